This is an optimization exercise on Yosys and OpenROAD, whose aim is small area and a short achievable clock period, not a production implementation. Where RTL was checked, it was by simulation tests only, not by an equivalence proof against the original. The runs stand in the order in which they began. Some may have run side by side, so a run need not build on the results above it, and the first need not be the original design. The series may have gaps, and a smaller design here may also do less where the tests do not look. No functional check of the RTL was part of runs 1 to 3, 9, 11 and 12. No activity file was given, so power comes from the tool's default toggle rates.

--- design.v ---
module HA (input logic a, b, output logic s, c );
    assign s = a ^ b;
    assign c = a & b;
endmodule
module mBB (
    input  logic       en,
    input  logic [1:0] a, b, sel,
    output logic [3:0] p
);
    localparam UxU = 2'b00;
    localparam UxS = 2'b01;
    localparam SxU = 2'b10;
    localparam SxS = 2'b11;
    logic [1:0] ai, bi;
    logic [3:0] pi;
    assign ai = (!en)? 0 : (sel==UxS)? b : a;
    assign bi = (!en)? 0 : (sel==UxS)? a : b;
    logic [1:0] pp0, pp1;
    assign pp0 = { (ai[1] & bi[0]), (ai[0] & bi[0]) };
    assign pp1 = { (ai[1] & bi[1]), (ai[0] & bi[1]) };
    assign pi[0] = pp0[0];
    logic HA_p1_co;
    HA HA_p1(
        .a((sel==0)? pp0[1] : ~pp0[1]),
        .b((sel==0)? pp1[0] : ~pp1[0]),
        .c(HA_p1_co),
        .s(pi[1]));
    logic HA_p2_1_co, HA_p2_1_s;
    HA HA_p2_1(
        .a(1'b1),
        .b(pp1[1]),
        .c(HA_p2_1_co),
        .s(HA_p2_1_s));
    logic HA_p2_0_a, p3_0;
    assign HA_p2_0_a = (sel==0)? pp1[1] : HA_p2_1_s;
    HA HA_p2_0(
        .a(HA_p2_0_a),
        .b(HA_p1_co),
        .c(p3_0),
        .s(pi[2]));
    assign pi[3] = (sel==0)? p3_0: ~(HA_p2_1_co | p3_0);
    always @(*) begin
        if (en) begin
            case (sel)
                UxU, SxS: p <= pi;
                UxS, SxU: p <= (~bi[1])? pi : 
                        {(pi[3] ^ ai[1]) ^ (pi[2] & ai[0]),  
                         (pi[2] ^ ai[0]) ,  pi[1:0]};        
            endcase
        end else begin
            p <= 4'b0; 
        end
    end
endmodule
module mFU (
    input  logic        clk, nrst,
    input  logic [ 7:0] a, b,
    input  logic [ 1:0] mode,
    output logic [15:0] p
);
    localparam _8x8 = 2'b00;
    localparam _4x4 = 2'b01;
    localparam _2x2 = 2'b10;
    localparam NOOP = 2'b11;
    logic [15:0] en;
    always @(*) begin
        case (mode)
            _8x8: en = 16'b1111_1111_1111_1111;
            _4x4: en = 16'b1111_0000_0000_1111;
            _2x2: en = 16'b1001_0000_0000_1001; 
            default: en = 16'b0;
        endcase
    end
    logic [31:0] sel;
    always @(*) begin
        case (mode)
            _8x8: sel = 32'b11100100_10100000_01000100_00000000;
            _4x4: sel = 32'b11100100_00000000_00000000_11100100;
            _2x2: sel = 32'b11000011_00000000_00000000_11000011; 
            default: sel = 32'b0;
        endcase
    end
    logic [3:0] p0_ll, p0_hl, p0_lh, p0_hh;
    logic [3:0] p1_ll, p1_hl, p1_lh, p1_hh;
    logic [3:0] p2_ll, p2_hl, p2_lh, p2_hh;
    logic [3:0] p3_ll, p3_hl, p3_lh, p3_hh;
    mBB mbb_0_hh(.en(en[15]), .a(a[7:6]), .b(b[7:6]), .sel(sel[31:30]), .p(p0_hh));
    mBB mbb_0_hl(.en(en[14]), .a(a[7:6]), .b(b[5:4]), .sel(sel[29:28]), .p(p0_hl));
    mBB mbb_0_lh(.en(en[13]), .a(a[5:4]), .b(b[7:6]), .sel(sel[27:26]), .p(p0_lh));
    mBB mbb_0_ll(.en(en[12]), .a(a[5:4]), .b(b[5:4]), .sel(sel[25:24]), .p(p0_ll));
    mBB mbb_1_hh(.en(en[11]), .a(a[7:6]), .b(b[3:2]), .sel(sel[23:22]), .p(p1_hh));
    mBB mbb_1_hl(.en(en[10]), .a(a[7:6]), .b(b[1:0]), .sel(sel[21:20]), .p(p1_hl));
    mBB mbb_1_lh(.en(en[ 9]), .a(a[5:4]), .b(b[3:2]), .sel(sel[19:18]), .p(p1_lh));
    mBB mbb_1_ll(.en(en[ 8]), .a(a[5:4]), .b(b[1:0]), .sel(sel[17:16]), .p(p1_ll));
    mBB mbb_2_hh(.en(en[ 7]), .a(a[3:2]), .b(b[7:6]), .sel(sel[15:14]), .p(p2_hh));
    mBB mbb_2_hl(.en(en[ 6]), .a(a[3:2]), .b(b[5:4]), .sel(sel[13:12]), .p(p2_hl));
    mBB mbb_2_lh(.en(en[ 5]), .a(a[1:0]), .b(b[7:6]), .sel(sel[11:10]), .p(p2_lh));
    mBB mbb_2_ll(.en(en[ 4]), .a(a[1:0]), .b(b[5:4]), .sel(sel[ 9: 8]), .p(p2_ll));
    mBB mbb_3_hh(.en(en[ 3]), .a(a[3:2]), .b(b[3:2]), .sel(sel[ 7: 6]), .p(p3_hh));
    mBB mbb_3_hl(.en(en[ 2]), .a(a[3:2]), .b(b[1:0]), .sel(sel[ 5: 4]), .p(p3_hl));
    mBB mbb_3_lh(.en(en[ 1]), .a(a[1:0]), .b(b[3:2]), .sel(sel[ 3: 2]), .p(p3_lh));
    mBB mbb_3_ll(.en(en[ 0]), .a(a[1:0]), .b(b[1:0]), .sel(sel[ 1: 0]), .p(p3_ll));
    logic [7:0] p0, p1, p2, p3;
    logic p1_lh_ex, p2_hl_ex;
    logic p3_hl_ex, p3_lh_ex;
    assign p1_lh_ex = (mode==_8x8)? 0 : p1_lh[3];
    assign p2_hl_ex = (mode==_8x8)? 0 : p2_hl[3];
    assign p3_hl_ex = (mode==_8x8)? 0 : p3_hl[3];
    assign p3_lh_ex = (mode==_8x8)? 0 : p3_lh[3];
    assign p0 = {p0_hh,p0_ll} + { { {2{p0_hl[3]}} , p0_hl } + { {2{p0_lh[3]}} , p0_lh } , 2'b00};
    assign p1 = {p1_hh,p1_ll} + { { {2{p1_hl[3]}} , p1_hl } + { {2{p1_lh_ex}} , p1_lh } , 2'b00};
    assign p2 = {p2_hh,p2_ll} + { { {2{p2_hl_ex}} , p2_hl } + { {2{p2_lh[3]}} , p2_lh } , 2'b00};
    assign p3 = {p3_hh,p3_ll} + { { {2{p3_hl_ex}} , p3_hl } + { {2{p3_lh_ex}} , p3_lh } , 2'b00};
    always @(*) begin
        if (!nrst) begin
            p = 16'h0;
        end else begin
            case (mode)
                _8x8:    p = { p0, p3 } +  { { {4{p1[7]}} , p1 } + { {4{p2[7]}} , p2 } , 4'b0000 };
                _4x4:    p = {{8{p0[7]}},p0} + {{8{p3[7]}},p3};
                _2x2:    p = {{12{p0_hh[3]}},p0_hh} + {{12{p0_ll[3]}},p0_ll} + {{12{p3_hh[3]}},p3_hh} + {{12{p3_ll[3]}},p3_ll};
                default: p = 16'h0;
            endcase
        end
    end
endmodule
module pe #(
    parameter int DATA_WIDTH = 8
) (
    input logic i_clk, i_nrst, 
    input logic [1:0] i_mode,
    input logic [DATA_WIDTH-1:0] i_ifmap, i_weight,
    input logic [DATA_WIDTH*2-1:0] i_psum,
    input logic i_reg_clear,  
    input logic i_pe_en,   
    input logic i_psum_out_en,
    output logic [DATA_WIDTH-1:0] o_ifmap, o_weight,
    output logic [DATA_WIDTH*2-1:0] o_ofmap
);
    logic [DATA_WIDTH-1:0] reg_ifmap, reg_weight;
    logic [DATA_WIDTH*2-1:0] reg_psum, o_multiplier, reg_psum_out;
    always_ff @(posedge i_clk or negedge i_nrst) begin
        if (~i_nrst) begin
            reg_ifmap <= 0;
            reg_weight <= 0;
        end else begin
            if (i_reg_clear) begin
                reg_ifmap <= 0;
                reg_weight <= 0;
            end else if (i_pe_en) begin
                reg_ifmap <= i_ifmap;
                reg_weight <= i_weight;
            end
        end
    end
    mFU mfu (
        .clk(i_clk),
        .nrst(i_nrst),
        .a(i_ifmap),
        .b(i_weight),
        .mode(i_mode),
        .p(o_multiplier)
    );
    logic write_en;
    assign write_en = i_pe_en & (reg_ifmap != 0 & reg_weight != 0);
    always_ff @(posedge i_clk or negedge i_nrst) begin
        if(~i_nrst) begin
            reg_psum <= 0;
            reg_psum_out <= 0;
        end else begin
            if(i_psum_out_en) begin
                reg_psum_out <= reg_psum;
            end else if (i_reg_clear) begin
                reg_psum <= 0;
                reg_psum_out <= 0;
            end else if(i_pe_en) begin
                reg_psum <= reg_psum + o_multiplier;
            end 
        end
    end
    always_comb begin
        o_ifmap = reg_ifmap;
        o_weight = reg_weight;
        o_ofmap = reg_psum_out;
    end
endmodule
module systolic_array #(
    parameter DATA_WIDTH = 8,
    parameter WIDTH = 2,
    parameter HEIGHT = 2
) (
    input logic i_clk, i_nrst, i_reg_clear, i_pe_en, i_psum_out_en,
    input logic [1:0] i_mode,
    input logic [0:HEIGHT-1][DATA_WIDTH-1:0] i_ifmap, 
    input logic [0:WIDTH-1][DATA_WIDTH-1:0] i_weight,
    output logic [0:HEIGHT-1][DATA_WIDTH*2-1:0] o_ofmap
);
    logic [0:HEIGHT-1][0:WIDTH][DATA_WIDTH-1:0] mat_A;
    logic [0:HEIGHT][0:WIDTH-1][DATA_WIDTH-1:0] mat_B;
    logic [0:HEIGHT-1][0:WIDTH][DATA_WIDTH*2-1:0] mat_C;
    genvar jj;
    generate
        for (jj=0; jj < HEIGHT; jj++) begin : y_ios
            assign mat_A[jj][0] = i_ifmap[jj]; 
            assign o_ofmap[jj] = mat_C[jj][0];
        end
    endgenerate
    genvar ii;
    generate
        for (ii=0; ii < WIDTH; ii++) begin : x_ios
            assign mat_B[0][ii] = i_weight[ii];
        end
    endgenerate
    genvar i, j;
    generate
        for (j=0; j < HEIGHT; j++) begin : y_axis
            for (i=0; i < WIDTH; i++) begin : x_axis
                pe #(
                    .DATA_WIDTH(DATA_WIDTH)
                ) pe_inst (
                    .i_clk(i_clk),
                    .i_nrst(i_nrst),
                    .i_mode(i_mode),
                    .i_ifmap(mat_A[j][i]),
                    .i_weight(mat_B[j][i]),
                    .i_reg_clear(i_reg_clear),
                    .i_pe_en(i_pe_en),
                    .i_psum_out_en(i_psum_out_en),
                    .o_ifmap(mat_A[j][i+1]),
                    .o_weight(mat_B[j+1][i]),
                    .o_ofmap(mat_C[j][i])
                );
            end
        end
    endgenerate
endmodule
module systolic_top (
    input  logic         i_clk,
    input  logic         i_nrst,
    input  logic         i_reg_clear,
    input  logic         i_pe_en,
    input  logic         i_psum_out_en,
    input  logic [1:0]   i_mode,
    input  logic [63:0]  i_ifmap,    
    input  logic [7:0]   i_weight,
    output logic [127:0] o_ofmap     
);
    systolic_array #(
        .DATA_WIDTH(8),
        .WIDTH(1),
        .HEIGHT(8)
    ) systolic_array_inst (
        .i_clk(i_clk),
        .i_nrst(i_nrst),
        .i_mode(i_mode),
        .i_reg_clear(i_reg_clear),
        .i_pe_en(i_pe_en),
        .i_psum_out_en(i_psum_out_en),
        .i_ifmap(i_ifmap),
        .i_weight(i_weight),
        .o_ofmap(o_ofmap)
    );
endmodule
--- run.sh ---
#!/bin/bash
# synth_recipe.tcl (not shown) runs the flow's synth.tcl, then flattens the netlist and writes it again
# the make line also repeats each setting of config.mk as NAME=value (left out here)
make -C /OpenROAD-flow-scripts/flow DESIGN_CONFIG=/design/flow/config.mk WORK_HOME=/design/flow/orfs CLKGATE_MAP_FILE= SYNTH_SCRIPT=/design/flow/synth_recipe.tcl finish
--- config.mk ---
export PLATFORM = sky130hd
export DESIGN_NAME = systolic_top
export DESIGN_NICKNAME = systolic_top
export VERILOG_FILES = /design/flow/design.v
export SDC_FILE = /design/flow/constraint.sdc
export NUM_CORES = 4
export LEC_CHECK = 0
export CAP_MARGIN = 20
export CORE_MARGIN = 2
export CORE_UTILIZATION = 40
export SLEW_MARGIN = 20
--- constraint.sdc ---
create_clock -name core_clock -period 10.0 [get_ports {i_clk}]
set_input_delay 2.0000 -clock core_clock [delete_from_list [all_inputs] [get_ports {i_clk}]]
set_output_delay 2.0000 -clock core_clock [all_outputs]
set_load 0.01 [all_outputs]
==> summary.md, run 1 <==
| Metric | Value |
|---|---|
| Worst-Skew Late Latency | `about 0.60 ns` |
| Area grow syn2layout | `12.11%` |
| Leading cell type by number of instances after synthesis | `ha_1` |
| Synthesized area per cell | `approximately 8 sq um` |
| Gr usage total | `24.38%` |
| Leakage | `0.03363 uW` |
| Number of synthesized flops with an enable pin | `0` |
| TritonRoute pass-1 iters | `8` |
| Top cell by count, worst path | `ha_1` |
| Worst min path class | `flip-flop to flip-flop` |
| Mapped cell area | `between 50000 and 60000 sq um` |
| CTS Root Cell | `clkbuf_16` |
| Top_reg_cell synth | `dfrtp_1` |
| Die height | `about 380 um` |
| Routed WL per cell | `approximately 19 um` |
| Vias in the first global route | `51160` |
| Pin count of the biggest net entering global routing | `approximately 150` |
| Peak Freq | `approximately 0.10 GHz` |
| Total congestion overflow | `0` |
| Clk slew on worst S/H paths | `0.06 ns` |
| Placed inst area | `about 62000 sq um` |
| Post-synth ARST share | `between 90% and 100%` |
| PwrDens | `roughly 120 nW/um^2` |
| Maximum Capacitance Violations | `0` |
| Max FO, Critical Path | `39` |
| Clk buf depth | `3` |
| Routed Antenna Nets | `0` |
| Gpl congestion | `0.9184` |
| Final wirelength | `175500 um` |
| Final HPWL DP | `roughly 140000 um` |
| Worst clock skew | `between 0.02 and 0.03 ns` |
| Drt drc | `0` |
| Postcts setup bufs | `0` |
| Final Setup Violations | `0` |
| Die W | `378.6 um` |
| CTS tree | `done` |
| Post-route cell area | `62920 sq um` |
| Worst Path Arrival | `~10 ns` |
| Synth top area share | `approximately a quarter` |
| Highest-delay cell along the critical path | `or4_1` |
| Max IR drop VDD | `around 0.11 mV` |
| Rows | `between 100 and 150` |
| Initial antenna violation count | `14` |
| Crit-path leading delay family | `adder cells` |
| Fin. max-slew vios | `0` |
| Syn Inst Count | `roughly 7000` |
| Initial Utilization | `about 40%` |
| Slew margin rel. | `20.90%` |
| Crit. Startpoint | `i_mode[0]` |
| Final min period | `9.532 ns` |
| Initial DRC Count | `3109` |
| CP bufs+invs | `7` |
| Register bit total from synthesis | `between 300 and 400` |
| Netlist cell types | `73` |
| Sequential area share after synthesis | `13.91%` |
| CTS Buf Count | `38` |
| Yosys warnings | `3` |
| Crit. End Element | `flip-flop` |
| Worst EP required | `between 10 and 15 ns` |
| First-pass GRT wire length | `between 200000 and 300000 um` |
| Top post-synthesis cells by count | `ha_1, a21oi_1, nand2_1, inv_1, xnor2_1` |
| Status | `no timing/DRC/antenna violations` |
| Measured slew at the worst slew-check pin | `roughly 1.2 ns` |
| Final Hold Violating Endpoints | `0` |
| Vias per std cell | `around 5.6` |
| Total number of vias | `50360` |
| Nets | `~8500` |
| Core ar. | `approximately 140000 sq um` |
| IO Pins | `approximately 210` |
| Delay of the slowest critical-path stage | `0.51 ns` |
| Crit share post-route | `a little over nine tenths` |
| Share of cells above drive strength 1 | `5.536%` |
| CP startpoint kind | `input port` |
| Final TNS setup | `0 ns` |
| Critical setup path kind | `input port to flip-flop` |
| Cell taking the most area after synthesis | `ha_1` |
| Port Buffers | `a little over 200` |
| CTS H-tree depth | `2` |
| Syn Nets | `between 8000 and 9000` |
| Synth top area cells | `ha_1, dfrtp_1, xnor2_1` |
| Sink Count | `around 310` |
| Die area | `~140000 sq um` |
## metal layers
layer	wire length, um	vias to the layer above	GRT usage, %
met5	7	-	0
met4	8389	2	10.56
met3	5683	329	1.772
met2	90650	893	46.30
met1	70720	24300	27.72
li1	-	24840	-
## worst paths after layout
kind	endpoint	slack (ns)	depth (start not counted)
setup / recovery	flip-flop	0.47	37
hold / removal	flip-flop	0.50	1
setup reg to reg	flip-flop	2.52	32
hold reg to reg	flip-flop	0.50	1
max in group asynchronous	asynchronous set/reset pin	6.56	3
min in group asynchronous	asynchronous set/reset pin	1.35	1
## cells by family after synthesis
group,count (synthesis),synth area share [%]
muxes,150,2.675
buffers and inverters,979,6.577
xor gates and xnor gates,651,10.23
adders and majority gates,1222,29.60
AOI/OAI and AO/OA,1828,20.83
and+or+nand+nor,1875,16.18
DFF,312,13.91
## state kept, by name (all words and copies together) (netlist names)
signal	count
systolic_array_inst.y_axis.x_axis.pe_inst.reg_psum_out	128
systolic_array_inst.y_axis.x_axis.pe_inst.reg_weight	56
systolic_array_inst.y_axis.x_axis.pe_inst.reg_psum	128
## power by group
| group | total [uW] | leakage, uW | internal, uW | switching, uW |
|---|---|---|---|---|
| Sequential | 1520 | 0.00431 | 1380 | 141 |
| Combinational | 4770 | 0.0287 | 2120 | 2650 |
| Clock | 1530 | 0.000653 | 895 | 639 |
## through the flow
stage               hold WS [ns]  setup slack (ns)  util (%)  cells  power [uW]
floorplan                 0.4759            0.7167         -   7017        4819
global placement          0.4812          -0.01504     44.17   8999        6219
detailed placement        0.4807           -0.1558     44.17   8999        6292
CTS                       0.4987            0.4343     45.13   9065        7879
global route              0.5056        -0.0006963     45.14   9069        8486
finish                    0.4952            0.4685     45.15   9071        7824
## layout by cell type, fill, tap and decap left out, types with 151 or more instances in the layout
cell type / count
a21o_1: 243
and3_1: 233
dfrtp_1: 312
xnor2_1: 520
nand2_1: 636
buf_4: 261
a21oi_1: 694
ha_1: 1040
clkdlybuf4s50_1: 202
inv_1: 597
a22o_1: 151
fa_1: 176
o21ai_0: 253
nor2_1: 339
and2_1: 177
## what timing repair did
action	in CTS	in global routing
hold buffers	0	0
gates resized for setup	0	4
endpoints found under the setup margin	0	6
## worst reg2reg max path, delay by kind of cell (launching register included)
kind | cells | cell delay (ns)
adder cells (fa/ha/maj) | 8 | 2.21
AO/OA/AOI/OAI | 11 | 2.13
AND/OR/NAND/NOR | 5 | 1.09
flip-flops | 1 | 0.79
XOR/XNOR | 5 | 0.76
buffers and inverters | 3 | 0.37
## final cells by class
class / instances / area, sq um
clock buffers: 45 / 1028
diodes: 6 / 15.01
flip-flops and latches: 312 / 7807
multi-input cells: 5726 / 44760
clock inverters: 21 / 299.0
well taps: 1876 / 2347
repair buffers: 485 / 4402
inverters: 600 / 2256
fillers: 13770 / 76440
==> inputs of run 2 (changes only) <==
==> design.v (replaced) <==
module fa (
    input  logic a, b, c,
    output logic s, co
);
    assign s  = a ^ b ^ c;
    assign co = (a & b) | (a & c) | (b & c);
endmodule
module mFU (
    input  logic [7:0]  a, b,
    input  logic        m8, m4, m2,
    input  logic [15:0] acc,
    output logic [15:0] sum
);
    wire p0_0 = (((m8|m4)&(a[0]&b[0])))|(m2&((~a[1]&a[0]&~b[1]&b[0])|(~a[1]&a[0]&b[1]&b[0])|(a[1]&a[0]&~b[1]&b[0])|(a[1]&a[0]&b[1]&b[0])));
    wire p0_1 = (((m4)&(a[4]&b[4])))|(m2&((~a[3]&a[2]&~b[3]&b[2])|(~a[3]&a[2]&b[3]&b[2])|(a[3]&a[2]&~b[3]&b[2])|(a[3]&a[2]&b[3]&b[2])));
    wire p0_2 = (m2&((~a[5]&a[4]&~b[5]&b[4])|(~a[5]&a[4]&b[5]&b[4])|(a[5]&a[4]&~b[5]&b[4])|(a[5]&a[4]&b[5]&b[4])));
    wire p0_3 = (m2&((~a[7]&a[6]&~b[7]&b[6])|(~a[7]&a[6]&b[7]&b[6])|(a[7]&a[6]&~b[7]&b[6])|(a[7]&a[6]&b[7]&b[6])));
    wire p0_4 = acc[0];
    wire p1_0 = (((m8|m4)&(a[0]&b[1])))|(m2&((~a[1]&~a[0]&~b[1]&~b[0])|(~a[1]&~a[0]&~b[1]&b[0])|(~a[1]&~a[0]&b[1]&~b[0])|(~a[1]&~a[0]&b[1]&b[0])|(~a[1]&a[0]&~b[1]&~b[0])|(~a[1]&a[0]&~b[1]&b[0])|(a[1]&~a[0]&~b[1]&~b[0])|(a[1]&~a[0]&b[1]&~b[0])|(a[1]&a[0]&~b[1]&~b[0])|(a[1]&a[0]&b[1]&b[0])));
    wire p1_1 = (((m8|m4)&(a[1]&b[0])))|(m2&((~a[3]&~a[2]&~b[3]&~b[2])|(~a[3]&~a[2]&~b[3]&b[2])|(~a[3]&~a[2]&b[3]&~b[2])|(~a[3]&~a[2]&b[3]&b[2])|(~a[3]&a[2]&~b[3]&~b[2])|(~a[3]&a[2]&~b[3]&b[2])|(a[3]&~a[2]&~b[3]&~b[2])|(a[3]&~a[2]&b[3]&~b[2])|(a[3]&a[2]&~b[3]&~b[2])|(a[3]&a[2]&b[3]&b[2])));
    wire p1_2 = (((m4)&(a[4]&b[5])))|(m2&((~a[5]&~a[4]&~b[5]&~b[4])|(~a[5]&~a[4]&~b[5]&b[4])|(~a[5]&~a[4]&b[5]&~b[4])|(~a[5]&~a[4]&b[5]&b[4])|(~a[5]&a[4]&~b[5]&~b[4])|(~a[5]&a[4]&~b[5]&b[4])|(a[5]&~a[4]&~b[5]&~b[4])|(a[5]&~a[4]&b[5]&~b[4])|(a[5]&a[4]&~b[5]&~b[4])|(a[5]&a[4]&b[5]&b[4])));
    wire p1_3 = (((m4)&(a[5]&b[4])))|(m2&((~a[7]&~a[6]&~b[7]&~b[6])|(~a[7]&~a[6]&~b[7]&b[6])|(~a[7]&~a[6]&b[7]&~b[6])|(~a[7]&~a[6]&b[7]&b[6])|(~a[7]&a[6]&~b[7]&~b[6])|(~a[7]&a[6]&~b[7]&b[6])|(a[7]&~a[6]&~b[7]&~b[6])|(a[7]&~a[6]&b[7]&~b[6])|(a[7]&a[6]&~b[7]&~b[6])|(a[7]&a[6]&b[7]&b[6])));
    wire p1_4 = acc[1];
    wire p2_0 = (((m8|m4)&(a[0]&b[2])))|(m2&((a[1]&~a[0]&b[1]&~b[0])|(a[1]&~a[0]&b[1]&b[0])|(a[1]&a[0]&b[1]&~b[0])));
    wire p2_1 = (((m8|m4)&(a[1]&b[1])))|(m2&((a[3]&~a[2]&b[3]&~b[2])|(a[3]&~a[2]&b[3]&b[2])|(a[3]&a[2]&b[3]&~b[2])));
    wire p2_2 = (((m8|m4)&(a[2]&b[0])))|(m2&((a[5]&~a[4]&b[5]&~b[4])|(a[5]&~a[4]&b[5]&b[4])|(a[5]&a[4]&b[5]&~b[4])));
    wire p2_3 = (((m4)&(a[4]&b[6])))|(m2&((a[7]&~a[6]&b[7]&~b[6])|(a[7]&~a[6]&b[7]&b[6])|(a[7]&a[6]&b[7]&~b[6])));
    wire p2_4 = (((m4)&(a[5]&b[5])));
    wire p2_5 = (((m4)&(a[6]&b[4])));
    wire p2_6 = acc[2];
    wire p3_0 = (((m8)&(a[0]&b[3]))|((m4)&~(a[0]&b[3])))|(m2);
    wire p3_1 = (((m8|m4)&(a[1]&b[2])));
    wire p3_2 = (((m8|m4)&(a[2]&b[1])));
    wire p3_3 = (((m8)&(a[3]&b[0]))|((m4)&~(a[3]&b[0])));
    wire p3_4 = (((m4)&~(a[4]&b[7])));
    wire p3_5 = (((m4)&(a[5]&b[6])));
    wire p3_6 = (((m4)&(a[6]&b[5])));
    wire p3_7 = (((m4)&~(a[7]&b[4])));
    wire p3_8 = acc[3];
    wire p4_0 = (((m8)&(a[1]&b[3]))|((m4)&~(a[1]&b[3])))|(m2);
    wire p4_1 = (((m8|m4)&(a[2]&b[2])));
    wire p4_2 = (((m8)&(a[3]&b[1]))|((m4)&~(a[3]&b[1])));
    wire p4_3 = (((m8)&(a[0]&b[4])))|(((m4)&~(a[5]&b[7])));
    wire p4_4 = (((m8)&(a[4]&b[0])))|(((m4)&(a[6]&b[6])));
    wire p4_5 = (((m4)&~(a[7]&b[5])));
    wire p4_6 = acc[4];
    wire p5_0 = (((m8)&(a[2]&b[3]))|((m4)&~(a[2]&b[3])));
    wire p5_1 = (((m8)&(a[3]&b[2]))|((m4)&~(a[3]&b[2])));
    wire p5_2 = (m4|m2)|(((m8)&(a[0]&b[5])));
    wire p5_3 = (((m8)&(a[1]&b[4])))|(((m4)&~(a[6]&b[7])));
    wire p5_4 = (((m8)&(a[4]&b[1])))|(((m4)&~(a[7]&b[6])));
    wire p5_5 = (((m8)&(a[5]&b[0])));
    wire p5_6 = acc[5];
    wire p6_0 = (((m8|m4)&(a[3]&b[3])))|(m2);
    wire p6_1 = (((m8)&(a[0]&b[6])))|(((m4)&(a[7]&b[7])));
    wire p6_2 = (((m8)&(a[1]&b[5])));
    wire p6_3 = (((m8)&(a[2]&b[4])));
    wire p6_4 = (((m8)&(a[4]&b[2])));
    wire p6_5 = (((m8)&(a[5]&b[1])));
    wire p6_6 = (((m8)&(a[6]&b[0])));
    wire p6_7 = acc[6];
    wire p7_0 = (((m8)&~(a[0]&b[7])))|(m2);
    wire p7_1 = (((m8)&(a[1]&b[6])));
    wire p7_2 = (((m8)&(a[2]&b[5])));
    wire p7_3 = (((m8)&(a[3]&b[4])));
    wire p7_4 = (((m8)&(a[4]&b[3])));
    wire p7_5 = (((m8)&(a[5]&b[2])));
    wire p7_6 = (((m8)&(a[6]&b[1])));
    wire p7_7 = (((m8)&~(a[7]&b[0])));
    wire p7_8 = acc[7];
    wire p8_0 = (m8|m4|m2);
    wire p8_1 = (((m8)&~(a[1]&b[7])));
    wire p8_2 = (((m8)&(a[2]&b[6])));
    wire p8_3 = (((m8)&(a[3]&b[5])));
    wire p8_4 = (((m8)&(a[4]&b[4])));
    wire p8_5 = (((m8)&(a[5]&b[3])));
    wire p8_6 = (((m8)&(a[6]&b[2])));
    wire p8_7 = (((m8)&~(a[7]&b[1])));
    wire p8_8 = acc[8];
    wire p9_0 = (m4|m2)|(((m8)&~(a[2]&b[7])));
    wire p9_1 = (((m8)&(a[3]&b[6])));
    wire p9_2 = (((m8)&(a[4]&b[5])));
    wire p9_3 = (((m8)&(a[5]&b[4])));
    wire p9_4 = (((m8)&(a[6]&b[3])));
    wire p9_5 = (((m8)&~(a[7]&b[2])));
    wire p9_6 = acc[9];
    wire p10_0 = (m4|m2)|(((m8)&~(a[3]&b[7])));
    wire p10_1 = (((m8)&(a[4]&b[6])));
    wire p10_2 = (((m8)&(a[5]&b[5])));
    wire p10_3 = (((m8)&(a[6]&b[4])));
    wire p10_4 = (((m8)&~(a[7]&b[3])));
    wire p10_5 = acc[10];
    wire p11_0 = (m4|m2)|(((m8)&~(a[4]&b[7])));
    wire p11_1 = (((m8)&(a[5]&b[6])));
    wire p11_2 = (((m8)&(a[6]&b[5])));
    wire p11_3 = (((m8)&~(a[7]&b[4])));
    wire p11_4 = acc[11];
    wire p12_0 = (m4|m2)|(((m8)&~(a[5]&b[7])));
    wire p12_1 = (((m8)&(a[6]&b[6])));
    wire p12_2 = (((m8)&~(a[7]&b[5])));
    wire p12_3 = acc[12];
    wire p13_0 = (m4|m2)|(((m8)&~(a[6]&b[7])));
    wire p13_1 = (((m8)&~(a[7]&b[6])));
    wire p13_2 = acc[13];
    wire p14_0 = (m4|m2)|(((m8)&(a[7]&b[7])));
    wire p14_1 = acc[14];
    wire p15_0 = (m8|m4|m2);
    wire p15_1 = acc[15];
    wire s0, c0;
    fa us0 (.a(p0_4), .b(p0_2), .c(p0_3), .s(s0), .co(c0));
    wire s1, c1;
    fa us1 (.a(p0_0), .b(p0_1), .c(s0), .s(s1), .co(c1));
    wire s2, c2;
    fa us2 (.a(p1_4), .b(p1_0), .c(p1_1), .s(s2), .co(c2));
    wire s3, c3;
    fa us3 (.a(p1_2), .b(p1_3), .c(c0), .s(s3), .co(c3));
    wire s4, c4;
    fa us4 (.a(s2), .b(c1), .c(s3), .s(s4), .co(c4));
    wire s5, c5;
    fa us5 (.a(p2_6), .b(p2_4), .c(p2_5), .s(s5), .co(c5));
    wire s6, c6;
    fa us6 (.a(p2_0), .b(p2_1), .c(p2_2), .s(s6), .co(c6));
    wire s7, c7;
    fa us7 (.a(p2_3), .b(s5), .c(c2), .s(s7), .co(c7));
    wire s8, c8;
    fa us8 (.a(s6), .b(c3), .c(s7), .s(s8), .co(c8));
    wire s9, c9;
    fa us9 (.a(p3_8), .b(p3_1), .c(p3_2), .s(s9), .co(c9));
    wire s10, c10;
    fa us10 (.a(p3_3), .b(p3_4), .c(p3_5), .s(s10), .co(c10));
    wire s11, c11;
    fa us11 (.a(p3_6), .b(p3_7), .c(p3_0), .s(s11), .co(c11));
    wire s12, c12;
    fa us12 (.a(c5), .b(s10), .c(s9), .s(s12), .co(c12));
    wire s13, c13;
    fa us13 (.a(c6), .b(s11), .c(s12), .s(s13), .co(c13));
    wire s14, c14;
    fa us14 (.a(c7), .b(s13), .c(c8), .s(s14), .co(c14));
    wire s15, c15;
    fa us15 (.a(p4_6), .b(p4_1), .c(p4_2), .s(s15), .co(c15));
    wire s16, c16;
    fa us16 (.a(p4_5), .b(p4_0), .c(p4_3), .s(s16), .co(c16));
    wire s17, c17;
    fa us17 (.a(p4_4), .b(c10), .c(c9), .s(s17), .co(c17));
    wire s18, c18;
    fa us18 (.a(s15), .b(c11), .c(s16), .s(s18), .co(c18));
    wire s19, c19;
    fa us19 (.a(c12), .b(s17), .c(s18), .s(s19), .co(c19));
    wire s20, c20;
    fa us20 (.a(c13), .b(s19), .c(c14), .s(s20), .co(c20));
    wire s21, c21;
    fa us21 (.a(p5_6), .b(p5_0), .c(p5_1), .s(s21), .co(c21));
    wire s22, c22;
    fa us22 (.a(p5_5), .b(p5_2), .c(p5_3), .s(s22), .co(c22));
    wire s23, c23;
    fa us23 (.a(p5_4), .b(c15), .c(s21), .s(s23), .co(c23));
    wire s24, c24;
    fa us24 (.a(c16), .b(s22), .c(c17), .s(s24), .co(c24));
    wire s25, c25;
    fa us25 (.a(s23), .b(c18), .c(s24), .s(s25), .co(c25));
    wire s26, c26;
    fa us26 (.a(c19), .b(s25), .c(c20), .s(s26), .co(c26));
    wire s27, c27;
    fa us27 (.a(p6_7), .b(p6_2), .c(p6_3), .s(s27), .co(c27));
    wire s28, c28;
    fa us28 (.a(p6_4), .b(p6_5), .c(p6_6), .s(s28), .co(c28));
    wire s29, c29;
    fa us29 (.a(p6_0), .b(p6_1), .c(c21), .s(s29), .co(c29));
    wire s30, c30;
    fa us30 (.a(s27), .b(s28), .c(c22), .s(s30), .co(c30));
    wire s31, c31;
    fa us31 (.a(c23), .b(s29), .c(s30), .s(s31), .co(c31));
    wire s32, c32;
    fa us32 (.a(c24), .b(s31), .c(c25), .s(s32), .co(c32));
    wire s33, c33;
    fa us33 (.a(p7_8), .b(p7_1), .c(p7_2), .s(s33), .co(c33));
    wire s34, c34;
    fa us34 (.a(p7_3), .b(p7_4), .c(p7_5), .s(s34), .co(c34));
    wire s35, c35;
    fa us35 (.a(p7_6), .b(p7_7), .c(p7_0), .s(s35), .co(c35));
    wire s36, c36;
    fa us36 (.a(c27), .b(c28), .c(s33), .s(s36), .co(c36));
    wire s37, c37;
    fa us37 (.a(s34), .b(s35), .c(c29), .s(s37), .co(c37));
    wire s38, c38;
    fa us38 (.a(s36), .b(c30), .c(s37), .s(s38), .co(c38));
    wire s39, c39;
    fa us39 (.a(c31), .b(s38), .c(c32), .s(s39), .co(c39));
    wire s40, c40;
    fa us40 (.a(p8_8), .b(p8_0), .c(p8_1), .s(s40), .co(c40));
    wire s41, c41;
    fa us41 (.a(p8_2), .b(p8_3), .c(p8_4), .s(s41), .co(c41));
    wire s42, c42;
    fa us42 (.a(p8_5), .b(p8_6), .c(p8_7), .s(s42), .co(c42));
    wire s43, c43;
    fa us43 (.a(c33), .b(c34), .c(s40), .s(s43), .co(c43));
    wire s44, c44;
    fa us44 (.a(s41), .b(s42), .c(c35), .s(s44), .co(c44));
    wire s45, c45;
    fa us45 (.a(c36), .b(s43), .c(s44), .s(s45), .co(c45));
    wire s46, c46;
    fa us46 (.a(c37), .b(s45), .c(c38), .s(s46), .co(c46));
    wire s47, c47;
    fa us47 (.a(p9_6), .b(p9_1), .c(p9_2), .s(s47), .co(c47));
    wire s48, c48;
    fa us48 (.a(p9_3), .b(p9_4), .c(p9_5), .s(s48), .co(c48));
    wire s49, c49;
    fa us49 (.a(p9_0), .b(c40), .c(c41), .s(s49), .co(c49));
    wire s50, c50;
    fa us50 (.a(c42), .b(s47), .c(s48), .s(s50), .co(c50));
    wire s51, c51;
    fa us51 (.a(c43), .b(s49), .c(s50), .s(s51), .co(c51));
    wire s52, c52;
    fa us52 (.a(c44), .b(s51), .c(c45), .s(s52), .co(c52));
    wire s53, c53;
    fa us53 (.a(p10_5), .b(p10_1), .c(p10_2), .s(s53), .co(c53));
    wire s54, c54;
    fa us54 (.a(p10_3), .b(p10_4), .c(p10_0), .s(s54), .co(c54));
    wire s55, c55;
    fa us55 (.a(c47), .b(c48), .c(s53), .s(s55), .co(c55));
    wire s56, c56;
    fa us56 (.a(s54), .b(c49), .c(c50), .s(s56), .co(c56));
    wire s57, c57;
    fa us57 (.a(s55), .b(c51), .c(s56), .s(s57), .co(c57));
    wire s58, c58;
    fa us58 (.a(p11_4), .b(p11_1), .c(p11_2), .s(s58), .co(c58));
    wire s59, c59;
    fa us59 (.a(p11_3), .b(p11_0), .c(c53), .s(s59), .co(c59));
    wire s60, c60;
    fa us60 (.a(s58), .b(c54), .c(c55), .s(s60), .co(c60));
    wire s61, c61;
    fa us61 (.a(s59), .b(c56), .c(s60), .s(s61), .co(c61));
    wire s62, c62;
    fa us62 (.a(p12_3), .b(p12_1), .c(p12_2), .s(s62), .co(c62));
    wire s63, c63;
    fa us63 (.a(p12_0), .b(c58), .c(s62), .s(s63), .co(c63));
    wire s64, c64;
    fa us64 (.a(c59), .b(s63), .c(c60), .s(s64), .co(c64));
    wire s65, c65;
    fa us65 (.a(p13_2), .b(p13_1), .c(p13_0), .s(s65), .co(c65));
    wire s66, c66;
    fa us66 (.a(c62), .b(s65), .c(c63), .s(s66), .co(c66));
    wire s67, c67;
    fa us67 (.a(p14_1), .b(p14_0), .c(c65), .s(s67), .co(c67));
    wire s68, c68;
    fa us68 (.a(p15_1), .b(p15_0), .c(c67), .s(s68), .co(c68));
    wire [15:0] x = {s68, s67, s66, c61, c57, s57, s52, s46, s39, s32, s26, s20, s14, c4, s4, s1};
    wire [15:0] y = {1'b0, c66, c64, s64, s61, c52, c46, c39, 1'b0, c26, 1'b0, 1'b0, 1'b0, s8, 1'b0, 1'b0};
    assign sum = x + y;
endmodule
module pe (
    input  logic        i_clk, i_nrst,
    input  logic        i_reg_clear, i_pe_en, i_psum_out_en,
    input  logic [1:0]  i_mode,
    input  logic [7:0]  i_ifmap, i_weight,
    output logic [7:0]  o_weight,
    output logic [15:0] o_ofmap
);
    logic [7:0]  w_q, a_q;
    logic        m8_q, m4_q, m2_q;
    logic [15:0] acc_q, out_q, sum;
    wire go = i_pe_en & ~i_reg_clear & ~i_psum_out_en;
    always_ff @(posedge i_clk or negedge i_nrst) begin
        if (~i_nrst) begin
            w_q   <= 8'd0;
            m8_q  <= 1'b0;
            m4_q  <= 1'b0;
            m2_q  <= 1'b0;
            acc_q <= 16'd0;
            out_q <= 16'd0;
        end else begin
            if (i_reg_clear)      w_q <= 8'd0;
            else if (i_pe_en)     w_q <= i_weight;
            m8_q <= go & (i_mode == 2'b00);
            m4_q <= go & (i_mode == 2'b01);
            m2_q <= go & (i_mode == 2'b10);
            acc_q <= (i_reg_clear & ~i_psum_out_en) ? 16'd0 : sum;
            if (i_psum_out_en)    out_q <= sum;
            else if (i_reg_clear) out_q <= 16'd0;
        end
    end
    always_ff @(posedge i_clk) a_q <= i_ifmap;
    mFU mfu (.a(a_q), .b(w_q), .m8(m8_q), .m4(m4_q), .m2(m2_q), .acc(acc_q), .sum(sum));
    assign o_weight = w_q;
    assign o_ofmap  = out_q;
endmodule
module systolic_array #(
    parameter int HEIGHT = 8
) (
    input  logic                         i_clk, i_nrst, i_reg_clear, i_pe_en, i_psum_out_en,
    input  logic [1:0]                   i_mode,
    input  logic [0:HEIGHT-1][7:0]       i_ifmap,
    input  logic [7:0]                   i_weight,
    output logic [0:HEIGHT-1][15:0]      o_ofmap
);
    logic [0:HEIGHT][7:0] wchain;
    assign wchain[0] = i_weight;
    genvar r;
    generate
        for (r = 0; r < HEIGHT; r++) begin : y_axis
            pe pe_inst (
                .i_clk(i_clk), .i_nrst(i_nrst),
                .i_reg_clear(i_reg_clear), .i_pe_en(i_pe_en), .i_psum_out_en(i_psum_out_en),
                .i_mode(i_mode),
                .i_ifmap(i_ifmap[r]), .i_weight(wchain[r]),
                .o_weight(wchain[r+1]), .o_ofmap(o_ofmap[r])
            );
        end
    endgenerate
endmodule
module systolic_top (
    input  logic         i_clk,
    input  logic         i_nrst,
    input  logic         i_reg_clear,
    input  logic         i_pe_en,
    input  logic         i_psum_out_en,
    input  logic [1:0]   i_mode,
    input  logic [63:0]  i_ifmap,    
    input  logic [7:0]   i_weight,
    output logic [127:0] o_ofmap     
);
    systolic_array #(.HEIGHT(8)) systolic_array_inst (
        .i_clk(i_clk), .i_nrst(i_nrst), .i_mode(i_mode),
        .i_reg_clear(i_reg_clear), .i_pe_en(i_pe_en), .i_psum_out_en(i_psum_out_en),
        .i_ifmap(i_ifmap), .i_weight(i_weight), .o_ofmap(o_ofmap)
    );
endmodule
==> run 2 against run 1 <==
Still clean. Die area decreased by 37%. Non-clock buffer count decreased by 255. Sequential share of layout area increased by 11 points. Register-to-register slack improved by 0.62 ns. Worst hold slack got worse by 0.019 ns. Synthesized cell count decreased by 48%. Global-route usage decreased by 2.1 points. Sequential cell count increased by 75. Total power decreased by 16%. Cell count decreased by 47%. Synthesized area decreased by 37%. Highest routed layer is now met4.
==> summary.md, run 2 <==
| Metric | Value |
|---|---|
| ANT cells | `0 (was 6)` |
| CP startpoint kind | `flip-flop (was input port)` |
| Critical path depth in cells | `16 (was 37)` |
| Placed Cells | `4758 (was 8999)` |
| PwrDens | `166.5 nW/um^2 (was 124.4 nW/um^2)` |
| Initial antenna violation count | `0 (was 14)` |
| Share of cells above drive strength 1 | `4.415% (was 5.536%)` |
| Measured slew at the worst slew-check pin | `0.9529 ns (was 1.187 ns)` |
| Netlist cell types | `60 (was 73)` |
| Mapped cell area | `35310 sq um (was 56120 sq um)` |
| Non-filler instance count after layout | `4847 (was 9071)` |
| Clk slew on worst S/H paths | `0.06 ns (about the same)` |
| Critical R2R Capture | `systolic_array_inst.y_axis[1].pe_inst.acc_q[15]` |
| Worst min path class | `flip-flop to flip-flop (unchanged)` |
| Crit share post-route | `68.64% (was 95.32%)` |
| Final min period | `6.864 ns (was 9.532 ns)` |
| Drt drc | `0 (unchanged)` |
| Delay of the slowest critical-path stage | `0.99 ns (was 0.51 ns)` |
| Post-synth ARST share | `83.46% (was 100.0%)` |
| Placed inst area | `37980 sq um (was 61560 sq um)` |
| Synthesized area per cell | `9.657 sq um (was 7.998 sq um)` |
| Postcts setup bufs | `0 (unchanged)` |
| Cell taking the most area after synthesis | `fa_1 (was ha_1)` |
| First-pass GRT wire length | `158300 um (was 278600 um)` |
| Number of synthesized flops with an enable pin | `0 (unchanged)` |
| Post-route cell area | `39580 sq um (was 62920 sq um)` |
| Finished Core Util | `45.41% (was 45.15%)` |
| CTS tree | `done (unchanged)` |
| Highest-delay cell along the critical path | `dfrtp_4 (was or4_1)` |
| Gr usage total | `22.27% (was 24.38%)` |
| Max IR drop VDD | `0.1176 mV (was 0.1072 mV)` |
| Vias in the first global route | `27060 (was 51160)` |
| Critical setup path kind | `flip-flop to flip-flop (was input port to flip-flop)` |
| Core ar. | `87160 sq um (was 139400 sq um)` |
| Top post-synthesis cells by count | `fa_1, inv_1, nand2_1, dfrtp_1, clkbuf_1 (was ha_1, a21oi_1, nand2_1, inv_1, xnor2_1)` |
| Gpl congestion | `0.8437 (was 0.9184)` |
| Final Hold Violating Endpoints | `0 (unchanged)` |
| Total number of vias | `26150 (was 50360)` |
| CP endpoint | `systolic_array_inst.y_axis[1].pe_inst.acc_q[15]` |
| Leakage | `0.01927 uW (was 0.03363 uW)` |
| Rows | `108 (was 137)` |
| Worst EP required | `10.51 ns (was 10.46 ns)` |
| Pin count of the biggest net entering global routing | `136 (was 145)` |
| Top cell by count, worst path | `fa_1 (was ha_1)` |
| Unrepaired setup endpoints after global routing | `no` |
| Worst-path cell chain | `or2_2 -> buf_4 -> nand3_1 -> fa_1 -> fa_1 -> fa_1 -> inv_1 -> fa_1 -> fa_1 -> inv_1 -> fa_1 -> nand4b_1 -> o21ai_0 -> nand4_1 -> a31oi_1 -> mux2i_1` |
| Worst Path Arrival | `7.38 ns (was 9.99 ns)` |
| Nets | `4358 (was 8464)` |
| Clk buf depth | `3 (unchanged)` |
| Worst Hold Depth | `2 (was 1)` |
| Crit-path leading delay family | `adder cells (unchanged)` |
| Final Setup Violations | `0 (unchanged)` |
| Initial Utilization | `40.51% (was 40.27%)` |
| Die area | `90660 sq um (was 143300 sq um)` |
| Top_reg_cell synth | `dfrtp_1 (unchanged)` |
| Crit. End Element | `flip-flop (unchanged)` |
| Final HPWL DP | `69890 um (was 139700 um)` |
| Most frequent cells in the layout | `fa_1, inv_1, nand2_1 (was ha_1, a21oi_1, nand2_1)` |
| Maximum Capacitance Violations | `0 (unchanged)` |
| Max FO, Critical Path | `100 (was 39)` |
| Peak Freq | `0.1457 GHz (was 0.1049 GHz)` |
| Reg2reg path depth | `16 (was 32)` |
| Biggest regs | `systolic_array_inst.y_axis.pe_inst.acc_q (128), systolic_array_inst.y_axis.pe_inst.out_q (128) (was systolic_array_inst.y_axis.x_axis.pe_inst.reg_psum (128), systolic_array_inst.y_axis.x_axis.pe_inst.reg_psum_out (128), systolic_array_inst.y_axis.x_axis.pe_inst.reg_weight (56))` |
| Status | `no timing/DRC/antenna violations (unchanged)` |
| IO Pins | `207 (unchanged)` |
| Routed Antenna Nets | `0 (unchanged)` |
| Commonest non-fill, non-tap cell in the layout | `fa_1 (was ha_1)` |
| Die W | `301.1 um (was 378.6 um)` |
| Routed WL per cell | `20.42 um (was 19.34 um)` |
| Fin. max-slew vios | `0 (unchanged)` |
| Area grow syn2layout | `12.12% (was 12.11%)` |
| CTS Root Cell | `clkbuf_16 (unchanged)` |
| Worst clock skew | `0.01361 ns (was 0.02543 ns)` |
| CTS H-tree depth | `2 (unchanged)` |
| Register bit total from synthesis | `387 (was 312)` |
| Sink Count | `387 (was 312)` |
| R2R setup slack | `3.14 ns (was 2.52 ns)` |
| Worst-Skew Late Latency | `0.59 ns (was 0.60 ns)` |
| Initial DRC Count | `1783 (was 3109)` |
| Port Buffers | `206 (unchanged)` |
| Syn Nets | `4360 (was 8318)` |
| Sequential area share after synthesis | `26.52% (was 13.91%)` |
| CP bufs+invs | `3 (was 7)` |
| Leading cell type by number of instances after synthesis | `fa_1 (was ha_1)` |
| Synth top area cells | `fa_1, dfrtp_1, inv_1 (was ha_1, dfrtp_1, xnor2_1)` |
| Syn Inst Count | `3656 (was 7017)` |
| Post-cts sizing count | `0 (unchanged)` |
| Die height | `301.1 um (was 378.6 um)` |
| Total power | `6589 uW (was 7824 uW)` |
| Hold_sp | `systolic_array_inst.y_axis[4].pe_inst.out_q[6]` |
| Vias per std cell | `5.395 (was 5.552)` |
| Yosys warnings | `1 (was 3)` |
| Synth top area share | `30.85% (was 23.32%)` |
| Hold Buf Count CTS | `0 (unchanged)` |
| Final wirelength | `99000 um (was 175500 um)` |
| Total congestion overflow | `0 (unchanged)` |
| Slew margin rel. | `36.48% (was 20.90%)` |
| Crit. Startpoint | `systolic_array_inst.y_axis[1].pe_inst.m8_q (was i_mode[0])` |
| R2R Path Start | `systolic_array_inst.y_axis[1].pe_inst.m8_q` |
| CTS Buf Count | `49 (was 38)` |
| TritonRoute pass-1 iters | `6 (was 8)` |
| Final TNS setup | `0 ns (unchanged)` |
-- run 2: logic make-up after synthesis --
family / share of synthesized area [%]
compound gates: 9.473
xor+xnor: 3.250
fa+ha+maj: 33.72
buf+inv: 8.619
flops: 26.52
mux: 2.949
simple gates: 15.47
-- run 2: worst min path at each step --
stage                                                            endpoint  slack [ns]
after floorplan           systolic_array_inst.y_axis[0].pe_inst.out_q[10]        0.52
after CTS                  systolic_array_inst.y_axis[4].pe_inst.out_q[7]        0.48
final                      systolic_array_inst.y_axis[4].pe_inst.out_q[6]        0.48
after global placement     systolic_array_inst.y_axis[2].pe_inst.out_q[6]        0.46
after global routing       systolic_array_inst.y_axis[3].pe_inst.out_q[7]        0.50
after detailed placement   systolic_array_inst.y_axis[4].pe_inst.out_q[7]        0.47
-- run 2: stage by stage --
stage,setup slack [ns],hold slack [ns]
2_1_floorplan,4.684,0.5162
3_3_place_gp,3.353,0.4638
3_5_place_dp,3.273,0.4711
4_1_cts,3.243,0.4832
5_1_grt,2.788,0.5008
6_report,3.136,0.4764
-- run 2: layer usage --
metal | vias up | wire length, um | track usage, %
li1 | 11830 | - | -
met1 | 13440 | 44520 | 32.11
met2 | 760 | 46490 | 35.36
met3 | 121 | 5904 | 3.307
met4 | 0 | 2079 | 5.449
met5 | - | 0 | 0
-- run 2: tightest hold or removal path: cells and delay by family, from the launching register on --
family,cells,cell delay [ns]
simple gates,1,0.04
flops,1,0.34
compound gates,1,0.06
-- run 2: power breakdown --
group	switching, uW	total (uW)	internal (uW)
clock network	728	1790	1060
registers	322	2270	1950
logic	1370	2530	1150
-- run 2: area by class of cell --
| cell class | instances | area (sq um) |
|---|---|---|
| clock buffer | 72 | 1433 |
| inverter | 525 | 1972 |
| multi-input combinational | 2461 | 22920 |
| sequential | 387 | 9375 |
| clock inverter | 17 | 175.2 |
| tap | 1155 | 1445 |
| fill | 8412 | 47580 |
| timing repair buffer | 230 | 2262 |
==> inputs of run 3 (changes only) <==
==> design.v (replaced) <==
module fa (
    input  logic a, b, c,
    output logic s, co
);
    assign s  = a ^ b ^ c;
    assign co = (a & b) | (a & c) | (b & c);
endmodule
module ha (
    input  logic a, b,
    output logic s, co
);
    assign s  = a ^ b;
    assign co = a & b;
endmodule
module mFU (
    input  logic [7:0]  a, b,
    input  logic        s_2, s_4, s_8, s_24, s_48, s_248,
    input  logic [15:0] acc,
    input  logic [2:0]  accc,
    output logic [2:0]  sumc,
    output logic [15:0] sum
);
    wire p0_0 = ((s_48&(a[0]&b[0])))|(s_2&((~a[1]&a[0]&~b[1]&b[0])|(~a[1]&a[0]&b[1]&b[0])|(a[1]&a[0]&~b[1]&b[0])|(a[1]&a[0]&b[1]&b[0])));
    wire p0_1 = ((s_4&(a[4]&b[4])))|(s_2&((~a[3]&a[2]&~b[3]&b[2])|(~a[3]&a[2]&b[3]&b[2])|(a[3]&a[2]&~b[3]&b[2])|(a[3]&a[2]&b[3]&b[2])));
    wire p0_2 = (s_2&((~a[5]&a[4]&~b[5]&b[4])|(~a[5]&a[4]&b[5]&b[4])|(a[5]&a[4]&~b[5]&b[4])|(a[5]&a[4]&b[5]&b[4])));
    wire p0_3 = (s_2&((~a[7]&a[6]&~b[7]&b[6])|(~a[7]&a[6]&b[7]&b[6])|(a[7]&a[6]&~b[7]&b[6])|(a[7]&a[6]&b[7]&b[6])));
    wire p0_4 = acc[0];
    wire p1_0 = ((s_48&(a[0]&b[1])))|(s_2&((~a[1]&~a[0]&~b[1]&~b[0])|(~a[1]&~a[0]&~b[1]&b[0])|(~a[1]&~a[0]&b[1]&~b[0])|(~a[1]&~a[0]&b[1]&b[0])|(~a[1]&a[0]&~b[1]&~b[0])|(~a[1]&a[0]&~b[1]&b[0])|(a[1]&~a[0]&~b[1]&~b[0])|(a[1]&~a[0]&b[1]&~b[0])|(a[1]&a[0]&~b[1]&~b[0])|(a[1]&a[0]&b[1]&b[0])));
    wire p1_1 = ((s_48&(a[1]&b[0])))|(s_2&((~a[3]&~a[2]&~b[3]&~b[2])|(~a[3]&~a[2]&~b[3]&b[2])|(~a[3]&~a[2]&b[3]&~b[2])|(~a[3]&~a[2]&b[3]&b[2])|(~a[3]&a[2]&~b[3]&~b[2])|(~a[3]&a[2]&~b[3]&b[2])|(a[3]&~a[2]&~b[3]&~b[2])|(a[3]&~a[2]&b[3]&~b[2])|(a[3]&a[2]&~b[3]&~b[2])|(a[3]&a[2]&b[3]&b[2])));
    wire p1_2 = ((s_4&(a[4]&b[5])))|(s_2&((~a[5]&~a[4]&~b[5]&~b[4])|(~a[5]&~a[4]&~b[5]&b[4])|(~a[5]&~a[4]&b[5]&~b[4])|(~a[5]&~a[4]&b[5]&b[4])|(~a[5]&a[4]&~b[5]&~b[4])|(~a[5]&a[4]&~b[5]&b[4])|(a[5]&~a[4]&~b[5]&~b[4])|(a[5]&~a[4]&b[5]&~b[4])|(a[5]&a[4]&~b[5]&~b[4])|(a[5]&a[4]&b[5]&b[4])));
    wire p1_3 = ((s_4&(a[5]&b[4])))|(s_2&((~a[7]&~a[6]&~b[7]&~b[6])|(~a[7]&~a[6]&~b[7]&b[6])|(~a[7]&~a[6]&b[7]&~b[6])|(~a[7]&~a[6]&b[7]&b[6])|(~a[7]&a[6]&~b[7]&~b[6])|(~a[7]&a[6]&~b[7]&b[6])|(a[7]&~a[6]&~b[7]&~b[6])|(a[7]&~a[6]&b[7]&~b[6])|(a[7]&a[6]&~b[7]&~b[6])|(a[7]&a[6]&b[7]&b[6])));
    wire p1_4 = acc[1];
    wire p2_0 = ((s_48&(a[0]&b[2])))|(s_2&((a[1]&~a[0]&b[1]&~b[0])|(a[1]&~a[0]&b[1]&b[0])|(a[1]&a[0]&b[1]&~b[0])));
    wire p2_1 = ((s_48&(a[1]&b[1])))|(s_2&((a[3]&~a[2]&b[3]&~b[2])|(a[3]&~a[2]&b[3]&b[2])|(a[3]&a[2]&b[3]&~b[2])));
    wire p2_2 = ((s_48&(a[2]&b[0])))|(s_2&((a[5]&~a[4]&b[5]&~b[4])|(a[5]&~a[4]&b[5]&b[4])|(a[5]&a[4]&b[5]&~b[4])));
    wire p2_3 = ((s_4&(a[4]&b[6])))|(s_2&((a[7]&~a[6]&b[7]&~b[6])|(a[7]&~a[6]&b[7]&b[6])|(a[7]&a[6]&b[7]&~b[6])));
    wire p2_4 = ((s_4&(a[5]&b[5])));
    wire p2_5 = ((s_4&(a[6]&b[4])));
    wire p2_6 = acc[2];
    wire p3_0 = ((s_8&(a[0]&b[3]))|(s_4&~(a[0]&b[3])))|(s_2);
    wire p3_1 = ((s_48&(a[1]&b[2])));
    wire p3_2 = ((s_48&(a[2]&b[1])));
    wire p3_3 = ((s_8&(a[3]&b[0]))|(s_4&~(a[3]&b[0])));
    wire p3_4 = ((s_4&~(a[4]&b[7])));
    wire p3_5 = ((s_4&(a[5]&b[6])));
    wire p3_6 = ((s_4&(a[6]&b[5])));
    wire p3_7 = ((s_4&~(a[7]&b[4])));
    wire p3_8 = acc[3];
    wire p4_0 = ((s_8&(a[1]&b[3]))|(s_4&~(a[1]&b[3])))|(s_2);
    wire p4_1 = ((s_48&(a[2]&b[2])));
    wire p4_2 = ((s_8&(a[3]&b[1]))|(s_4&~(a[3]&b[1])));
    wire p4_3 = ((s_8&(a[0]&b[4])))|((s_4&~(a[5]&b[7])));
    wire p4_4 = ((s_8&(a[4]&b[0])))|((s_4&(a[6]&b[6])));
    wire p4_5 = ((s_4&~(a[7]&b[5])));
    wire p4_6 = acc[4];
    wire p4_7 = accc[0];
    wire p5_0 = ((s_8&(a[2]&b[3]))|(s_4&~(a[2]&b[3])));
    wire p5_1 = ((s_8&(a[3]&b[2]))|(s_4&~(a[3]&b[2])));
    wire p5_2 = (s_24)|((s_8&(a[0]&b[5])));
    wire p5_3 = ((s_8&(a[1]&b[4])))|((s_4&~(a[6]&b[7])));
    wire p5_4 = ((s_8&(a[4]&b[1])))|((s_4&~(a[7]&b[6])));
    wire p5_5 = ((s_8&(a[5]&b[0])));
    wire p5_6 = acc[5];
    wire p6_0 = ((s_48&(a[3]&b[3])))|(s_2);
    wire p6_1 = ((s_8&(a[0]&b[6])))|((s_4&(a[7]&b[7])));
    wire p6_2 = ((s_8&(a[1]&b[5])));
    wire p6_3 = ((s_8&(a[2]&b[4])));
    wire p6_4 = ((s_8&(a[4]&b[2])));
    wire p6_5 = ((s_8&(a[5]&b[1])));
    wire p6_6 = ((s_8&(a[6]&b[0])));
    wire p6_7 = acc[6];
    wire p7_0 = ((s_8&~(a[0]&b[7])))|(s_2);
    wire p7_1 = ((s_8&(a[1]&b[6])));
    wire p7_2 = ((s_8&(a[2]&b[5])));
    wire p7_3 = ((s_8&(a[3]&b[4])));
    wire p7_4 = ((s_8&(a[4]&b[3])));
    wire p7_5 = ((s_8&(a[5]&b[2])));
    wire p7_6 = ((s_8&(a[6]&b[1])));
    wire p7_7 = ((s_8&~(a[7]&b[0])));
    wire p7_8 = acc[7];
    wire p8_0 = (s_248);
    wire p8_1 = ((s_8&~(a[1]&b[7])));
    wire p8_2 = ((s_8&(a[2]&b[6])));
    wire p8_3 = ((s_8&(a[3]&b[5])));
    wire p8_4 = ((s_8&(a[4]&b[4])));
    wire p8_5 = ((s_8&(a[5]&b[3])));
    wire p8_6 = ((s_8&(a[6]&b[2])));
    wire p8_7 = ((s_8&~(a[7]&b[1])));
    wire p8_8 = acc[8];
    wire p8_9 = accc[1];
    wire p9_0 = (s_24)|((s_8&~(a[2]&b[7])));
    wire p9_1 = ((s_8&(a[3]&b[6])));
    wire p9_2 = ((s_8&(a[4]&b[5])));
    wire p9_3 = ((s_8&(a[5]&b[4])));
    wire p9_4 = ((s_8&(a[6]&b[3])));
    wire p9_5 = ((s_8&~(a[7]&b[2])));
    wire p9_6 = acc[9];
    wire p10_0 = (s_24)|((s_8&~(a[3]&b[7])));
    wire p10_1 = ((s_8&(a[4]&b[6])));
    wire p10_2 = ((s_8&(a[5]&b[5])));
    wire p10_3 = ((s_8&(a[6]&b[4])));
    wire p10_4 = ((s_8&~(a[7]&b[3])));
    wire p10_5 = acc[10];
    wire p11_0 = (s_24)|((s_8&~(a[4]&b[7])));
    wire p11_1 = ((s_8&(a[5]&b[6])));
    wire p11_2 = ((s_8&(a[6]&b[5])));
    wire p11_3 = ((s_8&~(a[7]&b[4])));
    wire p11_4 = acc[11];
    wire p12_0 = (s_24)|((s_8&~(a[5]&b[7])));
    wire p12_1 = ((s_8&(a[6]&b[6])));
    wire p12_2 = ((s_8&~(a[7]&b[5])));
    wire p12_3 = acc[12];
    wire p12_4 = accc[2];
    wire p13_0 = (s_24)|((s_8&~(a[6]&b[7])));
    wire p13_1 = ((s_8&~(a[7]&b[6])));
    wire p13_2 = acc[13];
    wire p14_0 = (s_24)|((s_8&(a[7]&b[7])));
    wire p14_1 = acc[14];
    wire p15_0 = (s_248);
    wire p15_1 = acc[15];
    wire s0, c0;
    ha us0 (.a(p8_8), .b(p8_9), .s(s0), .co(c0));
    wire s1, c1;
    ha us1 (.a(p2_6), .b(p2_4), .s(s1), .co(c1));
    wire s2, c2;
    fa us2 (.a(p3_8), .b(p3_1), .c(p3_2), .s(s2), .co(c2));
    wire s3, c3;
    fa us3 (.a(p3_3), .b(p3_4), .c(p3_5), .s(s3), .co(c3));
    wire s4, c4;
    fa us4 (.a(p4_6), .b(p4_7), .c(p4_1), .s(s4), .co(c4));
    wire s5, c5;
    fa us5 (.a(p4_2), .b(p4_5), .c(p4_0), .s(s5), .co(c5));
    wire s6, c6;
    fa us6 (.a(p5_6), .b(p5_0), .c(p5_1), .s(s6), .co(c6));
    wire s7, c7;
    ha us7 (.a(p5_5), .b(p5_2), .s(s7), .co(c7));
    wire s8, c8;
    fa us8 (.a(p6_7), .b(p6_2), .c(p6_3), .s(s8), .co(c8));
    wire s9, c9;
    fa us9 (.a(p6_4), .b(p6_5), .c(p6_6), .s(s9), .co(c9));
    wire s10, c10;
    fa us10 (.a(p7_8), .b(p7_1), .c(p7_2), .s(s10), .co(c10));
    wire s11, c11;
    fa us11 (.a(p7_3), .b(p7_4), .c(p7_5), .s(s11), .co(c11));
    wire s12, c12;
    ha us12 (.a(p7_6), .b(p7_7), .s(s12), .co(c12));
    wire s13, c13;
    fa us13 (.a(p8_0), .b(s0), .c(p8_1), .s(s13), .co(c13));
    wire s14, c14;
    fa us14 (.a(p8_2), .b(p8_3), .c(p8_4), .s(s14), .co(c14));
    wire s15, c15;
    fa us15 (.a(p8_5), .b(p8_6), .c(p8_7), .s(s15), .co(c15));
    wire s16, c16;
    fa us16 (.a(p9_6), .b(c0), .c(p9_1), .s(s16), .co(c16));
    wire s17, c17;
    fa us17 (.a(p9_2), .b(p9_3), .c(p9_4), .s(s17), .co(c17));
    wire s18, c18;
    ha us18 (.a(p9_5), .b(p9_0), .s(s18), .co(c18));
    wire s19, c19;
    fa us19 (.a(p10_5), .b(p10_1), .c(p10_2), .s(s19), .co(c19));
    wire s20, c20;
    ha us20 (.a(p10_3), .b(p10_4), .s(s20), .co(c20));
    wire s21, c21;
    ha us21 (.a(p11_4), .b(p11_1), .s(s21), .co(c21));
    wire s22, c22;
    ha us22 (.a(p0_4), .b(p0_2), .s(s22), .co(c22));
    wire s23, c23;
    fa us23 (.a(p1_4), .b(p1_0), .c(p1_1), .s(s23), .co(c23));
    wire s24, c24;
    fa us24 (.a(p2_5), .b(p2_0), .c(p2_1), .s(s24), .co(c24));
    wire s25, c25;
    ha us25 (.a(p2_2), .b(p2_3), .s(s25), .co(c25));
    wire s26, c26;
    fa us26 (.a(p3_6), .b(p3_7), .c(p3_0), .s(s26), .co(c26));
    wire s27, c27;
    fa us27 (.a(c1), .b(s2), .c(s3), .s(s27), .co(c27));
    wire s28, c28;
    fa us28 (.a(p4_3), .b(p4_4), .c(c2), .s(s28), .co(c28));
    wire s29, c29;
    fa us29 (.a(c3), .b(s4), .c(s5), .s(s29), .co(c29));
    wire s30, c30;
    fa us30 (.a(p5_3), .b(p5_4), .c(c4), .s(s30), .co(c30));
    wire s31, c31;
    fa us31 (.a(s6), .b(s7), .c(c5), .s(s31), .co(c31));
    wire s32, c32;
    fa us32 (.a(p6_0), .b(p6_1), .c(c6), .s(s32), .co(c32));
    wire s33, c33;
    fa us33 (.a(c7), .b(s8), .c(s9), .s(s33), .co(c33));
    wire s34, c34;
    fa us34 (.a(p7_0), .b(s12), .c(c8), .s(s34), .co(c34));
    wire s35, c35;
    fa us35 (.a(c9), .b(s10), .c(s11), .s(s35), .co(c35));
    wire s36, c36;
    fa us36 (.a(c12), .b(c10), .c(c11), .s(s36), .co(c36));
    wire s37, c37;
    fa us37 (.a(s13), .b(s14), .c(s15), .s(s37), .co(c37));
    wire s38, c38;
    fa us38 (.a(c13), .b(c14), .c(c15), .s(s38), .co(c38));
    wire s39, c39;
    fa us39 (.a(s16), .b(s17), .c(s18), .s(s39), .co(c39));
    wire s40, c40;
    fa us40 (.a(p10_0), .b(s20), .c(c16), .s(s40), .co(c40));
    wire s41, c41;
    fa us41 (.a(c17), .b(c18), .c(s19), .s(s41), .co(c41));
    wire s42, c42;
    fa us42 (.a(p11_2), .b(p11_3), .c(p11_0), .s(s42), .co(c42));
    wire s43, c43;
    fa us43 (.a(c20), .b(s21), .c(c19), .s(s43), .co(c43));
    wire s44, c44;
    fa us44 (.a(p12_3), .b(p12_4), .c(p12_1), .s(s44), .co(c44));
    wire s45, c45;
    fa us45 (.a(p12_2), .b(p12_0), .c(c21), .s(s45), .co(c45));
    wire s46, c46;
    ha us46 (.a(p13_2), .b(p13_1), .s(s46), .co(c46));
    wire s47, c47;
    ha us47 (.a(p0_3), .b(p0_0), .s(s47), .co(c47));
    wire s48, c48;
    fa us48 (.a(p1_2), .b(p1_3), .c(c22), .s(s48), .co(c48));
    wire s49, c49;
    fa us49 (.a(s1), .b(s25), .c(c23), .s(s49), .co(c49));
    wire s50, c50;
    fa us50 (.a(c25), .b(c24), .c(s26), .s(s50), .co(c50));
    wire s51, c51;
    fa us51 (.a(c26), .b(c27), .c(s28), .s(s51), .co(c51));
    wire s52, c52;
    fa us52 (.a(c28), .b(s30), .c(c29), .s(s52), .co(c52));
    wire s53, c53;
    fa us53 (.a(c30), .b(s32), .c(s33), .s(s53), .co(c53));
    wire s54, c54;
    fa us54 (.a(c32), .b(c33), .c(s34), .s(s54), .co(c54));
    wire s55, c55;
    fa us55 (.a(c34), .b(c35), .c(s36), .s(s55), .co(c55));
    wire s56, c56;
    fa us56 (.a(c36), .b(c37), .c(s38), .s(s56), .co(c56));
    wire s57, c57;
    fa us57 (.a(c38), .b(c39), .c(s40), .s(s57), .co(c57));
    wire s58, c58;
    fa us58 (.a(s42), .b(c40), .c(c41), .s(s58), .co(c58));
    wire s59, c59;
    fa us59 (.a(s44), .b(c42), .c(s45), .s(s59), .co(c59));
    wire s60, c60;
    fa us60 (.a(p13_0), .b(s46), .c(c44), .s(s60), .co(c60));
    wire s61, c61;
    ha us61 (.a(p14_1), .b(p14_0), .s(s61), .co(c61));
    wire s62, c62;
    ha us62 (.a(p0_1), .b(s22), .s(s62), .co(c62));
    wire s63, c63;
    fa us63 (.a(c47), .b(s23), .c(s48), .s(s63), .co(c63));
    wire s64, c64;
    fa us64 (.a(s24), .b(c48), .c(s49), .s(s64), .co(c64));
    wire s65, c65;
    fa us65 (.a(s27), .b(c49), .c(s50), .s(s65), .co(c65));
    wire s66, c66;
    fa us66 (.a(c50), .b(s29), .c(s51), .s(s66), .co(c66));
    wire s67, c67;
    fa us67 (.a(s31), .b(c51), .c(s52), .s(s67), .co(c67));
    wire s68, c68;
    fa us68 (.a(c31), .b(s53), .c(c52), .s(s68), .co(c68));
    wire s69, c69;
    fa us69 (.a(s35), .b(c53), .c(s54), .s(s69), .co(c69));
    wire s70, c70;
    fa us70 (.a(s37), .b(c54), .c(s55), .s(s70), .co(c70));
    wire s71, c71;
    fa us71 (.a(s39), .b(c55), .c(s56), .s(s71), .co(c71));
    wire s72, c72;
    fa us72 (.a(s41), .b(c56), .c(s57), .s(s72), .co(c72));
    wire s73, c73;
    fa us73 (.a(s43), .b(c57), .c(s58), .s(s73), .co(c73));
    wire s74, c74;
    fa us74 (.a(c43), .b(s59), .c(c58), .s(s74), .co(c74));
    wire s75, c75;
    fa us75 (.a(c45), .b(s60), .c(c59), .s(s75), .co(c75));
    wire s76, c76;
    fa us76 (.a(c46), .b(s61), .c(c60), .s(s76), .co(c76));
    wire s77, c77;
    fa us77 (.a(p15_1), .b(p15_0), .c(c61), .s(s77), .co(c77));
    wire [15:0] x = {s77, s76, s75, c73, c72, c71, c70, c69, s69, c67, c66, c65, c64, c63, c62, s47};
    wire [15:0] y = {c76, c75, c74, s74, s73, s72, s71, s70, c68, s68, s67, s66, s65, s64, s63, s62};
    assign {sumc[0], sum[3:0]} = {1'b0, x[3:0]} + {1'b0, y[3:0]};
    assign {sumc[1], sum[7:4]} = {1'b0, x[7:4]} + {1'b0, y[7:4]};
    assign {sumc[2], sum[11:8]} = {1'b0, x[11:8]} + {1'b0, y[11:8]};
    assign sum[15:12] = x[15:12] + y[15:12];
endmodule
module pe (
    input  logic        i_clk, i_nrst,
    input  logic        i_reg_clear, i_pe_en, i_psum_out_en,
    input  logic [1:0]  i_mode,
    input  logic [7:0]  i_ifmap, i_weight,
    output logic [7:0]  o_weight,
    output logic [15:0] o_ofmap
);
    logic [7:0]  w_q, a_q;
    logic [15:0] acc_q, out_q, sum;
    logic [2:0]  accc_q, outc_q, sumc;
    logic        s_2, s_4, s_8, s_24, s_48, s_248;
    wire go = i_pe_en & ~i_reg_clear & ~i_psum_out_en & (|i_ifmap);
    wire d8 = go & (i_mode == 2'b00);
    wire d4 = go & (i_mode == 2'b01);
    wire d2 = go & (i_mode == 2'b10);
    wire clr_acc = i_reg_clear & ~i_psum_out_en;
    always_ff @(posedge i_clk or negedge i_nrst) begin
        if (~i_nrst) begin
            w_q   <= 8'd0;
            acc_q <= 16'd0;
            out_q <= 16'd0;
            accc_q <= '0;
            outc_q <= '0;
            s_2 <= 1'b0;
            s_4 <= 1'b0;
            s_8 <= 1'b0;
            s_24 <= 1'b0;
            s_48 <= 1'b0;
            s_248 <= 1'b0;
        end else begin
            if (i_reg_clear)      w_q <= 8'd0;
            else if (i_pe_en)     w_q <= i_weight;
            s_2 <= d2;
            s_4 <= d4;
            s_8 <= d8;
            s_24 <= d2 | d4;
            s_48 <= d4 | d8;
            s_248 <= d2 | d4 | d8;
            acc_q <= clr_acc ? 16'd0 : sum;
            accc_q <= clr_acc ? '0 : sumc;
            if (i_psum_out_en) begin
                out_q <= sum;
                outc_q <= sumc;
            end else if (i_reg_clear) begin
                out_q <= 16'd0;
                outc_q <= '0;
            end
        end
    end
    always_ff @(posedge i_clk) a_q <= i_ifmap;
    mFU mfu (.a(a_q), .b(w_q), .s_2(s_2), .s_4(s_4), .s_8(s_8), .s_24(s_24), .s_48(s_48), .s_248(s_248), .acc(acc_q), .accc(accc_q), .sumc(sumc), .sum(sum));
    assign o_weight = w_q;
    assign o_ofmap  = out_q + {12'd0, outc_q[0], 4'd0} + {8'd0, outc_q[1], 8'd0} + {4'd0, outc_q[2], 12'd0};
endmodule
module systolic_array #(
    parameter int HEIGHT = 8
) (
    input  logic                         i_clk, i_nrst, i_reg_clear, i_pe_en, i_psum_out_en,
    input  logic [1:0]                   i_mode,
    input  logic [0:HEIGHT-1][7:0]       i_ifmap,
    input  logic [7:0]                   i_weight,
    output logic [0:HEIGHT-1][15:0]      o_ofmap
);
    logic [0:HEIGHT][7:0] wchain;
    assign wchain[0] = i_weight;
    genvar r;
    generate
        for (r = 0; r < HEIGHT; r++) begin : y_axis
            pe pe_inst (
                .i_clk(i_clk), .i_nrst(i_nrst),
                .i_reg_clear(i_reg_clear), .i_pe_en(i_pe_en), .i_psum_out_en(i_psum_out_en),
                .i_mode(i_mode),
                .i_ifmap(i_ifmap[r]), .i_weight(wchain[r]),
                .o_weight(wchain[r+1]), .o_ofmap(o_ofmap[r])
            );
        end
    endgenerate
endmodule
module systolic_top (
    input  logic         i_clk,
    input  logic         i_nrst,
    input  logic         i_reg_clear,
    input  logic         i_pe_en,
    input  logic         i_psum_out_en,
    input  logic [1:0]   i_mode,
    input  logic [63:0]  i_ifmap,    
    input  logic [7:0]   i_weight,
    output logic [127:0] o_ofmap     
);
    systolic_array #(.HEIGHT(8)) systolic_array_inst (
        .i_clk(i_clk), .i_nrst(i_nrst), .i_mode(i_mode),
        .i_reg_clear(i_reg_clear), .i_pe_en(i_pe_en), .i_psum_out_en(i_psum_out_en),
        .i_ifmap(i_ifmap), .i_weight(i_weight), .o_ofmap(o_ofmap)
    );
endmodule
==> run 3 against run 2 <==
Synthesized area grew 18%. Clock skew rose by 0.0097 ns. Setup slack improved by 1.6 ns. Sequential power is about 20% higher. Combinational power rose by 9.5%. First-iteration DRC count is 6.4% higher. Utilization is 0.54 points lower. Clock power rose by 27%. Critical path depth decreased by 9. Sequential share of layout area is 1.5 points higher.
==> summary.md, run 3 <==
| Metric | Value |
|---|---|
| Final TNS setup | `0 ns (unchanged)` |
| Adder-Cell Fraction of Synth Area | `33.75% (was 33.72%)` |
| Die height | `327.1 um (was 301.1 um)` |
| Vias per std cell | `5.209 (was 5.395)` |
| CP startpoint kind | `flip-flop (unchanged)` |
| Leakage | `0.02329 uW (was 0.01927 uW)` |
| Worst-Skew Late Latency | `0.67 ns (was 0.59 ns)` |
| Int Pwr | `4989 uW (was 4166 uW)` |
| Clk slew on worst S/H paths | `0.06 ns (about the same)` |
| Maximum Capacitance Violations | `0 (unchanged)` |
| Seq pwr share | `35.0% (was 34.5%)` |
| Fin. max-slew vios | `0 (unchanged)` |
| Clock power frac | `29.4% (was 27.2%)` |
| Synthesized area per cell | `9.720 sq um (was 9.657 sq um)` |
| Post-cts sizing count | `0 (unchanged)` |
| Final Setup Violations | `0 (unchanged)` |
| Clk buf depth | `3 (unchanged)` |
| Yosys warnings | `1 (unchanged)` |
| Worst EP required | `8.00 ns (was 10.51 ns)` |
| First-pass GRT wire length | `178600 um (was 158300 um)` |
| Mux cell area share after synthesis | `2.325% (was 2.949%)` |
| TritonRoute pass-1 iters | `5 (was 6)` |
| CTS Root Cell | `clkbuf_16 (unchanged)` |
| Core ar. | `103500 sq um (was 87160 sq um)` |
| Crit share post-route | `52.25% (was 68.64%)` |
| Initial Utilization | `40.34% (was 40.51%)` |
| Die area | `107000 sq um (was 90660 sq um)` |
| Area grow syn2layout | `11.22% (was 12.12%)` |
| Simple-Gate Fraction of Synth Area | `12.49% (was 15.47%)` |
| Final min period | `5.225 ns (was 6.864 ns)` |
| Worst min path class | `flip-flop to flip-flop (unchanged)` |
| Pin count of the biggest net entering global routing | `164 (was 136)` |
| Synth top area share | `26.08% (was 30.85%)` |
| Final Hold Violating Endpoints | `0 (unchanged)` |
| Gr usage total | `21.17% (was 22.27%)` |
| Post-Synth XOR/XNOR Area | `3.734% (was 3.250%)` |
| Netlist cell types | `46 (was 60)` |
| Postcts setup bufs | `0 (unchanged)` |
| Syn Inst Count | `4296 (was 3656)` |
| Largest family of logic cells by synthesized area | `adder cells (unchanged)` |
| Final HPWL DP | `80140 um (was 69890 um)` |
| Critical setup path kind | `flip-flop to primary output (was flip-flop to flip-flop)` |
| Rows | `118 (was 108)` |
| IO Pins | `207 (unchanged)` |
| Top post-synthesis cells by count | `inv_1, fa_1, dfrtp_1, nand2_1, ha_1 (was fa_1, inv_1, nand2_1, dfrtp_1, clkbuf_1)` |
| Post-synth ARST share | `86.67% (was 83.46%)` |
| Most frequent cells in the layout | `inv_1, fa_1, dfrtp_1 (was fa_1, inv_1, nand2_1)` |
| Commonest non-fill, non-tap cell in the layout | `inv_1 (was fa_1)` |
| Number of synthesized flops with an enable pin | `0 (unchanged)` |
| Final wirelength | `109500 um (was 99000 um)` |
| Sw Share | `35.71% (was 36.78%)` |
| Max IR drop VDD | `0.1390 mV (was 0.1176 mV)` |
| Unrepaired setup endpoints after global routing | `no (unchanged)` |
| Crit. End Element | `primary output (was flip-flop)` |
| CTS H-tree depth | `2 (unchanged)` |
| Mapped cell area | `41760 sq um (was 35310 sq um)` |
| Hold Buf Count CTS | `0 (unchanged)` |
| Routed WL per cell | `19.25 um (was 20.42 um)` |
| Total congestion overflow | `0 (unchanged)` |
| Port Buffers | `206 (unchanged)` |
| Psw | `2772 uW (was 2424 uW)` |
| PwrDens | `167.1 nW/um^2 (was 166.5 nW/um^2)` |
| Measured slew at the worst slew-check pin | `1.179 ns (was 0.9529 ns)` |
| FILL cells | `9901 (was 8412)` |
| Vias in the first global route | `30890 (was 27060)` |
| Drt drc | `0 (unchanged)` |
| Syn Nets | `5175 (was 4360)` |
| Synth top area cells | `fa_1, dfrtp_1, ha_1 (was fa_1, dfrtp_1, inv_1)` |
| Status | `no timing/DRC/antenna violations (unchanged)` |
| Cell taking the most area after synthesis | `fa_1 (unchanged)` |
| Sink Count | `480 (was 387)` |
| Biggest regs | `systolic_array_inst.y_axis.pe_inst.acc_q (128), systolic_array_inst.y_axis.pe_inst.out_q (128) (unchanged)` |
| Nets | `5138 (was 4358)` |
| Finished Core Util | `44.87% (was 45.41%)` |
| Initial antenna violation count | `5 (was 0)` |
| Total power | `7761 uW (was 6589 uW)` |
| Worst clock skew | `0.02333 ns (was 0.01361 ns)` |
| Worst Path Arrival | `3.22 ns (was 7.38 ns)` |
| Sequential area share after synthesis | `28.00% (was 26.52%)` |
| Total number of vias | `29640 (was 26150)` |
| Register bit total from synthesis | `480 (was 387)` |
| Leading cell type by number of instances after synthesis | `inv_1 (was fa_1)` |
| Routed Antenna Nets | `0 (unchanged)` |
| Gpl congestion | `0.8477 (was 0.8437)` |
| Die W | `327.1 um (was 301.1 um)` |
| Initial DRC Count | `1898 (was 1783)` |
| CTS tree | `done (unchanged)` |
| Peak Freq | `0.1914 GHz (was 0.1457 GHz)` |
| Max FO, Critical Path | `3 (was 100)` |
| CTS Buf Count | `58 (was 49)` |
| Share of cells above drive strength 1 | `3.504% (was 4.415%)` |
| Slew margin rel. | `21.38% (was 36.48%)` |
| Compound-Gate Fraction of Synth Area | `10.05% (was 9.473%)` |
| Top_reg_cell synth | `dfrtp_1 (unchanged)` |
| Comb pwr share | `35.6% (was 38.3%)` |
==> run 3: changes by cell type after synthesis, sizes merged, moves of 22 or more <==
cell / delta
inv: +188
dfrtp: +93
ha: +175
a21oi: +56
nor2: +39
and3: -79
xor2: +29
a21boi: +22
nor2b: +37
or4: +23
buf: +45
mux2: -24
a21o: +66
==> run 3: final timing paths <==
path                                                                 from  slack, ns                                               to  cells after the start
hold / removal             systolic_array_inst.y_axis[5].pe_inst.out_q[1]       0.48   systolic_array_inst.y_axis[5].pe_inst.out_q[1]                      2
setup reg to reg                systolic_array_inst.y_axis[0].pe_inst.s_8       5.43  systolic_array_inst.y_axis[0].pe_inst.outc_q[2]                     14
setup / recovery           systolic_array_inst.y_axis[7].pe_inst.out_q[4]       4.78                                      o_ofmap[14]                      7
min in group asynchronous                                          i_nrst       1.38   systolic_array_inst.y_axis[0].pe_inst.out_q[0]                      1
hold reg to reg            systolic_array_inst.y_axis[5].pe_inst.out_q[1]       0.48   systolic_array_inst.y_axis[5].pe_inst.out_q[1]                      2
max in group asynchronous                                          i_nrst       7.07   systolic_array_inst.y_axis[3].pe_inst.acc_q[3]                      2
==> run 3: power groups by stage <==
stage | clock network [uW] | registers [uW] | logic [uW]
2_1_floorplan | 0 | 2580 | 1860
3_3_place_gp | 0 | 2740 | 2780
3_5_place_dp | 0 | 2750 | 2810
4_1_cts | 2340 | 2710 | 2840
5_1_grt | 2420 | 2770 | 3160
6_report | 2280 | 2720 | 2770
==> run 3: critical path, cell delays in order, from the launching register on <==
cell and delay (ns):
dfrtp_1 0.39, ha_1 0.26, ha_1 0.26, a41oi_1 0.47, nor2_1 0.07, o21ai_0 0.22
xnor2_1 0.28, clkdlybuf4s50_1 0.63
==> run 3: logic make-up after synthesis <==
family,count (synthesis)
simple gates,1104
mux,96
buf+inv,1032
xor+xnor,178
compound gates,606
fa+ha+maj,800
flops,480
==> run 3: per-layer routing <==
metal  part of all wire (%)  track usage, %  wire length [um]  up-vias
li1                       -               -                 -    13640
met1                     45           30.13             49340    15110
met2                     48           34.55             52110      757
met3                    5.5           2.943              6005      132
met4                    1.9           4.378              2060        0
met5                      0               0                 0        -
==> run 3: area by class of cell <==
| cell class | count | area [sq um] | share of cell area, % |
|---|---|---|---|
| tap | 1380 | 1727 | 3.718 |
| multi-input combinational | 2784 | 26040 | 56.08 |
| clock buffer | 83 | 1785 | 3.845 |
| timing repair buffer | 222 | 2215 | 4.769 |
| antenna | 1 | 2.502 | 0.005389 |
| inverter | 713 | 2679 | 5.768 |
| clock inverter | 27 | 295.3 | 0.6358 |
| sequential | 480 | 11690 | 25.18 |
==> run 3: through the flow <==
step                hold slack, ns  area [sq um]  instances  worst slack (ns)
detailed placement          0.4695         44360       5579             5.136
global route                0.5003         46440       5690             4.596
finish                      0.4796         46440       5690             4.775
CTS                         0.4835         46440       5689             4.662
floorplan                   0.4510         41760       4296             5.794
global placement            0.4638         44360       5579             5.209
==> inputs of run 4 (changes only) <==
--- a/design.v
+++ b/design.v
@@ -16,8 +16,6 @@
     input  logic [7:0]  a, b,
     input  logic        s_2, s_4, s_8, s_24, s_48, s_248,
     input  logic [15:0] acc,
-    input  logic [2:0]  accc,
-    output logic [2:0]  sumc,
     output logic [15:0] sum
 );
     wire p0_0 = ((s_48&(a[0]&b[0])))|(s_2&((~a[1]&a[0]&~b[1]&b[0])|(~a[1]&a[0]&b[1]&b[0])|(a[1]&a[0]&~b[1]&b[0])|(a[1]&a[0]&b[1]&b[0])));
@@ -53,7 +51,6 @@
     wire p4_4 = ((s_8&(a[4]&b[0])))|((s_4&(a[6]&b[6])));
     wire p4_5 = ((s_4&~(a[7]&b[5])));
     wire p4_6 = acc[4];
-    wire p4_7 = accc[0];
     wire p5_0 = ((s_8&(a[2]&b[3]))|(s_4&~(a[2]&b[3])));
     wire p5_1 = ((s_8&(a[3]&b[2]))|(s_4&~(a[3]&b[2])));
     wire p5_2 = (s_24)|((s_8&(a[0]&b[5])));
@@ -87,7 +84,6 @@
     wire p8_6 = ((s_8&(a[6]&b[2])));
     wire p8_7 = ((s_8&~(a[7]&b[1])));
     wire p8_8 = acc[8];
-    wire p8_9 = accc[1];
     wire p9_0 = (s_24)|((s_8&~(a[2]&b[7])));
     wire p9_1 = ((s_8&(a[3]&b[6])));
     wire p9_2 = ((s_8&(a[4]&b[5])));
@@ -110,7 +106,6 @@
     wire p12_1 = ((s_8&(a[6]&b[6])));
     wire p12_2 = ((s_8&~(a[7]&b[5])));
     wire p12_3 = acc[12];
-    wire p12_4 = accc[2];
     wire p13_0 = (s_24)|((s_8&~(a[6]&b[7])));
     wire p13_1 = ((s_8&~(a[7]&b[6])));
     wire p13_2 = acc[13];
@@ -119,167 +114,150 @@
     wire p15_0 = (s_248);
     wire p15_1 = acc[15];
     wire s0, c0;
-    ha us0 (.a(p8_8), .b(p8_9), .s(s0), .co(c0));
+    ha us0 (.a(p2_6), .b(p2_4), .s(s0), .co(c0));
     wire s1, c1;
-    ha us1 (.a(p2_6), .b(p2_4), .s(s1), .co(c1));
+    fa us1 (.a(p3_8), .b(p3_1), .c(p3_2), .s(s1), .co(c1));
     wire s2, c2;
-    fa us2 (.a(p3_8), .b(p3_1), .c(p3_2), .s(s2), .co(c2));
+    fa us2 (.a(p3_3), .b(p3_4), .c(p3_5), .s(s2), .co(c2));
     wire s3, c3;
-    fa us3 (.a(p3_3), .b(p3_4), .c(p3_5), .s(s3), .co(c3));
+    fa us3 (.a(p4_6), .b(p4_1), .c(p4_2), .s(s3), .co(c3));
     wire s4, c4;
-    fa us4 (.a(p4_6), .b(p4_7), .c(p4_1), .s(s4), .co(c4));
+    ha us4 (.a(p4_5), .b(p4_0), .s(s4), .co(c4));
     wire s5, c5;
-    fa us5 (.a(p4_2), .b(p4_5), .c(p4_0), .s(s5), .co(c5));
+    fa us5 (.a(p5_6), .b(p5_0), .c(p5_1), .s(s5), .co(c5));
     wire s6, c6;
-    fa us6 (.a(p5_6), .b(p5_0), .c(p5_1), .s(s6), .co(c6));
+    ha us6 (.a(p5_5), .b(p5_2), .s(s6), .co(c6));
     wire s7, c7;
-    ha us7 (.a(p5_5), .b(p5_2), .s(s7), .co(c7));
+    fa us7 (.a(p6_7), .b(p6_2), .c(p6_3), .s(s7), .co(c7));
     wire s8, c8;
-    fa us8 (.a(p6_7), .b(p6_2), .c(p6_3), .s(s8), .co(c8));
+    fa us8 (.a(p6_4), .b(p6_5), .c(p6_6), .s(s8), .co(c8));
     wire s9, c9;
-    fa us9 (.a(p6_4), .b(p6_5), .c(p6_6), .s(s9), .co(c9));
+    fa us9 (.a(p7_8), .b(p7_1), .c(p7_2), .s(s9), .co(c9));
     wire s10, c10;
-    fa us10 (.a(p7_8), .b(p7_1), .c(p7_2), .s(s10), .co(c10));
+    fa us10 (.a(p7_3), .b(p7_4), .c(p7_5), .s(s10), .co(c10));
     wire s11, c11;
-    fa us11 (.a(p7_3), .b(p7_4), .c(p7_5), .s(s11), .co(c11));
+    ha us11 (.a(p7_6), .b(p7_7), .s(s11), .co(c11));
     wire s12, c12;
-    ha us12 (.a(p7_6), .b(p7_7), .s(s12), .co(c12));
+    fa us12 (.a(p8_8), .b(p8_0), .c(p8_1), .s(s12), .co(c12));
     wire s13, c13;
-    fa us13 (.a(p8_0), .b(s0), .c(p8_1), .s(s13), .co(c13));
+    fa us13 (.a(p8_2), .b(p8_3), .c(p8_4), .s(s13), .co(c13));
     wire s14, c14;
-    fa us14 (.a(p8_2), .b(p8_3), .c(p8_4), .s(s14), .co(c14));
+    fa us14 (.a(p8_5), .b(p8_6), .c(p8_7), .s(s14), .co(c14));
     wire s15, c15;
-    fa us15 (.a(p8_5), .b(p8_6), .c(p8_7), .s(s15), .co(c15));
+    fa us15 (.a(p9_6), .b(p9_1), .c(p9_2), .s(s15), .co(c15));
     wire s16, c16;
-    fa us16 (.a(p9_6), .b(c0), .c(p9_1), .s(s16), .co(c16));
+    fa us16 (.a(p9_3), .b(p9_4), .c(p9_5), .s(s16), .co(c16));
     wire s17, c17;
-    fa us17 (.a(p9_2), .b(p9_3), .c(p9_4), .s(s17), .co(c17));
+    fa us17 (.a(p10_5), .b(p10_1), .c(p10_2), .s(s17), .co(c17));
     wire s18, c18;
-    ha us18 (.a(p9_5), .b(p9_0), .s(s18), .co(c18));
+    ha us18 (.a(p0_4), .b(p0_2), .s(s18), .co(c18));
     wire s19, c19;
-    fa us19 (.a(p10_5), .b(p10_1), .c(p10_2), .s(s19), .co(c19));
+    fa us19 (.a(p1_4), .b(p1_0), .c(p1_1), .s(s19), .co(c19));
     wire s20, c20;
-    ha us20 (.a(p10_3), .b(p10_4), .s(s20), .co(c20));
+    fa us20 (.a(p2_5), .b(p2_0), .c(p2_1), .s(s20), .co(c20));
     wire s21, c21;
-    ha us21 (.a(p11_4), .b(p11_1), .s(s21), .co(c21));
+    ha us21 (.a(p2_2), .b(p2_3), .s(s21), .co(c21));
     wire s22, c22;
-    ha us22 (.a(p0_4), .b(p0_2), .s(s22), .co(c22));
+    fa us22 (.a(p3_6), .b(p3_7), .c(p3_0), .s(s22), .co(c22));
     wire s23, c23;
-    fa us23 (.a(p1_4), .b(p1_0), .c(p1_1), .s(s23), .co(c23));
+    fa us23 (.a(c0), .b(s1), .c(s2), .s(s23), .co(c23));
     wire s24, c24;
-    fa us24 (.a(p2_5), .b(p2_0), .c(p2_1), .s(s24), .co(c24));
+    fa us24 (.a(p4_3), .b(p4_4), .c(c1), .s(s24), .co(c24));
     wire s25, c25;
-    ha us25 (.a(p2_2), .b(p2_3), .s(s25), .co(c25));
+    fa us25 (.a(c2), .b(s3), .c(s4), .s(s25), .co(c25));
     wire s26, c26;
-    fa us26 (.a(p3_6), .b(p3_7), .c(p3_0), .s(s26), .co(c26));
+    fa us26 (.a(p5_3), .b(p5_4), .c(c3), .s(s26), .co(c26));
     wire s27, c27;
-    fa us27 (.a(c1), .b(s2), .c(s3), .s(s27), .co(c27));
+    fa us27 (.a(c4), .b(s5), .c(s6), .s(s27), .co(c27));
     wire s28, c28;
-    fa us28 (.a(p4_3), .b(p4_4), .c(c2), .s(s28), .co(c28));
+    fa us28 (.a(p6_0), .b(p6_1), .c(c5), .s(s28), .co(c28));
     wire s29, c29;
-    fa us29 (.a(c3), .b(s4), .c(s5), .s(s29), .co(c29));
+    fa us29 (.a(c6), .b(s7), .c(s8), .s(s29), .co(c29));
     wire s30, c30;
-    fa us30 (.a(p5_3), .b(p5_4), .c(c4), .s(s30), .co(c30));
+    fa us30 (.a(p7_0), .b(s11), .c(c7), .s(s30), .co(c30));
     wire s31, c31;
-    fa us31 (.a(s6), .b(s7), .c(c5), .s(s31), .co(c31));
+    fa us31 (.a(c8), .b(s10), .c(s9), .s(s31), .co(c31));
     wire s32, c32;
-    fa us32 (.a(p6_0), .b(p6_1), .c(c6), .s(s32), .co(c32));
+    fa us32 (.a(c11), .b(c10), .c(c9), .s(s32), .co(c32));
     wire s33, c33;
-    fa us33 (.a(c7), .b(s8), .c(s9), .s(s33), .co(c33));
+    fa us33 (.a(s12), .b(s13), .c(s14), .s(s33), .co(c33));
     wire s34, c34;
-    fa us34 (.a(p7_0), .b(s12), .c(c8), .s(s34), .co(c34));
+    fa us34 (.a(p9_0), .b(c12), .c(c13), .s(s34), .co(c34));
     wire s35, c35;
-    fa us35 (.a(c9), .b(s10), .c(s11), .s(s35), .co(c35));
+    fa us35 (.a(c14), .b(s15), .c(s16), .s(s35), .co(c35));
     wire s36, c36;
-    fa us36 (.a(c12), .b(c10), .c(c11), .s(s36), .co(c36));
+    fa us36 (.a(p10_3), .b(p10_4), .c(p10_0), .s(s36), .co(c36));
     wire s37, c37;
-    fa us37 (.a(s13), .b(s14), .c(s15), .s(s37), .co(c37));
+    fa us37 (.a(c15), .b(c16), .c(s17), .s(s37), .co(c37));
     wire s38, c38;
-    fa us38 (.a(c13), .b(c14), .c(c15), .s(s38), .co(c38));
+    fa us38 (.a(p11_4), .b(p11_1), .c(p11_2), .s(s38), .co(c38));
     wire s39, c39;
-    fa us39 (.a(s16), .b(s17), .c(s18), .s(s39), .co(c39));
+    fa us39 (.a(p11_3), .b(p11_0), .c(c17), .s(s39), .co(c39));
     wire s40, c40;
-    fa us40 (.a(p10_0), .b(s20), .c(c16), .s(s40), .co(c40));
+    fa us40 (.a(p12_3), .b(p12_1), .c(p12_2), .s(s40), .co(c40));
     wire s41, c41;
-    fa us41 (.a(c17), .b(c18), .c(s19), .s(s41), .co(c41));
+    ha us41 (.a(p0_3), .b(p0_0), .s(s41), .co(c41));
     wire s42, c42;
-    fa us42 (.a(p11_2), .b(p11_3), .c(p11_0), .s(s42), .co(c42));
+    fa us42 (.a(p1_2), .b(p1_3), .c(c18), .s(s42), .co(c42));
     wire s43, c43;
-    fa us43 (.a(c20), .b(s21), .c(c19), .s(s43), .co(c43));
+    fa us43 (.a(s0), .b(s21), .c(c19), .s(s43), .co(c43));
     wire s44, c44;
-    fa us44 (.a(p12_3), .b(p12_4), .c(p12_1), .s(s44), .co(c44));
+    fa us44 (.a(c21), .b(c20), .c(s22), .s(s44), .co(c44));
     wire s45, c45;
-    fa us45 (.a(p12_2), .b(p12_0), .c(c21), .s(s45), .co(c45));
+    fa us45 (.a(c22), .b(c23), .c(s24), .s(s45), .co(c45));
     wire s46, c46;
-    ha us46 (.a(p13_2), .b(p13_1), .s(s46), .co(c46));
+    fa us46 (.a(c24), .b(c25), .c(s26), .s(s46), .co(c46));
     wire s47, c47;
-    ha us47 (.a(p0_3), .b(p0_0), .s(s47), .co(c47));
+    fa us47 (.a(c26), .b(c27), .c(s28), .s(s47), .co(c47));
     wire s48, c48;
-    fa us48 (.a(p1_2), .b(p1_3), .c(c22), .s(s48), .co(c48));
+    fa us48 (.a(c28), .b(c29), .c(s30), .s(s48), .co(c48));
     wire s49, c49;
-    fa us49 (.a(s1), .b(s25), .c(c23), .s(s49), .co(c49));
+    fa us49 (.a(c30), .b(c31), .c(s32), .s(s49), .co(c49));
     wire s50, c50;
-    fa us50 (.a(c25), .b(c24), .c(s26), .s(s50), .co(c50));
+    fa us50 (.a(c32), .b(c33), .c(s34), .s(s50), .co(c50));
     wire s51, c51;
-    fa us51 (.a(c26), .b(c27), .c(s28), .s(s51), .co(c51));
+    fa us51 (.a(s36), .b(c34), .c(c35), .s(s51), .co(c51));
     wire s52, c52;
-    fa us52 (.a(c28), .b(s30), .c(c29), .s(s52), .co(c52));
+    fa us52 (.a(s38), .b(c36), .c(c37), .s(s52), .co(c52));
     wire s53, c53;
-    fa us53 (.a(c30), .b(s32), .c(s33), .s(s53), .co(c53));
+    fa us53 (.a(p12_0), .b(c38), .c(s40), .s(s53), .co(c53));
     wire s54, c54;
-    fa us54 (.a(c32), .b(c33), .c(s34), .s(s54), .co(c54));
+    fa us54 (.a(p13_2), .b(p13_1), .c(p13_0), .s(s54), .co(c54));
     wire s55, c55;
-    fa us55 (.a(c34), .b(c35), .c(s36), .s(s55), .co(c55));
+    ha us55 (.a(p0_1), .b(s18), .s(s55), .co(c55));
     wire s56, c56;
-    fa us56 (.a(c36), .b(c37), .c(s38), .s(s56), .co(c56));
+    fa us56 (.a(c41), .b(s19), .c(s42), .s(s56), .co(c56));
     wire s57, c57;
-    fa us57 (.a(c38), .b(c39), .c(s40), .s(s57), .co(c57));
+    fa us57 (.a(s20), .b(c42), .c(s43), .s(s57), .co(c57));
     wire s58, c58;
-    fa us58 (.a(s42), .b(c40), .c(c41), .s(s58), .co(c58));
+    fa us58 (.a(s23), .b(c43), .c(s44), .s(s58), .co(c58));
     wire s59, c59;
-    fa us59 (.a(s44), .b(c42), .c(s45), .s(s59), .co(c59));
+    fa us59 (.a(s25), .b(c44), .c(s45), .s(s59), .co(c59));
     wire s60, c60;
-    fa us60 (.a(p13_0), .b(s46), .c(c44), .s(s60), .co(c60));
+    fa us60 (.a(s27), .b(c45), .c(s46), .s(s60), .co(c60));
     wire s61, c61;
-    ha us61 (.a(p14_1), .b(p14_0), .s(s61), .co(c61));
+    fa us61 (.a(s29), .b(c46), .c(s47), .s(s61), .co(c61));
     wire s62, c62;
-    ha us62 (.a(p0_1), .b(s22), .s(s62), .co(c62));
+    fa us62 (.a(s31), .b(c47), .c(s48), .s(s62), .co(c62));
     wire s63, c63;
-    fa us63 (.a(c47), .b(s23), .c(s48), .s(s63), .co(c63));
+    fa us63 (.a(s33), .b(c48), .c(s49), .s(s63), .co(c63));
     wire s64, c64;
-    fa us64 (.a(s24), .b(c48), .c(s49), .s(s64), .co(c64));
+    fa us64 (.a(s35), .b(c49), .c(s50), .s(s64), .co(c64));
     wire s65, c65;
-    fa us65 (.a(s27), .b(c49), .c(s50), .s(s65), .co(c65));
+    fa us65 (.a(s37), .b(c50), .c(s51), .s(s65), .co(c65));
     wire s66, c66;
-    fa us66 (.a(c50), .b(s29), .c(s51), .s(s66), .co(c66));
+    fa us66 (.a(s39), .b(c51), .c(s52), .s(s66), .co(c66));
     wire s67, c67;
-    fa us67 (.a(s31), .b(c51), .c(s52), .s(s67), .co(c67));
+    fa us67 (.a(c39), .b(s53), .c(c52), .s(s67), .co(c67));
     wire s68, c68;
-    fa us68 (.a(c31), .b(s53), .c(c52), .s(s68), .co(c68));
+    fa us68 (.a(c40), .b(s54), .c(c53), .s(s68), .co(c68));
     wire s69, c69;
-    fa us69 (.a(s35), .b(c53), .c(s54), .s(s69), .co(c69));
+    fa us69 (.a(p14_1), .b(p14_0), .c(c54), .s(s69), .co(c69));
     wire s70, c70;
-    fa us70 (.a(s37), .b(c54), .c(s55), .s(s70), .co(c70));
-    wire s71, c71;
-    fa us71 (.a(s39), .b(c55), .c(s56), .s(s71), .co(c71));
-    wire s72, c72;
-    fa us72 (.a(s41), .b(c56), .c(s57), .s(s72), .co(c72));
-    wire s73, c73;
-    fa us73 (.a(s43), .b(c57), .c(s58), .s(s73), .co(c73));
-    wire s74, c74;
-    fa us74 (.a(c43), .b(s59), .c(c58), .s(s74), .co(c74));
-    wire s75, c75;
-    fa us75 (.a(c45), .b(s60), .c(c59), .s(s75), .co(c75));
-    wire s76, c76;
-    fa us76 (.a(c46), .b(s61), .c(c60), .s(s76), .co(c76));
-    wire s77, c77;
-    fa us77 (.a(p15_1), .b(p15_0), .c(c61), .s(s77), .co(c77));
-    wire [15:0] x = {s77, s76, s75, c73, c72, c71, c70, c69, s69, c67, c66, c65, c64, c63, c62, s47};
-    wire [15:0] y = {c76, c75, c74, s74, s73, s72, s71, s70, c68, s68, s67, s66, s65, s64, s63, s62};
-    assign {sumc[0], sum[3:0]} = {1'b0, x[3:0]} + {1'b0, y[3:0]};
-    assign {sumc[1], sum[7:4]} = {1'b0, x[7:4]} + {1'b0, y[7:4]};
-    assign {sumc[2], sum[11:8]} = {1'b0, x[11:8]} + {1'b0, y[11:8]};
-    assign sum[15:12] = x[15:12] + y[15:12];
+    ha us70 (.a(p15_1), .b(p15_0), .s(s70), .co(c70));
+    wire [15:0] x = {s70, s69, s68, c66, c65, c64, c63, c62, c61, c60, c59, c58, c57, c56, c55, s41};
+    wire [15:0] y = {c69, c68, c67, s67, s66, s65, s64, s63, s62, s61, s60, s59, s58, s57, s56, s55};
+    assign sum = x + y;
 endmodule
 module pe (
     input  logic        i_clk, i_nrst,
@@ -291,7 +269,6 @@
 );
     logic [7:0]  w_q, a_q;
     logic [15:0] acc_q, out_q, sum;
-    logic [2:0]  accc_q, outc_q, sumc;
     logic        s_2, s_4, s_8, s_24, s_48, s_248;
     wire go = i_pe_en & ~i_reg_clear & ~i_psum_out_en & (|i_ifmap);
     wire d8 = go & (i_mode == 2'b00);
@@ -303,8 +280,6 @@
             w_q   <= 8'd0;
             acc_q <= 16'd0;
             out_q <= 16'd0;
-            accc_q <= '0;
-            outc_q <= '0;
             s_2 <= 1'b0;
             s_4 <= 1'b0;
             s_8 <= 1'b0;
@@ -321,20 +296,17 @@
             s_48 <= d4 | d8;
             s_248 <= d2 | d4 | d8;
             acc_q <= clr_acc ? 16'd0 : sum;
-            accc_q <= clr_acc ? '0 : sumc;
             if (i_psum_out_en) begin
                 out_q <= sum;
-                outc_q <= sumc;
             end else if (i_reg_clear) begin
                 out_q <= 16'd0;
-                outc_q <= '0;
             end
         end
     end
     always_ff @(posedge i_clk) a_q <= i_ifmap;
-    mFU mfu (.a(a_q), .b(w_q), .s_2(s_2), .s_4(s_4), .s_8(s_8), .s_24(s_24), .s_48(s_48), .s_248(s_248), .acc(acc_q), .accc(accc_q), .sumc(sumc), .sum(sum));
+    mFU mfu (.a(a_q), .b(w_q), .s_2(s_2), .s_4(s_4), .s_8(s_8), .s_24(s_24), .s_48(s_48), .s_248(s_248), .acc(acc_q), .sum(sum));
     assign o_weight = w_q;
-    assign o_ofmap  = out_q + {12'd0, outc_q[0], 4'd0} + {8'd0, outc_q[1], 8'd0} + {4'd0, outc_q[2], 12'd0};
+    assign o_ofmap  = out_q;
 endmodule
 module systolic_array #(
     parameter int HEIGHT = 8
==> run 4 against run 3 <==
Still clean on timing, DRC and antenna. Global-route usage grew 1.3 points. Worst hold slack lost 0.0034 ns. Cell count shrank 3.9%. Die area shrank 7.3%. Wire length shrank 1.3%. Non-clock buffer count grew 6. Synthesized cell count shrank 3.4%. Synthesized area shrank 7.4%. Utilization grew 0.16 points. Clock skew grew 0.0031 ns. First-iteration DRC count grew 12%. Sequential share of layout area shrank 0.98 points.
==> summary.md, run 4 <==
| Metric | Value |
|---|---|
| Synth top area cells | `fa_1, dfrtp_1, inv_1 (was fa_1, dfrtp_1, ha_1)` |
| Final Setup Violations | `0 (unchanged)` |
| Initial Utilization | `40.15% (was 40.34%)` |
| Register bit total from synthesis | `432 (was 480)` |
| Worst hold margin | `0.4762 ns (was 0.4796 ns)` |
| Unrepaired setup endpoints after global routing | `no (unchanged)` |
| Max IR drop VDD | `0.1121 mV (was 0.1390 mV)` |
| Simple-Gate Fraction of Synth Area | `13.99% (was 12.49%)` |
| Leading cell type by number of instances after synthesis | `inv_1 (unchanged)` |
| Biggest regs | `systolic_array_inst.y_axis.pe_inst.acc_q (128), systolic_array_inst.y_axis.pe_inst.out_q (128) (unchanged)` |
| Final Hold Violating Endpoints | `0 (unchanged)` |
| Sequential cell area | `10490 sq um (was 11690 sq um)` |
| Clk slew on worst S/H paths | `0.06 ns (about the same)` |
| Compound-Gate Fraction of Synth Area | `12.06% (was 10.05%)` |
| Total congestion overflow | `0 (unchanged)` |
| Initial DRC Count | `2123 (was 1898)` |
| Multi-input gate area | `24650 sq um (was 26040 sq um)` |
| FILL cells | `9309 (was 9901)` |
| Rows | `114 (was 118)` |
| Commonest non-fill, non-tap cell in the layout | `inv_1 (unchanged)` |
| Crit. End Element | `flip-flop (was primary output)` |
| Worst Path Arrival | `5.59 ns (was 3.22 ns)` |
| Seq pwr share | `33.9% (was 35.0%)` |
| Post-synth ARST share | `85.19% (was 86.67%)` |
| Number of synthesized flops with an enable pin | `0 (unchanged)` |
| Die area | `99140 sq um (was 107000 sq um)` |
| Adder-Cell Fraction of Synth Area | `32.06% (was 33.75%)` |
| Hold Buf Count CTS | `0 (unchanged)` |
| Fin. max-slew vios | `0 (unchanged)` |
| Status | `no timing/DRC/antenna violations (unchanged)` |
| Port Buffers | `206 (unchanged)` |
| Worst-Skew Late Latency | `0.65 ns (was 0.67 ns)` |
| Vias per std cell | `5.326 (was 5.209)` |
| Syn Nets | `4917 (was 5175)` |
| Final TNS setup | `0 ns (unchanged)` |
| Total power | `7181 uW (was 7761 uW)` |
| IO Pins | `207 (unchanged)` |
| Pin count of the biggest net entering global routing | `125 (was 164)` |
| PwrDens | `165.6 nW/um^2 (was 167.1 nW/um^2)` |
| Postcts setup bufs | `0 (unchanged)` |
| Routed WL per cell | `19.77 um (was 19.25 um)` |
| Gr usage total | `22.42% (was 21.17%)` |
| Mux cell area share after synthesis | `2.564% (was 2.325%)` |
| Largest family of logic cells by synthesized area | `adder cells (unchanged)` |
| Initial antenna violation count | `2 (was 5)` |
| Share of cells above drive strength 1 | `4.103% (was 3.504%)` |
| Worst EP required | `10.53 ns (was 8.00 ns)` |
| First-pass GRT wire length | `174800 um (was 178600 um)` |
| Mapped cell area | `38660 sq um (was 41760 sq um)` |
| CTS tree | `done (unchanged)` |
| Critical setup path kind | `flip-flop to flip-flop (was flip-flop to primary output)` |
| Final wirelength | `108100 um (was 109500 um)` |
| Measured slew at the worst slew-check pin | `0.9983 ns (was 1.179 ns)` |
| Routed Antenna Nets | `0 (unchanged)` |
| Leakage | `0.02170 uW (was 0.02329 uW)` |
| Peak Freq | `0.1977 GHz (was 0.1914 GHz)` |
| Worst clock skew | `0.02642 ns (was 0.02333 ns)` |
| TritonRoute pass-1 iters | `6 (was 5)` |
| Vias in the first global route | `30400 (was 30890)` |
| Gpl congestion | `0.8914 (was 0.8477)` |
| Max FO, Critical Path | `50 (was 3)` |
| Comb pwr share | `36.2% (was 35.6%)` |
| Int Pwr | `4573 uW (was 4989 uW)` |
| Crit share post-route | `50.58% (was 52.25%)` |
| Post-Synth XOR/XNOR Area | `3.059% (was 3.734%)` |
| Area grow syn2layout | `12.16% (was 11.22%)` |
| Core ar. | `96280 sq um (was 103500 sq um)` |
| Slew margin rel. | `33.44% (was 21.38%)` |
| Most frequent cells in the layout | `inv_1, fa_1, nand2_1 (was inv_1, fa_1, dfrtp_1)` |
| Sequential area share after synthesis | `27.14% (was 28.00%)` |
| Clk buf depth | `3 (unchanged)` |
| Synthesized area per cell | `9.315 sq um (was 9.720 sq um)` |
| Drt drc | `0 (unchanged)` |
| Final min period | `5.058 ns (was 5.225 ns)` |
| Die W | `314.9 um (was 327.1 um)` |
| Top post-synthesis cells by count | `inv_1, fa_1, nand2_1, dfrtp_1, nor2_1 (was inv_1, fa_1, dfrtp_1, nand2_1, ha_1)` |
| Sink Count | `432 (was 480)` |
| Worst-path cell chain | `buf_4 -> and2_1 -> nand2_1 -> fa_1 -> inv_1 -> fa_1 -> fa_1 -> inv_1 -> fa_1 -> inv_1 -> ha_1 -> a21oi_4 -> a21oi_1 -> o21ai_2 -> nor4b_2 -> a21oi_1 -> or3_1 -> a32o_1 (was ha_1 -> ha_1 -> a41oi_1 -> nor2_1 -> o21ai_0 -> xnor2_1 -> clkdlybuf4s50_1)` |
| Top cell by count, worst path | `fa_1 (was ha_1)` |
| ANT cells | `0 (was 1)` |
| Netlist cell types | `78 (was 46)` |
| Sw Share | `36.31% (was 35.71%)` |
| Psw | `2607 uW (was 2772 uW)` |
| Clock power frac | `29.8% (was 29.4%)` |
| CTS H-tree depth | `2 (unchanged)` |
| Non-filler instance count after layout | `5468 (was 5690)` |
| CTS Buf Count | `53 (was 58)` |
| Nets | `4915 (was 5138)` |
| Top_reg_cell synth | `dfrtp_1 (unchanged)` |
| Final HPWL DP | `78640 um (was 80140 um)` |
| Syn Inst Count | `4150 (was 4296)` |
| Die height | `314.9 um (was 327.1 um)` |
| Placed Cells | `5369 (was 5579)` |
| Cell taking the most area after synthesis | `fa_1 (unchanged)` |
| CP startpoint kind | `flip-flop (unchanged)` |
| Highest-delay cell along the critical path | `fa_1 (was clkdlybuf4s50_1)` |
| Yosys warnings | `1 (unchanged)` |
| Synth top area share | `26.10% (was 26.08%)` |
| Maximum Capacitance Violations | `0 (unchanged)` |
| Total number of vias | `29120 (was 29640)` |
| CTS Root Cell | `clkbuf_16 (unchanged)` |
| Post-cts sizing count | `0 (unchanged)` |
| Delay of the slowest critical-path stage | `0.52 ns (was 0.63 ns)` |
| Worst min path class | `flip-flop to flip-flop (unchanged)` |
[run 4: cell count changes after synthesis, moves of 21 or more]
cell / change
ha_1: -72
o21ai_0: +27
buf_4: -31
and3_1: +44
inv_1: -60
nor2_1: +61
nor2b_1: -47
buf_2: -21
a22o_1: -38
fa_1: -40
xnor2_1: -24
or4_1: -23
dfrtp_1: -48
[run 4: power groups by stage]
| stage | Combinational [uW] | Sequential [uW] | Clock, uW |
|---|---|---|---|
| after detailed placement | 2620 | 2470 | 0 |
| after global routing | 2970 | 2480 | 2260 |
| after global placement | 2600 | 2470 | 0 |
| after floorplan | 1640 | 2400 | 0 |
| final | 2600 | 2440 | 2140 |
| after CTS | 2650 | 2440 | 2200 |
[run 4: layout make-up]
type,instances,area share (%)
multi-input cells,2780,56.85
inverters,653,5.659
clock buffers,75,3.728
clock inverters,24,0.7388
flip-flops and latches,432,24.19
well taps,1276,3.682
repair buffers,228,5.148
[run 4: cells by family after synthesis]
logic type               count (synthesis)
buffers and inverters                  938
multiplexers                            97
XOR/XNOR                               135
flip-flops                             432
adder cells (fa/ha/maj)                688
AND/OR/NAND/NOR                       1178
AO/OA/AOI/OAI                          682
[run 4: through the flow]
| stage | area (sq um) | setup WS (ns) | utilization [%] |
|---|---|---|---|
| 3_3_place_gp | 41420 | 5.070 | 43.02 |
| 3_5_place_dp | 41420 | 4.998 | 43.02 |
| 4_1_cts | 43360 | 4.968 | 45.03 |
| 6_report | 43360 | 4.942 | 45.03 |
| 2_1_floorplan | 38660 | 5.168 | - |
| 5_1_grt | 43360 | 4.562 | 45.03 |
[run 4: layer usage]
metal,share of wire [%],GRT usage [%],vias to the layer above
met3,6.0,3.289,173
met5,0.011,0,-
met2,46,35.72,914
met1,45,31.73,14610
li1,-,-,13420
met4,2.8,6.602,2
[run 4: path summary, 6_finish.rpt]
check                                                                from                                               to  slack, ns  depth (start not counted)
min                        systolic_array_inst.y_axis[1].pe_inst.out_q[7]   systolic_array_inst.y_axis[1].pe_inst.out_q[7]       0.48                          2
max                             systolic_array_inst.y_axis[7].pe_inst.s_8  systolic_array_inst.y_axis[7].pe_inst.out_q[14]       4.94                         18
min reg2reg                systolic_array_inst.y_axis[1].pe_inst.out_q[7]   systolic_array_inst.y_axis[1].pe_inst.out_q[7]       0.48                          2
min in group asynchronous                                          i_nrst  systolic_array_inst.y_axis[1].pe_inst.out_q[10]       1.33                          1
max in group asynchronous                                          i_nrst   systolic_array_inst.y_axis[5].pe_inst.out_q[8]       6.80                          3
max reg2reg                     systolic_array_inst.y_axis[7].pe_inst.s_8  systolic_array_inst.y_axis[7].pe_inst.out_q[14]       4.94                         18
[run 4: critical path, delay by kind of cell, from the launching register on]
family,cells,cell delay [ns]
adder cells (fa/ha/maj),5,2.31
AND/OR/NAND/NOR,4,0.95
AO/OA/AOI/OAI,5,0.85
buffers and inverters,4,0.50
flip-flops,1,0.32
==> inputs of run 5 (changes only) <==
--- a/config.mk
+++ b/config.mk
@@ -5,6 +5,7 @@
 export SDC_FILE = /design/flow/constraint.sdc
 export NUM_CORES = 4
 export LEC_CHECK = 0
+export ABC_CLOCK_PERIOD_IN_PS = 4000
 export CAP_MARGIN = 20
 export CORE_MARGIN = 2
 export CORE_UTILIZATION = 40
==> run 5 against run 4 <==
Worst hold slack unchanged. Fmax unchanged. Total power unchanged. Via count unchanged. Design area unchanged. Count of clock-buffer cells in the layout unchanged. Sequential share of layout area unchanged. Clock power about the same. Synthesized cell count unchanged. Critical endpoint unchanged. Highest routed layer unchanged.
==> summary.md, run 5 <==
| Metric | Value |
|---|---|
| Status | `no timing/DRC/antenna violations (unchanged)` |
| Number of synthesized flops with an enable pin | `0 (unchanged)` |
| Synthesized area per cell | `9.315 sq um (unchanged)` |
| Max IR drop VDD | `0.1121 mV (unchanged)` |
| Die area | `99140 sq um (unchanged)` |
| Initial DRC Count | `2123 (unchanged)` |
| Leakage | `0.02170 uW (unchanged)` |
| Vias per std cell | `5.326 (unchanged)` |
| Met3 Resource Use GR | `3.289% (unchanged)` |
| Fin. max-slew vios | `0 (unchanged)` |
| Core ar. | `96280 sq um (unchanged)` |
| Slew margin rel. | `33.44% (unchanged)` |
| Initial antenna violation count | `2 (unchanged)` |
| CTS Buf Count | `53 (unchanged)` |
| Unrepaired setup endpoints after global routing | `no (unchanged)` |
| Netlist cell types | `78 (unchanged)` |
| Worst hold margin | `0.4762 ns (unchanged)` |
| Share of cells above drive strength 1 | `4.103% (unchanged)` |
| Worst EP required | `10.53 ns (about the same)` |
| Synth top area share | `26.10% (unchanged)` |
| Nets | `4915 (unchanged)` |
| Max FO, Critical Path | `50 (unchanged)` |
| Routed Antenna Nets | `0 (unchanged)` |
| Final min period | `5.058 ns (unchanged)` |
| Syn Nets | `4917 (unchanged)` |
| Final TNS setup | `0 ns (unchanged)` |
| Drt drc | `0 (unchanged)` |
| GR Util met1 | `31.73% (unchanged)` |
| Top_reg_cell synth | `dfrtp_1 (unchanged)` |
| Port Buffers | `206 (unchanged)` |
| Routing usage on met2 | `35.72% (unchanged)` |
| Critical setup path kind | `flip-flop to flip-flop (unchanged)` |
| Postcts setup bufs | `0 (unchanged)` |
| Worst clock skew | `0.02642 ns (unchanged)` |
| Gr usage total | `22.42% (unchanged)` |
| CTS H-tree depth | `2 (unchanged)` |
| Cell taking the most area after synthesis | `fa_1 (unchanged)` |
| Post-synth ARST share | `85.19% (unchanged)` |
| Post-cts sizing count | `0 (unchanged)` |
| Crit share post-route | `50.58% (unchanged)` |
| Peak Freq | `0.1977 GHz (unchanged)` |
| Comb pwr share | `36.2% (about the same)` |
| CP startpoint kind | `flip-flop (unchanged)` |
| Most frequent cells in the layout | `inv_1, fa_1, nand2_1 (unchanged)` |
| Top post-synthesis cells by count | `inv_1, fa_1, nand2_1, dfrtp_1, nor2_1 (unchanged)` |
| Clock power frac | `29.8% (about the same)` |
| Leading cell type by number of instances after synthesis | `inv_1 (unchanged)` |
| Int Pwr | `4573 uW (unchanged)` |
| Final HPWL DP | `78640 um (unchanged)` |
| Total number of vias | `29120 (unchanged)` |
| Crit. End Element | `flip-flop (unchanged)` |
| Sink Count | `432 (unchanged)` |
| Total congestion overflow | `0 (unchanged)` |
| Final Hold Violating Endpoints | `0 (unchanged)` |
| Synth top area cells | `fa_1, dfrtp_1, inv_1 (unchanged)` |
| Commonest non-fill, non-tap cell in the layout | `inv_1 (unchanged)` |
| Sw Share | `36.31% (unchanged)` |
| Mapped cell area | `38660 sq um (unchanged)` |
| Syn Inst Count | `4150 (unchanged)` |
| TritonRoute pass-1 iters | `6 (unchanged)` |
| Worst Path Arrival | `5.59 ns (about the same)` |
| IO Pins | `207 (unchanged)` |
| Final Setup Violations | `0 (unchanged)` |
| Seq pwr share | `33.9% (about the same)` |
| Total power | `7181 uW (unchanged)` |
| Area grow syn2layout | `12.16% (unchanged)` |
| Die W | `314.9 um (unchanged)` |
| First-pass GRT wire length | `174800 um (unchanged)` |
| Die height | `314.9 um (unchanged)` |
| Maximum Capacitance Violations | `0 (unchanged)` |
| Biggest regs | `systolic_array_inst.y_axis.pe_inst.acc_q (128), systolic_array_inst.y_axis.pe_inst.out_q (128) (unchanged)` |
| Hold Buf Count CTS | `0 (unchanged)` |
| Clk slew on worst S/H paths | `0.06 ns (about the same)` |
| Clk buf depth | `3 (unchanged)` |
| Final wirelength | `108100 um (unchanged)` |
| Sequential area share after synthesis | `27.14% (unchanged)` |
| Register bit total from synthesis | `432 (unchanged)` |
| Vias in the first global route | `30400 (unchanged)` |
| Worst min path class | `flip-flop to flip-flop (unchanged)` |
| Yosys warnings | `1 (unchanged)` |
| Pin count of the biggest net entering global routing | `125 (unchanged)` |
| PwrDens | `165.6 nW/um^2 (unchanged)` |
| CTS tree | `done (unchanged)` |
| Measured slew at the worst slew-check pin | `0.9983 ns (unchanged)` |
| CTS Root Cell | `clkbuf_16 (unchanged)` |
| ANT cells | `0 (unchanged)` |
| Most crowded layer after global routing | `met2 (unchanged)` |
| Psw | `2607 uW (unchanged)` |
| Worst-Skew Late Latency | `0.65 ns (about the same)` |
| Initial Utilization | `40.15% (unchanged)` |
| Gpl congestion | `0.8914 (unchanged)` |
| Routed WL per cell | `19.77 um (unchanged)` |
| Rows | `114 (unchanged)` |
run 5: cell counts after synthesis:
No cell type changed its count.
run 5: final timing paths:
check	to	slack (ns)	startpoint	cells after the start
max	systolic_array_inst.y_axis[7].pe_inst.out_q[14]	4.94	systolic_array_inst.y_axis[7].pe_inst.s_8	18
max reg2reg	systolic_array_inst.y_axis[7].pe_inst.out_q[14]	4.94	systolic_array_inst.y_axis[7].pe_inst.s_8	18
max in group asynchronous	systolic_array_inst.y_axis[5].pe_inst.out_q[8]	6.80	i_nrst	3
min	systolic_array_inst.y_axis[1].pe_inst.out_q[7]	0.48	systolic_array_inst.y_axis[1].pe_inst.out_q[7]	2
min reg2reg	systolic_array_inst.y_axis[1].pe_inst.out_q[7]	0.48	systolic_array_inst.y_axis[1].pe_inst.out_q[7]	2
min in group asynchronous	systolic_array_inst.y_axis[1].pe_inst.out_q[10]	1.33	i_nrst	1
run 5: power groups by stage:
| stage | registers (uW) | logic (uW) | clock network, uW |
|---|---|---|---|
| floorplan | 2400 | 1640 | 0 |
| global placement | 2470 | 2600 | 0 |
| detailed placement | 2470 | 2620 | 0 |
| CTS | 2440 | 2650 | 2200 |
| global route | 2480 | 2970 | 2260 |
| finish | 2440 | 2600 | 2140 |
run 5: per-stage QoR:
| step | utilization [%] | cells | worst slack (ns) | area (sq um) |
|---|---|---|---|---|
| after global routing | 45.03 | 5468 | 4.562 | 43360 |
| final | 45.03 | 5468 | 4.942 | 43360 |
| after global placement | 43.02 | 5369 | 5.070 | 41420 |
| after floorplan | - | 4150 | 5.168 | 38660 |
| after CTS | 45.03 | 5468 | 4.968 | 43360 |
| after detailed placement | 43.02 | 5369 | 4.998 | 41420 |
run 5: cells by family (layout without fill, tap and decap cells):
group / after synthesis / after routing / synth area share (%)
flip-flops: 432 / 432 / 27.14
adder cells (fa/ha/maj): 688 / 688 / 32.06
AO/OA/AOI/OAI: 682 / 682 / 12.06
AND/OR/NAND/NOR: 1178 / 1178 / 13.99
multiplexers: 97 / 97 / 2.564
XOR/XNOR: 135 / 135 / 3.059
buffers and inverters: 938 / 980 / 9.137
run 5: final cells by class:
class	count	area, sq um
Fill cell	9309	52920
Multi-Input combinational cell	2780	24650
Sequential cell	432	10490
Inverter	653	2454
Timing Repair Buffer	228	2232
Clock buffer	75	1617
Tap cell	1276	1597
Clock inverter	24	320.3
run 5: critical path, stage by stage (launching register included):
cell and delay [ns]:
dfrtp_1 0.32, buf_4 0.36, and2_1 0.30, nand2_1 0.10, fa_1 0.51, inv_1 0.05, fa_1 0.39, fa_1 0.52
inv_1 0.05, fa_1 0.48, inv_1 0.04, ha_1 0.41, a21oi_4 0.22, a21oi_1 0.12, o21ai_2 0.15, nor4b_2 0.21
a21oi_1 0.10, or3_1 0.34, a32o_1 0.26
run 5: metal layers:
metal	vias up	part of all wire, %
met5	-	0.011
met1	14610	45
li1	13420	-
met2	914	46
met4	2	2.8
met3	173	6.0
==> inputs of run 6 (changes only) <==
--- a/config.mk
+++ b/config.mk
@@ -5,8 +5,8 @@
 export SDC_FILE = /design/flow/constraint.sdc
 export NUM_CORES = 4
 export LEC_CHECK = 0
-export ABC_CLOCK_PERIOD_IN_PS = 4000
 export CAP_MARGIN = 20
 export CORE_MARGIN = 2
 export CORE_UTILIZATION = 40
+export SETUP_SLACK_MARGIN = 5
 export SLEW_MARGIN = 20
==> run 6 against run 5 <==
Largest cell class unchanged. Synthesized cell count is the same. First-iteration DRC count shrank 1.2%. Design area grew 0.81%. Sequential cell count is the same. Count of clock-buffer cells in the layout is the same. Wire length grew 0.42%. Synthesized area is the same. Die area is the same. Total power grew 0.16%. Critical endpoint is now systolic_array_inst.y_axis[3].pe_inst.out_q[13]. Sequential power is essentially flat. Register-to-register slack gained 0.27 ns.
==> summary.md, run 6 <==
| Metric | Value |
|---|---|
| Status | `no timing/DRC/antenna violations (unchanged)` |
| Highest-delay cell along the critical path | `fa_1 (unchanged)` |
| Worst Path Arrival | `5.29 ns (was 5.59 ns)` |
| ANT cells | `0 (unchanged)` |
| CP startpoint kind | `flip-flop (unchanged)` |
| Sequential cell area | `10570 sq um (was 10490 sq um)` |
| CTS Root Cell | `clkbuf_16 (unchanged)` |
| Final min period | `4.789 ns (was 5.058 ns)` |
| Place WS | `4.998 ns (unchanged)` |
| CTS H-tree depth | `2 (unchanged)` |
| Final Setup Violations | `0 (unchanged)` |
| Nets | `4929 (was 4915)` |
| Unrepaired setup endpoints after global routing | `yes (was no)` |
| Gpl congestion | `0.8914 (unchanged)` |
| Max FO, Critical Path | `50 (unchanged)` |
| Number of synthesized flops with an enable pin | `0 (unchanged)` |
| Worst min path class | `flip-flop to flip-flop (unchanged)` |
| Gr usage total | `22.42% (about the same)` |
| Biggest regs | `systolic_array_inst.y_axis.pe_inst.acc_q (128), systolic_array_inst.y_axis.pe_inst.out_q (128) (unchanged)` |
| Commonest non-fill, non-tap cell in the layout | `inv_1 (unchanged)` |
| Total number of vias | `29150 (was 29120)` |
| Netlist cell types | `78 (unchanged)` |
| Met2 WL post-DR | `50200 um (was 49940 um)` |
| Max IR drop VDD | `0.1123 mV (was 0.1121 mV)` |
| Syn Nets | `4917 (unchanged)` |
| Share of cells above drive strength 1 | `6.372% (was 4.103%)` |
| Finished Core Util | `45.40% (was 45.03%)` |
| PwrDens | `164.6 nW/um^2 (was 165.6 nW/um^2)` |
| Synthesized area per cell | `9.315 sq um (unchanged)` |
| Vias per std cell | `5.317 (was 5.326)` |
| CTS Buf Count | `53 (unchanged)` |
| Top sig layer | `met5 (unchanged)` |
| Maximum Capacitance Violations | `0 (unchanged)` |
| Cell taking the most area after synthesis | `fa_1 (unchanged)` |
| Leading cell type by number of instances after synthesis | `inv_1 (unchanged)` |
| Met1 wire length | `49140 um (was 48670 um)` |
| Routed WL per cell | `19.80 um (was 19.77 um)` |
| Worst-path cell chain | `buf_8 -> and2_1 -> nand2_1 -> fa_1 -> inv_1 -> fa_1 -> fa_1 -> inv_1 -> fa_1 -> inv_1 -> ha_1 -> a21oi_1 -> nor2b_1 -> o21ai_0 -> o31ai_2 -> o41ai_2 -> xor2_1 -> o21ai_1 (was buf_4 -> and2_1 -> nand2_1 -> fa_1 -> inv_1 -> fa_1 -> fa_1 -> inv_1 -> fa_1 -> inv_1 -> ha_1 -> a21oi_4 -> a21oi_1 -> o21ai_2 -> nor4b_2 -> a21oi_1 -> or3_1 -> a32o_1)` |
| Area grow syn2layout | `13.07% (was 12.16%)` |
| Clk slew on worst S/H paths | `0.06 ns (about the same)` |
| Fin. max-slew vios | `0 (unchanged)` |
| Crit share post-route | `47.89% (was 50.58%)` |
| FILL cells | `9277 (was 9309)` |
| Slew margin rel. | `34.05% (was 33.44%)` |
| Hold Buf Count CTS | `0 (unchanged)` |
| Final wirelength | `108500 um (was 108100 um)` |
| Final TNS setup | `0 ns (unchanged)` |
| Reg2reg path depth | `18 (unchanged)` |
| Total power | `7192 uW (was 7181 uW)` |
| Initial DRC Count | `2098 (was 2123)` |
| Die area | `99140 sq um (unchanged)` |
| Total congestion overflow | `0 (unchanged)` |
| Sequential area share after synthesis | `27.14% (unchanged)` |
| Measured slew at the worst slew-check pin | `0.9892 ns (was 0.9983 ns)` |
| Initial Utilization | `40.15% (unchanged)` |
| Multi-input gate area | `24710 sq um (was 24650 sq um)` |
| IO Pins | `207 (unchanged)` |
| Top post-synthesis cells by count | `inv_1, fa_1, nand2_1, dfrtp_1, nor2_1 (unchanged)` |
| Worst EP required | `10.50 ns (was 10.53 ns)` |
| Die height | `314.9 um (unchanged)` |
| Most frequent cells in the layout | `inv_1, fa_1, nand2_1 (unchanged)` |
| Final Hold Violating Endpoints | `0 (unchanged)` |
| Sink Count | `432 (unchanged)` |
| CTS tree | `done (unchanged)` |
| Worst-Skew Late Latency | `0.65 ns (about the same)` |
| Pin count of the biggest net entering global routing | `125 (unchanged)` |
| Syn Inst Count | `4150 (unchanged)` |
| Slack of the critical path | `5.211 ns (was 4.942 ns)` |
| Worst Hold Depth | `2 (unchanged)` |
| Mapped cell area | `38660 sq um (unchanged)` |
| Synth top area share | `26.10% (unchanged)` |
| Port Buffers | `206 (unchanged)` |
| Synth top area cells | `fa_1, dfrtp_1, inv_1 (unchanged)` |
| First-pass GRT wire length | `174800 um (about the same)` |
| Leakage | `0.02172 uW (was 0.02170 uW)` |
| Vias in the first global route | `30400 (about the same)` |
| Crit. End Element | `flip-flop (unchanged)` |
| Core ar. | `96280 sq um (unchanged)` |
| DR WL met3 | `6213 um (was 6463 um)` |
| TritonRoute pass-1 iters | `6 (unchanged)` |
| Initial antenna violation count | `2 (unchanged)` |
| Final HPWL DP | `78640 um (unchanged)` |
| Clk buf depth | `3 (unchanged)` |
| Routed Antenna Nets | `0 (unchanged)` |
| Drt drc | `0 (unchanged)` |
| Post-synth ARST share | `85.19% (unchanged)` |
| Worst clock skew | `0.02525 ns (was 0.02642 ns)` |
| Rows | `114 (unchanged)` |
| Register bit total from synthesis | `432 (unchanged)` |
| Delay of the slowest critical-path stage | `0.52 ns (about the same)` |
| Yosys warnings | `1 (unchanged)` |
| Die W | `314.9 um (unchanged)` |
| Top_reg_cell synth | `dfrtp_1 (unchanged)` |
| Peak Freq | `0.2088 GHz (was 0.1977 GHz)` |
| Top cell by count, worst path | `fa_1 (unchanged)` |
| Critical setup path kind | `flip-flop to flip-flop (unchanged)` |
## run 6: where the power goes
part | total, uW | internal [uW] | switching, uW
Combinational | 2610 | 1140 | 1470
Clock | 2140 | 1310 | 833
Sequential | 2440 | 2140 | 305
Total | 7190 | 4580 | 2610
## run 6: metal layers
layer,up-vias,track usage [%]
met4,2,6.602
met1,14650,31.73
met3,173,3.289
li1,13450,-
met5,-,0
met2,870,35.72
## run 6: area by class of cell
class | count | area share, %
multi-input cells | 2780 | 56.53
well taps | 1276 | 3.653
repair buffers | 242 | 5.585
clock inverters | 24 | 0.7328
flip-flops and latches | 432 | 24.19
clock buffers | 75 | 3.699
inverters | 653 | 5.614
## run 6: final timing paths
check	to	slack (ns)	startpoint
worst max-delay path	systolic_array_inst.y_axis[3].pe_inst.out_q[13]	5.21	systolic_array_inst.y_axis[3].pe_inst.s_8
worst min-delay path	systolic_array_inst.y_axis[1].pe_inst.out_q[7]	0.48	systolic_array_inst.y_axis[1].pe_inst.out_q[7]
worst max register to register	systolic_array_inst.y_axis[3].pe_inst.out_q[13]	5.21	systolic_array_inst.y_axis[3].pe_inst.s_8
worst min register to register	systolic_array_inst.y_axis[1].pe_inst.out_q[7]	0.48	systolic_array_inst.y_axis[1].pe_inst.out_q[7]
max in group asynchronous	systolic_array_inst.y_axis[5].pe_inst.s_4	6.76	i_nrst
min in group asynchronous	systolic_array_inst.y_axis[1].pe_inst.out_q[10]	1.34	i_nrst
## run 6: per-stage QoR
stage	cells	hold WS [ns]	area (sq um)
6_report	5482	0.4774	43710
3_5_place_dp	5369	0.4718	41420
3_3_place_gp	5369	0.4607	41420
2_1_floorplan	4150	0.5162	38660
5_1_grt	5482	0.4993	43710
4_1_cts	5468	0.4851	43360
## run 6: kinds of logic after synthesis
group	Yosys count	synth area share [%]
muxes	97	2.564
adders and majority gates	688	32.06
buffers and inverters	938	9.137
AOI/OAI and AO/OA	682	12.06
xor gates and xnor gates	135	3.059
and+or+nand+nor	1178	13.99
DFF	432	27.14
## run 6: what timing repair did
item / in CTS / in global routing
setup endpoints to repair: 1 / 78
cloned: 0 / 1
setup buffers: 0 / 13
resized for setup: 1 / 107
pin swaps: 0 / 6
## run 6: critical path: cells and delay by family, from the launching register on
kind            cells  cell delay, ns
compound gates      5            0.88
xor+xnor            1            0.25
fa+ha+maj           5            2.26
buf+inv             4            0.40
flops               1            0.36
simple gates        3            0.49
==> inputs of run 7 (changes only) <==
--- a/config.mk
+++ b/config.mk
@@ -10,3 +10,5 @@
 export CORE_UTILIZATION = 40
 export SETUP_SLACK_MARGIN = 5
 export SLEW_MARGIN = 20
+export SYNTH_HIERARCHICAL = 1
+export SYNTH_MINIMUM_KEEP_SIZE = 0
==> run 7 against run 6 <==
Still clean. Sequential share of layout area increased by 0.27 points. Setup slack got worse by 0.069 ns. Clock power about the same. Synthesized area decreased by 0.64%. Non-clock buffer count decreased by 10. First-iteration DRC count decreased by 1.9%. Sequential power increased by 2%.
==> summary.md, run 7 <==
| Metric | Value |
|---|---|
| Status | `no timing/DRC/antenna violations (unchanged)` |
| Initial antenna violation count | `1 (was 2)` |
| CP bufs+invs | `0 (was 4)` |
| Gr usage total | `22.52% (was 22.42%)` |
| Most frequent cells in the layout | `fa_1, dfrtp_1, and3_1 (was inv_1, fa_1, nand2_1)` |
| Initial Utilization | `40.42% (was 40.15%)` |
| Pin count of the biggest net entering global routing | `81 (was 125)` |
| Leakage | `0.02143 uW (was 0.02172 uW)` |
| Sink Count | `432 (unchanged)` |
| CTS Buf Count | `53 (unchanged)` |
| Highest-delay cell along the critical path | `dfrtp_1 (was fa_1)` |
| Routed Antenna Nets | `0 (unchanged)` |
| Area grow syn2layout | `12.52% (was 13.07%)` |
| PwrDens | `174.2 nW/um^2 (was 164.6 nW/um^2)` |
| Fin. max-slew vios | `0 (unchanged)` |
| Yosys warnings | `7 (was 1)` |
| FILL cells | `8993 (was 9277)` |
| Netlist cell types | `52 (was 78)` |
| Largest family of logic cells by synthesized area | `adder cells (unchanged)` |
| Post-Synth XOR/XNOR Area | `3.101% (was 3.059%)` |
| Adder-Cell Fraction of Synth Area | `32.53% (was 32.06%)` |
| Sequential area share after synthesis | `27.31% (was 27.14%)` |
| Top_reg_cell synth | `dfrtp_1 (unchanged)` |
| Compound-Gate Fraction of Synth Area | `14.75% (was 12.06%)` |
| Routed WL per cell | `22.18 um (was 19.80 um)` |
| Peak Freq | `0.2059 GHz (was 0.2088 GHz)` |
| Unrepaired setup endpoints after global routing | `yes (unchanged)` |
| Final TNS setup | `0 ns (unchanged)` |
| Syn Inst Count | `3592 (was 4150)` |
| Final min period | `4.857 ns (was 4.789 ns)` |
| Max FO, Critical Path | `12 (was 50)` |
| Slack of the critical path | `5.143 ns (was 5.211 ns)` |
| Final Setup Violations | `0 (unchanged)` |
| Crit. End Element | `flip-flop (unchanged)` |
| Worst EP required | `10.54 ns (was 10.50 ns)` |
| Top cell by count, worst path | `fa_1 (unchanged)` |
| TritonRoute pass-1 iters | `5 (was 6)` |
| Worst-Skew Late Latency | `0.65 ns (about the same)` |
| CTS Root Cell | `clkbuf_16 (unchanged)` |
| Delay of the slowest critical-path stage | `0.64 ns (was 0.52 ns)` |
| Top post-synthesis cells by count | `fa_1, dfrtp_1, and3_1, nand2_1, clkbuf_1 (was inv_1, fa_1, nand2_1, dfrtp_1, nor2_1)` |
| Sequential cell area | `10570 sq um (about the same)` |
| Die area | `98510 sq um (was 99140 sq um)` |
| Total number of vias | `28130 (was 29150)` |
| CTS tree | `done (unchanged)` |
| Die height | `313.9 um (was 314.9 um)` |
| Final wirelength | `109200 um (was 108500 um)` |
| Crit-path leading delay family | `adder cells (unchanged)` |
| Core ar. | `95010 sq um (was 96280 sq um)` |
| Vias in the first global route | `29760 (was 30400)` |
| Measured slew at the worst slew-check pin | `1.159 ns (was 0.9892 ns)` |
| Mux cell area share after synthesis | `2.606% (was 2.564%)` |
| Place WS | `5.054 ns (was 4.998 ns)` |
| Initial DRC Count | `2058 (was 2098)` |
| Total congestion overflow | `0 (unchanged)` |
| Biggest regs | `systolic_array_inst.y_axis.pe_inst.acc_q (128), systolic_array_inst.y_axis.pe_inst.out_q (128) (unchanged)` |
| Vias per std cell | `5.711 (was 5.317)` |
| Share of cells above drive strength 1 | `8.661% (was 6.372%)` |
| Synth top area cells | `fa_1, dfrtp_1, ha_1 (was fa_1, dfrtp_1, inv_1)` |
| Leading cell type by number of instances after synthesis | `fa_1 (was inv_1)` |
| Critical setup path kind | `flip-flop to flip-flop (unchanged)` |
| Syn Nets | `4367 (was 4917)` |
| Final Hold Violating Endpoints | `0 (unchanged)` |
| Worst Path Arrival | `5.40 ns (was 5.29 ns)` |
| Worst-path cell chain | `nand2_1 -> mux2_2 -> fa_1 -> fa_1 -> fa_1 -> fa_1 -> ha_1 -> nor2_1 -> o211ai_2 -> a31o_1 -> o311ai_2 -> or3b_1 -> a22o_1 (was buf_8 -> and2_1 -> nand2_1 -> fa_1 -> inv_1 -> fa_1 -> fa_1 -> inv_1 -> fa_1 -> inv_1 -> ha_1 -> a21oi_1 -> nor2b_1 -> o21ai_0 -> o31ai_2 -> o41ai_2 -> xor2_1 -> o21ai_1)` |
| IO Pins | `207 (unchanged)` |
| Die W | `313.9 um (was 314.9 um)` |
| Nets | `4390 (was 4929)` |
| Synthesized area per cell | `10.69 sq um (was 9.315 sq um)` |
| Synth top area share | `26.27% (was 26.10%)` |
| Slew margin rel. | `22.00% (was 34.05%)` |
| Commonest non-fill, non-tap cell in the layout | `fa_1 (was inv_1)` |
| First-pass GRT wire length | `175500 um (was 174800 um)` |
| Final HPWL DP | `78890 um (was 78640 um)` |
| Drt drc | `0 (unchanged)` |
| Post-synth ARST share | `85.19% (unchanged)` |
| Max IR drop VDD | `0.1340 mV (was 0.1123 mV)` |
| Worst min path class | `flip-flop to flip-flop (unchanged)` |
| Finished Core Util | `45.49% (was 45.40%)` |
| Number of synthesized flops with an enable pin | `0 (unchanged)` |
| CTS H-tree depth | `2 (unchanged)` |
| Clk buf depth | `3 (unchanged)` |
| Rows | `113 (was 114)` |
| Postcts setup bufs | `0 (unchanged)` |
| Gpl congestion | `0.8878 (was 0.8914)` |
| Crit share post-route | `48.57% (was 47.89%)` |
| Port Buffers | `206 (unchanged)` |
| Cell taking the most area after synthesis | `fa_1 (unchanged)` |
| Simple-Gate Fraction of Synth Area | `15.90% (was 13.99%)` |
| Clk slew on worst S/H paths | `0.06 ns (about the same)` |
| CP startpoint kind | `flip-flop (unchanged)` |
| Maximum Capacitance Violations | `0 (unchanged)` |
| Register bit total from synthesis | `432 (unchanged)` |
| Mapped cell area | `38410 sq um (was 38660 sq um)` |
| Multi-input gate area | `26510 sq um (was 24710 sq um)` |
| Worst clock skew | `0.01835 ns (was 0.02525 ns)` |
| ANT cells | `0 (unchanged)` |
==> run 7: layout make-up <==
class / instances / area share, %
well taps: 1265 / 3.662
inverters: 104 / 0.9033
clock buffers: 75 / 3.567
clock inverters: 25 / 0.8078
repair buffers: 232 / 5.255
flip-flops and latches: 432 / 24.46
multi-input cells: 2792 / 61.35
==> run 7: path summary, 6_finish.rpt <==
kind	start	to	slack, ns	cells past startpoint
max	systolic_array_inst.y_axis[1].pe_inst.w_q[2]	systolic_array_inst.y_axis[1].pe_inst.out_q[13]	5.14	13
min	systolic_array_inst.y_axis[1].pe_inst.out_q[4]	systolic_array_inst.y_axis[1].pe_inst.out_q[4]	0.49	1
max reg2reg	systolic_array_inst.y_axis[1].pe_inst.w_q[2]	systolic_array_inst.y_axis[1].pe_inst.out_q[13]	5.14	13
min reg2reg	systolic_array_inst.y_axis[1].pe_inst.out_q[4]	systolic_array_inst.y_axis[1].pe_inst.out_q[4]	0.49	1
max in group asynchronous	i_nrst	systolic_array_inst.y_axis[2].pe_inst.out_q[2]	6.64	3
min in group asynchronous	i_nrst	systolic_array_inst.y_axis[7].pe_inst.acc_q[1]	1.36	1
==> run 7: report_power, final <==
part	switching, uW	leakage, uW	total [uW]	internal, uW
Combinational	1530	0.0152	2900	1370
Clock	844	0.000917	2120	1280
Sequential	359	0.00536	2500	2150
Total	2730	0.0214	7530	4790
==> run 7: worst reg2reg max path, stage by stage (launching register included) <==
cell      delay [ns]
dfrtp_1         0.64
nand2_1         0.17
mux2_2          0.32
fa_1            0.49
fa_1            0.44
fa_1            0.55
fa_1            0.42
ha_1            0.27
nor2_1          0.15
o211ai_2        0.16
a31o_1          0.30
o311ai_2        0.21
or3b_1          0.39
a22o_1          0.24
==> run 7: routing by layer <==
metal	global-route usage [%]	share of wire, %
met1	31.18	44
met2	37.14	49
met3	3.015	4.7
met4	6.133	2.3
met5	0	0.015
==> run 7: logic make-up after synthesis <==
logic type	count (synthesis)
AOI/OAI and AO/OA	728
xor gates and xnor gates	136
adders and majority gates	696
buffers and inverters	368
DFF	432
muxes	96
and+or+nand+nor	1136
==> run 7: Yosys stat by module, one instance, submodules excluded, a selection <==
module,copies in the design,area (sq um)
pe,8,1817
mFU,8,1630
fa,496,20.02
ha,72,12.51
==> run 7: timing repair <==
item | CTS | global route
endpoints found under the setup margin | 0 | 14
hold buffers | 0 | 0
resized for setup | 0 | 75
==> run 7: through the flow <==
stage / hold slack (ns) / area [sq um] / total power, uW / instances
6_report: 0.4933 / 43220 / 7528 / 4925
5_1_grt: 0.5072 / 43220 / 8045 / 4925
4_1_cts: 0.4980 / 43070 / 7627 / 4925
3_5_place_dp: 0.4786 / 41180 / 5432 / 4825
3_3_place_gp: 0.4804 / 41160 / 5436 / 4824
2_1_floorplan: 0.4843 / 38410 / 4314 / 3592
==> inputs of run 8 (changes only) <==
--- a/config.mk
+++ b/config.mk
@@ -8,7 +8,6 @@
 export CAP_MARGIN = 20
 export CORE_MARGIN = 2
 export CORE_UTILIZATION = 40
+export CTS_BUF_LIST = sky130_fd_sc_hd__clkbuf_8
 export SETUP_SLACK_MARGIN = 5
 export SLEW_MARGIN = 20
-export SYNTH_HIERARCHICAL = 1
-export SYNTH_MINIMUM_KEEP_SIZE = 0
==> run 8 against run 7 <==
Still clean. Register-to-register slack better by 0.04 ns. Count of clock-buffer cells in the layout rose by 30. Utilization fell by 0.11 points. Non-clock buffer count rose by 12. Synthesized area rose by 0.65%. Largest cell class unchanged.
==> summary.md, run 8 <==
| Metric | Value |
|---|---|
| Critical setup path kind | `flip-flop to flip-flop (unchanged)` |
| Vias per std cell | `5.314 (was 5.711)` |
| Worst EP required | `10.59 ns (was 10.54 ns)` |
| Status | `no timing/DRC/antenna violations (unchanged)` |
| Share of cells above drive strength 1 | `7.225% (was 8.661%)` |
| Die area | `99140 sq um (was 98510 sq um)` |
| Syn Inst Count | `4150 (was 3592)` |
| Vias in the first global route | `30730 (was 29760)` |
| Netlist cell types | `78 (was 52)` |
| First-pass GRT wire length | `175600 um (was 175500 um)` |
| PwrDens | `161.5 nW/um^2 (was 174.2 nW/um^2)` |
| CTS Buf Count | `83 (was 53)` |
| Nets | `4961 (was 4390)` |
| Worst clock skew | `0.03011 ns (was 0.01835 ns)` |
| Synth top area cells | `fa_1, dfrtp_1, inv_1 (was fa_1, dfrtp_1, ha_1)` |
| Hold_sp | `systolic_array_inst.y_axis[4].pe_inst.out_q[10] (was systolic_array_inst.y_axis[1].pe_inst.out_q[4])` |
| Non-filler instance count after layout | `5540 (was 4925)` |
| Gr usage total | `22.52% (about the same)` |
| Fin. max-slew vios | `0 (unchanged)` |
| Die height | `314.9 um (was 313.9 um)` |
| Crit. Startpoint | `systolic_array_inst.y_axis[5].pe_inst.a_q[5] (was systolic_array_inst.y_axis[1].pe_inst.w_q[2])` |
| Final TNS setup | `0 ns (unchanged)` |
| Clock power frac | `28.4% (was 28.2%)` |
| Hold Buf Count CTS | `0 (unchanged)` |
| Max FO, Critical Path | `14 (was 12)` |
| Seq pwr share | `34.6% (was 33.3%)` |
| Number of synthesized flops with an enable pin | `0 (unchanged)` |
| Final Setup Violations | `0 (unchanged)` |
| Final min period | `4.819 ns (was 4.857 ns)` |
| Int Pwr | `4429 uW (was 4793 uW)` |
| Top post-synthesis cells by count | `inv_1, fa_1, nand2_1, dfrtp_1, nor2_1 (was fa_1, dfrtp_1, and3_1, nand2_1, clkbuf_1)` |
| Register bit total from synthesis | `432 (unchanged)` |
| Routed WL per cell | `19.70 um (was 22.18 um)` |
| Most frequent cells in the layout | `inv_1, fa_1, nand2_1 (was fa_1, dfrtp_1, and3_1)` |
| Final Hold Violating Endpoints | `0 (unchanged)` |
| Yosys warnings | `1 (was 7)` |
| Sequential area share after synthesis | `27.14% (was 27.31%)` |
| Worst min path class | `flip-flop to flip-flop (unchanged)` |
| Leading cell type by number of instances after synthesis | `inv_1 (was fa_1)` |
| Psw | `2627 uW (was 2735 uW)` |
| FILL cells | `9316 (was 8993)` |
| CTS tree | `done (unchanged)` |
| Crit share post-route | `48.19% (was 48.57%)` |
| Total power | `7056 uW (was 7528 uW)` |
| Crit. End Element | `flip-flop (unchanged)` |
| Synthesized area per cell | `9.315 sq um (was 10.69 sq um)` |
| Initial DRC Count | `2096 (was 2058)` |
| Placed Cells | `5369 (was 4825)` |
| TritonRoute pass-1 iters | `5 (unchanged)` |
| Commonest non-fill, non-tap cell in the layout | `inv_1 (was fa_1)` |
| Pin count of the biggest net entering global routing | `125 (was 81)` |
| Worst Path Arrival | `5.41 ns (was 5.40 ns)` |
| Worst-Skew Late Latency | `0.72 ns (was 0.65 ns)` |
| Measured slew at the worst slew-check pin | `0.9841 ns (was 1.159 ns)` |
| Core ar. | `96280 sq um (was 95010 sq um)` |
| Port Buffers | `206 (unchanged)` |
| Initial Utilization | `40.15% (was 40.42%)` |
| Max IR drop VDD | `0.1036 mV (was 0.1340 mV)` |
| Final HPWL DP | `78640 um (was 78890 um)` |
| Post-synth ARST share | `85.19% (unchanged)` |
| Biggest regs | `systolic_array_inst.y_axis.pe_inst.acc_q (128), systolic_array_inst.y_axis.pe_inst.out_q (128) (unchanged)` |
| Total congestion overflow | `0 (unchanged)` |
| Routed Antenna Nets | `0 (unchanged)` |
| Unrepaired setup endpoints after global routing | `yes (unchanged)` |
| R2R Path Start | `systolic_array_inst.y_axis[5].pe_inst.a_q[5] (was systolic_array_inst.y_axis[1].pe_inst.w_q[2])` |
| Initial antenna violation count | `2 (was 1)` |
| Top_reg_cell synth | `dfrtp_1 (unchanged)` |
| Cell taking the most area after synthesis | `fa_1 (unchanged)` |
| Peak Freq | `0.2075 GHz (was 0.2059 GHz)` |
| Maximum Capacitance Violations | `0 (unchanged)` |
| Clk buf depth | `3 (unchanged)` |
| Synth top area share | `26.10% (was 26.27%)` |
| Syn Nets | `4917 (was 4367)` |
| Die W | `314.9 um (was 313.9 um)` |
| Sw Share | `37.23% (was 36.33%)` |
| Gpl congestion | `0.8914 (was 0.8878)` |
| Sink Count | `432 (unchanged)` |
| Comb pwr share | `37.0% (was 38.5%)` |
| Leakage | `0.02184 uW (was 0.02143 uW)` |
| CP startpoint kind | `flip-flop (unchanged)` |
| CTS Root Cell | `clkbuf_8 (was clkbuf_16)` |
| Clk slew on worst S/H paths | `0.06 ns (about the same)` |
| Area grow syn2layout | `13.01% (was 12.52%)` |
| Drt drc | `0 (unchanged)` |
| Slew margin rel. | `34.39% (was 22.00%)` |
| Rows | `114 (was 113)` |
| Mapped cell area | `38660 sq um (was 38410 sq um)` |
| CTS H-tree depth | `3 (was 2)` |
| Final wirelength | `109100 um (was 109200 um)` |
| Total number of vias | `29440 (was 28130)` |
| IO Pins | `207 (unchanged)` |
==> run 8: cell count changes in the layout (fill, tap and decap cells not counted), sizes merged, moves of 36 or more <==
cell,change
nand3,+93
nor2,+149
a31oi,+47
a211oi,-36
and3,-128
o21ai,+127
nand2,+133
inv,+573
a22o,-117
and2,-126
nand4,-47
==> run 8: per-stage QoR <==
step / hold WS [ns] / util [%] / worst slack (ns) / cell area, sq um
after floorplan: 0.5162 / - / 5.168 / 38660
after global placement: 0.4607 / 43.02 / 5.070 / 41420
after detailed placement: 0.4718 / 43.02 / 4.998 / 41420
after CTS: 0.4843 / 44.98 / 5.001 / 43310
after global routing: 0.5009 / 45.37 / 4.990 / 43690
final: 0.4766 / 45.37 / 5.181 / 43690
==> run 8: final cells by class <==
| cell class | count | area, sq um | area share, % |
|---|---|---|---|
| clock inverter | 49 | 436.7 | 0.9996 |
| sequential | 432 | 10570 | 24.20 |
| multi-input combinational | 2780 | 24710 | 56.56 |
| timing repair buffer | 244 | 2474 | 5.662 |
| inverter | 653 | 2454 | 5.616 |
| clock buffer | 105 | 1445 | 3.308 |
| tap | 1276 | 1597 | 3.655 |
| antenna | 1 | 2.502 | 0.005728 |
==> run 8: logic make-up (layout without fill, tap and decap cells) <==
group / after synthesis / count (layout) / share of synthesized area, %
other cells: 0 / 1 / 0
fa+ha+maj: 688 / 688 / 32.06
mux: 97 / 97 / 2.564
flops: 432 / 432 / 27.14
buf+inv: 938 / 1051 / 9.137
compound gates: 682 / 682 / 12.06
simple gates: 1178 / 1178 / 13.99
xor+xnor: 135 / 135 / 3.059
==> run 8: path summary, 6_finish.rpt <==
check | endpoint | slack (ns) | depth (start not counted)
setup reg to reg | systolic_array_inst.y_axis[5].pe_inst.acc_q[14] | 5.18 | 16
max in group asynchronous | systolic_array_inst.y_axis[6].pe_inst.w_q[5] | 6.83 | 3
min in group asynchronous | systolic_array_inst.y_axis[1].pe_inst.out_q[11] | 1.26 | 1
setup / recovery | systolic_array_inst.y_axis[5].pe_inst.acc_q[14] | 5.18 | 16
hold reg to reg | systolic_array_inst.y_axis[4].pe_inst.out_q[10] | 0.48 | 2
hold / removal | systolic_array_inst.y_axis[4].pe_inst.out_q[10] | 0.48 | 2
==> run 8: metal layers <==
metal / GRT usage, % / up-vias / wire length, um
met3: 3.631 / 174 / 7121
met4: 6.981 / 0 / 2808
li1: - / 13530 / -
met2: 35.69 / 1002 / 50580
met5: 0 / - / 0
met1: 31.69 / 14730 / 48630
==> run 8: timing repair <==
action	in CTS	in global routing
resized for setup	1	106
pin swaps	0	6
setup endpoints to repair	1	77
buffers inserted	0	14
gates cloned	0	2
==> run 8: power by group through the flow <==
| stage | registers, uW | clock network (uW) | logic, uW |
|---|---|---|---|
| 2_1_floorplan | 2400 | 0 | 1640 |
| 3_3_place_gp | 2470 | 0 | 2600 |
| 3_5_place_dp | 2470 | 0 | 2620 |
| 4_1_cts | 2450 | 2070 | 2650 |
| 5_1_grt | 2480 | 2140 | 2990 |
| 6_report | 2440 | 2000 | 2610 |
==> run 8: worst max-delay path: stages, from the launching register on <==
cell       delay [ns]
dfxtp_1          0.70
nand3_1          0.21
fa_1             0.53
inv_1            0.06
fa_1             0.41
fa_1             0.51
inv_1            0.05
fa_1             0.47
inv_1            0.04
ha_1             0.36
a21oi_2          0.19
nand3_1          0.08
nand3b_1         0.19
a31oi_1          0.36
o21bai_2         0.13
mux2i_1          0.15
a2111oi_2        0.27
==> inputs of run 9 (changes only) <==
==> design.v (replaced) <==
module fa (
    input  logic a, b, c,
    output logic s, co
);
    assign s  = a ^ b ^ c;
    assign co = (a & b) | (a & c) | (b & c);
endmodule
module ha (
    input  logic a, b,
    output logic s, co
);
    assign s  = a ^ b;
    assign co = a & b;
endmodule
module mFU (
    input  logic [3:0]  n, o, t,
    input  logic        s_8, s_4, s_2, s_48,
    input  logic [7:0]  b,
    input  logic [15:0] acc,
    output logic [15:0] sum
);
    wire [3:0] n48 = n & {4{s_48}}, o48 = o & {4{s_48}}, t48 = t & {4{s_48}};
    wire [3:0] n8  = n & {4{s_8}},  o8  = o & {4{s_8}},  t8  = t & {4{s_8}};
    wire [3:0] n4  = n & {4{s_4}},  o4  = o & {4{s_4}},  t4  = t & {4{s_4}};
    wire p0_0 = ((((o48[0]&b[0]))^n48[0]))|((s_2&((n[0]&o[0]&~t[0]&~b[1]&b[0])|(n[0]&o[0]&~t[0]&b[1]&b[0])|(~n[0]&o[0]&~t[0]&~b[1]&b[0])|(~n[0]&o[0]&~t[0]&b[1]&b[0]))));
    wire p0_1 = (n48[0])|((s_2&((n[1]&o[1]&~t[1]&~b[3]&b[2])|(n[1]&o[1]&~t[1]&b[3]&b[2])|(~n[1]&o[1]&~t[1]&~b[3]&b[2])|(~n[1]&o[1]&~t[1]&b[3]&b[2]))));
    wire p0_2 = ((((o4[2]&b[4]))^n4[2]))|((s_2&((n[2]&o[2]&~t[2]&~b[5]&b[4])|(n[2]&o[2]&~t[2]&b[5]&b[4])|(~n[2]&o[2]&~t[2]&~b[5]&b[4])|(~n[2]&o[2]&~t[2]&b[5]&b[4]))));
    wire p0_3 = ((s_2&((n[3]&o[3]&~t[3]&~b[7]&b[6])|(n[3]&o[3]&~t[3]&b[7]&b[6])|(~n[3]&o[3]&~t[3]&~b[7]&b[6])|(~n[3]&o[3]&~t[3]&b[7]&b[6]))))|(n4[2]);
    wire p0_4 = acc[0];
    wire p1_0 = ((((o48[0]&b[1])|(t48[0]&b[0]))^n48[0]))|((s_2&((n[0]&~o[0]&t[0]&~b[1]&~b[0])|(n[0]&~o[0]&t[0]&b[1]&~b[0])|(n[0]&o[0]&~t[0]&~b[1]&~b[0])|(n[0]&o[0]&~t[0]&b[1]&b[0])|(~n[0]&~o[0]&~t[0]&~b[1]&~b[0])|(~n[0]&~o[0]&~t[0]&~b[1]&b[0])|(~n[0]&~o[0]&~t[0]&b[1]&~b[0])|(~n[0]&~o[0]&~t[0]&b[1]&b[0])|(~n[0]&o[0]&~t[0]&~b[1]&~b[0])|(~n[0]&o[0]&~t[0]&~b[1]&b[0]))));
    wire p1_1 = ((((o4[2]&b[5])|(t4[2]&b[4]))^n4[2]))|((s_2&((n[1]&~o[1]&t[1]&~b[3]&~b[2])|(n[1]&~o[1]&t[1]&b[3]&~b[2])|(n[1]&o[1]&~t[1]&~b[3]&~b[2])|(n[1]&o[1]&~t[1]&b[3]&b[2])|(~n[1]&~o[1]&~t[1]&~b[3]&~b[2])|(~n[1]&~o[1]&~t[1]&~b[3]&b[2])|(~n[1]&~o[1]&~t[1]&b[3]&~b[2])|(~n[1]&~o[1]&~t[1]&b[3]&b[2])|(~n[1]&o[1]&~t[1]&~b[3]&~b[2])|(~n[1]&o[1]&~t[1]&~b[3]&b[2]))));
    wire p1_2 = ((s_2&((n[2]&~o[2]&t[2]&~b[5]&~b[4])|(n[2]&~o[2]&t[2]&b[5]&~b[4])|(n[2]&o[2]&~t[2]&~b[5]&~b[4])|(n[2]&o[2]&~t[2]&b[5]&b[4])|(~n[2]&~o[2]&~t[2]&~b[5]&~b[4])|(~n[2]&~o[2]&~t[2]&~b[5]&b[4])|(~n[2]&~o[2]&~t[2]&b[5]&~b[4])|(~n[2]&~o[2]&~t[2]&b[5]&b[4])|(~n[2]&o[2]&~t[2]&~b[5]&~b[4])|(~n[2]&o[2]&~t[2]&~b[5]&b[4]))));
    wire p1_3 = ((s_2&((n[3]&~o[3]&t[3]&~b[7]&~b[6])|(n[3]&~o[3]&t[3]&b[7]&~b[6])|(n[3]&o[3]&~t[3]&~b[7]&~b[6])|(n[3]&o[3]&~t[3]&b[7]&b[6])|(~n[3]&~o[3]&~t[3]&~b[7]&~b[6])|(~n[3]&~o[3]&~t[3]&~b[7]&b[6])|(~n[3]&~o[3]&~t[3]&b[7]&~b[6])|(~n[3]&~o[3]&~t[3]&b[7]&b[6])|(~n[3]&o[3]&~t[3]&~b[7]&~b[6])|(~n[3]&o[3]&~t[3]&~b[7]&b[6]))));
    wire p1_4 = acc[1];
    wire p2_0 = ((((o48[0]&b[2])|(t48[0]&b[1]))^n48[0]))|((s_2&((n[0]&~o[0]&t[0]&b[1]&~b[0])|(n[0]&~o[0]&t[0]&b[1]&b[0])|(n[0]&o[0]&~t[0]&b[1]&~b[0]))));
    wire p2_1 = ((((o48[1]&b[0]))^n48[1]))|((s_2&((n[1]&~o[1]&t[1]&b[3]&~b[2])|(n[1]&~o[1]&t[1]&b[3]&b[2])|(n[1]&o[1]&~t[1]&b[3]&~b[2]))));
    wire p2_2 = (n48[1])|((s_2&((n[2]&~o[2]&t[2]&b[5]&~b[4])|(n[2]&~o[2]&t[2]&b[5]&b[4])|(n[2]&o[2]&~t[2]&b[5]&~b[4]))));
    wire p2_3 = ((((o4[2]&b[6])|(t4[2]&b[5]))^n4[2]))|((s_2&((n[3]&~o[3]&t[3]&b[7]&~b[6])|(n[3]&~o[3]&t[3]&b[7]&b[6])|(n[3]&o[3]&~t[3]&b[7]&~b[6]))));
    wire p2_4 = ((((o4[3]&b[4]))^n4[3]));
    wire p2_5 = (n4[3]);
    wire p2_6 = acc[2];
    wire p3_0 = ((((o48[0]&b[3])|(t48[0]&b[2]))^n48[0]))|(s_2);
    wire p3_1 = ((((o48[1]&b[1])|(t48[1]&b[0]))^n48[1]));
    wire p3_2 = ((((o4[2]&b[7])|(t4[2]&b[6]))^n4[2]));
    wire p3_3 = ((((o4[3]&b[5])|(t4[3]&b[4]))^n4[3]));
    wire p3_4 = acc[3];
    wire p4_0 = ((((o48[1]&b[2])|(t48[1]&b[1]))^n48[1]))|(s_2);
    wire p4_1 = ((((o8[0]&b[4])|(t8[0]&b[3]))^n8[0]))|((s_4&~((((o4[0]&b[3])|(t4[0]&b[3])))^n4[0])));
    wire p4_2 = ((((o8[2]&b[0]))^n8[2]))|((s_4&~((((o4[2]&b[7])|(t4[2]&b[7])))^n4[2])));
    wire p4_3 = ((((o4[3]&b[6])|(t4[3]&b[5]))^n4[3]))|(n8[2]);
    wire p4_4 = acc[4];
    wire p5_0 = ((((o48[1]&b[3])|(t48[1]&b[2]))^n48[1]));
    wire p5_1 = ((s_4|s_2))|((((o8[0]&b[5])|(t8[0]&b[4]))^n8[0]));
    wire p5_2 = ((((o8[2]&b[1])|(t8[2]&b[0]))^n8[2]))|((((o4[3]&b[7])|(t4[3]&b[6]))^n4[3]));
    wire p5_3 = acc[5];
    wire p6_0 = ((s_4|s_2))|((((o8[0]&b[6])|(t8[0]&b[5]))^n8[0]));
    wire p6_1 = ((((o8[1]&b[4])|(t8[1]&b[3]))^n8[1]))|((s_4&~((((o4[1]&b[3])|(t4[1]&b[3])))^n4[1])));
    wire p6_2 = ((((o8[2]&b[2])|(t8[2]&b[1]))^n8[2]))|((s_4&~((((o4[3]&b[7])|(t4[3]&b[7])))^n4[3])));
    wire p6_3 = ((((o8[3]&b[0]))^n8[3]));
    wire p6_4 = (n8[3]);
    wire p6_5 = acc[6];
    wire p7_0 = ((((o8[0]&b[7])|(t8[0]&b[6]))^n8[0]))|(s_2);
    wire p7_1 = ((((o8[1]&b[5])|(t8[1]&b[4]))^n8[1]));
    wire p7_2 = ((((o8[2]&b[3])|(t8[2]&b[2]))^n8[2]));
    wire p7_3 = ((((o8[3]&b[1])|(t8[3]&b[0]))^n8[3]));
    wire p7_4 = acc[7];
    wire p8_0 = ((s_8|s_4|s_2));
    wire p8_1 = ((s_8&~((((o8[0]&b[7])|(t8[0]&b[7])))^n8[0])));
    wire p8_2 = ((((o8[1]&b[6])|(t8[1]&b[5]))^n8[1]));
    wire p8_3 = ((((o8[2]&b[4])|(t8[2]&b[3]))^n8[2]));
    wire p8_4 = ((((o8[3]&b[2])|(t8[3]&b[1]))^n8[3]));
    wire p8_5 = acc[8];
    wire p9_0 = ((s_8|s_4|s_2));
    wire p9_1 = ((((o8[1]&b[7])|(t8[1]&b[6]))^n8[1]));
    wire p9_2 = ((((o8[2]&b[5])|(t8[2]&b[4]))^n8[2]));
    wire p9_3 = ((((o8[3]&b[3])|(t8[3]&b[2]))^n8[3]));
    wire p9_4 = acc[9];
    wire p10_0 = ((s_4|s_2))|((s_8&~((((o8[1]&b[7])|(t8[1]&b[7])))^n8[1])));
    wire p10_1 = ((((o8[2]&b[6])|(t8[2]&b[5]))^n8[2]));
    wire p10_2 = ((((o8[3]&b[4])|(t8[3]&b[3]))^n8[3]));
    wire p10_3 = acc[10];
    wire p11_0 = ((s_8|s_4|s_2));
    wire p11_1 = ((((o8[2]&b[7])|(t8[2]&b[6]))^n8[2]));
    wire p11_2 = ((((o8[3]&b[5])|(t8[3]&b[4]))^n8[3]));
    wire p11_3 = acc[11];
    wire p12_0 = ((s_4|s_2))|((s_8&~((((o8[2]&b[7])|(t8[2]&b[7])))^n8[2])));
    wire p12_1 = ((((o8[3]&b[6])|(t8[3]&b[5]))^n8[3]));
    wire p12_2 = acc[12];
    wire p13_0 = ((s_8|s_4|s_2));
    wire p13_1 = ((((o8[3]&b[7])|(t8[3]&b[6]))^n8[3]));
    wire p13_2 = acc[13];
    wire p14_0 = ((s_4|s_2))|((s_8&~((((o8[3]&b[7])|(t8[3]&b[7])))^n8[3])));
    wire p14_1 = acc[14];
    wire p15_0 = ((s_8|s_4|s_2));
    wire p15_1 = acc[15];
    wire s0, c0;
    ha us0 (.a(p2_6), .b(p2_5), .s(s0), .co(c0));
    wire s1, c1;
    ha us1 (.a(p0_4), .b(p0_0), .s(s1), .co(c1));
    wire s2, c2;
    fa us2 (.a(p1_4), .b(p1_2), .c(p1_3), .s(s2), .co(c2));
    wire s3, c3;
    fa us3 (.a(p2_4), .b(s0), .c(p2_0), .s(s3), .co(c3));
    wire s4, c4;
    ha us4 (.a(p2_1), .b(p2_2), .s(s4), .co(c4));
    wire s5, c5;
    fa us5 (.a(p3_4), .b(p3_1), .c(p3_2), .s(s5), .co(c5));
    wire s6, c6;
    fa us6 (.a(p3_3), .b(c0), .c(p3_0), .s(s6), .co(c6));
    wire s7, c7;
    fa us7 (.a(p4_4), .b(p4_0), .c(p4_1), .s(s7), .co(c7));
    wire s8, c8;
    ha us8 (.a(p4_2), .b(p4_3), .s(s8), .co(c8));
    wire s9, c9;
    fa us9 (.a(p5_3), .b(p5_0), .c(p5_1), .s(s9), .co(c9));
    wire s10, c10;
    fa us10 (.a(p6_5), .b(p6_4), .c(p6_3), .s(s10), .co(c10));
    wire s11, c11;
    ha us11 (.a(p6_0), .b(p6_1), .s(s11), .co(c11));
    wire s12, c12;
    fa us12 (.a(p7_4), .b(p7_1), .c(p7_2), .s(s12), .co(c12));
    wire s13, c13;
    ha us13 (.a(p7_3), .b(p7_0), .s(s13), .co(c13));
    wire s14, c14;
    fa us14 (.a(p8_5), .b(p8_0), .c(p8_1), .s(s14), .co(c14));
    wire s15, c15;
    fa us15 (.a(p8_2), .b(p8_3), .c(p8_4), .s(s15), .co(c15));
    wire s16, c16;
    fa us16 (.a(p9_4), .b(p9_0), .c(p9_1), .s(s16), .co(c16));
    wire s17, c17;
    ha us17 (.a(p9_2), .b(p9_3), .s(s17), .co(c17));
    wire s18, c18;
    fa us18 (.a(p10_3), .b(p10_1), .c(p10_2), .s(s18), .co(c18));
    wire s19, c19;
    ha us19 (.a(p11_3), .b(p11_0), .s(s19), .co(c19));
    wire s20, c20;
    ha us20 (.a(p0_1), .b(p0_2), .s(s20), .co(c20));
    wire s21, c21;
    fa us21 (.a(p1_0), .b(p1_1), .c(c1), .s(s21), .co(c21));
    wire s22, c22;
    fa us22 (.a(p2_3), .b(c2), .c(s4), .s(s22), .co(c22));
    wire s23, c23;
    fa us23 (.a(c4), .b(s5), .c(c3), .s(s23), .co(c23));
    wire s24, c24;
    fa us24 (.a(c5), .b(s8), .c(c6), .s(s24), .co(c24));
    wire s25, c25;
    fa us25 (.a(p5_2), .b(c8), .c(c7), .s(s25), .co(c25));
    wire s26, c26;
    fa us26 (.a(p6_2), .b(s10), .c(s11), .s(s26), .co(c26));
    wire s27, c27;
    fa us27 (.a(c10), .b(c11), .c(s12), .s(s27), .co(c27));
    wire s28, c28;
    fa us28 (.a(c12), .b(c13), .c(s14), .s(s28), .co(c28));
    wire s29, c29;
    fa us29 (.a(s17), .b(c14), .c(c15), .s(s29), .co(c29));
    wire s30, c30;
    fa us30 (.a(p10_0), .b(c17), .c(c16), .s(s30), .co(c30));
    wire s31, c31;
    fa us31 (.a(p11_1), .b(p11_2), .c(s19), .s(s31), .co(c31));
    wire s32, c32;
    fa us32 (.a(p12_2), .b(p12_1), .c(c19), .s(s32), .co(c32));
    wire s33, c33;
    ha us33 (.a(p13_2), .b(p13_0), .s(s33), .co(c33));
    wire s34, c34;
    ha us34 (.a(p0_3), .b(s1), .s(s34), .co(c34));
    wire s35, c35;
    fa us35 (.a(c20), .b(s2), .c(s21), .s(s35), .co(c35));
    wire s36, c36;
    fa us36 (.a(s3), .b(c21), .c(s22), .s(s36), .co(c36));
    wire s37, c37;
    fa us37 (.a(s6), .b(c22), .c(s23), .s(s37), .co(c37));
    wire s38, c38;
    fa us38 (.a(s7), .b(c23), .c(s24), .s(s38), .co(c38));
    wire s39, c39;
    fa us39 (.a(s9), .b(c24), .c(s25), .s(s39), .co(c39));
    wire s40, c40;
    fa us40 (.a(c9), .b(s26), .c(c25), .s(s40), .co(c40));
    wire s41, c41;
    fa us41 (.a(s13), .b(c26), .c(s27), .s(s41), .co(c41));
    wire s42, c42;
    fa us42 (.a(s15), .b(c27), .c(s28), .s(s42), .co(c42));
    wire s43, c43;
    fa us43 (.a(s16), .b(c28), .c(s29), .s(s43), .co(c43));
    wire s44, c44;
    fa us44 (.a(s18), .b(c29), .c(s30), .s(s44), .co(c44));
    wire s45, c45;
    fa us45 (.a(c18), .b(s31), .c(c30), .s(s45), .co(c45));
    wire s46, c46;
    fa us46 (.a(p12_0), .b(c31), .c(s32), .s(s46), .co(c46));
    wire s47, c47;
    fa us47 (.a(p13_1), .b(s33), .c(c32), .s(s47), .co(c47));
    wire s48, c48;
    fa us48 (.a(p14_1), .b(c33), .c(p14_0), .s(s48), .co(c48));
    wire s49, c49;
    ha us49 (.a(p15_1), .b(p15_0), .s(s49), .co(c49));
    wire [15:0] x = {s49, s48, c46, s46, c44, c43, c42, c41, s41, c39, c38, c37, c36, c35, c34, s20};
    wire [15:0] y = {c48, c47, s47, c45, s45, s44, s43, s42, c40, s40, s39, s38, s37, s36, s35, s34};
    assign sum = x + y;
endmodule
module pe (
    input  logic        i_clk, i_nrst,
    input  logic        i_reg_clear, i_pe_en, i_psum_out_en,
    input  logic [1:0]  i_mode,
    input  logic [7:0]  i_ifmap, i_weight,
    output logic [7:0]  o_weight,
    output logic [15:0] o_ofmap
);
    logic [7:0]  w_q;
    logic [15:0] acc_q, out_q, sum;
    logic [3:0]  n_q, o_q, t_q;
    logic        s_8, s_4, s_2, s_48;
    wire go = i_pe_en & ~i_reg_clear & ~i_psum_out_en & (|i_ifmap);
    wire d8 = go & (i_mode == 2'b00);
    wire d4 = go & (i_mode == 2'b01);
    wire d2 = go & (i_mode == 2'b10);
    wire clr_acc = i_reg_clear & ~i_psum_out_en;
    logic [3:0] nb, dn, dd1, dd2;
    assign nb[0] = 1'b0;
    assign nb[1] = ~d2 & i_ifmap[1];           
    assign nb[2] = d8 & i_ifmap[3];            
    assign nb[3] = ~d2 & i_ifmap[5];           
    genvar k;
    generate
        for (k = 0; k < 4; k++) begin : booth
            wire hi = i_ifmap[2*k+1], lo = i_ifmap[2*k];
            assign dn[k]  = go & hi & ~(lo & nb[k]);
            assign dd1[k] = go & (lo ^ nb[k]);
            assign dd2[k] = go & ((hi & ~lo & ~nb[k]) | (~hi & lo & nb[k]));
        end
    endgenerate
    always_ff @(posedge i_clk or negedge i_nrst) begin
        if (~i_nrst) begin
            w_q   <= 8'd0;
            acc_q <= 16'd0;
            out_q <= 16'd0;
            n_q   <= 4'd0;
            o_q   <= 4'd0;
            t_q   <= 4'd0;
            s_8   <= 1'b0;
            s_4   <= 1'b0;
            s_2   <= 1'b0;
            s_48  <= 1'b0;
        end else begin
            if (i_reg_clear)      w_q <= 8'd0;
            else if (i_pe_en)     w_q <= i_weight;
            n_q  <= dn;
            o_q  <= dd1;
            t_q  <= dd2;
            s_8  <= d8;
            s_4  <= d4;
            s_2  <= d2;
            s_48 <= d8 | d4;
            acc_q <= clr_acc ? 16'd0 : sum;
            if (i_psum_out_en)    out_q <= sum;
            else if (i_reg_clear) out_q <= 16'd0;
        end
    end
    mFU mfu (.n(n_q), .o(o_q), .t(t_q), .s_8(s_8), .s_4(s_4), .s_2(s_2), .s_48(s_48),
             .b(w_q), .acc(acc_q), .sum(sum));
    assign o_weight = w_q;
    assign o_ofmap  = out_q;
endmodule
module systolic_array #(
    parameter int HEIGHT = 8
) (
    input  logic                         i_clk, i_nrst, i_reg_clear, i_pe_en, i_psum_out_en,
    input  logic [1:0]                   i_mode,
    input  logic [0:HEIGHT-1][7:0]       i_ifmap,
    input  logic [7:0]                   i_weight,
    output logic [0:HEIGHT-1][15:0]      o_ofmap
);
    logic [0:HEIGHT][7:0] wchain;
    assign wchain[0] = i_weight;
    genvar r;
    generate
        for (r = 0; r < HEIGHT; r++) begin : y_axis
            pe pe_inst (
                .i_clk(i_clk), .i_nrst(i_nrst),
                .i_reg_clear(i_reg_clear), .i_pe_en(i_pe_en), .i_psum_out_en(i_psum_out_en),
                .i_mode(i_mode),
                .i_ifmap(i_ifmap[r]), .i_weight(wchain[r]),
                .o_weight(wchain[r+1]), .o_ofmap(o_ofmap[r])
            );
        end
    endgenerate
endmodule
module systolic_top (
    input  logic         i_clk,
    input  logic         i_nrst,
    input  logic         i_reg_clear,
    input  logic         i_pe_en,
    input  logic         i_psum_out_en,
    input  logic [1:0]   i_mode,
    input  logic [63:0]  i_ifmap,    
    input  logic [7:0]   i_weight,
    output logic [127:0] o_ofmap     
);
    systolic_array #(.HEIGHT(8)) systolic_array_inst (
        .i_clk(i_clk), .i_nrst(i_nrst), .i_mode(i_mode),
        .i_reg_clear(i_reg_clear), .i_pe_en(i_pe_en), .i_psum_out_en(i_psum_out_en),
        .i_ifmap(i_ifmap), .i_weight(i_weight), .o_ofmap(o_ofmap)
    );
endmodule
--- a/config.mk
+++ b/config.mk
@@ -8,6 +8,5 @@
 export CAP_MARGIN = 20
 export CORE_MARGIN = 2
 export CORE_UTILIZATION = 40
-export CTS_BUF_LIST = sky130_fd_sc_hd__clkbuf_8
 export SETUP_SLACK_MARGIN = 5
 export SLEW_MARGIN = 20
==> run 9 against run 8 <==
First-iteration DRC count grew 21%. Via count grew 8.1%. Critical path depth shrank 1. Count of clock-buffer cells in the layout shrank 27. Utilization shrank 0.30 points. Clock skew shrank 0.0045 ns. Clock power grew 5%. Sequential cell count grew 16. Wire length grew 3.6%.
==> summary.md, run 9 <==
| Metric | Value |
|---|---|
| Status | `no timing/DRC/antenna violations (unchanged)` |
| Synth top area share | `27.63% (was 26.10%)` |
| CTS H-tree depth | `2 (was 3)` |
| Highest-delay cell along the critical path | `dfrtp_1 (was dfxtp_1)` |
| Die area | `104000 sq um (was 99140 sq um)` |
| Share of cells above drive strength 1 | `4.717% (was 7.225%)` |
| Initial antenna violation count | `20 (was 2)` |
| Die height | `322.5 um (was 314.9 um)` |
| Drt drc | `0 (unchanged)` |
| Number of synthesized flops with an enable pin | `0 (unchanged)` |
| First-pass GRT wire length | `182500 um (was 175600 um)` |
| PwrDens | `151.4 nW/um^2 (was 161.5 nW/um^2)` |
| Worst-Skew Late Latency | `0.64 ns (was 0.72 ns)` |
| CTS Root Cell | `clkbuf_16 (was clkbuf_8)` |
| Post-synth ARST share | `100.0% (was 85.19%)` |
| Synth top area cells | `dfrtp_1, fa_1, ha_1 (was fa_1, dfrtp_1, inv_1)` |
| Vias per std cell | `5.395 (was 5.314)` |
| Syn Inst Count | `4550 (was 4150)` |
| Mapped cell area | `40570 sq um (was 38660 sq um)` |
| Gpl congestion | `0.8725 (was 0.8914)` |
| Final Setup Violations | `0 (unchanged)` |
| Final wirelength | `113100 um (was 109100 um)` |
| Slew margin rel. | `29.62% (was 34.39%)` |
| Die W | `322.5 um (was 314.9 um)` |
| Top_reg_cell synth | `dfrtp_1 (unchanged)` |
| Critical setup path kind | `flip-flop to flip-flop (unchanged)` |
| CP bufs+invs | `1 (was 3)` |
| Total number of vias | `31830 (was 29440)` |
| Top post-synthesis cells by count | `inv_1, dfrtp_1, nand2_1, xnor2_1, fa_1 (was inv_1, fa_1, nand2_1, dfrtp_1, nor2_1)` |
| IO Pins | `207 (unchanged)` |
| FILL cells | `9794 (was 9316)` |
| Worst clock skew | `0.02560 ns (was 0.03011 ns)` |
| Syn Nets | `5165 (was 4917)` |
| Fin. max-slew vios | `0 (unchanged)` |
| Commonest non-fill, non-tap cell in the layout | `inv_1 (unchanged)` |
| Routed Antenna Nets | `0 (unchanged)` |
| Peak Freq | `0.2100 GHz (was 0.2075 GHz)` |
| Total congestion overflow | `0 (unchanged)` |
| CTS Buf Count | `56 (was 83)` |
| Most frequent cells in the layout | `inv_1, nand2_1, dfrtp_1 (was inv_1, fa_1, nand2_1)` |
| Cell taking the most area after synthesis | `dfrtp_1 (was fa_1)` |
| Yosys warnings | `1 (unchanged)` |
| Max FO, Critical Path | `13 (was 14)` |
| Crit share post-route | `47.61% (was 48.19%)` |
| Biggest regs | `systolic_array_inst.y_axis.pe_inst.acc_q (128), systolic_array_inst.y_axis.pe_inst.out_q (128), systolic_array_inst.y_axis.pe_inst.w_q (64) (was systolic_array_inst.y_axis.pe_inst.acc_q (128), systolic_array_inst.y_axis.pe_inst.out_q (128))` |
| Sink Count | `448 (was 432)` |
| Non-filler instance count after layout | `5900 (was 5540)` |
| Placed Cells | `5794 (was 5369)` |
| Vias in the first global route | `31900 (was 30730)` |
| Gr usage total | `22.12% (was 22.52%)` |
| CTS tree | `done (unchanged)` |
| Measured slew at the worst slew-check pin | `1.052 ns (was 0.9841 ns)` |
| CP startpoint kind | `flip-flop (unchanged)` |
| Worst-path cell chain | `a22oi_1 -> xnor2_1 -> nand2_1 -> fa_1 -> inv_1 -> fa_1 -> fa_1 -> ha_1 -> a21o_1 -> a31o_1 -> o211ai_2 -> o311ai_2 -> o31ai_2 -> xor2_1 -> o21ai_1 (was nand3_1 -> fa_1 -> inv_1 -> fa_1 -> fa_1 -> inv_1 -> fa_1 -> inv_1 -> ha_1 -> a21oi_2 -> nand3_1 -> nand3b_1 -> a31oi_1 -> o21bai_2 -> mux2i_1 -> a2111oi_2)` |
| Crit. End Element | `flip-flop (unchanged)` |
| Top cell by count, worst path | `fa_1 (unchanged)` |
| Worst EP required | `10.49 ns (was 10.59 ns)` |
| Initial Utilization | `40.45% (was 40.15%)` |
| Crit-path leading delay family | `adder cells (unchanged)` |
| Worst hold margin | `0.4769 ns (was 0.4766 ns)` |
| Routed WL per cell | `19.16 um (was 19.70 um)` |
| Netlist cell types | `86 (was 78)` |
| Leakage | `0.02042 uW (was 0.02184 uW)` |
| Nets | `5110 (was 4961)` |
| Unrepaired setup endpoints after global routing | `yes (unchanged)` |
| Rows | `116 (was 114)` |
| Sequential cell area | `11270 sq um (was 10570 sq um)` |
| Area grow syn2layout | `11.44% (was 13.01%)` |
| Final Hold Violating Endpoints | `0 (unchanged)` |
| Leading cell type by number of instances after synthesis | `inv_1 (unchanged)` |
| Max IR drop VDD | `0.1414 mV (was 0.1036 mV)` |
| Sequential area share after synthesis | `27.63% (was 27.14%)` |
| Register bit total from synthesis | `448 (was 432)` |
| Core ar. | `100300 sq um (was 96280 sq um)` |
| Initial DRC Count | `2541 (was 2096)` |
| Clk buf depth | `3 (unchanged)` |
| Worst min path class | `flip-flop to flip-flop (unchanged)` |
| Synthesized area per cell | `8.916 sq um (was 9.315 sq um)` |
| Final min period | `4.761 ns (was 4.819 ns)` |
| Multi-input gate area | `26360 sq um (was 24710 sq um)` |
| Worst Path Arrival | `5.25 ns (was 5.41 ns)` |
| Delay of the slowest critical-path stage | `0.62 ns (was 0.70 ns)` |
| Port Buffers | `206 (unchanged)` |
| TritonRoute pass-1 iters | `5 (unchanged)` |
| Clk slew on worst S/H paths | `0.06 ns (about the same)` |
| Maximum Capacitance Violations | `0 (unchanged)` |
| Final HPWL DP | `82730 um (was 78640 um)` |
| Pin count of the biggest net entering global routing | `154 (was 125)` |
| Final TNS setup | `0 ns (unchanged)` |
run 9: metrics by stage:
step	power [uW]	instance area [sq um]	setup slack, ns	utilization (%)
final	6844	45210	5.239	45.08
after global routing	7362	45190	4.963	45.06
after CTS	6968	45120	5.114	44.98
after detailed placement	4807	43230	4.499	43.10
after global placement	4774	43230	4.562	43.10
after floorplan	3899	40570	5.609	-
run 9: cells by family (layout without fill, tap and decap cells):
logic type                 Yosys count  in the layout  synth area share (%)
AOI/OAI and AO/OA                 1016           1016                 16.57
xor gates and xnor gates           422            422                 9.111
adders and majority gates          536            536                 22.16
buffers and inverters              807            794                 7.489
DFF                                448            448                 27.63
muxes                               79             79                 1.965
other                                0              6                     0
and+or+nand+nor                   1242           1242                 15.08
run 9: final timing paths:
path                                                                 from                                              end  slack, ns  cells after the start
setup / recovery             systolic_array_inst.y_axis[7].pe_inst.o_q[2]  systolic_array_inst.y_axis[7].pe_inst.out_q[13]       5.24                     15
hold / removal             systolic_array_inst.y_axis[6].pe_inst.out_q[8]   systolic_array_inst.y_axis[6].pe_inst.out_q[8]       0.48                      2
setup reg to reg             systolic_array_inst.y_axis[7].pe_inst.o_q[2]  systolic_array_inst.y_axis[7].pe_inst.out_q[13]       5.24                     15
hold reg to reg            systolic_array_inst.y_axis[6].pe_inst.out_q[8]   systolic_array_inst.y_axis[6].pe_inst.out_q[8]       0.48                      2
max in group asynchronous                                          i_nrst     systolic_array_inst.y_axis[4].pe_inst.w_q[4]       7.25                      2
min in group asynchronous                                          i_nrst   systolic_array_inst.y_axis[2].pe_inst.out_q[1]       1.38                      1
run 9: metal layers:
layer  track usage (%)  vias up  share of wire (%)
li1                  -    15120                  -
met1             30.64    15730                 45
met2             35.60      778                 46
met3             4.062      175                6.3
met4             5.701       32                2.3
met5                 0        -               0.17
run 9: worst min-delay path, delay by kind of cell (launching register included):
kind            cells  cell delay, ns
simple gates        1            0.04
compound gates      1            0.06
flops               1            0.34
run 9: final cells by class:
class                           count  share of cell area (%)
Sequential cell                   448                   24.93
Clock inverter                     22                  0.6310
Antenna cell                        6                 0.03321
Clock buffer                       78                   3.551
Multi-Input combinational cell   3295                   58.30
Tap cell                         1357                   3.756
Inverter                          472                   3.925
Timing Repair Buffer              222                   4.874
run 9: repair_timing:
| action | 4_1_cts | 5_1_grt |
|---|---|---|
| setup buffers | 0 | 0 |
| gates resized for setup | 0 | 50 |
| hold buffers | 0 | 0 |
| endpoints found under the setup margin | 0 | 79 |
run 9: report_power, final:
group	internal (uW)	leakage (uW)	switching (uW)
Clock	1270	0.000922	835
Sequential	2180	0.00596	249
Combinational	1020	0.0135	1290
==> inputs of run 10 (changes only) <==
==> design.v: back to that of run 4 <==
--- a/config.mk
+++ b/config.mk
@@ -8,5 +8,8 @@
 export CAP_MARGIN = 20
 export CORE_MARGIN = 2
 export CORE_UTILIZATION = 40
+export CTS_BUF_LIST = sky130_fd_sc_hd__clkbuf_8
+export CTS_CLUSTER_DIAMETER = 60
+export CTS_CLUSTER_SIZE = 16
 export SETUP_SLACK_MARGIN = 5
 export SLEW_MARGIN = 20
==> run 10 against run 9 <==
Global-route usage is 0.22 points higher. Synthesized cell count is 8.8% lower. Still clean. Worst hold slack improved by 0.0078 ns. Combinational power rose by 12%. Non-clock buffer count up 30. Via count decreased by 8.0%. Cell count is 6.9% lower. Sequential share of layout area decreased by 0.40 points. Largest cell class unchanged. Highest routed layer unchanged.
==> summary.md, run 10 <==
| Metric | Value |
|---|---|
| First-pass GRT wire length | `174500 um (was 182500 um)` |
| Simple-Gate Fraction of Synth Area | `13.99% (was 15.08%)` |
| Hold Buf Count CTS | `0 (unchanged)` |
| Critical setup path kind | `flip-flop to flip-flop (unchanged)` |
| Max FO, Critical Path | `14 (was 13)` |
| Final wirelength | `108200 um (was 113100 um)` |
| Most frequent cells in the layout | `inv_1, fa_1, nand2_1 (was inv_1, nand2_1, dfrtp_1)` |
| Routed WL per cell | `19.70 um (was 19.16 um)` |
| Nets | `4939 (was 5110)` |
| Worst-Skew Late Latency | `0.75 ns (was 0.64 ns)` |
| Adder-Cell Fraction of Synth Area | `32.06% (was 22.16%)` |
| Non-filler instance count after layout | `5494 (was 5900)` |
| Netlist cell types | `78 (was 86)` |
| Post-synth ARST share | `85.19% (was 100.0%)` |
| Final HPWL DP | `78640 um (was 82730 um)` |
| Initial Utilization | `40.15% (was 40.45%)` |
| Biggest regs | `systolic_array_inst.y_axis.pe_inst.acc_q (128), systolic_array_inst.y_axis.pe_inst.out_q (128) (was systolic_array_inst.y_axis.pe_inst.acc_q (128), systolic_array_inst.y_axis.pe_inst.out_q (128), systolic_array_inst.y_axis.pe_inst.w_q (64))` |
| Fin. max-slew vios | `0 (unchanged)` |
| Port Buffers | `206 (unchanged)` |
| Synth top area share | `26.10% (was 27.63%)` |
| Gr usage total | `22.34% (was 22.12%)` |
| Clk buf depth | `3 (unchanged)` |
| Worst clock skew | `0.04621 ns (was 0.02560 ns)` |
| CP startpoint kind | `flip-flop (unchanged)` |
| Top post-synthesis cells by count | `inv_1, fa_1, nand2_1, dfrtp_1, nor2_1 (was inv_1, dfrtp_1, nand2_1, xnor2_1, fa_1)` |
| Compound-Gate Fraction of Synth Area | `12.06% (was 16.57%)` |
| Rows | `114 (was 116)` |
| Placed inst area | `41420 sq um (was 43230 sq um)` |
| Maximum Capacitance Violations | `0 (unchanged)` |
| Worst hold margin | `0.4847 ns (was 0.4769 ns)` |
| Die area | `99140 sq um (was 104000 sq um)` |
| TritonRoute pass-1 iters | `5 (unchanged)` |
| Finished Core Util | `44.78% (was 45.08%)` |
| CTS Buf Count | `53 (was 56)` |
| Die W | `314.9 um (was 322.5 um)` |
| Clk slew on worst S/H paths | `0.10 ns (was 0.06 ns)` |
| CTS tree | `done (unchanged)` |
| Total congestion overflow | `0 (unchanged)` |
| Status | `no timing/DRC/antenna violations (unchanged)` |
| Syn Inst Count | `4150 (was 4550)` |
| Mapped cell area | `38660 sq um (was 40570 sq um)` |
| Placed Cells | `5369 (was 5794)` |
| Initial antenna violation count | `3 (was 20)` |
| CTS H-tree depth | `2 (unchanged)` |
| Vias per std cell | `5.329 (was 5.395)` |
| Final Hold Violating Endpoints | `0 (unchanged)` |
| Gpl congestion | `0.8914 (was 0.8725)` |
| Crit share post-route | `48.00% (was 47.61%)` |
| Yosys warnings | `1 (unchanged)` |
| Commonest non-fill, non-tap cell in the layout | `inv_1 (unchanged)` |
| Crit. End Element | `flip-flop (unchanged)` |
| Leakage | `0.02149 uW (was 0.02042 uW)` |
| Peak Freq | `0.2083 GHz (was 0.2100 GHz)` |
| PwrDens | `152.3 nW/um^2 (was 151.4 nW/um^2)` |
| Max IR drop VDD | `0.1040 mV (was 0.1414 mV)` |
| Slew margin rel. | `33.19% (was 29.62%)` |
| Pin count of the biggest net entering global routing | `125 (was 154)` |
| Die height | `314.9 um (was 322.5 um)` |
| Initial DRC Count | `2239 (was 2541)` |
| Unrepaired setup endpoints after global routing | `no (was yes)` |
| Core ar. | `96280 sq um (was 100300 sq um)` |
| Final Setup Violations | `0 (unchanged)` |
| Worst min path class | `flip-flop to flip-flop (unchanged)` |
| Post-Synth XOR/XNOR Area | `3.059% (was 9.111%)` |
| Syn Nets | `4917 (was 5165)` |
| Worst EP required | `10.63 ns (was 10.49 ns)` |
| Measured slew at the worst slew-check pin | `1.002 ns (was 1.052 ns)` |
| Final TNS setup | `0 ns (unchanged)` |
| Share of cells above drive strength 1 | `6.664% (was 4.717%)` |
| Routed Antenna Nets | `0 (unchanged)` |
| Leading cell type by number of instances after synthesis | `inv_1 (unchanged)` |
| Top_reg_cell synth | `dfrtp_1 (unchanged)` |
| Vias in the first global route | `30370 (was 31900)` |
| Largest family of logic cells by synthesized area | `adder cells (unchanged)` |
| Synthesized area per cell | `9.315 sq um (was 8.916 sq um)` |
| Sink Count | `432 (was 448)` |
| Post-route cell area | `43110 sq um (was 45210 sq um)` |
| CTS Root Cell | `clkbuf_8 (was clkbuf_16)` |
| Area grow syn2layout | `11.53% (was 11.44%)` |
| Number of synthesized flops with an enable pin | `0 (unchanged)` |
| Synth top area cells | `fa_1, dfrtp_1, inv_1 (was dfrtp_1, fa_1, ha_1)` |
| Drt drc | `0 (unchanged)` |
| Mux cell area share after synthesis | `2.564% (was 1.965%)` |
| Cell taking the most area after synthesis | `fa_1 (was dfrtp_1)` |
| Worst Path Arrival | `5.43 ns (was 5.25 ns)` |
| IO Pins | `207 (unchanged)` |
| Sequential area share after synthesis | `27.14% (was 27.63%)` |
| Final min period | `4.800 ns (was 4.761 ns)` |
| Register bit total from synthesis | `432 (was 448)` |
| Total number of vias | `29280 (was 31830)` |
## run 10: metrics by stage
step                power [uW]  setup slack, ns
detailed placement        5090            4.998
finish                    6568            5.200
global placement          5064            5.070
CTS                       6670            5.002
floorplan                 4041            5.168
global route              7120            4.983
## run 10: per-layer routing
layer	share of wire, %	track usage (%)	up-vias
met4	2.5	5.974	2
li1	-	-	13470
met2	46	35.53	947
met1	45	31.71	14690
met5	0.011	0	-
met3	6.0	3.559	173
## run 10: kinds of logic (layout without fill, tap and decap cells)
logic type,Yosys count,after routing
AND/OR/NAND/NOR,1178,1178
adder cells (fa/ha/maj),688,688
flip-flops,432,432
multiplexers,97,97
buffers and inverters,938,1005
other,0,1
XOR/XNOR,135,135
AO/OA/AOI/OAI,682,682
## run 10: cell type report
cell class	instances	area, sq um
inverter	653	2454
multi-input combinational	2780	24700
antenna	1	2.502
fill	9357	53170
clock inverter	43	484.2
clock buffer	57	784.5
sequential	432	10580
timing repair buffer	252	2516
tap	1276	1597
## run 10: final timing paths
| check | from | to | slack, ns | cells past startpoint |
|---|---|---|---|---|
| min in group asynchronous | i_nrst | systolic_array_inst.y_axis[1].pe_inst.out_q[10] | 1.24 | 1 |
| max in group asynchronous | i_nrst | systolic_array_inst.y_axis[6].pe_inst.w_q[5] | 6.85 | 3 |
| hold reg to reg | systolic_array_inst.y_axis[4].pe_inst.out_q[6] | systolic_array_inst.y_axis[4].pe_inst.out_q[6] | 0.48 | 2 |
| hold / removal | systolic_array_inst.y_axis[4].pe_inst.out_q[6] | systolic_array_inst.y_axis[4].pe_inst.out_q[6] | 0.48 | 2 |
| setup reg to reg | systolic_array_inst.y_axis[5].pe_inst.a_q[5] | systolic_array_inst.y_axis[5].pe_inst.acc_q[14] | 5.20 | 16 |
| setup / recovery | systolic_array_inst.y_axis[5].pe_inst.a_q[5] | systolic_array_inst.y_axis[5].pe_inst.acc_q[14] | 5.20 | 16 |
## run 10: worst max-delay path, stage by stage, from the launching register on
cell and delay [ns]:
dfxtp_1 0.71, nand3_1 0.21, fa_1 0.53, inv_1 0.06, fa_1 0.41, fa_1 0.51
inv_1 0.05, fa_1 0.47, inv_1 0.04, ha_1 0.36, a21oi_2 0.19, nand3_1 0.08
nand3b_1 0.19, a31oi_1 0.35, o21bai_2 0.13, mux2i_1 0.15, a2111oi_2 0.27
## run 10: what timing repair did
action / CTS / global route
buffers inserted: 0 / 23
gates resized for setup: 1 / 108
setup endpoints to repair: 1 / 81
gates cloned: 0 / 1
pin swaps: 0 / 5
## run 10: power breakdown
part           switching (uW)  internal (uW)  total, uW  leakage [uW]
clock                     855            670       1530      0.000662
sequential                303           2130       2430       0.00538
combinational            1470           1140       2610        0.0154
==> inputs of run 11 (changes only) <==
--- a/design.v
+++ b/design.v
@@ -14,10 +14,12 @@
 endmodule
 module mFU (
     input  logic [7:0]  a, b,
-    input  logic        s_2, s_4, s_8, s_24, s_48, s_248,
+    input  logic        s_2, s_4, s_8, s_48,
     input  logic [15:0] acc,
     output logic [15:0] sum
 );
+    wire s_24 = s_2 | s_4;
+    wire s_248 = s_2 | s_4 | s_8;
     wire p0_0 = ((s_48&(a[0]&b[0])))|(s_2&((~a[1]&a[0]&~b[1]&b[0])|(~a[1]&a[0]&b[1]&b[0])|(a[1]&a[0]&~b[1]&b[0])|(a[1]&a[0]&b[1]&b[0])));
     wire p0_1 = ((s_4&(a[4]&b[4])))|(s_2&((~a[3]&a[2]&~b[3]&b[2])|(~a[3]&a[2]&b[3]&b[2])|(a[3]&a[2]&~b[3]&b[2])|(a[3]&a[2]&b[3]&b[2])));
     wire p0_2 = (s_2&((~a[5]&a[4]&~b[5]&b[4])|(~a[5]&a[4]&b[5]&b[4])|(a[5]&a[4]&~b[5]&b[4])|(a[5]&a[4]&b[5]&b[4])));
@@ -269,7 +271,7 @@
 );
     logic [7:0]  w_q, a_q;
     logic [15:0] acc_q, out_q, sum;
-    logic        s_2, s_4, s_8, s_24, s_48, s_248;
+    logic        s_2, s_4, s_8, s_48;
     wire go = i_pe_en & ~i_reg_clear & ~i_psum_out_en & (|i_ifmap);
     wire d8 = go & (i_mode == 2'b00);
     wire d4 = go & (i_mode == 2'b01);
@@ -283,18 +285,14 @@
             s_2 <= 1'b0;
             s_4 <= 1'b0;
             s_8 <= 1'b0;
-            s_24 <= 1'b0;
             s_48 <= 1'b0;
-            s_248 <= 1'b0;
         end else begin
             if (i_reg_clear)      w_q <= 8'd0;
             else if (i_pe_en)     w_q <= i_weight;
             s_2 <= d2;
             s_4 <= d4;
             s_8 <= d8;
-            s_24 <= d2 | d4;
             s_48 <= d4 | d8;
-            s_248 <= d2 | d4 | d8;
             acc_q <= clr_acc ? 16'd0 : sum;
             if (i_psum_out_en) begin
                 out_q <= sum;
@@ -304,7 +302,7 @@
         end
     end
     always_ff @(posedge i_clk) a_q <= i_ifmap;
-    mFU mfu (.a(a_q), .b(w_q), .s_2(s_2), .s_4(s_4), .s_8(s_8), .s_24(s_24), .s_48(s_48), .s_248(s_248), .acc(acc_q), .sum(sum));
+    mFU mfu (.a(a_q), .b(w_q), .s_2(s_2), .s_4(s_4), .s_8(s_8), .s_48(s_48), .acc(acc_q), .sum(sum));
     assign o_weight = w_q;
     assign o_ofmap  = out_q;
 endmodule
==> flow/run.sh (new file) <==
#!/bin/bash
# Standard layout, with one netlist step between synthesis and floorplan:
# fixpol.py removes polarity inverters around full-adder cells (a full adder
# inverted on all three inputs gives both outputs inverted), choosing which
# adders to take in inverted polarity so that the fewest inverters remain.
# Registers and all other cells are left as the standard synthesis made them.
set -euo pipefail
R=orfs/results/${FLOW_PLATFORM}/systolic_top/base
bash standard.sh synth > synth.log 2>&1
cp $R/1_2_yosys.v 1_2_yosys.orig.v
python3 flow/fixpol.py 1_2_yosys.orig.v $R/1_2_yosys.v > fixpol.log 2>&1
rm -f $R/1_synth.odb $R/1_synth.sdc
bash standard.sh finish > layout.log 2>&1
==> flow/fixpol.py (new file) <==
#!/usr/bin/env python3
"""Remove polarity inverters around full-adder cells in a flat Yosys netlist.

A full adder is self-dual: inverting its three inputs inverts both outputs.
Each sky130 fa cell may therefore be "flipped" (inputs and outputs taken in the
other polarity) without changing the function. This picks flips by local search
to minimise the inverters needed, then rewrites the netlist: all inv_1 cells
that are not driving module ports are removed and one inverter per signal that
some pin needs in inverted polarity is recreated.

usage: fixpol.py IN.v OUT.v
"""
import re, sys, random
from collections import defaultdict

FA = "sky130_fd_sc_hd__fa_1"
INV = "sky130_fd_sc_hd__inv_1"
OUTPINS = {"X", "Y", "Q", "Q_N", "SUM", "COUT", "HI", "LO"}

src = open(sys.argv[1]).read()
mstart = src.index("module ")
# split into header (module line + decls), cells, footer
cell_re = re.compile(r"^\s*(sky130_fd_sc_hd__\w+)\s+(\S+)\s*\((.*?)\);\s*$", re.S | re.M)
pin_re = re.compile(r"\.(\w+)\((.*?)\)\s*(?:,|$)", re.S)

cells = []
spans = []
for m in cell_re.finditer(src):
    typ, name, body = m.group(1), m.group(2), m.group(3)
    pins = {}
    for pm in pin_re.finditer(body):
        pins[pm.group(1)] = pm.group(2).strip()
    cells.append([typ, name, pins])
    spans.append((m.start(), m.end()))
assert spans, "no cells"
head = src[:spans[0][0]]
tail = src[spans[-1][1]:]
between = [src[spans[i][1]:spans[i + 1][0]] for i in range(len(spans) - 1)]
assert all(b.strip() == "" for b in between), "unexpected text between cells"
assert "assign" not in tail and "assign" not in head.split(");", 1)[1] if ");" in head else True

ports = set()
hdr = head[head.index("module "):]
for d in re.finditer(r"^\s*(input|output|inout)\s+(\[[^\]]*\]\s*)?(.+?);", hdr, re.M):
    for nm in d.group(3).split(","):
        ports.add(nm.strip())
def is_port(net):
    base = re.sub(r"\s*\[\d+\]$", "", net)
    return base in ports or net in ports

driver = {}
for i, (t, n, p) in enumerate(cells):
    for pin, net in p.items():
        if pin in OUTPINS:
            driver[net] = (i, pin)

def is_inv(i):
    return cells[i][0] == INV

# removable inverters: output not a port
removable = set()
for i, (t, n, p) in enumerate(cells):
    if t == INV and not is_port(p["Y"]):
        removable.add(i)

def root(net):
    """(signal net, polarity) after stripping removable inverters."""
    pol = 0
    seen = 0
    while net in driver and driver[net][0] in removable and seen < 50:
        net = cells[driver[net][0]][2]["A"]
        pol ^= 1
        seen += 1
    return net, pol

# consumer pins (cell index, pin) of non-removable cells, needing (signal, polarity)
uses = []
for i, (t, n, p) in enumerate(cells):
    if i in removable:
        continue
    for pin, net in p.items():
        if pin in OUTPINS:
            continue
        if net.startswith("1'b") or net == "":
            continue
        s, pol = root(net)
        uses.append([i, pin, s, pol])
# module output ports driven through removable inverters: treat port net as consumer
portuses = []
for i in removable:
    pass  # removable excludes port-driving inverters by construction

fa_ids = [i for i, c in enumerate(cells) if c[0] == FA]
fa_out = {}  # signal net -> fa index
for i in fa_ids:
    for pin in ("SUM", "COUT"):
        fa_out[cells[i][2][pin]] = i
flip = {i: 0 for i in fa_ids}
uses_of_fa_in = defaultdict(list)   # fa -> use indices (its inputs)
uses_of_sig = defaultdict(list)     # signal -> use indices
for k, (i, pin, s, pol) in enumerate(uses):
    uses_of_sig[s].append(k)
    if i in flip:
        uses_of_fa_in[i].append(k)

def eff(k):
    i, pin, s, pol = uses[k]
    e = pol
    if i in flip and flip[i]:
        e ^= 1
    if s in fa_out and flip[fa_out[s]]:
        e ^= 1
    return e

def sig_cost(s):
    return 1 if any(eff(k) for k in uses_of_sig[s]) else 0

def touched(i):
    sigs = set(uses[k][2] for k in uses_of_fa_in[i])
    sigs.add(cells[i][2]["SUM"]); sigs.add(cells[i][2]["COUT"])
    return sigs

def total():
    return sum(sig_cost(s) for s in uses_of_sig)

before = len(removable)
cost0 = total()
import math
random.seed(1)
cur = cost0
best = cur
bestflip = dict(flip)
T = 1.0
N = 200000
for step in range(N):
    T = 1.0 * (1 - step / N) + 0.02
    i = random.choice(fa_ids)
    sigs = touched(i)
    c0 = sum(sig_cost(s) for s in sigs)
    flip[i] ^= 1
    c1 = sum(sig_cost(s) for s in sigs)
    d = c1 - c0
    if d <= 0 or random.random() < math.exp(-d / T):
        cur += d
        if cur < best:
            best = cur
            bestflip = dict(flip)
    else:
        flip[i] ^= 1
flip.update(bestflip)
cost1 = total()

# rewrite
out_cells = []
invnet = {}
newinv = []
cnt = 0
def inv_of(s):
    global cnt
    if s.startswith("1'b"):
        return "1'b1" if s == "1'b0" else "1'b0"
    if s not in invnet:
        nm = f"\\polinv_{cnt}_n "
        invnet[s] = nm
        newinv.append((f"polinv_{cnt}", s, nm))
        cnt += 1
    return invnet[s]

OUTNAME = {"and2_1": "X", "and3_1": "X", "and4_1": "X", "or2_1": "X", "or3_1": "X", "or4_1": "X",
           "a21o_1": "X", "a31o_1": "X", "a32o_1": "X", "a22o_1": "X", "a211o_1": "X", "o21a_1": "X",
           "o22a_1": "X", "o211a_1": "X", "o31a_1": "X", "mux2_1": "X", "xor2_1": "X", "xnor2_1": "Y",
           "nand2_1": "Y", "nand3_1": "Y", "nor2_1": "Y", "a21oi_1": "Y"}
SWAP = {"nand2_1": "and2_1", "nand3_1": "and3_1", "nand4_1": "and4_1", "nor2_1": "or2_1",
        "nor3_1": "or3_1", "nor4_1": "or4_1", "a21oi_1": "a21o_1", "a31oi_1": "a31o_1",
        "a32oi_1": "a32o_1", "a22oi_1": "a22o_1", "a211oi_1": "a211o_1", "o21ai_0": "o21a_1",
        "o21ai_1": "o21a_1", "o22ai_1": "o22a_1", "o211ai_1": "o211a_1", "o31ai_1": "o31a_1",
        "mux2i_1": "mux2_1", "xnor2_1": "xor2_1", "xor2_1": "xnor2_1", "and2_1": "nand2_1",
        "and3_1": "nand3_1", "or2_1": "nor2_1", "a21o_1": "a21oi_1"}
swapped = set()
for sg, ks in uses_of_sig.items():
    if sg not in driver or is_port(sg):
        continue
    di, dp = driver[sg]
    t = cells[di][0].replace("sky130_fd_sc_hd__", "")
    if t in SWAP and dp in ("X", "Y") and ks and all(eff(k) for k in ks):
        swapped.add(sg)
        nt = SWAP[t]
        cells[di][0] = "sky130_fd_sc_hd__" + nt
        oldpins = cells[di][2]
        net = oldpins.pop(dp)
        oldpins[OUTNAME[nt]] = net
newpins = {}
for k, (i, pin, s, pol) in enumerate(uses):
    e = eff(k)
    if s in swapped:
        e = 0
    newpins[(i, pin)] = inv_of(s) if e else s
# constants on fa inputs of flipped cells
for i in fa_ids:
    if flip[i]:
        for pin in ("A", "B", "CIN"):
            net = cells[i][2][pin]
            if net.startswith("1'b"):
                newpins[(i, pin)] = "1'b1" if net == "1'b0" else "1'b0"

def esc(net):
    return net.rstrip() + " " if net.startswith("\\") else net

lines = []
for i, (t, n, p) in enumerate(cells):
    if i in removable:
        continue
    pl = []
    for pin, net in p.items():
        pl.append(f"    .{pin}({esc(newpins.get((i, pin), net))})")
    lines.append(f"  {t} {n} (\n" + ",\n".join(pl) + "\n  );")
for nm, a, y in newinv:
    lines.append(f"  {INV} {nm} (\n    .A({esc(a)}),\n    .Y({esc(y)})\n  );")
wires = "".join(f"  wire {y};\n" for _, _, y in newinv)
# insert wire decls before first cell
out = head + wires + "\n".join(lines) + "\n" + tail
open(sys.argv[2], "w").write(out)
print(f"inverters: {before} removable, cost before {cost0}, after {cost1}, flipped {sum(flip.values())}/{len(fa_ids)}", file=sys.stderr)
==> standard.sh (new file) <==
#!/bin/bash
# synth_recipe.tcl (not shown) runs the flow's synth.tcl, then flattens the netlist and writes it again
# the make line also repeats each setting of config.mk as NAME=value (left out here)
make -C /OpenROAD-flow-scripts/flow DESIGN_CONFIG=/design/flow/config.mk WORK_HOME=/design/flow/orfs CLKGATE_MAP_FILE= SYNTH_SCRIPT=/design/flow/synth_recipe.tcl "${@:-finish}"
removed: run.sh
==> run 11 against run 10 <==
Still clean. Clock skew about the same. Count of clock-buffer cells in the layout fell by 2. Die area fell by 4.9%. Clock power down 7%. Via count fell by 5.3%. Largest cell class unchanged.
==> summary.md, run 11 <==
| Metric | Value |
|---|---|
| Status | `no timing/DRC/antenna violations (unchanged)` |
| Final min period | `4.789 ns (was 4.800 ns)` |
| Final TNS setup | `0 ns (unchanged)` |
| Core ar. | `91390 sq um (was 96280 sq um)` |
| Nets | `4474 (was 4939)` |
| Initial Utilization | `40.21% (was 40.15%)` |
| Crit share post-route | `47.89% (was 48.00%)` |
| Yosys warnings | `1 (unchanged)` |
| CP startpoint kind | `flip-flop (unchanged)` |
| Die height | `307.1 um (was 314.9 um)` |
| Share of cells above drive strength 1 | `7.282% (was 6.664%)` |
| Gr usage total | `22.62% (was 22.34%)` |
| Unrepaired setup endpoints after global routing | `yes (was no)` |
| Syn Nets | `4454 (was 4917)` |
| Rows | `111 (was 114)` |
| Die W | `307.1 um (was 314.9 um)` |
| TritonRoute pass-1 iters | `6 (was 5)` |
| Final Setup Violations | `0 (unchanged)` |
| Initial DRC Count | `2166 (was 2239)` |
| Gpl congestion | `0.9082 (was 0.8914)` |
| Final Hold Violating Endpoints | `0 (unchanged)` |
| Fin. max-slew vios | `0 (unchanged)` |
| Area grow syn2layout | `12.00% (was 11.53%)` |
| Clk slew on worst S/H paths | `0.09 ns (was 0.10 ns)` |
| Clock power frac | `22.3% (was 23.2%)` |
| Initial antenna violation count | `7 (was 3)` |
| Maximum Capacitance Violations | `0 (unchanged)` |
| Vias per std cell | `5.616 (was 5.329)` |
| Die area | `94310 sq um (was 99140 sq um)` |
| CTS Buf Count | `50 (was 53)` |
| Port Buffers | `206 (unchanged)` |
| Syn Inst Count | `3687 (was 4150)` |
| Max FO, Critical Path | `13 (was 14)` |
| Routed Antenna Nets | `0 (unchanged)` |
| Psw | `2563 uW (was 2631 uW)` |
| Vias in the first global route | `28410 (was 30370)` |
| Total power | `6438 uW (was 6568 uW)` |
| Measured slew at the worst slew-check pin | `1.105 ns (was 1.002 ns)` |
| Drt drc | `0 (unchanged)` |
| Slew margin rel. | `25.91% (was 33.19%)` |
| Worst Path Arrival | `5.36 ns (was 5.43 ns)` |
| Final HPWL DP | `75910 um (was 78640 um)` |
| IO Pins | `207 (unchanged)` |
| Total number of vias | `27730 (was 29280)` |
| First-pass GRT wire length | `167300 um (was 174500 um)` |
| Leakage | `0.02081 uW (was 0.02149 uW)` |
| Crit. End Element | `flip-flop (unchanged)` |
| Total congestion overflow | `0 (unchanged)` |
| Sink Count | `416 (was 432)` |
| Synthesized area per cell | `9.967 sq um (was 9.315 sq um)` |
| Biggest regs | `systolic_array_inst.y_axis.pe_inst.acc_q (128), systolic_array_inst.y_axis.pe_inst.out_q (128) (unchanged)` |
| Worst-Skew Late Latency | `0.72 ns (was 0.75 ns)` |
| Mapped cell area | `36750 sq um (was 38660 sq um)` |
| CTS Root Cell | `clkbuf_8 (unchanged)` |
| Routed WL per cell | `21.23 um (was 19.70 um)` |
| Sw Share | `39.82% (was 40.05%)` |
| Int Pwr | `3875 uW (was 3937 uW)` |
| Worst EP required | `10.57 ns (was 10.63 ns)` |
| Worst clock skew | `0.04644 ns (was 0.04621 ns)` |
| Commonest non-fill, non-tap cell in the layout | `fa_1 (was inv_1)` |
| Pin count of the biggest net entering global routing | `145 (was 125)` |
| Max IR drop VDD | `0.1092 mV (was 0.1040 mV)` |
| PwrDens | `156.4 nW/um^2 (was 152.3 nW/um^2)` |
| Critical setup path kind | `flip-flop to flip-flop (unchanged)` |
| Comb pwr share | `40.0% (was 39.7%)` |
| CTS H-tree depth | `2 (unchanged)` |
| Finished Core Util | `45.04% (was 44.78%)` |
| Most frequent cells in the layout | `fa_1, nand2_1, dfrtp_1 (was inv_1, fa_1, nand2_1)` |
| CTS tree | `done (unchanged)` |
| Clk buf depth | `3 (unchanged)` |
| Final wirelength | `104800 um (was 108200 um)` |
| Peak Freq | `0.2088 GHz (was 0.2083 GHz)` |
| Worst min path class | `flip-flop to flip-flop (unchanged)` |
| Seq pwr share | `37.7% (was 37.1%)` |
run 11: cell count changes in the layout (fill, tap and decap cells not counted), sizes merged, moves of 23 or more:
cell | before | now
nor3 | 13 | 36
a31oi | 63 | 36
nor2 | 285 | 258
inv | 678 | 179
and3 | 160 | 210
nand3 | 205 | 171
a21o | 76 | 46
nand2 | 405 | 432
and2 | 18 | 52
run 11: routing by layer:
layer | global-route usage (%) | share of wire, % | vias up
met5 | 0 | 0.023 | -
met4 | 6.466 | 2.6 | 4
met3 | 4.011 | 6.6 | 139
met2 | 35.56 | 47 | 893
met1 | 32.09 | 44 | 14120
li1 | - | - | 12580
run 11: worst paths after layout:
check / startpoint / to / slack, ns / depth (start not counted)
max in group asynchronous: i_nrst / systolic_array_inst.y_axis[3].pe_inst.s_4 / 7.36 / 2
hold reg to reg: systolic_array_inst.y_axis[2].pe_inst.out_q[2] / systolic_array_inst.y_axis[2].pe_inst.out_q[2] / 0.48 / 2
setup / recovery: systolic_array_inst.y_axis[4].pe_inst.w_q[3] / systolic_array_inst.y_axis[4].pe_inst.out_q[15] / 5.21 / 14
min in group asynchronous: i_nrst / systolic_array_inst.y_axis[7].pe_inst.out_q[11] / 1.25 / 1
hold / removal: systolic_array_inst.y_axis[2].pe_inst.out_q[2] / systolic_array_inst.y_axis[2].pe_inst.out_q[2] / 0.48 / 2
setup reg to reg: systolic_array_inst.y_axis[4].pe_inst.w_q[3] / systolic_array_inst.y_axis[4].pe_inst.out_q[15] / 5.21 / 14
run 11: area by class of cell:
cell class	instances	area [sq um]
Clock buffer	55	757.0
Tap cell	1186	1484
Clock inverter	39	456.7
Inverter	160	603.1
Antenna cell	3	7.507
Fill cell	8677	50230
Sequential cell	416	10180
Timing Repair Buffer	252	2482
Multi-Input combinational cell	2827	25190
run 11: what timing repair did:
| action | 4_1_cts | 5_1_grt |
|---|---|---|
| setup buffers | 0 | 24 |
| resized for setup | 19 | 110 |
| hold buffers | 0 | 0 |
| pin swaps | 1 | 7 |
| setup endpoints to repair | 17 | 82 |
run 11: critical path: stages, from the launching register on:
cell	delay [ns]
dfrtp_2	0.51
nand2_1	0.13
mux2_2	0.36
fa_1	0.50
fa_1	0.42
fa_1	0.56
fa_1	0.42
ha_1	0.35
and3_1	0.20
and3_1	0.19
a21oi_2	0.21
a31oi_1	0.16
a221o_1	0.38
xnor2_2	0.18
o21ai_1	0.07
run 11: power by group through the flow:
stage	Sequential, uW	Combinational (uW)	Clock [uW]
floorplan	2360	1590	0
global placement	2460	2520	0
detailed placement	2450	2540	0
CTS	2430	2570	1480
global route	2470	2900	1550
finish	2430	2580	1430
run 11: through the flow:
stage          worst slack (ns)  instances  area (sq um)  hold WS, ns
3_5_place_dp              4.786       4817         39420       0.4689
6_report                  5.211       4938         41160       0.4840
4_1_cts                   4.976       4911         40670       0.4911
5_1_grt                   4.984       4937         41150       0.5177
3_3_place_gp              4.763       4817         39420       0.4638
2_1_floorplan             5.300       3687         36750       0.5162
==> inputs of run 12 (changes only) <==
--- a/design.v
+++ b/design.v
@@ -271,6 +271,7 @@
 );
     logic [7:0]  w_q, a_q;
     logic [15:0] acc_q, out_q, sum;
+    logic        zero_q;    
     logic        s_2, s_4, s_8, s_48;
     wire go = i_pe_en & ~i_reg_clear & ~i_psum_out_en & (|i_ifmap);
     wire d8 = go & (i_mode == 2'b00);
@@ -280,7 +281,7 @@
     always_ff @(posedge i_clk or negedge i_nrst) begin
         if (~i_nrst) begin
             w_q   <= 8'd0;
-            acc_q <= 16'd0;
+            zero_q <= 1'b1;
             out_q <= 16'd0;
             s_2 <= 1'b0;
             s_4 <= 1'b0;
@@ -293,7 +294,7 @@
             s_4 <= d4;
             s_8 <= d8;
             s_48 <= d4 | d8;
-            acc_q <= clr_acc ? 16'd0 : sum;
+            zero_q <= clr_acc;
             if (i_psum_out_en) begin
                 out_q <= sum;
             end else if (i_reg_clear) begin
@@ -301,8 +302,11 @@
             end
         end
     end
-    always_ff @(posedge i_clk) a_q <= i_ifmap;
-    mFU mfu (.a(a_q), .b(w_q), .s_2(s_2), .s_4(s_4), .s_8(s_8), .s_48(s_48), .acc(acc_q), .sum(sum));
+    always_ff @(posedge i_clk) begin
+        a_q   <= i_ifmap;
+        acc_q <= sum;
+    end
+    mFU mfu (.a(a_q), .b(w_q), .s_2(s_2), .s_4(s_4), .s_8(s_8), .s_48(s_48), .acc(acc_q & {16{~zero_q}}), .sum(sum));
     assign o_weight = w_q;
     assign o_ofmap  = out_q;
 endmodule
==> run 12 against run 11 <==
Synthesized cell count is 1.8% higher. Design area increased by 0.42%. Critical path type unchanged. Via count rose by 1.3%. Clock power fell by 3%. First-iteration DRC count rose by 9.7%. Register-to-register slack worse by 0.18 ns. Non-clock buffer count fell by 16. Clock skew fell by 0.012 ns. Sequential share of layout area is 1.7 points lower. Global-route usage increased by 0.27 points. Critical path depth shrank 3. Fmax down 3.6%.
==> summary.md, run 12 <==
| Metric | Value |
|---|---|
| Rows | `111 (unchanged)` |
| Slew margin rel. | `36.28% (was 25.91%)` |
| TritonRoute pass-1 iters | `6 (unchanged)` |
| Routed Antenna Nets | `0 (unchanged)` |
| Measured slew at the worst slew-check pin | `0.9535 ns (was 1.105 ns)` |
| Worst clock skew | `0.03417 ns (was 0.04644 ns)` |
| Syn Inst Count | `3752 (was 3687)` |
| Worst EP required | `10.63 ns (was 10.57 ns)` |
| Pin count of the biggest net entering global routing | `99 (was 145)` |
| Area grow syn2layout | `11.29% (was 12.00%)` |
| Maximum Capacitance Violations | `0 (unchanged)` |
| FILL cells | `8827 (was 8677)` |
| Clk buf depth | `3 (unchanged)` |
| Crit. End Element | `flip-flop (unchanged)` |
| Worst hold margin | `0.4864 ns (was 0.4840 ns)` |
| Worst-Skew Late Latency | `0.74 ns (was 0.72 ns)` |
| Crit share post-route | `49.67% (was 47.89%)` |
| Finished Core Util | `45.02% (was 45.04%)` |
| Gpl congestion | `0.8897 (was 0.9082)` |
| PwrDens | `149.9 nW/um^2 (was 156.4 nW/um^2)` |
| Total number of vias | `28100 (was 27730)` |
| Die area | `95290 sq um (was 94310 sq um)` |
| Mapped cell area | `37130 sq um (was 36750 sq um)` |
| Syn Nets | `4519 (was 4454)` |
| Initial DRC Count | `2376 (was 2166)` |
| CP startpoint kind | `flip-flop (unchanged)` |
| Status | `no timing/DRC/antenna violations (unchanged)` |
| Max FO, Critical Path | `19 (was 13)` |
| Synthesized area per cell | `9.897 sq um (was 9.967 sq um)` |
| Worst Path Arrival | `5.60 ns (was 5.36 ns)` |
| Final Setup Violations | `0 (unchanged)` |
| Vias in the first global route | `28660 (was 28410)` |
| Fin. max-slew vios | `0 (unchanged)` |
| Leakage | `0.02027 uW (was 0.02081 uW)` |
| Vias per std cell | `5.583 (was 5.616)` |
| Die W | `308.7 um (was 307.1 um)` |
| First-pass GRT wire length | `169700 um (was 167300 um)` |
| Final wirelength | `107400 um (was 104800 um)` |
| CTS H-tree depth | `2 (unchanged)` |
| Peak Freq | `0.2013 GHz (was 0.2088 GHz)` |
| Routed WL per cell | `21.34 um (was 21.23 um)` |
| Biggest regs | `systolic_array_inst.y_axis.pe_inst.acc_q (128), systolic_array_inst.y_axis.pe_inst.out_q (128) (unchanged)` |
| Most crowded layer after global routing | `met2 (unchanged)` |
| Post-route cell area | `41330 sq um (was 41160 sq um)` |
| Yosys warnings | `1 (unchanged)` |
| Final min period | `4.967 ns (was 4.789 ns)` |
| GR Util met1 | `33.04% (was 32.09%)` |
| Slack of the critical path | `5.033 ns (was 5.211 ns)` |
| IO Pins | `207 (unchanged)` |
| Routing usage on met2 | `35.34% (was 35.56%)` |
| Die height | `308.7 um (was 307.1 um)` |
| Commonest non-fill, non-tap cell in the layout | `fa_1 (unchanged)` |
| CTS tree | `done (unchanged)` |
| Most frequent cells in the layout | `fa_1, nand2_1, inv_1 (was fa_1, nand2_1, dfrtp_1)` |
| Final TNS setup | `0 ns (unchanged)` |
| Port Buffers | `206 (unchanged)` |
| Core ar. | `91800 sq um (was 91390 sq um)` |
| Max IR drop VDD | `0.09349 mV (was 0.1092 mV)` |
| CTS Root Cell | `clkbuf_8 (unchanged)` |
| Hold Buf Count CTS | `0 (unchanged)` |
| Nets | `4510 (was 4474)` |
| Unrepaired setup endpoints after global routing | `yes (unchanged)` |
| Sink Count | `417 (was 416)` |
| CTS Buf Count | `50 (unchanged)` |
| Final HPWL DP | `76420 um (was 75910 um)` |
| Final Hold Violating Endpoints | `0 (unchanged)` |
| Share of cells above drive strength 1 | `5.945% (was 7.282%)` |
| Total congestion overflow | `0 (unchanged)` |
| Initial antenna violation count | `2 (was 7)` |
| Place WS | `4.478 ns (was 4.786 ns)` |
| Clk slew on worst S/H paths | `0.09 ns (about the same)` |
| Critical setup path kind | `flip-flop to flip-flop (unchanged)` |
| Gr usage total | `22.89% (was 22.62%)` |
| Drt drc | `0 (unchanged)` |
| Initial Utilization | `40.45% (was 40.21%)` |
| Placed inst area | `39800 sq um (was 39420 sq um)` |
| Met3 Resource Use GR | `3.768% (was 4.011%)` |
| Worst min path class | `flip-flop to flip-flop (unchanged)` |
==> run 12: layout make-up <==
class                   count  area [sq um]  area share, %
multi-input cells        2807         25820          62.48
flip-flops and latches    417          9527          23.05
inverters                 231         867.1          2.098
clock buffers              52         715.7          1.732
diodes                      5         12.51        0.03027
well taps                1243          1555          3.763
repair buffers            236          2401          5.810
clock inverters            42         429.2          1.038
==> run 12: worst paths after layout <==
path	cells after the start	slack, ns	from	to
worst max-delay path	11	5.03	systolic_array_inst.y_axis[2].pe_inst.s_2	systolic_array_inst.y_axis[2].pe_inst.out_q[11]
min in group asynchronous	1	1.34	i_nrst	systolic_array_inst.y_axis[5].pe_inst.out_q[0]
worst min-delay path	2	0.49	systolic_array_inst.y_axis[2].pe_inst.out_q[1]	systolic_array_inst.y_axis[2].pe_inst.out_q[1]
worst min register to register	2	0.49	systolic_array_inst.y_axis[2].pe_inst.out_q[1]	systolic_array_inst.y_axis[2].pe_inst.out_q[1]
max in group asynchronous	2	7.26	i_nrst	systolic_array_inst.y_axis[5].pe_inst.w_q[4]
worst max register to register	11	5.03	systolic_array_inst.y_axis[2].pe_inst.s_2	systolic_array_inst.y_axis[2].pe_inst.out_q[11]
==> run 12: through the flow <==
stage,cells,power (uW)
after floorplan,3752,3877
after global placement,4924,4795
after detailed placement,4924,4806
after CTS,5024,6257
after global routing,5029,6662
final,5033,6195
==> run 12: timing repair <==
action / 4_1_cts / 5_1_grt
endpoints found under the setup margin: 81 / 65
hold endpoints to repair: 0 / 0
gates resized for setup: 9 / 74
cloned: 2 / 0
pin swaps: 0 / 2
setup buffers: 4 / 3
==> run 12: routing by layer <==
layer	part of all wire, %	wire length (um)	vias to the layer above
li1	-	-	12880
met1	45	48680	14100
met2	45	48680	973
met3	6.8	7297	151
met4	2.5	2729	0
met5	0	0	-
==> run 12: power breakdown <==
part | internal (uW) | total (uW) | switching, uW
logic | 1150 | 2460 | 1310
clock network | 556 | 1390 | 834
registers | 2060 | 2340 | 284
==> run 12: worst max-delay path, cell delays in order (launching register included) <==
cell     delay (ns)
dfrtp_1        0.63
or3_1          0.56
fa_1           0.54
fa_1           0.46
fa_1           0.54
fa_1           0.43
ha_1           0.36
a21o_1         0.22
or4_4          0.55
and2_1         0.19
xor2_1         0.15
a22o_1         0.23
==> inputs of run 13 (changes only) <==
--- a/design.v
+++ b/design.v
@@ -14,12 +14,10 @@
 endmodule
 module mFU (
     input  logic [7:0]  a, b,
-    input  logic        s_2, s_4, s_8, s_48,
+    input  logic        s_2, s_4, s_8, s_24, s_48, s_248,
     input  logic [15:0] acc,
     output logic [15:0] sum
 );
-    wire s_24 = s_2 | s_4;
-    wire s_248 = s_2 | s_4 | s_8;
     wire p0_0 = ((s_48&(a[0]&b[0])))|(s_2&((~a[1]&a[0]&~b[1]&b[0])|(~a[1]&a[0]&b[1]&b[0])|(a[1]&a[0]&~b[1]&b[0])|(a[1]&a[0]&b[1]&b[0])));
     wire p0_1 = ((s_4&(a[4]&b[4])))|(s_2&((~a[3]&a[2]&~b[3]&b[2])|(~a[3]&a[2]&b[3]&b[2])|(a[3]&a[2]&~b[3]&b[2])|(a[3]&a[2]&b[3]&b[2])));
     wire p0_2 = (s_2&((~a[5]&a[4]&~b[5]&b[4])|(~a[5]&a[4]&b[5]&b[4])|(a[5]&a[4]&~b[5]&b[4])|(a[5]&a[4]&b[5]&b[4])));
@@ -271,8 +269,7 @@
 );
     logic [7:0]  w_q, a_q;
     logic [15:0] acc_q, out_q, sum;
-    logic        zero_q;    
-    logic        s_2, s_4, s_8, s_48;
+    logic        s_2, s_4, s_8, s_24, s_48, s_248;
     wire go = i_pe_en & ~i_reg_clear & ~i_psum_out_en & (|i_ifmap);
     wire d8 = go & (i_mode == 2'b00);
     wire d4 = go & (i_mode == 2'b01);
@@ -281,20 +278,24 @@
     always_ff @(posedge i_clk or negedge i_nrst) begin
         if (~i_nrst) begin
             w_q   <= 8'd0;
-            zero_q <= 1'b1;
+            acc_q <= 16'd0;
             out_q <= 16'd0;
             s_2 <= 1'b0;
             s_4 <= 1'b0;
             s_8 <= 1'b0;
+            s_24 <= 1'b0;
             s_48 <= 1'b0;
+            s_248 <= 1'b0;
         end else begin
             if (i_reg_clear)      w_q <= 8'd0;
             else if (i_pe_en)     w_q <= i_weight;
             s_2 <= d2;
             s_4 <= d4;
             s_8 <= d8;
+            s_24 <= d2 | d4;
             s_48 <= d4 | d8;
-            zero_q <= clr_acc;
+            s_248 <= d2 | d4 | d8;
+            acc_q <= clr_acc ? 16'd0 : sum;
             if (i_psum_out_en) begin
                 out_q <= sum;
             end else if (i_reg_clear) begin
@@ -302,11 +303,8 @@
             end
         end
     end
-    always_ff @(posedge i_clk) begin
-        a_q   <= i_ifmap;
-        acc_q <= sum;
-    end
-    mFU mfu (.a(a_q), .b(w_q), .s_2(s_2), .s_4(s_4), .s_8(s_8), .s_48(s_48), .acc(acc_q & {16{~zero_q}}), .sum(sum));
+    always_ff @(posedge i_clk) a_q <= i_ifmap;
+    mFU mfu (.a(a_q), .b(w_q), .s_2(s_2), .s_4(s_4), .s_8(s_8), .s_24(s_24), .s_48(s_48), .s_248(s_248), .acc(acc_q), .sum(sum));
     assign o_weight = w_q;
     assign o_ofmap  = out_q;
 endmodule
--- a/flow/run.sh
+++ b/flow/run.sh
@@ -5,6 +5,10 @@
 # adders to take in inverted polarity so that the fewest inverters remain.
 # Registers and all other cells are left as the standard synthesis made them.
 set -euo pipefail
+# repair setup timing towards a slack of 6 ns (the standard flow's setting stops at 5)
+export SETUP_SLACK_MARGIN=6
+# every port still gets its own buffer, as the smallest buffer cell (the resizer upsizes as needed)
+export BUFFER_PORTS_ARGS="-buffer_cell sky130_fd_sc_hd__buf_1"
 R=orfs/results/${FLOW_PLATFORM}/systolic_top/base
 bash standard.sh synth > synth.log 2>&1
 cp $R/1_2_yosys.v 1_2_yosys.orig.v
--- a/config.mk
+++ b/config.mk
@@ -11,5 +11,4 @@
 export CTS_BUF_LIST = sky130_fd_sc_hd__clkbuf_8
 export CTS_CLUSTER_DIAMETER = 60
 export CTS_CLUSTER_SIZE = 16
-export SETUP_SLACK_MARGIN = 5
 export SLEW_MARGIN = 20
==> run 13 against run 12 <==
Still clean on timing, DRC and antenna. Sequential power grew 6%. Synthesized area shrank 0.14%. Total power grew 14%. Die area shrank 0.14%.
==> summary.md, run 13 <==
| Metric | Value |
|---|---|
| Int Pwr | `4212 uW (was 3763 uW)` |
| Most crowded layer after global routing | `met2 (unchanged)` |
| Comb pwr share | `44.9% (was 39.7%)` |
| TritonRoute pass-1 iters | `6 (unchanged)` |
| Area grow syn2layout | `26.67% (was 11.29%)` |
| Mapped cell area | `37080 sq um (was 37130 sq um)` |
| FILL cells | `8202 (was 8827)` |
| First-pass GRT wire length | `180500 um (was 169700 um)` |
| Initial DRC Count | `2313 (was 2376)` |
| Final TNS setup | `0 ns (unchanged)` |
| GR Util met1 | `33.83% (was 33.04%)` |
| Sink Count | `432 (was 417)` |
| Syn Nets | `4433 (was 4519)` |
| Routed Antenna Nets | `0 (unchanged)` |
| Max FO, Critical Path | `10 (was 19)` |
| Final Setup Violations | `0 (unchanged)` |
| Die W | `308.5 um (was 308.7 um)` |
| Worst-Skew Late Latency | `0.72 ns (was 0.74 ns)` |
| Pin count of the biggest net entering global routing | `148 (was 99)` |
| Biggest regs | `systolic_array_inst.y_axis.pe_inst.acc_q (128), systolic_array_inst.y_axis.pe_inst.out_q (128) (unchanged)` |
| Final HPWL DP | `76000 um (was 76420 um)` |
| Rows | `111 (unchanged)` |
| Most frequent cells in the layout | `fa_1, nand2_1, dfrtp_1 (was fa_1, nand2_1, inv_1)` |
| Clock power frac | `20.0% (was 22.4%)` |
| Die area | `95160 sq um (was 95290 sq um)` |
| Measured slew at the worst slew-check pin | `0.9905 ns (was 0.9535 ns)` |
| Drt drc | `0 (unchanged)` |
| Nets | `4772 (was 4510)` |
| Slew margin rel. | `33.97% (was 36.28%)` |
| Maximum Capacitance Violations | `0 (unchanged)` |
| Psw | `2833 uW (was 2433 uW)` |
| Met3 Resource Use GR | `4.391% (was 3.768%)` |
| Seq pwr share | `35.1% (was 37.8%)` |
| CTS Root Cell | `clkbuf_8 (unchanged)` |
| Synthesized area per cell | `10.12 sq um (was 9.897 sq um)` |
| Routing usage on met2 | `39.04% (was 35.34%)` |
| CP startpoint kind | `flip-flop (unchanged)` |
| Peak Freq | `0.2252 GHz (was 0.2013 GHz)` |
| Clk buf depth | `3 (unchanged)` |
| Port Buffers | `206 (unchanged)` |
| Commonest non-fill, non-tap cell in the layout | `fa_1 (unchanged)` |
| Share of cells above drive strength 1 | `29.38% (was 5.945%)` |
| CTS tree | `done (unchanged)` |
| Die height | `308.5 um (was 308.7 um)` |
| CTS H-tree depth | `2 (unchanged)` |
| Final Hold Violating Endpoints | `0 (unchanged)` |
| Gr usage total | `24.43% (was 22.89%)` |
| Max IR drop VDD | `0.1222 mV (was 0.09349 mV)` |
| Syn Inst Count | `3666 (was 3752)` |
| Initial antenna violation count | `4 (was 2)` |
| Fin. max-slew vios | `0 (unchanged)` |
| Initial Utilization | `40.39% (was 40.45%)` |
| Worst Path Arrival | `4.99 ns (was 5.60 ns)` |
| Gpl congestion | `0.8608 (was 0.8897)` |
| Critical setup path kind | `flip-flop to flip-flop (unchanged)` |
| Final wirelength | `116400 um (was 107400 um)` |
| Worst hold margin | `0.4810 ns (was 0.4864 ns)` |
| Sw Share | `40.21% (was 39.26%)` |
| Routed WL per cell | `22.02 um (was 21.34 um)` |
| Worst min path class | `flip-flop to flip-flop (unchanged)` |
| Final min period | `4.440 ns (was 4.967 ns)` |
| Vias per std cell | `5.544 (was 5.583)` |
| Total number of vias | `29320 (was 28100)` |
| Crit. End Element | `flip-flop (unchanged)` |
| Total congestion overflow | `0 (unchanged)` |
| Unrepaired setup endpoints after global routing | `yes (unchanged)` |
| Yosys warnings | `1 (unchanged)` |
| Multi-input gate area | `28230 sq um (was 25820 sq um)` |
| PwrDens | `150.0 nW/um^2 (was 149.9 nW/um^2)` |
| Worst clock skew | `0.02870 ns (was 0.03417 ns)` |
| Leakage | `0.02232 uW (was 0.02027 uW)` |
| Core ar. | `91800 sq um (unchanged)` |
| IO Pins | `207 (unchanged)` |
| CTS Buf Count | `46 (was 50)` |
| Worst EP required | `10.55 ns (was 10.63 ns)` |
| Clk slew on worst S/H paths | `0.10 ns (was 0.09 ns)` |
| Status | `no timing/DRC/antenna violations (unchanged)` |
| Sequential cell area | `10750 sq um (was 9527 sq um)` |
| Vias in the first global route | `30510 (was 28660)` |
| Crit share post-route | `44.40% (was 49.67%)` |
-- run 13: stage by stage --
step                      power (uW)  util [%]  cell area [sq um]  setup slack [ns]  instances
after floorplan                 4185         -              38500             5.634       3666
after global placement          4934     42.99              39470             5.223       4850
after detailed placement        4957     42.99              39470             5.235       4850
after CTS                       6851     49.11              45080             5.554       5205
after global routing            7543     51.17              46970             5.423       5289
final                           7045     51.17              46970             5.560       5289
-- run 13: final timing paths --
kind                                                                start                                         endpoint  slack [ns]  cells past startpoint
max                          systolic_array_inst.y_axis[6].pe_inst.a_q[2]  systolic_array_inst.y_axis[6].pe_inst.out_q[14]        5.56                     14
min                        systolic_array_inst.y_axis[3].pe_inst.out_q[3]   systolic_array_inst.y_axis[3].pe_inst.out_q[3]        0.48                      2
max reg2reg                  systolic_array_inst.y_axis[6].pe_inst.a_q[2]  systolic_array_inst.y_axis[6].pe_inst.out_q[14]        5.56                     14
min reg2reg                systolic_array_inst.y_axis[3].pe_inst.out_q[3]   systolic_array_inst.y_axis[3].pe_inst.out_q[3]        0.48                      2
max in group asynchronous                                          i_nrst   systolic_array_inst.y_axis[4].pe_inst.out_q[7]        6.87                      3
min in group asynchronous                                          i_nrst  systolic_array_inst.y_axis[1].pe_inst.acc_q[12]        1.27                      1
-- run 13: power groups by stage --
stage,registers (uW),logic [uW],clock network (uW)
2_1_floorplan,2430,1760,0
3_3_place_gp,2510,2420,0
3_5_place_dp,2500,2450,0
4_1_cts,2470,2920,1460
5_1_grt,2520,3500,1520
6_report,2480,3160,1410
-- run 13: critical path, stage by stage (launching register included) --
cell      delay (ns)
dfxtp_2         0.51
nand2_2         0.12
mux2_4          0.32
fa_2            0.34
fa_1            0.48
fa_2            0.56
fa_1            0.44
ha_4            0.33
o21a_1          0.14
o21ai_2         0.06
a311oi_2        0.35
o31ai_2         0.14
o21a_1          0.23
xor2_2          0.18
o21ai_1         0.08
-- run 13: repair_timing --
item,CTS,global route
buffers inserted,245,72
resized for setup,552,266
pin swaps,234,218
hold buffers,0,0
setup endpoints to repair,170,196
gates cloned,24,9
-- run 13: final cells by class --
| cell class | count | share of cell area (%) |
|---|---|---|
| tap | 1243 | 3.311 |
| clock buffer | 52 | 1.524 |
| timing repair buffer | 576 | 9.981 |
| clock inverter | 34 | 0.8337 |
| antenna | 3 | 0.01598 |
| inverter | 169 | 1.356 |
| multi-input combinational | 2780 | 60.09 |
| sequential | 432 | 22.89 |
-- run 13: layer usage --
metal,wire length [um],part of all wire (%)
met5,0,0
met4,3427,2.9
met3,8604,7.4
met2,55090,47
met1,49330,42
==> inputs of run 14 (changes only) <==
--- a/flow/run.sh
+++ b/flow/run.sh
@@ -5,8 +5,8 @@
 # adders to take in inverted polarity so that the fewest inverters remain.
 # Registers and all other cells are left as the standard synthesis made them.
 set -euo pipefail
-# repair setup timing towards a slack of 6 ns (the standard flow's setting stops at 5)
-export SETUP_SLACK_MARGIN=6
+# repair setup timing towards a slack of 7 ns (the standard flow's setting stops at 5)
+export SETUP_SLACK_MARGIN=7
 # every port still gets its own buffer, as the smallest buffer cell (the resizer upsizes as needed)
 export BUFFER_PORTS_ARGS="-buffer_cell sky130_fd_sc_hd__buf_1"
 R=orfs/results/${FLOW_PLATFORM}/systolic_top/base
==> run 14 against run 13 <==
Sequential cell count did not move. Synthesized area did not move. Cell count rose by 3.8%. Die area did not move. Setup slack got worse by 0.025 ns. Critical endpoint is now systolic_array_inst.y_axis[5].pe_inst.out_q[12]. Largest power group unchanged. Highest routed layer is now met5.
==> summary.md, run 14 <==
| Metric | Value |
|---|---|
| Status | `no timing/DRC/antenna violations (unchanged)` |
| Share of cells above drive strength 1 | `39.76% (was 29.38%)` |
| Final wirelength | `119900 um (was 116400 um)` |
| Final TNS setup | `0 ns (unchanged)` |
| Highest-delay cell along the critical path | `dfrtp_4 (was fa_2)` |
| Sink Count | `432 (unchanged)` |
| R2R setup slack | `5.53 ns (was 5.56 ns)` |
| Initial Utilization | `40.39% (unchanged)` |
| Crit-path leading delay family | `adder cells (unchanged)` |
| Measured slew at the worst slew-check pin | `0.8414 ns (was 0.9905 ns)` |
| Nets | `4964 (was 4772)` |
| Clk buf depth | `3 (unchanged)` |
| Worst Path Arrival | `5.06 ns (was 4.99 ns)` |
| Worst min path class | `flip-flop to flip-flop (unchanged)` |
| Worst-Skew Late Latency | `0.75 ns (was 0.72 ns)` |
| Clk slew on worst S/H paths | `0.10 ns (about the same)` |
| Crit share post-route | `44.65% (was 44.40%)` |
| Sw Share | `39.43% (was 40.21%)` |
| Drt drc | `0 (unchanged)` |
| Multi-input gate area | `29330 sq um (was 28230 sq um)` |
| Total number of vias | `30530 (was 29320)` |
| CTS H-tree depth | `2 (unchanged)` |
| Yosys warnings | `1 (unchanged)` |
| Final Setup Violations | `0 (unchanged)` |
| Most frequent cells in the layout | `buf_4, fa_1, nand2_1 (was fa_1, nand2_1, dfrtp_1)` |
| Initial antenna violation count | `6 (was 4)` |
| Clock power frac | `19.5% (was 20.0%)` |
| TritonRoute pass-1 iters | `6 (unchanged)` |
| Fin. max-slew vios | `0 (unchanged)` |
| Total power | `7792 uW (was 7045 uW)` |
| Slew margin rel. | `43.90% (was 33.97%)` |
| CTS Root Cell | `clkbuf_8 (unchanged)` |
| Worst-path cell chain | `buf_12 -> mux2_4 -> fa_2 -> fa_1 -> fa_2 -> fa_1 -> ha_4 -> nand3_4 -> a41oi_2 -> a31oi_4 -> buf_4 -> buf_6 -> xnor2_4 -> o21ai_1 (was nand2_2 -> mux2_4 -> fa_2 -> fa_1 -> fa_2 -> fa_1 -> ha_4 -> o21a_1 -> o21ai_2 -> a311oi_2 -> o31ai_2 -> o21a_1 -> xor2_2 -> o21ai_1)` |
| Maximum Capacitance Violations | `0 (unchanged)` |
| PwrDens | `154.2 nW/um^2 (was 150.0 nW/um^2)` |
| Port Buffers | `206 (unchanged)` |
| Worst clock skew | `0.05284 ns (was 0.02870 ns)` |
| Final min period | `4.465 ns (was 4.440 ns)` |
| Area grow syn2layout | `36.31% (was 26.67%)` |
| Gpl congestion | `0.8675 (was 0.8608)` |
| Peak Freq | `0.2240 GHz (was 0.2252 GHz)` |
| Vias per std cell | `5.564 (was 5.544)` |
| Vias in the first global route | `31180 (was 30510)` |
| Syn Inst Count | `3666 (unchanged)` |
| Comb pwr share | `48.7% (was 44.9%)` |
| CP bufs+invs | `3 (was 0)` |
| Hold Buf Count CTS | `0 (unchanged)` |
| First-pass GRT wire length | `184800 um (was 180500 um)` |
| Die area | `95160 sq um (unchanged)` |
| Syn Nets | `4433 (unchanged)` |
| Routed WL per cell | `21.84 um (was 22.02 um)` |
| Rows | `111 (unchanged)` |
| Final Hold Violating Endpoints | `0 (unchanged)` |
| CTS tree | `done (unchanged)` |
| Delay of the slowest critical-path stage | `0.54 ns (was 0.56 ns)` |
| Max FO, Critical Path | `5 (was 10)` |
| CTS Buf Count | `51 (was 46)` |
| Leakage | `0.02415 uW (was 0.02232 uW)` |
| Worst EP required | `10.60 ns (was 10.55 ns)` |
| Die W | `308.5 um (unchanged)` |
| Biggest regs | `systolic_array_inst.y_axis.pe_inst.acc_q (128), systolic_array_inst.y_axis.pe_inst.out_q (128) (unchanged)` |
| Routed Antenna Nets | `0 (unchanged)` |
| Total congestion overflow | `0 (unchanged)` |
| IO Pins | `207 (unchanged)` |
| Commonest non-fill, non-tap cell in the layout | `buf_4 (was fa_1)` |
| Mapped cell area | `37080 sq um (unchanged)` |
| Pin count of the biggest net entering global routing | `138 (was 148)` |
| Crit. End Element | `flip-flop (unchanged)` |
| Initial DRC Count | `2280 (was 2313)` |
| Unrepaired setup endpoints after global routing | `yes (unchanged)` |
| Placed Cells | `4853 (was 4850)` |
| Synthesized area per cell | `10.12 sq um (unchanged)` |
| Sequential cell area | `10790 sq um (was 10750 sq um)` |
| Critical setup path kind | `flip-flop to flip-flop (unchanged)` |
| FILL cells | `7867 (was 8202)` |
| Final HPWL DP | `76170 um (was 76000 um)` |
| CP startpoint kind | `flip-flop (unchanged)` |
| Die height | `308.5 um (unchanged)` |
| Core ar. | `91800 sq um (unchanged)` |
| Seq pwr share | `31.8% (was 35.1%)` |
| Int Pwr | `4720 uW (was 4212 uW)` |
| Non-filler instance count after layout | `5488 (was 5289)` |
| Max IR drop VDD | `0.1358 mV (was 0.1222 mV)` |
| Gr usage total | `25.02% (was 24.43%)` |
| Psw | `3072 uW (was 2833 uW)` |
## run 14: stage by stage
| stage | utilization (%) | worst slack (ns) | hold WS [ns] | instance area, sq um |
|---|---|---|---|---|
| 6_report | 55.06 | 5.535 | 0.4951 | 50550 |
| 5_1_grt | 55.06 | 5.390 | 0.5250 | 50540 |
| 4_1_cts | 52.17 | 5.569 | 0.4932 | 47890 |
| 3_5_place_dp | 43.72 | 5.261 | 0.4696 | 40130 |
| 3_3_place_gp | 43.72 | 5.288 | 0.4614 | 40130 |
| 2_1_floorplan | - | 5.634 | 0.5111 | 39430 |
## run 14: final cells by class
class	count	area share, %
Inverter	169	1.285
Timing Repair Buffer	762	13.79
Tap cell	1243	3.077
Multi-Input combinational cell	2781	58.03
Clock buffer	53	1.443
Sequential cell	432	21.35
Antenna cell	5	0.02475
Clock inverter	43	1.000
## run 14: power groups by stage
stage	Sequential, uW	Clock (uW)	Combinational [uW]
2_1_floorplan	2430	0	1870
3_3_place_gp	2500	0	2540
3_5_place_dp	2500	0	2570
4_1_cts	2470	1570	3370
5_1_grt	2520	1620	4150
6_report	2480	1520	3800
## run 14: layer usage
metal | GRT usage (%) | vias to the layer above | part of all wire, %
met5 | 0 | - | 0.0067
li1 | - | 13520 | -
met3 | 4.267 | 226 | 7.0
met2 | 39.52 | 1111 | 47
met1 | 34.99 | 15680 | 42
met4 | 8.179 | 2 | 3.4
## run 14: repair_timing
action	in CTS	in global routing
buffers inserted	347	151
cloned	33	3
resized for setup	832	358
pin swaps	327	191
setup endpoints to repair	426	377
## run 14: path summary, 6_finish.rpt
kind | start | to | cells past startpoint
worst max-delay path | systolic_array_inst.y_axis[5].pe_inst.s_4 | systolic_array_inst.y_axis[5].pe_inst.out_q[12] | 14
worst min-delay path | systolic_array_inst.y_axis[2].pe_inst.out_q[7] | systolic_array_inst.y_axis[2].pe_inst.out_q[7] | 2
worst max register to register | systolic_array_inst.y_axis[5].pe_inst.s_4 | systolic_array_inst.y_axis[5].pe_inst.out_q[12] | 14
worst min register to register | systolic_array_inst.y_axis[2].pe_inst.out_q[7] | systolic_array_inst.y_axis[2].pe_inst.out_q[7] | 2
max in group asynchronous | i_nrst | systolic_array_inst.y_axis[5].pe_inst.s_4 | 3
min in group asynchronous | i_nrst | systolic_array_inst.y_axis[1].pe_inst.out_q[13] | 2
## run 14: worst min-delay path: stages, from the launching register on
cell and delay (ns):
dfrtp_1 0.35, nand2_1 0.05, o21ai_1 0.06
==> inputs of run 15 (changes only) <==
--- a/flow/run.sh
+++ b/flow/run.sh
@@ -5,10 +5,6 @@
 # adders to take in inverted polarity so that the fewest inverters remain.
 # Registers and all other cells are left as the standard synthesis made them.
 set -euo pipefail
-# repair setup timing towards a slack of 7 ns (the standard flow's setting stops at 5)
-export SETUP_SLACK_MARGIN=7
-# every port still gets its own buffer, as the smallest buffer cell (the resizer upsizes as needed)
-export BUFFER_PORTS_ARGS="-buffer_cell sky130_fd_sc_hd__buf_1"
 R=orfs/results/${FLOW_PLATFORM}/systolic_top/base
 bash standard.sh synth > synth.log 2>&1
 cp $R/1_2_yosys.v 1_2_yosys.orig.v
--- a/config.mk
+++ b/config.mk
@@ -11,4 +11,5 @@
 export CTS_BUF_LIST = sky130_fd_sc_hd__clkbuf_8
 export CTS_CLUSTER_DIAMETER = 60
 export CTS_CLUSTER_SIZE = 16
+export SETUP_SLACK_MARGIN = 5
 export SLEW_MARGIN = 20
==> run 15 against run 14 <==
Sequential cell count did not move. Clock power down 7%. Critical endpoint is now systolic_array_inst.y_axis[2].pe_inst.out_q[14]. Utilization decreased by 10 points. Via count fell by 9.9%. Sequential share of layout area grew 4.3 points. Highest routed layer unchanged. Largest power group unchanged.
==> summary.md, run 15 <==
| Metric | Value |
|---|---|
| Status | `no timing/DRC/antenna violations (unchanged)` |
| Drt drc | `0 (unchanged)` |
| DR WL met3 | `5950 um (was 8430 um)` |
| Port Buffers | `206 (unchanged)` |
| CTS Root Cell | `clkbuf_8 (unchanged)` |
| Initial antenna violation count | `4 (was 6)` |
| Sink Count | `432 (unchanged)` |
| Worst EP required | `10.58 ns (was 10.60 ns)` |
| Biggest regs | `systolic_array_inst.y_axis.pe_inst.acc_q (128), systolic_array_inst.y_axis.pe_inst.out_q (128) (unchanged)` |
| Maximum Capacitance Violations | `0 (unchanged)` |
| TritonRoute pass-1 iters | `5 (was 6)` |
| Worst-Skew Late Latency | `0.72 ns (was 0.75 ns)` |
| Synthesized area per cell | `10.12 sq um (unchanged)` |
| Area grow syn2layout | `11.11% (was 36.31%)` |
| Top cell by count, worst path | `fa_1` |
| Crit. Startpoint | `systolic_array_inst.y_axis[2].pe_inst.w_q[3] (was systolic_array_inst.y_axis[5].pe_inst.s_4)` |
| Yosys warnings | `1 (unchanged)` |
| Initial DRC Count | `2050 (was 2280)` |
| Routed WL per cell | `21.19 um (was 21.84 um)` |
| Syn Nets | `4433 (unchanged)` |
| Non-filler instance count after layout | `4951 (was 5488)` |
| Met1 wire length | `46870 um (was 50900 um)` |
| Initial Utilization | `40.39% (unchanged)` |
| Vias in the first global route | `28710 (was 31180)` |
| Vias per std cell | `5.554 (was 5.564)` |
| Leakage | `0.02076 uW (was 0.02415 uW)` |
| Final wirelength | `104900 um (was 119900 um)` |
| Highest-delay cell along the critical path | `dfrtp_2 (was dfrtp_4)` |
| Crit share post-route | `47.84% (was 44.65%)` |
| Clk buf depth | `3 (unchanged)` |
| Clk slew on worst S/H paths | `0.10 ns (about the same)` |
| Max IR drop VDD | `0.09204 mV (was 0.1358 mV)` |
| Worst Hold Depth | `2 (unchanged)` |
| Final HPWL DP | `75450 um (was 76170 um)` |
| Peak Freq | `0.2090 GHz (was 0.2240 GHz)` |
| Die height | `308.5 um (unchanged)` |
| Nets | `4432 (was 4964)` |
| Fin. max-slew vios | `0 (unchanged)` |
| Met2 WL post-DR | `49350 um (was 56490 um)` |
| CTS H-tree depth | `2 (unchanged)` |
| Placed inst area | `39810 sq um (was 40130 sq um)` |
| Total congestion overflow | `0 (unchanged)` |
| Most frequent cells in the layout | `fa_1, nand2_1, dfrtp_1 (was buf_4, fa_1, nand2_1)` |
| Hold Buf Count CTS | `0 (unchanged)` |
| Reg2reg path depth | `13 (was 14)` |
| Placed Cells | `4851 (was 4853)` |
| Share of cells above drive strength 1 | `6.476% (was 39.76%)` |
| Die W | `308.5 um (unchanged)` |
| Crit-path leading delay family | `adder cells (unchanged)` |
| CTS Buf Count | `49 (was 51)` |
| CP startpoint kind | `flip-flop (unchanged)` |
| Critical path depth in cells | `13 (was 14)` |
| Slew margin rel. | `36.73% (was 43.90%)` |
| CTS tree | `done (unchanged)` |
| Final min period | `4.784 ns (was 4.465 ns)` |
| Gr usage total | `22.72% (was 25.02%)` |
| Final TNS setup | `0 ns (unchanged)` |
| Measured slew at the worst slew-check pin | `0.9491 ns (was 0.8414 ns)` |
| Final Setup Violations | `0 (unchanged)` |
| Max FO, Critical Path | `13 (was 5)` |
| Worst-path cell chain | `nand2_1 -> mux2_2 -> fa_1 -> fa_1 -> fa_1 -> fa_1 -> ha_1 -> or3_1 -> nor3_1 -> o21ai_0 -> a21boi_1 -> xor2_1 -> o21ai_0 (was buf_12 -> mux2_4 -> fa_2 -> fa_1 -> fa_2 -> fa_1 -> ha_4 -> nand3_4 -> a41oi_2 -> a31oi_4 -> buf_4 -> buf_6 -> xnor2_4 -> o21ai_1)` |
| Worst clock skew | `0.03078 ns (was 0.05284 ns)` |
| CP bufs+invs | `0 (was 3)` |
| Mapped cell area | `37080 sq um (unchanged)` |
| Commonest non-fill, non-tap cell in the layout | `fa_1 (was buf_4)` |
| Rows | `111 (unchanged)` |
| Die area | `95160 sq um (unchanged)` |
| Delay of the slowest critical-path stage | `0.53 ns (was 0.54 ns)` |
| Total number of vias | `27500 (was 30530)` |
| IO Pins | `207 (unchanged)` |
| Unrepaired setup endpoints after global routing | `yes (unchanged)` |
| Gpl congestion | `0.8608 (was 0.8675)` |
| Crit. End Element | `flip-flop (unchanged)` |
| Worst Path Arrival | `5.36 ns (was 5.06 ns)` |
| First-pass GRT wire length | `168600 um (was 184800 um)` |
| PwrDens | `154.4 nW/um^2 (was 154.2 nW/um^2)` |
| R2R Path Start | `systolic_array_inst.y_axis[2].pe_inst.w_q[3] (was systolic_array_inst.y_axis[5].pe_inst.s_4)` |
| Hold_sp | `systolic_array_inst.y_axis[3].pe_inst.out_q[3] (was systolic_array_inst.y_axis[2].pe_inst.out_q[7])` |
| Final Hold Violating Endpoints | `0 (unchanged)` |
| Critical setup path kind | `flip-flop to flip-flop (unchanged)` |
| Worst min path class | `flip-flop to flip-flop (unchanged)` |
| Core ar. | `91800 sq um (unchanged)` |
| Syn Inst Count | `3666 (unchanged)` |
| Pin count of the biggest net entering global routing | `153 (was 138)` |
| Post-route cell area | `41200 sq um (was 50550 sq um)` |
| Routed Antenna Nets | `0 (unchanged)` |
| Top sig layer | `met5 (unchanged)` |
## run 15: area by class of cell
type	instances	area, sq um
fill	8806	50600
multi-input combinational	2780	24970
sequential	432	10560
timing repair buffer	233	2342
tap	1243	1555
clock buffer	51	701.9
inverter	169	636.9
clock inverter	41	437.9
antenna	2	5.005
## run 15: worst paths after layout
path / to / slack [ns]
setup / recovery: systolic_array_inst.y_axis[2].pe_inst.out_q[14] / 5.22
hold / removal: systolic_array_inst.y_axis[3].pe_inst.out_q[3] / 0.48
setup reg to reg: systolic_array_inst.y_axis[2].pe_inst.out_q[14] / 5.22
hold reg to reg: systolic_array_inst.y_axis[3].pe_inst.out_q[3] / 0.48
max in group asynchronous: systolic_array_inst.y_axis[5].pe_inst.s_4 / 7.31
min in group asynchronous: systolic_array_inst.y_axis[1].pe_inst.out_q[7] / 1.29
## run 15: layer usage
| metal | up-vias | GRT usage [%] |
|---|---|---|
| met5 | - | 0 |
| met4 | 2 | 6.296 |
| met3 | 142 | 3.821 |
| met2 | 753 | 36.04 |
| met1 | 14150 | 32.14 |
| li1 | 12450 | - |
## run 15: through the flow
stage          total power [uW]  hold WS [ns]  setup WS [ns]  util, %
3_5_place_dp               4987        0.4704          4.941    43.37
6_report                   6362        0.4840          5.216    44.88
4_1_cts                    6454        0.4919          5.008    44.61
3_3_place_gp               4965        0.4639          4.905    43.37
2_1_floorplan              3971        0.5162          5.308        -
5_1_grt                    6860        0.5159          4.945    44.88
## run 15: tightest hold or removal path, delay by kind of cell (launching register included)
| family | cells | cell delay, ns |
|---|---|---|
| simple gates | 1 | 0.04 |
| flops | 1 | 0.35 |
| compound gates | 1 | 0.06 |
## run 15: what timing repair did
action / in CTS / in global routing
resized for setup: 2 / 86
endpoints found under the setup margin: 2 / 70
setup buffers: 0 / 6
pin swaps: 0 / 3
## run 15: where the power goes
part,total [uW],switching (uW),internal (uW)
clock network,1420,832,589
registers,2460,332,2130
logic,2480,1350,1130
==> inputs of run 16 (changes only) <==
--- a/flow/run.sh
+++ b/flow/run.sh
@@ -5,6 +5,8 @@
 # adders to take in inverted polarity so that the fewest inverters remain.
 # Registers and all other cells are left as the standard synthesis made them.
 set -euo pipefail
+# every port still gets its own buffer, as the smallest buffer cell (the resizer upsizes as needed)
+export BUFFER_PORTS_ARGS="-buffer_cell sky130_fd_sc_hd__buf_1"
 R=orfs/results/${FLOW_PLATFORM}/systolic_top/base
 bash standard.sh synth > synth.log 2>&1
 cp $R/1_2_yosys.v 1_2_yosys.orig.v
--- a/flow/fixpol.py
+++ b/flow/fixpol.py
@@ -112,8 +112,23 @@
         e ^= 1
     return e
 
+SWAPPABLE = {"nand2_1", "nand3_1", "nand4_1", "nor2_1", "nor3_1", "nor4_1", "a21oi_1", "a31oi_1",
+             "a32oi_1", "a22oi_1", "a211oi_1", "o21ai_0", "o21ai_1", "o22ai_1", "o211ai_1",
+             "o31ai_1", "mux2i_1", "xnor2_1", "xor2_1", "and2_1", "and3_1", "or2_1", "a21o_1"}
+swappable_sig = set()
+for sg in list(driver):
+    di, dp = driver[sg]
+    if dp in ("X", "Y") and not is_port(sg) and cells[di][0].replace("sky130_fd_sc_hd__", "") in SWAPPABLE:
+        swappable_sig.add(sg)
+
 def sig_cost(s):
-    return 1 if any(eff(k) for k in uses_of_sig[s]) else 0
+    ks = uses_of_sig[s]
+    n = sum(eff(k) for k in ks)
+    if n == 0:
+        return 0
+    if n == len(ks) and s in swappable_sig:
+        return 0
+    return 1
 
 def touched(i):
     sigs = set(uses[k][2] for k in uses_of_fa_in[i])
==> run 16 against run 15 <==
Still clean on timing, DRC and antenna. Sequential power barely moved. Synthesized area fell by 0.50%. Non-clock buffer count rose by 5. Design area fell by 3.4%. Die area fell by 0.49%. Register-to-register slack got worse by 0.07 ns. Total power fell by 1.8%. Clock power rose by 8%. Count of clock-buffer cells in the layout rose by 5. Critical endpoint is now systolic_array_inst.y_axis[6].pe_inst.out_q[15].
==> summary.md, run 16 <==
| Metric | Value |
|---|---|
| CTS Root Cell | `clkbuf_8 (unchanged)` |
| Final Setup Violations | `0 (unchanged)` |
| Mapped cell area | `36900 sq um (was 37080 sq um)` |
| Die height | `307.7 um (was 308.5 um)` |
| Syn Inst Count | `3550 (was 3666)` |
| Reg2reg path depth | `14 (was 13)` |
| Die area | `94690 sq um (was 95160 sq um)` |
| Highest-delay cell along the critical path | `dfrtp_1 (was dfrtp_2)` |
| Worst min path class | `flip-flop to flip-flop (unchanged)` |
| Commonest non-fill, non-tap cell in the layout | `fa_1 (unchanged)` |
| Final min period | `4.855 ns (was 4.784 ns)` |
| Sequential cell area | `10560 sq um (about the same)` |
| Comb pwr share | `35.8% (was 38.9%)` |
| Worst clock skew | `0.03274 ns (was 0.03078 ns)` |
| Worst Hold Depth | `2 (unchanged)` |
| Maximum Capacitance Violations | `0 (unchanged)` |
| Final wirelength | `104700 um (was 104900 um)` |
| CTS tree | `done (unchanged)` |
| Crit share post-route | `48.55% (was 47.84%)` |
| Syn Nets | `4317 (was 4433)` |
| PwrDens | `156.9 nW/um^2 (was 154.4 nW/um^2)` |
| Sink Count | `432 (unchanged)` |
| Status | `no timing/DRC/antenna violations (unchanged)` |
| Clk buf depth | `3 (unchanged)` |
| Int Pwr | `3711 uW (was 3852 uW)` |
| FILL cells | `8766 (was 8806)` |
| Top cell by count, worst path | `fa_1 (unchanged)` |
| Worst EP required | `10.62 ns (was 10.58 ns)` |
| Worst-Skew Late Latency | `0.75 ns (was 0.72 ns)` |
| Final Hold Violating Endpoints | `0 (unchanged)` |
| CP startpoint kind | `flip-flop (unchanged)` |
| Gpl congestion | `0.8813 (was 0.8608)` |
| Nets | `4324 (was 4432)` |
| Drt drc | `0 (unchanged)` |
| Critical setup path kind | `flip-flop to flip-flop (unchanged)` |
| Clk slew on worst S/H paths | `0.09 ns (was 0.10 ns)` |
| Rows | `111 (unchanged)` |
| Worst-path cell chain | `and2_1 -> and2_1 -> fa_1 -> fa_1 -> fa_1 -> fa_1 -> ha_1 -> a41oi_1 -> nor2b_1 -> o31ai_1 -> a31oi_1 -> o22ai_1 -> xnor2_1 -> o21ai_0 (was nand2_1 -> mux2_2 -> fa_1 -> fa_1 -> fa_1 -> fa_1 -> ha_1 -> or3_1 -> nor3_1 -> o21ai_0 -> a21boi_1 -> xor2_1 -> o21ai_0)` |
| Biggest regs | `systolic_array_inst.y_axis.pe_inst.acc_q (128), systolic_array_inst.y_axis.pe_inst.out_q (128) (unchanged)` |
| Peak Freq | `0.2060 GHz (was 0.2090 GHz)` |
| Routed WL per cell | `21.86 um (was 21.19 um)` |
| Delay of the slowest critical-path stage | `0.57 ns (was 0.53 ns)` |
| Routed Antenna Nets | `0 (unchanged)` |
| Most frequent cells in the layout | `fa_1, nand2_1, dfrtp_1 (unchanged)` |
| Multi-input gate area | `25210 sq um (was 24970 sq um)` |
| Final HPWL DP | `76010 um (was 75450 um)` |
| Max IR drop VDD | `0.1306 mV (was 0.09204 mV)` |
| Gr usage total | `22.62% (was 22.72%)` |
| Critical path depth in cells | `14 (was 13)` |
| Measured slew at the worst slew-check pin | `0.9761 ns (was 0.9491 ns)` |
| R2R Path Start | `systolic_array_inst.y_axis[6].pe_inst.w_q[5] (was systolic_array_inst.y_axis[2].pe_inst.w_q[3])` |
| Initial DRC Count | `2151 (was 2050)` |
| Final TNS setup | `0 ns (unchanged)` |
| Initial Utilization | `40.31% (was 40.39%)` |
| Leakage | `0.02046 uW (was 0.02076 uW)` |
| TritonRoute pass-1 iters | `6 (was 5)` |
| Crit. Startpoint | `systolic_array_inst.y_axis[6].pe_inst.w_q[5] (was systolic_array_inst.y_axis[2].pe_inst.w_q[3])` |
| CTS H-tree depth | `2 (unchanged)` |
| Die W | `307.7 um (was 308.5 um)` |
| IO Pins | `207 (unchanged)` |
| CP bufs+invs | `0 (unchanged)` |
| Pin count of the biggest net entering global routing | `154 (was 153)` |
| Fin. max-slew vios | `0 (unchanged)` |
| First-pass GRT wire length | `166200 um (was 168600 um)` |
| Worst Path Arrival | `5.47 ns (was 5.36 ns)` |
| Vias in the first global route | `28050 (was 28710)` |
| Area grow syn2layout | `7.898% (was 11.11%)` |
| Yosys warnings | `1 (unchanged)` |
| Max FO, Critical Path | `11 (was 13)` |
| Synthesized area per cell | `10.39 sq um (was 10.12 sq um)` |
| Sw Share | `40.59% (was 39.45%)` |
| Worst hold margin | `0.4810 ns (was 0.4840 ns)` |
| Unrepaired setup endpoints after global routing | `yes (unchanged)` |
| Crit. End Element | `flip-flop (unchanged)` |
| Crit-path leading delay family | `adder cells (unchanged)` |
| Vias per std cell | `5.638 (was 5.554)` |
| Clock power frac | `24.6% (was 22.3%)` |
| Psw | `2535 uW (was 2509 uW)` |
| CTS Buf Count | `52 (was 49)` |
| Total congestion overflow | `0 (unchanged)` |
| Share of cells above drive strength 1 | `6.998% (was 6.476%)` |
| Initial antenna violation count | `5 (was 4)` |
| Port Buffers | `206 (unchanged)` |
| Hold_sp | `systolic_array_inst.y_axis[4].pe_inst.out_q[8] (was systolic_array_inst.y_axis[3].pe_inst.out_q[3])` |
| Total number of vias | `27000 (was 27500)` |
| Hold Buf Count CTS | `0 (unchanged)` |
| Slew margin rel. | `34.92% (was 36.73%)` |
| Core ar. | `91520 sq um (was 91800 sq um)` |
| Seq pwr share | `39.5% (was 38.7%)` |
## run 16: area by class of cell
class,count,share of cell area (%)
antenna,1,0.006286
clock buffer,56,1.936
clock inverter,42,1.289
inverter,53,0.5060
multi-input combinational,2780,63.32
sequential,432,26.52
tap,1186,3.727
timing repair buffer,238,2.693
## run 16: power groups by stage
stage	clock network, uW	registers [uW]	logic (uW)
finish	1540	2470	2240
CTS	1590	2470	2270
global route	1650	2510	2560
detailed placement	0	2500	2240
global placement	0	2510	2220
floorplan	0	2420	1540
## run 16: layer usage
| metal | global-route usage, % | vias up | part of all wire (%) |
|---|---|---|---|
| met3 | 4.060 | 135 | 6.8 |
| li1 | - | 12220 | - |
| met4 | 6.965 | 4 | 2.7 |
| met1 | 31.91 | 13800 | 44 |
| met5 | 0 | - | 0.027 |
| met2 | 35.43 | 836 | 46 |
## run 16: final timing paths
path / endpoint / slack (ns)
setup / recovery: systolic_array_inst.y_axis[6].pe_inst.out_q[15] / 5.14
setup reg to reg: systolic_array_inst.y_axis[6].pe_inst.out_q[15] / 5.14
max in group asynchronous: systolic_array_inst.y_axis[4].pe_inst.out_q[15] / 6.52
hold reg to reg: systolic_array_inst.y_axis[4].pe_inst.out_q[8] / 0.48
min in group asynchronous: systolic_array_inst.y_axis[1].pe_inst.out_q[9] / 1.37
hold / removal: systolic_array_inst.y_axis[4].pe_inst.out_q[8] / 0.48
## run 16: timing repair
| action | in CTS | in global routing |
|---|---|---|
| gates resized for setup | 1 | 78 |
| pin swaps | 0 | 2 |
| setup buffers | 0 | 9 |
| endpoints found under the setup margin | 2 | 67 |
## run 16: through the flow
step | area, sq um | setup WS [ns] | utilization, % | total power (uW) | cells
3_5_place_dp | 38290 | 4.970 | 41.83 | 4748 | 4680
5_1_grt | 39810 | 4.969 | 43.50 | 6722 | 4788
2_1_floorplan | 36900 | 5.425 | - | 3963 | 3550
6_report | 39810 | 5.145 | 43.50 | 6246 | 4788
4_1_cts | 39580 | 5.004 | 43.24 | 6332 | 4778
3_3_place_gp | 38290 | 5.055 | 41.83 | 4729 | 4680
## run 16: worst min-delay path: cells and delay by family (launching register included)
family	cells	cell delay, ns
flip-flops	1	0.34
AND/OR/NAND/NOR	1	0.05
AO/OA/AOI/OAI	1	0.06
==> inputs of run 17 (changes only) <==
--- a/config.mk
+++ b/config.mk
@@ -7,7 +7,7 @@
 export LEC_CHECK = 0
 export CAP_MARGIN = 20
 export CORE_MARGIN = 2
-export CORE_UTILIZATION = 40
+export CORE_UTILIZATION = 55
 export CTS_BUF_LIST = sky130_fd_sc_hd__clkbuf_8
 export CTS_CLUSTER_DIAMETER = 60
 export CTS_CLUSTER_SIZE = 16
==> run 17 against run 16 <==
Register-to-register slack got worse by 0.03 ns. Synthesized area is the same. Global-route usage up 7.2 points. Total power fell by 2.4%. Critical path type unchanged. Highest routed layer unchanged.
==> summary.md, run 17 <==
| Metric | Value |
|---|---|
| Worst Path Arrival | `5.46 ns (was 5.47 ns)` |
| Share of cells above drive strength 1 | `7.085% (was 6.998%)` |
| Total number of vias | `27490 (was 27000)` |
| Initial antenna violation count | `2 (was 5)` |
| Final wirelength | `101500 um (was 104700 um)` |
| Top cell by count, worst path | `fa_1 (unchanged)` |
| Peak Freq | `0.2045 GHz (was 0.2060 GHz)` |
| Drt drc | `0 (unchanged)` |
| Worst hold margin | `0.4823 ns (was 0.4810 ns)` |
| Crit. End Element | `flip-flop (unchanged)` |
| Slew margin rel. | `29.61% (was 34.92%)` |
| Worst-Skew Late Latency | `0.69 ns (was 0.75 ns)` |
| Area grow syn2layout | `6.704% (was 7.898%)` |
| Max FO, Critical Path | `10 (was 11)` |
| Vias in the first global route | `28760 (was 28050)` |
| Worst Hold Depth | `2 (unchanged)` |
| Yosys warnings | `1 (unchanged)` |
| Die height | `263.0 um (was 307.7 um)` |
| Sink Count | `432 (unchanged)` |
| Unrepaired setup endpoints after global routing | `yes (unchanged)` |
| Measured slew at the worst slew-check pin | `1.056 ns (was 0.9761 ns)` |
| Status | `no timing/DRC/antenna violations (unchanged)` |
| Die area | `69170 sq um (was 94690 sq um)` |
| Syn Nets | `4317 (unchanged)` |
| CTS tree | `done (unchanged)` |
| PwrDens | `154.9 nW/um^2 (was 156.9 nW/um^2)` |
| Max IR drop VDD | `0.1401 mV (was 0.1306 mV)` |
| Rows | `94 (was 111)` |
| Total congestion overflow | `0 (unchanged)` |
| Highest-delay cell along the critical path | `dfxtp_1 (was dfrtp_1)` |
| Syn Inst Count | `3550 (unchanged)` |
| Mapped cell area | `36900 sq um (unchanged)` |
| TritonRoute pass-1 iters | `5 (was 6)` |
| Finished Core Util | `59.57% (was 43.50%)` |
| Final Hold Violating Endpoints | `0 (unchanged)` |
| Initial DRC Count | `2512 (was 2151)` |
| Clk buf depth | `3 (unchanged)` |
| Total power | `6098 uW (was 6246 uW)` |
| Most frequent cells in the layout | `fa_1, nand2_1, dfrtp_1 (unchanged)` |
| Leakage | `0.02044 uW (was 0.02046 uW)` |
| Final TNS setup | `0 ns (unchanged)` |
| Reg2reg path depth | `14 (unchanged)` |
| Worst EP required | `10.57 ns (was 10.62 ns)` |
| R2R setup slack | `5.11 ns (was 5.14 ns)` |
| Crit share post-route | `48.90% (was 48.55%)` |
| First-pass GRT wire length | `163300 um (was 166200 um)` |
| CTS Buf Count | `47 (was 52)` |
| Worst-path cell chain | `nand2_1 -> mux2_2 -> fa_1 -> fa_1 -> fa_1 -> fa_1 -> ha_1 -> nand3_1 -> a21oi_1 -> o21ai_2 -> nor4b_2 -> a21oi_1 -> or3_1 -> a32o_1 (was and2_1 -> and2_1 -> fa_1 -> fa_1 -> fa_1 -> fa_1 -> ha_1 -> a41oi_1 -> nor2b_1 -> o31ai_1 -> a31oi_1 -> o22ai_1 -> xnor2_1 -> o21ai_0)` |
| Biggest regs | `systolic_array_inst.y_axis.pe_inst.acc_q (128), systolic_array_inst.y_axis.pe_inst.out_q (128) (unchanged)` |
| Vias per std cell | `6.157 (was 5.638)` |
| Routed WL per cell | `22.73 um (was 21.86 um)` |
| Final min period | `4.890 ns (was 4.855 ns)` |
| Core ar. | `66100 sq um (was 91520 sq um)` |
| Nets | `4328 (was 4324)` |
| Hold Buf Count CTS | `0 (unchanged)` |
| Initial Utilization | `55.82% (was 40.31%)` |
| CP startpoint kind | `flip-flop (unchanged)` |
| Port Buffers | `206 (unchanged)` |
| Gpl congestion | `0.8769 (was 0.8813)` |
| CTS H-tree depth | `2 (unchanged)` |
| Pin count of the biggest net entering global routing | `84 (was 154)` |
| Routed Antenna Nets | `0 (unchanged)` |
| Final HPWL DP | `73250 um (was 76010 um)` |
| CTS Root Cell | `clkbuf_8 (unchanged)` |
| IO Pins | `207 (unchanged)` |
| Hold_sp | `systolic_array_inst.y_axis[5].pe_inst.out_q[3] (was systolic_array_inst.y_axis[4].pe_inst.out_q[8])` |
| Hold path endpoint | `systolic_array_inst.y_axis[5].pe_inst.out_q[3] (was systolic_array_inst.y_axis[4].pe_inst.out_q[8])` |
| FILL cells | `5654 (was 8766)` |
| Fin. max-slew vios | `0 (unchanged)` |
| Commonest non-fill, non-tap cell in the layout | `fa_1 (unchanged)` |
| Delay of the slowest critical-path stage | `0.59 ns (was 0.57 ns)` |
| Critical R2R Capture | `systolic_array_inst.y_axis[7].pe_inst.out_q[14] (was systolic_array_inst.y_axis[6].pe_inst.out_q[15])` |
| Maximum Capacitance Violations | `0 (unchanged)` |
| Worst min path class | `flip-flop to flip-flop (unchanged)` |
| Synthesized area per cell | `10.39 sq um (unchanged)` |
| Critical setup path kind | `flip-flop to flip-flop (unchanged)` |
| Final Setup Violations | `0 (unchanged)` |
| Clk slew on worst S/H paths | `0.09 ns (about the same)` |
| Gr usage total | `29.82% (was 22.62%)` |
| R2R Path Start | `systolic_array_inst.y_axis[7].pe_inst.a_q[2] (was systolic_array_inst.y_axis[6].pe_inst.w_q[5])` |
| Die W | `263.0 um (was 307.7 um)` |
| Worst clock skew | `0.03592 ns (was 0.03274 ns)` |
run 17: worst max-delay path, delay by kind of cell, from the launching register on:
family,cells,cell delay (ns)
and+or+nand+nor,4,0.97
DFF,1,0.59
AOI/OAI and AO/OA,4,0.66
adders and majority gates,5,2.24
muxes,1,0.32
run 17: area by class of cell:
cell class | count | area (sq um) | area share (%)
multi-input cells | 2780 | 25240 | 64.11
flip-flops and latches | 432 | 10570 | 26.84
repair buffers | 247 | 1141 | 2.898
well taps | 864 | 1081 | 2.746
clock buffers | 51 | 701.9 | 1.783
clock inverters | 36 | 436.7 | 1.109
inverters | 53 | 201.4 | 0.5116
diodes | 1 | 2.502 | 0.006356
run 17: through the flow:
step | cells | cell area [sq um] | worst slack [ns]
5_1_grt | 4463 | 39370 | 4.922
3_5_place_dp | 4358 | 37870 | 4.796
2_1_floorplan | 3550 | 36900 | 5.425
4_1_cts | 4445 | 39030 | 5.001
6_report | 4464 | 39370 | 5.110
3_3_place_gp | 4358 | 37870 | 4.892
run 17: where the power goes:
| part | switching (uW) | internal, uW |
|---|---|---|
| clock network | 783 | 626 |
| registers | 331 | 2130 |
| logic | 1330 | 896 |
| total | 2440 | 3650 |
run 17: worst max path at each step:
| stage | start | to | cells past startpoint |
|---|---|---|---|
| after detailed placement | systolic_array_inst.y_axis[1].pe_inst.s_8 | systolic_array_inst.y_axis[1].pe_inst.out_q[15] | 13 |
| after global routing | systolic_array_inst.y_axis[7].pe_inst.a_q[2] | systolic_array_inst.y_axis[7].pe_inst.out_q[14] | 14 |
| final | systolic_array_inst.y_axis[7].pe_inst.a_q[2] | systolic_array_inst.y_axis[7].pe_inst.out_q[14] | 14 |
| after CTS | systolic_array_inst.y_axis[4].pe_inst.w_q[3] | systolic_array_inst.y_axis[4].pe_inst.out_q[15] | 13 |
| after global placement | systolic_array_inst.y_axis[1].pe_inst.s_8 | systolic_array_inst.y_axis[1].pe_inst.out_q[15] | 13 |
| after floorplan | systolic_array_inst.y_axis[7].pe_inst.s_8 | systolic_array_inst.y_axis[7].pe_inst.out_q[14] | 16 |
run 17: routing by layer:
| metal | vias to the layer above | global-route usage, % | routed length (um) |
|---|---|---|---|
| li1 | 12210 | - | - |
| met1 | 14040 | 42.37 | 43800 |
| met2 | 1037 | 47.23 | 47710 |
| met3 | 190 | 4.237 | 6686 |
| met4 | 2 | 10.36 | 3279 |
| met5 | - | 0 | 12 |
run 17: repair_timing:
item,CTS,global route
pin swaps,0,3
buffers inserted,0,18
gates resized for setup,7,83
endpoints found under the setup margin,21,73
==> inputs of run 18 (changes only) <==
--- a/flow/fixpol.py
+++ b/flow/fixpol.py
@@ -112,23 +112,8 @@
         e ^= 1
     return e
 
-SWAPPABLE = {"nand2_1", "nand3_1", "nand4_1", "nor2_1", "nor3_1", "nor4_1", "a21oi_1", "a31oi_1",
-             "a32oi_1", "a22oi_1", "a211oi_1", "o21ai_0", "o21ai_1", "o22ai_1", "o211ai_1",
-             "o31ai_1", "mux2i_1", "xnor2_1", "xor2_1", "and2_1", "and3_1", "or2_1", "a21o_1"}
-swappable_sig = set()
-for sg in list(driver):
-    di, dp = driver[sg]
-    if dp in ("X", "Y") and not is_port(sg) and cells[di][0].replace("sky130_fd_sc_hd__", "") in SWAPPABLE:
-        swappable_sig.add(sg)
-
 def sig_cost(s):
-    ks = uses_of_sig[s]
-    n = sum(eff(k) for k in ks)
-    if n == 0:
-        return 0
-    if n == len(ks) and s in swappable_sig:
-        return 0
-    return 1
+    return 1 if any(eff(k) for k in uses_of_sig[s]) else 0
 
 def touched(i):
     sigs = set(uses[k][2] for k in uses_of_fa_in[i])
--- a/config.mk
+++ b/config.mk
@@ -7,7 +7,7 @@
 export LEC_CHECK = 0
 export CAP_MARGIN = 20
 export CORE_MARGIN = 2
-export CORE_UTILIZATION = 55
+export CORE_UTILIZATION = 40
 export CTS_BUF_LIST = sky130_fd_sc_hd__clkbuf_8
 export CTS_CLUSTER_DIAMETER = 60
 export CTS_CLUSTER_SIZE = 16
==> run 18 against run 17 <==
Sequential cell count stayed put. Synthesized area is 0.50% higher. Via count is 0.65% lower. Synthesized cell count is 3.3% higher. Global-route usage is 7.5 points lower. Worst hold slack worse by 0.0017 ns. Fmax is 1.6% higher. Cell count is 11% higher. Count of clock-buffer cells in the layout is 1 lower. First-iteration DRC count is 19% lower. Largest power group unchanged.
==> summary.md, run 18 <==
| Metric | Value |
|---|---|
| Unrepaired setup endpoints after global routing | `yes (unchanged)` |
| First-pass GRT wire length | `164800 um (was 163300 um)` |
| Vias in the first global route | `28530 (was 28760)` |
| Finished Core Util | `43.41% (was 59.57%)` |
| Max IR drop VDD | `0.1047 mV (was 0.1401 mV)` |
| Die height | `308.5 um (was 263.0 um)` |
| Vias per std cell | `5.522 (was 6.157)` |
| Total congestion overflow | `0 (unchanged)` |
| Final wirelength | `103100 um (was 101500 um)` |
| Final TNS setup | `0 ns (unchanged)` |
| Area grow syn2layout | `7.453% (was 6.704%)` |
| Placed Cells | `4852 (was 4358)` |
| Port Buffers | `206 (unchanged)` |
| Crit. End Element | `flip-flop (unchanged)` |
| Clk slew on worst S/H paths | `0.11 ns (was 0.09 ns)` |
| Fin. max-slew vios | `0 (unchanged)` |
| Mapped cell area | `37080 sq um (was 36900 sq um)` |
| FILL cells | `8956 (was 5654)` |
| Initial antenna violation count | `4 (was 2)` |
| Syn Nets | `4433 (was 4317)` |
| Final min period | `4.812 ns (was 4.890 ns)` |
| Total number of vias | `27310 (was 27490)` |
| Worst-Skew Late Latency | `0.71 ns (was 0.69 ns)` |
| Critical setup path kind | `flip-flop to flip-flop (unchanged)` |
| Worst EP required | `10.59 ns (was 10.57 ns)` |
| Multi-input gate area | `24950 sq um (was 25240 sq um)` |
| Final Setup Violations | `0 (unchanged)` |
| Routed WL per cell | `20.84 um (was 22.73 um)` |
| CTS Root Cell | `clkbuf_8 (unchanged)` |
| Initial DRC Count | `2031 (was 2512)` |
| Drt drc | `0 (unchanged)` |
| Non-filler instance count after layout | `4945 (was 4464)` |
| Clk buf depth | `3 (unchanged)` |
| Yosys warnings | `1 (unchanged)` |
| Measured slew at the worst slew-check pin | `0.9079 ns (was 1.056 ns)` |
| Nets | `4430 (was 4328)` |
| Share of cells above drive strength 1 | `6.160% (was 7.085%)` |
| PwrDens | `152.2 nW/um^2 (was 154.9 nW/um^2)` |
| Slew margin rel. | `39.48% (was 29.61%)` |
| TritonRoute pass-1 iters | `5 (unchanged)` |
| Routing usage on met2 | `35.48% (was 47.23%)` |
| Syn Inst Count | `3666 (was 3550)` |
| Biggest regs | `systolic_array_inst.y_axis.pe_inst.acc_q (128), systolic_array_inst.y_axis.pe_inst.out_q (128) (unchanged)` |
| Gr usage total | `22.28% (was 29.82%)` |
| Sequential cell area | `10550 sq um (was 10570 sq um)` |
| Total power | `6064 uW (was 6098 uW)` |
| Core ar. | `91800 sq um (was 66100 sq um)` |
| Die area | `95160 sq um (was 69170 sq um)` |
| Max FO, Critical Path | `11 (was 10)` |
| Rows | `111 (was 94)` |
| Crit share post-route | `48.12% (was 48.90%)` |
| Maximum Capacitance Violations | `0 (unchanged)` |
| Most frequent cells in the layout | `fa_1, nand2_1, dfrtp_1 (unchanged)` |
| Slack of the critical path | `5.188 ns (was 5.110 ns)` |
| Status | `no timing/DRC/antenna violations (unchanged)` |
| Pin count of the biggest net entering global routing | `149 (was 84)` |
| Hold Buf Count CTS | `0 (unchanged)` |
| Gpl congestion | `0.8766 (was 0.8769)` |
| CTS Buf Count | `47 (unchanged)` |
| Leakage | `0.02022 uW (was 0.02044 uW)` |
| CTS H-tree depth | `2 (unchanged)` |
| Met3 Resource Use GR | `3.821% (was 4.237%)` |
| Final HPWL DP | `75370 um (was 73250 um)` |
| CP startpoint kind | `flip-flop (unchanged)` |
| Worst min path class | `flip-flop to flip-flop (unchanged)` |
| Sink Count | `432 (unchanged)` |
| Place WS | `4.907 ns (was 4.796 ns)` |
| Die W | `308.5 um (was 263.0 um)` |
| Worst Path Arrival | `5.40 ns (was 5.46 ns)` |
| Routed Antenna Nets | `0 (unchanged)` |
| Commonest non-fill, non-tap cell in the layout | `fa_1 (unchanged)` |
| CTS tree | `done (unchanged)` |
| IO Pins | `207 (unchanged)` |
| Final Hold Violating Endpoints | `0 (unchanged)` |
| Worst clock skew | `0.03594 ns (was 0.03592 ns)` |
| Peak Freq | `0.2078 GHz (was 0.2045 GHz)` |
| GR Util met1 | `30.90% (was 42.37%)` |
| Synthesized area per cell | `10.12 sq um (was 10.39 sq um)` |
| Initial Utilization | `40.39% (was 55.82%)` |
| Most crowded layer after global routing | `met2 (unchanged)` |
run 18: worst paths after layout:
kind,slack (ns),depth (start not counted),from,endpoint
worst max-delay path,5.19,14,systolic_array_inst.y_axis[7].pe_inst.w_q[2],systolic_array_inst.y_axis[7].pe_inst.out_q[14]
worst max register to register,5.19,14,systolic_array_inst.y_axis[7].pe_inst.w_q[2],systolic_array_inst.y_axis[7].pe_inst.out_q[14]
min in group asynchronous,1.18,1,i_nrst,systolic_array_inst.y_axis[1].pe_inst.out_q[13]
max in group asynchronous,6.84,3,i_nrst,systolic_array_inst.y_axis[5].pe_inst.w_q[2]
worst min register to register,0.48,2,systolic_array_inst.y_axis[4].pe_inst.out_q[6],systolic_array_inst.y_axis[4].pe_inst.out_q[6]
worst min-delay path,0.48,2,systolic_array_inst.y_axis[4].pe_inst.out_q[6],systolic_array_inst.y_axis[4].pe_inst.out_q[6]
run 18: timing repair:
item | CTS | global route
gates resized for setup | 2 | 74
setup endpoints to repair | 3 | 65
setup buffers | 0 | 5
pin swaps | 0 | 1
run 18: power by group:
part / switching (uW) / leakage, uW / internal (uW)
Combinational: 1340 / 0.0143 / 887
Clock: 784 / 0.000552 / 590
Sequential: 327 / 0.00540 / 2130
run 18: worst max-delay path, cell delays in order (launching register included):
cell and delay (ns):
dfrtp_1 0.65, nand2_1 0.17, mux2_2 0.31, fa_1 0.48, fa_1 0.43, fa_1 0.43, fa_1 0.53, ha_2 0.32
nand3_1 0.18, a21oi_1 0.10, o21ai_2 0.17, nor4b_2 0.22, a21oi_1 0.10, or3_1 0.34, a32o_1 0.26
run 18: final cells by class:
cell class | instances | share of cell area (%)
repair buffers | 233 | 2.704
flip-flops and latches | 432 | 26.48
inverters | 169 | 1.598
multi-input cells | 2780 | 62.61
well taps | 1243 | 3.903
diodes | 1 | 0.006280
clock buffers | 50 | 1.727
clock inverters | 37 | 0.9797
run 18: routing by layer:
layer | vias to the layer above | wire length, um
met5 | - | 26
met4 | 4 | 3238
met3 | 160 | 6296
met2 | 828 | 47980
met1 | 13890 | 45540
li1 | 12420 | -
run 18: stage by stage:
stage	cell area [sq um]	hold WS (ns)
final	39850	0.4806
after global placement	38550	0.4613
after global routing	39850	0.4969
after CTS	39650	0.4876
after detailed placement	38560	0.4683
after floorplan	37080	0.5162
==> inputs of run 19 (changes only) <==
--- a/config.mk
+++ b/config.mk
@@ -9,7 +9,7 @@
 export CORE_MARGIN = 2
 export CORE_UTILIZATION = 40
 export CTS_BUF_LIST = sky130_fd_sc_hd__clkbuf_8
-export CTS_CLUSTER_DIAMETER = 60
-export CTS_CLUSTER_SIZE = 16
+export CTS_CLUSTER_DIAMETER = 70
+export CTS_CLUSTER_SIZE = 20
 export SETUP_SLACK_MARGIN = 5
 export SLEW_MARGIN = 20
==> run 19 against run 18 <==
Still clean. Clock power down 4%. Sequential power about the same. Total power is 0.85% lower. Critical path type unchanged. Largest power group unchanged.
==> summary.md, run 19 <==
| Metric | Value |
|---|---|
| Worst Path Arrival | `5.40 ns (about the same)` |
| Pin count of the biggest net entering global routing | `149 (unchanged)` |
| R2R Path Start | `systolic_array_inst.y_axis[7].pe_inst.w_q[2] (unchanged)` |
| Leakage | `0.02017 uW (was 0.02022 uW)` |
| Die area | `95160 sq um (unchanged)` |
| Share of cells above drive strength 1 | `5.783% (was 6.160%)` |
| CTS tree | `done (unchanged)` |
| Slack of the critical path | `5.177 ns (was 5.188 ns)` |
| Yosys warnings | `1 (unchanged)` |
| First-pass GRT wire length | `164800 um (about the same)` |
| CTS Root Cell | `clkbuf_8 (unchanged)` |
| Worst-Skew Late Latency | `0.69 ns (was 0.71 ns)` |
| Routed WL per cell | `20.92 um (was 20.84 um)` |
| Reg2reg path depth | `14 (unchanged)` |
| Sink Count | `432 (unchanged)` |
| CTS Buf Count | `39 (was 47)` |
| Slew margin rel. | `38.93% (was 39.48%)` |
| Comb pwr share | `37.2% (was 36.8%)` |
| Drt drc | `0 (unchanged)` |
| Commonest non-fill, non-tap cell in the layout | `fa_1 (unchanged)` |
| Routed Antenna Nets | `0 (unchanged)` |
| Total congestion overflow | `0 (unchanged)` |
| Crit. End Element | `flip-flop (unchanged)` |
| Worst EP required | `10.58 ns (was 10.59 ns)` |
| Final wirelength | `103100 um (about the same)` |
| IO Pins | `207 (unchanged)` |
| Total number of vias | `27150 (was 27310)` |
| Final Hold Violating Endpoints | `0 (unchanged)` |
| Crit share post-route | `48.23% (was 48.12%)` |
| Maximum Capacitance Violations | `0 (unchanged)` |
| Final Setup Violations | `0 (unchanged)` |
| TritonRoute pass-1 iters | `6 (was 5)` |
| Worst clock skew | `0.03653 ns (was 0.03594 ns)` |
| Rows | `111 (unchanged)` |
| Syn Inst Count | `3666 (unchanged)` |
| Mapped cell area | `37080 sq um (unchanged)` |
| Gpl congestion | `0.8766 (unchanged)` |
| Vias per std cell | `5.509 (was 5.522)` |
| Measured slew at the worst slew-check pin | `0.9161 ns (was 0.9079 ns)` |
| Worst min path class | `flip-flop to flip-flop (unchanged)` |
| Psw | `2426 uW (was 2455 uW)` |
| Sw Share | `40.35% (was 40.49%)` |
| Post-route cell area | `39750 sq um (was 39850 sq um)` |
| Max IR drop VDD | `0.08893 mV (was 0.1047 mV)` |
| Die height | `308.5 um (unchanged)` |
| Biggest regs | `systolic_array_inst.y_axis.pe_inst.acc_q (128), systolic_array_inst.y_axis.pe_inst.out_q (128) (unchanged)` |
| Hold_sp | `systolic_array_inst.y_axis[4].pe_inst.out_q[6] (unchanged)` |
| CP endpoint | `systolic_array_inst.y_axis[7].pe_inst.out_q[14] (unchanged)` |
| Port Buffers | `206 (unchanged)` |
| Non-filler instance count after layout | `4927 (was 4945)` |
| Clock power frac | `22.0% (was 22.7%)` |
| Placed Cells | `4852 (unchanged)` |
| Synthesized area per cell | `10.12 sq um (unchanged)` |
| PwrDens | `151.3 nW/um^2 (was 152.2 nW/um^2)` |
| Place WS | `4.907 ns (unchanged)` |
| Final min period | `4.823 ns (was 4.812 ns)` |
| Initial antenna violation count | `4 (unchanged)` |
| Gr usage total | `22.28% (about the same)` |
| Fin. max-slew vios | `0 (unchanged)` |
| CP startpoint kind | `flip-flop (unchanged)` |
| Initial DRC Count | `2104 (was 2031)` |
| Syn Nets | `4433 (unchanged)` |
| Peak Freq | `0.2073 GHz (was 0.2078 GHz)` |
| Placed inst area | `38560 sq um (unchanged)` |
| Final HPWL DP | `75370 um (unchanged)` |
| Unrepaired setup endpoints after global routing | `yes (unchanged)` |
| Nets | `4422 (was 4430)` |
| Core ar. | `91800 sq um (unchanged)` |
| Area grow syn2layout | `7.190% (was 7.453%)` |
| Crit. Startpoint | `systolic_array_inst.y_axis[7].pe_inst.w_q[2] (unchanged)` |
| Vias in the first global route | `28500 (was 28530)` |
| Seq pwr share | `40.9% (was 40.5%)` |
| Clk slew on worst S/H paths | `0.12 ns (was 0.11 ns)` |
| Initial Utilization | `40.39% (unchanged)` |
| Max FO, Critical Path | `11 (unchanged)` |
| Critical setup path kind | `flip-flop to flip-flop (unchanged)` |
| Die W | `308.5 um (unchanged)` |
| Most frequent cells in the layout | `fa_1, nand2_1, dfrtp_1 (unchanged)` |
| Int Pwr | `3586 uW (was 3609 uW)` |
| Final TNS setup | `0 ns (unchanged)` |
| CTS H-tree depth | `2 (unchanged)` |
| R2R setup slack | `5.18 ns (was 5.19 ns)` |
| Status | `no timing/DRC/antenna violations (unchanged)` |
| Finished Core Util | `43.30% (was 43.41%)` |
| Critical R2R Capture | `systolic_array_inst.y_axis[7].pe_inst.out_q[14] (unchanged)` |
| Clk buf depth | `3 (unchanged)` |
run 19: power groups by stage:
stage / Sequential, uW / Clock (uW) / Combinational [uW]
2_1_floorplan: 2420 / 0 / 1550
3_3_place_gp: 2500 / 0 / 2230
3_5_place_dp: 2490 / 0 / 2250
4_1_cts: 2460 / 1370 / 2270
5_1_grt: 2510 / 1430 / 2560
6_report: 2460 / 1320 / 2230
run 19: per-stage QoR:
step / hold WS, ns / power, uW
2_1_floorplan: 0.5162 / 3971
3_3_place_gp: 0.4613 / 4725
3_5_place_dp: 0.4683 / 4743
4_1_cts: 0.4853 / 6106
5_1_grt: 0.5054 / 6499
6_report: 0.4787 / 6012
run 19: area by class of cell:
class | instances | area (sq um)
Multi-Input combinational cell | 2780 | 24950
Tap cell | 1243 | 1555
Inverter | 169 | 636.9
Timing Repair Buffer | 233 | 1069
Fill cell | 8988 | 52050
Clock inverter | 27 | 410.4
Antenna cell | 1 | 2.502
Clock buffer | 42 | 578.1
Sequential cell | 432 | 10550
run 19: what timing repair did:
action | in CTS | in global routing
gates cloned | 0 | 0
endpoints found under the hold margin | 0 | 0
endpoints found under the setup margin | 3 | 68
hold buffers | 0 | 0
resized for setup | 2 | 74
buffers inserted | 0 | 5
pin swaps | 0 | 1
run 19: worst min path at each step:
stage / slack, ns / cells after the start / end
final: 0.48 / 2 / systolic_array_inst.y_axis[4].pe_inst.out_q[6]
after global routing: 0.51 / 2 / systolic_array_inst.y_axis[3].pe_inst.out_q[2]
after CTS: 0.49 / 2 / systolic_array_inst.y_axis[4].pe_inst.out_q[6]
after detailed placement: 0.47 / 2 / systolic_array_inst.y_axis[4].pe_inst.out_q[6]
after global placement: 0.46 / 2 / systolic_array_inst.y_axis[4].pe_inst.out_q[1]
after floorplan: 0.52 / 2 / systolic_array_inst.y_axis[0].pe_inst.out_q[10]
run 19: critical path: stages, from the launching register on:
cell and delay [ns]:
dfrtp_1 0.67, nand2_1 0.17, mux2_2 0.31, fa_1 0.48
fa_1 0.43, fa_1 0.43, fa_1 0.53, ha_2 0.32
nand3_1 0.18, a21oi_1 0.10, o21ai_2 0.17, nor4b_2 0.22
a21oi_1 0.10, or3_1 0.34, a32o_1 0.26
run 19: per-layer routing:
metal	track usage (%)	vias to the layer above	part of all wire, %
met5	0	-	0.028
met4	7.294	4	3.2
met3	3.759	161	6.3
met2	35.50	789	46
met1	30.89	13790	44
li1	-	12400	-

## afterwards: timing with drivers on the ports
How much do the figures lean on ideal ports? The routed layouts below were timed once more, with nothing changed but the port constraints.
Step 1 (the two cells are an assumption about what drives the block):
set clk [get_ports {i_clk}]
set_driving_cell -lib_cell sky130_fd_sc_hd__clkbuf_16 $clk
set_driving_cell -lib_cell sky130_fd_sc_hd__buf_2 [delete_from_list [all_inputs] $clk]
Step 2 also shifts input and output timing later by t, the mid clock arrival at the registers, as if the neighbouring blocks saw the same clock.
a / b / c = ideal ports / drivers / drivers and shift; a / b = the first two.
| run | t, ns | slack for setup (ns) | pins driven straight from the clock port |
|---|---|---|---|
| run 1 | 0.659 | 0.468 / 0.518 / -0.141 | 1 |
| run 2 | 0.643 | 3.136 / 3.136 / 3.136 | 1 |
| run 3 | 0.721 | 4.775 / 4.708 / 5.183 | 1 |
| run 4 | 0.705 | 4.942 / 4.942 / 4.942 | 1 |
| run 5 | 0.705 | 4.942 / 4.942 / 4.942 | 1 |
| run 6 | 0.703 | 5.211 / 5.211 / 5.211 | 1 |
| run 7 | 0.710 | 5.143 / 5.143 / 5.143 | 1 |
| run 8 | 0.766 | 5.181 / 5.181 / 5.181 | 1 |
| run 9 | 0.701 | 5.239 / 5.239 / 4.771 | 1 |
| run 10 | 0.784 | 5.200 / 5.200 / 5.200 | 1 |
| run 11 | 0.760 | 5.211 / 5.211 / 4.952 | 1 |
| run 12 | 0.788 | 5.033 / 5.033 / 4.586 | 1 |
| run 13 | 0.762 | 5.560 / 5.560 / 5.282 | 1 |
| run 14 | 0.785 | 5.535 / 5.535 / 5.535 | 1 |
| run 15 | 0.768 | 5.216 / 5.216 / 5.216 | 1 |
| run 16 | 0.794 | 5.145 / 5.145 / 5.145 | 1 |
| run 17 | 0.733 | 5.110 / 5.110 / 5.110 | 1 |
| run 18 | 0.752 | 5.188 / 5.188 / 5.188 | 1 |
| run 19 | 0.733 | 5.177 / 5.177 / 5.177 | 1 |
With both steps, setup timing fails in run 1, where it was met with ideal ports. The setup slack of run 1, which loses most, moves by +0.050 ns with the drivers and by -0.609 ns with both steps.
